Context: an optimization exercise on an open-source flow, tuned for small area. The choices shown serve that exercise and are no tape-out recipe.
In this exercise RTL edits were held to simulation tests only and were not proved equivalent to the original.
Runs are listed by start time; runs that overlapped did not see each other's results, and the first one shown may already differ from the original design.
Some runs may be left out. An edit can pass the tests and still lose a function that they never use.
Power figures rest on the tool's default switching activity, not on a simulated workload.

## design/flow/design.v

```verilog
module bcd(
		input      [7:0] value,
		output reg [3:0] hundreds,
		output reg [3:0] tens,
		output reg [3:0] ones
	);
	integer i;
	always @( value ) begin
		hundreds = 0;
		tens = 0;
		ones = 0;
		for( i=7; i>=0; i=i-1 ) begin
			if( hundreds >= 5 )
				hundreds = hundreds + 3;
			if( tens >= 5 )
				tens = tens + 3;
			if( ones >= 5 )
				ones = ones + 3;
			hundreds = hundreds << 1;
			hundreds[0] = tens[3];
			tens = tens << 1;
			tens[0] = ones[3];
			ones = ones << 1;
			ones[0] = value[i];
		end
	end
endmodule
module seven_segment(
		input      [3:0] value,
		output reg [6:0] display
	);
	always @( value ) begin
		case( value )
			0: display <= 7'b1000000;
			1: display <= 7'b1001111;
			2: display <= 7'b0100100;
			3: display <= 7'b0110000;
			4: display <= 7'b0011001;
			5: display <= 7'b0010010;
			6: display <= 7'b0000010;
			7: display <= 7'b1111000;
			8: display <= 7'b0000000;
			9: display <= 7'b0011000;
			default: display <= 7'b1111111;
		endcase
	end
endmodule
module clock(
		input  [0:0] CLOCK_24,
		input        RST,
		input  [1:0] KEY,
		output [6:0] HEX0,
		output [6:0] HEX1,
		output [6:0] HEX2,
		output [6:0] HEX3,
		output [13:0] GPIO_0
	);
	localparam DIVIDE = 2400;
	reg  [11:0] int_count;
	reg  [5:0] seconds;
	reg  [5:0] minutes;
	reg  [4:0] hours;
	reg  [5:0] days;
	reg  [4:0] months;
	reg  [6:0] years;
	reg  [7:0] bcd_input;
	wire [3:0] bcd_output_ones;
	wire [3:0] bcd_output_tens;
	wire [3:0] bcd_output_hundreds;
	bcd bcd_decoder(
		.value( bcd_input ),
		.hundreds( bcd_output_hundreds ),
		.tens( bcd_output_tens ),
		.ones( bcd_output_ones )
	);
	reg  [3:0] ss_input;
	wire [6:0] ss_output;
	seven_segment ss_decoder(
		.value( ss_input ),
		.display( ss_output )
	);
	reg  [3:0] display_counter;
	reg  [6:0] display_buffer [0:5];
	assign GPIO_0[13:7] = display_buffer[0];
	assign GPIO_0[6:0]  = display_buffer[1];
	assign HEX0         = display_buffer[2];
	assign HEX1         = display_buffer[3];
	assign HEX2         = display_buffer[4];
	assign HEX3         = display_buffer[5];
	reg  [3:0] set_state;
	reg key_ff1 [0:1];
	reg key_ff2 [0:1];
	reg key_reg [0:1];
	integer i;
	always @( posedge CLOCK_24[0] ) begin
		for( i=1; i>=0; i=i-1 ) begin
			if( RST ) begin
				key_ff1[i] <= 0;
				key_ff2[i] <= 0;
			end
			else begin
				key_ff1[i] <= !KEY[i];
				key_ff2[i] <= key_ff1[i];
			end
		end
	end
	always @( posedge CLOCK_24[0] ) begin
		if( RST ) begin
		int_count = 0;
		seconds = 0;
		minutes = 0;
		hours = 0;
		days = 1;
		months = 1;
		years = 0;
		set_state = 0;
		display_counter = 0;
		key_reg[0] = 0;
		key_reg[1] = 0;
		end
		else begin
		int_count = int_count + 1;
		if( int_count == DIVIDE ) begin
			seconds = seconds + 1;
			int_count = 0;
			if( seconds == 60 ) begin
				seconds = 0;
				minutes = minutes + 1;
			end
			if( minutes == 60 ) begin
				minutes = 0;
				hours = hours + 1;
			end
			if( hours == 24 ) begin
				hours = 0;
				days = days + 1;
			end
			if( ( months == 4 || months == 6 || months == 9 || months == 11 ) && days == 31 && set_state == 0 ) begin
				months = months + 1;
				days = 1;
			end
			else if( months == 2 && years[1:0] == 0 && days == 30 && set_state == 0 ) begin
				months = months + 1;
				days = 1;
			end
			else if( months == 2 && years[1:0] != 0 && days == 29 && set_state == 0 ) begin
				months = months + 1;
				days = 1;
			end
			else if( days == 32 ) begin
				months = months + 1;
				days = 1;				
			end
			if( months == 13 ) begin
				months = 1;
				years = years + 1;
			end
		end
		if( key_ff2[0] && !key_reg[0] ) begin
			set_state = set_state + 1;
			if( set_state == 7 )
				set_state = 0;
			key_reg[0] = 1;
		end
		if( key_ff2[1] && !key_reg[1] ) begin
			case( set_state )
				1: begin
					hours = hours + 1;
					if( hours == 24 )
						hours = 0;
				end
				2: begin
					minutes = minutes + 1;
					if( minutes == 60 )
						minutes = 0;
				end
				3: begin
					seconds = 0;
					int_count = 0;
				end
				4: begin
					days = days + 1;
					if( days == 32 )
						days = 1;
				end
				5: begin
					months = months + 1;
					if( months == 13 )
						months = 1;
				end
				6: begin
					years = years + 1;
					if( years == 100 )
						years = 0;
				end
			endcase
			key_reg[1] = 1;
		end
		for( i=1; i>=0; i=i-1 ) begin
			if( !key_ff2[i] )
				key_reg[i] = 0;
		end
		if( key_ff2[1] && set_state == 0 || set_state > 3 ) begin
			case( display_counter[3:1] )
				0: bcd_input <= months;
				1: bcd_input <= days;
				2: bcd_input <= years;
			endcase
		end
		else begin
			case( display_counter[3:1] )
				0: bcd_input <= minutes;
				1: bcd_input <= hours;
				2: bcd_input <= seconds;
			endcase
		end
		if( display_counter[0] )
			ss_input <= bcd_output_ones;
		else
			ss_input <= bcd_output_tens;
		display_buffer[display_counter] = ss_output;
		if( int_count[8] == 0 ) begin
			case( set_state )
				1,4: begin
					display_buffer[5] = 7'b1111111;
					display_buffer[4] = 7'b1111111;
				end
				2,5: begin
					display_buffer[3] = 7'b1111111;
					display_buffer[2] = 7'b1111111;
				end
				3,6: begin
					display_buffer[1] = 7'b1111111;
					display_buffer[0] = 7'b1111111;
				end
			endcase
		end
		display_counter = display_counter + 1;
		if( display_counter == 6 )
			display_counter = 0;
		end
	end
endmodule
```

## design/flow/run.sh

```bash
#!/bin/bash
# synth_recipe.tcl (not shown) runs the flow's synth.tcl, then flattens the netlist and writes it again
# the make line also repeats each setting of config.mk as NAME=value (left out here)
make -C /OpenROAD-flow-scripts/flow DESIGN_CONFIG=/design/flow/config.mk WORK_HOME=/design/flow/orfs CLKGATE_MAP_FILE= SYNTH_SCRIPT=/design/flow/synth_recipe.tcl finish
```

## design/flow/config.mk

```make
export PLATFORM = sky130hd
export DESIGN_NAME = clock
export DESIGN_NICKNAME = clock
export VERILOG_FILES = /design/flow/design.v
export SDC_FILE = /design/flow/constraint.sdc
export NUM_CORES = 4
export LEC_CHECK = 0
export CAP_MARGIN = 20
export CORE_MARGIN = 2
export CORE_UTILIZATION = 40
export SLEW_MARGIN = 20
```

## design/flow/constraint.sdc

```tcl
create_clock -name core_clock -period 10.0 [get_ports {CLOCK_24}]
set_input_delay 2.0000 -clock core_clock [delete_from_list [all_inputs] [get_ports {CLOCK_24}]]
set_output_delay 2.0000 -clock core_clock [all_outputs]
set_load 0.01 [all_outputs]
```

==> impl_results.md, run 1 <==
- Dpl cell area: 8570 µm²
- Worst endpoint required time: 10.29 ns
- Die Area: 21000 µm²
- Worst Max-Slew Pin Slew: 1.12 ns
- GRT overflow: 0
- Row cnt: 51
- Final hold viol count: 0
- Diodes inserted: 0
- Yosys warnings: 6
- Layout cells sized above 1: 0.0707
- CP startpoint kind: flip-flop
- Ys flop type: dfxtp_1
- Slew margin rel.: 0.245
- Area share of the largest cell type after synthesis: 0.278
- Maximum buffer depth of the clock tree: 2
- Gpl congestion: 0.905
- Buffers on Ports: 45
- Max FO, Critical Path: 7
- Clock skew: 0.0119 ns
- Register area share after synthesis: 0.319
- Worst Setup Slack post-DPL: 4.79 ns
- Initial cell density of the core: 0.408
- Routed WL: 20100 µm
- GRT Total Usage: 0.198
- Mapped Area: 7930 µm²
- Clock latency on the worst-skew pair: 0.41 ns
- Vias in the first global route: 6395
- Syn_area_per_cell: 8.08 µm²
- Crit Path Class: reg2reg
- Hold Path Depth: 1
- Data arrival time of the worst path: 5.50 ns
- Die Ht: 145 µm
- Power density cells: 187 nW/µm²
- Reg clk slew, reported paths: 0.06 ns
- Most common cell after layout, fill and taps aside: nand2_1
- Endpoint type of the worst setup path: flip-flop
- Post-Synthesis Cells: 981
- RSZ-0062 raised after global routing: no
- Max FFs per register: 42
- Worst r2r path cells: 26
- Max Fclk: 0.192 GHz
- Post-synth EDFFs: 11
- CTS buffer count: 17
- WL/cell: 15.7 µm
- TritonCTS clock tree: built
- Minimum clock period: 5.20 ns
- Setup WS post-layout: 4.80 ns
- Max-cap viol count: 0
- Syn Nets: 1023
- Vias/cell: 5.41
- Fin. max-slew vios: 0
- Router iterations before antenna repair: 5
- Via count: 6937
- Syn-to-layout area delta: 15.0%
- Setup TNS: 0 ns
- First DRT Iteration DRCs: 428
- Initial antenna violation count: 0
- Synthesized flop and latch total: 121
- Design Power: 0.00170 W
- First-pass GRT wire length: 33100 µm
- Fin crit share: 0.520
- I/O pins: 46
- Number of H-tree levels: 4
- ANT nets after route: 0
- Sink Count: 121
- Most frequent cells in the layout: 145 x nand2_1, 110 x dfxtp_1, 86 x nor2_1
- Detailed placer's ending HPWL: 14600 µm
- Gates resized, CTS repair: 0
- Worst-case vdd ir drop: 0.000152 V
- P_leak: 3.51 nW
- Setup violators final: 0
- Fin area: 9120 µm²
- Nets: 1048
- Synth area leaders: dfxtp_1 28%, nand2_1 6.9%, ha_1 6.0%
- Clk root buf: clkbuf_16
- Remaining DRCs: 0
- Die X: 145 µm
- Outcome: no timing/DRC/antenna violations
- Synth area leader: dfxtp_1
- # Post-CTS Setup Buffers: 0
- Core Area: 19500 µm²
- FFs w/ async S/R, synth: 0
- Tightest Hold Check Type: reg2reg
- CTS Hold Buffers Added: 0
- Largest net degree at the start of global routing: 44
- Netlist cell types: 85
==> synth_stat cells (4+ instances only) <==
| master | number |
|---|---|
| a211oi_1 | 8 |
| a21boi_0 | 4 |
| a21o_1 | 8 |
| a21oi_1 | 27 |
| a22oi_1 | 5 |
| a31oi_1 | 9 |
| a32oi_1 | 5 |
| and2_1 | 19 |
| and3_1 | 10 |
| and4_1 | 4 |
| buf_2 | 6 |
| clkbuf_1 | 35 |
| dfxtp_1 | 110 |
| edfxtp_1 | 11 |
| ha_1 | 38 |
| inv_1 | 42 |
| mux2_2 | 8 |
| mux2i_1 | 33 |
| nand2_1 | 145 |
| nand2b_1 | 15 |
| nand3_1 | 50 |
| nand4_1 | 12 |
| nand4b_1 | 4 |
| nor2_1 | 86 |
| nor2b_1 | 18 |
| nor3_1 | 32 |
| nor3b_1 | 6 |
| nor4_1 | 8 |
| nor4b_1 | 9 |
| o211ai_1 | 11 |
| o21a_1 | 10 |
| o21ai_0 | 30 |
| o21ai_1 | 5 |
| o22ai_1 | 9 |
| o31a_1 | 7 |
| o31ai_1 | 4 |
| or2_2 | 5 |
| or3_1 | 6 |
| or4_1 | 5 |
| xnor2_1 | 36 |
| xor2_1 | 19 |
==> cells by family (layout without fill, tap and decap cells) <==
group                    after synthesis  after routing  synth area share
AO/OA/AOI/OAI                        183            183             0.170
adder cells (fa/ha/maj)               38             38            0.0599
multiplexers                          45             45            0.0623
buffers and inverters                 87            124            0.0435
AND/OR/NAND/NOR                      452            452             0.284
XOR/XNOR                              55             55            0.0607
flip-flops                           121            121             0.319
==> per-stage QoR <==
step,hold slack (ns),cells,utilization
2_1_floorplan,0.414,981,-
3_3_place_gp,0.423,1251,0.440
3_5_place_dp,0.424,1252,0.440
4_1_cts,0.437,1283,0.468
5_1_grt,0.463,1283,0.469
6_report,0.436,1283,0.469
==> layer usage <==
metal | vias to the layer above | GRT usage | share of wire
met5 | - | 0 | 0
met4 | 0 | 0.0491 | 0.012
met3 | 17 | 0.0494 | 0.050
met2 | 131 | 0.302 | 0.44
met1 | 3227 | 0.280 | 0.50
li1 | 3562 | - | -
==> worst max-delay path, cell delays in order, from the launching register on <==
cell and delay [ns]:
edfxtp_1 0.40, inv_1 0.11, ha_1 0.14, inv_1 0.04, ha_1 0.22, a21oi_1 0.26, xnor2_1 0.23, ha_1 0.20
nand2b_1 0.11, o211ai_1 0.13, and2_1 0.19, xnor2_1 0.29, ha_1 0.25, nand2b_1 0.08, nor2b_1 0.13, mux2i_1 0.27
ha_1 0.20, inv_1 0.04, ha_1 0.20, a21oi_1 0.25, xor2_1 0.11, nor2_1 0.11, a21oi_1 0.07, mux2i_1 0.48
inv_1 0.09, ha_1 0.21, o31a_1 0.29
==> path summary, 6_finish.rpt <==
check / startpoint / endpoint / slack [ns]
hold / removal: key_ff1[1] / key_ff2[1] / 0.44
setup / recovery: bcd_input[4] / ss_output[5] / 4.80
hold reg to reg: key_ff1[1] / key_ff2[1] / 0.44
setup reg to reg: bcd_input[4] / ss_output[5] / 4.80
==> report_power, final <==
group          switching (W)  leakage, nW  internal [W]
sequential         0.0000920         1.02      0.000592
combinational       0.000216         2.23      0.000235
clock               0.000224        0.266      0.000346
==> layout make-up <==
cell class,instances,area [µm²]
inverters,43,161
clock inverters,11,98.8
well taps,265,332
clock buffers,20,447
multi-input cells,773,5060
fillers,1893,10300
flip-flops and latches,121,2530
repair buffers,50,488
==> run 2: changes to the inputs <==
==> design/flow/design.v (replaced) <==
module bcd;
endmodule
module seven_segment;
endmodule
module clock(
		input [0:0] CLOCK_24,
		input RST,
		input [1:0] KEY,
		output [6:0] HEX0,
		output [6:0] HEX1,
		output [6:0] HEX2,
		output [6:0] HEX3,
		output [13:0] GPIO_0
	);
	wire _0000_;
	wire _0001_;
	wire _0002_;
	wire _0003_;
	wire _0004_;
	wire _0005_;
	wire _0006_;
	wire _0007_;
	wire _0008_;
	wire _0009_;
	wire _0010_;
	wire _0011_;
	wire _0012_;
	wire _0013_;
	wire _0014_;
	wire _0015_;
	wire _0016_;
	wire _0017_;
	wire _0018_;
	wire _0019_;
	wire _0020_;
	wire _0021_;
	wire _0022_;
	wire _0023_;
	wire _0024_;
	wire _0025_;
	wire _0026_;
	wire _0027_;
	wire _0028_;
	wire _0029_;
	wire _0030_;
	wire _0031_;
	wire _0032_;
	wire _0033_;
	wire _0034_;
	wire _0035_;
	wire _0036_;
	wire _0037_;
	wire _0038_;
	wire _0039_;
	wire _0040_;
	wire _0041_;
	wire _0042_;
	wire _0043_;
	wire _0044_;
	wire _0045_;
	wire _0046_;
	wire _0047_;
	wire _0048_;
	wire _0049_;
	wire _0050_;
	wire _0051_;
	wire _0052_;
	wire _0053_;
	wire _0054_;
	wire _0055_;
	wire _0056_;
	wire _0057_;
	wire _0058_;
	wire _0059_;
	wire _0060_;
	wire _0061_;
	wire _0062_;
	wire _0063_;
	wire _0064_;
	wire _0065_;
	wire _0066_;
	wire _0067_;
	wire _0068_;
	wire _0069_;
	wire _0070_;
	wire _0071_;
	wire _0072_;
	wire _0073_;
	wire _0074_;
	wire _0075_;
	wire _0076_;
	wire _0077_;
	wire _0078_;
	wire _0079_;
	wire _0080_;
	wire _0081_;
	wire _0082_;
	wire _0083_;
	wire _0084_;
	wire _0085_;
	wire _0086_;
	wire _0087_;
	wire _0088_;
	wire _0089_;
	wire _0090_;
	wire _0091_;
	wire _0092_;
	wire _0093_;
	wire _0094_;
	wire _0095_;
	wire _0096_;
	wire _0097_;
	wire _0098_;
	wire _0099_;
	wire _0100_;
	wire _0101_;
	wire _0102_;
	wire _0103_;
	wire _0104_;
	wire _0105_;
	wire _0106_;
	wire _0107_;
	wire _0108_;
	wire _0109_;
	wire _0110_;
	wire _0111_;
	wire _0112_;
	wire _0113_;
	wire _0114_;
	wire _0115_;
	wire _0116_;
	wire _0117_;
	wire _0118_;
	wire _0119_;
	wire _0120_;
	wire _0121_;
	wire _0122_;
	wire _0123_;
	wire _0124_;
	wire _0125_;
	wire _0126_;
	wire _0127_;
	wire _0128_;
	wire _0129_;
	wire _0130_;
	wire _0131_;
	wire _0132_;
	wire _0133_;
	wire _0134_;
	wire _0135_;
	wire _0136_;
	wire _0137_;
	wire _0138_;
	wire _0139_;
	wire _0140_;
	wire _0141_;
	wire _0142_;
	wire _0143_;
	wire _0144_;
	wire _0145_;
	wire _0146_;
	wire _0147_;
	wire _0148_;
	wire _0149_;
	wire _0150_;
	wire _0151_;
	wire _0152_;
	wire _0153_;
	wire _0154_;
	wire _0155_;
	wire _0156_;
	wire _0157_;
	wire _0158_;
	wire _0159_;
	wire _0160_;
	wire _0161_;
	wire _0162_;
	wire _0163_;
	wire _0164_;
	wire _0165_;
	wire _0166_;
	wire _0167_;
	wire _0168_;
	wire _0169_;
	wire _0170_;
	wire _0171_;
	wire _0172_;
	wire _0173_;
	wire _0174_;
	wire _0175_;
	wire _0176_;
	wire _0177_;
	wire _0178_;
	wire _0179_;
	wire _0180_;
	wire _0181_;
	wire _0182_;
	wire _0183_;
	wire _0184_;
	wire _0185_;
	wire _0186_;
	wire _0187_;
	wire _0188_;
	wire _0189_;
	wire _0190_;
	wire _0191_;
	wire _0192_;
	wire _0193_;
	wire _0194_;
	wire _0195_;
	wire _0196_;
	wire _0197_;
	wire _0198_;
	wire _0199_;
	wire _0200_;
	wire _0201_;
	wire _0202_;
	wire _0203_;
	wire _0204_;
	wire _0205_;
	wire _0206_;
	wire _0207_;
	wire _0208_;
	wire _0209_;
	wire _0210_;
	wire _0211_;
	wire _0212_;
	wire _0213_;
	wire _0214_;
	wire _0215_;
	wire _0216_;
	wire _0217_;
	wire _0218_;
	wire _0219_;
	wire _0220_;
	wire _0221_;
	wire _0222_;
	wire _0223_;
	wire _0224_;
	wire _0225_;
	wire _0226_;
	wire _0227_;
	wire _0228_;
	wire _0229_;
	wire _0230_;
	wire _0231_;
	wire _0232_;
	wire _0233_;
	wire _0234_;
	wire _0235_;
	wire _0236_;
	wire _0237_;
	wire _0238_;
	wire _0239_;
	wire _0240_;
	wire _0241_;
	wire _0242_;
	wire _0243_;
	wire _0244_;
	wire _0245_;
	wire _0246_;
	wire _0247_;
	wire _0248_;
	wire _0249_;
	wire _0250_;
	wire _0251_;
	wire _0252_;
	wire _0253_;
	wire _0254_;
	wire _0255_;
	wire _0256_;
	wire _0257_;
	wire _0258_;
	wire _0259_;
	wire _0260_;
	wire _0261_;
	wire _0262_;
	wire _0263_;
	wire _0264_;
	wire _0265_;
	wire _0266_;
	wire _0267_;
	wire _0268_;
	wire _0269_;
	wire _0270_;
	wire _0271_;
	wire _0272_;
	wire _0273_;
	wire _0274_;
	wire _0275_;
	wire _0276_;
	wire _0277_;
	wire _0278_;
	wire _0279_;
	wire _0280_;
	wire _0281_;
	wire _0282_;
	wire _0283_;
	wire _0284_;
	wire _0285_;
	wire _0286_;
	wire _0287_;
	wire _0288_;
	wire _0289_;
	wire _0290_;
	wire _0291_;
	wire _0292_;
	wire _0293_;
	wire _0294_;
	wire _0295_;
	wire _0296_;
	wire _0297_;
	wire _0298_;
	wire _0299_;
	wire _0300_;
	wire _0301_;
	wire _0302_;
	wire _0303_;
	wire _0304_;
	wire _0305_;
	wire _0306_;
	wire _0307_;
	wire _0308_;
	wire _0309_;
	wire _0310_;
	wire _0311_;
	wire _0312_;
	wire _0313_;
	wire _0314_;
	wire _0315_;
	wire _0316_;
	wire _0317_;
	wire _0318_;
	wire _0319_;
	wire _0320_;
	wire _0321_;
	wire _0322_;
	wire _0323_;
	wire _0324_;
	wire _0325_;
	wire _0326_;
	wire _0327_;
	wire _0328_;
	wire _0329_;
	wire _0330_;
	wire _0331_;
	wire _0332_;
	wire _0333_;
	wire _0334_;
	wire _0335_;
	wire _0336_;
	wire _0337_;
	wire _0338_;
	wire _0339_;
	wire _0340_;
	wire _0341_;
	wire _0342_;
	wire _0343_;
	wire _0344_;
	wire _0345_;
	wire _0346_;
	wire _0347_;
	wire _0348_;
	wire _0349_;
	wire _0350_;
	wire _0351_;
	wire _0352_;
	wire _0353_;
	wire _0354_;
	wire _0355_;
	wire _0356_;
	wire _0357_;
	wire _0358_;
	wire _0359_;
	wire _0360_;
	wire _0361_;
	wire _0362_;
	wire _0363_;
	wire _0364_;
	wire _0365_;
	wire _0366_;
	wire _0367_;
	wire _0368_;
	wire _0369_;
	wire _0370_;
	wire _0371_;
	wire _0372_;
	wire _0373_;
	wire _0374_;
	wire _0375_;
	wire _0376_;
	wire _0377_;
	wire _0378_;
	wire _0379_;
	wire _0380_;
	wire _0381_;
	wire _0382_;
	wire _0383_;
	wire _0384_;
	wire _0385_;
	wire _0386_;
	wire _0387_;
	wire _0388_;
	wire _0389_;
	wire _0390_;
	wire _0391_;
	wire _0392_;
	wire _0393_;
	wire _0394_;
	wire _0395_;
	wire _0396_;
	wire _0397_;
	wire _0398_;
	wire _0399_;
	wire _0400_;
	wire _0401_;
	wire _0402_;
	wire _0403_;
	wire _0404_;
	wire _0405_;
	wire _0406_;
	wire _0407_;
	wire _0408_;
	wire _0409_;
	wire _0410_;
	wire _0411_;
	wire _0412_;
	wire _0413_;
	wire _0414_;
	wire _0415_;
	wire _0416_;
	wire _0417_;
	wire _0418_;
	wire _0419_;
	wire _0420_;
	wire _0421_;
	wire _0422_;
	wire _0423_;
	wire _0424_;
	wire _0425_;
	wire _0426_;
	wire _0427_;
	wire _0428_;
	wire _0429_;
	wire _0430_;
	wire _0431_;
	wire _0432_;
	wire _0433_;
	wire _0434_;
	wire _0435_;
	wire _0436_;
	wire _0437_;
	wire _0438_;
	wire _0439_;
	wire _0440_;
	wire _0441_;
	wire _0442_;
	wire _0443_;
	wire _0444_;
	wire _0445_;
	wire _0446_;
	wire _0447_;
	wire _0448_;
	wire _0449_;
	wire _0450_;
	wire _0451_;
	wire _0452_;
	wire _0453_;
	wire _0454_;
	wire _0455_;
	wire _0456_;
	wire _0457_;
	wire _0458_;
	wire _0459_;
	wire _0460_;
	wire _0461_;
	wire _0462_;
	wire _0463_;
	wire _0464_;
	wire _0465_;
	wire _0466_;
	wire _0467_;
	wire _0468_;
	wire _0469_;
	wire _0470_;
	wire _0471_;
	wire _0472_;
	wire _0473_;
	wire _0474_;
	wire _0475_;
	wire _0476_;
	wire _0477_;
	wire _0478_;
	wire _0479_;
	wire _0480_;
	wire _0481_;
	wire _0482_;
	wire _0483_;
	wire _0484_;
	wire _0485_;
	wire _0486_;
	wire _0487_;
	wire _0488_;
	wire _0489_;
	wire _0490_;
	wire _0491_;
	wire _0492_;
	wire _0493_;
	wire _0494_;
	wire _0495_;
	wire _0496_;
	wire _0497_;
	wire _0498_;
	wire _0499_;
	wire _0500_;
	wire _0501_;
	wire _0502_;
	wire _0503_;
	wire _0504_;
	wire _0505_;
	wire _0506_;
	wire _0507_;
	wire _0508_;
	wire day_o_0_;
	wire day_o_1_;
	wire day_o_2_;
	wire day_o_3_;
	wire day_t_0_;
	wire day_t_1_;
	wire dc_0_;
	wire dc_1_;
	wire dc_2_;
	wire dg0_0_;
	wire dg0_1_;
	wire dg0_2_;
	wire dg0_3_;
	wire dg1_0_;
	wire dg1_1_;
	wire dg1_2_;
	wire dg1_3_;
	wire dg2_0_;
	wire dg2_1_;
	wire dg2_2_;
	wire dg2_3_;
	wire dg3_0_;
	wire dg3_2_;
	wire dg4_0_;
	wire dg4_1_;
	wire dg4_2_;
	wire dg4_3_;
	wire dg5_0_;
	wire dg5_1_;
	wire dg5_2_;
	wire hr_o_0_;
	wire hr_o_1_;
	wire hr_o_2_;
	wire hr_o_3_;
	wire hr_t_0_;
	wire hr_t_1_;
	wire int_count_0_;
	wire int_count_10_;
	wire int_count_11_;
	wire int_count_1_;
	wire int_count_2_;
	wire int_count_3_;
	wire int_count_4_;
	wire int_count_5_;
	wire int_count_6_;
	wire int_count_7_;
	wire int_count_8_;
	wire int_count_9_;
	wire key_ff1_0_;
	wire key_ff1_1_;
	wire key_ff2_0_;
	wire key_ff2_1_;
	wire key_reg_0_;
	wire key_reg_1_;
	wire min_o_0_;
	wire min_o_1_;
	wire min_o_2_;
	wire min_o_3_;
	wire min_t_0_;
	wire min_t_1_;
	wire min_t_2_;
	wire mon_o_0_;
	wire mon_o_1_;
	wire mon_o_2_;
	wire mon_o_3_;
	wire mon_t;
	wire p2_0_;
	wire p2_1_;
	wire p2_2_;
	wire p2_3_;
	wire q_0_;
	wire q_1_;
	wire q_2_;
	wire q_3_;
	wire sec_o_0_;
	wire sec_o_1_;
	wire sec_o_2_;
	wire sec_o_3_;
	wire sec_t_0_;
	wire sec_t_1_;
	wire sec_t_2_;
	wire set_state_0_;
	wire set_state_1_;
	wire set_state_2_;
	wire yr_h;
	wire yr_o_0_;
	wire yr_o_1_;
	wire yr_o_2_;
	wire yr_o_3_;
	wire yr_t_0_;
	wire yr_t_1_;
	wire yr_t_2_;
	wire yr_t_3_;
	reg r_dg2_0;
	always @( posedge CLOCK_24[0] ) r_dg2_0 <= _0027_;
	assign dg2_0_ = r_dg2_0;
	reg r_dg2_1;
	always @( posedge CLOCK_24[0] ) r_dg2_1 <= _0026_;
	assign dg2_1_ = r_dg2_1;
	reg r_dg2_2;
	always @( posedge CLOCK_24[0] ) r_dg2_2 <= _0025_;
	assign dg2_2_ = r_dg2_2;
	reg r_dg2_3;
	always @( posedge CLOCK_24[0] ) r_dg2_3 <= _0003_;
	assign dg2_3_ = r_dg2_3;
	reg r_dg1_0;
	always @( posedge CLOCK_24[0] ) r_dg1_0 <= _0024_;
	assign dg1_0_ = r_dg1_0;
	reg r_dg1_1;
	always @( posedge CLOCK_24[0] ) r_dg1_1 <= _0023_;
	assign dg1_1_ = r_dg1_1;
	reg r_dg1_2;
	always @( posedge CLOCK_24[0] ) r_dg1_2 <= _0022_;
	assign dg1_2_ = r_dg1_2;
	reg r_dg1_3;
	always @( posedge CLOCK_24[0] ) r_dg1_3 <= _0002_;
	assign dg1_3_ = r_dg1_3;
	reg r_dg0_0;
	always @( posedge CLOCK_24[0] ) r_dg0_0 <= _0021_;
	assign dg0_0_ = r_dg0_0;
	reg r_dg0_1;
	always @( posedge CLOCK_24[0] ) r_dg0_1 <= _0020_;
	assign dg0_1_ = r_dg0_1;
	reg r_dg0_2;
	always @( posedge CLOCK_24[0] ) r_dg0_2 <= _0019_;
	assign dg0_2_ = r_dg0_2;
	reg r_dg0_3;
	always @( posedge CLOCK_24[0] ) r_dg0_3 <= _0001_;
	assign dg0_3_ = r_dg0_3;
	reg r_dc_0;
	always @( posedge CLOCK_24[0] ) r_dc_0 <= _0018_;
	assign dc_0_ = r_dc_0;
	reg r_dc_1;
	always @( posedge CLOCK_24[0] ) r_dc_1 <= _0017_;
	assign dc_1_ = r_dc_1;
	reg r_dc_2;
	always @( posedge CLOCK_24[0] ) r_dc_2 <= _0000_;
	assign dc_2_ = r_dc_2;
	reg r_set_state_0;
	always @( posedge CLOCK_24[0] ) r_set_state_0 <= _0016_;
	assign set_state_0_ = r_set_state_0;
	reg r_set_state_1;
	always @( posedge CLOCK_24[0] ) r_set_state_1 <= _0015_;
	assign set_state_1_ = r_set_state_1;
	reg r_set_state_2;
	always @( posedge CLOCK_24[0] ) r_set_state_2 <= _0085_;
	assign set_state_2_ = r_set_state_2;
	reg r_yr_o_0;
	always @( posedge CLOCK_24[0] ) r_yr_o_0 <= _0014_;
	assign yr_o_0_ = r_yr_o_0;
	reg r_yr_o_1;
	always @( posedge CLOCK_24[0] ) r_yr_o_1 <= _0013_;
	assign yr_o_1_ = r_yr_o_1;
	reg r_yr_o_2;
	always @( posedge CLOCK_24[0] ) r_yr_o_2 <= _0012_;
	assign yr_o_2_ = r_yr_o_2;
	reg r_yr_o_3;
	always @( posedge CLOCK_24[0] ) r_yr_o_3 <= _0084_;
	assign yr_o_3_ = r_yr_o_3;
	reg r_yr_t_0;
	always @( posedge CLOCK_24[0] ) r_yr_t_0 <= _0011_;
	assign yr_t_0_ = r_yr_t_0;
	reg r_yr_t_1;
	always @( posedge CLOCK_24[0] ) r_yr_t_1 <= _0010_;
	assign yr_t_1_ = r_yr_t_1;
	reg r_yr_t_2;
	always @( posedge CLOCK_24[0] ) r_yr_t_2 <= _0009_;
	assign yr_t_2_ = r_yr_t_2;
	reg r_yr_t_3;
	always @( posedge CLOCK_24[0] ) r_yr_t_3 <= _0083_;
	assign yr_t_3_ = r_yr_t_3;
	reg r_yr_h;
	always @( posedge CLOCK_24[0] ) r_yr_h <= _0082_;
	assign yr_h = r_yr_h;
	reg r_mon_o_0;
	always @( posedge CLOCK_24[0] ) r_mon_o_0 <= _0008_;
	assign mon_o_0_ = r_mon_o_0;
	reg r_mon_o_1;
	always @( posedge CLOCK_24[0] ) r_mon_o_1 <= _0007_;
	assign mon_o_1_ = r_mon_o_1;
	reg r_mon_o_2;
	always @( posedge CLOCK_24[0] ) r_mon_o_2 <= _0006_;
	assign mon_o_2_ = r_mon_o_2;
	reg r_mon_o_3;
	always @( posedge CLOCK_24[0] ) r_mon_o_3 <= _0081_;
	assign mon_o_3_ = r_mon_o_3;
	reg r_mon_t;
	always @( posedge CLOCK_24[0] ) r_mon_t <= _0080_;
	assign mon_t = r_mon_t;
	reg r_day_o_0;
	always @( posedge CLOCK_24[0] ) r_day_o_0 <= _0005_;
	assign day_o_0_ = r_day_o_0;
	reg r_day_o_1;
	always @( posedge CLOCK_24[0] ) r_day_o_1 <= _0004_;
	assign day_o_1_ = r_day_o_1;
	reg r_day_o_2;
	always @( posedge CLOCK_24[0] ) r_day_o_2 <= _0071_;
	assign day_o_2_ = r_day_o_2;
	reg r_day_o_3;
	always @( posedge CLOCK_24[0] ) r_day_o_3 <= _0079_;
	assign day_o_3_ = r_day_o_3;
	reg r_day_t_0;
	always @( posedge CLOCK_24[0] ) r_day_t_0 <= _0069_;
	assign day_t_0_ = r_day_t_0;
	reg r_day_t_1;
	always @( posedge CLOCK_24[0] ) r_day_t_1 <= _0078_;
	assign day_t_1_ = r_day_t_1;
	reg r_hr_o_0;
	always @( posedge CLOCK_24[0] ) r_hr_o_0 <= _0067_;
	assign hr_o_0_ = r_hr_o_0;
	reg r_hr_o_1;
	always @( posedge CLOCK_24[0] ) r_hr_o_1 <= _0065_;
	assign hr_o_1_ = r_hr_o_1;
	reg r_hr_o_2;
	always @( posedge CLOCK_24[0] ) r_hr_o_2 <= _0063_;
	assign hr_o_2_ = r_hr_o_2;
	reg r_hr_o_3;
	always @( posedge CLOCK_24[0] ) r_hr_o_3 <= _0077_;
	assign hr_o_3_ = r_hr_o_3;
	reg r_hr_t_0;
	always @( posedge CLOCK_24[0] ) r_hr_t_0 <= _0061_;
	assign hr_t_0_ = r_hr_t_0;
	reg r_hr_t_1;
	always @( posedge CLOCK_24[0] ) r_hr_t_1 <= _0076_;
	assign hr_t_1_ = r_hr_t_1;
	reg r_min_o_0;
	always @( posedge CLOCK_24[0] ) r_min_o_0 <= _0060_;
	assign min_o_0_ = r_min_o_0;
	reg r_min_o_1;
	always @( posedge CLOCK_24[0] ) r_min_o_1 <= _0059_;
	assign min_o_1_ = r_min_o_1;
	reg r_min_o_2;
	always @( posedge CLOCK_24[0] ) r_min_o_2 <= _0058_;
	assign min_o_2_ = r_min_o_2;
	reg r_min_o_3;
	always @( posedge CLOCK_24[0] ) r_min_o_3 <= _0075_;
	assign min_o_3_ = r_min_o_3;
	reg r_min_t_0;
	always @( posedge CLOCK_24[0] ) r_min_t_0 <= _0057_;
	assign min_t_0_ = r_min_t_0;
	reg r_min_t_1;
	always @( posedge CLOCK_24[0] ) r_min_t_1 <= _0056_;
	assign min_t_1_ = r_min_t_1;
	reg r_min_t_2;
	always @( posedge CLOCK_24[0] ) r_min_t_2 <= _0074_;
	assign min_t_2_ = r_min_t_2;
	reg r_sec_o_0;
	always @( posedge CLOCK_24[0] ) r_sec_o_0 <= _0055_;
	assign sec_o_0_ = r_sec_o_0;
	reg r_sec_o_1;
	always @( posedge CLOCK_24[0] ) r_sec_o_1 <= _0054_;
	assign sec_o_1_ = r_sec_o_1;
	reg r_sec_o_2;
	always @( posedge CLOCK_24[0] ) r_sec_o_2 <= _0053_;
	assign sec_o_2_ = r_sec_o_2;
	reg r_sec_o_3;
	always @( posedge CLOCK_24[0] ) r_sec_o_3 <= _0073_;
	assign sec_o_3_ = r_sec_o_3;
	reg r_sec_t_0;
	always @( posedge CLOCK_24[0] ) r_sec_t_0 <= _0052_;
	assign sec_t_0_ = r_sec_t_0;
	reg r_sec_t_1;
	always @( posedge CLOCK_24[0] ) r_sec_t_1 <= _0051_;
	assign sec_t_1_ = r_sec_t_1;
	reg r_sec_t_2;
	always @( posedge CLOCK_24[0] ) r_sec_t_2 <= _0040_;
	assign sec_t_2_ = r_sec_t_2;
	reg r_int_count_0;
	always @( posedge CLOCK_24[0] ) r_int_count_0 <= _0050_;
	assign int_count_0_ = r_int_count_0;
	reg r_int_count_1;
	always @( posedge CLOCK_24[0] ) r_int_count_1 <= _0049_;
	assign int_count_1_ = r_int_count_1;
	reg r_int_count_2;
	always @( posedge CLOCK_24[0] ) r_int_count_2 <= _0048_;
	assign int_count_2_ = r_int_count_2;
	reg r_int_count_3;
	always @( posedge CLOCK_24[0] ) r_int_count_3 <= _0047_;
	assign int_count_3_ = r_int_count_3;
	reg r_int_count_4;
	always @( posedge CLOCK_24[0] ) r_int_count_4 <= _0046_;
	assign int_count_4_ = r_int_count_4;
	reg r_int_count_5;
	always @( posedge CLOCK_24[0] ) r_int_count_5 <= _0045_;
	assign int_count_5_ = r_int_count_5;
	reg r_int_count_6;
	always @( posedge CLOCK_24[0] ) r_int_count_6 <= _0044_;
	assign int_count_6_ = r_int_count_6;
	reg r_int_count_7;
	always @( posedge CLOCK_24[0] ) r_int_count_7 <= _0043_;
	assign int_count_7_ = r_int_count_7;
	reg r_int_count_8;
	always @( posedge CLOCK_24[0] ) r_int_count_8 <= _0042_;
	assign int_count_8_ = r_int_count_8;
	reg r_int_count_9;
	always @( posedge CLOCK_24[0] ) r_int_count_9 <= _0039_;
	assign int_count_9_ = r_int_count_9;
	reg r_int_count_10;
	always @( posedge CLOCK_24[0] ) r_int_count_10 <= _0038_;
	assign int_count_10_ = r_int_count_10;
	reg r_int_count_11;
	always @( posedge CLOCK_24[0] ) r_int_count_11 <= _0041_;
	assign int_count_11_ = r_int_count_11;
	reg r_dg4_0;
	always @( posedge CLOCK_24[0] ) r_dg4_0 <= _0037_;
	assign dg4_0_ = r_dg4_0;
	reg r_dg4_1;
	always @( posedge CLOCK_24[0] ) r_dg4_1 <= _0036_;
	assign dg4_1_ = r_dg4_1;
	reg r_dg4_2;
	always @( posedge CLOCK_24[0] ) r_dg4_2 <= _0035_;
	assign dg4_2_ = r_dg4_2;
	reg r_dg4_3;
	always @( posedge CLOCK_24[0] ) r_dg4_3 <= _0062_;
	assign dg4_3_ = r_dg4_3;
	reg r_dg3_0;
	always @( posedge CLOCK_24[0] ) r_dg3_0 <= _0034_;
	assign dg3_0_ = r_dg3_0;
	reg r_HEX1_5;
	always @( posedge CLOCK_24[0] ) r_HEX1_5 <= _0033_;
	assign HEX1[5] = r_HEX1_5;
	reg r_dg3_2;
	always @( posedge CLOCK_24[0] ) r_dg3_2 <= _0064_;
	assign dg3_2_ = r_dg3_2;
	reg r_dg5_0;
	always @( posedge CLOCK_24[0] ) r_dg5_0 <= _0032_;
	assign dg5_0_ = r_dg5_0;
	reg r_dg5_1;
	always @( posedge CLOCK_24[0] ) r_dg5_1 <= _0031_;
	assign dg5_1_ = r_dg5_1;
	reg r_dg5_2;
	always @( posedge CLOCK_24[0] ) r_dg5_2 <= _0066_;
	assign dg5_2_ = r_dg5_2;
	reg r_key_ff1_0;
	always @( posedge CLOCK_24[0] ) r_key_ff1_0 <= _0030_;
	assign key_ff1_0_ = r_key_ff1_0;
	reg r_key_ff1_1;
	always @( posedge CLOCK_24[0] ) r_key_ff1_1 <= _0068_;
	assign key_ff1_1_ = r_key_ff1_1;
	reg r_key_ff2_0;
	always @( posedge CLOCK_24[0] ) r_key_ff2_0 <= _0029_;
	assign key_ff2_0_ = r_key_ff2_0;
	reg r_key_ff2_1;
	always @( posedge CLOCK_24[0] ) r_key_ff2_1 <= _0070_;
	assign key_ff2_1_ = r_key_ff2_1;
	reg r_key_reg_0;
	always @( posedge CLOCK_24[0] ) r_key_reg_0 <= _0028_;
	assign key_reg_0_ = r_key_reg_0;
	reg r_key_reg_1;
	always @( posedge CLOCK_24[0] ) r_key_reg_1 <= _0072_;
	assign key_reg_1_ = r_key_reg_1;
	reg r_p2_0;
	always @( posedge CLOCK_24[0] ) r_p2_0 <= q_0_;
	assign p2_0_ = r_p2_0;
	reg r_p2_1;
	always @( posedge CLOCK_24[0] ) r_p2_1 <= q_1_;
	assign p2_1_ = r_p2_1;
	reg r_p2_2;
	always @( posedge CLOCK_24[0] ) r_p2_2 <= q_2_;
	assign p2_2_ = r_p2_2;
	reg r_p2_3;
	always @( posedge CLOCK_24[0] ) r_p2_3 <= q_3_;
	assign p2_3_ = r_p2_3;
	assign _0086_ = (~(dc_0_)&~(dc_2_));
	assign _0087_ = (~(set_state_0_));
	assign _0088_ = (~(set_state_1_));
	assign _0089_ = (~(_0087_)&~(set_state_2_)) | (~(_0088_)&~(set_state_2_)) | (~(key_reg_1_)&~(set_state_2_));
	assign _0090_ = (~(_0089_));
	assign _0091_ = (~(sec_t_2_)&~(_0090_)) | (~(_0086_)&~(_0090_));
	assign _0092_ = (~(dc_1_));
	assign _0093_ = (~(dc_0_)) | (~(dc_2_));
	assign _0094_ = (~(_0092_)&~(_0093_));
	assign _0095_ = (~(dc_2_));
	assign _0096_ = (~(dc_1_)&~(_0095_));
	assign _0097_ = (~(_0096_));
	assign _0098_ = (~(dc_0_)&~(_0097_));
	assign _0099_ = (~(min_t_2_));
	assign _0100_ = (~(min_o_2_));
	assign _0101_ = (~(dc_0_));
	assign _0102_ = (~(dc_1_)&~(_0101_));
	assign _0103_ = (~(_0102_));
	assign _0104_ = (~(dc_2_)&~(_0092_));
	assign _0105_ = (~(_0104_)) | (~(dc_0_));
	assign _0106_ = (~(_0100_)&~(_0103_)) | (~(_0099_)&~(_0105_));
	assign _0107_ = (~(hr_o_2_)&~(_0098_)&~(_0106_)) | (~(hr_o_2_)&~(sec_o_2_)&~(_0106_)) | (~(_0094_)&~(_0098_)&~(_0106_)) | (~(_0094_)&~(sec_o_2_)&~(_0106_));
	assign _0108_ = (~(yr_o_2_));
	assign _0109_ = (~(day_o_2_));
	assign _0110_ = (~(_0094_));
	assign _0111_ = (~(_0098_));
	assign _0112_ = (~(_0108_)&~(_0111_)) | (~(_0109_)&~(_0110_));
	assign _0113_ = (~(mon_o_2_));
	assign _0114_ = (~(yr_t_2_));
	assign _0115_ = (~(_0086_));
	assign _0116_ = (~(_0113_)&~(_0103_)) | (~(_0114_)&~(_0115_));
	assign _0117_ = (~(_0089_)&~(_0116_)&~(_0112_));
	assign q_2_ = (~(_0091_)&~(_0117_)) | (~(_0107_)&~(_0117_));
	assign _0118_ = (~(hr_t_1_));
	assign _0119_ = (~(_0101_)) | (~(dc_1_));
	assign _0120_ = (~(_0095_)&~(_0119_));
	assign _0121_ = (~(min_o_1_)&~(_0103_)) | (~(sec_t_1_)&~(_0115_));
	assign _0122_ = (~(_0118_)&~(_0121_)) | (~(_0120_)&~(_0121_));
	assign _0123_ = (~(sec_o_1_)&~(_0111_)) | (~(hr_o_1_)&~(_0110_)) | (~(_0122_));
	assign _0124_ = (~(mon_o_1_));
	assign _0125_ = (~(_0124_)&~(_0103_)) | (~(_0090_));
	assign _0126_ = (~(min_t_1_)&~(_0105_)) | (~(_0125_));
	assign _0127_ = (~(day_o_1_));
	assign _0128_ = (~(yr_t_1_));
	assign _0129_ = (~(_0127_)&~(_0110_)) | (~(_0128_)&~(_0115_));
	assign _0130_ = (~(day_t_1_)&~(_0098_)&~(_0129_)) | (~(day_t_1_)&~(yr_o_1_)&~(_0129_)) | (~(_0120_)&~(_0098_)&~(_0129_)) | (~(_0120_)&~(yr_o_1_)&~(_0129_));
	assign q_1_ = (~(_0130_)&~(_0123_)) | (~(_0130_)&~(_0089_)) | (~(_0126_)&~(_0123_)) | (~(_0126_)&~(_0089_));
	assign _0131_ = (~(mon_o_0_)&~(yr_t_0_)&~(_0089_)) | (~(mon_o_0_)&~(_0086_)&~(_0089_)) | (~(_0102_)&~(yr_t_0_)&~(_0089_)) | (~(_0102_)&~(_0086_)&~(_0089_));
	assign _0132_ = (~(mon_t));
	assign _0133_ = (~(_0132_)&~(_0105_));
	assign _0134_ = (~(day_t_0_)&~(_0133_)) | (~(_0120_)&~(_0133_));
	assign _0135_ = (~(day_o_0_)&~(_0098_)) | (~(day_o_0_)&~(yr_o_0_)) | (~(_0094_)&~(_0098_)) | (~(_0094_)&~(yr_o_0_));
	assign _0136_ = (~(min_o_0_)&~(sec_t_0_)&~(_0090_)) | (~(min_o_0_)&~(_0086_)&~(_0090_)) | (~(_0102_)&~(sec_t_0_)&~(_0090_)) | (~(_0102_)&~(_0086_)&~(_0090_));
	assign _0137_ = (~(hr_o_0_));
	assign _0138_ = (~(min_t_0_));
	assign _0139_ = (~(_0137_)&~(_0110_)) | (~(_0138_)&~(_0105_));
	assign _0140_ = (~(hr_t_0_)&~(_0098_)&~(_0139_)) | (~(hr_t_0_)&~(sec_o_0_)&~(_0139_)) | (~(_0120_)&~(_0098_)&~(_0139_)) | (~(_0120_)&~(sec_o_0_)&~(_0139_));
	assign q_0_ = (~(_0131_)&~(_0140_)) | (~(_0131_)&~(_0136_)) | (~(_0134_)&~(_0140_)) | (~(_0135_)&~(_0140_)) | (~(_0134_)&~(_0136_)) | (~(_0135_)&~(_0136_));
	assign _0141_ = (~(dg5_2_));
	assign _0142_ = (~(dg5_0_));
	assign _0143_ = (~(dg5_1_));
	assign HEX3[4] = (~(_0142_)&~(_0143_)) | (~(_0141_));
	assign _0144_ = (~(dg1_1_));
	assign _0145_ = (~(dg1_0_));
	assign _0146_ = (~(_0145_)&~(dg1_3_)) | (~(dg1_2_)&~(dg1_3_));
	assign _0147_ = (~(dg1_1_)&~(dg1_3_));
	assign _0148_ = (~(_0147_)) | (~(dg1_0_));
	assign GPIO_0[1] = (~(_0144_)&~(_0146_)) | (~(_0148_));
	assign _0149_ = (~(dg2_1_));
	assign _0150_ = (~(dg2_3_));
	assign _0151_ = (~(_0149_)&~(_0150_));
	assign _0152_ = (~(dg2_1_)&~(dg2_3_));
	assign _0153_ = (~(dg2_0_)&~(_0151_)) | (~(_0152_)&~(_0151_));
	assign _0154_ = (~(dg2_2_));
	assign _0155_ = (~(dg2_1_)&~(_0154_));
	assign _0156_ = ((_0155_)) | ((_0153_));
	assign _0157_ = (~(_0154_)) | (~(dg2_1_));
	assign HEX0[2] = (~(dg2_0_)&~(_0157_)) | (~(_0156_));
	assign _0158_ = (~(dg4_0_));
	assign _0159_ = (~(dg4_2_));
	assign _0160_ = (~(_0158_)&~(_0159_));
	assign _0161_ = (~(_0160_)) | (~(dg4_1_));
	assign _0162_ = (~(dg4_1_));
	assign _0163_ = (~(_0162_)&~(dg4_0_)) | (~(dg4_2_)&~(dg4_0_));
	assign _0164_ = (~(dg4_1_)&~(_0160_)&~(_0163_));
	assign _0165_ = (~(_0164_));
	assign HEX2[3] = (~(_0165_)) | (~(_0161_));
	assign _0166_ = (~(dg1_2_));
	assign _0167_ = (~(_0166_)&~(dg1_3_)) | (~(GPIO_0[1]));
	assign _0168_ = (~(_0166_)) | (~(dg1_1_));
	assign GPIO_0[2] = (~(dg1_0_)&~(_0168_)) | (~(_0167_));
	assign HEX3[5] = (~(_0141_)) | (~(_0143_));
	assign HEX2[5] = (~(_0158_)&~(_0162_)) | (~(dg4_2_)&~(_0162_));
	assign _0169_ = (~(HEX2[5])) | (~(_0158_));
	assign _0170_ = (~(_0158_)&~(dg4_3_)) | (~(dg4_2_)&~(dg4_3_));
	assign _0171_ = (~(dg4_3_));
	assign _0172_ = (~(_0171_)) | (~(_0162_)) | (~(dg4_0_));
	assign HEX2[1] = (~(_0162_)&~(_0170_)) | (~(_0172_));
	assign _0173_ = (~(dg4_3_)&~(_0164_)) | (~(HEX2[1]));
	assign HEX2[2] = (~(_0173_)) | (~(_0169_));
	assign _0174_ = (~(_0144_)) | (~(dg1_2_));
	assign _0175_ = (~(_0168_)) | (~(_0174_)) | (~(dg1_0_));
	assign GPIO_0[3] = (~(dg1_0_)&~(_0174_)) | (~(_0175_));
	assign _0176_ = (~(dg4_3_)&~(dg4_1_)&~(dg4_2_));
	assign HEX2[4] = (~(_0176_)&~(_0163_));
	assign GPIO_0[4] = (~(_0145_)&~(_0147_)) | (~(_0174_));
	assign HEX3[6] = (~(_0141_)) | (~(dg5_1_));
	assign GPIO_0[5] = (~(_0145_)&~(_0144_)) | (~(dg1_2_)&~(_0144_));
	assign HEX3[0] = (~(dg5_1_)&~(_0142_)) | (~(_0141_));
	assign HEX3[2] = (~(dg5_0_)&~(_0143_)) | ((HEX3[0]));
	assign GPIO_0[6] = ((_0147_)&(_0168_)&(_0174_)) | ((GPIO_0[5])&(_0168_)&(_0174_));
	assign _0177_ = (~(HEX1[5]));
	assign _0178_ = (~(dg3_2_));
	assign _0179_ = (~(HEX1[5])&~(_0178_));
	assign _0180_ = (~(dg3_0_));
	assign _0181_ = (~(dg3_2_)&~(_0177_));
	assign HEX1[1] = (~(_0180_)&~(_0181_));
	assign _0182_ = (~(dg3_2_)&~(HEX1[1]));
	assign HEX1[2] = (~(_0179_)&~(_0182_)) | (~(dg3_0_)&~(_0177_));
	assign _0183_ = (~(dg0_0_));
	assign _0184_ = (~(dg0_2_));
	assign _0185_ = (~(dg0_1_)&~(_0184_));
	assign _0186_ = (~(_0185_)) | (~(_0183_));
	assign _0187_ = (~(dg0_1_));
	assign _0188_ = (~(dg0_3_));
	assign _0189_ = (~(_0187_)&~(_0188_));
	assign _0190_ = (~(dg0_1_)&~(dg0_3_));
	assign _0191_ = (~(dg0_0_)&~(_0189_)) | (~(_0190_)&~(_0189_));
	assign _0192_ = ((_0185_)) | ((_0191_));
	assign GPIO_0[7] = (~(_0192_)) | (~(_0186_));
	assign HEX2[0] = (~(dg4_0_)&~(dg4_1_)&~(_0159_)) | (~(_0173_));
	assign GPIO_0[8] = (~(dg0_0_)&~(_0187_)&~(_0184_)) | (~(_0191_));
	assign GPIO_0[0] = (~(dg1_0_)&~(_0174_)) | (~(_0167_));
	assign _0193_ = (~(_0176_));
	assign HEX2[6] = (~(_0161_)) | (~(_0193_));
	assign HEX1[4] = (~(_0180_)&~(_0177_)) | (~(_0178_));
	assign _0194_ = (~(dg2_0_));
	assign _0195_ = (~(_0194_)) | (~(dg2_2_));
	assign _0196_ = (~(_0195_)) | (~(dg2_1_));
	assign HEX0[5] = (~(_0196_));
	assign _0197_ = (~(_0152_)&~(HEX0[5]));
	assign _0198_ = (~(_0155_));
	assign _0199_ = (~(_0198_)) | (~(_0157_));
	assign HEX0[6] = (~(_0199_)&~(_0197_));
	assign _0200_ = (~(_0184_)) | (~(dg0_1_));
	assign GPIO_0[9] = (~(dg0_0_)&~(_0200_)) | (~(_0192_));
	assign HEX1[6] = (~(_0179_)&~(_0181_));
	assign HEX0[4] = (~(_0194_)&~(_0152_)) | (~(_0198_));
	assign _0201_ = (~(_0185_));
	assign _0202_ = (~(_0201_)) | (~(_0200_));
	assign GPIO_0[10] = (~(_0183_)&~(_0202_)) | (~(_0186_));
	assign HEX1[0] = (~(_0179_)&~(_0182_)) | (~(dg3_0_)&~(_0182_));
	assign _0203_ = (~(hr_o_3_)&~(_0090_));
	assign _0204_ = (~(day_o_3_)&~(_0089_)) | (~(_0094_));
	assign _0205_ = (~(yr_o_3_));
	assign _0206_ = (~(_0205_)&~(_0111_));
	assign _0207_ = (~(mon_o_3_));
	assign _0208_ = (~(yr_t_3_));
	assign _0209_ = (~(_0207_)&~(_0103_)) | (~(_0208_)&~(_0115_));
	assign _0210_ = (~(_0089_)&~(_0209_)&~(_0206_));
	assign _0211_ = (~(min_o_3_)&~(_0098_)&~(_0090_)) | (~(min_o_3_)&~(sec_o_3_)&~(_0090_)) | (~(_0102_)&~(_0098_)&~(_0090_)) | (~(_0102_)&~(sec_o_3_)&~(_0090_));
	assign q_3_ = (~(_0211_)&~(_0210_)) | (~(_0203_)&~(_0204_));
	assign GPIO_0[12] = (~(_0183_)&~(_0187_)) | (~(dg0_2_)&~(_0187_));
	assign _0212_ = (~(_0190_)&~(GPIO_0[12]));
	assign GPIO_0[13] = (~(_0212_)&~(_0202_));
	assign HEX0[3] = (~(_0194_)&~(_0199_)) | (~(dg2_1_)&~(_0195_));
	assign HEX0[0] = (~(dg2_0_)&~(_0198_)) | (~(_0156_));
	assign HEX0[1] = (~(_0149_)&~(_0195_)) | (~(_0153_));
	assign GPIO_0[11] = (~(_0183_)&~(_0190_)) | (~(_0201_));
	assign _0000_ = (~(RST)&~(_0092_));
	assign _0213_ = (~(p2_3_));
	assign _0214_ = (~(key_reg_0_));
	assign _0215_ = (~(_0214_)&~(set_state_0_)) | (~(key_ff2_0_)&~(set_state_0_));
	assign _0216_ = (~(key_ff2_0_));
	assign _0217_ = (~(key_reg_0_)&~(_0087_)&~(_0216_));
	assign _0218_ = (~(_0215_)&~(_0217_));
	assign _0219_ = (~(_0218_));
	assign _0220_ = (~(set_state_2_)&~(_0088_)&~(_0219_));
	assign _0221_ = (~(_0220_));
	assign _0222_ = (~(_0215_));
	assign _0223_ = (~(_0217_)) | (~(_0088_));
	assign _0224_ = (~(_0088_)&~(_0222_)) | (~(_0223_));
	assign _0225_ = (~(_0224_)) | (~(set_state_2_));
	assign _0226_ = (~(key_ff2_1_));
	assign _0227_ = (~(key_reg_1_)&~(_0226_));
	assign _0228_ = (~(_0227_));
	assign _0229_ = (~(_0228_)&~(_0221_));
	assign _0230_ = (~(int_count_6_));
	assign _0231_ = (~(int_count_8_));
	assign _0232_ = (~(int_count_11_));
	assign _0233_ = (~(int_count_1_)) | (~(int_count_0_));
	assign _0234_ = (~(_0233_));
	assign _0235_ = (~(_0234_)) | (~(int_count_2_));
	assign _0236_ = (~(_0235_));
	assign _0237_ = (~(_0236_)) | (~(int_count_3_));
	assign _0238_ = (~(_0237_));
	assign _0239_ = (~(_0238_)) | (~(int_count_4_));
	assign _0240_ = (~(_0230_)&~(_0231_)&~(_0232_)&~(_0239_));
	assign _0241_ = (~(_0239_));
	assign _0242_ = (~(_0241_)) | (~(int_count_5_));
	assign _0243_ = (~(_0230_)&~(_0242_));
	assign _0244_ = (~(_0243_)) | (~(int_count_7_));
	assign _0245_ = (~(_0244_));
	assign _0246_ = (~(int_count_8_)&~(_0245_));
	assign _0247_ = (~(_0231_)&~(_0244_));
	assign _0248_ = (~(_0240_)&~(_0247_)&~(_0246_));
	assign _0249_ = (~(_0248_));
	assign _0250_ = (~(_0229_)&~(_0249_));
	assign _0251_ = (~(_0221_)&~(_0250_)) | (~(_0225_)&~(_0250_));
	assign _0252_ = (~(_0115_)&~(_0251_));
	assign _0253_ = (~(_0086_)&~(_0251_));
	assign _0001_ = (~(_0252_)&~(_0188_)) | (~(_0252_)&~(_0253_)) | (~(_0213_)&~(_0188_)) | (~(_0213_)&~(_0253_));
	assign _0254_ = (~(_0103_)&~(_0251_));
	assign _0255_ = (~(dg1_3_)&~(_0102_)&~(_0251_));
	assign _0002_ = (~(_0254_)&~(_0255_)) | (~(_0213_)&~(_0255_));
	assign _0256_ = (~(set_state_2_));
	assign _0257_ = (~(set_state_1_)&~(_0256_));
	assign _0258_ = (~(_0257_));
	assign _0259_ = (~(_0258_)&~(_0219_));
	assign _0260_ = (~(_0259_));
	assign _0261_ = (~(_0224_)) | (~(_0256_));
	assign _0262_ = (~(_0260_)&~(_0248_)) | (~(_0261_)&~(_0248_));
	assign _0263_ = (~(dc_2_)&~(_0092_)&~(_0262_));
	assign _0264_ = (~(_0104_)&~(_0262_));
	assign _0003_ = (~(_0264_)&~(_0263_)) | (~(_0264_)&~(_0213_)) | (~(_0150_)&~(_0263_)) | (~(_0150_)&~(_0213_));
	assign _0265_ = (~(day_o_0_));
	assign _0266_ = (~(hr_o_1_));
	assign _0267_ = (~(min_o_0_));
	assign _0268_ = (~(sec_t_2_));
	assign _0269_ = (~(sec_t_0_));
	assign _0270_ = (~(sec_o_3_));
	assign _0271_ = (~(sec_o_0_));
	assign _0272_ = (~(_0240_));
	assign _0273_ = (~(_0271_)&~(_0272_));
	assign _0274_ = (~(_0273_));
	assign _0275_ = (~(_0269_)&~(_0270_)&~(_0274_));
	assign _0276_ = (~(_0275_));
	assign _0277_ = (~(_0268_)&~(_0276_));
	assign _0278_ = (~(_0277_));
	assign _0279_ = (~(min_t_2_)) | (~(min_t_0_)) | (~(min_o_3_));
	assign _0280_ = (~(_0267_)&~(_0279_)&~(_0278_));
	assign _0281_ = (~(_0280_));
	assign _0282_ = (~(_0118_)&~(_0266_)&~(_0137_)&~(_0281_));
	assign _0283_ = (~(_0282_));
	assign _0284_ = (~(_0265_)&~(_0283_));
	assign _0285_ = (~(day_o_0_)&~(_0282_));
	assign _0286_ = (~(_0285_)&~(_0284_));
	assign _0287_ = (~(_0286_));
	assign _0288_ = (~(day_o_3_)&~(_0287_));
	assign _0289_ = (~(mon_o_0_));
	assign _0290_ = (~(mon_t)&~(_0289_)) | (~(mon_o_3_)&~(_0289_));
	assign _0291_ = (~(mon_o_2_)&~(mon_o_1_));
	assign _0292_ = (~(_0291_));
	assign _0293_ = (~(_0132_)&~(_0292_)) | (~(_0207_)&~(_0292_));
	assign _0294_ = (~(mon_o_0_)&~(mon_o_3_));
	assign _0295_ = (~(mon_o_2_)&~(_0293_)) | (~(mon_o_2_)&~(_0290_)) | (~(_0132_)&~(_0293_)) | (~(_0294_)&~(_0293_)) | (~(_0132_)&~(_0290_)) | (~(_0294_)&~(_0290_));
	assign _0296_ = (~(_0288_)) | (~(_0295_));
	assign _0297_ = (~(day_o_3_));
	assign _0298_ = (~(day_o_1_)&~(_0284_)) | (~(_0297_));
	assign _0299_ = (~(_0294_)) | (~(_0113_)) | (~(mon_o_1_));
	assign _0300_ = (~(_0299_));
	assign _0301_ = (~(yr_t_0_));
	assign _0302_ = (~(yr_o_0_));
	assign _0303_ = (~(yr_o_1_)&~(_0301_)) | (~(_0302_));
	assign _0304_ = (~(yr_o_1_)&~(_0303_)) | (~(_0301_)&~(_0303_));
	assign _0305_ = (~(_0304_)) | (~(_0132_)) | (~(_0300_));
	assign _0306_ = (~(_0287_)) | (~(_0305_));
	assign _0307_ = (~(_0306_)) | (~(_0256_)) | (~(_0087_)) | (~(_0088_));
	assign _0308_ = (~(day_t_0_)&~(mon_t)&~(_0299_)&~(_0304_));
	assign _0309_ = (~(_0297_)&~(_0308_)) | (~(_0109_));
	assign _0310_ = (~(_0127_)&~(_0297_)) | (~(day_o_2_));
	assign _0311_ = (~(_0284_)) | (~(_0310_));
	assign _0312_ = (~(_0285_));
	assign _0313_ = (~(day_o_2_)&~(_0127_));
	assign _0314_ = (~(_0312_)) | (~(_0313_));
	assign _0315_ = (~(_0314_)) | (~(day_t_1_)) | (~(_0240_));
	assign _0316_ = (~(_0309_)&~(_0307_)&~(_0315_)) | (~(_0309_)&~(_0298_)&~(_0315_)) | (~(_0311_)&~(_0307_)&~(_0315_)) | (~(_0311_)&~(_0298_)&~(_0315_));
	assign _0317_ = (~(day_o_1_)&~(_0297_));
	assign _0318_ = ((day_t_0_)&~(_0317_)) | (~(day_t_0_)&(_0317_));
	assign _0319_ = (~(_0316_)) | (~(_0318_));
	assign _0320_ = (~(_0319_));
	assign _0321_ = (~(_0320_)) | (~(_0296_));
	assign _0322_ = (~(day_o_1_)&~(_0284_)) | (~(_0321_));
	assign _0323_ = (~(day_o_1_)&~(_0322_)) | (~(_0284_)&~(_0322_));
	assign _0324_ = (~(_0217_));
	assign _0325_ = (~(_0088_)&~(_0324_));
	assign _0326_ = (~(_0325_));
	assign _0327_ = (~(set_state_2_)&~(_0326_)) | (~(_0222_)&~(_0258_));
	assign _0328_ = (~(_0327_)) | (~(_0227_));
	assign _0329_ = (~(_0328_));
	assign _0330_ = (~(_0312_)&~(_0284_)) | (~(_0329_)&~(_0284_));
	assign _0331_ = (~(_0330_));
	assign _0332_ = (~(_0127_)&~(_0330_));
	assign _0333_ = (~(day_o_2_)&~(_0332_));
	assign _0334_ = (~(day_t_1_)&~(day_o_3_)) | (~(day_t_0_)) | (~(_0331_)) | (~(_0333_));
	assign _0335_ = (~(_0321_)) | (~(_0334_));
	assign _0336_ = (~(_0286_)&~(_0335_)) | (~(_0329_));
	assign _0337_ = (~(_0286_)&~(_0336_)) | (~(_0335_)&~(_0336_));
	assign _0338_ = (~(RST));
	assign _0339_ = (~(_0317_)) | (~(_0109_));
	assign _0340_ = (~(_0323_)&~(_0337_)) | (~(_0338_)) | (~(_0339_));
	assign _0004_ = (~(_0323_)&~(_0340_)) | (~(_0337_)&~(_0340_));
	assign _0341_ = (~(_0319_)) | (~(_0287_));
	assign _0342_ = (~(_0328_)&~(_0341_)) | (~(_0338_));
	assign _0005_ = ((_0335_)&(_0288_)) | ((_0328_)&(_0341_)) | ((_0342_));
	assign _0343_ = (~(_0132_)&~(_0299_)&~(_0321_));
	assign _0344_ = (~(_0289_)&~(_0228_)&~(_0260_));
	assign _0345_ = (~(_0228_)&~(_0260_));
	assign _0346_ = (~(mon_o_0_)&~(_0345_));
	assign _0347_ = (~(_0346_)&~(_0321_));
	assign _0348_ = (~(_0344_)&~(_0347_));
	assign _0349_ = (~(_0124_)&~(_0343_)&~(_0348_));
	assign _0350_ = (~(_0349_));
	assign _0351_ = (~(_0113_)&~(_0350_));
	assign _0352_ = (~(mon_o_2_)&~(_0349_)) | (~(_0338_));
	assign _0006_ = (~(_0352_)&~(_0351_));
	assign _0353_ = (~(_0207_)&~(_0348_));
	assign _0354_ = (~(_0124_)&~(_0343_)) | (~(_0348_));
	assign _0355_ = (~(_0320_)) | (~(_0295_));
	assign _0356_ = (~(_0300_)&~(_0320_)) | (~(mon_t)) | (~(_0345_)) | (~(_0355_));
	assign _0357_ = (~(_0350_)) | (~(_0338_)) | (~(_0354_)) | (~(_0356_));
	assign _0007_ = (~(_0113_)&~(_0357_)) | (~(_0353_)&~(_0357_));
	assign _0358_ = (~(_0344_)&~(_0346_));
	assign _0359_ = (~(_0321_)) | (~(_0358_));
	assign _0360_ = (~(_0358_)&~(_0321_));
	assign _0361_ = (~(RST)&~(_0360_));
	assign _0008_ = (~(_0361_)) | (~(_0359_));
	assign _0362_ = (~(yr_o_2_)&~(yr_o_1_));
	assign _0363_ = (~(_0362_));
	assign _0364_ = (~(_0205_)&~(_0363_));
	assign _0365_ = (~(_0302_)&~(_0228_)&~(_0225_));
	assign _0366_ = (~(_0228_)&~(_0225_));
	assign _0367_ = (~(yr_o_0_)&~(_0366_));
	assign _0368_ = (~(_0367_));
	assign _0369_ = (~(_0343_)&~(_0365_)) | (~(_0368_)&~(_0365_));
	assign _0370_ = (~(_0369_));
	assign _0371_ = (~(_0370_)) | (~(yr_t_0_)) | (~(_0364_));
	assign _0372_ = (~(_0128_)&~(_0371_));
	assign _0373_ = (~(yr_t_2_)&~(_0372_));
	assign _0374_ = (~(_0372_));
	assign _0375_ = (~(_0114_)&~(_0374_));
	assign _0009_ = (~(RST)&~(_0373_)&~(_0375_));
	assign _0376_ = (~(_0371_));
	assign _0377_ = (~(yr_t_2_)&~(yr_t_0_)&~(_0128_));
	assign _0378_ = (~(_0377_)) | (~(_0208_)) | (~(yr_h));
	assign _0379_ = (~(yr_o_1_));
	assign _0380_ = (~(_0108_)&~(_0379_));
	assign _0381_ = (~(_0380_));
	assign _0382_ = (~(yr_o_3_)&~(_0378_)&~(_0381_)&~(_0369_));
	assign _0383_ = (~(_0128_)&~(_0382_));
	assign _0384_ = (~(_0376_)&~(_0383_));
	assign _0385_ = (~(_0343_));
	assign _0386_ = (~(_0302_)&~(_0385_)) | (~(yr_h));
	assign _0387_ = (~(_0364_)) | (~(_0128_));
	assign _0388_ = (~(yr_t_2_)&~(_0301_)&~(_0208_)&~(_0387_));
	assign _0389_ = (~(_0370_)) | (~(_0386_)) | (~(_0388_));
	assign _0390_ = (~(_0389_)) | (~(_0338_));
	assign _0010_ = (~(_0372_)&~(_0390_)&~(_0384_));
	assign _0391_ = (~(_0370_)&~(yr_t_0_)) | (~(_0364_)&~(yr_t_0_));
	assign _0011_ = (~(RST)&~(_0391_)&~(_0376_));
	assign _0392_ = (~(_0381_)) | (~(_0363_));
	assign _0393_ = (~(_0370_)&~(RST)) | (~(_0392_)&~(RST));
	assign _0012_ = ((yr_o_2_)&(_0393_)) | ((_0370_)&(_0393_));
	assign _0394_ = (~(yr_o_1_)&~(_0370_));
	assign _0395_ = (~(_0379_)&~(_0369_));
	assign _0013_ = (~(RST)&~(_0364_)&~(_0395_)&~(_0394_));
	assign _0396_ = (~(_0365_)&~(_0367_));
	assign _0397_ = (~(_0396_)&~(_0343_)) | (~(_0338_));
	assign _0014_ = (~(_0343_)&~(_0397_)) | (~(_0396_)&~(_0397_));
	assign _0398_ = (~(key_reg_0_)&~(_0256_)&~(_0088_)&~(_0216_)) | (~(_0338_));
	assign _0399_ = (~(_0324_)) | (~(set_state_1_));
	assign _0015_ = (~(_0399_)&~(_0398_)) | (~(_0223_)&~(_0398_));
	assign _0016_ = (~(_0398_)&~(_0219_));
	assign _0017_ = (~(RST)&~(_0101_));
	assign _0018_ = (~(dc_2_)&~(RST));
	assign _0400_ = (~(p2_2_));
	assign _0019_ = (~(_0252_)&~(_0184_)) | (~(_0252_)&~(_0253_)) | (~(_0400_)&~(_0184_)) | (~(_0400_)&~(_0253_));
	assign _0401_ = (~(p2_1_));
	assign _0020_ = (~(_0252_)&~(_0187_)) | (~(_0252_)&~(_0253_)) | (~(_0401_)&~(_0187_)) | (~(_0401_)&~(_0253_));
	assign _0402_ = (~(p2_0_));
	assign _0021_ = (~(_0252_)&~(_0183_)) | (~(_0252_)&~(_0253_)) | (~(_0402_)&~(_0183_)) | (~(_0402_)&~(_0253_));
	assign _0403_ = (~(_0102_)&~(_0251_));
	assign _0022_ = (~(_0254_)&~(_0166_)) | (~(_0254_)&~(_0403_)) | (~(_0400_)&~(_0166_)) | (~(_0400_)&~(_0403_));
	assign _0023_ = (~(_0254_)&~(_0144_)) | (~(_0254_)&~(_0403_)) | (~(_0401_)&~(_0144_)) | (~(_0401_)&~(_0403_));
	assign _0024_ = (~(_0254_)&~(_0145_)) | (~(_0254_)&~(_0403_)) | (~(_0402_)&~(_0145_)) | (~(_0402_)&~(_0403_));
	assign _0025_ = (~(_0264_)&~(_0263_)) | (~(_0264_)&~(_0400_)) | (~(_0154_)&~(_0263_)) | (~(_0154_)&~(_0400_));
	assign _0026_ = (~(_0264_)&~(_0263_)) | (~(_0264_)&~(_0401_)) | (~(_0149_)&~(_0263_)) | (~(_0149_)&~(_0401_));
	assign _0027_ = (~(_0264_)&~(_0263_)) | (~(_0264_)&~(_0402_)) | (~(_0194_)&~(_0263_)) | (~(_0194_)&~(_0402_));
	assign _0028_ = (~(RST)&~(_0216_));
	assign _0404_ = (~(key_ff1_0_));
	assign _0029_ = (~(RST)&~(_0404_));
	assign _0030_ = (~(KEY[0])&~(RST));
	assign _0405_ = (~(set_state_2_)&~(set_state_1_)&~(_0219_));
	assign _0406_ = (~(_0327_)&~(_0405_)) | (~(_0249_));
	assign _0407_ = (~(_0406_));
	assign _0408_ = (~(_0097_)&~(_0407_));
	assign _0409_ = (~(_0096_)&~(_0407_));
	assign _0031_ = (~(_0408_)&~(_0143_)) | (~(_0408_)&~(_0409_)) | (~(_0401_)&~(_0143_)) | (~(_0401_)&~(_0409_));
	assign _0032_ = (~(_0408_)&~(_0142_)) | (~(_0408_)&~(_0409_)) | (~(_0402_)&~(_0142_)) | (~(_0402_)&~(_0409_));
	assign _0410_ = (~(_0093_)&~(_0262_));
	assign _0411_ = (~(dc_0_)&~(_0262_)) | (~(dc_2_)&~(_0262_));
	assign _0033_ = (~(_0410_)&~(_0177_)) | (~(_0410_)&~(_0411_)) | (~(_0401_)&~(_0177_)) | (~(_0401_)&~(_0411_));
	assign _0034_ = (~(_0410_)&~(_0180_)) | (~(_0410_)&~(_0411_)) | (~(_0402_)&~(_0180_)) | (~(_0402_)&~(_0411_));
	assign _0412_ = (~(_0119_)&~(_0407_));
	assign _0413_ = (~(_0101_)&~(_0407_)) | (~(dc_1_)&~(_0407_));
	assign _0035_ = (~(_0412_)&~(_0159_)) | (~(_0412_)&~(_0413_)) | (~(_0400_)&~(_0159_)) | (~(_0400_)&~(_0413_));
	assign _0036_ = (~(_0412_)&~(_0162_)) | (~(_0412_)&~(_0413_)) | (~(_0401_)&~(_0162_)) | (~(_0401_)&~(_0413_));
	assign _0037_ = (~(_0412_)&~(_0158_)) | (~(_0412_)&~(_0413_)) | (~(_0402_)&~(_0158_)) | (~(_0402_)&~(_0413_));
	assign _0414_ = (~(_0247_)) | (~(int_count_9_));
	assign _0415_ = (~(_0414_));
	assign _0416_ = (~(_0415_)) | (~(int_count_10_));
	assign _0417_ = (~(int_count_10_)&~(_0415_));
	assign _0418_ = (~(RST)&~(_0229_));
	assign _0419_ = (~(_0418_)) | (~(_0272_));
	assign _0038_ = (~(_0419_)&~(_0417_)&(_0416_));
	assign _0420_ = (~(int_count_9_)&~(_0247_));
	assign _0039_ = (~(_0419_)&~(_0420_)&~(_0415_));
	assign _0421_ = (~(_0278_)) | (~(_0418_));
	assign _0422_ = (~(_0275_)) | (~(sec_t_1_));
	assign _0040_ = (~(_0268_)&~(_0421_)) | (~(_0422_)&~(_0421_));
	assign _0041_ = (~(_0416_)&~(_0419_)) | (~(_0232_)&~(_0419_));
	assign _0423_ = (~(_0418_));
	assign _0042_ = (~(_0423_)&~(_0249_));
	assign _0424_ = (~(int_count_7_)&~(_0243_));
	assign _0043_ = (~(_0424_)&~(_0419_)&~(_0245_));
	assign _0425_ = (~(_0242_));
	assign _0426_ = (~(int_count_6_)&~(_0425_));
	assign _0044_ = (~(_0243_)&~(_0419_)&~(_0426_));
	assign _0427_ = (~(int_count_5_)&~(_0241_));
	assign _0045_ = (~(_0425_)&~(_0427_)&~(_0419_));
	assign _0428_ = (~(int_count_4_)&~(_0238_)) | (~(_0418_));
	assign _0046_ = (~(_0241_)&~(_0428_));
	assign _0429_ = (~(int_count_3_)&~(_0236_)) | (~(_0418_));
	assign _0047_ = (~(_0238_)&~(_0429_));
	assign _0430_ = (~(int_count_2_)&~(_0234_)) | (~(_0418_));
	assign _0048_ = (~(_0236_)&~(_0430_));
	assign _0431_ = (~(int_count_1_)&~(int_count_0_));
	assign _0049_ = (~(_0234_)&~(_0431_)&~(_0423_));
	assign _0050_ = (~(int_count_0_)&~(_0423_));
	assign _0432_ = (~(sec_t_1_)&~(_0275_));
	assign _0051_ = (~(_0432_)&~(_0421_)&(_0422_));
	assign _0433_ = (~(_0273_)&~(sec_t_0_)) | (~(sec_o_3_)&~(sec_t_0_));
	assign _0052_ = (~(_0423_)&~(_0433_)&~(_0275_));
	assign _0434_ = (~(sec_o_2_));
	assign _0435_ = (~(sec_o_1_));
	assign _0436_ = (~(_0273_)) | (~(_0435_)) | (~(_0270_)) | (~(_0418_));
	assign _0437_ = (~(_0273_)&~(_0423_));
	assign _0438_ = (~(_0434_)&~(_0437_));
	assign _0439_ = (~(_0273_)) | (~(sec_o_1_)) | (~(_0270_)) | (~(_0418_));
	assign _0053_ = (~(_0439_)&~(_0438_)) | (~(_0439_)&~(_0436_)) | (~(_0434_)&~(_0438_)) | (~(_0434_)&~(_0436_));
	assign _0440_ = (~(_0437_));
	assign _0054_ = (~(_0435_)&~(_0440_)) | (~(_0436_));
	assign _0055_ = (~(_0271_)&~(_0440_)) | (~(_0272_)&~(_0440_));
	assign _0441_ = (~(min_o_3_));
	assign _0442_ = (~(min_o_0_)&~(_0277_));
	assign _0443_ = (~(_0267_)&~(_0278_));
	assign _0444_ = (~(_0442_)&~(_0443_));
	assign _0445_ = (~(_0444_));
	assign _0446_ = (~(_0228_)&~(_0261_));
	assign _0447_ = (~(_0446_)&~(_0445_));
	assign _0448_ = (~(_0442_)&~(_0447_));
	assign _0449_ = (~(_0448_));
	assign _0450_ = (~(min_o_1_));
	assign _0451_ = (~(_0100_)&~(_0445_)) | (~(_0450_)&~(_0445_));
	assign _0452_ = (~(_0441_)&~(_0451_)&~(_0449_));
	assign _0453_ = (~(_0452_));
	assign _0454_ = (~(_0138_)&~(_0453_));
	assign _0455_ = (~(_0454_));
	assign _0456_ = (~(_0455_)) | (~(_0338_));
	assign _0457_ = (~(min_t_2_)&~(RST)&~(_0455_));
	assign _0458_ = (~(min_t_1_)&~(_0457_));
	assign _0056_ = (~(min_t_1_)&~(_0458_)) | (~(_0456_)&~(_0458_));
	assign _0057_ = (~(_0138_)&~(_0456_)) | (~(_0453_)&~(_0456_));
	assign _0459_ = (~(_0450_)&~(_0449_));
	assign _0460_ = (~(min_o_2_)&~(_0459_));
	assign _0461_ = (~(_0453_)) | (~(_0338_));
	assign _0462_ = (~(_0459_)) | (~(min_o_2_));
	assign _0463_ = (~(_0462_));
	assign _0058_ = (~(_0460_)&~(_0463_)&~(_0461_));
	assign _0464_ = (~(min_o_1_)&~(_0448_));
	assign _0059_ = (~(_0459_)&~(_0464_)&~(_0461_));
	assign _0465_ = (~(_0447_));
	assign _0466_ = (~(_0445_)) | (~(_0446_));
	assign _0060_ = (~(_0465_)&~(RST)) | (~(_0466_)&~(RST));
	assign _0467_ = (~(_0405_)) | (~(_0227_));
	assign _0468_ = (~(_0467_)) | (~(_0137_));
	assign _0469_ = ((_0137_)&~(_0467_)) | (~(_0137_)&(_0467_));
	assign _0470_ = (~(_0281_)) | (~(_0469_));
	assign _0471_ = (~(_0470_)) | (~(_0468_));
	assign _0472_ = (~(hr_o_1_)&~(_0471_));
	assign _0473_ = (~(hr_o_3_));
	assign _0474_ = (~(hr_o_2_)&~(_0473_));
	assign _0475_ = (~(_0472_)) | (~(_0474_));
	assign _0476_ = (~(_0338_)) | (~(hr_t_0_));
	assign _0477_ = (~(hr_t_0_));
	assign _0478_ = (~(_0477_)&~(_0475_)) | (~(_0338_)&~(_0475_));
	assign _0061_ = (~(_0475_)&~(_0478_)) | (~(_0476_)&~(_0478_));
	assign _0062_ = (~(_0412_)&~(_0171_)) | (~(_0412_)&~(_0413_)) | (~(_0213_)&~(_0171_)) | (~(_0213_)&~(_0413_));
	assign _0479_ = (~(_0266_)&~(_0471_));
	assign _0480_ = (~(_0477_)) | (~(_0473_)) | (~(hr_t_1_));
	assign _0481_ = (~(_0479_)&~(hr_o_2_)) | (~(_0480_)&~(hr_o_2_));
	assign _0063_ = (~(hr_o_2_)&~(RST)&~(_0481_)) | (~(_0479_)&~(RST)&~(_0481_));
	assign _0064_ = (~(_0410_)&~(_0178_)) | (~(_0410_)&~(_0411_)) | (~(_0400_)&~(_0178_)) | (~(_0400_)&~(_0411_));
	assign _0482_ = (~(hr_o_1_)&~(RST)&~(_0474_)&~(_0471_));
	assign _0065_ = ((hr_o_1_)&(_0338_)&(_0471_)) | ((_0482_));
	assign _0066_ = (~(_0141_)&~(_0096_)) | (~(_0406_));
	assign _0483_ = ((_0469_)) | ((_0281_));
	assign _0067_ = (~(_0483_)&~(RST)) | (~(_0470_)&~(RST));
	assign _0068_ = (~(KEY[1])&~(RST));
	assign _0484_ = (~(_0331_)&~(day_t_0_)) | (~(_0109_)&~(day_t_0_)) | (~(_0317_)&~(day_t_0_));
	assign _0069_ = (~(RST)&~(_0484_)&~(_0335_));
	assign _0485_ = (~(key_ff1_1_));
	assign _0070_ = (~(RST)&~(_0485_));
	assign _0486_ = (~(day_o_1_)&~(_0109_));
	assign _0487_ = (~(_0486_)&~(_0313_)&~(_0330_));
	assign _0071_ = (~(RST)&~(_0487_)&~(_0333_));
	assign _0072_ = (~(RST)&~(_0226_));
	assign _0073_ = (~(_0270_)&~(_0440_)) | (~(_0434_)&~(_0439_));
	assign _0488_ = (~(_0457_)) | (~(min_t_1_));
	assign _0074_ = (~(_0099_)&~(_0456_)) | (~(_0488_));
	assign _0489_ = (~(min_o_3_)&~(_0463_));
	assign _0490_ = (~(_0441_)&~(_0462_));
	assign _0075_ = (~(_0461_)&~(_0490_)&~(_0489_));
	assign _0491_ = ((hr_t_1_)&~(_0475_)) | (~(hr_t_1_)&(_0475_));
	assign _0492_ = (~(_0479_)) | (~(_0473_));
	assign _0493_ = (~(hr_o_2_)&~(_0492_)) | (~(hr_t_1_)) | (~(_0477_)) | (~(_0338_));
	assign _0076_ = (~(_0476_)&~(_0491_)) | (~(_0493_));
	assign _0494_ = (~(_0474_)) | (~(hr_o_1_)) | (~(_0338_));
	assign _0495_ = (~(_0492_));
	assign _0496_ = (~(_0473_)&~(_0479_));
	assign _0497_ = (~(_0496_)&~(_0495_)) | (~(hr_o_2_)&~(_0471_)) | (~(_0338_));
	assign _0077_ = (~(_0497_)) | (~(_0494_));
	assign _0498_ = (~(day_t_1_)&~(_0335_)) | (~(_0338_));
	assign _0078_ = (~(day_t_1_)&~(_0498_)) | (~(_0335_)&~(_0498_));
	assign _0499_ = (~(_0297_)&~(_0487_));
	assign _0500_ = (~(day_o_2_)&~(_0499_)) | (~(_0297_)&~(_0499_)) | (~(_0332_)&~(_0499_));
	assign _0079_ = (~(RST)&~(_0500_)&~(_0316_));
	assign _0501_ = (~(_0353_)) | (~(_0291_));
	assign _0502_ = (~(_0385_)) | (~(_0338_)) | (~(_0356_));
	assign _0080_ = (~(_0501_)&~(_0502_)) | (~(_0132_)&~(_0502_));
	assign _0503_ = (~(mon_o_2_)) | (~(mon_o_1_));
	assign _0504_ = (~(_0292_)) | (~(_0503_));
	assign _0505_ = (~(mon_o_3_)&~(_0351_)) | (~(_0338_));
	assign _0081_ = (~(_0353_)&~(_0505_)) | (~(_0504_)&~(_0505_));
	assign _0506_ = (~(_0343_)&~(yr_h)) | (~(yr_o_0_)&~(yr_h)) | (~(_0388_)&~(yr_h));
	assign _0082_ = (~(RST)&~(_0506_)&~(_0382_));
	assign _0507_ = (~(_0375_)&~(_0390_)) | (~(yr_t_3_)&~(_0390_));
	assign _0083_ = ((yr_t_3_)&(_0507_)) | ((_0375_)&(_0507_));
	assign _0508_ = (~(yr_o_3_)&~(_0381_)&~(_0369_));
	assign _0084_ = ((_0338_)&(_0378_)&(_0508_)) | ((_0393_)&(yr_o_3_));
	assign _0085_ = (~(_0326_)&~(_0398_)) | (~(_0256_)&~(_0398_));
	assign HEX3[3] = HEX3[0];
	assign HEX3[1] = HEX3[0];
	assign HEX1[3] = HEX1[0];
endmodule
--- a/design/flow/config.mk
+++ b/design/flow/config.mk
@@ -6,6 +6,7 @@
 export NUM_CORES = 4
 export LEC_CHECK = 0
+export ABC_AREA = 1
 export CAP_MARGIN = 20
 export CORE_MARGIN = 2
-export CORE_UTILIZATION = 40
+export CORE_UTILIZATION = 60
 export SLEW_MARGIN = 20
==> run 2 against run 1 <==
  * Cell count shrank 35%
  * Clock skew down 0.0038 ns
  * Die area is 58% lower
  * Area after synthesis fell by 39%
  * Core utilization rose by 25 points
  * Still clean on timing, DRC and antenna
  * Global-route usage grew 6.8 points
  * Highest routed layer unchanged
  * First-iteration DRC count fell by 34%
  * Non-clock buffer count down 5
  * Combinational power is 47% lower
==> impl_results.md, run 2 <==
- Outcome: no timing/DRC/antenna violations
- Minimum clock period: 4.26 ns (-0.946 ns)
- Synthesized flop and latch total: 90 (-26%)
- Fin crit share: 0.426 (-0.0946)
- CP startpoint kind: input port
- Fin area: 5600 µm² (-39%)
- Most common cell after layout, fill and taps aside: inv_1
- Post-synth EDFFs: 0 (-11)
- CTS buffer count: 9 (-8)
- Syn_area_per_cell: 7.07 µm² (-13%)
- Number of H-tree levels: 3 (-1)
- RSZ-0062 raised after global routing: no
- Worst-case vdd ir drop: 0.0000988 V (-35%)
- Synth cell count leaders: 133 x inv_1, 116 x nand2_1, 90 x dfxtp_1
- Area occupied by multi-input gates: 2470 µm² (-51%)
- Dpl cell area: 5380 µm² (-37%)
- Data arrival time of the worst path: 4.55 ns (-0.95 ns)
- GRT Total Usage: 0.266 (+0.0682)
- Crit Path Class: in2reg
- Fin. max-slew vios: 0 (unchanged)
- Initial antenna violation count: 0 (unchanged)
- CP startpoint: RST
- Gpl congestion: 0.901 (-0.45%)
- Routed WL: 10900 µm (-46%)
- Worst path max stage delay: 0.81 ns (+0.33 ns)
- Die Ht: 93.9 µm (-35%)
- Synth area leader: dfxtp_1
- Nets: 762 (-27%)
- Detailed placer's ending HPWL: 8570 µm (-42%)
- Vias/cell: 5.54 (+2.4%)
- Post-Synthesis Cells: 686 (-30%)
- Register area share after synthesis: 0.372 (+0.0523)
- Power density cells: 164 nW/µm² (-12%)
- Row cnt: 32 (-37%)
- Reg clk slew, reported paths: 0.09 ns (+0.03 ns)
- Syn-to-layout area delta: 15.6%
- Max FO, Critical Path: 23 (+16)
- First-pass GRT wire length: 18800 µm (-43%)
- Final hold viol count: 0 (unchanged)
- Design Power: 0.000921 W (-46%)
- Max Fclk: 0.235 GHz (+22%)
- # Post-CTS Setup Buffers: 0 (unchanged)
- I/O pins: 46 (unchanged)
- Worst Max-Slew Pin Slew: 0.780 ns (-0.336 ns)
- Top-count cell post-synth: inv_1
- ANT nets after route: 0 (unchanged)
- Min-delay src: r_key_ff1_0
- Vias in the first global route: 4313 (-33%)
- Most frequent cells in the layout: 133 x inv_1, 116 x nand2_1, 90 x dfxtp_1
- Gates resized, CTS repair: 0 (unchanged)
- Buffers on Ports: 45 (unchanged)
- Yosys warnings: 1 (-5)
- Fin util: 0.721 (+0.253)
- Router iterations before antenna repair: 5 (unchanged)
- Netlist cell types: 48 (-44%)
- Ys flop type: dfxtp_1
- Mapped Area: 4850 µm² (-39%)
- Tightest Hold Check Type: reg2reg
- Placed insts: 824 (-34%)
- Die X: 93.9 µm (-35%)
- Area share of the largest cell type after synthesis: 0.372 (+0.0940)
- P_leak: 2.58 nW (-26%)
- Sink Count: 90 (-26%)
- Diodes inserted: 0 (unchanged)
- Initial cell density of the core: 0.624 (+0.217)
- Worst endpoint required time: 10.29 ns (about the same)
- Post-route non-filler standard cell count: 840 (-35%)
- Clock latency on the worst-skew pair: 0.37 ns (-0.04 ns)
- FFs w/ async S/R, synth: 0 (unchanged)
- Crit path max-delay family: buffers and inverters
- CP Buf/Inv Count: 3 (-1)
- Die Area: 8820 µm² (-58%)
- Slew margin rel.: 0.478 (+0.233)
- Register cell area after layout: 1800 µm² (-29%)
- # fillers: 683 (-64%)
- Layout cells sized above 1: 0.0678 (-0.00298)
- Clk root buf: clkbuf_8
- First DRT Iteration DRCs: 281 (-34%)
- WL/cell: 13.0 µm (-17%)
- Maximum buffer depth of the clock tree: 2 (unchanged)
- Via count: 4653 (-33%)
- TritonCTS clock tree: built
- Syn Nets: 715 (-30%)
- Clock skew: 0.00810 ns (-0.00376 ns)
- Setup violators final: 0 (unchanged)
- Reg2reg start: r_int_count_0
- Synth area leaders: dfxtp_1 37%, inv_1 10%, nand2_1 9.0%
- Max-cap viol count: 0 (unchanged)
- GRT overflow: 0 (unchanged)
- Endpoint type of the worst setup path: flip-flop
- Largest net degree at the start of global routing: 24 (-45%)
- Slowest stage cell, crit path: clkdlybuf4s50_1
- Core Area: 7770 µm² (-60%)
- Setup TNS: 0 ns (unchanged)
- Remaining DRCs: 0 (unchanged)
- CTS Hold Buffers Added: 0 (unchanged)
- CP Cell Sequence: clkdlybuf4s50_1 -> inv_1 -> nand2_1 -> inv_1 -> nand2_1 -> nor3b_1
==> run 2: final cells by class <==
| cell class | instances | share of cell area |
|---|---|---|
| Sequential cell | 90 | 0.322 |
| Clock inverter | 5 | 0.0154 |
| Timing Repair Buffer | 45 | 0.0804 |
| Tap cell | 102 | 0.0228 |
| Inverter | 140 | 0.0938 |
| Multi-Input combinational cell | 447 | 0.441 |
| Clock buffer | 11 | 0.0252 |
==> run 2: metal layers <==
metal / vias up / global-route usage / part of all wire
li1: 2347 / - / -
met1: 2148 / 0.319 / 0.43
met2: 141 / 0.479 / 0.51
met3: 17 / 0.0514 / 0.050
met4: 0 / 0.0845 / 0.017
met5: - / 0 / 0
==> run 2: per-stage QoR <==
stage / setup WS, ns / hold WS [ns]
global route: 5.49 / 0.444
CTS: 5.72 / 0.415
floorplan: 6.71 / 0.388
finish: 5.74 / 0.413
detailed placement: 5.34 / 0.400
global placement: 5.44 / 0.399
==> run 2: logic make-up (layout without fill, tap and decap cells) <==
group / count (synthesis) / count (layout) / synth area share
AND/OR/NAND/NOR: 277 / 277 / 0.267
buffers and inverters: 149 / 201 / 0.119
AO/OA/AOI/OAI: 143 / 143 / 0.174
flip-flops: 90 / 90 / 0.372
adder cells (fa/ha/maj): 25 / 25 / 0.0645
XOR/XNOR: 2 / 2 / 0.00361
==> run 2: worst paths after layout <==
kind	end	slack, ns	depth (start not counted)
setup / recovery	r_int_count_10	5.74	6
hold / removal	r_key_ff2_0	0.41	2
setup reg to reg	r_yr_t_3	6.48	23
hold reg to reg	r_key_ff2_0	0.41	2
==> run 2: report_power, final <==
group / internal [W] / switching [W] / total [W]
Combinational: 0.000126 / 0.000113 / 0.000239
Sequential: 0.000379 / 0.0000212 / 0.000401
Clock: 0.000149 / 0.000132 / 0.000282
Total: 0.000654 / 0.000267 / 0.000921
==> run 2: worst register-to-register path, stage by stage (launching register included) <==
cell and delay, ns:
dfxtp_1 0.35, ha_1 0.18, nand2_2 0.08, nor2_4 0.12, nand2_4 0.09, nor2_8 0.12
nand2_2 0.10, nor3_4 0.22, nand3b_1 0.19, nor4_1 0.30, ha_1 0.31, a21oi_1 0.10
nor2_2 0.13, nand2_2 0.06, nor2_2 0.11, nand2_2 0.11, nor2_8 0.15, nand4_1 0.11
nand2_2 0.17, nand2_1 0.10, nand2_1 0.08, nand2_1 0.10, o21ai_1 0.09, nor2_1 0.05
==> run 3: changes to the inputs <==
==> design/flow/design.v (replaced) <==
module bcd;
endmodule
module seven_segment;
endmodule
module clock(
		input [0:0] CLOCK_24,
		input RST,
		input [1:0] KEY,
		output [6:0] HEX0,
		output [6:0] HEX1,
		output [6:0] HEX2,
		output [6:0] HEX3,
		output [13:0] GPIO_0
	);
	wire _0000_;
	wire _0001_;
	wire _0002_;
	wire _0003_;
	wire _0004_;
	wire _0005_;
	wire _0006_;
	wire _0007_;
	wire _0008_;
	wire _0009_;
	wire _0010_;
	wire _0011_;
	wire _0012_;
	wire _0013_;
	wire _0014_;
	wire _0015_;
	wire _0016_;
	wire _0017_;
	wire _0018_;
	wire _0019_;
	wire _0020_;
	wire _0021_;
	wire _0022_;
	wire _0023_;
	wire _0024_;
	wire _0025_;
	wire _0026_;
	wire _0027_;
	wire _0028_;
	wire _0029_;
	wire _0030_;
	wire _0031_;
	wire _0032_;
	wire _0033_;
	wire _0034_;
	wire _0035_;
	wire _0036_;
	wire _0037_;
	wire _0038_;
	wire _0039_;
	wire _0040_;
	wire _0041_;
	wire _0042_;
	wire _0043_;
	wire _0044_;
	wire _0045_;
	wire _0046_;
	wire _0047_;
	wire _0048_;
	wire _0049_;
	wire _0050_;
	wire _0051_;
	wire _0052_;
	wire _0053_;
	wire _0054_;
	wire _0055_;
	wire _0056_;
	wire _0057_;
	wire _0058_;
	wire _0059_;
	wire _0060_;
	wire _0061_;
	wire _0062_;
	wire _0063_;
	wire _0064_;
	wire _0065_;
	wire _0066_;
	wire _0067_;
	wire _0068_;
	wire _0069_;
	wire _0070_;
	wire _0071_;
	wire _0072_;
	wire _0073_;
	wire _0074_;
	wire _0075_;
	wire _0076_;
	wire _0077_;
	wire _0078_;
	wire _0079_;
	wire _0080_;
	wire _0081_;
	wire _0082_;
	wire _0083_;
	wire _0084_;
	wire _0085_;
	wire _0086_;
	wire _0087_;
	wire _0088_;
	wire _0089_;
	wire _0090_;
	wire _0091_;
	wire _0092_;
	wire _0093_;
	wire _0094_;
	wire _0095_;
	wire _0096_;
	wire _0097_;
	wire _0098_;
	wire _0099_;
	wire _0100_;
	wire _0101_;
	wire _0102_;
	wire _0103_;
	wire _0104_;
	wire _0105_;
	wire _0106_;
	wire _0107_;
	wire _0108_;
	wire _0109_;
	wire _0110_;
	wire _0111_;
	wire _0112_;
	wire _0113_;
	wire _0114_;
	wire _0115_;
	wire _0116_;
	wire _0117_;
	wire _0118_;
	wire _0119_;
	wire _0120_;
	wire _0121_;
	wire _0122_;
	wire _0123_;
	wire _0124_;
	wire _0125_;
	wire _0126_;
	wire _0127_;
	wire _0128_;
	wire _0129_;
	wire _0130_;
	wire _0131_;
	wire _0132_;
	wire _0133_;
	wire _0134_;
	wire _0135_;
	wire _0136_;
	wire _0137_;
	wire _0138_;
	wire _0139_;
	wire _0140_;
	wire _0141_;
	wire _0142_;
	wire _0143_;
	wire _0144_;
	wire _0145_;
	wire _0146_;
	wire _0147_;
	wire _0148_;
	wire _0149_;
	wire _0150_;
	wire _0151_;
	wire _0152_;
	wire _0153_;
	wire _0154_;
	wire _0155_;
	wire _0156_;
	wire _0157_;
	wire _0158_;
	wire _0159_;
	wire _0160_;
	wire _0161_;
	wire _0162_;
	wire _0163_;
	wire _0164_;
	wire _0165_;
	wire _0166_;
	wire _0167_;
	wire _0168_;
	wire _0169_;
	wire _0170_;
	wire _0171_;
	wire _0172_;
	wire _0173_;
	wire _0174_;
	wire _0175_;
	wire _0176_;
	wire _0177_;
	wire _0178_;
	wire _0179_;
	wire _0180_;
	wire _0181_;
	wire _0182_;
	wire _0183_;
	wire _0184_;
	wire _0185_;
	wire _0186_;
	wire _0187_;
	wire _0188_;
	wire _0189_;
	wire _0190_;
	wire _0191_;
	wire _0192_;
	wire _0193_;
	wire _0194_;
	wire _0195_;
	wire _0196_;
	wire _0197_;
	wire _0198_;
	wire _0199_;
	wire _0200_;
	wire _0201_;
	wire _0202_;
	wire _0203_;
	wire _0204_;
	wire _0205_;
	wire _0206_;
	wire _0207_;
	wire _0208_;
	wire _0209_;
	wire _0210_;
	wire _0211_;
	wire _0212_;
	wire _0213_;
	wire _0214_;
	wire _0215_;
	wire _0216_;
	wire _0217_;
	wire _0218_;
	wire _0219_;
	wire _0220_;
	wire _0221_;
	wire _0222_;
	wire _0223_;
	wire _0224_;
	wire _0225_;
	wire _0226_;
	wire _0227_;
	wire _0228_;
	wire _0229_;
	wire _0230_;
	wire _0231_;
	wire _0232_;
	wire _0233_;
	wire _0234_;
	wire _0235_;
	wire _0236_;
	wire _0237_;
	wire _0238_;
	wire _0239_;
	wire _0240_;
	wire _0241_;
	wire _0242_;
	wire _0243_;
	wire _0244_;
	wire _0245_;
	wire _0246_;
	wire _0247_;
	wire _0248_;
	wire _0249_;
	wire _0250_;
	wire _0251_;
	wire _0252_;
	wire _0253_;
	wire _0254_;
	wire _0255_;
	wire _0256_;
	wire _0257_;
	wire _0258_;
	wire _0259_;
	wire _0260_;
	wire _0261_;
	wire _0262_;
	wire _0263_;
	wire _0264_;
	wire _0265_;
	wire _0266_;
	wire _0267_;
	wire _0268_;
	wire _0269_;
	wire _0270_;
	wire _0271_;
	wire _0272_;
	wire _0273_;
	wire _0274_;
	wire _0275_;
	wire _0276_;
	wire _0277_;
	wire _0278_;
	wire _0279_;
	wire _0280_;
	wire _0281_;
	wire _0282_;
	wire _0283_;
	wire _0284_;
	wire _0285_;
	wire _0286_;
	wire _0287_;
	wire _0288_;
	wire _0289_;
	wire _0290_;
	wire _0291_;
	wire _0292_;
	wire _0293_;
	wire _0294_;
	wire _0295_;
	wire _0296_;
	wire _0297_;
	wire _0298_;
	wire _0299_;
	wire _0300_;
	wire _0301_;
	wire _0302_;
	wire _0303_;
	wire _0304_;
	wire _0305_;
	wire _0306_;
	wire _0307_;
	wire _0308_;
	wire _0309_;
	wire _0310_;
	wire _0311_;
	wire _0312_;
	wire _0313_;
	wire _0314_;
	wire _0315_;
	wire _0316_;
	wire _0317_;
	wire _0318_;
	wire _0319_;
	wire _0320_;
	wire _0321_;
	wire _0322_;
	wire _0323_;
	wire _0324_;
	wire _0325_;
	wire _0326_;
	wire _0327_;
	wire _0328_;
	wire _0329_;
	wire _0330_;
	wire _0331_;
	wire _0332_;
	wire _0333_;
	wire _0334_;
	wire _0335_;
	wire _0336_;
	wire _0337_;
	wire _0338_;
	wire _0339_;
	wire _0340_;
	wire _0341_;
	wire _0342_;
	wire _0343_;
	wire _0344_;
	wire _0345_;
	wire _0346_;
	wire _0347_;
	wire _0348_;
	wire _0349_;
	wire _0350_;
	wire _0351_;
	wire _0352_;
	wire _0353_;
	wire _0354_;
	wire _0355_;
	wire _0356_;
	wire _0357_;
	wire _0358_;
	wire _0359_;
	wire _0360_;
	wire _0361_;
	wire _0362_;
	wire _0363_;
	wire _0364_;
	wire _0365_;
	wire _0366_;
	wire _0367_;
	wire _0368_;
	wire _0369_;
	wire _0370_;
	wire _0371_;
	wire _0372_;
	wire _0373_;
	wire _0374_;
	wire _0375_;
	wire _0376_;
	wire _0377_;
	wire _0378_;
	wire _0379_;
	wire _0380_;
	wire _0381_;
	wire _0382_;
	wire _0383_;
	wire _0384_;
	wire _0385_;
	wire _0386_;
	wire _0387_;
	wire _0388_;
	wire _0389_;
	wire _0390_;
	wire _0391_;
	wire _0392_;
	wire _0393_;
	wire _0394_;
	wire _0395_;
	wire _0396_;
	wire _0397_;
	wire _0398_;
	wire _0399_;
	wire _0400_;
	wire _0401_;
	wire _0402_;
	wire _0403_;
	wire _0404_;
	wire _0405_;
	wire _0406_;
	wire _0407_;
	wire _0408_;
	wire _0409_;
	wire _0410_;
	wire _0411_;
	wire _0412_;
	wire _0413_;
	wire _0414_;
	wire _0415_;
	wire _0416_;
	wire _0417_;
	wire _0418_;
	wire _0419_;
	wire _0420_;
	wire _0421_;
	wire _0422_;
	wire _0423_;
	wire _0424_;
	wire _0425_;
	wire _0426_;
	wire _0427_;
	wire _0428_;
	wire _0429_;
	wire _0430_;
	wire _0431_;
	wire _0432_;
	wire _0433_;
	wire _0434_;
	wire _0435_;
	wire _0436_;
	wire _0437_;
	wire _0438_;
	wire _0439_;
	wire _0440_;
	wire _0441_;
	wire _0442_;
	wire _0443_;
	wire _0444_;
	wire _0445_;
	wire _0446_;
	wire _0447_;
	wire _0448_;
	wire _0449_;
	wire _0450_;
	wire _0451_;
	wire _0452_;
	wire _0453_;
	wire _0454_;
	wire _0455_;
	wire _0456_;
	wire _0457_;
	wire _0458_;
	wire _0459_;
	wire _0460_;
	wire _0461_;
	wire _0462_;
	wire _0463_;
	wire _0464_;
	wire _0465_;
	wire _0466_;
	wire _0467_;
	wire _0468_;
	wire _0469_;
	wire _0470_;
	wire _0471_;
	wire _0472_;
	wire _0473_;
	wire _0474_;
	wire _0475_;
	wire _0476_;
	wire _0477_;
	wire _0478_;
	wire _0479_;
	wire _0480_;
	wire _0481_;
	wire _0482_;
	wire _0483_;
	wire _0484_;
	wire _0485_;
	wire _0486_;
	wire _0487_;
	wire _0488_;
	wire _0489_;
	wire _0490_;
	wire _0491_;
	wire _0492_;
	wire _0493_;
	wire _0494_;
	wire _0495_;
	wire _0496_;
	wire _0497_;
	wire _0498_;
	wire _0499_;
	wire days_0_;
	wire days_1_;
	wire days_2_;
	wire days_3_;
	wire days_4_;
	wire dc_0_;
	wire dc_1_;
	wire dc_2_;
	wire dg0_0_;
	wire dg0_1_;
	wire dg0_2_;
	wire dg0_3_;
	wire dg1_0_;
	wire dg1_1_;
	wire dg1_2_;
	wire dg1_3_;
	wire dg2_0_;
	wire dg2_1_;
	wire dg2_2_;
	wire dg2_3_;
	wire dg3_0_;
	wire dg3_2_;
	wire dg4_0_;
	wire dg4_1_;
	wire dg4_2_;
	wire dg4_3_;
	wire dg5_0_;
	wire dg5_1_;
	wire dg5_2_;
	wire hours_0_;
	wire hours_1_;
	wire hours_2_;
	wire hours_3_;
	wire hours_4_;
	wire int_count_0_;
	wire int_count_10_;
	wire int_count_11_;
	wire int_count_1_;
	wire int_count_2_;
	wire int_count_3_;
	wire int_count_4_;
	wire int_count_5_;
	wire int_count_6_;
	wire int_count_7_;
	wire int_count_8_;
	wire int_count_9_;
	wire key_ff1_0_;
	wire key_ff1_1_;
	wire key_ff2_0_;
	wire key_ff2_1_;
	wire key_reg_0_;
	wire key_reg_1_;
	wire minutes_0_;
	wire minutes_1_;
	wire minutes_2_;
	wire minutes_3_;
	wire minutes_4_;
	wire minutes_5_;
	wire months_0_;
	wire months_1_;
	wire months_2_;
	wire months_3_;
	wire p2_0_;
	wire p2_1_;
	wire p2_2_;
	wire p2_3_;
	wire q_0_;
	wire q_1_;
	wire q_2_;
	wire q_3_;
	wire seconds_0_;
	wire seconds_1_;
	wire seconds_2_;
	wire seconds_3_;
	wire seconds_4_;
	wire seconds_5_;
	wire set_state_0_;
	wire set_state_1_;
	wire set_state_2_;
	wire years_0_;
	wire years_1_;
	wire years_2_;
	wire years_3_;
	wire years_4_;
	wire years_5_;
	wire years_6_;
	reg r_p2_0;
	always @( posedge CLOCK_24[0] ) r_p2_0 <= q_0_;
	assign p2_0_ = r_p2_0;
	reg r_p2_1;
	always @( posedge CLOCK_24[0] ) r_p2_1 <= q_1_;
	assign p2_1_ = r_p2_1;
	reg r_p2_2;
	always @( posedge CLOCK_24[0] ) r_p2_2 <= q_2_;
	assign p2_2_ = r_p2_2;
	reg r_p2_3;
	always @( posedge CLOCK_24[0] ) r_p2_3 <= q_3_;
	assign p2_3_ = r_p2_3;
	reg r_key_reg_0;
	always @( posedge CLOCK_24[0] ) r_key_reg_0 <= _0037_;
	assign key_reg_0_ = r_key_reg_0;
	reg r_key_reg_1;
	always @( posedge CLOCK_24[0] ) r_key_reg_1 <= _0057_;
	assign key_reg_1_ = r_key_reg_1;
	reg r_key_ff2_0;
	always @( posedge CLOCK_24[0] ) r_key_ff2_0 <= _0036_;
	assign key_ff2_0_ = r_key_ff2_0;
	reg r_key_ff2_1;
	always @( posedge CLOCK_24[0] ) r_key_ff2_1 <= _0058_;
	assign key_ff2_1_ = r_key_ff2_1;
	reg r_key_ff1_0;
	always @( posedge CLOCK_24[0] ) r_key_ff1_0 <= _0035_;
	assign key_ff1_0_ = r_key_ff1_0;
	reg r_key_ff1_1;
	always @( posedge CLOCK_24[0] ) r_key_ff1_1 <= _0059_;
	assign key_ff1_1_ = r_key_ff1_1;
	reg r_dg5_0;
	always @( posedge CLOCK_24[0] ) r_dg5_0 <= _0034_;
	assign dg5_0_ = r_dg5_0;
	reg r_dg5_1;
	always @( posedge CLOCK_24[0] ) r_dg5_1 <= _0033_;
	assign dg5_1_ = r_dg5_1;
	reg r_dg5_2;
	always @( posedge CLOCK_24[0] ) r_dg5_2 <= _0060_;
	assign dg5_2_ = r_dg5_2;
	reg r_dg3_0;
	always @( posedge CLOCK_24[0] ) r_dg3_0 <= _0032_;
	assign dg3_0_ = r_dg3_0;
	reg r_HEX1_5;
	always @( posedge CLOCK_24[0] ) r_HEX1_5 <= _0031_;
	assign HEX1[5] = r_HEX1_5;
	reg r_dg3_2;
	always @( posedge CLOCK_24[0] ) r_dg3_2 <= _0061_;
	assign dg3_2_ = r_dg3_2;
	reg r_dg4_0;
	always @( posedge CLOCK_24[0] ) r_dg4_0 <= _0030_;
	assign dg4_0_ = r_dg4_0;
	reg r_dg4_1;
	always @( posedge CLOCK_24[0] ) r_dg4_1 <= _0029_;
	assign dg4_1_ = r_dg4_1;
	reg r_dg4_2;
	always @( posedge CLOCK_24[0] ) r_dg4_2 <= _0028_;
	assign dg4_2_ = r_dg4_2;
	reg r_dg4_3;
	always @( posedge CLOCK_24[0] ) r_dg4_3 <= _0062_;
	assign dg4_3_ = r_dg4_3;
	reg r_dg2_0;
	always @( posedge CLOCK_24[0] ) r_dg2_0 <= _0027_;
	assign dg2_0_ = r_dg2_0;
	reg r_dg2_1;
	always @( posedge CLOCK_24[0] ) r_dg2_1 <= _0026_;
	assign dg2_1_ = r_dg2_1;
	reg r_dg2_2;
	always @( posedge CLOCK_24[0] ) r_dg2_2 <= _0025_;
	assign dg2_2_ = r_dg2_2;
	reg r_dg2_3;
	always @( posedge CLOCK_24[0] ) r_dg2_3 <= _0063_;
	assign dg2_3_ = r_dg2_3;
	reg r_dg1_0;
	always @( posedge CLOCK_24[0] ) r_dg1_0 <= _0024_;
	assign dg1_0_ = r_dg1_0;
	reg r_dg1_1;
	always @( posedge CLOCK_24[0] ) r_dg1_1 <= _0023_;
	assign dg1_1_ = r_dg1_1;
	reg r_dg1_2;
	always @( posedge CLOCK_24[0] ) r_dg1_2 <= _0022_;
	assign dg1_2_ = r_dg1_2;
	reg r_dg1_3;
	always @( posedge CLOCK_24[0] ) r_dg1_3 <= _0064_;
	assign dg1_3_ = r_dg1_3;
	reg r_dg0_0;
	always @( posedge CLOCK_24[0] ) r_dg0_0 <= _0021_;
	assign dg0_0_ = r_dg0_0;
	reg r_dg0_1;
	always @( posedge CLOCK_24[0] ) r_dg0_1 <= _0020_;
	assign dg0_1_ = r_dg0_1;
	reg r_dg0_2;
	always @( posedge CLOCK_24[0] ) r_dg0_2 <= _0019_;
	assign dg0_2_ = r_dg0_2;
	reg r_dg0_3;
	always @( posedge CLOCK_24[0] ) r_dg0_3 <= _0065_;
	assign dg0_3_ = r_dg0_3;
	reg r_dc_0;
	always @( posedge CLOCK_24[0] ) r_dc_0 <= _0018_;
	assign dc_0_ = r_dc_0;
	reg r_dc_1;
	always @( posedge CLOCK_24[0] ) r_dc_1 <= _0017_;
	assign dc_1_ = r_dc_1;
	reg r_dc_2;
	always @( posedge CLOCK_24[0] ) r_dc_2 <= _0066_;
	assign dc_2_ = r_dc_2;
	reg r_set_state_0;
	always @( posedge CLOCK_24[0] ) r_set_state_0 <= _0016_;
	assign set_state_0_ = r_set_state_0;
	reg r_set_state_1;
	always @( posedge CLOCK_24[0] ) r_set_state_1 <= _0015_;
	assign set_state_1_ = r_set_state_1;
	reg r_set_state_2;
	always @( posedge CLOCK_24[0] ) r_set_state_2 <= _0067_;
	assign set_state_2_ = r_set_state_2;
	reg r_years_0;
	always @( posedge CLOCK_24[0] ) r_years_0 <= _0014_;
	assign years_0_ = r_years_0;
	reg r_years_1;
	always @( posedge CLOCK_24[0] ) r_years_1 <= _0013_;
	assign years_1_ = r_years_1;
	reg r_years_2;
	always @( posedge CLOCK_24[0] ) r_years_2 <= _0012_;
	assign years_2_ = r_years_2;
	reg r_years_3;
	always @( posedge CLOCK_24[0] ) r_years_3 <= _0011_;
	assign years_3_ = r_years_3;
	reg r_years_4;
	always @( posedge CLOCK_24[0] ) r_years_4 <= _0010_;
	assign years_4_ = r_years_4;
	reg r_years_5;
	always @( posedge CLOCK_24[0] ) r_years_5 <= _0009_;
	assign years_5_ = r_years_5;
	reg r_years_6;
	always @( posedge CLOCK_24[0] ) r_years_6 <= _0068_;
	assign years_6_ = r_years_6;
	reg r_months_0;
	always @( posedge CLOCK_24[0] ) r_months_0 <= _0008_;
	assign months_0_ = r_months_0;
	reg r_months_1;
	always @( posedge CLOCK_24[0] ) r_months_1 <= _0007_;
	assign months_1_ = r_months_1;
	reg r_months_2;
	always @( posedge CLOCK_24[0] ) r_months_2 <= _0006_;
	assign months_2_ = r_months_2;
	reg r_months_3;
	always @( posedge CLOCK_24[0] ) r_months_3 <= _0069_;
	assign months_3_ = r_months_3;
	reg r_days_0;
	always @( posedge CLOCK_24[0] ) r_days_0 <= _0005_;
	assign days_0_ = r_days_0;
	reg r_days_1;
	always @( posedge CLOCK_24[0] ) r_days_1 <= _0004_;
	assign days_1_ = r_days_1;
	reg r_days_2;
	always @( posedge CLOCK_24[0] ) r_days_2 <= _0003_;
	assign days_2_ = r_days_2;
	reg r_days_3;
	always @( posedge CLOCK_24[0] ) r_days_3 <= _0002_;
	assign days_3_ = r_days_3;
	reg r_days_4;
	always @( posedge CLOCK_24[0] ) r_days_4 <= _0070_;
	assign days_4_ = r_days_4;
	reg r_hours_0;
	always @( posedge CLOCK_24[0] ) r_hours_0 <= _0001_;
	assign hours_0_ = r_hours_0;
	reg r_hours_1;
	always @( posedge CLOCK_24[0] ) r_hours_1 <= _0000_;
	assign hours_1_ = r_hours_1;
	reg r_hours_2;
	always @( posedge CLOCK_24[0] ) r_hours_2 <= _0078_;
	assign hours_2_ = r_hours_2;
	reg r_hours_3;
	always @( posedge CLOCK_24[0] ) r_hours_3 <= _0077_;
	assign hours_3_ = r_hours_3;
	reg r_hours_4;
	always @( posedge CLOCK_24[0] ) r_hours_4 <= _0071_;
	assign hours_4_ = r_hours_4;
	reg r_minutes_0;
	always @( posedge CLOCK_24[0] ) r_minutes_0 <= _0076_;
	assign minutes_0_ = r_minutes_0;
	reg r_minutes_1;
	always @( posedge CLOCK_24[0] ) r_minutes_1 <= _0056_;
	assign minutes_1_ = r_minutes_1;
	reg r_minutes_2;
	always @( posedge CLOCK_24[0] ) r_minutes_2 <= _0055_;
	assign minutes_2_ = r_minutes_2;
	reg r_minutes_3;
	always @( posedge CLOCK_24[0] ) r_minutes_3 <= _0054_;
	assign minutes_3_ = r_minutes_3;
	reg r_minutes_4;
	always @( posedge CLOCK_24[0] ) r_minutes_4 <= _0053_;
	assign minutes_4_ = r_minutes_4;
	reg r_minutes_5;
	always @( posedge CLOCK_24[0] ) r_minutes_5 <= _0072_;
	assign minutes_5_ = r_minutes_5;
	reg r_seconds_0;
	always @( posedge CLOCK_24[0] ) r_seconds_0 <= _0052_;
	assign seconds_0_ = r_seconds_0;
	reg r_seconds_1;
	always @( posedge CLOCK_24[0] ) r_seconds_1 <= _0051_;
	assign seconds_1_ = r_seconds_1;
	reg r_seconds_2;
	always @( posedge CLOCK_24[0] ) r_seconds_2 <= _0050_;
	assign seconds_2_ = r_seconds_2;
	reg r_seconds_3;
	always @( posedge CLOCK_24[0] ) r_seconds_3 <= _0049_;
	assign seconds_3_ = r_seconds_3;
	reg r_seconds_4;
	always @( posedge CLOCK_24[0] ) r_seconds_4 <= _0048_;
	assign seconds_4_ = r_seconds_4;
	reg r_seconds_5;
	always @( posedge CLOCK_24[0] ) r_seconds_5 <= _0073_;
	assign seconds_5_ = r_seconds_5;
	reg r_int_count_0;
	always @( posedge CLOCK_24[0] ) r_int_count_0 <= _0047_;
	assign int_count_0_ = r_int_count_0;
	reg r_int_count_1;
	always @( posedge CLOCK_24[0] ) r_int_count_1 <= _0046_;
	assign int_count_1_ = r_int_count_1;
	reg r_int_count_2;
	always @( posedge CLOCK_24[0] ) r_int_count_2 <= _0045_;
	assign int_count_2_ = r_int_count_2;
	reg r_int_count_3;
	always @( posedge CLOCK_24[0] ) r_int_count_3 <= _0044_;
	assign int_count_3_ = r_int_count_3;
	reg r_int_count_4;
	always @( posedge CLOCK_24[0] ) r_int_count_4 <= _0043_;
	assign int_count_4_ = r_int_count_4;
	reg r_int_count_5;
	always @( posedge CLOCK_24[0] ) r_int_count_5 <= _0042_;
	assign int_count_5_ = r_int_count_5;
	reg r_int_count_6;
	always @( posedge CLOCK_24[0] ) r_int_count_6 <= _0041_;
	assign int_count_6_ = r_int_count_6;
	reg r_int_count_7;
	always @( posedge CLOCK_24[0] ) r_int_count_7 <= _0040_;
	assign int_count_7_ = r_int_count_7;
	reg r_int_count_9;
	always @( posedge CLOCK_24[0] ) r_int_count_9 <= _0039_;
	assign int_count_9_ = r_int_count_9;
	reg r_int_count_10;
	always @( posedge CLOCK_24[0] ) r_int_count_10 <= _0038_;
	assign int_count_10_ = r_int_count_10;
	reg r_int_count_11;
	always @( posedge CLOCK_24[0] ) r_int_count_11 <= _0074_;
	assign int_count_11_ = r_int_count_11;
	reg r_int_count_8;
	always @( posedge CLOCK_24[0] ) r_int_count_8 <= _0075_;
	assign int_count_8_ = r_int_count_8;
	assign _0079_ = (~(set_state_1_));
	assign _0080_ = (~(set_state_0_));
	assign _0081_ = (~(_0079_)&~(set_state_2_)) | (~(_0080_)&~(set_state_2_)) | (~(key_reg_1_)&~(set_state_2_));
	assign _0082_ = (~(dc_0_)&~(dc_1_));
	assign _0083_ = (~(_0082_));
	assign _0084_ = (~(_0083_)&~(_0081_));
	assign _0085_ = (~(_0084_));
	assign _0086_ = (~(months_1_));
	assign _0087_ = (~(dc_2_));
	assign _0088_ = (~(dc_1_));
	assign _0089_ = (~(_0087_)&~(_0088_));
	assign _0090_ = (~(_0089_));
	assign _0091_ = (~(days_1_)&~(_0081_)&~(_0090_));
	assign _0092_ = (~(dc_2_)&~(_0088_));
	assign _0093_ = (~(dc_0_));
	assign _0094_ = (~(dc_1_)&~(_0093_));
	assign _0095_ = (~(_0092_)&~(_0094_));
	assign _0096_ = (~(seconds_1_));
	assign _0097_ = (~(hours_1_));
	assign _0098_ = (~(_0096_)&~(_0089_)) | (~(_0096_)&~(_0097_)) | (~(_0082_)&~(_0089_)) | (~(_0082_)&~(_0097_));
	assign _0099_ = (~(minutes_1_)&~(_0095_)) | (~(_0098_));
	assign _0100_ = (~(_0081_)&~(_0095_));
	assign _0101_ = (~(_0100_)&~(_0099_)&~(_0091_)) | (~(_0100_)&~(_0081_)&~(_0091_)) | (~(_0086_)&~(_0099_)&~(_0091_)) | (~(_0086_)&~(_0081_)&~(_0091_));
	assign _0102_ = ((years_1_)&(_0101_)) | ((_0085_)&(_0101_));
	assign _0103_ = (~(years_6_));
	assign _0104_ = (~(_0103_)&~(years_4_)&~(_0085_));
	assign _0105_ = (~(minutes_4_));
	assign _0106_ = (~(_0105_)&~(_0095_));
	assign _0107_ = (~(seconds_4_));
	assign _0108_ = (~(hours_4_));
	assign _0109_ = (~(_0108_)&~(_0090_)) | (~(_0107_)&~(_0083_));
	assign _0110_ = (~(_0106_)&~(_0109_)) | (~(_0081_));
	assign _0111_ = (~(days_4_));
	assign _0112_ = (~(_0111_)&~(_0081_)&~(_0090_));
	assign _0113_ = (~(_0084_)&~(_0112_)) | (~(_0103_)&~(_0112_)) | (~(years_4_)&~(_0112_));
	assign _0114_ = (~(_0113_)) | (~(_0110_));
	assign _0115_ = (~(_0114_));
	assign _0116_ = (~(_0100_));
	assign _0117_ = (~(years_2_));
	assign _0118_ = (~(_0081_)&~(dc_1_)) | (~(seconds_2_)&~(dc_1_));
	assign _0119_ = (~(_0117_)&~(_0081_)) | (~(_0118_));
	assign _0120_ = (~(days_2_));
	assign _0121_ = (~(_0081_)&~(_0088_)) | (~(hours_2_)&~(_0088_));
	assign _0122_ = (~(_0120_)&~(_0081_)) | (~(_0121_));
	assign _0123_ = (~(minutes_2_));
	assign _0124_ = (~(_0123_)&~(_0095_));
	assign _0125_ = (~(_0119_)&~(_0124_)) | (~(_0122_)&~(_0124_)) | (~(_0095_)&~(_0124_));
	assign _0126_ = (~(_0125_)) | (~(_0116_));
	assign _0127_ = (~(months_2_)&~(_0116_)) | (~(_0126_));
	assign _0128_ = (~(_0127_));
	assign _0129_ = (~(_0128_)&~(_0104_)) | (~(_0115_)&~(_0104_));
	assign _0130_ = (~(minutes_3_)&~(_0095_)) | (~(seconds_3_)&~(_0083_));
	assign _0131_ = (~(_0130_)) | (~(_0081_));
	assign _0132_ = (~(months_3_)&~(_0116_)) | (~(years_3_)&~(_0085_)) | (~(_0131_));
	assign _0133_ = (~(years_5_));
	assign _0134_ = (~(seconds_5_));
	assign _0135_ = (~(minutes_5_));
	assign _0136_ = (~(_0135_)&~(_0095_)) | (~(_0134_)&~(_0083_));
	assign _0137_ = (~(_0136_)) | (~(_0081_));
	assign _0138_ = (~(_0133_)&~(_0085_)) | (~(_0137_));
	assign _0139_ = (~(_0132_)) | (~(_0138_));
	assign _0140_ = (~(_0115_)&~(_0128_));
	assign _0141_ = (~(_0140_));
	assign _0142_ = (~(_0141_)) | (~(_0129_)) | (~(_0139_));
	assign _0143_ = (~(hours_3_));
	assign _0144_ = (~(_0081_)) | (~(_0143_));
	assign _0145_ = (~(days_3_)&~(_0081_)) | (~(_0144_));
	assign _0146_ = (~(_0089_)&~(_0138_)&~(_0132_)) | (~(_0145_)&~(_0138_)&~(_0132_));
	assign _0147_ = (~(_0146_));
	assign _0148_ = (~(_0147_)) | (~(_0104_)) | (~(_0139_));
	assign _0149_ = (~(_0140_)) | (~(_0132_)) | (~(_0138_));
	assign _0150_ = (~(_0142_)&~(_0102_)) | (~(_0149_)&~(_0102_)) | (~(_0148_)&~(_0102_));
	assign _0151_ = (~(dc_1_)&~(_0087_));
	assign _0152_ = (~(_0151_));
	assign _0153_ = (~(_0152_)&~(_0092_)) | (~(_0093_)&~(_0092_));
	assign _0154_ = (~(_0153_));
	assign _0155_ = (~(_0103_)&~(years_4_)&~(_0085_)&~(_0127_));
	assign _0156_ = (~(_0155_));
	assign _0157_ = (~(_0156_)) | (~(_0139_)) | (~(_0147_));
	assign _0158_ = (~(_0139_)&~(_0156_));
	assign _0159_ = (~(_0147_)&~(_0141_));
	assign _0160_ = (~(_0153_)&~(_0158_)&~(_0159_));
	assign _0161_ = (~(_0140_)&~(_0157_)) | (~(_0160_));
	assign _0162_ = (~(minutes_0_));
	assign _0163_ = (~(hours_0_)&~(_0088_)) | (~(seconds_0_)&~(dc_0_));
	assign _0164_ = (~(_0094_)&~(_0163_)) | (~(_0162_)&~(_0163_));
	assign _0165_ = (~(years_0_)&~(_0083_));
	assign _0166_ = (~(_0094_));
	assign _0167_ = (~(months_0_)&~(_0166_)) | (~(_0088_)&~(days_0_));
	assign _0168_ = (~(_0081_)&~(_0165_)&~(_0167_));
	assign _0169_ = (~(_0081_)&~(_0168_)) | (~(_0164_)&~(_0168_));
	assign q_0_ = (~(_0150_)&~(_0161_)) | (~(_0154_)&~(_0169_));
	assign _0170_ = (~(years_4_)&~(_0138_)) | (~(_0087_)) | (~(years_6_)) | (~(_0084_));
	assign _0171_ = (~(_0139_)&~(_0129_));
	assign _0172_ = (~(_0154_)&~(_0159_));
	assign _0173_ = (~(_0172_)) | (~(_0157_));
	assign _0174_ = (~(_0171_)&~(_0173_)) | (~(_0170_));
	assign _0175_ = (~(_0147_)&~(_0156_)) | (~(_0174_));
	assign _0176_ = (~(_0147_)&~(_0115_)) | (~(_0125_)&~(_0115_));
	assign _0177_ = (~(_0104_)&~(_0176_)) | (~(_0139_));
	assign _0178_ = (~(_0114_)&~(_0139_));
	assign _0179_ = (~(_0147_)) | (~(_0104_)) | (~(_0125_));
	assign _0180_ = (~(_0179_)) | (~(_0178_));
	assign _0181_ = (~(_0177_)) | (~(_0180_));
	assign _0182_ = (~(_0102_));
	assign _0183_ = (~(_0182_)) | (~(_0153_));
	assign _0184_ = (~(_0153_)&~(_0181_)) | (~(_0183_));
	assign _0185_ = (~(_0184_));
	assign _0186_ = (~(_0185_)&~(_0175_));
	assign _0187_ = (~(_0153_)&~(_0178_));
	assign _0188_ = (~(_0104_)&~(_0138_)) | (~(_0187_));
	assign _0189_ = (~(_0181_)) | (~(_0128_));
	assign _0190_ = (~(_0177_)) | (~(_0127_)) | (~(_0180_));
	assign _0191_ = (~(_0189_)) | (~(_0153_)) | (~(_0190_));
	assign _0192_ = (~(_0191_)) | (~(_0188_));
	assign _0193_ = (~(_0186_)) | (~(_0192_));
	assign _0194_ = (~(_0142_)) | (~(_0153_));
	assign _0195_ = (~(_0158_)&~(_0194_));
	assign _0196_ = (~(_0191_)) | (~(_0188_)) | (~(_0195_));
	assign _0197_ = (~(_0196_)&(_0175_)) | (~(_0184_)&(_0175_));
	assign _0198_ = (~(_0184_)&~(_0196_)) | (~(_0197_));
	assign q_1_ = (~(_0198_)) | (~(_0193_));
	assign _0199_ = (~(_0186_)&~(_0197_));
	assign q_3_ = (~(_0199_)&~(q_1_));
	assign _0200_ = (~(_0102_)&~(_0175_)) | (~(_0195_)&~(_0175_));
	assign _0201_ = (~(_0182_)&~(_0192_)) | (~(_0195_)&~(_0192_));
	assign q_2_ = (~(_0201_)&~(_0200_));
	assign _0202_ = (~(dg3_2_));
	assign _0203_ = (~(HEX1[5])&~(_0202_));
	assign _0204_ = (~(HEX1[5]));
	assign _0205_ = (~(dg3_2_)&~(_0204_));
	assign HEX1[6] = (~(_0203_)&~(_0205_));
	assign _0206_ = (~(HEX1[6])) | (~(dg3_0_));
	assign HEX1[0] = (~(_0202_)&~(dg3_0_)) | (~(_0206_));
	assign _0207_ = (~(dg1_0_));
	assign _0208_ = (~(_0207_)) | (~(dg1_2_));
	assign _0209_ = (~(dg1_2_));
	assign _0210_ = (~(dg1_3_));
	assign _0211_ = (~(dg1_1_));
	assign _0212_ = (~(_0210_)&~(_0211_));
	assign _0213_ = (~(dg1_3_)&~(dg1_1_)&~(_0207_));
	assign _0214_ = (~(_0213_)&~(_0212_)) | (~(_0209_)&~(_0212_));
	assign GPIO_0[0] = (~(dg1_1_)&~(_0208_)) | (~(_0214_));
	assign _0215_ = (~(dg5_2_));
	assign _0216_ = (~(dg5_0_));
	assign _0217_ = (~(dg5_1_));
	assign HEX3[4] = (~(_0216_)&~(_0217_)) | (~(_0215_));
	assign HEX3[5] = (~(_0215_)) | (~(_0217_));
	assign _0218_ = (~(_0212_)&~(_0213_));
	assign GPIO_0[1] = (~(_0211_)&~(_0208_)) | (~(_0218_));
	assign _0219_ = (~(dg4_3_));
	assign _0220_ = (~(_0219_)&~(dg4_1_)) | (~(dg4_0_)&~(dg4_1_));
	assign _0221_ = (~(dg4_0_));
	assign _0222_ = (~(dg4_1_));
	assign HEX2[5] = (~(_0221_)&~(_0222_)) | (~(dg4_2_)&~(_0222_));
	assign HEX2[1] = (~(HEX2[5])&~(_0220_)) | (~(_0219_)&~(_0220_));
	assign _0223_ = (~(HEX2[5])) | (~(dg4_2_));
	assign _0224_ = (~(_0221_)) | (~(_0222_)) | (~(dg4_2_));
	assign _0225_ = (~(dg4_1_)&~(dg4_2_));
	assign _0226_ = (~(_0225_));
	assign HEX2[3] = (~(_0221_)&~(_0226_)) | (~(_0224_)) | (~(_0223_));
	assign GPIO_0[5] = (~(_0207_)&~(_0211_)) | (~(dg1_2_)&~(_0211_));
	assign _0227_ = (~(GPIO_0[5])) | (~(_0207_));
	assign GPIO_0[2] = (~(_0214_)) | (~(_0227_));
	assign HEX3[6] = (~(_0215_)) | (~(dg5_1_));
	assign _0228_ = (~(_0211_)&~(dg1_0_)) | (~(dg1_2_)&~(dg1_0_));
	assign _0229_ = (~(_0211_)) | (~(_0209_));
	assign _0230_ = (~(dg1_1_)&~(_0207_)) | (~(dg1_2_));
	assign GPIO_0[3] = (~(_0230_)&~(_0228_)) | (~(_0229_)&~(_0228_));
	assign HEX2[4] = (~(_0219_)&~(_0224_)) | (~(_0219_)&~(_0221_)) | (~(_0225_)&~(_0224_)) | (~(_0225_)&~(_0221_));
	assign GPIO_0[4] = (~(_0210_)&~(_0228_)) | (~(_0211_)&~(_0228_)) | (~(_0209_)&~(_0228_));
	assign _0231_ = (~(GPIO_0[5])) | (~(dg1_2_));
	assign GPIO_0[6] = (~(dg1_3_)&~(_0229_)) | (~(_0231_));
	assign _0232_ = (~(dg0_0_));
	assign _0233_ = (~(dg0_2_));
	assign _0234_ = (~(dg0_1_)&~(_0233_));
	assign _0235_ = (~(_0234_)) | (~(_0232_));
	assign _0236_ = (~(dg0_3_));
	assign _0237_ = (~(dg0_1_));
	assign _0238_ = (~(_0236_)&~(_0237_));
	assign _0239_ = (~(dg0_3_)&~(dg0_1_));
	assign _0240_ = (~(dg0_0_)&~(_0238_)) | (~(_0239_)&~(_0238_));
	assign _0241_ = ((_0234_)) | ((_0240_));
	assign GPIO_0[7] = (~(_0241_)) | (~(_0235_));
	assign _0242_ = (~(dg3_0_));
	assign HEX1[4] = (~(_0242_)&~(_0204_)) | (~(_0202_));
	assign GPIO_0[8] = (~(dg0_0_)&~(_0237_)&~(_0233_)) | (~(_0240_));
	assign HEX2[6] = (~(dg4_3_)&~(_0226_)) | (~(_0223_));
	assign _0243_ = (~(_0233_)) | (~(dg0_1_));
	assign GPIO_0[9] = (~(dg0_0_)&~(_0243_)) | (~(_0241_));
	assign _0244_ = (~(dg2_0_));
	assign _0245_ = (~(dg2_2_));
	assign _0246_ = (~(dg2_1_)&~(_0245_));
	assign _0247_ = (~(_0246_)) | (~(_0244_));
	assign _0248_ = (~(dg2_3_));
	assign _0249_ = (~(dg2_1_));
	assign _0250_ = (~(_0248_)&~(_0249_));
	assign _0251_ = (~(dg2_3_)&~(dg2_1_));
	assign _0252_ = (~(dg2_0_)&~(_0250_)) | (~(_0251_)&~(_0250_));
	assign _0253_ = ((_0246_)) | ((_0252_));
	assign HEX0[0] = (~(_0253_)) | (~(_0247_));
	assign HEX3[0] = (~(dg5_1_)&~(_0216_)) | (~(_0215_));
	assign HEX3[2] = (~(dg5_0_)&~(_0217_)) | ((HEX3[0]));
	assign _0254_ = (~(_0234_));
	assign _0255_ = (~(_0254_)) | (~(_0243_));
	assign GPIO_0[10] = (~(_0232_)&~(_0255_)) | (~(_0235_));
	assign GPIO_0[11] = (~(_0232_)&~(_0239_)) | (~(_0254_));
	assign HEX1[1] = (~(_0242_)&~(_0205_));
	assign GPIO_0[12] = (~(_0232_)&~(_0237_)) | (~(dg0_2_)&~(_0237_));
	assign _0256_ = (~(_0239_)&~(GPIO_0[12]));
	assign GPIO_0[13] = (~(_0256_)&~(_0255_));
	assign _0257_ = (~(_0246_));
	assign _0258_ = (~(_0245_)) | (~(dg2_1_));
	assign _0259_ = (~(_0257_)) | (~(_0258_));
	assign _0260_ = (~(_0244_)) | (~(dg2_2_));
	assign _0261_ = (~(_0260_)) | (~(dg2_1_));
	assign HEX0[5] = (~(_0261_));
	assign _0262_ = (~(_0251_)&~(HEX0[5]));
	assign HEX0[6] = (~(_0259_)&~(_0262_));
	assign _0263_ = (~(HEX2[5])) | (~(_0221_));
	assign _0264_ = (~(dg4_3_)&~(_0225_)) | ((_0220_));
	assign HEX2[2] = (~(_0264_)) | (~(_0263_));
	assign HEX0[1] = (~(_0249_)&~(_0260_)) | (~(_0252_));
	assign HEX0[4] = (~(_0244_)&~(_0251_)) | (~(_0257_));
	assign HEX0[3] = (~(_0244_)&~(_0259_)) | (~(_0247_));
	assign HEX0[2] = (~(dg2_0_)&~(_0258_)) | (~(_0253_));
	assign HEX1[2] = (~(dg3_0_)&~(_0204_)) | (~(_0206_));
	assign HEX2[0] = (~(_0264_)) | (~(_0224_));
	assign _0265_ = (~(hours_0_));
	assign _0266_ = (~(set_state_1_)&~(set_state_2_));
	assign _0267_ = (~(key_ff2_1_));
	assign _0268_ = (~(key_reg_1_)&~(_0267_));
	assign _0269_ = (~(key_ff2_0_));
	assign _0270_ = (~(key_reg_0_)&~(_0080_)&~(_0269_));
	assign _0271_ = (~(key_reg_0_)&~(_0269_));
	assign _0272_ = (~(set_state_0_)&~(_0271_));
	assign _0273_ = (~(_0270_)&~(_0272_));
	assign _0274_ = (~(_0273_)) | (~(_0266_)) | (~(_0268_));
	assign _0275_ = (~(_0274_)) | (~(_0265_));
	assign _0276_ = (~(seconds_3_));
	assign _0277_ = (~(int_count_1_)) | (~(int_count_0_));
	assign _0278_ = (~(_0277_));
	assign _0279_ = (~(_0278_)) | (~(int_count_2_));
	assign _0280_ = (~(_0279_));
	assign _0281_ = (~(_0280_)) | (~(int_count_3_));
	assign _0282_ = (~(_0281_));
	assign _0283_ = (~(_0282_)) | (~(int_count_4_));
	assign _0284_ = (~(_0283_));
	assign _0285_ = (~(int_count_6_));
	assign _0286_ = (~(int_count_11_));
	assign _0287_ = (~(int_count_8_));
	assign _0288_ = (~(_0285_)&~(_0286_)&~(_0287_));
	assign _0289_ = (~(_0284_)) | (~(_0288_));
	assign _0290_ = (~(_0289_));
	assign _0291_ = (~(_0290_)) | (~(seconds_0_));
	assign _0292_ = (~(_0096_)&~(_0291_));
	assign _0293_ = (~(_0292_));
	assign _0294_ = (~(_0276_)&~(_0134_)&~(_0107_)&~(_0293_));
	assign _0295_ = (~(_0294_));
	assign _0296_ = (~(_0162_)&~(_0295_));
	assign _0297_ = (~(minutes_3_));
	assign _0298_ = (~(minutes_1_));
	assign _0299_ = (~(_0297_)&~(_0135_)&~(_0105_)&~(_0298_));
	assign _0300_ = (~(_0296_)) | (~(_0299_));
	assign _0301_ = ((_0265_)&~(_0274_)) | (~(_0265_)&(_0274_));
	assign _0302_ = (~(_0300_)) | (~(_0301_));
	assign _0303_ = (~(_0302_)) | (~(_0275_));
	assign _0304_ = (~(RST));
	assign _0305_ = (~(_0097_)&~(_0303_));
	assign _0306_ = (~(_0305_));
	assign _0307_ = (~(_0306_)) | (~(_0304_));
	assign _0000_ = (~(_0097_)&~(_0307_)) | (~(_0303_)&~(_0307_));
	assign _0308_ = ((_0301_)) | ((_0300_));
	assign _0001_ = (~(_0308_)&~(RST)) | (~(_0302_)&~(RST));
	assign _0309_ = (~(days_1_));
	assign _0310_ = (~(days_0_));
	assign _0311_ = (~(hours_4_)) | (~(hours_2_));
	assign _0312_ = (~(_0265_)&~(_0097_)&~(_0311_)&~(_0300_));
	assign _0313_ = (~(_0312_));
	assign _0314_ = (~(_0310_)&~(_0313_));
	assign _0315_ = (~(_0314_));
	assign _0316_ = (~(_0309_)&~(_0315_));
	assign _0317_ = (~(_0313_)) | (~(_0310_));
	assign _0318_ = (~(_0315_)) | (~(_0317_));
	assign _0319_ = (~(_0309_)&~(_0318_));
	assign _0320_ = (~(_0268_));
	assign _0321_ = (~(_0270_));
	assign _0322_ = (~(_0079_)&~(set_state_2_)&~(_0321_));
	assign _0323_ = (~(_0079_)&~(_0322_)) | (~(set_state_2_)&~(_0322_)) | (~(_0272_)&~(_0322_));
	assign _0324_ = (~(_0320_)&~(_0323_));
	assign _0325_ = (~(_0319_)&~(_0316_)) | (~(_0324_)&~(_0316_));
	assign _0326_ = (~(_0120_)&~(_0325_));
	assign _0327_ = ((years_0_)) | ((years_1_));
	assign _0328_ = (~(months_2_));
	assign _0329_ = (~(months_0_)&~(months_3_));
	assign _0330_ = (~(_0329_)) | (~(_0328_)) | (~(months_1_));
	assign _0331_ = (~(_0327_)&~(_0330_)) | (~(_0318_));
	assign _0332_ = ((_0331_)&(_0080_)&(_0266_)) | ((_0316_));
	assign _0333_ = (~(months_0_));
	assign _0334_ = (~(months_3_));
	assign _0335_ = (~(_0333_)&~(_0334_));
	assign _0336_ = (~(_0335_)) | (~(_0328_));
	assign _0337_ = (~(_0329_)) | (~(months_2_));
	assign _0338_ = (~(_0327_)) | (~(_0328_)) | (~(months_1_)) | (~(_0329_));
	assign _0339_ = (~(_0315_)) | (~(_0309_)) | (~(_0338_));
	assign _0340_ = (~(days_3_)) | (~(days_4_)) | (~(days_2_));
	assign _0341_ = (~(_0340_));
	assign _0342_ = (~(_0339_)) | (~(_0290_)) | (~(_0341_));
	assign _0343_ = (~(_0319_)&~(_0342_)) | (~(_0336_)&~(_0342_)) | (~(_0337_)&~(_0342_));
	assign _0344_ = (~(_0332_)) | (~(_0343_));
	assign _0345_ = (~(_0344_));
	assign _0346_ = (~(RST)&~(_0345_));
	assign _0347_ = (~(days_3_)&~(_0326_)) | (~(_0346_));
	assign _0002_ = (~(days_3_)&~(_0347_)) | (~(_0326_)&~(_0347_));
	assign _0348_ = (~(_0120_)&~(_0325_)) | (~(_0346_));
	assign _0003_ = (~(_0120_)&~(_0348_)) | (~(_0325_)&~(_0348_));
	assign _0349_ = (~(_0325_)&~(_0345_));
	assign _0350_ = (~(days_1_)&~(_0314_)) | (~(_0346_));
	assign _0351_ = (~(_0319_)&~(RST)) | (~(_0341_)&~(RST));
	assign _0352_ = (~(_0344_)&(_0324_)) | (~(_0318_)&(_0324_));
	assign _0353_ = (~(_0352_)) | (~(_0351_));
	assign _0004_ = (~(_0350_)&~(_0349_)) | (~(_0353_)&~(_0349_));
	assign _0354_ = (~(_0344_)) | (~(_0318_));
	assign _0355_ = (~(_0324_)&~(_0354_));
	assign _0005_ = (~(_0352_)&~(_0355_)) | (~(_0351_));
	assign _0356_ = (~(_0273_)) | (~(_0079_)) | (~(set_state_2_));
	assign _0357_ = (~(_0320_)&~(_0356_));
	assign _0358_ = (~(_0345_)) | (~(_0357_));
	assign _0359_ = (~(_0358_));
	assign _0360_ = (~(_0357_)&~(_0345_));
	assign _0361_ = (~(_0360_));
	assign _0362_ = (~(_0361_)&~(_0359_)) | (~(months_0_)&~(_0359_));
	assign _0363_ = (~(_0086_)&~(_0362_));
	assign _0364_ = (~(_0363_));
	assign _0365_ = (~(_0328_)&~(_0364_));
	assign _0366_ = (~(_0334_)&~(_0328_));
	assign _0367_ = (~(_0361_)) | (~(_0366_));
	assign _0368_ = (~(_0367_)) | (~(_0304_));
	assign _0369_ = (~(months_1_)&~(_0368_)) | (~(_0335_)&~(_0368_)) | (~(_0359_)&~(_0368_));
	assign _0370_ = (~(months_2_)&~(_0363_)) | (~(_0369_));
	assign _0006_ = (~(_0370_)&~(_0365_));
	assign _0371_ = (~(_0359_)&~(_0360_)) | (~(months_0_)) | (~(_0367_));
	assign _0372_ = (~(_0333_)&~(_0366_)) | (~(_0358_)) | (~(_0361_));
	assign _0008_ = (~(_0371_)) | (~(_0304_)) | (~(_0372_));
	assign _0373_ = (~(_0362_)) | (~(_0086_));
	assign _0374_ = (~(_0364_)) | (~(_0369_)) | (~(_0373_));
	assign _0007_ = (~(_0369_)&~(_0008_)) | (~(_0374_));
	assign _0375_ = (~(years_4_));
	assign _0376_ = (~(_0345_)) | (~(_0366_));
	assign _0377_ = (~(_0376_));
	assign _0378_ = (~(years_0_)&~(_0377_));
	assign _0379_ = (~(_0377_)) | (~(years_0_));
	assign _0380_ = (~(_0321_)) | (~(_0079_));
	assign _0381_ = (~(key_reg_0_)&~(_0079_)&~(_0269_));
	assign _0382_ = (~(_0381_));
	assign _0383_ = (~(_0380_)) | (~(set_state_2_)) | (~(_0268_)) | (~(_0382_));
	assign _0384_ = (~(_0379_)&~(_0378_)) | (~(_0383_)&~(_0378_));
	assign _0385_ = (~(_0384_)) | (~(years_1_));
	assign _0386_ = (~(_0117_)&~(_0385_));
	assign _0387_ = (~(_0386_)) | (~(years_3_));
	assign _0388_ = (~(_0375_)&~(_0387_));
	assign _0389_ = (~(years_5_)&~(_0388_));
	assign _0390_ = (~(_0378_));
	assign _0391_ = (~(_0390_)) | (~(_0379_));
	assign _0392_ = ((years_3_)) | ((_0103_));
	assign _0393_ = (~(_0375_)) | (~(_0117_)) | (~(years_5_)) | (~(years_1_));
	assign _0394_ = (~(_0383_)&~(_0392_)&~(_0393_)&~(_0391_)) | (~(_0304_));
	assign _0395_ = (~(_0388_)) | (~(years_5_));
	assign _0396_ = (~(_0395_));
	assign _0009_ = (~(_0394_)&~(_0389_)&~(_0396_));
	assign _0397_ = (~(_0387_));
	assign _0398_ = (~(years_4_)&~(_0397_)) | (~(_0304_));
	assign _0010_ = (~(_0388_)&~(_0398_));
	assign _0399_ = (~(years_3_)&~(_0386_)) | (~(_0304_));
	assign _0011_ = (~(_0399_)&~(_0397_));
	assign _0400_ = (~(_0385_));
	assign _0401_ = (~(years_2_)&~(_0400_));
	assign _0012_ = (~(_0386_)&~(_0401_)&~(_0394_));
	assign _0402_ = (~(years_1_)&~(_0384_)) | (~(_0304_));
	assign _0013_ = (~(_0402_)&~(_0400_));
	assign _0403_ = (~(_0383_)&~(_0391_)) | ((_0383_)&(_0391_));
	assign _0014_ = (~(RST)&~(_0403_));
	assign _0404_ = (~(_0273_));
	assign _0405_ = (~(_0380_)) | (~(_0382_));
	assign _0406_ = ((_0079_)&(_0405_)) | ((set_state_2_)&(_0405_)) | ((_0404_)&(_0405_));
	assign _0015_ = (~(RST)&~(_0406_));
	assign _0016_ = (~(set_state_1_)&~(RST)&~(_0404_)) | (~(_0080_)&~(RST)&~(_0404_)) | (~(set_state_2_)&~(RST)&~(_0404_));
	assign _0017_ = (~(RST)&~(_0093_));
	assign _0018_ = (~(dc_2_)&~(RST));
	assign _0407_ = (~(p2_2_));
	assign _0408_ = (~(_0284_)) | (~(int_count_5_));
	assign _0409_ = (~(_0285_)&~(_0408_));
	assign _0410_ = (~(_0409_)) | (~(int_count_7_));
	assign _0411_ = (~(_0410_));
	assign _0412_ = (~(int_count_8_)&~(_0411_));
	assign _0413_ = (~(_0287_)&~(_0410_));
	assign _0414_ = (~(_0413_)&~(_0412_));
	assign _0415_ = (~(_0079_)&~(set_state_2_)&~(_0320_)&~(_0404_));
	assign _0416_ = (~(_0415_));
	assign _0417_ = (~(_0414_)) | (~(_0289_)) | (~(_0416_));
	assign _0418_ = (~(_0417_));
	assign _0419_ = (~(set_state_2_)&~(_0273_)&~(_0405_));
	assign _0420_ = (~(_0406_)&~(_0419_)&~(_0418_));
	assign _0421_ = (~(_0093_)&~(_0420_)) | (~(_0087_)&~(_0420_));
	assign _0422_ = (~(dc_0_)&~(dc_2_)&~(_0420_));
	assign _0019_ = (~(_0421_)&~(_0422_)) | (~(_0421_)&~(_0407_)) | (~(_0233_)&~(_0422_)) | (~(_0233_)&~(_0407_));
	assign _0423_ = (~(p2_1_));
	assign _0020_ = (~(_0421_)&~(_0422_)) | (~(_0421_)&~(_0423_)) | (~(_0237_)&~(_0422_)) | (~(_0237_)&~(_0423_));
	assign _0424_ = (~(p2_0_));
	assign _0021_ = (~(_0421_)&~(_0422_)) | (~(_0421_)&~(_0424_)) | (~(_0232_)&~(_0422_)) | (~(_0232_)&~(_0424_));
	assign _0425_ = (~(_0094_)&~(_0420_));
	assign _0426_ = (~(_0166_)&~(_0420_));
	assign _0022_ = (~(_0425_)&~(_0407_)) | (~(_0425_)&~(_0426_)) | (~(_0209_)&~(_0407_)) | (~(_0209_)&~(_0426_));
	assign _0023_ = (~(_0425_)&~(_0423_)) | (~(_0425_)&~(_0426_)) | (~(_0211_)&~(_0423_)) | (~(_0211_)&~(_0426_));
	assign _0024_ = (~(_0425_)&~(_0424_)) | (~(_0425_)&~(_0426_)) | (~(_0207_)&~(_0424_)) | (~(_0207_)&~(_0426_));
	assign _0427_ = (~(_0419_));
	assign _0428_ = (~(_0356_)&~(_0418_)) | (~(_0427_)&~(_0418_));
	assign _0429_ = (~(_0092_)&~(_0428_));
	assign _0430_ = (~(dc_2_)&~(_0088_)&~(_0428_));
	assign _0025_ = (~(_0429_)&~(_0430_)) | (~(_0429_)&~(_0407_)) | (~(_0245_)&~(_0430_)) | (~(_0245_)&~(_0407_));
	assign _0026_ = (~(_0429_)&~(_0430_)) | (~(_0429_)&~(_0423_)) | (~(_0249_)&~(_0430_)) | (~(_0249_)&~(_0423_));
	assign _0027_ = (~(_0429_)&~(_0430_)) | (~(_0429_)&~(_0424_)) | (~(_0244_)&~(_0430_)) | (~(_0244_)&~(_0424_));
	assign _0431_ = (~(dg4_2_));
	assign _0432_ = (~(_0273_)) | (~(_0266_));
	assign _0433_ = (~(_0323_)) | (~(_0432_));
	assign _0434_ = (~(_0417_)) | (~(_0433_));
	assign _0435_ = (~(_0434_));
	assign _0436_ = (~(_0093_)&~(_0435_)) | (~(dc_1_)&~(_0435_));
	assign _0437_ = (~(dc_0_)&~(_0088_)&~(_0435_));
	assign _0028_ = (~(_0436_)&~(_0437_)) | (~(_0436_)&~(_0407_)) | (~(_0431_)&~(_0437_)) | (~(_0431_)&~(_0407_));
	assign _0029_ = (~(_0436_)&~(_0437_)) | (~(_0436_)&~(_0423_)) | (~(_0222_)&~(_0437_)) | (~(_0222_)&~(_0423_));
	assign _0030_ = (~(_0436_)&~(_0437_)) | (~(_0436_)&~(_0424_)) | (~(_0221_)&~(_0437_)) | (~(_0221_)&~(_0424_));
	assign _0438_ = (~(dc_0_)&~(_0428_)) | (~(dc_2_)&~(_0428_));
	assign _0439_ = (~(_0093_)&~(_0087_)&~(_0428_));
	assign _0031_ = (~(_0438_)&~(_0439_)) | (~(_0438_)&~(_0423_)) | (~(_0204_)&~(_0439_)) | (~(_0204_)&~(_0423_));
	assign _0032_ = (~(_0438_)&~(_0439_)) | (~(_0438_)&~(_0424_)) | (~(_0242_)&~(_0439_)) | (~(_0242_)&~(_0424_));
	assign _0440_ = (~(_0152_)&~(_0435_));
	assign _0441_ = (~(_0151_)&~(_0435_));
	assign _0033_ = (~(_0440_)&~(_0217_)) | (~(_0440_)&~(_0441_)) | (~(_0423_)&~(_0217_)) | (~(_0423_)&~(_0441_));
	assign _0034_ = (~(_0440_)&~(_0216_)) | (~(_0440_)&~(_0441_)) | (~(_0424_)&~(_0216_)) | (~(_0424_)&~(_0441_));
	assign _0035_ = (~(KEY[0])&~(RST));
	assign _0442_ = (~(key_ff1_0_));
	assign _0036_ = (~(RST)&~(_0442_));
	assign _0037_ = (~(RST)&~(_0269_));
	assign _0443_ = (~(_0413_)) | (~(int_count_9_));
	assign _0444_ = (~(_0443_));
	assign _0445_ = (~(_0444_)) | (~(int_count_10_));
	assign _0446_ = (~(int_count_10_)&~(_0444_));
	assign _0447_ = (~(RST)&~(_0415_));
	assign _0448_ = (~(_0289_)) | (~(_0447_));
	assign _0038_ = (~(_0448_)&~(_0446_)&(_0445_));
	assign _0449_ = (~(int_count_9_)&~(_0413_));
	assign _0039_ = (~(_0448_)&~(_0449_)&~(_0444_));
	assign _0450_ = (~(int_count_7_)&~(_0409_));
	assign _0040_ = (~(_0450_)&~(_0448_)&~(_0411_));
	assign _0451_ = (~(_0408_));
	assign _0452_ = (~(int_count_6_)&~(_0451_));
	assign _0041_ = (~(_0409_)&~(_0448_)&~(_0452_));
	assign _0453_ = (~(int_count_5_)&~(_0284_));
	assign _0042_ = (~(_0453_)&~(_0448_)&~(_0451_));
	assign _0454_ = (~(int_count_4_)&~(_0282_)) | (~(_0447_));
	assign _0043_ = (~(_0284_)&~(_0454_));
	assign _0455_ = (~(int_count_3_)&~(_0280_)) | (~(_0447_));
	assign _0044_ = (~(_0282_)&~(_0455_));
	assign _0456_ = (~(int_count_2_)&~(_0278_)) | (~(_0447_));
	assign _0045_ = (~(_0280_)&~(_0456_));
	assign _0457_ = (~(int_count_1_)&~(int_count_0_));
	assign _0046_ = (~(_0278_)&~(_0457_)&~(_0448_));
	assign _0047_ = (~(int_count_0_)&~(_0448_));
	assign _0458_ = (~(_0292_)) | (~(seconds_2_));
	assign _0459_ = (~(_0276_)&~(_0458_));
	assign _0460_ = (~(_0459_)) | (~(seconds_4_));
	assign _0461_ = (~(_0295_)) | (~(_0447_));
	assign _0462_ = (~(seconds_4_)&~(_0459_));
	assign _0048_ = (~(_0462_)&~(_0461_)&(_0460_));
	assign _0463_ = (~(_0458_));
	assign _0464_ = (~(seconds_3_)&~(_0463_));
	assign _0049_ = (~(_0464_)&~(_0459_)&~(_0461_));
	assign _0465_ = (~(seconds_2_)&~(_0292_));
	assign _0050_ = (~(_0463_)&~(_0465_)&~(_0461_));
	assign _0466_ = (~(_0291_));
	assign _0467_ = (~(seconds_1_)&~(_0466_)) | (~(_0447_));
	assign _0051_ = (~(_0292_)&~(_0467_));
	assign _0468_ = (~(seconds_0_)&~(_0290_)) | (~(_0447_));
	assign _0052_ = (~(_0468_)&~(_0466_));
	assign _0469_ = (~(minutes_0_)&~(_0294_));
	assign _0470_ = (~(_0469_));
	assign _0471_ = (~(_0419_)) | (~(_0268_));
	assign _0472_ = (~(_0469_)&~(_0296_));
	assign _0473_ = (~(_0472_)) | (~(_0471_));
	assign _0474_ = (~(_0473_)) | (~(_0470_));
	assign _0475_ = (~(_0298_)&~(_0474_));
	assign _0476_ = (~(_0475_)) | (~(minutes_2_));
	assign _0477_ = (~(_0297_)&~(_0476_));
	assign _0478_ = (~(_0477_)) | (~(minutes_4_));
	assign _0479_ = (~(_0474_));
	assign _0480_ = (~(_0479_)) | (~(_0299_));
	assign _0481_ = (~(_0480_)) | (~(_0304_));
	assign _0482_ = (~(minutes_4_)&~(_0477_));
	assign _0053_ = (~(_0481_)&~(_0482_)&(_0478_));
	assign _0483_ = (~(_0476_));
	assign _0484_ = (~(minutes_3_)&~(_0483_));
	assign _0054_ = (~(_0477_)&~(_0481_)&~(_0484_));
	assign _0485_ = (~(minutes_2_)&~(_0475_));
	assign _0055_ = (~(_0485_)&~(_0481_)&~(_0483_));
	assign _0486_ = (~(minutes_1_)&~(_0479_)) | (~(_0304_));
	assign _0056_ = (~(_0475_)&~(_0486_));
	assign _0057_ = (~(RST)&~(_0267_));
	assign _0487_ = (~(key_ff1_1_));
	assign _0058_ = (~(RST)&~(_0487_));
	assign _0059_ = (~(RST)&~(KEY[1]));
	assign _0060_ = (~(_0215_)&~(_0151_)) | (~(_0434_));
	assign _0061_ = (~(_0438_)&~(_0439_)) | (~(_0438_)&~(_0407_)) | (~(_0202_)&~(_0439_)) | (~(_0202_)&~(_0407_));
	assign _0488_ = (~(p2_3_));
	assign _0062_ = (~(_0436_)&~(_0437_)) | (~(_0436_)&~(_0488_)) | (~(_0219_)&~(_0437_)) | (~(_0219_)&~(_0488_));
	assign _0063_ = (~(_0429_)&~(_0430_)) | (~(_0429_)&~(_0488_)) | (~(_0248_)&~(_0430_)) | (~(_0248_)&~(_0488_));
	assign _0064_ = (~(_0425_)&~(_0488_)) | (~(_0425_)&~(_0426_)) | (~(_0210_)&~(_0488_)) | (~(_0210_)&~(_0426_));
	assign _0065_ = (~(_0421_)&~(_0422_)) | (~(_0421_)&~(_0488_)) | (~(_0236_)&~(_0422_)) | (~(_0236_)&~(_0488_));
	assign _0066_ = (~(RST)&~(_0088_));
	assign _0489_ = (~(set_state_2_)&~(_0322_)) | (~(_0382_)&~(_0322_));
	assign _0067_ = (~(RST)&~(_0489_));
	assign _0490_ = (~(years_6_)&~(_0396_));
	assign _0491_ = (~(_0103_)&~(_0395_));
	assign _0068_ = (~(_0394_)&~(_0491_)&~(_0490_));
	assign _0069_ = ((months_3_)&(_0369_)) | ((_0365_)&(_0369_));
	assign _0492_ = (~(_0326_)) | (~(days_3_));
	assign _0493_ = (~(_0111_)&~(_0492_)) | (~(_0346_));
	assign _0070_ = (~(_0111_)&~(_0493_)) | (~(_0492_)&~(_0493_));
	assign _0494_ = (~(_0305_)) | (~(hours_2_));
	assign _0495_ = (~(_0143_)&~(_0494_));
	assign _0071_ = ((_0306_)&(hours_4_)&(_0304_)) | ((_0311_)&(hours_4_)&(_0304_)) | ((_0306_)&(_0495_)&(_0304_)) | ((_0311_)&(_0495_)&(_0304_));
	assign _0072_ = (~(_0478_)&~(_0481_)) | (~(_0135_)&~(_0481_));
	assign _0073_ = (~(_0460_)&~(_0461_)) | (~(_0134_)&~(_0461_));
	assign _0074_ = (~(_0445_)&~(_0448_)) | (~(_0286_)&~(_0448_));
	assign _0075_ = (~(RST)&~(_0417_));
	assign _0496_ = ((_0471_)) | ((_0472_));
	assign _0076_ = (~(_0496_)&~(RST)) | (~(_0473_)&~(RST));
	assign _0497_ = (~(_0494_));
	assign _0498_ = (~(_0497_)&~(hours_3_)) | (~(_0108_)&~(hours_3_));
	assign _0077_ = (~(RST)&~(_0495_)&~(_0498_));
	assign _0499_ = (~(hours_2_)&~(_0305_)) | (~(_0304_));
	assign _0078_ = (~(_0499_)&~(_0497_));
	assign HEX3[3] = HEX3[0];
	assign HEX3[1] = HEX3[0];
	assign HEX1[3] = HEX1[0];
endmodule
==> run 3 against run 2 <==
  * Cell count is 1.2% lower
  * Non-clock buffer count did not move
  * Total power down 0.40%
==> impl_results.md, run 3 <==
- Sink Count: 83 (-7.8%)
- Clock skew: 0.0125 ns (+0.00445 ns)
- Die Area: 8590 µm² (-2.5%)
- Worst-case vdd ir drop: 0.0000835 V (-15%)
- Via count: 4408 (-5.3%)
- CTS buffer count: 9 (unchanged)
- Tightest Hold Check Type: reg2reg
- Nets: 750 (-1.6%)
- First-pass GRT wire length: 18100 µm (-3.5%)
- GRT Total Usage: 0.258 (-0.00807)
- Most frequent CP cell: nand2_1
- Worst Max-Slew Pin Slew: 0.779 ns (-0.00168 ns)
- Yosys warnings: 1 (unchanged)
- Slowest stage cell, crit path: dfxtp_1
- Synth area leaders: dfxtp_1 35%, inv_1 9.9%, nand2_1 8.3%
- Setup TNS: 0 ns (unchanged)
- Initial cell density of the core: 0.614 (-0.0101)
- FFs w/ async S/R, synth: 0 (unchanged)
- # Post-CTS Setup Buffers: 0 (unchanged)
- Ys flop type: dfxtp_1
- Data arrival time of the worst path: 4.61 ns (+0.06 ns)
- RSZ-0062 raised after global routing: no
- Die Ht: 92.7 µm (-1.3%)
- Setup violators final: 0 (unchanged)
- Row cnt: 32 (unchanged)
- Clock latency on the worst-skew pair: 0.36 ns (about the same)
- Gates resized, CTS repair: 0 (unchanged)
- Slew margin rel.: 0.479 (+0.00112)
- Router iterations before antenna repair: 5 (unchanged)
- Post-synth EDFFs: 0 (unchanged)
- Mapped Area: 4720 µm² (-2.6%)
- Worst endpoint required time: 10.23 ns (-0.06 ns)
- Vias/cell: 5.31 (-4.1%)
- P_leak: 2.46 nW (-4.9%)
- Largest net degree at the start of global routing: 21 (-13%)
- Core Area: 7690 µm² (-1.0%)
- GRT overflow: 0 (unchanged)
- I/O pins: 46 (unchanged)
- Worst path max stage delay: 0.35 ns (-0.46 ns)
- Detailed placer's ending HPWL: 8190 µm (-4.4%)
- CTS Hold Buffers Added: 0 (unchanged)
- Synthesized flop and latch total: 83 (-7.8%)
- Register cell area after layout: 1660 µm² (-7.8%)
- Area occupied by multi-input gates: 2470 µm² (+0.10%)
- Synth area leader: dfxtp_1
- Power density cells: 169 nW/µm² (+2.8%)
- CP Buf/Inv Count: 6 (+3)
- Crit Path Class: reg2reg
- Vias in the first global route: 4178 (-3.1%)
- Reg clk slew, reported paths: 0.09 ns (about the same)
- Initial antenna violation count: 0 (unchanged)
- First DRT Iteration DRCs: 253 (-10%)
- Most common cell after layout, fill and taps aside: inv_1
- Netlist cell types: 48 (unchanged)
- Max-cap viol count: 0 (unchanged)
- Outcome: no timing/DRC/antenna violations
- Post-Synthesis Cells: 677 (-1.3%)
- Max Fclk: 0.228 GHz (-2.8%)
- Fin crit share: 0.438 (+0.0123)
- WL/cell: 12.5 µm (-3.8%)
- Maximum buffer depth of the clock tree: 2 (unchanged)
- Number of H-tree levels: 3 (unchanged)
- Crit path max-delay family: simple AND/OR/NAND/NOR gates
- Syn Nets: 704 (-1.5%)
- Dpl cell area: 5230 µm² (-2.7%)
- TritonCTS clock tree: built
- Design Power: 0.000918 W (-0.40%)
- CP startpoint kind: flip-flop
- Top-count cell post-synth: inv_1
- Syn_area_per_cell: 6.97 µm² (-1.3%)
- Synth cell count leaders: 125 x inv_1, 104 x nand2_1, 88 x nor2_1
- # fillers: 643 (-5.9%)
- Clk root buf: clkbuf_8
- Diodes inserted: 0 (unchanged)
- Die X: 92.7 µm (-1.3%)
- Endpoint type of the worst setup path: flip-flop
- Minimum clock period: 4.38 ns (+0.123 ns)
- Final hold viol count: 0 (unchanged)
- Buffers on Ports: 45 (unchanged)
- Layout cells sized above 1: 0.100 (+0.0325)
- Fin area: 5430 µm² (-3.1%)
- ANT nets after route: 0 (unchanged)
- Max FO, Critical Path: 5 (-78%)
- Remaining DRCs: 0 (unchanged)
- Syn-to-layout area delta: 15.1%
- Most frequent cells in the layout: 125 x inv_1, 104 x nand2_1, 88 x nor2_1
- Area share of the largest cell type after synthesis: 0.352 (-0.0196)
- Gpl congestion: 0.920 (+2.0%)
- Fin. max-slew vios: 0 (unchanged)
- Routed WL: 10400 µm (-4.9%)
- Register area share after synthesis: 0.352 (-0.0196)
-- run 3: area by class of cell --
class,instances,share of cell area
clock buffers,9,0.0228
clock inverters,7,0.0141
inverters,137,0.0954
multi-input cells,447,0.455
flip-flops and latches,83,0.306
well taps,102,0.0235
repair buffers,45,0.0829
-- run 3: power by group --
group / internal [W] / switching [W] / leakage (nW)
combinational: 0.000152 / 0.000144 / 1.68
clock: 0.000118 / 0.000126 / 0.102
sequential: 0.000356 / 0.0000215 / 0.680
-- run 3: tightest hold or removal path: cells and delay by family, from the launching register on --
| kind | cells | cell delay (ns) |
|---|---|---|
| DFF | 1 | 0.31 |
| buffers and inverters | 1 | 0.04 |
| and+or+nand+nor | 1 | 0.03 |
-- run 3: cell families (layout without fill, tap and decap cells) --
group | after synthesis | count (layout) | share of synthesized area
buffers and inverters | 147 | 198 | 0.124
xor gates and xnor gates | 1 | 1 | 0.00186
DFF | 83 | 83 | 0.352
and+or+nand+nor | 303 | 303 | 0.309
AOI/OAI and AO/OA | 120 | 120 | 0.151
adders and majority gates | 23 | 23 | 0.0625
-- run 3: metal layers --
layer	vias to the layer above	wire length (µm)	global-route usage
met3	17	421	0.0399
met2	97	5000	0.458
met1	2026	4740	0.312
li1	2268	-	-
met5	-	0	0
met4	0	221	0.107
-- run 3: path summary, 6_finish.rpt --
path                               startpoint           to  slack (ns)  cells after the start
worst max-delay path            r_int_count_0    r_years_6        5.62                     33
worst min-delay path              r_key_ff1_0  r_key_ff2_0        0.42                      2
worst max register to register  r_int_count_0    r_years_6        5.62                     33
worst min register to register    r_key_ff1_0  r_key_ff2_0        0.42                      2
-- run 3: stage by stage --
| step | utilization | hold WS (ns) | instances | setup slack (ns) |
|---|---|---|---|---|
| 2_1_floorplan | - | 0.388 | 677 | 6.30 |
| 3_3_place_gp | 0.681 | 0.392 | 814 | 5.93 |
| 3_5_place_dp | 0.681 | 0.405 | 814 | 5.66 |
| 4_1_cts | 0.707 | 0.421 | 830 | 5.64 |
| 5_1_grt | 0.707 | 0.436 | 830 | 4.96 |
| 6_report | 0.707 | 0.416 | 830 | 5.62 |
==> run 4: changes to the inputs <==
--- a/design/flow/config.mk
+++ b/design/flow/config.mk
@@ -10,3 +10,5 @@
 export CORE_MARGIN = 2
 export CORE_UTILIZATION = 60
+export CTS_CLUSTER_DIAMETER = 200
+export CTS_CLUSTER_SIZE = 50
 export SLEW_MARGIN = 20
==> run 4 against run 3 <==
  * Clock power hardly changed
  * Register-to-register slack about the same
  * Area after synthesis did not move
  * Critical endpoint unchanged
  * Clock-buffer cell count unchanged
  * Sequential share of layout area unchanged
  * Global-route usage unchanged
  * Critical path type unchanged
  * Largest cell class unchanged
  * Clock skew did not move
==> impl_results.md, run 4 <==
- Die Area: 8590 µm² (unchanged)
- Ys flop type: dfxtp_1
- Vias in the first global route: 4178 (unchanged)
- Worst path max stage delay: 0.35 ns (about the same)
- P_leak: 2.46 nW (unchanged)
- First-pass GRT wire length: 18100 µm (unchanged)
- Tightest Hold Check Type: reg2reg
- Most frequent cells in the layout: 125 x inv_1, 104 x nand2_1, 88 x nor2_1
- Clock skew: 0.0125 ns (unchanged)
- Die X: 92.7 µm (unchanged)
- Row cnt: 32 (unchanged)
- Remaining DRCs: 0 (unchanged)
- Crit path max-delay family: simple AND/OR/NAND/NOR gates
- Maximum buffer depth of the clock tree: 2 (unchanged)
- Reg2reg start: r_int_count_0
- CP startpoint: r_int_count_0
- Layout cells sized above 1: 0.100 (unchanged)
- Fin crit share: 0.438 (unchanged)
- ANT nets after route: 0 (unchanged)
- Syn Nets: 704 (unchanged)
- Worst r2r dst: r_years_6
- WL/cell: 12.5 µm (unchanged)
- TritonCTS clock tree: built
- Netlist cell types: 48 (unchanged)
- Mapped Area: 4720 µm² (unchanged)
- Register area share after synthesis: 0.352 (unchanged)
- Worst endpoint required time: 10.23 ns (about the same)
- Adder-cell area share of the yosys netlist: 0.0625 (unchanged)
- Worst r2r path cells: 33 (unchanged)
- Sink Count: 83 (unchanged)
- Crit Path Class: reg2reg
- Area share of the largest cell type after synthesis: 0.352 (unchanged)
- Main combinational cell family by area after synthesis: simple AND/OR/NAND/NOR gates
- First DRT Iteration DRCs: 253 (unchanged)
- Placed insts: 814 (unchanged)
- Max-cap viol count: 0 (unchanged)
- I/O pins: 46 (unchanged)
- Post-Synthesis Cells: 677 (unchanged)
- Yosys warnings: 1 (unchanged)
- Outcome: no timing/DRC/antenna violations
- Number of H-tree levels: 3 (unchanged)
- Max FO, Critical Path: 5 (unchanged)
- Post-route non-filler standard cell count: 830 (unchanged)
- Syn-to-layout area delta: 15.1% (unchanged)
- Clock latency on the worst-skew pair: 0.36 ns (about the same)
- Top-count cell post-synth: inv_1
- Clk root buf: clkbuf_8
- Initial cell density of the core: 0.614 (unchanged)
- Vias/cell: 5.31 (unchanged)
- R2r setup slk: 5.62 ns (about the same)
- CTS buffer count: 9 (unchanged)
- Final hold viol count: 0 (unchanged)
- Synthesized flop and latch total: 83 (unchanged)
- Nets: 750 (unchanged)
- Synth Area in Simple Gates: 0.309 (unchanged)
- Max Fclk: 0.228 GHz (unchanged)
- Worst-case vdd ir drop: 0.0000835 V (unchanged)
- RSZ-0062 raised after global routing: no
- Synth cell count leaders: 125 x inv_1, 104 x nand2_1, 88 x nor2_1
- Fin. max-slew vios: 0 (unchanged)
- Diodes inserted: 0 (unchanged)
- FFs w/ async S/R, synth: 0 (unchanged)
- Synth area leaders: dfxtp_1 35%, inv_1 9.9%, nand2_1 8.3%
- Buffers on Ports: 45 (unchanged)
- Reg clk slew, reported paths: 0.09 ns (about the same)
- Gates resized, CTS repair: 0 (unchanged)
- Multiplexer share of the synthesized area: 0 (unchanged)
- Data arrival time of the worst path: 4.61 ns (about the same)
- # fillers: 643 (unchanged)
- Endpoint type of the worst setup path: flip-flop
- Worst Max-Slew Pin Slew: 0.779 ns (unchanged)
- Minimum clock period: 4.38 ns (unchanged)
- Detailed placer's ending HPWL: 8190 µm (unchanged)
- Setup TNS: 0 ns (unchanged)
- Setup violators final: 0 (unchanged)
- Initial antenna violation count: 0 (unchanged)
- Gpl congestion: 0.920 (unchanged)
- Worst Setup EP: r_years_6
- Slew margin rel.: 0.479 (unchanged)
- Most frequent CP cell: nand2_1
- CP startpoint kind: flip-flop
- Routed WL: 10400 µm (unchanged)
- Post-synth EDFFs: 0 (unchanged)
- Synth Area in Compound Gates: 0.151 (unchanged)
- Via count: 4408 (unchanged)
- Die Ht: 92.7 µm (unchanged)
- Syn_area_per_cell: 6.97 µm² (unchanged)
- Largest net degree at the start of global routing: 21 (unchanged)
- GRT overflow: 0 (unchanged)
- Slowest stage cell, crit path: dfxtp_1
- Core Area: 7690 µm² (unchanged)
- WP depth: 33 (unchanged)
- CP Buf/Inv Count: 6 (unchanged)
- Most common cell after layout, fill and taps aside: inv_1
- Router iterations before antenna repair: 5 (unchanged)
- Synth area leader: dfxtp_1
- Dpl cell area: 5230 µm² (unchanged)
- CTS Hold Buffers Added: 0 (unchanged)
- Post-synthesis xor/xnor area fraction: 0.00186 (unchanged)
- Fin area: 5430 µm² (unchanged)
- GRT Total Usage: 0.258 (unchanged)
- Power density cells: 169 nW/µm² (unchanged)
- # Post-CTS Setup Buffers: 0 (unchanged)
==> run 4: cell counts after synthesis <==
No cell type changed its count.
==> run 4: kinds of logic after synthesis <==
kind of cell	after synthesis
flip-flops	83
buffers and inverters	147
XOR/XNOR	1
AO/OA/AOI/OAI	120
adder cells (fa/ha/maj)	23
AND/OR/NAND/NOR	303
==> run 4: per-stage QoR <==
step	setup slack, ns	hold slack (ns)	power (W)	util
after floorplan	6.30	0.388	0.000545	-
after global placement	5.93	0.392	0.000676	0.681
after detailed placement	5.66	0.405	0.000682	0.681
after CTS	5.64	0.421	0.000922	0.707
after global routing	4.96	0.436	0.000969	0.707
final	5.62	0.416	0.000918	0.707
==> run 4: metal layers <==
layer | vias to the layer above | share of wire | track usage
li1 | 2268 | - | -
met1 | 2026 | 0.46 | 0.312
met2 | 97 | 0.48 | 0.458
met3 | 17 | 0.041 | 0.0399
met4 | 0 | 0.021 | 0.107
met5 | - | 0 | 0
==> run 4: final cells by class <==
class                   instances  area (µm²)  share of cell area
multi-input cells             447        2470               0.455
flip-flops and latches         83        1660               0.306
inverters                     137         518              0.0954
repair buffers                 45         450              0.0829
well taps                     102         128              0.0235
clock buffers                   9         124              0.0228
clock inverters                 7        76.3              0.0141
==> run 4: power breakdown <==
part	total (W)	leakage [nW]	internal, W	switching [W]
Combinational	0.000296	1.68	0.000152	0.000144
Clock	0.000244	0.102	0.000118	0.000126
Sequential	0.000378	0.680	0.000356	0.0000215
Total	0.000918	2.46	0.000626	0.000292
==> run 4: worst min-delay path: stages (launching register included) <==
cell,delay [ns]
dfxtp_1,0.31
inv_1,0.04
nor2_1,0.03
==> run 4: how the worst min path moves through the flow <==
stage,end,cells past startpoint,slack (ns),start
floorplan,r_key_ff2_0,2,0.39,r_key_ff1_0
global placement,r_key_ff2_0,2,0.39,r_key_ff1_0
CTS,r_key_ff2_0,2,0.42,r_key_ff1_0
detailed placement,r_key_ff2_0,2,0.40,r_key_ff1_0
global route,r_key_ff2_0,2,0.44,r_key_ff1_0
finish,r_key_ff2_0,2,0.42,r_key_ff1_0
==> run 5: changes to the inputs <==
--- a/design/flow/config.mk
+++ b/design/flow/config.mk
@@ -10,5 +10,6 @@
 export CORE_MARGIN = 2
 export CORE_UTILIZATION = 60
-export CTS_CLUSTER_DIAMETER = 200
-export CTS_CLUSTER_SIZE = 50
+export CTS_BUF_LIST = sky130_fd_sc_hd__clkbuf_16
+export CTS_CLUSTER_DIAMETER = 500
+export CTS_CLUSTER_SIZE = 100
 export SLEW_MARGIN = 20
==> run 5 against run 4 <==
  * Still clean
  * Cell area up 1.9%
  * Die area unchanged
  * Clock-buffer cell count is the same
  * Register-to-register slack is essentially flat
  * Synthesized cell count did not move
  * Clock power increased by 36%
  * Sequential share of layout area down 0.56 points
==> impl_results.md, run 5 <==
- Outcome: no timing/DRC/antenna violations
- Vias in the first global route: 4194 (+0.38%)
- Clock skew: 0.0107 ns (-0.00189 ns)
- Max Fclk: 0.228 GHz (-0.31%)
- Post-route non-filler standard cell count: 830 (unchanged)
- Synth area leaders: dfxtp_1 35%, inv_1 9.9%, nand2_1 8.3%
- Die Ht: 92.7 µm (unchanged)
- Core Area: 7690 µm² (unchanged)
- Gates resized, CTS repair: 0 (unchanged)
- Tightest Hold Check Type: reg2reg
- Clk root buf: clkbuf_16
- Router iterations before antenna repair: 5 (unchanged)
- Worst path max stage delay: 0.34 ns (about the same)
- # Post-CTS Setup Buffers: 0 (unchanged)
- ANT nets after route: 0 (unchanged)
- Row cnt: 32 (unchanged)
- Setup violators final: 0 (unchanged)
- Dpl cell area: 5230 µm² (unchanged)
- Worst Max-Slew Pin Slew: 0.776 ns (-0.00301 ns)
- Crit Path Class: reg2reg
- Gpl congestion: 0.920 (unchanged)
- CTS buffer count: 9 (unchanged)
- CP startpoint kind: flip-flop
- Data arrival time of the worst path: 4.61 ns (about the same)
- Register area share after synthesis: 0.352 (unchanged)
- RSZ-0062 raised after global routing: no
- Synth area leader: dfxtp_1
- Syn-to-layout area delta: 17.2%
- Register cell area after layout: 1660 µm² (unchanged)
- Max-cap viol count: 0 (unchanged)
- Maximum buffer depth of the clock tree: 2 (unchanged)
- # fillers: 629 (-2.2%)
- Initial cell density of the core: 0.614 (unchanged)
- Synth cell count leaders: 125 x inv_1, 104 x nand2_1, 88 x nor2_1
- Power density cells: 182 nW/µm² (+7.7%)
- Layout cells sized above 1: 0.100 (unchanged)
- Minimum clock period: 4.39 ns (+0.0136 ns)
- Area occupied by multi-input gates: 2470 µm² (unchanged)
- Synthesized flop and latch total: 83 (unchanged)
- Netlist cell types: 48 (unchanged)
- Vias/cell: 5.32 (+0.23%)
- Setup TNS: 0 ns (unchanged)
- CTS Hold Buffers Added: 0 (unchanged)
- Slew margin rel.: 0.481 (+0.00202)
- Syn Nets: 704 (unchanged)
- Most common cell after layout, fill and taps aside: inv_1
- Yosys warnings: 1 (unchanged)
- Number of H-tree levels: 3 (unchanged)
- P_leak: 2.51 nW (+1.9%)
- First DRT Iteration DRCs: 252 (-0.40%)
- GRT overflow: 0 (unchanged)
- Remaining DRCs: 0 (unchanged)
- FFs w/ async S/R, synth: 0 (unchanged)
- Buffers on Ports: 45 (unchanged)
- Final hold slack: 0.413 ns (-0.00335 ns)
- I/O pins: 46 (unchanged)
- Max FO, Critical Path: 5 (unchanged)
- Clock latency on the worst-skew pair: 0.34 ns (-0.02 ns)
- Slowest stage cell, crit path: dfxtp_1
- Placed insts: 814 (unchanged)
- Worst-case vdd ir drop: 0.0000891 V (+6.7%)
- Sink Count: 83 (unchanged)
- Fin crit share: 0.439 (+0.00136)
- Area share of the largest cell type after synthesis: 0.352 (unchanged)
- Via count: 4418 (+0.23%)
- WL/cell: 12.6 µm (+0.90%)
- TritonCTS clock tree: built
- Reg clk slew, reported paths: 0.07 ns (-0.02 ns)
- Endpoint type of the worst setup path: flip-flop
- First-pass GRT wire length: 18300 µm (+1.0%)
- Most frequent CP cell: nand2_1
- Most frequent cells in the layout: 125 x inv_1, 104 x nand2_1, 88 x nor2_1
- Nets: 750 (unchanged)
- Detailed placer's ending HPWL: 8190 µm (unchanged)
- Worst endpoint required time: 10.21 ns (-0.02 ns)
- Initial antenna violation count: 0 (unchanged)
- Post-Synthesis Cells: 677 (unchanged)
- Mapped Area: 4720 µm² (unchanged)
- Final hold viol count: 0 (unchanged)
- Fin area: 5530 µm² (+1.9%)
- GRT Total Usage: 0.261 (+0.00294)
- Ys flop type: dfxtp_1
- Top-count cell post-synth: inv_1
- Diodes inserted: 0 (unchanged)
- Largest net degree at the start of global routing: 21 (unchanged)
- Post-synth EDFFs: 0 (unchanged)
- Fin. max-slew vios: 0 (unchanged)
- Syn_area_per_cell: 6.97 µm² (unchanged)
- Routed WL: 10500 µm (+0.90%)
- Die Area: 8590 µm² (unchanged)
- Die X: 92.7 µm (unchanged)
run 5: cell count changes in the layout (fill, tap and decap cells not counted):
cell / previous run / this run
clkbuf_16: 0 / 9
clkbuf_8: 9 / 0
run 5: metal layers:
metal | part of all wire | vias to the layer above | GRT usage
li1 | - | 2274 | -
met3 | 0.047 | 15 | 0.0504
met2 | 0.49 | 111 | 0.468
met5 | 0 | - | 0
met1 | 0.45 | 2018 | 0.320
met4 | 0.015 | 0 | 0.0723
run 5: cell families after synthesis:
group	share of synthesized area
AND/OR/NAND/NOR	0.309
XOR/XNOR	0.00186
AO/OA/AOI/OAI	0.151
adder cells (fa/ha/maj)	0.0625
flip-flops	0.352
buffers and inverters	0.124
run 5: final timing paths:
path / end / slack [ns] / cells past startpoint / start
max: r_years_6 / 5.61 / 33 / r_int_count_0
min: r_key_ff2_0 / 0.41 / 2 / r_key_ff1_0
max reg2reg: r_years_6 / 5.61 / 33 / r_int_count_0
min reg2reg: r_key_ff2_0 / 0.41 / 2 / r_key_ff1_0
run 5: layout make-up:
| cell class | count | area share |
|---|---|---|
| Tap cell | 102 | 0.0231 |
| Timing Repair Buffer | 45 | 0.0814 |
| Clock inverter | 7 | 0.0138 |
| Sequential cell | 83 | 0.300 |
| Multi-Input combinational cell | 447 | 0.447 |
| Inverter | 137 | 0.0936 |
| Clock buffer | 9 | 0.0407 |
run 5: worst max-delay path: cells and delay by family, from the launching register on:
family	cells	cell delay, ns
compound gates	3	0.23
fa+ha+maj	5	0.92
buf+inv	6	0.55
flops	1	0.34
simple gates	19	2.18
run 5: power by group:
part	internal (W)	switching (W)	total [W]
registers	0.000357	0.0000217	0.000378
clock network	0.000195	0.000137	0.000333
logic	0.000152	0.000144	0.000296
run 5: metrics by stage:
step            util  power (W)  worst slack, ns
2_1_floorplan      -   0.000545             6.30
3_3_place_gp   0.681   0.000676             5.93
3_5_place_dp   0.681   0.000682             5.66
4_1_cts        0.720    0.00101             5.62
5_1_grt        0.720    0.00106             4.97
6_report       0.720    0.00101             5.61
==> run 6: changes to the inputs <==
==> design/flow/design.v (replaced) <==
module bcd;
endmodule
module seven_segment;
endmodule
module clock(
		input [0:0] CLOCK_24,
		input RST,
		input [1:0] KEY,
		output [6:0] HEX0,
		output [6:0] HEX1,
		output [6:0] HEX2,
		output [6:0] HEX3,
		output [13:0] GPIO_0
	);
	wire _000_;
	wire _001_;
	wire _002_;
	wire _003_;
	wire _004_;
	wire _005_;
	wire _006_;
	wire _007_;
	wire _008_;
	wire _009_;
	wire _010_;
	wire _011_;
	wire _012_;
	wire _013_;
	wire _014_;
	wire _015_;
	wire _016_;
	wire _017_;
	wire _018_;
	wire _019_;
	wire _020_;
	wire _021_;
	wire _022_;
	wire _023_;
	wire _024_;
	wire _025_;
	wire _026_;
	wire _027_;
	wire _028_;
	wire _029_;
	wire _030_;
	wire _031_;
	wire _032_;
	wire _033_;
	wire _034_;
	wire _035_;
	wire _036_;
	wire _037_;
	wire _038_;
	wire _039_;
	wire _040_;
	wire _041_;
	wire _042_;
	wire _043_;
	wire _044_;
	wire _045_;
	wire _046_;
	wire _047_;
	wire _048_;
	wire _049_;
	wire _050_;
	wire _051_;
	wire _052_;
	wire _053_;
	wire _054_;
	wire _055_;
	wire _056_;
	wire _057_;
	wire _058_;
	wire _059_;
	wire _060_;
	wire _061_;
	wire _062_;
	wire _063_;
	wire _064_;
	wire _065_;
	wire _066_;
	wire _067_;
	wire _068_;
	wire _069_;
	wire _070_;
	wire _071_;
	wire _072_;
	wire _073_;
	wire _074_;
	wire _075_;
	wire _076_;
	wire _077_;
	wire _078_;
	wire _079_;
	wire _080_;
	wire _081_;
	wire _082_;
	wire _083_;
	wire _084_;
	wire _085_;
	wire _086_;
	wire _087_;
	wire _088_;
	wire _089_;
	wire _090_;
	wire _091_;
	wire _092_;
	wire _093_;
	wire _094_;
	wire _095_;
	wire _096_;
	wire _097_;
	wire _098_;
	wire _099_;
	wire _100_;
	wire _101_;
	wire _102_;
	wire _103_;
	wire _104_;
	wire _105_;
	wire _106_;
	wire _107_;
	wire _108_;
	wire _109_;
	wire _110_;
	wire _111_;
	wire _112_;
	wire _113_;
	wire _114_;
	wire _115_;
	wire _116_;
	wire _117_;
	wire _118_;
	wire _119_;
	wire _120_;
	wire _121_;
	wire _122_;
	wire _123_;
	wire _124_;
	wire _125_;
	wire _126_;
	wire _127_;
	wire _128_;
	wire _129_;
	wire _130_;
	wire _131_;
	wire _132_;
	wire _133_;
	wire _134_;
	wire _135_;
	wire _136_;
	wire _137_;
	wire _138_;
	wire _139_;
	wire _140_;
	wire _141_;
	wire _142_;
	wire _143_;
	wire _144_;
	wire _145_;
	wire _146_;
	wire _147_;
	wire _148_;
	wire _149_;
	wire _150_;
	wire _151_;
	wire _152_;
	wire _153_;
	wire _154_;
	wire _155_;
	wire _156_;
	wire _157_;
	wire _158_;
	wire _159_;
	wire _160_;
	wire _161_;
	wire _162_;
	wire _163_;
	wire _164_;
	wire _165_;
	wire _166_;
	wire _167_;
	wire _168_;
	wire _169_;
	wire _170_;
	wire _171_;
	wire _172_;
	wire _173_;
	wire _174_;
	wire _175_;
	wire _176_;
	wire _177_;
	wire _178_;
	wire _179_;
	wire _180_;
	wire _181_;
	wire _182_;
	wire _183_;
	wire _184_;
	wire _185_;
	wire _186_;
	wire _187_;
	wire _188_;
	wire _189_;
	wire _190_;
	wire _191_;
	wire _192_;
	wire _193_;
	wire _194_;
	wire _195_;
	wire _196_;
	wire _197_;
	wire _198_;
	wire _199_;
	wire _200_;
	wire _201_;
	wire _202_;
	wire _203_;
	wire _204_;
	wire _205_;
	wire _206_;
	wire _207_;
	wire _208_;
	wire _209_;
	wire _210_;
	wire _211_;
	wire _212_;
	wire _213_;
	wire _214_;
	wire _215_;
	wire _216_;
	wire _217_;
	wire _218_;
	wire _219_;
	wire _220_;
	wire _221_;
	wire _222_;
	wire _223_;
	wire _224_;
	wire _225_;
	wire _226_;
	wire _227_;
	wire _228_;
	wire _229_;
	wire _230_;
	wire _231_;
	wire _232_;
	wire _233_;
	wire _234_;
	wire _235_;
	wire _236_;
	wire _237_;
	wire _238_;
	wire _239_;
	wire _240_;
	wire _241_;
	wire _242_;
	wire _243_;
	wire _244_;
	wire _245_;
	wire _246_;
	wire _247_;
	wire _248_;
	wire _249_;
	wire _250_;
	wire _251_;
	wire _252_;
	wire _253_;
	wire _254_;
	wire _255_;
	wire _256_;
	wire _257_;
	wire _258_;
	wire _259_;
	wire _260_;
	wire _261_;
	wire _262_;
	wire _263_;
	wire _264_;
	wire _265_;
	wire _266_;
	wire _267_;
	wire _268_;
	wire _269_;
	wire _270_;
	wire _271_;
	wire _272_;
	wire _273_;
	wire _274_;
	wire _275_;
	wire _276_;
	wire _277_;
	wire _278_;
	wire _279_;
	wire _280_;
	wire _281_;
	wire _282_;
	wire _283_;
	wire _284_;
	wire _285_;
	wire _286_;
	wire _287_;
	wire _288_;
	wire _289_;
	wire _290_;
	wire _291_;
	wire _292_;
	wire _293_;
	wire _294_;
	wire _295_;
	wire _296_;
	wire _297_;
	wire _298_;
	wire _299_;
	wire _300_;
	wire _301_;
	wire _302_;
	wire _303_;
	wire _304_;
	wire _305_;
	wire _306_;
	wire _307_;
	wire _308_;
	wire _309_;
	wire _310_;
	wire _311_;
	wire _312_;
	wire _313_;
	wire _314_;
	wire _315_;
	wire _316_;
	wire _317_;
	wire _318_;
	wire _319_;
	wire _320_;
	wire _321_;
	wire _322_;
	wire _323_;
	wire _324_;
	wire _325_;
	wire _326_;
	wire _327_;
	wire _328_;
	wire _329_;
	wire _330_;
	wire _331_;
	wire _332_;
	wire _333_;
	wire _334_;
	wire _335_;
	wire _336_;
	wire _337_;
	wire _338_;
	wire _339_;
	wire _340_;
	wire _341_;
	wire _342_;
	wire _343_;
	wire _344_;
	wire _345_;
	wire _346_;
	wire _347_;
	wire _348_;
	wire _349_;
	wire _350_;
	wire _351_;
	wire _352_;
	wire _353_;
	wire _354_;
	wire _355_;
	wire _356_;
	wire _357_;
	wire _358_;
	wire _359_;
	wire _360_;
	wire _361_;
	wire days_0_;
	wire days_1_;
	wire days_2_;
	wire days_3_;
	wire days_4_;
	wire dc_0_;
	wire dc_1_;
	wire dc_2_;
	wire dg0_0_;
	wire dg0_1_;
	wire dg0_2_;
	wire dg0_3_;
	wire dg1_0_;
	wire dg1_1_;
	wire dg1_2_;
	wire dg1_3_;
	wire dg2_0_;
	wire dg2_1_;
	wire dg2_2_;
	wire dg2_3_;
	wire dg3_0_;
	wire dg3_1_;
	wire dg3_2_;
	wire dg4_0_;
	wire dg4_1_;
	wire dg4_2_;
	wire dg4_3_;
	wire dg5_1_;
	wire dg5_2_;
	wire enc_d_0_;
	wire enc_d_1_;
	wire enc_d_2_;
	wire enc_d_3_;
	wire hours_0_;
	wire hours_1_;
	wire hours_2_;
	wire hours_3_;
	wire hours_4_;
	wire int_hi_0_;
	wire int_hi_1_;
	wire int_hi_2_;
	wire int_hi_3_;
	wire int_lo_0_;
	wire int_lo_1_;
	wire int_lo_2_;
	wire int_lo_3_;
	wire int_lo_4_;
	wire int_lo_5_;
	wire int_lo_6_;
	wire int_lo_7_;
	wire key_ff1_0_;
	wire key_ff1_1_;
	wire key_ff2_0_;
	wire key_ff2_1_;
	wire key_reg_0_;
	wire key_reg_1_;
	wire minutes_0_;
	wire minutes_1_;
	wire minutes_2_;
	wire minutes_3_;
	wire minutes_4_;
	wire minutes_5_;
	wire months_0_;
	wire months_1_;
	wire months_2_;
	wire months_3_;
	wire p2_0_;
	wire p2_1_;
	wire p2_2_;
	wire p2_3_;
	wire seconds_0_;
	wire seconds_1_;
	wire seconds_2_;
	wire seconds_3_;
	wire seconds_4_;
	wire seconds_5_;
	wire set_state_0_;
	wire set_state_1_;
	wire set_state_2_;
	wire years_0_;
	wire years_1_;
	wire years_2_;
	wire years_3_;
	wire years_4_;
	wire years_5_;
	wire years_6_;
	reg r_p2_0;
	always @( posedge CLOCK_24[0] ) r_p2_0 <= enc_d_0_;
	assign p2_0_ = r_p2_0;
	reg r_p2_1;
	always @( posedge CLOCK_24[0] ) r_p2_1 <= enc_d_1_;
	assign p2_1_ = r_p2_1;
	reg r_p2_2;
	always @( posedge CLOCK_24[0] ) r_p2_2 <= enc_d_2_;
	assign p2_2_ = r_p2_2;
	reg r_p2_3;
	always @( posedge CLOCK_24[0] ) r_p2_3 <= enc_d_3_;
	assign p2_3_ = r_p2_3;
	reg r_key_reg_0;
	always @( posedge CLOCK_24[0] ) r_key_reg_0 <= _046_;
	assign key_reg_0_ = r_key_reg_0;
	reg r_key_reg_1;
	always @( posedge CLOCK_24[0] ) r_key_reg_1 <= _047_;
	assign key_reg_1_ = r_key_reg_1;
	reg r_key_ff2_0;
	always @( posedge CLOCK_24[0] ) r_key_ff2_0 <= _045_;
	assign key_ff2_0_ = r_key_ff2_0;
	reg r_key_ff2_1;
	always @( posedge CLOCK_24[0] ) r_key_ff2_1 <= _048_;
	assign key_ff2_1_ = r_key_ff2_1;
	reg r_key_ff1_0;
	always @( posedge CLOCK_24[0] ) r_key_ff1_0 <= _044_;
	assign key_ff1_0_ = r_key_ff1_0;
	reg r_key_ff1_1;
	always @( posedge CLOCK_24[0] ) r_key_ff1_1 <= _049_;
	assign key_ff1_1_ = r_key_ff1_1;
	reg r_HEX3_6;
	always @( posedge CLOCK_24[0] ) r_HEX3_6 <= _043_;
	assign HEX3[6] = r_HEX3_6;
	reg r_dg5_1;
	always @( posedge CLOCK_24[0] ) r_dg5_1 <= _042_;
	assign dg5_1_ = r_dg5_1;
	reg r_dg5_2;
	always @( posedge CLOCK_24[0] ) r_dg5_2 <= _050_;
	assign dg5_2_ = r_dg5_2;
	reg r_dg3_0;
	always @( posedge CLOCK_24[0] ) r_dg3_0 <= _041_;
	assign dg3_0_ = r_dg3_0;
	reg r_dg3_1;
	always @( posedge CLOCK_24[0] ) r_dg3_1 <= _040_;
	assign dg3_1_ = r_dg3_1;
	reg r_dg3_2;
	always @( posedge CLOCK_24[0] ) r_dg3_2 <= _051_;
	assign dg3_2_ = r_dg3_2;
	reg r_dg4_0;
	always @( posedge CLOCK_24[0] ) r_dg4_0 <= _039_;
	assign dg4_0_ = r_dg4_0;
	reg r_dg4_1;
	always @( posedge CLOCK_24[0] ) r_dg4_1 <= _038_;
	assign dg4_1_ = r_dg4_1;
	reg r_dg4_2;
	always @( posedge CLOCK_24[0] ) r_dg4_2 <= _037_;
	assign dg4_2_ = r_dg4_2;
	reg r_dg4_3;
	always @( posedge CLOCK_24[0] ) r_dg4_3 <= _052_;
	assign dg4_3_ = r_dg4_3;
	reg r_dg2_0;
	always @( posedge CLOCK_24[0] ) r_dg2_0 <= _036_;
	assign dg2_0_ = r_dg2_0;
	reg r_dg2_1;
	always @( posedge CLOCK_24[0] ) r_dg2_1 <= _035_;
	assign dg2_1_ = r_dg2_1;
	reg r_dg2_2;
	always @( posedge CLOCK_24[0] ) r_dg2_2 <= _034_;
	assign dg2_2_ = r_dg2_2;
	reg r_dg2_3;
	always @( posedge CLOCK_24[0] ) r_dg2_3 <= _053_;
	assign dg2_3_ = r_dg2_3;
	reg r_dg1_0;
	always @( posedge CLOCK_24[0] ) r_dg1_0 <= _033_;
	assign dg1_0_ = r_dg1_0;
	reg r_dg1_1;
	always @( posedge CLOCK_24[0] ) r_dg1_1 <= _032_;
	assign dg1_1_ = r_dg1_1;
	reg r_dg1_2;
	always @( posedge CLOCK_24[0] ) r_dg1_2 <= _031_;
	assign dg1_2_ = r_dg1_2;
	reg r_dg1_3;
	always @( posedge CLOCK_24[0] ) r_dg1_3 <= _054_;
	assign dg1_3_ = r_dg1_3;
	reg r_dg0_0;
	always @( posedge CLOCK_24[0] ) r_dg0_0 <= _030_;
	assign dg0_0_ = r_dg0_0;
	reg r_dg0_1;
	always @( posedge CLOCK_24[0] ) r_dg0_1 <= _029_;
	assign dg0_1_ = r_dg0_1;
	reg r_dg0_2;
	always @( posedge CLOCK_24[0] ) r_dg0_2 <= _028_;
	assign dg0_2_ = r_dg0_2;
	reg r_dg0_3;
	always @( posedge CLOCK_24[0] ) r_dg0_3 <= _055_;
	assign dg0_3_ = r_dg0_3;
	reg r_dc_0;
	always @( posedge CLOCK_24[0] ) r_dc_0 <= _027_;
	assign dc_0_ = r_dc_0;
	reg r_dc_1;
	always @( posedge CLOCK_24[0] ) r_dc_1 <= _026_;
	assign dc_1_ = r_dc_1;
	reg r_dc_2;
	always @( posedge CLOCK_24[0] ) r_dc_2 <= _056_;
	assign dc_2_ = r_dc_2;
	reg r_set_state_0;
	always @( posedge CLOCK_24[0] ) r_set_state_0 <= _025_;
	assign set_state_0_ = r_set_state_0;
	reg r_set_state_1;
	always @( posedge CLOCK_24[0] ) r_set_state_1 <= _024_;
	assign set_state_1_ = r_set_state_1;
	reg r_set_state_2;
	always @( posedge CLOCK_24[0] ) r_set_state_2 <= _057_;
	assign set_state_2_ = r_set_state_2;
	reg r_years_0;
	always @( posedge CLOCK_24[0] ) r_years_0 <= _023_;
	assign years_0_ = r_years_0;
	reg r_years_1;
	always @( posedge CLOCK_24[0] ) r_years_1 <= _022_;
	assign years_1_ = r_years_1;
	reg r_years_2;
	always @( posedge CLOCK_24[0] ) r_years_2 <= _021_;
	assign years_2_ = r_years_2;
	reg r_years_3;
	always @( posedge CLOCK_24[0] ) r_years_3 <= _020_;
	assign years_3_ = r_years_3;
	reg r_years_4;
	always @( posedge CLOCK_24[0] ) r_years_4 <= _019_;
	assign years_4_ = r_years_4;
	reg r_years_5;
	always @( posedge CLOCK_24[0] ) r_years_5 <= _018_;
	assign years_5_ = r_years_5;
	reg r_years_6;
	always @( posedge CLOCK_24[0] ) r_years_6 <= _058_;
	assign years_6_ = r_years_6;
	reg r_months_0;
	always @( posedge CLOCK_24[0] ) r_months_0 <= _017_;
	assign months_0_ = r_months_0;
	reg r_months_1;
	always @( posedge CLOCK_24[0] ) r_months_1 <= _016_;
	assign months_1_ = r_months_1;
	reg r_months_2;
	always @( posedge CLOCK_24[0] ) r_months_2 <= _015_;
	assign months_2_ = r_months_2;
	reg r_months_3;
	always @( posedge CLOCK_24[0] ) r_months_3 <= _059_;
	assign months_3_ = r_months_3;
	reg r_days_0;
	always @( posedge CLOCK_24[0] ) r_days_0 <= _014_;
	assign days_0_ = r_days_0;
	reg r_days_1;
	always @( posedge CLOCK_24[0] ) r_days_1 <= _013_;
	assign days_1_ = r_days_1;
	reg r_days_2;
	always @( posedge CLOCK_24[0] ) r_days_2 <= _012_;
	assign days_2_ = r_days_2;
	reg r_days_3;
	always @( posedge CLOCK_24[0] ) r_days_3 <= _011_;
	assign days_3_ = r_days_3;
	reg r_days_4;
	always @( posedge CLOCK_24[0] ) r_days_4 <= _060_;
	assign days_4_ = r_days_4;
	reg r_hours_0;
	always @( posedge CLOCK_24[0] ) r_hours_0 <= _010_;
	assign hours_0_ = r_hours_0;
	reg r_hours_1;
	always @( posedge CLOCK_24[0] ) r_hours_1 <= _009_;
	assign hours_1_ = r_hours_1;
	reg r_hours_2;
	always @( posedge CLOCK_24[0] ) r_hours_2 <= _008_;
	assign hours_2_ = r_hours_2;
	reg r_hours_3;
	always @( posedge CLOCK_24[0] ) r_hours_3 <= _007_;
	assign hours_3_ = r_hours_3;
	reg r_hours_4;
	always @( posedge CLOCK_24[0] ) r_hours_4 <= _061_;
	assign hours_4_ = r_hours_4;
	reg r_minutes_0;
	always @( posedge CLOCK_24[0] ) r_minutes_0 <= _006_;
	assign minutes_0_ = r_minutes_0;
	reg r_minutes_1;
	always @( posedge CLOCK_24[0] ) r_minutes_1 <= _005_;
	assign minutes_1_ = r_minutes_1;
	reg r_minutes_2;
	always @( posedge CLOCK_24[0] ) r_minutes_2 <= _004_;
	assign minutes_2_ = r_minutes_2;
	reg r_minutes_3;
	always @( posedge CLOCK_24[0] ) r_minutes_3 <= _003_;
	assign minutes_3_ = r_minutes_3;
	reg r_minutes_4;
	always @( posedge CLOCK_24[0] ) r_minutes_4 <= _002_;
	assign minutes_4_ = r_minutes_4;
	reg r_minutes_5;
	always @( posedge CLOCK_24[0] ) r_minutes_5 <= _062_;
	assign minutes_5_ = r_minutes_5;
	reg r_seconds_0;
	always @( posedge CLOCK_24[0] ) r_seconds_0 <= _001_;
	assign seconds_0_ = r_seconds_0;
	reg r_seconds_1;
	always @( posedge CLOCK_24[0] ) r_seconds_1 <= _000_;
	assign seconds_1_ = r_seconds_1;
	reg r_seconds_2;
	always @( posedge CLOCK_24[0] ) r_seconds_2 <= _078_;
	assign seconds_2_ = r_seconds_2;
	reg r_seconds_3;
	always @( posedge CLOCK_24[0] ) r_seconds_3 <= _077_;
	assign seconds_3_ = r_seconds_3;
	reg r_seconds_4;
	always @( posedge CLOCK_24[0] ) r_seconds_4 <= _076_;
	assign seconds_4_ = r_seconds_4;
	reg r_seconds_5;
	always @( posedge CLOCK_24[0] ) r_seconds_5 <= _063_;
	assign seconds_5_ = r_seconds_5;
	reg r_int_hi_1;
	always @( posedge CLOCK_24[0] ) r_int_hi_1 <= _074_;
	assign int_hi_1_ = r_int_hi_1;
	reg r_int_hi_2;
	always @( posedge CLOCK_24[0] ) r_int_hi_2 <= _073_;
	assign int_hi_2_ = r_int_hi_2;
	reg r_int_hi_3;
	always @( posedge CLOCK_24[0] ) r_int_hi_3 <= _064_;
	assign int_hi_3_ = r_int_hi_3;
	reg r_int_hi_0;
	always @( posedge CLOCK_24[0] ) r_int_hi_0 <= _075_;
	assign int_hi_0_ = r_int_hi_0;
	reg r_int_lo_0;
	always @( posedge CLOCK_24[0] ) r_int_lo_0 <= _072_;
	assign int_lo_0_ = r_int_lo_0;
	reg r_int_lo_1;
	always @( posedge CLOCK_24[0] ) r_int_lo_1 <= _071_;
	assign int_lo_1_ = r_int_lo_1;
	reg r_int_lo_2;
	always @( posedge CLOCK_24[0] ) r_int_lo_2 <= _070_;
	assign int_lo_2_ = r_int_lo_2;
	reg r_int_lo_3;
	always @( posedge CLOCK_24[0] ) r_int_lo_3 <= _069_;
	assign int_lo_3_ = r_int_lo_3;
	reg r_int_lo_4;
	always @( posedge CLOCK_24[0] ) r_int_lo_4 <= _068_;
	assign int_lo_4_ = r_int_lo_4;
	reg r_int_lo_5;
	always @( posedge CLOCK_24[0] ) r_int_lo_5 <= _067_;
	assign int_lo_5_ = r_int_lo_5;
	reg r_int_lo_6;
	always @( posedge CLOCK_24[0] ) r_int_lo_6 <= _066_;
	assign int_lo_6_ = r_int_lo_6;
	reg r_int_lo_7;
	always @( posedge CLOCK_24[0] ) r_int_lo_7 <= _065_;
	assign int_lo_7_ = r_int_lo_7;
	assign _079_ = (~(HEX3[6]));
	assign _080_ = (~(p2_0_));
	assign HEX3[2] = (~(dg5_1_));
	assign _081_ = (~(dg3_0_));
	assign HEX1[2] = (~(dg3_1_));
	assign _082_ = (~(dg4_0_));
	assign _083_ = (~(dg4_2_));
	assign _084_ = (~(dg2_0_));
	assign _085_ = (~(dg2_1_));
	assign _086_ = (~(dg2_2_));
	assign _087_ = (~(dg1_0_));
	assign _088_ = (~(dg1_1_));
	assign _089_ = (~(dg1_2_));
	assign _090_ = (~(dg0_0_));
	assign _091_ = (~(dg0_2_));
	assign _092_ = (~(days_1_));
	assign _093_ = (~(set_state_1_));
	assign _094_ = (~(months_1_));
	assign _095_ = (~(dc_0_));
	assign _096_ = (~(dc_1_));
	assign HEX2[6] = (~(dg4_2_)&~(dg4_3_)) | (~(_082_)&~(dg4_1_));
	assign _097_ = (~(dg1_3_)&~(dg1_0_));
	assign _098_ = (~(_088_)&~(_097_));
	assign GPIO_0[3] = (~(dg1_0_)&~(_098_)) | (~(dg1_2_)&~(_098_));
	assign HEX1[0] = (~(dg3_2_)&~(dg3_0_)) | (~(dg3_1_)&(dg3_0_));
	assign GPIO_0[4] = (~(dg1_0_)&~(_089_)) | (~(dg1_3_));
	assign GPIO_0[5] = (~(dg1_2_)&~(dg1_3_)) | (~(dg1_0_)&~(_088_));
	assign HEX1[1] = (~(dg3_2_)&~(_081_)) | (~(dg3_1_)&~(_081_));
	assign HEX2[1] = (~(dg4_3_)&~(_082_)) | (~(dg4_2_)&~(_082_));
	assign GPIO_0[6] = (~(dg1_2_)&~(dg1_3_)) | (~(_087_)&~(dg1_1_));
	assign GPIO_0[7] = (~(dg0_3_)&~(dg0_1_)) | (~(dg0_2_)&~(dg0_1_));
	assign GPIO_0[8] = (~(dg0_3_)&~(_090_)) | (~(dg0_2_)&~(_090_));
	assign _099_ = ((dg4_3_)&(dg4_1_)) | ((dg4_0_)&(dg4_1_));
	assign HEX2[3] = (~(dg4_0_)&~(_099_)) | (~(dg4_2_)&~(_099_));
	assign _100_ = (~(dg0_3_)) | (~(_090_));
	assign GPIO_0[9] = (~(dg0_1_)&~(dg0_2_)) | (~(_100_)&~(dg0_2_));
	assign HEX0[5] = (~(dg2_2_)&~(dg2_3_)) | (~(dg2_0_)&~(_085_));
	assign _101_ = (~(dg2_3_)&~(dg2_0_));
	assign _102_ = (~(_085_)&~(_101_));
	assign HEX0[3] = (~(dg2_0_)&~(_102_)) | (~(dg2_2_)&~(_102_));
	assign HEX1[4] = (~(dg3_0_)&~(HEX1[2])) | (~(dg3_2_));
	assign _103_ = ((dg0_3_)&(dg0_1_)) | ((dg0_0_)&(dg0_1_));
	assign GPIO_0[10] = (~(dg0_0_)&~(_103_)) | (~(dg0_2_)&~(_103_));
	assign GPIO_0[11] = (~(dg0_0_)&~(_091_)) | (~(dg0_3_));
	assign _104_ = (~(dg4_3_)) | (~(_082_));
	assign HEX2[2] = (~(dg4_1_)&~(dg4_2_)) | (~(_104_)&~(dg4_2_));
	assign HEX1[5] = (~(dg3_1_)&~(dg3_2_)) | (~(dg3_0_)&(dg3_2_));
	assign GPIO_0[12] = (~(dg0_2_)&~(dg0_3_)) | ((_090_)&(dg0_1_));
	assign HEX3[4] = (~(HEX3[6])&~(HEX3[2])) | (~(dg5_2_));
	assign GPIO_0[13] = (~(dg0_2_)&~(dg0_3_)) | (~(_090_)&~(dg0_1_));
	assign HEX1[6] = ((dg3_2_)&(dg3_0_)) | ((HEX1[2])&(dg3_0_));
	assign _105_ = (~(set_state_0_)&~(set_state_2_));
	assign _106_ = (~(set_state_0_)&~(set_state_1_)&~(set_state_2_));
	assign _107_ = (~(key_reg_1_)&~(set_state_2_)) | (~(_106_)&~(set_state_2_));
	assign _108_ = ((key_reg_1_)&(_106_)) | ((set_state_2_));
	assign _109_ = (~(minutes_0_)&~(_108_));
	assign _110_ = (~(_095_)&~(dc_1_));
	assign _111_ = (~(months_0_)&~(_107_)) | (~(_110_));
	assign _112_ = (~(seconds_0_)&~(_108_));
	assign _113_ = (~(years_0_)&~(_107_)) | (~(_095_));
	assign _114_ = (~(hours_0_)&~(_108_));
	assign _115_ = (~(days_0_)&~(_107_)) | (~(dc_1_));
	assign _116_ = (~(dc_0_)&~(dc_2_));
	assign _117_ = (~(dc_0_)) | (~(dc_2_));
	assign _118_ = (~(dc_1_)&~(_116_)) | (~(_117_)&~(_116_));
	assign _119_ = (~(_118_));
	assign _120_ = (~(_114_)&~(_115_)) | (~(_112_)&~(_113_)) | (~(_118_));
	assign _121_ = (~(dc_2_)) | (~(dc_1_));
	assign _122_ = (~(_107_)&~(_121_));
	assign _123_ = (~(dc_0_)&~(dc_1_)&~(_107_));
	assign _124_ = ((years_2_)) | (~(_123_));
	assign _125_ = (~(dc_0_)&~(dc_1_)&~(_108_));
	assign _126_ = (~(seconds_2_)&~(dc_0_)&~(dc_1_)&~(_108_));
	assign _127_ = (~(dc_2_)&~(_096_));
	assign _128_ = (~(_110_)&~(_127_));
	assign _129_ = (~(_107_)&~(_128_));
	assign _130_ = (~(months_2_)&~(_107_)&~(_128_));
	assign _131_ = (~(_108_)&~(_121_));
	assign _132_ = (~(dc_2_)) | (~(dc_1_)) | (~(_107_));
	assign _133_ = (~(_108_)&~(_128_));
	assign _134_ = (~(minutes_2_)&~(_108_)&~(_128_)) | (~(_132_)&~(hours_2_));
	assign _135_ = (~(_126_)&~(_130_)&~(_134_));
	assign _136_ = (~(days_2_)&~(_107_)&~(_121_)) | (~(_124_)) | (~(_135_));
	assign _137_ = (~(hours_4_)&~(_132_));
	assign _138_ = (~(days_4_)&~(_107_)) | (~(dc_2_)&~(_107_)) | (~(dc_1_)&~(_107_));
	assign _139_ = (~(seconds_4_)&~(dc_0_)&~(dc_1_)) | (~(_128_)&~(minutes_4_));
	assign _140_ = ((years_6_)) | (~(_123_)) | (~(years_4_));
	assign _141_ = (~(_137_)&~(_138_)&~(_139_)) | (~(_140_));
	assign _142_ = (~(_141_));
	assign _143_ = (~(years_5_)) | (~(_123_));
	assign _144_ = (~(seconds_5_)&~(_133_)) | (~(seconds_5_)&~(minutes_5_)) | (~(_125_)&~(_133_)) | (~(_125_)&~(minutes_5_));
	assign _145_ = (~(_143_)) | (~(_144_));
	assign _146_ = (~(seconds_3_)&~(_133_)&~(years_3_)) | (~(seconds_3_)&~(_133_)&~(_123_)) | (~(seconds_3_)&~(minutes_3_)&~(years_3_)) | (~(_125_)&~(_133_)&~(years_3_)) | (~(seconds_3_)&~(minutes_3_)&~(_123_)) | (~(_125_)&~(_133_)&~(_123_)) | (~(_125_)&~(minutes_3_)&~(years_3_)) | (~(_125_)&~(minutes_3_)&~(_123_));
	assign _147_ = (~(_145_)) | (~(_146_));
	assign _148_ = (~(_147_));
	assign _149_ = (~(_141_)) | (~(_148_));
	assign _150_ = (~(years_6_)) | (~(_123_));
	assign _151_ = ((years_4_)) | ((_150_));
	assign _152_ = (~(_147_)) | (~(_151_));
	assign _153_ = (~(_141_)&~(_152_)) | (~(_149_));
	assign _154_ = ((_136_)) | ((_153_));
	assign _155_ = (~(_149_)) | (~(_152_));
	assign _156_ = (~(_147_)&~(_151_));
	assign _157_ = (~(days_3_)&~(_129_)&~(_131_)) | (~(days_3_)&~(_129_)&~(hours_3_)) | (~(days_3_)&~(months_3_)&~(_131_)) | (~(_122_)&~(_129_)&~(_131_)) | (~(days_3_)&~(months_3_)&~(hours_3_)) | (~(_122_)&~(_129_)&~(hours_3_)) | (~(_122_)&~(months_3_)&~(_131_)) | (~(_122_)&~(months_3_)&~(hours_3_));
	assign _158_ = ((_146_)&(_157_)) | ((_145_));
	assign _159_ = (~(_158_)&~(_142_)) | (~(_155_)&~(_156_)) | (~(_136_));
	assign _160_ = (~(_154_)) | (~(_159_));
	assign _161_ = ((_125_)&(seconds_1_)) | ((years_1_)&(_123_));
	assign _162_ = ((_133_)&(minutes_1_)) | ((months_1_)&(_129_)) | ((_161_));
	assign _163_ = (~(days_1_)&~(_131_)&~(_162_)) | (~(days_1_)&~(hours_1_)&~(_162_)) | (~(_122_)&~(_131_)&~(_162_)) | (~(_122_)&~(hours_1_)&~(_162_));
	assign _164_ = ((_136_)) | ((_151_));
	assign _165_ = (~(_136_)) | (~(_141_));
	assign _166_ = (~(_147_)&~(_164_)) | (~(_147_)&~(_165_)) | (~(_158_)&~(_164_)) | (~(_158_)&~(_165_));
	assign _167_ = (~(_158_)&~(_166_)) | (~(_164_)&~(_166_));
	assign _168_ = (~(_148_)&~(_167_)) | (~(_151_)&~(_167_)) | (~(_154_)&~(_167_));
	assign _169_ = (~(_160_)&~(_168_)) | (~(_163_)&~(_168_));
	assign _170_ = (~(_136_)&~(_148_)) | (~(_141_)&~(_148_));
	assign _171_ = (~(_166_)&~(_170_)) | (~(_151_)&~(_158_));
	assign _172_ = (~(_118_)&~(_169_)&~(_171_)) | (~(_120_));
	assign _173_ = (~(_109_)&~(_111_)) | (~(_172_));
	assign _174_ = (~(years_5_)&~(years_4_));
	assign _175_ = (~(dc_2_)&~(_150_)&~(_174_)) | (~(_168_)&~(_119_));
	assign _176_ = ((_163_)) | (~(_118_));
	assign _177_ = (~(_118_)&~(_153_));
	assign _178_ = (~(_159_)) | (~(_177_));
	assign _179_ = ((_176_)&(_178_)) | ((_175_));
	assign _180_ = (~(_179_));
	assign _181_ = ((_175_)&(_176_)&(_178_));
	assign _182_ = ((_180_)) | ((_181_));
	assign _183_ = (~(_118_)) | (~(_171_));
	assign _184_ = (~(_118_)) | (~(_163_)) | (~(_171_));
	assign _185_ = ((_182_)) | (~(_184_));
	assign _186_ = (~(_145_)&~(_151_));
	assign _187_ = (~(_145_)&~(_186_)) | (~(_155_)&~(_186_));
	assign _188_ = (~(_118_)&~(_187_));
	assign _189_ = (~(_119_)&~(_160_));
	assign _190_ = (~(_188_)&~(_189_));
	assign _191_ = (~(_171_)&~(_173_)) | (~(_190_));
	assign _192_ = (~(_173_)&~(_190_)) | ((_191_)&(_180_));
	assign _193_ = ((_179_)&(_192_)) | ((_190_)&(_192_));
	assign enc_d_0_ = (~(_173_)&~(_193_)) | (~(_185_)&~(_193_));
	assign _194_ = (~(_173_)&(_185_));
	assign _195_ = (~(_179_)&~(_183_)) | (~(_173_));
	assign _196_ = (~(_179_)&~(_195_)) | (~(_183_)&~(_195_)) | (~(_190_)&~(_195_));
	assign enc_d_1_ = ((_194_)) | ((_196_));
	assign HEX0[4] = (~(dg2_0_)&~(_086_)) | (~(dg2_3_));
	assign _197_ = (~(_182_)&~(_191_));
	assign enc_d_2_ = (~(_182_)&~(_197_)) | (~(_192_)&~(_197_));
	assign HEX2[4] = (~(dg4_0_)&~(_083_)) | (~(dg4_3_));
	assign HEX0[0] = (~(dg2_3_)&~(dg2_1_)) | (~(dg2_2_)&~(dg2_1_));
	assign enc_d_3_ = ((_184_)&(_190_)) | ((_194_)) | ((_181_));
	assign HEX3[0] = (~(_079_)&~(dg5_1_));
	assign GPIO_0[1] = (~(dg1_3_)&~(_087_)) | (~(dg1_2_)&~(_087_));
	assign HEX2[5] = (~(dg4_2_)&~(dg4_3_)) | ((_082_)&(dg4_1_));
	assign GPIO_0[0] = (~(dg1_3_)&~(dg1_1_)) | (~(dg1_2_)&~(dg1_1_));
	assign HEX0[6] = (~(dg2_2_)&~(dg2_3_)) | (~(_084_)&~(dg2_1_));
	assign HEX2[0] = (~(dg4_3_)&~(dg4_1_)) | (~(dg4_2_)&~(dg4_1_));
	assign HEX0[1] = (~(dg2_3_)&~(_084_)) | (~(dg2_2_)&~(_084_));
	assign HEX3[5] = (~(dg5_2_)) | (~(HEX3[6]));
	assign _198_ = (~(dg1_3_)&~(_088_)) | (~(_087_)&~(_088_));
	assign GPIO_0[2] = (~(dg1_2_)&~(_198_));
	assign _199_ = (~(dg2_3_)&~(_085_)) | (~(_084_)&~(_085_));
	assign HEX0[2] = (~(dg2_2_)&~(_199_));
	assign _200_ = ((int_lo_3_)) | (~(int_lo_2_)) | (~(int_lo_4_));
	assign _201_ = (~(int_hi_3_)) | (~(int_hi_0_));
	assign _202_ = (~(int_lo_1_)&~(int_lo_0_)&~(_200_)&~(_201_));
	assign _203_ = (~(seconds_0_)&~(seconds_1_)) | (~(_202_)&~(seconds_1_));
	assign _204_ = (~(key_reg_0_)&(key_ff2_0_));
	assign _205_ = ((set_state_0_)&(_204_));
	assign _206_ = (~(set_state_0_)) | (~(_204_));
	assign _207_ = (~(set_state_0_)&~(_204_));
	assign _208_ = (~(_205_)&~(_207_));
	assign _209_ = ((_205_)) | ((_207_));
	assign _210_ = ((set_state_2_)) | (~(set_state_1_));
	assign _211_ = ((key_reg_1_)) | (~(key_ff2_1_));
	assign _212_ = (~(_209_)&~(_210_)&~(_211_));
	assign _213_ = (~(RST)&~(_212_));
	assign _214_ = ((seconds_1_)&(seconds_0_)&(_202_));
	assign _000_ = (~(RST)&~(_203_)&~(_212_)&~(_214_));
	assign _215_ = (~(seconds_0_)&~(_202_)) | ((seconds_0_)&(_202_));
	assign _001_ = (~(RST)&~(_212_)&~(_215_));
	assign _216_ = ((seconds_3_)&(seconds_4_)&(_214_));
	assign _217_ = (~(seconds_5_)) | (~(_216_));
	assign _218_ = (~(_217_));
	assign _219_ = (~(set_state_1_)) | (~(_204_));
	assign _220_ = (~(_105_)&~(_219_));
	assign _221_ = (~(_219_)&~(_105_)) | (~(set_state_1_)&~(_205_));
	assign _222_ = (~(set_state_2_)&~(_208_));
	assign _223_ = (~(set_state_2_)&~(_208_)&~(_221_));
	assign _224_ = (~(set_state_2_)&~(_208_)&~(_211_)&~(_221_));
	assign _225_ = (~(minutes_0_)&~(_217_)) | ((minutes_0_)&(_217_));
	assign _226_ = ((minutes_0_)&(_218_)) | ((minutes_0_)&(_224_)) | ((_218_)&(_224_));
	assign _227_ = ((minutes_1_)&(_226_));
	assign _228_ = ((minutes_1_)&(minutes_2_)&(_226_));
	assign _229_ = ((minutes_3_)&(_228_));
	assign _230_ = ((minutes_4_)&(minutes_5_)&(minutes_3_)&(minutes_1_));
	assign _231_ = ((_226_)&(_230_)) | ((RST));
	assign _232_ = (~(minutes_4_)&~(_229_)) | ((_231_));
	assign _002_ = (~(minutes_4_)&~(_232_)) | (~(_229_)&~(_232_));
	assign _233_ = (~(minutes_3_)&~(_228_));
	assign _003_ = (~(_229_)&~(_231_)&~(_233_));
	assign _234_ = (~(minutes_2_)&~(_227_));
	assign _004_ = (~(_228_)&~(_231_)&~(_234_));
	assign _235_ = (~(minutes_1_)&~(_226_));
	assign _005_ = (~(RST)&~(_227_)&~(_235_));
	assign _236_ = (~(_224_)&~(_225_)) | ((_224_)&(_225_));
	assign _006_ = (~(RST)&~(_236_));
	assign _237_ = ((minutes_0_)&(_218_)&(_230_));
	assign _238_ = (~(_237_));
	assign _239_ = ((set_state_1_)) | ((set_state_2_)) | ((_205_)) | ((_207_));
	assign _240_ = (~(_211_)&~(_239_));
	assign _241_ = ((_237_)&~(_240_)) | (~(_237_)&(_240_));
	assign _242_ = ((hours_0_)&(_237_)) | ((hours_0_)&(_240_)) | ((_237_)&(_240_));
	assign _243_ = ((hours_1_)&(_242_));
	assign _244_ = (~(hours_2_)) | (~(_243_));
	assign _245_ = (~(hours_4_)&~(RST)&~(_244_));
	assign _246_ = (~(hours_2_)&~(RST)) | (~(_243_)&~(RST));
	assign _007_ = ((_245_)&~(hours_3_)) | ((_246_)&(hours_3_));
	assign _008_ = ((hours_2_)&(_246_)) | ((_243_)&(_246_));
	assign _247_ = (~(hours_1_)&~(_242_));
	assign _009_ = (~(RST)&~(_243_)&~(_247_));
	assign _248_ = (~(hours_0_)&~(_241_)) | ((hours_0_)&(_241_));
	assign _010_ = (~(RST)&~(_248_));
	assign _249_ = (~(hours_2_)) | (~(hours_4_)) | (~(hours_1_)) | (~(hours_0_));
	assign _250_ = (~(_238_)&~(_249_));
	assign _251_ = ((days_0_)&(_250_));
	assign _252_ = (~(days_1_)&~(_251_));
	assign _253_ = (~(days_1_)) | (~(_251_));
	assign _254_ = (~(days_0_)&~(_250_)) | ((days_0_)&(_250_));
	assign _255_ = (~(months_0_)&~(months_3_));
	assign _256_ = (~(months_0_)&~(_094_)&~(months_2_)&~(months_3_));
	assign _257_ = (~(years_0_)&~(years_1_)) | (~(_256_));
	assign _258_ = (~(_092_)&~(_254_)) | (~(_257_)&~(_254_));
	assign _259_ = (~(years_0_)&~(years_1_)&~(_252_)&(_256_));
	assign _260_ = (~(_258_)&~(_259_)) | (~(_106_));
	assign _261_ = ((months_2_)) | (~(months_3_)) | (~(months_0_));
	assign _262_ = (~(days_1_)) | (~(_261_));
	assign _263_ = (~(months_2_)&~(_262_)&~(_254_)) | (~(_255_)&~(_262_)&~(_254_));
	assign _264_ = (~(days_3_)) | (~(days_2_)) | (~(days_4_));
	assign _265_ = (~(days_3_)) | (~(days_2_)) | (~(days_4_)) | (~(_202_));
	assign _266_ = (~(_253_)&~(_263_)&~(_265_)) | (~(_260_)&~(_263_)&~(_265_));
	assign _267_ = (~(_266_));
	assign _268_ = (~(_254_)) | (~(_267_));
	assign _269_ = (~(_206_)&~(_210_));
	assign _270_ = ((_206_)) | ((_210_));
	assign _271_ = (~(_093_)&~(_269_)) | (~(set_state_2_)&~(_269_)) | (~(_207_)&~(_269_));
	assign _272_ = (~(_211_)&~(_271_));
	assign _273_ = (~(_268_)) | (~(_272_));
	assign _274_ = (~(_253_)&~(_252_)) | (~(_273_)&~(_252_));
	assign _275_ = ((days_2_)&(_274_));
	assign _276_ = ((days_3_)&(days_2_)&(_274_));
	assign _277_ = (~(RST)&~(_266_));
	assign _278_ = (~(days_3_)&~(_275_)) | (~(_277_));
	assign _011_ = (~(_276_)&~(_278_));
	assign _279_ = (~(days_2_)&~(_274_));
	assign _012_ = (~(RST)&~(_266_)&~(_275_)&~(_279_));
	assign _280_ = ((_252_)) | (~(_253_));
	assign _281_ = (~(_267_)&~(_280_)) | (~(_273_)&~(_280_));
	assign _013_ = (~(_273_)&~(_281_)&~(RST)) | (~(_280_)&~(_281_)&~(RST));
	assign _282_ = (~(_268_)&~(_272_));
	assign _283_ = (~(_264_)&~(_280_));
	assign _284_ = (~(_273_)&~(_283_));
	assign _014_ = (~(_282_)&~(_284_)) | ((RST));
	assign _285_ = ((_093_)&(set_state_2_)&(_208_));
	assign _286_ = (~(_211_)&(_285_));
	assign _287_ = ((months_0_)&(_266_)) | ((months_0_)&(_286_)) | ((_266_)&(_286_));
	assign _288_ = ((months_1_)&(_287_));
	assign _289_ = (~(months_2_)) | (~(months_3_));
	assign _290_ = (~(_267_)&~(_289_));
	assign _291_ = (~(_094_)&~(_261_)) | (~(_266_));
	assign _292_ = (~(_267_)) | (~(_289_));
	assign _293_ = (~(_286_)&~(RST)) | (~(_291_)&~(RST)) | (~(_292_)&~(RST));
	assign _294_ = (~(_290_)&(_293_));
	assign _295_ = (~(months_2_)&~(_288_)) | (~(_294_));
	assign _015_ = (~(months_2_)&~(_295_)) | (~(_288_)&~(_295_));
	assign _296_ = (~(_286_)) | (~(_290_)) | (~(_293_));
	assign _297_ = (~(months_1_)&~(_287_));
	assign _298_ = (~(_288_)&~(_297_));
	assign _299_ = (~(_294_)) | (~(_298_));
	assign _016_ = (~(_296_)) | (~(_299_));
	assign _300_ = (~(months_0_)) | (~(_266_)) | (~(_289_));
	assign _301_ = (~(months_0_)&~(_266_)) | (~(_300_));
	assign _302_ = ((_286_)&~(_301_)) | (~(_286_)&(_301_));
	assign _017_ = (~(_293_)) | (~(_302_));
	assign _303_ = (~(years_0_)&~(_290_)) | ((years_0_)&(_290_));
	assign _304_ = (~(set_state_2_)) | (~(_219_));
	assign _305_ = ((_093_)&(_206_)) | ((_211_)) | ((_304_));
	assign _306_ = (~(_303_)&~(_305_));
	assign _307_ = ((years_0_)&(_290_)) | ((_306_));
	assign _308_ = ((years_1_)&(_307_));
	assign _309_ = ((years_2_)&(years_3_)&(_308_));
	assign _310_ = ((years_4_)&(_309_));
	assign _311_ = (~(years_5_)&~(_310_));
	assign _312_ = (~(years_4_)&~(years_2_)&~(years_3_)&(years_6_));
	assign _313_ = ((years_5_)&(years_1_)&(_306_)&(_312_)) | ((RST));
	assign _314_ = ((years_5_)&(years_4_)&(_309_));
	assign _018_ = (~(_311_)&~(_313_)&~(_314_));
	assign _315_ = (~(years_4_)&~(_309_));
	assign _019_ = (~(RST)&~(_310_)&~(_315_));
	assign _316_ = (~(years_2_)&~(years_3_)) | (~(_308_)&~(years_3_));
	assign _020_ = (~(RST)&~(_309_)&~(_316_));
	assign _317_ = (~(years_2_)&~(_313_)) | (~(_308_)&~(_313_));
	assign _021_ = ((years_2_)&(_317_)) | ((_308_)&(_317_));
	assign _318_ = (~(years_1_)&~(_307_));
	assign _022_ = (~(RST)&~(_308_)&~(_318_));
	assign _319_ = ((_303_)&(_305_));
	assign _023_ = (~(RST)&~(_306_)&~(_319_));
	assign _024_ = (~(RST)&~(_221_));
	assign _025_ = (~(RST)&~(_209_)&~(_220_));
	assign _026_ = (~(_095_)&~(RST));
	assign _027_ = (~(dc_2_)&~(RST));
	assign _320_ = ((_202_)) | ((_212_));
	assign _321_ = ((int_lo_6_)) | ((int_lo_2_)) | ((int_lo_1_)) | ((int_lo_0_));
	assign _322_ = (~(int_lo_3_)&~(int_lo_5_)&~(_321_));
	assign _323_ = (~(int_lo_4_)&(_322_)&(int_lo_7_));
	assign _324_ = (~(int_hi_0_)&~(_323_)) | ((int_hi_0_)&(_323_));
	assign _325_ = (~(_320_)&~(_324_));
	assign _326_ = (~(_221_)&~(_222_)&~(_325_));
	assign _327_ = (~(dc_0_)&~(dc_2_)&~(_326_));
	assign _328_ = (~(_116_)&~(_326_));
	assign _028_ = ((_328_)&(dg0_2_)) | ((p2_2_)&(_327_));
	assign _029_ = ((_328_)&(dg0_1_)) | ((p2_1_)&(_327_));
	assign _030_ = (~(_080_)&~(_328_)) | (~(_080_)&~(_090_)) | (~(_327_)&~(_328_)) | (~(_327_)&~(_090_));
	assign _329_ = (~(_095_)&~(dc_1_)&~(_326_));
	assign _330_ = (~(_110_)&~(_326_));
	assign _031_ = ((_330_)&(dg1_2_)) | ((p2_2_)&(_329_));
	assign _032_ = ((_330_)&(dg1_1_)) | ((p2_1_)&(_329_));
	assign _033_ = (~(_080_)&~(_330_)) | (~(_080_)&~(_087_)) | (~(_329_)&~(_330_)) | (~(_329_)&~(_087_));
	assign _331_ = (~(_223_)&~(_285_));
	assign _332_ = (~(_325_)&~(_331_));
	assign _333_ = (~(dc_2_)&~(_096_)&~(_332_));
	assign _334_ = (~(_127_)&~(_332_));
	assign _034_ = ((_334_)&(dg2_2_)) | ((p2_2_)&(_333_));
	assign _035_ = ((_334_)&(dg2_1_)) | ((p2_1_)&(_333_));
	assign _036_ = (~(_080_)&~(_334_)) | (~(_080_)&~(_084_)) | (~(_333_)&~(_334_)) | (~(_333_)&~(_084_));
	assign _335_ = (~(_239_)&~(_325_)) | (~(_271_)&~(_325_));
	assign _336_ = (~(dc_0_)&~(_096_)&~(_335_));
	assign _337_ = (~(_095_)&~(_335_)) | (~(dc_1_)&~(_335_));
	assign _037_ = ((_337_)&(dg4_2_)) | ((p2_2_)&(_336_));
	assign _038_ = ((_337_)&(dg4_1_)) | ((p2_1_)&(_336_));
	assign _039_ = (~(_080_)&~(_337_)) | (~(_080_)&~(_082_)) | (~(_336_)&~(_337_)) | (~(_336_)&~(_082_));
	assign _338_ = (~(_117_)&~(_332_));
	assign _339_ = (~(dc_0_)&~(_332_)) | (~(dc_2_)&~(_332_));
	assign _040_ = ((_339_)&(dg3_1_)) | ((p2_2_)&(_338_));
	assign _041_ = (~(_080_)&~(_339_)) | (~(_080_)&~(_081_)) | (~(_338_)&~(_339_)) | (~(_338_)&~(_081_));
	assign _340_ = (~(dc_2_)&~(_335_)) | (~(_096_)&~(_335_));
	assign _341_ = (~(dc_1_)&~(_335_)&(dc_2_));
	assign _042_ = ((_341_)&(p2_2_)) | ((dg5_1_)&(_340_));
	assign _043_ = (~(_079_)&~(_341_)) | (~(_079_)&~(_080_)) | (~(_340_)&~(_341_)) | (~(_340_)&~(_080_));
	assign _044_ = (~(KEY[0])&~(RST));
	assign _045_ = (~(RST)&(key_ff1_0_));
	assign _046_ = (~(RST)&(key_ff2_0_));
	assign _047_ = (~(RST)&(key_ff2_1_));
	assign _048_ = (~(RST)&(key_ff1_1_));
	assign _049_ = (~(RST)&~(KEY[1]));
	assign _050_ = ((_341_)&(p2_3_)) | ((dg5_2_)&(_340_));
	assign _051_ = ((_339_)&(dg3_2_)) | ((p2_3_)&(_338_));
	assign _052_ = ((_337_)&(dg4_3_)) | ((p2_3_)&(_336_));
	assign _053_ = ((_334_)&(dg2_3_)) | ((p2_3_)&(_333_));
	assign _054_ = ((_330_)&(dg1_3_)) | ((p2_3_)&(_329_));
	assign _055_ = ((_328_)&(dg0_3_)) | ((p2_3_)&(_327_));
	assign _056_ = (~(_096_)&~(RST));
	assign _057_ = (~(_270_)&~(RST)) | (~(_304_)&~(RST));
	assign _342_ = (~(years_6_)&~(_314_)) | ((_313_));
	assign _058_ = (~(years_6_)&~(_342_)) | (~(_314_)&~(_342_));
	assign _343_ = (~(months_2_)&~(months_3_)) | (~(_288_)&~(months_3_));
	assign _059_ = (~(_343_)&(_294_));
	assign _344_ = (~(days_4_)&~(_276_)) | (~(_277_));
	assign _060_ = (~(days_4_)&~(_344_)) | (~(_276_)&~(_344_));
	assign _061_ = ((_246_)&(hours_4_)) | ((hours_3_)&(_245_));
	assign _345_ = (~(minutes_4_)&~(minutes_5_)) | (~(_229_)&~(minutes_5_));
	assign _062_ = (~(_231_)&~(_345_));
	assign _346_ = (~(_213_)) | (~(_217_));
	assign _347_ = (~(seconds_2_)&~(seconds_5_)) | (~(_216_)&~(seconds_5_));
	assign _063_ = (~(_346_)&~(_347_));
	assign _348_ = ((int_hi_1_)&(int_hi_0_)&(_323_));
	assign _349_ = ((int_hi_2_)&(_348_));
	assign _350_ = (~(RST)&~(_320_));
	assign _351_ = (~(int_hi_3_)&~(_349_)) | (~(_350_));
	assign _064_ = (~(int_hi_3_)&~(_351_)) | (~(_349_)&~(_351_));
	assign _065_ = ((int_lo_6_)&(_350_));
	assign _066_ = ((int_lo_5_)&(_350_));
	assign _067_ = ((int_lo_4_)&(_350_));
	assign _068_ = ((int_lo_3_)&(_213_));
	assign _069_ = ((int_lo_2_)&(_350_));
	assign _070_ = ((int_lo_1_)&(_213_));
	assign _071_ = ((int_lo_0_)&(_213_));
	assign _352_ = ((int_lo_3_)&~(int_lo_5_)) | (~(int_lo_3_)&(int_lo_5_));
	assign _353_ = (~(int_lo_4_)&~(_322_));
	assign _354_ = (~(int_lo_7_)&~(_353_)) | ((int_lo_7_)&(_353_));
	assign _355_ = (~(_352_)&~(_354_)) | (~(_350_));
	assign _072_ = (~(_352_)&~(_355_)) | (~(_354_)&~(_355_));
	assign _356_ = (~(int_hi_2_)&~(_348_));
	assign _073_ = (~(RST)&~(_320_)&~(_349_)&~(_356_));
	assign _357_ = (~(int_hi_0_)&~(int_hi_1_)) | (~(_323_)&~(int_hi_1_));
	assign _074_ = (~(RST)&~(_320_)&~(_348_)&~(_357_));
	assign _075_ = (~(RST)&~(_320_)&~(_324_));
	assign _358_ = (~(seconds_2_)) | (~(_214_));
	assign _359_ = (~(seconds_2_)&~(seconds_4_)) | (~(seconds_3_)&~(seconds_4_)) | (~(_214_)&~(seconds_4_));
	assign _076_ = (~(seconds_2_)&~(_346_)&~(_359_)) | (~(_216_)&~(_346_)&~(_359_));
	assign _360_ = ((seconds_3_)&~(_358_)) | (~(seconds_3_)&(_358_));
	assign _077_ = (~(_346_)&~(_360_));
	assign _361_ = (~(seconds_2_)&~(_214_));
	assign _078_ = (~(_361_)&~(_346_)&(_358_));
	assign HEX3[3] = HEX3[0];
	assign HEX3[1] = HEX3[0];
	assign HEX1[3] = HEX1[0];
endmodule
--- a/design/flow/config.mk
+++ b/design/flow/config.mk
@@ -10,6 +10,3 @@
 export CORE_MARGIN = 2
 export CORE_UTILIZATION = 60
-export CTS_BUF_LIST = sky130_fd_sc_hd__clkbuf_16
-export CTS_CLUSTER_DIAMETER = 500
-export CTS_CLUSTER_SIZE = 100
 export SLEW_MARGIN = 20
==> run 6 against run 5 <==
  * First-iteration DRC count decreased by 25%
  * Highest routed layer unchanged
  * Maximum frequency down 8.6%
  * Critical endpoint unchanged
  * Sequential share of layout area up 2.2 points
  * Still clean
  * Clock skew rose by 0.0019 ns
  * Combinational power decreased by 17%
  * Area after synthesis down 6.0%
  * Non-clock buffer count up 1
==> impl_results.md, run 6 <==
- Outcome: no timing/DRC/antenna violations
- Reg2reg start: r_int_lo_4
- WL/cell: 12.8 µm (+1.1%)
- First DRT Iteration DRCs: 189 (-25%)
- Total internal power: 0.000608 W (-14%)
- Crit Path Class: reg2reg
- Register area share after synthesis: 0.374 (+0.0223)
- CTS buffer count: 9 (unchanged)
- Netlist cell types: 47 (-2.1%)
- Fin crit share: 0.481 (+0.0413)
- Sequential share of power: 0.437 (+0.061)
- Clock power frac: 0.284 (-0.046)
- Ys flop type: dfxtp_1
- Worst path max stage delay: 0.34 ns (about the same)
- Synth area leaders: dfxtp_1 37%, inv_1 10%, nand2_1 8.3%
- Worst r2r path cells: 33 (unchanged)
- Power density cells: 172 nW/µm² (-5.5%)
- Setup TNS: 0 ns (unchanged)
- CTS Hold Buffers Added: 0 (unchanged)
- Mapped Area: 4440 µm² (-6.0%)
- Clk root buf: clkbuf_8
- Data arrival time of the worst path: 5.07 ns (+0.46 ns)
- Sink Count: 83 (unchanged)
- I/O pins: 46 (unchanged)
- Most frequent CP cell: nand2_1
- Post-synth EDFFs: 0 (unchanged)
- Buffers on Ports: 45 (unchanged)
- Diodes inserted: 0 (unchanged)
- Detailed placer's ending HPWL: 7930 µm (-3.2%)
- Initial antenna violation count: 0 (unchanged)
- Row cnt: 31 (-3.1%)
- Yosys warnings: 1 (unchanged)
- Number of H-tree levels: 3 (unchanged)
- GRT overflow: 0 (unchanged)
- Maximum buffer depth of the clock tree: 2 (unchanged)
- Routed WL: 10100 µm (-3.3%)
- GRT Total Usage: 0.257 (-0.00422)
- Endpoint type of the worst setup path: flip-flop
- Remaining DRCs: 0 (unchanged)
- Hold Path Depth: 2 (unchanged)
- Worst Max-Slew Pin Slew: 0.688 ns (-0.0874 ns)
- Gpl congestion: 0.908 (-1.3%)
- Post-Synthesis Cells: 645 (-4.7%)
- P_sw: 0.000279 W (-8.0%)
- Gates resized, CTS repair: 0 (unchanged)
- Syn Nets: 661 (-6.1%)
- Fin. max-slew vios: 0 (unchanged)
- Reg clk slew, reported paths: 0.09 ns (+0.02 ns)
- Initial cell density of the core: 0.615 (+0.00124)
- Syn_area_per_cell: 6.88 µm² (-1.3%)
- Die Area: 8100 µm² (-5.7%)
- Min-delay src: r_key_ff1_1
- Layout cells sized above 1: 0.0763 (-0.0240)
- Setup violators final: 0 (unchanged)
- Max Fclk: 0.208 GHz (-8.6%)
- Area share of the largest cell type after synthesis: 0.374 (+0.0223)
- Vias/cell: 5.30 (-0.48%)
- P_leak: 2.32 nW (-7.6%)
- Via count: 4206 (-4.8%)
- R2r setup slk: 5.19 ns (-0.41 ns)
- # fillers: 633 (+0.64%)
- FFs w/ async S/R, synth: 0 (unchanged)
- Synth area leader: dfxtp_1
- Hold endpoint: r_key_ff2_1
- Synth cell count leaders: 121 x inv_1, 98 x nand2_1, 83 x dfxtp_1
- Die Ht: 90.0 µm (-2.9%)
- Top-count cell post-synth: inv_1
- Core Area: 7210 µm² (-6.2%)
- Clock latency on the worst-skew pair: 0.37 ns (+0.03 ns)
- Most common cell after layout, fill and taps aside: inv_1
- Final hold viol count: 0 (unchanged)
- Dpl cell area: 4940 µm² (-5.5%)
- Slew margin rel.: 0.538 (+0.0568)
- Router iterations before antenna repair: 5 (unchanged)
- Comb pwr share: 0.279 (-0.015)
- Minimum clock period: 4.81 ns (+0.413 ns)
- Sw frac: 0.314 (+0.0134)
- Vias in the first global route: 3947 (-5.9%)
- ANT nets after route: 0 (unchanged)
- Largest net degree at the start of global routing: 24 (+14%)
- Worst endpoint required time: 10.26 ns (+0.05 ns)
- TritonCTS clock tree: built
- Slowest stage cell, crit path: dfxtp_1
- CP startpoint kind: flip-flop
- Tightest Hold Check Type: reg2reg
- Max FO, Critical Path: 5 (unchanged)
- Clock skew: 0.0125 ns (+0.00189 ns)
- Most frequent cells in the layout: 121 x inv_1, 98 x nand2_1, 83 x dfxtp_1
- First-pass GRT wire length: 17200 µm (-6.1%)
- Nets: 706 (-5.9%)
- Synthesized flop and latch total: 83 (unchanged)
- Fin area: 5150 µm² (-6.8%)
- Worst r2r dst: r_years_6
- Syn-to-layout area delta: 16.1%
- Max-cap viol count: 0 (unchanged)
- Worst-case vdd ir drop: 0.0000771 V (-13%)
- Die X: 90.0 µm (-2.9%)
- RSZ-0062 raised after global routing: no
- # Post-CTS Setup Buffers: 0 (unchanged)
==> run 6: changes by cell type in the layout (fill, tap and decap cells not counted), moves of 5 or more <==
cell / before / now
a21oi_1: 33 / 44
nand3_1: 32 / 25
clkbuf_16: 9 / 0
nand2_1: 104 / 98
nor4_1: 0 / 5
clkbuf_8: 0 / 9
nor2_2: 11 / 3
o22ai_1: 8 / 29
nor2_1: 88 / 82
a22oi_1: 16 / 1
ha_1: 22 / 10
==> run 6: layer usage <==
layer / wire [µm] / vias up / part of all wire / GRT usage
li1: - / 2180 / - / -
met1: 4470 / 1891 / 0.44 / 0.297
met2: 4840 / 109 / 0.48 / 0.456
met3: 508 / 26 / 0.050 / 0.0662
met4: 323 / 0 / 0.032 / 0.0974
met5: 0 / - / 0 / 0
==> run 6: worst max-delay path by stage <==
stage | cells after the start | slack [ns] | start | end
final | 33 | 5.19 | r_int_lo_4 | r_years_6
after global routing | 33 | 4.60 | r_int_lo_4 | r_years_6
after CTS | 33 | 5.19 | r_int_lo_4 | r_years_6
after detailed placement | 33 | 5.28 | r_int_lo_4 | r_years_6
after global placement | 33 | 5.53 | r_int_lo_4 | r_years_6
after floorplan | 33 | 5.94 | r_int_lo_4 | r_years_6
==> run 6: power groups by stage <==
stage          sequential [W]  clock, W  combinational (W)
6_report             0.000388  0.000252           0.000247
4_1_cts              0.000387  0.000255           0.000248
2_1_floorplan        0.000386         0           0.000135
5_1_grt              0.000392  0.000268           0.000268
3_3_place_gp         0.000393         0           0.000243
3_5_place_dp         0.000395         0           0.000248
==> run 6: layout make-up <==
| cell class | count | area [µm²] | area share |
|---|---|---|---|
| Clock inverter | 7 | 86.3 | 0.0167 |
| Inverter | 128 | 480 | 0.0932 |
| Clock buffer | 9 | 124 | 0.0240 |
| Sequential cell | 83 | 1660 | 0.322 |
| Multi-Input combinational cell | 422 | 2220 | 0.431 |
| Timing Repair Buffer | 46 | 458 | 0.0888 |
| Tap cell | 99 | 124 | 0.0240 |
==> run 6: kinds of logic after synthesis <==
| kind of cell | after synthesis | synth area share |
|---|---|---|
| compound gates | 134 | 0.169 |
| xor+xnor | 2 | 0.00395 |
| fa+ha+maj | 12 | 0.0372 |
| buf+inv | 140 | 0.125 |
| flops | 83 | 0.374 |
| simple gates | 274 | 0.290 |
==> run 6: stage by stage <==
step           cells  hold slack (ns)  setup slack [ns]   util  total power, W
2_1_floorplan    645            0.388              5.94      -        0.000520
3_3_place_gp     778            0.391              5.53  0.685        0.000636
3_5_place_dp     778            0.400              5.28  0.685        0.000642
4_1_cts          794            0.414              5.19  0.715        0.000891
5_1_grt          794            0.430              4.60  0.715        0.000928
6_report         794            0.414              5.19  0.715        0.000886
==> run 6: worst max-delay path, delay by kind of cell (launching register included) <==
family                     cells  cell delay [ns]
AOI/OAI and AO/OA              4             0.49
adders and majority gates      4             0.75
buffers and inverters          6             0.49
DFF                            1             0.34
and+or+nand+nor               19             2.63
==> run 7: changes to the inputs <==
==> design/flow/design.v (replaced) <==
module bcd;
endmodule
module seven_segment;
endmodule
module clock(
		input [0:0] CLOCK_24,
		input RST,
		input [1:0] KEY,
		output [6:0] HEX0,
		output [6:0] HEX1,
		output [6:0] HEX2,
		output [6:0] HEX3,
		output [13:0] GPIO_0
	);
	wire _000_;
	wire _001_;
	wire _002_;
	wire _003_;
	wire _004_;
	wire _005_;
	wire _006_;
	wire _007_;
	wire _008_;
	wire _009_;
	wire _010_;
	wire _011_;
	wire _012_;
	wire _013_;
	wire _014_;
	wire _015_;
	wire _016_;
	wire _017_;
	wire _018_;
	wire _019_;
	wire _020_;
	wire _021_;
	wire _022_;
	wire _023_;
	wire _024_;
	wire _025_;
	wire _026_;
	wire _027_;
	wire _028_;
	wire _029_;
	wire _030_;
	wire _031_;
	wire _032_;
	wire _033_;
	wire _034_;
	wire _035_;
	wire _036_;
	wire _037_;
	wire _038_;
	wire _039_;
	wire _040_;
	wire _041_;
	wire _042_;
	wire _043_;
	wire _044_;
	wire _045_;
	wire _046_;
	wire _047_;
	wire _048_;
	wire _049_;
	wire _050_;
	wire _051_;
	wire _052_;
	wire _053_;
	wire _054_;
	wire _055_;
	wire _056_;
	wire _057_;
	wire _058_;
	wire _059_;
	wire _060_;
	wire _061_;
	wire _062_;
	wire _063_;
	wire _064_;
	wire _065_;
	wire _066_;
	wire _067_;
	wire _068_;
	wire _069_;
	wire _070_;
	wire _071_;
	wire _072_;
	wire _073_;
	wire _074_;
	wire _075_;
	wire _076_;
	wire _077_;
	wire _078_;
	wire _079_;
	wire _080_;
	wire _081_;
	wire _082_;
	wire _083_;
	wire _084_;
	wire _085_;
	wire _086_;
	wire _087_;
	wire _088_;
	wire _089_;
	wire _090_;
	wire _091_;
	wire _092_;
	wire _093_;
	wire _094_;
	wire _095_;
	wire _096_;
	wire _097_;
	wire _098_;
	wire _099_;
	wire _100_;
	wire _101_;
	wire _102_;
	wire _103_;
	wire _104_;
	wire _105_;
	wire _106_;
	wire _107_;
	wire _108_;
	wire _109_;
	wire _110_;
	wire _111_;
	wire _112_;
	wire _113_;
	wire _114_;
	wire _115_;
	wire _116_;
	wire _117_;
	wire _118_;
	wire _119_;
	wire _120_;
	wire _121_;
	wire _122_;
	wire _123_;
	wire _124_;
	wire _125_;
	wire _126_;
	wire _127_;
	wire _128_;
	wire _129_;
	wire _130_;
	wire _131_;
	wire _132_;
	wire _133_;
	wire _134_;
	wire _135_;
	wire _136_;
	wire _137_;
	wire _138_;
	wire _139_;
	wire _140_;
	wire _141_;
	wire _142_;
	wire _143_;
	wire _144_;
	wire _145_;
	wire _146_;
	wire _147_;
	wire _148_;
	wire _149_;
	wire _150_;
	wire _151_;
	wire _152_;
	wire _153_;
	wire _154_;
	wire _155_;
	wire _156_;
	wire _157_;
	wire _158_;
	wire _159_;
	wire _160_;
	wire _161_;
	wire _162_;
	wire _163_;
	wire _164_;
	wire _165_;
	wire _166_;
	wire _167_;
	wire _168_;
	wire _169_;
	wire _170_;
	wire _171_;
	wire _172_;
	wire _173_;
	wire _174_;
	wire _175_;
	wire _176_;
	wire _177_;
	wire _178_;
	wire _179_;
	wire _180_;
	wire _181_;
	wire _182_;
	wire _183_;
	wire _184_;
	wire _185_;
	wire _186_;
	wire _187_;
	wire _188_;
	wire _189_;
	wire _190_;
	wire _191_;
	wire _192_;
	wire _193_;
	wire _194_;
	wire _195_;
	wire _196_;
	wire _197_;
	wire _198_;
	wire _199_;
	wire _200_;
	wire _201_;
	wire _202_;
	wire _203_;
	wire _204_;
	wire _205_;
	wire _206_;
	wire _207_;
	wire _208_;
	wire _209_;
	wire _210_;
	wire _211_;
	wire _212_;
	wire _213_;
	wire _214_;
	wire _215_;
	wire _216_;
	wire _217_;
	wire _218_;
	wire _219_;
	wire _220_;
	wire _221_;
	wire _222_;
	wire _223_;
	wire _224_;
	wire _225_;
	wire _226_;
	wire _227_;
	wire _228_;
	wire _229_;
	wire _230_;
	wire _231_;
	wire _232_;
	wire _233_;
	wire _234_;
	wire _235_;
	wire _236_;
	wire _237_;
	wire _238_;
	wire _239_;
	wire _240_;
	wire _241_;
	wire _242_;
	wire _243_;
	wire _244_;
	wire _245_;
	wire _246_;
	wire _247_;
	wire _248_;
	wire _249_;
	wire _250_;
	wire _251_;
	wire _252_;
	wire _253_;
	wire _254_;
	wire _255_;
	wire _256_;
	wire _257_;
	wire _258_;
	wire _259_;
	wire _260_;
	wire _261_;
	wire _262_;
	wire _263_;
	wire _264_;
	wire _265_;
	wire _266_;
	wire _267_;
	wire _268_;
	wire _269_;
	wire _270_;
	wire _271_;
	wire _272_;
	wire _273_;
	wire _274_;
	wire _275_;
	wire _276_;
	wire _277_;
	wire _278_;
	wire _279_;
	wire _280_;
	wire _281_;
	wire _282_;
	wire _283_;
	wire _284_;
	wire _285_;
	wire _286_;
	wire _287_;
	wire _288_;
	wire _289_;
	wire _290_;
	wire _291_;
	wire _292_;
	wire _293_;
	wire _294_;
	wire _295_;
	wire _296_;
	wire _297_;
	wire _298_;
	wire _299_;
	wire _300_;
	wire _301_;
	wire _302_;
	wire _303_;
	wire _304_;
	wire _305_;
	wire _306_;
	wire _307_;
	wire _308_;
	wire _309_;
	wire _310_;
	wire _311_;
	wire _312_;
	wire _313_;
	wire _314_;
	wire _315_;
	wire _316_;
	wire _317_;
	wire _318_;
	wire _319_;
	wire _320_;
	wire _321_;
	wire _322_;
	wire _323_;
	wire _324_;
	wire _325_;
	wire _326_;
	wire _327_;
	wire _328_;
	wire _329_;
	wire _330_;
	wire _331_;
	wire _332_;
	wire _333_;
	wire _334_;
	wire _335_;
	wire _336_;
	wire _337_;
	wire _338_;
	wire _339_;
	wire _340_;
	wire _341_;
	wire _342_;
	wire _343_;
	wire _344_;
	wire _345_;
	wire _346_;
	wire _347_;
	wire _348_;
	wire _349_;
	wire _350_;
	wire _351_;
	wire _352_;
	wire _353_;
	wire _354_;
	wire _355_;
	wire _356_;
	wire _357_;
	wire _358_;
	wire _359_;
	wire _360_;
	wire _361_;
	wire _362_;
	wire _363_;
	wire days_0_;
	wire days_1_;
	wire days_2_;
	wire days_3_;
	wire days_4_;
	wire dc_0_;
	wire dc_1_;
	wire dc_2_;
	wire dg0_0_;
	wire dg0_1_;
	wire dg0_2_;
	wire dg0_3_;
	wire dg1_0_;
	wire dg1_1_;
	wire dg1_2_;
	wire dg1_3_;
	wire dg2_0_;
	wire dg2_1_;
	wire dg2_2_;
	wire dg2_3_;
	wire dg3_0_;
	wire dg3_1_;
	wire dg3_2_;
	wire dg4_0_;
	wire dg4_1_;
	wire dg4_2_;
	wire dg4_3_;
	wire dg5_1_;
	wire dg5_2_;
	wire enc_d_0_;
	wire enc_d_1_;
	wire enc_d_2_;
	wire enc_d_3_;
	wire hours_0_;
	wire hours_1_;
	wire hours_2_;
	wire hours_3_;
	wire hours_4_;
	wire int_hi_0_;
	wire int_hi_1_;
	wire int_hi_2_;
	wire int_hi_3_;
	wire int_lo_0_;
	wire int_lo_1_;
	wire int_lo_2_;
	wire int_lo_3_;
	wire int_lo_4_;
	wire int_lo_5_;
	wire int_lo_6_;
	wire int_lo_7_;
	wire key_ff1_0_;
	wire key_ff1_1_;
	wire key_ff2_0_;
	wire key_ff2_1_;
	wire key_reg_0_;
	wire key_reg_1_;
	wire minutes_0_;
	wire minutes_1_;
	wire minutes_2_;
	wire minutes_3_;
	wire minutes_4_;
	wire minutes_5_;
	wire months_0_;
	wire months_1_;
	wire months_2_;
	wire months_3_;
	wire p2_0_;
	wire p2_1_;
	wire p2_2_;
	wire p2_3_;
	wire seconds_0_;
	wire seconds_1_;
	wire seconds_2_;
	wire seconds_3_;
	wire seconds_4_;
	wire seconds_5_;
	wire set_state_0_;
	wire set_state_1_;
	wire set_state_2_;
	wire years_0_;
	wire years_1_;
	wire years_2_;
	wire years_3_;
	wire years_4_;
	wire years_5_;
	wire years_6_;
	reg r_p2_0;
	always @( posedge CLOCK_24[0] ) r_p2_0 <= enc_d_0_;
	assign p2_0_ = r_p2_0;
	reg r_p2_1;
	always @( posedge CLOCK_24[0] ) r_p2_1 <= enc_d_1_;
	assign p2_1_ = r_p2_1;
	reg r_p2_2;
	always @( posedge CLOCK_24[0] ) r_p2_2 <= enc_d_2_;
	assign p2_2_ = r_p2_2;
	reg r_p2_3;
	always @( posedge CLOCK_24[0] ) r_p2_3 <= enc_d_3_;
	assign p2_3_ = r_p2_3;
	reg r_key_reg_0;
	always @( posedge CLOCK_24[0] ) r_key_reg_0 <= key_ff2_0_;
	assign key_reg_0_ = r_key_reg_0;
	reg r_key_reg_1;
	always @( posedge CLOCK_24[0] ) r_key_reg_1 <= key_ff2_1_;
	assign key_reg_1_ = r_key_reg_1;
	reg r_key_ff2_0;
	always @( posedge CLOCK_24[0] ) r_key_ff2_0 <= _048_;
	assign key_ff2_0_ = r_key_ff2_0;
	reg r_key_ff2_1;
	always @( posedge CLOCK_24[0] ) r_key_ff2_1 <= _049_;
	assign key_ff2_1_ = r_key_ff2_1;
	reg r_key_ff1_0;
	always @( posedge CLOCK_24[0] ) r_key_ff1_0 <= _047_;
	assign key_ff1_0_ = r_key_ff1_0;
	reg r_key_ff1_1;
	always @( posedge CLOCK_24[0] ) r_key_ff1_1 <= _050_;
	assign key_ff1_1_ = r_key_ff1_1;
	reg r_HEX3_6;
	always @( posedge CLOCK_24[0] ) r_HEX3_6 <= _046_;
	assign HEX3[6] = r_HEX3_6;
	reg r_dg5_1;
	always @( posedge CLOCK_24[0] ) r_dg5_1 <= _045_;
	assign dg5_1_ = r_dg5_1;
	reg r_dg5_2;
	always @( posedge CLOCK_24[0] ) r_dg5_2 <= _051_;
	assign dg5_2_ = r_dg5_2;
	reg r_dg3_0;
	always @( posedge CLOCK_24[0] ) r_dg3_0 <= _044_;
	assign dg3_0_ = r_dg3_0;
	reg r_dg3_1;
	always @( posedge CLOCK_24[0] ) r_dg3_1 <= _043_;
	assign dg3_1_ = r_dg3_1;
	reg r_dg3_2;
	always @( posedge CLOCK_24[0] ) r_dg3_2 <= _052_;
	assign dg3_2_ = r_dg3_2;
	reg r_dg4_0;
	always @( posedge CLOCK_24[0] ) r_dg4_0 <= _042_;
	assign dg4_0_ = r_dg4_0;
	reg r_dg4_1;
	always @( posedge CLOCK_24[0] ) r_dg4_1 <= _041_;
	assign dg4_1_ = r_dg4_1;
	reg r_dg4_2;
	always @( posedge CLOCK_24[0] ) r_dg4_2 <= _040_;
	assign dg4_2_ = r_dg4_2;
	reg r_dg4_3;
	always @( posedge CLOCK_24[0] ) r_dg4_3 <= _053_;
	assign dg4_3_ = r_dg4_3;
	reg r_dg2_0;
	always @( posedge CLOCK_24[0] ) r_dg2_0 <= _039_;
	assign dg2_0_ = r_dg2_0;
	reg r_dg2_1;
	always @( posedge CLOCK_24[0] ) r_dg2_1 <= _038_;
	assign dg2_1_ = r_dg2_1;
	reg r_dg2_2;
	always @( posedge CLOCK_24[0] ) r_dg2_2 <= _037_;
	assign dg2_2_ = r_dg2_2;
	reg r_dg2_3;
	always @( posedge CLOCK_24[0] ) r_dg2_3 <= _054_;
	assign dg2_3_ = r_dg2_3;
	reg r_dg1_0;
	always @( posedge CLOCK_24[0] ) r_dg1_0 <= _036_;
	assign dg1_0_ = r_dg1_0;
	reg r_dg1_1;
	always @( posedge CLOCK_24[0] ) r_dg1_1 <= _035_;
	assign dg1_1_ = r_dg1_1;
	reg r_dg1_2;
	always @( posedge CLOCK_24[0] ) r_dg1_2 <= _034_;
	assign dg1_2_ = r_dg1_2;
	reg r_dg1_3;
	always @( posedge CLOCK_24[0] ) r_dg1_3 <= _055_;
	assign dg1_3_ = r_dg1_3;
	reg r_dg0_0;
	always @( posedge CLOCK_24[0] ) r_dg0_0 <= _033_;
	assign dg0_0_ = r_dg0_0;
	reg r_dg0_1;
	always @( posedge CLOCK_24[0] ) r_dg0_1 <= _032_;
	assign dg0_1_ = r_dg0_1;
	reg r_dg0_2;
	always @( posedge CLOCK_24[0] ) r_dg0_2 <= _031_;
	assign dg0_2_ = r_dg0_2;
	reg r_dg0_3;
	always @( posedge CLOCK_24[0] ) r_dg0_3 <= _056_;
	assign dg0_3_ = r_dg0_3;
	reg r_dc_0;
	always @( posedge CLOCK_24[0] ) r_dc_0 <= _029_;
	assign dc_0_ = r_dc_0;
	reg r_dc_1;
	always @( posedge CLOCK_24[0] ) r_dc_1 <= _028_;
	assign dc_1_ = r_dc_1;
	reg r_dc_2;
	always @( posedge CLOCK_24[0] ) r_dc_2 <= _057_;
	assign dc_2_ = r_dc_2;
	reg r_set_state_0;
	always @( posedge CLOCK_24[0] ) r_set_state_0 <= _027_;
	assign set_state_0_ = r_set_state_0;
	reg r_set_state_1;
	always @( posedge CLOCK_24[0] ) r_set_state_1 <= _026_;
	assign set_state_1_ = r_set_state_1;
	reg r_set_state_2;
	always @( posedge CLOCK_24[0] ) r_set_state_2 <= _058_;
	assign set_state_2_ = r_set_state_2;
	reg r_years_0;
	always @( posedge CLOCK_24[0] ) r_years_0 <= _025_;
	assign years_0_ = r_years_0;
	reg r_years_1;
	always @( posedge CLOCK_24[0] ) r_years_1 <= _024_;
	assign years_1_ = r_years_1;
	reg r_years_2;
	always @( posedge CLOCK_24[0] ) r_years_2 <= _023_;
	assign years_2_ = r_years_2;
	reg r_years_3;
	always @( posedge CLOCK_24[0] ) r_years_3 <= _022_;
	assign years_3_ = r_years_3;
	reg r_years_4;
	always @( posedge CLOCK_24[0] ) r_years_4 <= _021_;
	assign years_4_ = r_years_4;
	reg r_years_5;
	always @( posedge CLOCK_24[0] ) r_years_5 <= _020_;
	assign years_5_ = r_years_5;
	reg r_years_6;
	always @( posedge CLOCK_24[0] ) r_years_6 <= _059_;
	assign years_6_ = r_years_6;
	reg r_months_0;
	always @( posedge CLOCK_24[0] ) r_months_0 <= _019_;
	assign months_0_ = r_months_0;
	reg r_months_1;
	always @( posedge CLOCK_24[0] ) r_months_1 <= _018_;
	assign months_1_ = r_months_1;
	reg r_months_2;
	always @( posedge CLOCK_24[0] ) r_months_2 <= _017_;
	assign months_2_ = r_months_2;
	reg r_months_3;
	always @( posedge CLOCK_24[0] ) r_months_3 <= _060_;
	assign months_3_ = r_months_3;
	reg r_days_0;
	always @( posedge CLOCK_24[0] ) r_days_0 <= _016_;
	assign days_0_ = r_days_0;
	reg r_days_1;
	always @( posedge CLOCK_24[0] ) r_days_1 <= _015_;
	assign days_1_ = r_days_1;
	reg r_days_2;
	always @( posedge CLOCK_24[0] ) r_days_2 <= _014_;
	assign days_2_ = r_days_2;
	reg r_days_3;
	always @( posedge CLOCK_24[0] ) r_days_3 <= _013_;
	assign days_3_ = r_days_3;
	reg r_days_4;
	always @( posedge CLOCK_24[0] ) r_days_4 <= _061_;
	assign days_4_ = r_days_4;
	reg r_hours_0;
	always @( posedge CLOCK_24[0] ) r_hours_0 <= _012_;
	assign hours_0_ = r_hours_0;
	reg r_hours_1;
	always @( posedge CLOCK_24[0] ) r_hours_1 <= _011_;
	assign hours_1_ = r_hours_1;
	reg r_hours_2;
	always @( posedge CLOCK_24[0] ) r_hours_2 <= _010_;
	assign hours_2_ = r_hours_2;
	reg r_hours_3;
	always @( posedge CLOCK_24[0] ) r_hours_3 <= _009_;
	assign hours_3_ = r_hours_3;
	reg r_hours_4;
	always @( posedge CLOCK_24[0] ) r_hours_4 <= _062_;
	assign hours_4_ = r_hours_4;
	reg r_minutes_0;
	always @( posedge CLOCK_24[0] ) r_minutes_0 <= _008_;
	assign minutes_0_ = r_minutes_0;
	reg r_minutes_1;
	always @( posedge CLOCK_24[0] ) r_minutes_1 <= _007_;
	assign minutes_1_ = r_minutes_1;
	reg r_minutes_2;
	always @( posedge CLOCK_24[0] ) r_minutes_2 <= _006_;
	assign minutes_2_ = r_minutes_2;
	reg r_minutes_3;
	always @( posedge CLOCK_24[0] ) r_minutes_3 <= _005_;
	assign minutes_3_ = r_minutes_3;
	reg r_minutes_4;
	always @( posedge CLOCK_24[0] ) r_minutes_4 <= _004_;
	assign minutes_4_ = r_minutes_4;
	reg r_minutes_5;
	always @( posedge CLOCK_24[0] ) r_minutes_5 <= _063_;
	assign minutes_5_ = r_minutes_5;
	reg r_seconds_0;
	always @( posedge CLOCK_24[0] ) r_seconds_0 <= _003_;
	assign seconds_0_ = r_seconds_0;
	reg r_seconds_1;
	always @( posedge CLOCK_24[0] ) r_seconds_1 <= _002_;
	assign seconds_1_ = r_seconds_1;
	reg r_seconds_2;
	always @( posedge CLOCK_24[0] ) r_seconds_2 <= _001_;
	assign seconds_2_ = r_seconds_2;
	reg r_seconds_3;
	always @( posedge CLOCK_24[0] ) r_seconds_3 <= _000_;
	assign seconds_3_ = r_seconds_3;
	reg r_seconds_4;
	always @( posedge CLOCK_24[0] ) r_seconds_4 <= _076_;
	assign seconds_4_ = r_seconds_4;
	reg r_seconds_5;
	always @( posedge CLOCK_24[0] ) r_seconds_5 <= _064_;
	assign seconds_5_ = r_seconds_5;
	reg r_int_hi_1;
	always @( posedge CLOCK_24[0] ) r_int_hi_1 <= _075_;
	assign int_hi_1_ = r_int_hi_1;
	reg r_int_hi_2;
	always @( posedge CLOCK_24[0] ) r_int_hi_2 <= _074_;
	assign int_hi_2_ = r_int_hi_2;
	reg r_int_hi_3;
	always @( posedge CLOCK_24[0] ) r_int_hi_3 <= _065_;
	assign int_hi_3_ = r_int_hi_3;
	reg r_int_hi_0;
	always @( posedge CLOCK_24[0] ) r_int_hi_0 <= _030_;
	assign int_hi_0_ = r_int_hi_0;
	reg r_int_lo_0;
	always @( posedge CLOCK_24[0] ) r_int_lo_0 <= _073_;
	assign int_lo_0_ = r_int_lo_0;
	reg r_int_lo_1;
	always @( posedge CLOCK_24[0] ) r_int_lo_1 <= _072_;
	assign int_lo_1_ = r_int_lo_1;
	reg r_int_lo_2;
	always @( posedge CLOCK_24[0] ) r_int_lo_2 <= _071_;
	assign int_lo_2_ = r_int_lo_2;
	reg r_int_lo_3;
	always @( posedge CLOCK_24[0] ) r_int_lo_3 <= _070_;
	assign int_lo_3_ = r_int_lo_3;
	reg r_int_lo_4;
	always @( posedge CLOCK_24[0] ) r_int_lo_4 <= _069_;
	assign int_lo_4_ = r_int_lo_4;
	reg r_int_lo_5;
	always @( posedge CLOCK_24[0] ) r_int_lo_5 <= _068_;
	assign int_lo_5_ = r_int_lo_5;
	reg r_int_lo_6;
	always @( posedge CLOCK_24[0] ) r_int_lo_6 <= _067_;
	assign int_lo_6_ = r_int_lo_6;
	reg r_int_lo_7;
	always @( posedge CLOCK_24[0] ) r_int_lo_7 <= _066_;
	assign int_lo_7_ = r_int_lo_7;
	assign _077_ = (~(HEX3[6]));
	assign _078_ = (~(p2_0_));
	assign HEX3[2] = (~(dg5_1_));
	assign _079_ = (~(dg3_0_));
	assign HEX1[2] = (~(dg3_1_));
	assign _080_ = (~(dg4_0_));
	assign _081_ = (~(dg4_2_));
	assign _082_ = (~(dg2_0_));
	assign _083_ = (~(dg2_1_));
	assign _084_ = (~(dg2_2_));
	assign _085_ = (~(dg1_0_));
	assign _086_ = (~(dg1_2_));
	assign _087_ = (~(dg0_0_));
	assign _088_ = (~(dg0_2_));
	assign _089_ = (~(days_3_));
	assign _090_ = (~(minutes_3_));
	assign _091_ = (~(months_2_));
	assign _092_ = (~(dc_0_));
	assign _093_ = (~(dc_1_));
	assign _094_ = (~(dg1_3_)) | (~(_085_));
	assign GPIO_0[2] = (~(dg1_1_)&~(dg1_2_)) | (~(_094_)&~(dg1_2_));
	assign HEX2[6] = (~(dg4_2_)&~(dg4_3_)) | (~(_080_)&~(dg4_1_));
	assign _095_ = ((dg1_3_)&(dg1_1_)) | ((dg1_0_)&(dg1_1_));
	assign GPIO_0[3] = (~(dg1_0_)&~(_095_)) | (~(dg1_2_)&~(_095_));
	assign HEX1[0] = (~(dg3_2_)&~(dg3_0_)) | (~(dg3_1_)&(dg3_0_));
	assign GPIO_0[4] = (~(dg1_0_)&~(_086_)) | (~(dg1_3_));
	assign GPIO_0[5] = (~(dg1_2_)&~(dg1_3_)) | ((_085_)&(dg1_1_));
	assign HEX1[1] = (~(dg3_2_)&~(_079_)) | (~(dg3_1_)&~(_079_));
	assign HEX2[1] = (~(dg4_3_)&~(_080_)) | (~(dg4_2_)&~(_080_));
	assign GPIO_0[6] = (~(dg1_2_)&~(dg1_3_)) | (~(_085_)&~(dg1_1_));
	assign GPIO_0[7] = (~(dg0_3_)&~(dg0_1_)) | (~(dg0_2_)&~(dg0_1_));
	assign GPIO_0[8] = (~(dg0_3_)&~(_087_)) | (~(dg0_2_)&~(_087_));
	assign _096_ = ((dg4_3_)&(dg4_1_)) | ((dg4_0_)&(dg4_1_));
	assign HEX2[3] = (~(dg4_0_)&~(_096_)) | (~(dg4_2_)&~(_096_));
	assign _097_ = (~(dg0_3_)) | (~(_087_));
	assign GPIO_0[9] = (~(dg0_1_)&~(dg0_2_)) | (~(_097_)&~(dg0_2_));
	assign HEX0[5] = (~(dg2_2_)&~(dg2_3_)) | (~(dg2_0_)&~(_083_));
	assign _098_ = (~(dg2_3_)&~(dg2_0_));
	assign _099_ = (~(_083_)&~(_098_));
	assign HEX0[3] = (~(dg2_0_)&~(_099_)) | (~(dg2_2_)&~(_099_));
	assign HEX1[4] = (~(dg3_0_)&~(HEX1[2])) | (~(dg3_2_));
	assign _100_ = ((dg0_3_)&(dg0_1_)) | ((dg0_0_)&(dg0_1_));
	assign GPIO_0[10] = (~(dg0_0_)&~(_100_)) | (~(dg0_2_)&~(_100_));
	assign GPIO_0[11] = (~(dg0_0_)&~(_088_)) | (~(dg0_3_));
	assign _101_ = (~(dg4_3_)) | (~(_080_));
	assign HEX2[2] = (~(dg4_1_)&~(dg4_2_)) | (~(_101_)&~(dg4_2_));
	assign HEX1[5] = (~(dg3_1_)&~(dg3_2_)) | (~(dg3_0_)&(dg3_2_));
	assign GPIO_0[12] = (~(dg0_2_)&~(dg0_3_)) | ((_087_)&(dg0_1_));
	assign HEX3[4] = (~(HEX3[6])&~(HEX3[2])) | (~(dg5_2_));
	assign GPIO_0[13] = (~(dg0_2_)&~(dg0_3_)) | (~(_087_)&~(dg0_1_));
	assign HEX1[6] = ((dg3_2_)&(dg3_0_)) | ((HEX1[2])&(dg3_0_));
	assign _102_ = (~(set_state_0_)&~(set_state_1_));
	assign _103_ = (~(key_reg_1_)&~(set_state_2_)) | (~(_102_)&~(set_state_2_));
	assign _104_ = ((key_reg_1_)&(_102_)) | ((set_state_2_));
	assign _105_ = (~(dc_0_)&~(dc_1_));
	assign _106_ = (~(dc_0_)&~(dc_1_)&~(_103_));
	assign _107_ = (~(_104_)) | (~(_105_));
	assign _108_ = (~(years_6_)) | (~(_106_));
	assign _109_ = (~(dc_2_)) | (~(dc_1_));
	assign _110_ = (~(_104_)&~(_109_));
	assign _111_ = (~(dc_2_)) | (~(dc_1_)) | (~(_103_));
	assign _112_ = (~(dc_0_)&~(dc_1_)&~(_104_));
	assign _113_ = (~(_103_)) | (~(_105_));
	assign _114_ = ((dc_2_)) | (~(dc_1_));
	assign _115_ = (~(_114_));
	assign _116_ = (~(_092_)&~(dc_1_));
	assign _117_ = (~(dc_0_)) | (~(_093_));
	assign _118_ = (~(_114_)) | (~(_117_));
	assign _119_ = (~(_114_)&~(_104_)) | (~(_117_)&~(_104_));
	assign _120_ = (~(_119_));
	assign _121_ = (~(_103_)&~(_109_));
	assign _122_ = (~(dc_2_)) | (~(dc_1_)) | (~(_104_));
	assign _123_ = (~(_122_)&~(days_3_)) | (~(years_3_)&~(_107_));
	assign _124_ = (~(_090_)&~(_123_)) | (~(_119_)&~(_123_));
	assign _125_ = (~(_113_)&~(seconds_3_)) | (~(hours_3_)&~(_111_)) | (~(_124_));
	assign _126_ = (~(years_5_)) | (~(_106_));
	assign _127_ = (~(seconds_5_)&~(_119_)) | (~(seconds_5_)&~(minutes_5_)) | (~(_112_)&~(_119_)) | (~(_112_)&~(minutes_5_));
	assign _128_ = (~(_126_)) | (~(_127_));
	assign _129_ = ((_125_)) | ((_128_));
	assign _130_ = ((_125_)&(_128_));
	assign _131_ = (~(_130_));
	assign _132_ = (~(_104_)) | (~(_118_));
	assign _133_ = (~(months_3_)&~(_132_));
	assign _134_ = (~(_129_)&~(_133_)) | (~(_131_)&~(_133_));
	assign _135_ = (~(_132_)&~(months_2_)) | (~(hours_2_)&~(_111_));
	assign _136_ = (~(_122_)&~(days_2_)) | (~(years_2_)&~(_107_));
	assign _137_ = (~(_135_)&~(_136_));
	assign _138_ = (~(_120_)&~(minutes_2_)) | (~(seconds_2_)&~(_113_)) | (~(_137_));
	assign _139_ = (~(hours_4_)&~(_121_)) | (~(hours_4_)&~(days_4_)) | (~(_110_)&~(_121_)) | (~(_110_)&~(days_4_));
	assign _140_ = (~(years_6_)&(years_4_));
	assign _141_ = (~(seconds_4_)&~(_119_)&~(_140_)) | (~(seconds_4_)&~(_119_)&~(_106_)) | (~(seconds_4_)&~(minutes_4_)&~(_140_)) | (~(_112_)&~(_119_)&~(_140_)) | (~(seconds_4_)&~(minutes_4_)&~(_106_)) | (~(_112_)&~(_119_)&~(_106_)) | (~(_112_)&~(minutes_4_)&~(_140_)) | (~(_112_)&~(minutes_4_)&~(_106_));
	assign _142_ = (~(_139_)) | (~(_141_));
	assign _143_ = (~(_138_)) | (~(_142_));
	assign _144_ = (~(_129_)) | (~(_138_)) | (~(_142_));
	assign _145_ = (~(years_4_)&~(_108_));
	assign _146_ = (~(years_4_)&~(_108_)&~(_138_)) | (~(_144_));
	assign _147_ = (~(dc_1_)&(dc_2_));
	assign _148_ = (~(dc_0_)&~(_147_)) | (~(_114_)&~(_147_));
	assign _149_ = (~(_148_));
	assign _150_ = (~(_130_)) | (~(_146_));
	assign _151_ = (~(_130_)&~(_148_)) | (~(_146_)&~(_148_));
	assign _152_ = (~(_130_)&~(_146_)) | (~(_151_));
	assign _153_ = (~(months_1_)&~(_110_)) | (~(months_1_)&~(hours_1_)) | (~(_104_)&~(_110_)) | (~(_118_)&~(_110_)) | (~(_104_)&~(hours_1_)) | (~(_118_)&~(hours_1_));
	assign _154_ = (~(years_1_)&~(_112_)) | (~(years_1_)&~(seconds_1_)) | (~(_106_)&~(_112_)) | (~(_106_)&~(seconds_1_));
	assign _155_ = (~(_153_)) | (~(_154_));
	assign _156_ = (~(minutes_1_)&~(_121_)&~(_155_)) | (~(minutes_1_)&~(days_1_)&~(_155_)) | (~(_119_)&~(_121_)&~(_155_)) | (~(_119_)&~(days_1_)&~(_155_));
	assign _157_ = (~(_152_)&(_156_));
	assign _158_ = (~(_108_)&~(_134_)) | (~(_157_));
	assign _159_ = (~(_134_)) | (~(_143_));
	assign _160_ = (~(_150_)&~(_159_)) | (~(_146_)&(_159_));
	assign _161_ = (~(_125_)&~(_145_)) | (~(_139_)&~(_145_)) | (~(_141_)&~(_145_));
	assign _162_ = (~(years_4_)&~(years_2_)&~(_108_));
	assign _163_ = (~(_142_)&~(_162_)) | (~(_130_));
	assign _164_ = (~(_130_)&~(_142_)&~(_145_)) | (~(_163_));
	assign _165_ = (~(_164_));
	assign _166_ = (~(_138_)&(_134_)) | (~(_165_)&(_134_));
	assign _167_ = (~(_160_)&~(_161_)&~(_166_));
	assign _168_ = (~(_161_)&~(_167_)) | (~(_166_)&~(_167_));
	assign _169_ = (~(years_5_)&~(years_4_));
	assign _170_ = (~(dc_2_)&~(_108_)&~(_169_)) | (~(_168_)&~(_148_));
	assign _171_ = (~(_144_)) | (~(_148_));
	assign _172_ = (~(_164_)&~(_171_)) | (~(_148_)&~(_156_));
	assign _173_ = ((_170_)&~(_172_)) | (~(_170_)&(_172_));
	assign _174_ = (~(_173_)&(_158_));
	assign _175_ = (~(_174_));
	assign _176_ = (~(minutes_0_)&~(_117_));
	assign _177_ = (~(_093_)&~(hours_0_)) | (~(seconds_0_)&~(dc_0_));
	assign _178_ = (~(_176_)&~(_177_)) | (~(_103_));
	assign _179_ = (~(months_0_)) | (~(_116_));
	assign _180_ = (~(years_0_)&~(dc_1_)) | (~(years_0_)&~(days_0_)) | (~(_092_)&~(dc_1_)) | (~(_092_)&~(days_0_));
	assign _181_ = (~(_104_)&~(_148_)) | (~(_179_)&~(_148_)) | (~(_180_)&~(_148_));
	assign _182_ = (~(_178_)) | (~(_181_));
	assign _183_ = ((_138_)&~(_164_)) | (~(_138_)&(_164_));
	assign _184_ = (~(_168_)&~(_183_)&(_156_));
	assign _185_ = (~(_149_)&~(_160_)&~(_184_)) | (~(_182_));
	assign _186_ = ((_170_)) | (~(_172_)) | (~(_152_));
	assign _187_ = (~(_126_)&~(_161_)) | (~(_127_)&~(_161_));
	assign _188_ = (~(_128_)&~(_145_)) | (~(_148_));
	assign _189_ = (~(_144_)) | (~(_149_)) | (~(_183_));
	assign _190_ = (~(_187_)&~(_188_)) | (~(_189_));
	assign _191_ = (~(_190_)&(_186_));
	assign _192_ = (~(_186_)&(_190_));
	assign _193_ = (~(_185_)&~(_191_)&~(_192_));
	assign enc_d_0_ = (~(_175_)&~(_193_)) | (~(_185_)&~(_193_));
	assign _194_ = ((_185_)&(_191_));
	assign _195_ = (~(_185_)) | (~(_191_));
	assign _196_ = (~(_173_)&~(_185_));
	assign enc_d_1_ = (~(_194_)&~(_196_)) | (~(_158_));
	assign HEX0[4] = (~(dg2_0_)&~(_084_)) | (~(dg2_3_));
	assign _197_ = (~(_174_)) | (~(_195_));
	assign _198_ = (~(_170_)&(_185_));
	assign enc_d_3_ = (~(_198_)&~(_174_)) | (~(_157_)&~(_190_));
	assign _199_ = (~(_185_)&~(_191_)) | (~(enc_d_3_)) | (~(_173_));
	assign enc_d_2_ = (~(_197_)) | (~(_199_));
	assign HEX2[4] = (~(dg4_0_)&~(_081_)) | (~(dg4_3_));
	assign HEX0[0] = (~(dg2_3_)&~(dg2_1_)) | (~(dg2_2_)&~(dg2_1_));
	assign HEX3[0] = (~(_077_)&~(dg5_1_));
	assign GPIO_0[1] = (~(dg1_3_)&~(_085_)) | (~(dg1_2_)&~(_085_));
	assign HEX2[5] = (~(dg4_2_)&~(dg4_3_)) | ((_080_)&(dg4_1_));
	assign GPIO_0[0] = (~(dg1_3_)&~(dg1_1_)) | (~(dg1_2_)&~(dg1_1_));
	assign HEX0[6] = (~(dg2_2_)&~(dg2_3_)) | (~(_082_)&~(dg2_1_));
	assign HEX2[0] = (~(dg4_3_)&~(dg4_1_)) | (~(dg4_2_)&~(dg4_1_));
	assign HEX0[1] = (~(dg2_3_)&~(_082_)) | (~(dg2_2_)&~(_082_));
	assign HEX3[5] = (~(dg5_2_)) | (~(HEX3[6]));
	assign _200_ = (~(dg2_3_)&~(_083_)) | (~(_082_)&~(_083_));
	assign HEX0[2] = (~(dg2_2_)&~(_200_));
	assign _201_ = (~(key_reg_1_)&(key_ff2_1_));
	assign _202_ = ((key_reg_1_)) | (~(key_ff2_1_));
	assign _203_ = (~(key_reg_0_)&(key_ff2_0_));
	assign _204_ = (~(set_state_0_)&~(_203_));
	assign _205_ = (~(set_state_0_)&~(_203_)) | ((set_state_0_)&(_203_));
	assign _206_ = (~(_205_));
	assign _207_ = (~(set_state_1_)) | (~(_206_));
	assign _208_ = (~(set_state_2_)&~(_207_));
	assign _209_ = ((set_state_2_)) | ((_207_));
	assign _210_ = (~(_201_)&~(RST)) | (~(_208_)&~(RST));
	assign _211_ = ((_201_)&(_208_)) | ((RST));
	assign _212_ = ((int_lo_3_)) | (~(int_lo_2_)) | (~(int_lo_4_));
	assign _213_ = (~(int_lo_1_)&~(int_lo_0_));
	assign _214_ = (~(int_hi_3_)) | (~(int_hi_0_)) | (~(_213_));
	assign _215_ = (~(_212_)&~(_214_));
	assign _216_ = ((seconds_1_)&(seconds_0_)&(_215_));
	assign _217_ = ((seconds_3_)&(seconds_4_)&(_216_));
	assign _218_ = (~(seconds_5_)) | (~(_217_));
	assign _219_ = (~(_218_));
	assign _220_ = (~(_210_)) | (~(_218_));
	assign _221_ = (~(seconds_2_)) | (~(_216_));
	assign _222_ = ((seconds_3_)&~(_221_)) | (~(seconds_3_)&(_221_));
	assign _000_ = (~(_220_)&~(_222_));
	assign _223_ = (~(seconds_2_)&~(_216_));
	assign _001_ = (~(_223_)&~(_220_)&(_221_));
	assign _224_ = (~(seconds_0_)&~(seconds_1_)) | (~(_215_)&~(seconds_1_));
	assign _002_ = (~(_211_)&~(_216_)&~(_224_));
	assign _225_ = (~(seconds_0_)&~(_215_)) | ((seconds_0_)&(_215_));
	assign _003_ = (~(_211_)&~(_225_));
	assign _226_ = (~(minutes_0_)&~(_218_)) | ((minutes_0_)&(_218_));
	assign _227_ = ((set_state_0_)&(_203_)) | ((set_state_1_));
	assign _228_ = (~(set_state_1_)) | (~(_203_));
	assign _229_ = (~(_227_)) | (~(_228_));
	assign _230_ = (~(_205_)) | (~(_229_));
	assign _231_ = ((set_state_2_)) | ((_204_)) | ((_227_));
	assign _232_ = ((_207_)&(_230_)&(_231_));
	assign _233_ = (~(_201_)) | (~(_232_));
	assign _234_ = (~(set_state_2_)&~(_233_));
	assign _235_ = ((minutes_0_)&(_219_)) | ((minutes_0_)&(_234_)) | ((_219_)&(_234_));
	assign _236_ = ((minutes_1_)&(_235_));
	assign _237_ = ((minutes_1_)&(minutes_2_)&(_235_));
	assign _238_ = (~(minutes_3_)&~(minutes_4_)) | (~(_237_)&~(minutes_4_));
	assign _239_ = ((minutes_4_)&(minutes_3_)&(_237_));
	assign _240_ = ((minutes_5_)&(minutes_4_)&(minutes_3_)&(minutes_1_));
	assign _241_ = ((_235_)&(_240_)) | ((RST));
	assign _004_ = (~(_238_)&~(_239_)&~(_241_));
	assign _242_ = (~(minutes_3_)&~(_241_)) | (~(_237_)&~(_241_));
	assign _005_ = ((minutes_3_)&(_242_)) | ((_237_)&(_242_));
	assign _243_ = (~(minutes_2_)&~(_236_));
	assign _006_ = (~(_237_)&~(_241_)&~(_243_));
	assign _244_ = (~(minutes_1_)&~(_235_));
	assign _007_ = (~(RST)&~(_236_)&~(_244_));
	assign _245_ = (~(_226_)&~(_234_)) | ((_226_)&(_234_));
	assign _008_ = (~(RST)&~(_245_));
	assign _246_ = (~(_202_)&~(_231_));
	assign _247_ = ((hours_0_)&~(_246_)) | (~(hours_0_)&(_246_));
	assign _248_ = ((minutes_0_)&(_219_)&(_240_));
	assign _249_ = ((hours_0_)&(_246_)) | ((hours_0_)&(_248_)) | ((_246_)&(_248_));
	assign _250_ = ((hours_1_)&(_249_));
	assign _251_ = (~(hours_2_)) | (~(_250_));
	assign _252_ = (~(hours_4_)&~(RST)&~(_251_));
	assign _253_ = (~(hours_2_)&~(RST)) | (~(_250_)&~(RST));
	assign _009_ = ((_252_)&~(hours_3_)) | ((_253_)&(hours_3_));
	assign _010_ = ((hours_2_)&(_253_)) | ((_250_)&(_253_));
	assign _254_ = (~(hours_1_)&~(_249_));
	assign _011_ = (~(RST)&~(_250_)&~(_254_));
	assign _255_ = (~(_247_)&~(_248_)) | ((_247_)&(_248_));
	assign _012_ = (~(RST)&~(_255_));
	assign _256_ = ((hours_4_)&(hours_2_)&(hours_1_)&(hours_0_));
	assign _257_ = ((days_0_)&(_248_)&(_256_));
	assign _258_ = (~(days_0_)) | (~(_248_)) | (~(_256_));
	assign _259_ = (~(days_3_)) | (~(days_2_)) | (~(days_4_));
	assign _260_ = (~(days_3_)) | (~(days_2_)) | (~(days_1_)) | (~(days_4_));
	assign _261_ = (~(_258_)&~(_260_));
	assign _262_ = ((_248_)&(_256_)) | ((days_0_));
	assign _263_ = (~(_258_)) | (~(_262_));
	assign _264_ = (~(years_0_)&~(years_1_));
	assign _265_ = (~(months_0_)&~(months_3_));
	assign _266_ = (~(months_1_)) | (~(_091_)) | (~(_265_));
	assign _267_ = (~(years_0_)&~(years_1_)&~(_266_)) | (~(_263_));
	assign _268_ = (~(_264_)&~(_266_)) | (~(_258_)) | (~(_260_));
	assign _269_ = (~(set_state_0_)&~(set_state_1_)&~(set_state_2_)&~(_259_));
	assign _270_ = (~(_215_)&~(_261_)) | (~(_267_)&~(_261_)) | (~(_268_)&~(_261_)) | (~(_269_)&~(_261_));
	assign _271_ = (~(months_2_)&(months_0_));
	assign _272_ = (~(months_2_)) | (~(_265_));
	assign _273_ = (~(days_1_)) | (~(_272_));
	assign _274_ = (~(months_3_)&~(_273_)&~(_263_)) | (~(_271_)&~(_273_)&~(_263_));
	assign _275_ = (~(_270_)&~(_274_));
	assign _276_ = ((RST)) | ((_275_));
	assign _277_ = ((set_state_2_)&~(_228_)) | (~(set_state_2_)&(_228_));
	assign _278_ = ((_230_)) | ((_277_));
	assign _279_ = (~(_202_)&~(_278_));
	assign _280_ = (~(_257_)&~(_279_)) | (~(_262_));
	assign _281_ = (~(_257_)&~(_279_)) | (~(_262_)) | (~(days_1_));
	assign _282_ = (~(_257_)&~(_279_)) | (~(_262_)) | (~(days_2_)) | (~(days_1_));
	assign _283_ = (~(_089_)&~(_282_));
	assign _284_ = ((_089_)&(_282_));
	assign _013_ = (~(_276_)&~(_283_)&~(_284_));
	assign _285_ = ((days_2_)&~(_281_)) | (~(days_2_)&(_281_));
	assign _014_ = (~(_276_)&~(_285_));
	assign _286_ = (~(_263_)) | (~(_270_));
	assign _287_ = ((_279_)&~(_286_)) | (~(_279_)&(_286_));
	assign _288_ = (~(_260_)&~(_263_));
	assign _016_ = ((RST)) | ((_287_)) | ((_288_));
	assign _289_ = ((days_1_)&~(_280_)) | (~(days_1_)&(_280_));
	assign _015_ = (~(_270_)&~(_274_)&~(_016_)) | (~(_289_)&~(_276_));
	assign _290_ = (~(_205_)&~(_233_));
	assign _291_ = ((months_0_)&(_275_)) | ((months_0_)&(_290_)) | ((_275_)&(_290_));
	assign _292_ = (~(months_1_)) | (~(_291_));
	assign _293_ = ((months_2_)&(months_3_)&(_261_));
	assign _294_ = (~(_091_)) | (~(_270_));
	assign _295_ = ((months_1_)&(_271_)) | ((_270_));
	assign _296_ = (~(months_3_)&~(RST)) | (~(_290_)&~(RST)) | (~(_294_)&~(RST)) | (~(_295_)&~(RST));
	assign _297_ = (~(_293_)&(_296_));
	assign _298_ = (~(_091_)&~(_292_));
	assign _299_ = (~(_091_)&~(_292_)) | (~(_297_));
	assign _017_ = (~(_091_)&~(_299_)) | (~(_292_)&~(_299_));
	assign _300_ = ((months_1_)&~(_291_)) | (~(months_1_)&(_291_));
	assign _301_ = (~(months_2_)&~(_300_)) | (~(months_3_)&~(_300_)) | (~(_275_)&~(_300_));
	assign _302_ = ((_275_)&~(_290_)) | (~(_275_)&(_290_));
	assign _018_ = (~(months_2_)&~(_301_)&~(RST)) | (~(months_3_)&~(_301_)&~(RST)) | (~(_302_)&~(_301_)&~(RST));
	assign _303_ = (~(_293_)&(months_0_));
	assign _304_ = (~(_302_)&~(_303_)) | ((_302_)&(_303_));
	assign _019_ = (~(_296_)) | (~(_304_));
	assign _305_ = (~(set_state_2_)) | (~(_227_)) | (~(_228_));
	assign _306_ = (~(_202_)&~(_305_));
	assign _307_ = ((years_0_)&~(_293_)) | (~(years_0_)&(_293_));
	assign _308_ = ((years_0_)&(_293_)) | ((years_0_)&(_306_)) | ((_293_)&(_306_));
	assign _309_ = ((years_1_)&(_308_));
	assign _310_ = (~(years_2_)) | (~(_309_));
	assign _311_ = ((years_2_)&(years_3_)&(_309_));
	assign _312_ = (~(years_4_)&~(years_5_)) | (~(_311_)&~(years_5_));
	assign _313_ = (~(years_4_)&~(years_2_)&~(years_3_)&(years_6_));
	assign _314_ = ((years_5_)&(years_1_)&(_313_));
	assign _315_ = (~(_306_)&~(RST)) | (~(_307_)&~(RST)) | (~(_314_)&~(RST));
	assign _316_ = ((years_5_)&(years_4_)&(_311_));
	assign _020_ = (~(_312_)&~(_316_)&(_315_));
	assign _317_ = (~(years_4_)&~(RST)) | (~(_311_)&~(RST));
	assign _021_ = ((years_4_)&(_317_)) | ((_311_)&(_317_));
	assign _318_ = (~(years_2_)&~(years_3_)) | (~(_309_)&~(years_3_));
	assign _022_ = (~(RST)&~(_311_)&~(_318_));
	assign _319_ = (~(years_2_)&~(_309_));
	assign _320_ = (~(_310_)) | (~(_315_));
	assign _023_ = (~(_319_)&~(_320_));
	assign _321_ = (~(years_1_)&~(_308_));
	assign _024_ = (~(RST)&~(_309_)&~(_321_));
	assign _322_ = (~(_306_)&~(_307_)) | ((_306_)&(_307_));
	assign _025_ = (~(RST)&~(_322_));
	assign _026_ = (~(_209_)&~(RST)) | (~(_229_)&~(RST));
	assign _027_ = (~(set_state_1_)&~(_205_)&~(RST)) | (~(set_state_2_)&~(_205_)&~(RST)) | (~(_203_)&~(_205_)&~(RST));
	assign _028_ = (~(_092_)&~(RST));
	assign _029_ = (~(dc_2_)&~(RST));
	assign _323_ = (~(int_lo_6_)&~(int_lo_4_)&~(int_lo_3_)&~(int_lo_2_));
	assign _324_ = (~(_213_)) | (~(_323_));
	assign _325_ = (~(int_lo_5_)&~(_324_)&(int_lo_7_));
	assign _326_ = (~(int_hi_0_)) | (~(_325_));
	assign _327_ = (~(int_hi_0_)&~(_325_));
	assign _328_ = (~(_215_)&~(_327_));
	assign _329_ = (~(_326_)) | (~(_328_));
	assign _030_ = (~(_211_)&~(_329_));
	assign _330_ = (~(_209_)&~(_326_)) | (~(_209_)&~(_328_)) | (~(_305_)&~(_326_)) | (~(_305_)&~(_328_));
	assign _331_ = ((_201_)&(_208_)) | ((_330_));
	assign _332_ = (~(dc_0_)&~(dc_2_));
	assign _333_ = (~(dc_0_)&~(dc_2_)&~(_331_));
	assign _334_ = (~(_331_)&~(_332_));
	assign _031_ = ((_334_)&(dg0_2_)) | ((p2_2_)&(_333_));
	assign _032_ = ((_334_)&(dg0_1_)) | ((p2_1_)&(_333_));
	assign _033_ = (~(_078_)&~(_334_)) | (~(_078_)&~(_087_)) | (~(_333_)&~(_334_)) | (~(_333_)&~(_087_));
	assign _335_ = (~(_117_)&~(_331_));
	assign _336_ = (~(_116_)&~(_331_));
	assign _034_ = ((_336_)&(dg1_2_)) | ((p2_2_)&(_335_));
	assign _035_ = ((_336_)&(dg1_1_)) | ((p2_1_)&(_335_));
	assign _036_ = (~(_078_)&~(_336_)) | (~(_078_)&~(_085_)) | (~(_335_)&~(_336_)) | (~(_335_)&~(_085_));
	assign _337_ = ((_232_)&(_305_)&(_329_));
	assign _338_ = (~(_114_)&~(_337_));
	assign _339_ = (~(_115_)&~(_337_));
	assign _037_ = ((_339_)&(dg2_2_)) | ((p2_2_)&(_338_));
	assign _038_ = ((_339_)&(dg2_1_)) | ((p2_1_)&(_338_));
	assign _039_ = (~(_078_)&~(_339_)) | (~(_078_)&~(_082_)) | (~(_338_)&~(_339_)) | (~(_338_)&~(_082_));
	assign _340_ = (~(_231_)&~(_326_)) | (~(_231_)&~(_328_)) | (~(_278_)&~(_326_)) | (~(_278_)&~(_328_));
	assign _341_ = (~(dc_0_)&~(_093_)&~(_340_));
	assign _342_ = (~(_092_)&~(_340_)) | (~(dc_1_)&~(_340_));
	assign _040_ = ((_342_)&(dg4_2_)) | ((p2_2_)&(_341_));
	assign _041_ = ((_342_)&(dg4_1_)) | ((p2_1_)&(_341_));
	assign _042_ = (~(_078_)&~(_342_)) | (~(_078_)&~(_080_)) | (~(_341_)&~(_342_)) | (~(_341_)&~(_080_));
	assign _343_ = (~(dc_0_)) | (~(dc_2_));
	assign _344_ = (~(_337_)&~(_343_));
	assign _345_ = (~(dc_0_)&~(_337_)) | (~(dc_2_)&~(_337_));
	assign _043_ = ((_345_)&(dg3_1_)) | ((p2_2_)&(_344_));
	assign _044_ = (~(_078_)&~(_345_)) | (~(_078_)&~(_079_)) | (~(_344_)&~(_345_)) | (~(_344_)&~(_079_));
	assign _346_ = (~(_147_)&~(_340_));
	assign _347_ = (~(_340_)&(_147_));
	assign _045_ = ((_347_)&(p2_2_)) | ((dg5_1_)&(_346_));
	assign _046_ = (~(_077_)&~(_347_)) | (~(_077_)&~(_078_)) | (~(_346_)&~(_347_)) | (~(_346_)&~(_078_));
	assign _047_ = (~(KEY[0])&~(RST));
	assign _048_ = (~(RST)&(key_ff1_0_));
	assign _049_ = (~(RST)&(key_ff1_1_));
	assign _050_ = (~(RST)&~(KEY[1]));
	assign _051_ = ((_347_)&(p2_3_)) | ((dg5_2_)&(_346_));
	assign _052_ = ((_345_)&(dg3_2_)) | ((p2_3_)&(_344_));
	assign _053_ = ((_342_)&(dg4_3_)) | ((p2_3_)&(_341_));
	assign _054_ = ((_339_)&(dg2_3_)) | ((p2_3_)&(_338_));
	assign _055_ = ((_336_)&(dg1_3_)) | ((p2_3_)&(_335_));
	assign _056_ = ((_334_)&(dg0_3_)) | ((p2_3_)&(_333_));
	assign _057_ = (~(_093_)&~(RST));
	assign _058_ = (~(RST)&~(_208_)&~(_277_));
	assign _348_ = (~(years_6_)&~(_316_)) | (~(_315_));
	assign _059_ = (~(years_6_)&~(_348_)) | (~(_316_)&~(_348_));
	assign _060_ = ((months_3_)&(_297_)) | ((_298_)&(_297_));
	assign _349_ = (~(days_4_)&~(_283_)) | ((_276_));
	assign _061_ = (~(days_4_)&~(_349_)) | (~(_283_)&~(_349_));
	assign _062_ = ((_253_)&(hours_4_)) | ((hours_3_)&(_252_));
	assign _350_ = (~(minutes_5_)&~(_239_));
	assign _063_ = (~(_241_)&~(_350_));
	assign _351_ = (~(seconds_2_)&~(seconds_5_)) | (~(_217_)&~(seconds_5_));
	assign _064_ = (~(_220_)&~(_351_));
	assign _352_ = ((int_hi_1_)&(int_hi_0_)&(_325_));
	assign _353_ = ((int_hi_2_)&(_352_));
	assign _354_ = (~(_211_)&~(_215_));
	assign _355_ = ((_215_)) | (~(_210_));
	assign _356_ = (~(int_hi_3_)&~(_353_)) | (~(_354_));
	assign _065_ = (~(int_hi_3_)&~(_356_)) | (~(_353_)&~(_356_));
	assign _066_ = ((int_lo_6_)&(_354_));
	assign _067_ = ((int_lo_5_)&(_354_));
	assign _068_ = ((int_lo_4_)&(_354_));
	assign _069_ = ((int_lo_3_)&(_210_));
	assign _070_ = ((int_lo_2_)&(_354_));
	assign _071_ = ((int_lo_1_)&(_210_));
	assign _072_ = ((int_lo_0_)&(_210_));
	assign _357_ = (~(int_lo_3_)&~(int_lo_5_)) | ((int_lo_3_)&(int_lo_5_));
	assign _358_ = (~(_324_)) | (~(_357_));
	assign _359_ = ((int_lo_7_)&~(_358_)) | (~(int_lo_7_)&(_358_));
	assign _360_ = (~(int_lo_4_)&~(_359_)) | ((int_lo_4_)&(_359_));
	assign _073_ = (~(_355_)&~(_360_));
	assign _361_ = (~(int_hi_2_)&~(_352_));
	assign _074_ = (~(_353_)&~(_355_)&~(_361_));
	assign _362_ = (~(int_hi_0_)&~(int_hi_1_)) | (~(_325_)&~(int_hi_1_));
	assign _075_ = (~(_352_)&~(_355_)&~(_362_));
	assign _363_ = (~(seconds_2_)&~(seconds_4_)) | (~(seconds_3_)&~(seconds_4_)) | (~(_216_)&~(seconds_4_));
	assign _076_ = (~(seconds_2_)&~(_220_)&~(_363_)) | (~(_217_)&~(_220_)&~(_363_));
	assign HEX3[3] = HEX3[0];
	assign HEX3[1] = HEX3[0];
	assign HEX1[3] = HEX1[0];
endmodule
==> run 7 against run 6 <==
  * Maximum frequency rose by 29%
  * Synthesized cell count rose by 0.78%
  * Still clean
  * Critical path depth fell by 13
  * Cell area rose by 0.24%
  * Cell count rose by 0.76%
  * Clock power rose by about 10%
  * Combinational power fell by 4%
  * Worst setup slack improved by 1.1 ns
  * Via count rose by 0.14%
  * Critical endpoint unchanged
  * Routed wire length rose by 0.15%
==> impl_results.md, run 7 <==
- Max Fclk: 0.268 GHz (+29%)
- Slowest stage cell, crit path: dfxtp_1
- Remaining DRCs: 0 (unchanged)
- Mapped Area: 4420 µm² (-0.39%)
- # fillers: 594 (-6.2%)
- Detailed placer's ending HPWL: 7880 µm (-0.56%)
- Worst Max-Slew Pin Slew: 0.680 ns (-0.00853 ns)
- Syn-to-layout area delta: 16.9%
- ANT nets after route: 0 (unchanged)
- Register cell area after layout: 1660 µm² (unchanged)
- Hold Path Depth: 0 (-2)
- Worst r2r path cells: 20 (-39%)
- Clk root buf: clkbuf_8
- CP Cell Sequence: nor3_1 -> and3_1 -> nand2_1 -> nor4_1 -> ha_1 -> nand2_1 -> nor2_1 -> nand2_1 -> nor2_1 -> inv_1 -> nor2_1 -> fa_1 -> nand2_1 -> nor2_1 -> nand2_1 -> nor2_1 -> inv_1 -> nor2_1 -> o21ai_0 -> a21oi_1
- Crit Path Class: reg2reg
- Most frequent cells in the layout: 114 x inv_1, 105 x nand2_1, 83 x dfxtp_1
- Synth cell count leaders: 114 x inv_1, 105 x nand2_1, 83 x dfxtp_1
- # Post-CTS Setup Buffers: 0 (unchanged)
- Reg clk slew, reported paths: 0.09 ns (about the same)
- Most common cell after layout, fill and taps aside: inv_1
- Register area share after synthesis: 0.376 (+0.00148)
- Outcome: no timing/DRC/antenna violations
- Initial cell density of the core: 0.616 (+0.000885)
- Design Power: 0.000900 W (+1.5%)
- Max FO, Critical Path: 4 (-1)
- First-pass GRT wire length: 17800 µm (+3.6%)
- Post-Synthesis Cells: 650 (+0.78%)
- RSZ-0062 raised after global routing: no
- Nets: 712 (+0.85%)
- Endpoint type of the worst setup path: flip-flop
- Clock skew: 0.00741 ns (-0.00513 ns)
- Area share of the largest cell type after synthesis: 0.376 (+0.00148)
- Synth area leaders: dfxtp_1 38%, inv_1 9.7%, nand2_1 8.9%
- Die X: 89.8 µm (-0.19%)
- CTS buffer count: 9 (unchanged)
- Diodes inserted: 0 (unchanged)
- Tightest Hold Check Type: reg2reg
- Setup violators final: 0 (unchanged)
- Area occupied by multi-input gates: 2240 µm² (+0.85%)
- Final hold viol count: 0 (unchanged)
- Initial antenna violation count: 0 (unchanged)
- WL/cell: 12.7 µm (-0.60%)
- FFs w/ async S/R, synth: 0 (unchanged)
- Fin crit share: 0.373 (-0.108)
- Buffers on Ports: 45 (unchanged)
- Row cnt: 31 (unchanged)
- Syn_area_per_cell: 6.80 µm² (-1.2%)
- Gpl congestion: 0.928 (+2.2%)
- Worst path max stage delay: 0.33 ns (about the same)
- Worst endpoint required time: 10.30 ns (+0.04 ns)
- Largest net degree at the start of global routing: 18 (-25%)
- Data arrival time of the worst path: 4.02 ns (-1.05 ns)
- CP startpoint kind: flip-flop
- Fin. max-slew vios: 0 (unchanged)
- Setup TNS: 0 ns (unchanged)
- Synthesized flop and latch total: 83 (unchanged)
- Number of H-tree levels: 3 (unchanged)
- Routed WL: 10200 µm (+0.15%)
- Ys flop type: dfxtp_1
- First DRT Iteration DRCs: 214 (+13%)
- Core Area: 7180 µm² (-0.54%)
- Slew margin rel.: 0.545 (+0.00735)
- Yosys warnings: 1 (unchanged)
- Max-cap viol count: 0 (unchanged)
- Top-count cell post-synth: inv_1
- Maximum buffer depth of the clock tree: 2 (unchanged)
- Die Area: 8070 µm² (-0.38%)
- Sink Count: 83 (unchanged)
- Most frequent CP cell: nor2_1
- Clock latency on the worst-skew pair: 0.36 ns (about the same)
- Layout cells sized above 1: 0.0785 (+0.00220)
- Worst-case vdd ir drop: 0.0000775 V (+0.46%)
- Router iterations before antenna repair: 5 (unchanged)
- TritonCTS clock tree: built
- Die Ht: 89.8 µm (-0.19%)
- GRT Total Usage: 0.266 (+0.00878)
- I/O pins: 46 (unchanged)
- Netlist cell types: 34 (-28%)
- Gates resized, CTS repair: 0 (unchanged)
- Post-synth EDFFs: 0 (unchanged)
- Via count: 4212 (+0.14%)
- Syn Nets: 666 (+0.76%)
- CTS Hold Buffers Added: 0 (unchanged)
- Synth area leader: dfxtp_1
- GRT overflow: 0 (unchanged)
- Vias in the first global route: 4029 (+2.1%)
- Minimum clock period: 3.73 ns (-1.08 ns)
- Vias/cell: 5.27 (-0.61%)
- Power density cells: 174 nW/µm² (+1.2%)
- P_leak: 2.30 nW (-0.81%)
==> run 7: cell types whose count changed in the layout (fill, tap and decap cells not counted), moves of 3 or more <==
| cell | before | now |
|---|---|---|
| o21ai_1 | 4 | 0 |
| o211ai_1 | 3 | 0 |
| inv_1 | 121 | 114 |
| nand2_1 | 98 | 105 |
| o22ai_1 | 29 | 33 |
| nand3_1 | 25 | 39 |
| a31oi_1 | 1 | 4 |
| nor3_1 | 19 | 13 |
| nand4_1 | 7 | 10 |
| nor2_2 | 3 | 8 |
==> run 7: stage by stage <==
| stage | instances | util | setup WS [ns] | cell area (µm²) | hold WS, ns |
|---|---|---|---|---|---|
| 2_1_floorplan | 650 | - | 7.00 | 4420 | 0.331 |
| 3_3_place_gp | 784 | 0.688 | 6.21 | 4930 | 0.338 |
| 3_5_place_dp | 784 | 0.688 | 6.11 | 4930 | 0.343 |
| 4_1_cts | 800 | 0.720 | 6.28 | 5170 | 0.361 |
| 5_1_grt | 800 | 0.720 | 5.63 | 5170 | 0.371 |
| 6_report | 800 | 0.720 | 6.27 | 5170 | 0.359 |
==> run 7: final cells by class <==
class,count,share of cell area
timing repair buffer,45,0.0872
clock buffer,10,0.0266
clock inverter,6,0.0186
tap,99,0.0240
multi-input combinational,435,0.433
inverter,122,0.0886
sequential,83,0.322
==> run 7: logic make-up after synthesis <==
logic type	Yosys count	share of synthesized area
DFF	83	0.376
and+or+nand+nor	291	0.301
AOI/OAI and AO/OA	128	0.159
adders and majority gates	12	0.0391
buffers and inverters	132	0.118
xor gates and xnor gates	4	0.00792
==> run 7: routing by layer <==
metal	share of wire	routed length, µm	vias to the layer above	global-route usage
li1	-	-	2198	-
met1	0.47	4730	1908	0.323
met2	0.48	4870	89	0.478
met3	0.037	371	17	0.0360
met4	0.018	184	0	0.104
met5	0	0	-	0
==> run 7: critical path, delay by kind of cell, from the launching register on <==
family,cells,cell delay [ns]
adders and majority gates,2,0.52
buffers and inverters,2,0.13
DFF,1,0.33
AOI/OAI and AO/OA,2,0.22
and+or+nand+nor,14,2.44
==> run 7: final timing paths <==
path	slack, ns	from	to
worst min register to register	0.36	r_key_ff2_0	r_key_reg_0
worst min-delay path	0.36	r_key_ff2_0	r_key_reg_0
worst max-delay path	6.27	r_int_lo_3	r_years_6
worst max register to register	6.27	r_int_lo_3	r_years_6
==> run 7: where the power goes <==
part | internal, W | total, W | switching (W)
Combinational | 0.000120 | 0.000238 | 0.000118
Sequential | 0.000355 | 0.000384 | 0.0000286
Clock | 0.000150 | 0.000278 | 0.000127
Total | 0.000626 | 0.000900 | 0.000274
==> run 8: changes to the inputs <==
==> design/flow/design.v: back to that of run 6 <==
--- a/design/flow/config.mk
+++ b/design/flow/config.mk
@@ -9,4 +9,5 @@
 export CAP_MARGIN = 20
 export CORE_MARGIN = 2
-export CORE_UTILIZATION = 60
+export CORE_UTILIZATION = 80
+export PLACE_DENSITY = 0.85
 export SLEW_MARGIN = 20
==> run 8 against run 7 <==
  * The flow now stops in global placement
  * Area after synthesis grew 0.40%
  * Synthesized cell count down 0.77%
==> impl_results.md, run 8 <==
- Outcome: did not finish
- Halt Stage: global placement
- Err: [ERROR GPL-0301] Utilization 100.703 % exceeds 100%.
- Synth Area in Compound Gates: 0.169 (+0.0104)
- Top-count cell post-synth: inv_1
- Syn_area_per_cell: 6.88 µm² (+1.2%)
- Post-Synthesis Cells: 645 (-0.77%)
- Die X: 78.5 µm (-13%)
- Netlist cell types: 47 (+38%)
- Multiplexer share of the synthesized area: 0 (unchanged)
- Register area share after synthesis: 0.374 (-0.00148)
- Area share of the largest cell type after synthesis: 0.374 (-0.00148)
- Synth area leader: dfxtp_1
- Adder-cell area share of the yosys netlist: 0.0372 (-0.00185)
- Syn Nets: 661 (-0.75%)
- Synth area leaders: dfxtp_1 37%, inv_1 10%, nand2_1 8.3%
- Ys flop type: dfxtp_1
- Buffers on Ports: 45 (unchanged)
- Synth cell count leaders: 121 x inv_1, 98 x nand2_1, 83 x dfxtp_1
- FFs w/ async S/R, synth: 0 (unchanged)
- Post-synth EDFFs: 0 (unchanged)
- Mapped Area: 4440 µm² (+0.40%)
- Main combinational cell family by area after synthesis: simple AND/OR/NAND/NOR gates
- Post-synthesis xor/xnor area fraction: 0.00395 (-0.00398)
- Yosys warnings: 1 (unchanged)
- Synth Area in Simple Gates: 0.290 (-0.0108)
- Initial cell density of the core: 0.816 (+0.200)
- Synthesized flop and latch total: 83 (unchanged)
- I/O pins: 46 (unchanged)
- Die Ht: 78.5 µm (-13%)
- Row cnt: 27 (-13%)
## run 8: kinds of logic after synthesis
| group | count (synthesis) |
|---|---|
| buffers and inverters | 140 |
| flip-flops | 83 |
| XOR/XNOR | 2 |
| adder cells (fa/ha/maj) | 12 |
| AND/OR/NAND/NOR | 274 |
| AO/OA/AOI/OAI | 134 |
==> run 9: changes to the inputs <==
--- a/design/flow/config.mk
+++ b/design/flow/config.mk
@@ -9,5 +9,4 @@
 export CAP_MARGIN = 20
 export CORE_MARGIN = 2
-export CORE_UTILIZATION = 80
-export PLACE_DENSITY = 0.85
+export CORE_UTILIZATION = 40
 export SLEW_MARGIN = 20
==> run 9 against run 8 <==
  * The run now finishes clean
  * Area after synthesis unchanged
  * Synthesized cell count unchanged
==> impl_results.md, run 9 <==
- FFs w/ async S/R, synth: 0 (unchanged)
- Initial cell density of the core: 0.410 (-0.407)
- Final hold viol count: 0
- Synthesized flop and latch total: 83 (unchanged)
- GRT overflow: 0
- Data arrival time of the worst path: 5.02 ns
- WL/cell: 12.3 µm
- Vias/cell: 4.98
- Slew margin rel.: 0.528
- Max Fclk: 0.210 GHz
- Syn Nets: 661 (unchanged)
- Sink Count: 83
- Post-synth EDFFs: 0 (unchanged)
- Syn-to-layout area delta: 16.5%
- Netlist cell types: 47 (unchanged)
- Syn_area_per_cell: 6.88 µm² (unchanged)
- Die Ht: 109 µm (+39%)
- Setup violators final: 0
- Maximum buffer depth of the clock tree: 2
- Slowest stage cell, crit path: dfxtp_1
- Worst Setup Slack post-DPL: 5.27 ns
- Row cnt: 38 (+41%)
- Gates resized, CTS repair: 0
- GRT Total Usage: 0.184
- Max-cap viol count: 0
- Synth cell count leaders: 121 x inv_1, 98 x nand2_1, 83 x dfxtp_1
- Initial antenna violation count: 0
- # Post-CTS Setup Buffers: 0
- I/O pins: 46 (unchanged)
- CTS buffer count: 9
- # fillers: 1132
- Worst endpoint required time: 10.25 ns
- Core Area: 10800 µm²
- CTS Hold Buffers Added: 0
- Synth area leaders: dfxtp_1 37%, inv_1 10%, nand2_1 8.3%
- Ys flop type: dfxtp_1
- Setup TNS: 0 ns
- Via count: 4156
- Remaining DRCs: 0
- Worst Max-Slew Pin Slew: 0.703 ns
- Gpl congestion: 0.841
- Number of H-tree levels: 3
- Most frequent cells in the layout: 121 x inv_1, 98 x nand2_1, 83 x dfxtp_1
- Setup WS post-layout: 5.23 ns
- Reg clk slew, reported paths: 0.09 ns
- Minimum clock period: 4.77 ns
- Layout cells sized above 1: 0.0763
- Clk root buf: clkbuf_8
- Worst path max stage delay: 0.34 ns
- Worst-case vdd ir drop: 0.0000880 V
- Fin crit share: 0.477
- Die X: 109 µm (+39%)
- Detailed placer's ending HPWL: 7970 µm
- Nets: 706
- Area share of the largest cell type after synthesis: 0.374 (unchanged)
- Endpoint type of the worst setup path: flip-flop
- Clock latency on the worst-skew pair: 0.36 ns
- Vias in the first global route: 3805
- Post-Synthesis Cells: 645 (unchanged)
- P_leak: 2.30 nW
- Crit Path Class: reg2reg
- TritonCTS clock tree: built
- Routed WL: 10300 µm
- Outcome: no timing/DRC/antenna violations
- Max FO, Critical Path: 5
- Power density cells: 166 nW/µm²
- First-pass GRT wire length: 17400 µm
- Most common cell after layout, fill and taps aside: inv_1
- Tightest Hold Check Type: reg2reg
- RSZ-0062 raised after global routing: no
- Fin. max-slew vios: 0
- Largest net degree at the start of global routing: 24
- CP startpoint kind: flip-flop
- Die Area: 12000 µm²
- Router iterations before antenna repair: 4
- Clock skew: 0.00905 ns
- Diodes inserted: 0
- Mapped Area: 4440 µm² (unchanged)
- Buffers on Ports: 45 (unchanged)
- Register area share after synthesis: 0.374 (unchanged)
- Top-count cell post-synth: inv_1
- Yosys warnings: 1 (unchanged)
- Most frequent CP cell: nand2_1
- First DRT Iteration DRCs: 208
- ANT nets after route: 0
- Synth area leader: dfxtp_1
[run 9: cell counts after synthesis]
Identical to the previous run, type by type.
[run 9: cells by family (layout without fill, tap and decap cells)]
logic type | Yosys count | count (layout) | synth area share
xor gates and xnor gates | 2 | 2 | 0.00395
and+or+nand+nor | 274 | 274 | 0.290
buffers and inverters | 140 | 190 | 0.125
adders and majority gates | 12 | 12 | 0.0372
DFF | 83 | 83 | 0.374
AOI/OAI and AO/OA | 134 | 134 | 0.169
[run 9: worst max-delay path, delay by kind of cell (launching register included)]
| family | cells | cell delay, ns |
|---|---|---|
| compound gates | 4 | 0.47 |
| fa+ha+maj | 4 | 0.76 |
| buf+inv | 6 | 0.48 |
| flops | 1 | 0.34 |
| simple gates | 19 | 2.60 |
[run 9: per-layer routing]
layer | routed length [µm] | share of wire | GRT usage
met1 | 4750 | 0.46 | 0.230
met2 | 4860 | 0.47 | 0.318
met3 | 452 | 0.044 | 0.0296
met4 | 219 | 0.021 | 0.0669
met5 | 0 | 0 | 0
[run 9: power breakdown]
part           switching, W  total, W  internal [W]
Sequential        0.0000294  0.000387      0.000357
Combinational      0.000117  0.000247      0.000130
Clock              0.000132  0.000223     0.0000915
Total              0.000278  0.000857      0.000579
[run 9: path summary, 6_finish.rpt]
path                from     endpoint  cells after the start  slack (ns)
max           r_int_lo_4    r_years_6                     33        5.23
min          r_key_ff1_0  r_key_ff2_0                      2        0.41
max reg2reg   r_int_lo_4    r_years_6                     33        5.23
min reg2reg  r_key_ff1_0  r_key_ff2_0                      2        0.41
[run 9: metrics by stage]
stage,hold WS [ns],utilization,power (W),cell area [µm²],cells
4_1_cts,0.412,0.477,0.000863,5170,835
3_5_place_dp,0.397,0.461,0.000643,5000,819
2_1_floorplan,0.388,-,0.000520,4440,645
6_report,0.412,0.477,0.000857,5170,835
5_1_grt,0.447,0.477,0.000906,5170,835
3_3_place_gp,0.392,0.461,0.000638,5000,819
[run 9: layout make-up]
class,count,area [µm²],share of cell area
multi-input combinational,422,2220,0.429
sequential,83,1660,0.321
inverter,128,480,0.0929
timing repair buffer,46,458,0.0886
tap,140,175,0.0339
clock buffer,9,124,0.0240
clock inverter,7,51.3,0.00992
